This is an optimization exercise on Yosys and OpenROAD, whose aim is small area and a short achievable clock period, not a production implementation. RTL that was checked went through simulation tests only; none was proved equivalent to the original. Runs are listed by start time; runs that overlapped did not see each other's results, and the first one shown may already differ from the original design. Some runs may be left out. An edit can pass the tests and still lose a function that they never use. The RTL of runs 2 to 7, 9, 16, 21, 22, 28, 29, 33 to 36, 40, 44 to 47 and 52 was laid out without a check of its function. Power is estimated from default activity; no workload was simulated.

$ cat flow/run.sh
#!/bin/bash
# synth_recipe.tcl (not shown) runs the flow's synth.tcl, then flattens the netlist and writes it again
# the make line also repeats each setting of config.mk as NAME=value (left out here)
make -C /OpenROAD-flow-scripts/flow DESIGN_CONFIG=/design/flow/config.mk WORK_HOME=/design/flow/orfs CLKGATE_MAP_FILE= SYNTH_SCRIPT=/design/flow/synth_recipe.tcl finish
$ cat flow/config.mk
export PLATFORM = sky130hd
export DESIGN_NAME = Vcpu32Alu
export DESIGN_NICKNAME = Vcpu32Alu
export VERILOG_FILES = /design/flow/design.v
export SDC_FILE = /design/flow/constraint.sdc
export NUM_CORES = 4
export LEC_CHECK = 0
export CAP_MARGIN = 20
export CORE_MARGIN = 2
export CORE_UTILIZATION = 40
export SLEW_MARGIN = 20
$ cat flow/constraint.sdc
create_clock -name core_clock -period 5.5 [get_ports {clk}]
set_input_delay 1.1000 -clock core_clock [delete_from_list [all_inputs] [get_ports {clk}]]
set_output_delay 1.1000 -clock core_clock [all_outputs]
set_load 0.01 [all_outputs]
$ cat flow/design.v
module AluUnit (
   input    wire[0:32-1]  a,
   input    wire[0:32-1]  b,
   input    wire[0:7]               ac,
   output   wire[0:32-1]  r,
   output   wire                    c,
   output   wire                    n,
   output   wire                    z,
   output   wire                    err
   );
   wire[0:32-1] tmpA, tmpB, tAnd, tOr, tXor, tAdd, tmpR;
   wire tCout;
   AdderUnit #( .WIDTH( 32 )) U1 ( .a( tmpA ), .b( tmpB ), .inC( ac[0] ), .s( tAdd ), .outC( tCout )); 
   Mux_8_1  U2 (  .a0( 32'd0 ),
                  .a1( tmpA ),
                  .a2( tmpB ),
                  .a3( tAdd ),
                  .a4( 32'd0 ),
                  .a5( tAnd ),
                  .a6( tOr ),
                  .a7( tXor ),
                  .sel( ac[5:7] ), 
                  .enb( 1'b1 ),
                  .y( tmpR ));
   assign tmpA =  ( ac[3:4] == 2'b00 ) ? a :
                  ( ac[3:4] == 2'b01 ) ? { a[1:31], 1'b0 } :
                  ( ac[3:4] == 2'b10 ) ? { a[2:31], 2'b00 } :
                                         { a[3:31], 3'b000 };
   assign tmpB = ( ac[1] ? ( ~ b ) : ( b ));
   assign tAnd = tmpA & tmpB;
   assign tOr  = tmpA | tmpB;
   assign tXor = tmpA ^ tmpB;
   assign r    = ( ac[2] == 1'b1 ) ? ( ~ tmpR ) : ( tmpR );
   assign n    = r[0];
   assign z    = ( r == 32'd0 );
   assign c    = ( ac[5:7] == 3 ) ? tCout : 0;
   assign err  = 1'b0;  
endmodule
module AdderUnit #( 
   parameter WIDTH = 32
   ) ( 
   input    wire[0:WIDTH-1]   a, 
   input    wire[0:WIDTH-1]   b, 
   input    wire              inC,
   output   wire[0:WIDTH-1]   s,
   output   wire              outC
   );
   assign { outC, s } = a + b + inC;
endmodule
module Mux_8_1 #( 
   parameter WIDTH = 32
   ) (
   input  wire[0:WIDTH-1]  a0,
   input  wire[0:WIDTH-1]  a1,
   input  wire[0:WIDTH-1]  a2,
   input  wire[0:WIDTH-1]  a3,
   input  wire[0:WIDTH-1]  a4,
   input  wire[0:WIDTH-1]  a5,
   input  wire[0:WIDTH-1]  a6,
   input  wire[0:WIDTH-1]  a7,
   input  wire[0:2]        sel, 
   input  wire             enb,
   output reg[0:WIDTH-1]   y 
   );
   always @(*) begin
      if ( enb == 1'b0 ) begin
         y = 1'b0;
      end else begin
         y =   ( sel == 3'b000 ) ? a0 :
               ( sel == 3'b001 ) ? a1 :
               ( sel == 3'b010 ) ? a2 :
               ( sel == 3'b011 ) ? a3 :
               ( sel == 3'b100 ) ? a4 :
               ( sel == 3'b101 ) ? a5 :
               ( sel == 3'b110 ) ? a6 :
               ( sel == 3'b111 ) ? a7 :
               1'bX;
      end
   end
endmodule 
module Vcpu32Alu (
   input    wire                    clk,
   input    wire[0:32-1]  a,
   input    wire[0:32-1]  b,
   input    wire[0:7]               ac,
   output   reg[0:32-1]   r,
   output   reg                     c,
   output   reg                     n,
   output   reg                     z,
   output   reg                     err
   );
   reg[0:32-1]   regA, regB;
   reg[0:7]                regAc;
   wire[0:32-1]  wR;
   wire                    wC, wN, wZ, wErr;
   AluUnit U0 ( .a( regA ), .b( regB ), .ac( regAc ), .r( wR ), .c( wC ), .n( wN ), .z( wZ ), .err( wErr ));
   always @( posedge clk ) begin
      regA  <= a;
      regB  <= b;
      regAc <= ac;
      r     <= wR;
      c     <= wC;
      n     <= wN;
      z     <= wZ;
      err   <= wErr;
   end
endmodule
==> summary.txt, run 1 <==
- Htree depth: 3
- Primary FF master, synth: dfxtp_1
- Die area: approximately 21000 µm²
- Max cap viols: 0
- Worst r2r src: regAc[3]$_DFF_P_
- Wirelength per Cell: around 18 µm
- Gr ovfl total: 0
- Most common cell in the netlist: dfxtp_1
- Die X: around 150 µm
- Number of port buffers: 107
- Critical Path Start: regAc[3]$_DFF_P_
- Area delta synth->final: 18.9%
- Status: finished clean
- CP required: 5.82 ns
- Ys Warns: 2
- Slew @ Worst Pin: about 0.76 ns
- Hold_buf cts: 0
- Synth Register Bits: roughly 110
- Post-route ant nets: 0
- Placed cells: between 1000 and 1500
- Worst Setup End Kind: flip-flop
- Antenna diodes: 0
- Distinct cells, synth: 93
- Cell area after synthesis: 8120 µm²
- CTS tree: done
- Final period utilization: 0.892
- Hold Crit Class: reg2reg
- Layout net count: 1165
- CP Class: reg2reg
- Root buffer cell: clkbuf_16
- Fin area: between 9000 and 10000 µm²
- Tot GR Track Use: 0.217
- Met2 Use GR: 0.313
- Clock Skews: 0.0105 ns
- Antenna violations before repair: 0
- Busiest grt layer: met1
- FFs w/ async S/R, synth: 0
- Core Region: 20100 µm²
- DP HPWL: ~18 mm
- Initial Utilization: 0.404
- Max-slew violation count: 0
- Share of post-route cells with drive strength above 1: 0.0912
- Post-synth top cells: dfxtp_1, inv_1, a21oi_1
- Final Critical Period: 4.90 ns
- Later-pin clock latency in the skew report: 0.37 ns
- Post-CTS setup buffers: 0
- Reg2Reg Setup Slack: approximately 0.60 ns
- Maximum root-to-sink buffer count: 2
- 1st-iter DRT viols: ~650
- Fin. Hold Viols: 0
- Max IR drop VDD: between 0.15 and 0.2 mV
- Largest net degree at the start of global routing: 50
- Top cells by area, synth: dfxtp_1, ha_1, xor2_1
- CP startpoint kind: flip-flop
- Worst Path Max Fanout: 27
- Clock Sinks: between 100 and 150
- Setup slack after placement: approximately 0.63 ns
- Via density: about 5.6
- First-pass GRT wire length: 36.6 mm
- Placement Cell Area: 9340 µm²
- DRC viols: 0
- Final GP Congestion: 0.929
- Setup ws final: approximately 0.60 ns
- Number of global-route vias before repair: 6619
- Leak Pwr: around 4 nW
- Detailed Route WL: approximately 23 mm
- Fill cells: approximately 1900
- RR Endpoint: z$_DFF_P_
- Pwr dens: between 200 and 300 nW/µm²
- Reg2reg path depth: 14
- Synth top area share: 0.261
- Post-CTS resize count: 0
- Setup TNS: 0 ns
- Boundary pin count: between 100 and 150
- Number of CTS-inserted buffers: 9
- Die H: about 150 µm
- Drt pass-1 iters: 5
- Max Clock Freq: 0.204 GHz
- FP Rows: 52
- Reg clk slew, reported paths: roughly 0.080 ns
- Number of synthesized flops with an enable pin: 0
- Crit path capture: z$_DFF_P_
- Relative slew slack: 0.486
- Syn_area_per_cell: 8.49 µm²
- Share of the yosys chip area belonging to registers: 0.261
- Via count: ~7300
- Finish-stage setup viols: 0
- Post-synthesis cell count: about 960
- Final std cells w/o fill: around 1300
- GR Util met1: 0.330
- Worst EP arrival: ~5.2 ns
- Yosys top cell by area: dfxtp_1
- RSZ-0062 raised after global routing: false
- M3 GR Usage: 0.0313
-- power breakdown --
part	switching, mW	leakage [nW]	total, mW	internal (mW)
registers	0.0354	0.894	0.882	0.847
logic	0.618	2.98	1.09	0.473
clock network	0.314	0.153	0.686	0.372
-- metrics by stage --
step | total power, mW | utilization | hold slack, ns
after floorplan | 1.63 | - | 0.500
after global placement | 1.97 | 0.465 | 0.849
after detailed placement | 1.98 | 0.465 | 0.855
after CTS | 2.67 | 0.480 | 0.869
after global routing | 2.82 | 0.480 | 0.899
final | 2.66 | 0.480 | 0.858
-- area by class of cell --
class / instances / area (µm²) / share of cell area
tap: 270 / 338 / 0.0350
clock buffer: 10 / 239 / 0.0247
sequential: 106 / 2130 / 0.220
inverter: 83 / 312 / 0.0323
multi-input combinational: 698 / 5340 / 0.553
timing repair buffer: 128 / 1230 / 0.127
clock inverter: 6 / 73.8 / 0.00764
-- state kept, by name (all words and copies together) (netlist names) --
signal  flops
c           1
r          32
regA       32
regAc       8
regB       32
z           1
-- logic make-up after synthesis --
group,synth area share
AOI/OAI and AO/OA,0.242
buffers and inverters,0.0815
DFF,0.261
other,0.000462
adders and majority gates,0.104
and+or+nand+nor,0.140
xor gates and xnor gates,0.0857
muxes,0.0852
-- worst min-delay path by stage --
stage,start,to,slack [ns],cells past startpoint
floorplan,regAc[2]$_DFF_P_,r[25]$_DFF_P_,0.50,1
global placement,regAc[2]$_DFF_P_,r[29]$_DFF_P_,0.85,2
detailed placement,regAc[2]$_DFF_P_,r[29]$_DFF_P_,0.85,2
CTS,regB[0]$_DFF_P_,c$_SDFF_PN0_,0.87,4
global route,regAc[2]$_DFF_P_,r[30]$_DFF_P_,0.90,2
finish,regAc[2]$_DFF_P_,r[30]$_DFF_P_,0.86,2
-- worst max-delay path: stages, from the launching register on --
cell and delay (ns):
dfxtp_1 0.63, buf_4 0.42, mux2_2 0.39, o21a_1 0.21, ha_1 0.37, nand4_1 0.15, inv_1 0.09, a221oi_4 0.47
xnor2_2 0.16, a21oi_2 0.09, or4b_1 0.53, a2111o_1 0.44, or4b_1 0.56, nor4_2 0.14, and3_1 0.17
-- metal layers --
layer / vias up / part of all wire
li1: 3597 / -
met1: 3400 / 0.50
met2: 275 / 0.41
met3: 21 / 0.072
met4: 0 / 0.019
met5: - / 0
-- cell usage in the layout (no fill, tap or decap), types with 10 or more instances in the layout --
cell type	n
nor2b_1	10
nand2_1	59
a211oi_1	10
a22oi_1	15
inv_1	81
a31oi_1	12
nor2_1	44
dfxtp_1	102
o21ai_0	46
xor2_1	45
ha_1	64
nand2b_1	11
nor3_1	11
a221oi_1	23
mux2i_1	31
xnor2_1	27
buf_4	21
clkdlybuf4s50_1	107
nand3_1	16
mux2_2	11
nand4_1	14
a21oi_1	75
==> inputs of run 2 (changes only) <==
==> flow/design.v (replaced) <==
module Vcpu32Alu #(
   parameter K = 8                         
   ) (
   input    wire          clk,
   input    wire[0:31]    a,
   input    wire[0:31]    b,
   input    wire[0:7]     ac,
   output   wire[0:31]    r,
   output   wire          c,
   output   wire          n,
   output   wire          z,
   output   wire          err
   );
   localparam NG = 32 / K;
   wire        cin   = ac[0];
   wire [31:0] tA    = a << ac[3:4];
   wire [31:0] tB    = ac[1] ? ~b : b;
   wire [2:0]  op    = ac[5:7];
   wire        isAdd = ( op == 3'd3 );
   reg  [31:0] tL;
   always @(*) begin
      case ( op )
         3'd1:    tL = tA;
         3'd2:    tL = tB;
         3'd5:    tL = tA & tB;
         3'd6:    tL = tA | tB;
         3'd7:    tL = tA ^ tB;
         default: tL = 32'd0;
      endcase
   end
   wire [31:0]   gSum;
   wire [NG-1:0] gCout;
   genvar j;
   generate
      for ( j = 0; j < NG; j = j + 1 ) begin : grp
         if ( j == 0 ) begin : g0
            assign { gCout[j], gSum[K-1:0] } = tA[K-1:0] + tB[K-1:0] + cin;
         end else begin : gn
            assign { gCout[j], gSum[K*j+K-1:K*j] } = tA[K*j+K-1:K*j] + tB[K*j+K-1:K*j];
         end
      end
   endgenerate
   reg [31:0]   s1X;
   reg [NG-1:0] s1G;
   reg          s1Inv;
   always @( posedge clk ) begin
      s1X   <= isAdd ? gSum : tL;
      s1G   <= isAdd ? gCout : { NG { 1'b0 }};
      s1Inv <= ac[2];
   end
   wire [32:0] gVec;
   generate
      for ( j = 0; j < NG; j = j + 1 ) begin : gv
         assign gVec[K*j+K] = s1G[j];
         assign gVec[K*j+K-1:K*j+1] = 0;
      end
   endgenerate
   assign gVec[0] = 1'b0;
   wire [32:0] sum = { 1'b0, s1X } + gVec;
   reg [31:0] s2R;
   reg        s2C;
   always @( posedge clk ) begin
      s2R <= sum[31:0] ^ { 32 { s1Inv }};
      s2C <= sum[32];
   end
   assign r   = s2R;
   assign c   = s2C;
   assign n   = s2R[31];
   assign z   = ( s2R == 32'd0 );
   assign err = 1'b0;
endmodule
==> summary.txt, run 2 <==
- Status: finished clean (unchanged)
- Reg2Reg Setup Slack: 3.71 ns (was 0.60 ns)
- Final std cells w/o fill: 1082 (was 1301)
- DRC viols: 0 (unchanged)
- Antenna diodes: 0 (unchanged)
- FFs w/ async S/R, synth: 0 (unchanged)
- Post-synthesis cell count: 774 (was 956)
- Slew @ Worst Pin: 0.811 ns (was 0.760 ns)
- 1st-iter DRT viols: 494 (was 654)
- Share of post-route cells with drive strength above 1: 0.0727 (was 0.0912)
- Clock Sinks: 70 (was 106)
- Ys Warns: 1 (was 2)
- Number of CTS-inserted buffers: 9 (unchanged)
- Reg clk slew, reported paths: 0.05 ns (was 0.08 ns)
- Number of port buffers: 107 (unchanged)
- Syn_area_per_cell: 8.51 µm² (was 8.49 µm²)
- Highest-count cells in the layout ignoring fill and taps: clkdlybuf4s50_1, inv_1, o21ai_0 (was clkdlybuf4s50_1, dfxtp_1, inv_1)
- Top cells by area, synth: dfxtp_1, ha_1, xor2_1 (unchanged)
- First-pass GRT wire length: 29.8 mm (was 36.6 mm)
- Primary FF master, synth: dfxtp_1 (unchanged)
- Clock Skews: 0.00646 ns (was 0.0105 ns)
- Drt pass-1 iters: 6 (was 5)
- Yosys top cell by area: dfxtp_1 (unchanged)
- Synth top area share: 0.213 (was 0.261)
- Detailed Route WL: 18.4 mm (was 23.2 mm)
- Number of synthesized flops with an enable pin: 0 (unchanged)
- Antenna violations before repair: 0 (unchanged)
- DP HPWL: 14.3 mm (was 18.2 mm)
- Post-CTS resize count: 0 (unchanged)
- Later-pin clock latency in the skew report: 0.33 ns (was 0.37 ns)
- Max Clock Freq: 0.257 GHz (was 0.204 GHz)
- CP Class: in2reg (was reg2reg)
- Largest regs: s1X (32), s2R (32), s1G (4) (was r (32), regA (32), regB (32))
- Fin. Hold Viols: 0 (unchanged)
- Via count: 5918 (was 7293)
- Maximum root-to-sink buffer count: 2 (unchanged)
- Max cap viols: 0 (unchanged)
- Max-slew violation count: 0 (unchanged)
- Placed cells: 1067 (was 1285)
- Reg area: 1400 µm² (was 2130 µm²)
- Max IR drop VDD: 0.163 mV (was 0.150 mV)
- Relative slew slack: 0.459 (was 0.486)
- Most common cell in the netlist: inv_1 (was dfxtp_1)
- Distinct cells, synth: 62 (was 93)
- Htree depth: 3 (unchanged)
- RSZ-0062 raised after global routing: false (unchanged)
- Tot GR Track Use: 0.212 (was 0.217)
- Post-synth top cells: inv_1, o21ai_0, dfxtp_1 (was dfxtp_1, inv_1, a21oi_1)
- Worst Path Max Fanout: 26 (was 27)
- Die H: 132 µm (was 146 µm)
- Cell area after synthesis: 6590 µm² (was 8120 µm²)
- Number of global-route vias before repair: 5760 (was 6619)
- Final GP Congestion: 0.861 (was 0.929)
- Die X: 132 µm (was 146 µm)
- Final Critical Period: 3.89 ns (was 4.90 ns)
- Synth Register Bits: 70 (was 106)
- Largest net degree at the start of global routing: 44 (was 50)
- Worst EP arrival: 4.09 ns (was 5.22 ns)
- Boundary pin count: 109 (unchanged)
- CP startpoint kind: input port (was flip-flop)
- Commonest non-fill, non-tap cell in the layout: clkdlybuf4s50_1 (unchanged)
- Fill cells: 1521 (was 1940)
- Share of the yosys chip area belonging to registers: 0.213 (was 0.261)
- Finish-stage setup viols: 0 (unchanged)
- Via density: 5.47 (was 5.61)
- Hold_buf cts: 0 (unchanged)
- Worst Setup End Kind: flip-flop (unchanged)
- CP required: 5.70 ns (was 5.82 ns)
- Root buffer cell: clkbuf_16 (unchanged)
- Setup TNS: 0 ns (unchanged)
- Core Region: 16000 µm² (was 20100 µm²)
- Post-CTS setup buffers: 0 (unchanged)
- Initial Utilization: 0.412 (was 0.404)
- Area occupied by multi-input gates: 4670 µm² (was 5340 µm²)
- Gr ovfl total: 0 (unchanged)
- Hold Crit Class: reg2reg (unchanged)
- Pwr dens: 260 nW/µm² (was 275 nW/µm²)
- Final core utilization: 0.504 (was 0.480)
- Final period utilization: 0.708 (was 0.892)
- Layout net count: 1008 (was 1165)
- Leak Pwr: 3.44 nW (was 4.03 nW)
- Die area: 17500 µm² (was 21500 µm²)
- FP Rows: 46 (was 52)
- Fin Hold WS: 0.416 ns (was 0.858 ns)
- Post-route ant nets: 0 (unchanged)
- CTS tree: done (unchanged)
- Area delta synth->final: 22.4% (was 18.9%)
- Wirelength per Cell: 17.0 µm (was 17.9 µm)
run 2: changes by cell type in the layout (fill, tap and decap cells not counted), moves of 12 or more:
cell      delta
xnor2_1     +18
a221oi_1    -18
dfxtp_1     -32
o21ai_0     +26
a21oi_1     -39
a31oi_1     -12
a222oi_1    +13
run 2: routing by layer:
metal	share of wire	vias up	global-route usage
met5	0	-	0
met4	0.015	0	0.0741
met3	0.075	22	0.0296
met2	0.44	243	0.328
met1	0.47	2746	0.301
li1	-	2907	-
run 2: through the flow:
stage	instance area (µm²)	power [mW]	setup WS (ns)
after floorplan	6590	1.23	2.06
after global placement	7770	1.52	1.41
after detailed placement	7770	1.55	1.29
after CTS	8060	2.10	1.63
after global routing	8060	2.22	1.33
final	8060	2.09	1.61
run 2: kinds of logic after synthesis:
family	share of synthesized area
AOI/OAI and AO/OA	0.185
other	0.000569
buffers and inverters	0.0790
DFF	0.213
xor gates and xnor gates	0.134
muxes	0.125
adders and majority gates	0.144
and+or+nand+nor	0.119
run 2: area by class of cell:
| class | count | share of cell area |
|---|---|---|
| Clock buffer | 10 | 0.0296 |
| Clock inverter | 5 | 0.00621 |
| Timing Repair Buffer | 117 | 0.141 |
| Inverter | 79 | 0.0368 |
| Tap cell | 216 | 0.0335 |
| Multi-Input combinational cell | 585 | 0.579 |
| Sequential cell | 70 | 0.174 |
run 2: path summary, 6_finish.rpt:
path | startpoint | to | cells past startpoint
max | ac[3] | s1X[28]$_DFF_P_ | 10
min | s1X[2]$_DFF_P_ | s2R[2]$_DFF_P_ | 1
max reg2reg | s1X[8]$_DFF_P_ | s2C$_DFF_P_ | 6
min reg2reg | s1X[2]$_DFF_P_ | s2R[2]$_DFF_P_ | 1
run 2: where the power goes:
group	leakage (nW)	internal, mW	switching, mW	total, mW
logic	2.70	0.426	0.447	0.874
registers	0.587	0.606	0.0631	0.669
clock network	0.148	0.357	0.194	0.550
run 2: critical path, cell delays in order:
cell	delay, ns
clkdlybuf4s50_1	0.68
buf_4	0.39
mux2_2	0.39
o21ai_0	0.40
ha_1	0.39
mux2_2	0.29
nand2_1	0.06
o21ai_0	0.08
a2bb2oi_1	0.20
o211ai_1	0.11
==> inputs of run 3 (changes only) <==
--- a/flow/design.v
+++ b/flow/design.v
@@ -1,5 +1,5 @@
 module Vcpu32Alu #(
-   parameter K = 8                         
+   parameter K = 4                         
    ) (
    input    wire          clk,
    input    wire[0:31]    a,
==> summary.txt, run 3 <==
- Hold Crit Class: reg2reg (unchanged)
- Via density: 5.43 (was 5.47)
- Max Clock Freq: 0.241 GHz (was 0.257 GHz)
- Post-route ant nets: 0 (unchanged)
- Leak Pwr: 3.58 nW (was 3.44 nW)
- FFs w/ async S/R, synth: 0 (unchanged)
- Clock Skews: 0.0105 ns (was 0.00646 ns)
- Relative slew slack: 0.249 (was 0.459)
- First-pass GRT wire length: 29.6 mm (was 29.8 mm)
- Slew @ Worst Pin: 1.12 ns (was 0.811 ns)
- Final GP Congestion: 0.868 (was 0.861)
- Clock Sinks: 74 (was 70)
- Via count: 5742 (was 5918)
- Boundary pin count: 109 (unchanged)
- Die H: 132 µm (about the same)
- Share of the yosys chip area belonging to registers: 0.225 (was 0.213)
- 1st-iter DRT viols: 391 (was 494)
- Max-slew violation count: 0 (unchanged)
- Crit path capture: s1X[13]$_DFF_P_ (was s1X[28]$_DFF_P_)
- Worst Setup End Kind: flip-flop (unchanged)
- Area occupied by multi-input gates: 4630 µm² (was 4670 µm²)
- Fill cells: 1520 (was 1521)
- Finish-stage setup viols: 0 (unchanged)
- Fin. Hold Viols: 0 (unchanged)
- Largest net degree at the start of global routing: 42 (was 44)
- Synth top area share: 0.225 (was 0.213)
- FP Rows: 46 (unchanged)
- Post-synth top cells: dfxtp_1, ha_1, inv_1 (was inv_1, o21ai_0, dfxtp_1)
- RSZ-0062 raised after global routing: false (unchanged)
- Commonest non-fill, non-tap cell in the layout: clkdlybuf4s50_1 (unchanged)
- Share of post-route cells with drive strength above 1: 0.0760 (was 0.0727)
- Reg clk slew, reported paths: 0.06 ns (was 0.05 ns)
- Setup TNS: 0 ns (unchanged)
- Top cells by area, synth: dfxtp_1, ha_1, xor2_1 (unchanged)
- Tot GR Track Use: 0.210 (was 0.212)
- Crit-path slowest cell: clkdlybuf4s50_1 (unchanged)
- Ys Warns: 1 (unchanged)
- Antenna diodes: 0 (unchanged)
- Drt pass-1 iters: 5 (was 6)
- Number of CTS-inserted buffers: 9 (unchanged)
- Post-CTS setup buffers: 0 (unchanged)
- DRC viols: 0 (unchanged)
- Highest-count cells in the layout ignoring fill and taps: clkdlybuf4s50_1, dfxtp_1, inv_1, ha_1, xor2_1 (was clkdlybuf4s50_1, inv_1, o21ai_0)
- Reg2reg path depth: 7 (was 6)
- Gr ovfl total: 0 (unchanged)
- Primary FF master, synth: dfxtp_1 (unchanged)
- CTS tree: done (unchanged)
- Post-CTS resize count: 0 (unchanged)
- Antenna violations before repair: 0 (unchanged)
- RR Endpoint: s2R[26]$_DFF_P_ (was s2C$_DFF_P_)
- Die X: 132 µm (about the same)
- Post-synthesis cell count: 752 (was 774)
- DP HPWL: 14.5 mm (was 14.3 mm)
- CP Class: in2reg (unchanged)
- Slowest stage delay, CP: 1.08 ns (was 0.68 ns)
- Htree depth: 3 (unchanged)
- Syn_area_per_cell: 8.76 µm² (was 8.51 µm²)
- Layout net count: 992 (was 1008)
- Detailed Route WL: 18.3 mm (was 18.4 mm)
- Final Critical Period: 4.14 ns (was 3.89 ns)
- Reg2Reg Setup Slack: 3.45 ns (was 3.71 ns)
- Later-pin clock latency in the skew report: 0.33 ns (about the same)
- Area delta synth->final: 22.9% (was 22.4%)
- Worst Path Max Fanout: 22 (was 26)
- Critical-path cell list: clkdlybuf4s50_1, inv_1, a21oi_1, inv_1, ha_1, mux2_2, nand2_1, o21ai_0, a222oi_1, o21ai_0 (was clkdlybuf4s50_1, buf_4, mux2_2, o21ai_0, ha_1, mux2_2, nand2_1, o21ai_0, a2bb2oi_1, o211ai_1)
- Core Region: 16000 µm² (unchanged)
- Distinct cells, synth: 54 (was 62)
- Maximum root-to-sink buffer count: 2 (unchanged)
- CP startpoint kind: input port (unchanged)
- Worst EP arrival: 4.33 ns (was 4.09 ns)
- Cell area after synthesis: 6590 µm² (about the same)
- Pwr dens: 265 nW/µm² (was 260 nW/µm²)
- Final core utilization: 0.506 (was 0.504)
- Hold_buf cts: 0 (unchanged)
- Max cap viols: 0 (unchanged)
- Die area: 17500 µm² (about the same)
- Yosys top cell by area: dfxtp_1 (unchanged)
- Status: finished clean (unchanged)
- CP required: 5.69 ns (was 5.70 ns)
- Final period utilization: 0.753 (was 0.708)
- Critical Path Start: ac[4] (was ac[3])
- Number of synthesized flops with an enable pin: 0 (unchanged)
- Initial Utilization: 0.412 (about the same)
- Number of port buffers: 107 (unchanged)
- Wirelength per Cell: 17.3 µm (was 17.0 µm)
- Placed cells: 1043 (was 1067)
- Most common cell in the netlist: dfxtp_1 (was inv_1)
- Final std cells w/o fill: 1058 (was 1082)
- Synth Register Bits: 74 (was 70)
- Root buffer cell: clkbuf_16 (unchanged)
- Worst r2r src: s1X[4]$_DFF_P_ (was s1X[8]$_DFF_P_)
- Max IR drop VDD: 0.162 mV (was 0.163 mV)
- Number of global-route vias before repair: 5822 (was 5760)
- Reg area: 1480 µm² (was 1400 µm²)
- Largest regs: s1X (32), s2R (32), s1G (8) (was s1X (32), s2R (32), s1G (4))
==> run 3: where the power goes <==
group	total (mW)	switching [mW]	internal (mW)	leakage, nW
sequential	0.718	0.0820	0.636	0.620
combinational	0.802	0.396	0.406	2.80
clock	0.623	0.215	0.408	0.152
==> run 3: per-stage QoR <==
stage               instance area, µm²  total power [mW]  worst slack, ns  hold slack, ns
floorplan                         6590              1.22             2.21           0.406
global placement                  7780              1.49             1.18           0.411
detailed placement                7780              1.53             1.05           0.411
CTS                               8100              2.15             1.40           0.419
global route                      8100              2.27            0.989           0.443
finish                            8100              2.14             1.36           0.417
==> run 3: cells by family (layout without fill, tap and decap cells) <==
logic type      count (synthesis)  after routing  synth area share
mux                            53             53             0.115
compound gates                179            179             0.179
flops                          74             74             0.225
simple gates                  144            144             0.102
xor+xnor                      107            107             0.142
other cells                     1              1          0.000569
buf+inv                       113            203            0.0720
fa+ha+maj                      81             81             0.164
==> run 3: cell type report <==
cell class	instances	share of cell area
tap	216	0.0334
timing repair buffer	115	0.138
clock buffer	11	0.0300
inverter	73	0.0338
clock inverter	4	0.00943
multi-input combinational	565	0.572
sequential	74	0.183
==> run 3: layer usage <==
| metal | GRT usage | part of all wire |
|---|---|---|
| met3 | 0.0334 | 0.059 |
| met2 | 0.347 | 0.46 |
| met5 | 0 | 0 |
| met4 | 0.0723 | 0.022 |
| met1 | 0.279 | 0.46 |
==> run 3: worst min-delay path by stage <==
stage / from / endpoint / slack [ns] / cells after the start
after detailed placement: s1X[0]$_DFF_P_ / s2R[0]$_DFF_P_ / 0.41 / 1
after CTS: s1X[0]$_DFF_P_ / s2R[0]$_DFF_P_ / 0.42 / 1
after global placement: s1X[0]$_DFF_P_ / s2R[0]$_DFF_P_ / 0.41 / 1
after global routing: s1X[1]$_DFF_P_ / s2R[1]$_DFF_P_ / 0.44 / 1
final: s1X[0]$_DFF_P_ / s2R[0]$_DFF_P_ / 0.42 / 1
after floorplan: s1X[0]$_DFF_P_ / s2R[0]$_DFF_P_ / 0.41 / 1
==> run 3: critical path: cells and delay by family <==
family          cells  cell delay (ns)
compound gates      4             0.92
fa+ha+maj           1             0.32
buf+inv             3             1.65
mux                 1             0.27
simple gates        1             0.06
==> inputs of run 4 (changes only) <==
--- a/flow/design.v
+++ b/flow/design.v
@@ -1,5 +1,5 @@
 module Vcpu32Alu #(
-   parameter K = 4                         
+   parameter K = 8                         
    ) (
    input    wire          clk,
    input    wire[0:31]    a,
--- a/flow/config.mk
+++ b/flow/config.mk
@@ -8,4 +8,5 @@
 export CAP_MARGIN = 20
 export CORE_MARGIN = 2
 export CORE_UTILIZATION = 40
+export SETUP_SLACK_MARGIN = 2.5
 export SLEW_MARGIN = 20
==> summary.txt, run 4 <==
- Fraction of the mapped netlist area in compound gates: 0.185 (was 0.179)
- Number of global-route vias before repair: 5934 (was 5822)
- CP required: 5.71 ns (was 5.69 ns)
- Via density: 5.58 (was 5.43)
- Adder-cell share of the synthesized area: 0.144 (was 0.164)
- Boundary pin count: 109 (unchanged)
- CP startpoint kind: input port (unchanged)
- Fin area: 9000 µm² (was 8100 µm²)
- 1st-iter DRT viols: 464 (was 391)
- Post-synth top cells: inv_1, o21ai_0, dfxtp_1 (was dfxtp_1, ha_1, inv_1)
- Slew @ Worst Pin: 0.538 ns (was 1.12 ns)
- Tot Pwr: 2.22 mW (was 2.14 mW)
- Primary FF master, synth: dfxtp_1 (unchanged)
- Max-slew violation count: 0 (unchanged)
- Share of post-route cells with drive strength above 1: 0.225 (was 0.0760)
- DRC viols: 0 (unchanged)
- Relative slew slack: 0.641 (was 0.249)
- Post-synthesis cell count: 774 (was 752)
- First-pass GRT wire length: 29.9 mm (was 29.6 mm)
- Setup TNS: 0 ns (unchanged)
- Final GP Congestion: 0.887 (was 0.868)
- Status: finished clean (unchanged)
- Worst Path Max Fanout: 4 (was 22)
- Placement Cell Area: 7960 µm² (was 7780 µm²)
- Core Region: 16000 µm² (unchanged)
- Simple-gate area share of the yosys netlist: 0.119 (was 0.102)
- Fin Hold WS: 0.422 ns (was 0.417 ns)
- Number of synthesized flops with an enable pin: 0 (unchanged)
- Detailed Route WL: 19.7 mm (was 18.3 mm)
- Distinct cells, synth: 62 (was 54)
- Ys Warns: 1 (unchanged)
- Max Clock Freq: 0.329 GHz (was 0.241 GHz)
- Critical-path cell list: clkdlybuf4s15_1, mux4_2, ha_4, inv_2, fa_2, nor2b_2, o2111ai_1, nand3_1, mux2i_1, a221o_1 (was clkdlybuf4s50_1, inv_1, a21oi_1, inv_1, ha_1, mux2_2, nand2_1, o21ai_0, a222oi_1, o21ai_0)
- Hold Crit Class: reg2reg (unchanged)
- DP HPWL: 14.3 mm (was 14.5 mm)
- Leak Pwr: 3.77 nW (was 3.58 nW)
- Crit-path slowest cell: mux4_2 (was clkdlybuf4s50_1)
- Worst EP arrival: 3.25 ns (was 4.33 ns)
- Via count: 6189 (was 5742)
- Largest regs: s1X (32), s2R (32), s1G (4) (was s1X (32), s2R (32), s1G (8))
- Die H: 132 µm (about the same)
- FFs w/ async S/R, synth: 0 (unchanged)
- Number of port buffers: 107 (unchanged)
- Finish-stage setup viols: 0 (unchanged)
- Synth Register Bits: 70 (was 74)
- Clock Sinks: 70 (was 74)
- Gr ovfl total: 0 (unchanged)
- Maximum root-to-sink buffer count: 2 (unchanged)
- Xor-xnor portion of the synthesized cell area: 0.134 (was 0.142)
- CTS tree: done (unchanged)
- Most common cell in the netlist: inv_1 (was dfxtp_1)
- Cell area after synthesis: 6590 µm² (about the same)
- Share of the yosys chip area belonging to registers: 0.213 (was 0.225)
- Reg clk slew, reported paths: 0.05 ns (was 0.06 ns)
- Antenna diodes: 0 (unchanged)
- Tot GR Track Use: 0.212 (was 0.210)
- Highest-count cells in the layout ignoring fill and taps: clkdlybuf4s50_1, dfxtp_1, inv_1 (was clkdlybuf4s50_1, dfxtp_1, inv_1, ha_1, xor2_1)
- Final period utilization: 0.553 (was 0.753)
- Htree depth: 3 (unchanged)
- Main combinational cell family by area after synthesis: compound AO/OA/AOI/OAI gates (unchanged)
- Largest net degree at the start of global routing: 44 (was 42)
- Commonest non-fill, non-tap cell in the layout: clkdlybuf4s50_1 (unchanged)
- Synth top area share: 0.213 (was 0.225)
- Fin. Hold Viols: 0 (unchanged)
- Area delta synth->final: 36.6% (was 22.9%)
- Later-pin clock latency in the skew report: 0.32 ns (was 0.33 ns)
- Root buffer cell: clkbuf_16 (unchanged)
- Pwr dens: 247 nW/µm² (was 265 nW/µm²)
- Worst Setup End Kind: flip-flop (unchanged)
- Drt pass-1 iters: 7 (was 5)
- Antenna violations before repair: 0 (unchanged)
- CP Class: in2reg (unchanged)
- Max IR drop VDD: 0.171 mV (was 0.162 mV)
- Number of CTS-inserted buffers: 9 (unchanged)
- Final Critical Period: 3.04 ns (was 4.14 ns)
- Multiplexer share of the synthesized area: 0.125 (was 0.115)
- Die area: 17500 µm² (about the same)
- FP Rows: 46 (unchanged)
- RSZ-0062 raised after global routing: true (was false)
- Slowest stage delay, CP: 0.54 ns (was 1.08 ns)
- Yosys top cell by area: dfxtp_1 (unchanged)
- Wirelength per Cell: 17.7 µm (was 17.3 µm)
- Initial Utilization: 0.412 (about the same)
- Hold_buf cts: 0 (unchanged)
- Max cap viols: 0 (unchanged)
- Top cells by area, synth: dfxtp_1, ha_1, xor2_1 (unchanged)
- Layout net count: 1036 (was 992)
- Clock Skews: 0.00722 ns (was 0.0105 ns)
- Post-route ant nets: 0 (unchanged)
- Syn_area_per_cell: 8.51 µm² (was 8.76 µm²)
- Die X: 132 µm (about the same)
## run 4: cell types whose count changed in the layout (fill, tap and decap cells not counted), moves of 10 or more
cell / change
ha_4: +20
mux2_2: -12
dlygate4sd2_1: +11
inv_2: +14
o21ai_1: +14
a21o_1: -12
dlymetal6s2s_1: +10
buf_4: +24
xor2_2: +10
clkdlybuf4s50_1: -34
a22oi_1: -15
ha_1: -32
xor2_1: -21
## run 4: final timing paths
check,to,slack [ns],from,depth (start not counted)
worst max-delay path,s1X[22]$_DFF_P_,2.46,a[15],10
worst min-delay path,s2R[7]$_DFF_P_,0.42,s1X[7]$_DFF_P_,1
worst max register to register,s2R[28]$_DFF_P_,3.68,s1X[8]$_DFF_P_,6
worst min register to register,s2R[7]$_DFF_P_,0.42,s1X[7]$_DFF_P_,1
## run 4: cell families after synthesis
family,Yosys count
and+or+nand+nor,164
muxes,53
adders and majority gates,73
DFF,70
buffers and inverters,119
other,1
AOI/OAI and AO/OA,193
xor gates and xnor gates,101
## run 4: timing repair
item,in CTS,in global routing
setup buffers,9,16
endpoints found under the setup margin,37,27
hold endpoints to repair,0,0
gates resized for setup,75,92
pin swaps,12,24
cloned,1,1
## run 4: cell type report
type / count / area, µm²
Inverter: 79 / 299
Sequential cell: 70 / 1400
Clock buffer: 14 / 264
Fill cell: 1439 / 7000
Tap cell: 216 / 270
Clock inverter: 1 / 5.00
Multi-Input combinational cell: 585 / 5300
Timing Repair Buffer: 145 / 1450
## run 4: per-layer routing
layer	part of all wire	vias up	GRT usage
met4	0.017	0	0.0783
met5	0	-	0
met2	0.45	299	0.333
met1	0.45	2909	0.290
met3	0.076	30	0.0404
li1	-	2951	-
## run 4: worst max-delay path, delay by kind of cell
kind            cells  cell delay [ns]
simple gates        2             0.23
compound gates      2             0.47
mux                 2             0.71
buf+inv             2             0.31
fa+ha+maj           2             0.43
## run 4: where the power goes
| part | total (mW) | internal, mW | switching, mW |
|---|---|---|---|
| Sequential | 0.674 | 0.606 | 0.0677 |
| Clock | 0.517 | 0.326 | 0.191 |
| Combinational | 1.03 | 0.517 | 0.511 |
| Total | 2.22 | 1.45 | 0.769 |
## run 4: stage by stage
step                      setup WS (ns)  instances  utilization
after global placement             1.32       1068        0.497
after CTS                          2.35       1093        0.532
final                              2.46       1110        0.562
after floorplan                    2.36        774            -
after detailed placement           1.23       1068        0.498
after global routing               2.46       1110        0.562
==> inputs of run 5 (changes only) <==
--- a/flow/config.mk
+++ b/flow/config.mk
@@ -8,5 +8,5 @@
 export CAP_MARGIN = 20
 export CORE_MARGIN = 2
 export CORE_UTILIZATION = 40
-export SETUP_SLACK_MARGIN = 2.5
+export SETUP_SLACK_MARGIN = 3.5
 export SLEW_MARGIN = 20
==> summary.txt, run 5 <==
- Cell area after synthesis: 6590 µm² (unchanged)
- Setup TNS: 0 ns (unchanged)
- Fin area: 9960 µm² (was 9000 µm²)
- Leak Pwr: 4.12 nW (was 3.77 nW)
- Final core utilization: 0.622 (was 0.562)
- Worst r2r src: s1X[16]$_DFF_P_ (was s1X[8]$_DFF_P_)
- Top cells by area, synth: dfxtp_1, ha_1, xor2_1 (unchanged)
- Most common cell in the netlist: inv_1 (unchanged)
- CTS tree: done (unchanged)
- Final Critical Period: 2.93 ns (was 3.04 ns)
- Crit-path slowest cell: mux4_2 (unchanged)
- RSZ-0062 raised after global routing: true (unchanged)
- Synth Register Bits: 70 (unchanged)
- DRC viols: 0 (unchanged)
- Via density: 5.61 (was 5.58)
- Via count: 6480 (was 6189)
- Reg2reg path depth: 6 (unchanged)
- Area delta synth->final: 51.2% (was 36.6%)
- Post-synthesis cell count: 774 (unchanged)
- Area occupied by multi-input gates: 5850 µm² (was 5300 µm²)
- Post-route ant nets: 0 (unchanged)
- Hold Crit Class: reg2reg (unchanged)
- WHS Endpoint: s2R[2]$_DFF_P_ (was s2R[7]$_DFF_P_)
- Distinct cells, synth: 62 (unchanged)
- Die X: 132 µm (unchanged)
- Primary FF master, synth: dfxtp_1 (unchanged)
- CP Class: in2reg (unchanged)
- Largest regs: s1X (32), s2R (32), s1G (4) (unchanged)
- Pwr dens: 235 nW/µm² (was 247 nW/µm²)
- Layout net count: 1082 (was 1036)
- Reg area: 1430 µm² (was 1400 µm²)
- Placement Cell Area: 8110 µm² (was 7960 µm²)
- CP required: 5.71 ns (about the same)
- Clock Skews: 0.00627 ns (was 0.00722 ns)
- Number of port buffers: 107 (unchanged)
- Worst EP arrival: 3.14 ns (was 3.25 ns)
- Ys Warns: 1 (unchanged)
- Final GP Congestion: 0.873 (was 0.887)
- Max-slew violation count: 0 (unchanged)
- Worst Setup End Kind: flip-flop (unchanged)
- Syn_area_per_cell: 8.51 µm² (unchanged)
- Critical Path Stages: 10 (unchanged)
- Share of the yosys chip area belonging to registers: 0.213 (unchanged)
- Wirelength per Cell: 18.3 µm (was 17.7 µm)
- Die H: 132 µm (unchanged)
- Initial Utilization: 0.412 (unchanged)
- Detailed Route WL: 21.1 mm (was 19.7 mm)
- Htree depth: 3 (unchanged)
- Maximum root-to-sink buffer count: 2 (unchanged)
- 1st-iter DRT viols: 465 (was 464)
- Max cap viols: 0 (unchanged)
- Hold_sp: s1X[2]$_DFF_P_ (was s1X[7]$_DFF_P_)
- Drt pass-1 iters: 5 (was 7)
- Antenna violations before repair: 0 (unchanged)
- WHS Path Cells: 1 (unchanged)
- Fin. Hold Viols: 0 (unchanged)
- Crit path max-delay family: multiplexers (unchanged)
- Fill cells: 1355 (was 1439)
- Post-synth top cells: inv_1, o21ai_0, dfxtp_1 (unchanged)
- Tot GR Track Use: 0.237 (was 0.212)
- Root buffer cell: clkbuf_16 (unchanged)
- Critical-path cell list: buf_16, mux4_2, ha_4, inv_2, fa_2, nand2b_4, a21oi_2, o21a_1, or3_1, a31o_2 (was clkdlybuf4s15_1, mux4_2, ha_4, inv_2, fa_2, nor2b_2, o2111ai_1, nand3_1, mux2i_1, a221o_1)
- Boundary pin count: 109 (unchanged)
- Synth top area share: 0.213 (unchanged)
- Commonest non-fill, non-tap cell in the layout: buf_4 (was clkdlybuf4s50_1)
- Buffers and inverters on the worst path: 2 (unchanged)
- Highest-count cells in the layout ignoring fill and taps: buf_4, dfxtp_1, nand2_1, inv_1, xnor2_1 (was clkdlybuf4s50_1, dfxtp_1, inv_1)
- Core Region: 16000 µm² (unchanged)
- Final period utilization: 0.532 (was 0.553)
- Number of synthesized flops with an enable pin: 0 (unchanged)
- Reg2Reg Setup Slack: 3.69 ns (was 3.68 ns)
- FFs w/ async S/R, synth: 0 (unchanged)
- Worst Path Max Fanout: 7 (was 4)
- Clock Sinks: 70 (unchanged)
- Status: finished clean (unchanged)
- CP startpoint kind: input port (unchanged)
- RR Endpoint: s2R[25]$_DFF_P_ (was s2R[28]$_DFF_P_)
- Die area: 17500 µm² (unchanged)
- Later-pin clock latency in the skew report: 0.32 ns (about the same)
- Antenna diodes: 0 (unchanged)
- Slowest stage delay, CP: 0.54 ns (about the same)
- Number of CTS-inserted buffers: 9 (unchanged)
- Reg clk slew, reported paths: 0.05 ns (about the same)
- Max Clock Freq: 0.342 GHz (was 0.329 GHz)
- Finish-stage setup viols: 0 (unchanged)
- Yosys top cell by area: dfxtp_1 (unchanged)
- FP Rows: 46 (unchanged)
- First-pass GRT wire length: 33.2 mm (was 29.9 mm)
- Share of post-route cells with drive strength above 1: 0.405 (was 0.225)
- Gr ovfl total: 0 (unchanged)
- Max IR drop VDD: 0.199 mV (was 0.171 mV)
- DP HPWL: 14.5 mm (was 14.3 mm)
- Number of global-route vias before repair: 6338 (was 5934)
- Largest net degree at the start of global routing: 33 (was 44)
run 5: cell counts after synthesis:
Identical to the previous run, type by type.
run 5: repair_timing:
item	in CTS	in global routing
resized for setup	384	79
gates cloned	4	0
setup buffers	48	18
hold buffers	0	0
endpoints found under the setup margin	71	50
pin swaps	70	61
run 5: area by class of cell:
class | instances | area share
clock inverter | 1 | 0.000503
inverter | 79 | 0.0310
clock buffer | 14 | 0.0265
timing repair buffer | 191 | 0.184
multi-input combinational | 585 | 0.588
tap | 216 | 0.0271
sequential | 70 | 0.143
run 5: worst max path at each step:
stage               start              end
floorplan           ac[4]  s1X[22]$_DFF_P_
global placement    ac[3]   s1X[6]$_DFF_P_
detailed placement  ac[3]   s1X[6]$_DFF_P_
CTS                 ac[4]  s1X[14]$_DFF_P_
global route        ac[4]  s1X[22]$_DFF_P_
finish              ac[4]  s1X[14]$_DFF_P_
run 5: logic make-up after synthesis:
group	Yosys count	synth area share
buffers and inverters	119	0.0790
flip-flops	70	0.213
AND/OR/NAND/NOR	164	0.119
adder cells (fa/ha/maj)	73	0.144
XOR/XNOR	101	0.134
multiplexers	53	0.125
AO/OA/AOI/OAI	193	0.185
other	1	0.000569
run 5: through the flow:
step / setup slack (ns) / power, mW / std cells / hold WS (ns)
2_1_floorplan: 2.36 / 1.30 / 774 / 0.406
3_5_place_dp: 1.34 / 1.61 / 1071 / 0.418
4_1_cts: 2.54 / 2.26 / 1138 / 0.422
6_report: 2.57 / 2.34 / 1156 / 0.417
5_1_grt: 2.53 / 2.47 / 1156 / 0.427
3_3_place_gp: 1.43 / 1.59 / 1071 / 0.416
run 5: power breakdown:
group | switching (mW) | internal [mW] | total (mW) | leakage, nW
clock | 0.179 | 0.326 | 0.505 | 0.133
combinational | 0.577 | 0.573 | 1.15 | 3.40
sequential | 0.0741 | 0.614 | 0.688 | 0.588
total | 0.831 | 1.51 | 2.34 | 4.12
run 5: per-layer routing:
layer	routed length [µm]	GRT usage
met5	0	0
met4	349	0.0687
met3	1830	0.0431
met2	9600	0.387
met1	9330	0.322
run 5: worst register-to-register path, cell delays in order, from the launching register on:
cell	delay [ns]
dfxtp_1	0.30
ha_1	0.31
and3_1	0.17
a41o_1	0.32
and2b_1	0.22
a41oi_1	0.27
xnor2_1	0.15
==> inputs of run 6 (changes only) <==
==> flow/design.v (replaced) <==
module Vcpu32Alu (
   input    wire          clk,
   input    wire[0:31]    a,
   input    wire[0:31]    b,
   input    wire[0:7]     ac,
   output   wire[0:31]    r,
   output   wire          c,
   output   wire          n,
   output   wire          z,
   output   wire          err
   );
   wire [31:0] A   = a;
   wire [31:0] B   = b;
   wire        cin = ac[0];
   wire        invB = ac[1];
   wire [1:0]  sh  = ac[3:4];
   wire [2:0]  op  = ac[5:7];
   wire isAdd = ( op == 3'd3 );
   wire selA  = ( op == 3'd1 );
   wire selB  = ( op == 3'd2 );
   wire selAnd = ( op == 3'd5 );
   wire selOr  = ( op == 3'd6 );
   wire selXor = ( op == 3'd7 );
   wire [31:0] tA = ( sh == 2'd0 ) ? A :
                    ( sh == 2'd1 ) ? { A[30:0], 1'b0 } :
                    ( sh == 2'd2 ) ? { A[29:0], 2'b00 } :
                                     { A[28:0], 3'b000 };
   wire [31:0] tB = B ^ { 32 { invB }};
   wire [31:0] g  = tA & tB;
   wire [31:0] p  = tA ^ tB;
   wire [31:0] tL = ( { 32 { selA }} & tA ) | ( { 32 { selB }} & tB ) | ( { 32 { selAnd | selOr }} & g ) |
                    ( { 32 { selOr | selXor }} & p );
   wire s1c0_g0_1 = g[1] | ( p[1] & g[0] );
   wire s1c0_p0_1 = p[1] & p[0];
   wire s1c0_g0_3 = g[3] | ( p[3] & g[2] );
   wire s1c0_p0_3 = p[3] & p[2];
   wire s1c0_g1_2 = g[2] | ( p[2] & s1c0_g0_1 );
   wire s1c0_p1_2 = p[2] & s1c0_p0_1;
   wire s1c0_g1_3 = s1c0_g0_3 | ( s1c0_p0_3 & s1c0_g0_1 );
   wire s1c0_p1_3 = s1c0_p0_3 & s1c0_p0_1;
   wire sum_0 = p[0] ^ cin;
   wire sum_1 = p[1] ^ ( g[0] | ( p[0] & cin ));
   wire sum_2 = p[2] ^ ( s1c0_g0_1 | ( s1c0_p0_1 & cin ));
   wire sum_3 = p[3] ^ ( s1c0_g1_2 | ( s1c0_p1_2 & cin ));
   wire gco_0 = ( s1c0_g1_3 | ( s1c0_p1_3 & cin ));
   wire s1c1_g0_1 = g[5] | ( p[5] & g[4] );
   wire s1c1_p0_1 = p[5] & p[4];
   wire s1c1_g0_3 = g[7] | ( p[7] & g[6] );
   wire s1c1_p0_3 = p[7] & p[6];
   wire s1c1_g1_2 = g[6] | ( p[6] & s1c1_g0_1 );
   wire s1c1_p1_2 = p[6] & s1c1_p0_1;
   wire s1c1_g1_3 = s1c1_g0_3 | ( s1c1_p0_3 & s1c1_g0_1 );
   wire s1c1_p1_3 = s1c1_p0_3 & s1c1_p0_1;
   wire sum_4 = p[4];
   wire sum_5 = p[5] ^ g[4];
   wire sum_6 = p[6] ^ s1c1_g0_1;
   wire sum_7 = p[7] ^ s1c1_g1_2;
   wire gco_1 = s1c1_g1_3;
   wire s1c2_g0_1 = g[9] | ( p[9] & g[8] );
   wire s1c2_p0_1 = p[9] & p[8];
   wire s1c2_g0_3 = g[11] | ( p[11] & g[10] );
   wire s1c2_p0_3 = p[11] & p[10];
   wire s1c2_g1_2 = g[10] | ( p[10] & s1c2_g0_1 );
   wire s1c2_p1_2 = p[10] & s1c2_p0_1;
   wire s1c2_g1_3 = s1c2_g0_3 | ( s1c2_p0_3 & s1c2_g0_1 );
   wire s1c2_p1_3 = s1c2_p0_3 & s1c2_p0_1;
   wire sum_8 = p[8];
   wire sum_9 = p[9] ^ g[8];
   wire sum_10 = p[10] ^ s1c2_g0_1;
   wire sum_11 = p[11] ^ s1c2_g1_2;
   wire gco_2 = s1c2_g1_3;
   wire s1c3_g0_1 = g[13] | ( p[13] & g[12] );
   wire s1c3_p0_1 = p[13] & p[12];
   wire s1c3_g0_3 = g[15] | ( p[15] & g[14] );
   wire s1c3_p0_3 = p[15] & p[14];
   wire s1c3_g1_2 = g[14] | ( p[14] & s1c3_g0_1 );
   wire s1c3_p1_2 = p[14] & s1c3_p0_1;
   wire s1c3_g1_3 = s1c3_g0_3 | ( s1c3_p0_3 & s1c3_g0_1 );
   wire s1c3_p1_3 = s1c3_p0_3 & s1c3_p0_1;
   wire sum_12 = p[12];
   wire sum_13 = p[13] ^ g[12];
   wire sum_14 = p[14] ^ s1c3_g0_1;
   wire sum_15 = p[15] ^ s1c3_g1_2;
   wire gco_3 = s1c3_g1_3;
   wire s1c4_g0_1 = g[17] | ( p[17] & g[16] );
   wire s1c4_p0_1 = p[17] & p[16];
   wire s1c4_g0_3 = g[19] | ( p[19] & g[18] );
   wire s1c4_p0_3 = p[19] & p[18];
   wire s1c4_g1_2 = g[18] | ( p[18] & s1c4_g0_1 );
   wire s1c4_p1_2 = p[18] & s1c4_p0_1;
   wire s1c4_g1_3 = s1c4_g0_3 | ( s1c4_p0_3 & s1c4_g0_1 );
   wire s1c4_p1_3 = s1c4_p0_3 & s1c4_p0_1;
   wire sum_16 = p[16];
   wire sum_17 = p[17] ^ g[16];
   wire sum_18 = p[18] ^ s1c4_g0_1;
   wire sum_19 = p[19] ^ s1c4_g1_2;
   wire gco_4 = s1c4_g1_3;
   wire s1c5_g0_1 = g[21] | ( p[21] & g[20] );
   wire s1c5_p0_1 = p[21] & p[20];
   wire s1c5_g0_3 = g[23] | ( p[23] & g[22] );
   wire s1c5_p0_3 = p[23] & p[22];
   wire s1c5_g1_2 = g[22] | ( p[22] & s1c5_g0_1 );
   wire s1c5_p1_2 = p[22] & s1c5_p0_1;
   wire s1c5_g1_3 = s1c5_g0_3 | ( s1c5_p0_3 & s1c5_g0_1 );
   wire s1c5_p1_3 = s1c5_p0_3 & s1c5_p0_1;
   wire sum_20 = p[20];
   wire sum_21 = p[21] ^ g[20];
   wire sum_22 = p[22] ^ s1c5_g0_1;
   wire sum_23 = p[23] ^ s1c5_g1_2;
   wire gco_5 = s1c5_g1_3;
   wire s1c6_g0_1 = g[25] | ( p[25] & g[24] );
   wire s1c6_p0_1 = p[25] & p[24];
   wire s1c6_g0_3 = g[27] | ( p[27] & g[26] );
   wire s1c6_p0_3 = p[27] & p[26];
   wire s1c6_g1_2 = g[26] | ( p[26] & s1c6_g0_1 );
   wire s1c6_p1_2 = p[26] & s1c6_p0_1;
   wire s1c6_g1_3 = s1c6_g0_3 | ( s1c6_p0_3 & s1c6_g0_1 );
   wire s1c6_p1_3 = s1c6_p0_3 & s1c6_p0_1;
   wire sum_24 = p[24];
   wire sum_25 = p[25] ^ g[24];
   wire sum_26 = p[26] ^ s1c6_g0_1;
   wire sum_27 = p[27] ^ s1c6_g1_2;
   wire gco_6 = s1c6_g1_3;
   wire s1c7_g0_1 = g[29] | ( p[29] & g[28] );
   wire s1c7_p0_1 = p[29] & p[28];
   wire s1c7_g0_3 = g[31] | ( p[31] & g[30] );
   wire s1c7_p0_3 = p[31] & p[30];
   wire s1c7_g1_2 = g[30] | ( p[30] & s1c7_g0_1 );
   wire s1c7_p1_2 = p[30] & s1c7_p0_1;
   wire s1c7_g1_3 = s1c7_g0_3 | ( s1c7_p0_3 & s1c7_g0_1 );
   wire s1c7_p1_3 = s1c7_p0_3 & s1c7_p0_1;
   wire sum_28 = p[28];
   wire sum_29 = p[29] ^ g[28];
   wire sum_30 = p[30] ^ s1c7_g0_1;
   wire sum_31 = p[31] ^ s1c7_g1_2;
   wire gco_7 = s1c7_g1_3;
   wire [31:0] gSum = { sum_31, sum_30, sum_29, sum_28, sum_27, sum_26, sum_25, sum_24, sum_23, sum_22, sum_21, sum_20, sum_19, sum_18, sum_17, sum_16, sum_15, sum_14, sum_13, sum_12, sum_11, sum_10, sum_9, sum_8, sum_7, sum_6, sum_5, sum_4, sum_3, sum_2, sum_1, sum_0 };
   wire [7:0] gCo = { gco_7, gco_6, gco_5, gco_4, gco_3, gco_2, gco_1, gco_0 };
   reg [31:0]   s1X;
   reg [7:0]   s1G;
   reg          s1Inv;
   always @( posedge clk ) begin
      s1X   <= isAdd ? gSum : tL;
      s1G   <= { 8 { isAdd }} & gCo;
      s1Inv <= ac[2];
   end
   wire gP_0 = &s1X[3:0];
   wire gP_1 = &s1X[7:4];
   wire gP_2 = &s1X[11:8];
   wire gP_3 = &s1X[15:12];
   wire gP_4 = &s1X[19:16];
   wire gP_5 = &s1X[23:20];
   wire gP_6 = &s1X[27:24];
   wire gP_7 = &s1X[31:28];
   wire s2c_g0_1 = s1G[1] | ( gP_1 & s1G[0] );
   wire s2c_p0_1 = gP_1 & gP_0;
   wire s2c_g0_3 = s1G[3] | ( gP_3 & s1G[2] );
   wire s2c_p0_3 = gP_3 & gP_2;
   wire s2c_g0_5 = s1G[5] | ( gP_5 & s1G[4] );
   wire s2c_p0_5 = gP_5 & gP_4;
   wire s2c_g0_7 = s1G[7] | ( gP_7 & s1G[6] );
   wire s2c_p0_7 = gP_7 & gP_6;
   wire s2c_g1_2 = s1G[2] | ( gP_2 & s2c_g0_1 );
   wire s2c_p1_2 = gP_2 & s2c_p0_1;
   wire s2c_g1_3 = s2c_g0_3 | ( s2c_p0_3 & s2c_g0_1 );
   wire s2c_p1_3 = s2c_p0_3 & s2c_p0_1;
   wire s2c_g1_6 = s1G[6] | ( gP_6 & s2c_g0_5 );
   wire s2c_p1_6 = gP_6 & s2c_p0_5;
   wire s2c_g1_7 = s2c_g0_7 | ( s2c_p0_7 & s2c_g0_5 );
   wire s2c_p1_7 = s2c_p0_7 & s2c_p0_5;
   wire s2c_g2_4 = s1G[4] | ( gP_4 & s2c_g1_3 );
   wire s2c_p2_4 = gP_4 & s2c_p1_3;
   wire s2c_g2_5 = s2c_g0_5 | ( s2c_p0_5 & s2c_g1_3 );
   wire s2c_p2_5 = s2c_p0_5 & s2c_p1_3;
   wire s2c_g2_6 = s2c_g1_6 | ( s2c_p1_6 & s2c_g1_3 );
   wire s2c_p2_6 = s2c_p1_6 & s2c_p1_3;
   wire s2c_g2_7 = s2c_g1_7 | ( s2c_p1_7 & s2c_g1_3 );
   wire s2c_p2_7 = s2c_p1_7 & s2c_p1_3;
   wire rs_0 = s1X[0];
   wire rs_1 = s1X[1];
   wire rs_2 = s1X[2];
   wire rs_3 = s1X[3];
   wire rs_4 = s1X[4] ^ ( s1G[0] );
   wire rs_5 = s1X[5] ^ ( s1G[0] & ( &s1X[4:4] ) );
   wire rs_6 = s1X[6] ^ ( s1G[0] & ( &s1X[5:4] ) );
   wire rs_7 = s1X[7] ^ ( s1G[0] & ( &s1X[6:4] ) );
   wire rs_8 = s1X[8] ^ ( s2c_g0_1 );
   wire rs_9 = s1X[9] ^ ( s2c_g0_1 & ( &s1X[8:8] ) );
   wire rs_10 = s1X[10] ^ ( s2c_g0_1 & ( &s1X[9:8] ) );
   wire rs_11 = s1X[11] ^ ( s2c_g0_1 & ( &s1X[10:8] ) );
   wire rs_12 = s1X[12] ^ ( s2c_g1_2 );
   wire rs_13 = s1X[13] ^ ( s2c_g1_2 & ( &s1X[12:12] ) );
   wire rs_14 = s1X[14] ^ ( s2c_g1_2 & ( &s1X[13:12] ) );
   wire rs_15 = s1X[15] ^ ( s2c_g1_2 & ( &s1X[14:12] ) );
   wire rs_16 = s1X[16] ^ ( s2c_g1_3 );
   wire rs_17 = s1X[17] ^ ( s2c_g1_3 & ( &s1X[16:16] ) );
   wire rs_18 = s1X[18] ^ ( s2c_g1_3 & ( &s1X[17:16] ) );
   wire rs_19 = s1X[19] ^ ( s2c_g1_3 & ( &s1X[18:16] ) );
   wire rs_20 = s1X[20] ^ ( s2c_g2_4 );
   wire rs_21 = s1X[21] ^ ( s2c_g2_4 & ( &s1X[20:20] ) );
   wire rs_22 = s1X[22] ^ ( s2c_g2_4 & ( &s1X[21:20] ) );
   wire rs_23 = s1X[23] ^ ( s2c_g2_4 & ( &s1X[22:20] ) );
   wire rs_24 = s1X[24] ^ ( s2c_g2_5 );
   wire rs_25 = s1X[25] ^ ( s2c_g2_5 & ( &s1X[24:24] ) );
   wire rs_26 = s1X[26] ^ ( s2c_g2_5 & ( &s1X[25:24] ) );
   wire rs_27 = s1X[27] ^ ( s2c_g2_5 & ( &s1X[26:24] ) );
   wire rs_28 = s1X[28] ^ ( s2c_g2_6 );
   wire rs_29 = s1X[29] ^ ( s2c_g2_6 & ( &s1X[28:28] ) );
   wire rs_30 = s1X[30] ^ ( s2c_g2_6 & ( &s1X[29:28] ) );
   wire rs_31 = s1X[31] ^ ( s2c_g2_6 & ( &s1X[30:28] ) );
   wire [31:0] rSum = { rs_31, rs_30, rs_29, rs_28, rs_27, rs_26, rs_25, rs_24, rs_23, rs_22, rs_21, rs_20, rs_19, rs_18, rs_17, rs_16, rs_15, rs_14, rs_13, rs_12, rs_11, rs_10, rs_9, rs_8, rs_7, rs_6, rs_5, rs_4, rs_3, rs_2, rs_1, rs_0 };
   wire rCo = s2c_g2_7;
   reg [31:0] s2R;
   reg        s2C;
   always @( posedge clk ) begin
      s2R <= rSum ^ { 32 { s1Inv }};
      s2C <= rCo;
   end
   assign r   = s2R;
   assign c   = s2C;
   assign n   = s2R[31];
   assign z   = ( s2R == 32'd0 );
   assign err = 1'b0;
endmodule
--- a/flow/config.mk
+++ b/flow/config.mk
@@ -8,5 +8,5 @@
 export CAP_MARGIN = 20
 export CORE_MARGIN = 2
 export CORE_UTILIZATION = 40
-export SETUP_SLACK_MARGIN = 3.5
+export SETUP_SLACK_MARGIN = 2.5
 export SLEW_MARGIN = 20
==> summary.txt, run 6 <==
- Worst Setup End Kind: flip-flop (unchanged)
- Most frequent CP cell: o21ai_1
- Yosys top cell by area: dfxtp_1 (unchanged)
- Die H: 124 µm (was 132 µm)
- Htree depth: 3 (unchanged)
- Root buffer cell: clkbuf_16 (unchanged)
- Status: finished clean (unchanged)
- Synth top area share: 0.258 (was 0.213)
- Placement Cell Area: 6980 µm² (was 8110 µm²)
- Antenna violations before repair: 0 (unchanged)
- Final Critical Period: 3.12 ns (was 2.93 ns)
- Setup TNS: 0 ns (unchanged)
- Boundary pin count: 109 (unchanged)
- WHS Path Cells: 1 (unchanged)
- Wirelength per Cell: 16.7 µm (was 18.3 µm)
- Die area: 15300 µm² (was 17500 µm²)
- Via density: 5.44 (was 5.61)
- Via count: 4933 (was 6480)
- Busiest grt layer: met2 (unchanged)
- Later-pin clock latency in the skew report: 0.33 ns (was 0.32 ns)
- CTS tree: done (unchanged)
- Max Clock Freq: 0.321 GHz (was 0.342 GHz)
- Max-slew violation count: 0 (unchanged)
- Share of post-route cells with drive strength above 1: 0.197 (was 0.405)
- Antenna diodes: 0 (unchanged)
- Area delta synth->final: 31.5% (was 51.2%)
- Final GP Congestion: 0.837 (was 0.873)
- M3 GR Usage: 0.0174 (was 0.0431)
- Layout net count: 849 (was 1082)
- Final period utilization: 0.567 (was 0.532)
- Drt pass-1 iters: 5 (unchanged)
- Distinct cells, synth: 61 (was 62)
- Clock Skews: 0.00761 ns (was 0.00627 ns)
- DRC viols: 0 (unchanged)
- FP Rows: 43 (was 46)
- Most common cell in the netlist: dfxtp_1 (was inv_1)
- Max IR drop VDD: 0.154 mV (was 0.199 mV)
- Fin area: 7540 µm² (was 9960 µm²)
- Number of CTS-inserted buffers: 9 (unchanged)
- Core Region: 13900 µm² (was 16000 µm²)
- DP HPWL: 11.5 mm (was 14.5 mm)
- Highest-count cells in the layout ignoring fill and taps: clkdlybuf4s50_1, dfxtp_1, xor2_1 (was buf_4, dfxtp_1, nand2_1, inv_1, xnor2_1)
- First-pass GRT wire length: 24.2 mm (was 33.2 mm)
- WHS Endpoint: s2R[0]$_DFF_P_ (was s2R[2]$_DFF_P_)
- Critical Path Start: ac[4] (unchanged)
- Finish-stage setup viols: 0 (unchanged)
- Cell area after synthesis: 5740 µm² (was 6590 µm²)
- Pwr dens: 272 nW/µm² (was 235 nW/µm²)
- Die X: 124 µm (was 132 µm)
- Largest net degree at the start of global routing: 54 (was 33)
- CP required: 5.76 ns (was 5.71 ns)
- GR Util met1: 0.307 (was 0.322)
- Slowest stage delay, CP: 0.56 ns (was 0.54 ns)
- Worst Path Max Fanout: 7 (unchanged)
- Post-route ant nets: 0 (unchanged)
- Post-synth top cells: dfxtp_1, xor2_1, xnor2_1 (was inv_1, o21ai_0, dfxtp_1)
- Gr ovfl total: 0 (unchanged)
- Number of synthesized flops with an enable pin: 0 (unchanged)
- Clock Sinks: 74 (was 70)
- Crit-path slowest cell: fa_1 (was mux4_2)
- Fill cells: 1285 (was 1355)
- Relative slew slack: 0.392
- Share of the yosys chip area belonging to registers: 0.258 (was 0.213)
- Met2 Use GR: 0.311 (was 0.387)
- Fin Hold WS: 0.422 ns (was 0.417 ns)
- Worst r2r src: s1X[14]$_DFF_P_ (was s1X[16]$_DFF_P_)
- Syn_area_per_cell: 9.28 µm² (was 8.51 µm²)
- Primary FF master, synth: dfxtp_1 (unchanged)
- Crit path capture: s1X[26]$_DFF_P_ (was s1X[14]$_DFF_P_)
- CP startpoint kind: input port (unchanged)
- Hold_buf cts: 0 (unchanged)
- Tot GR Track Use: 0.204 (was 0.237)
- Hold Crit Class: reg2reg (unchanged)
- Worst EP arrival: 3.38 ns (was 3.14 ns)
- Max cap viols: 0 (unchanged)
- Reg2reg path depth: 8 (was 6)
- Maximum root-to-sink buffer count: 2 (unchanged)
- Number of port buffers: 107 (unchanged)
- Largest regs: s1X (32), s2R (32), s1G (8) (was s1X (32), s2R (32), s1G (4))
- FFs w/ async S/R, synth: 0 (unchanged)
- Critical-path cell list: buf_16, mux4_2, ha_4, fa_2, fa_1, nand2b_4, o211ai_1, o21ai_1, nand2_1, o21ai_1 (was buf_16, mux4_2, ha_4, inv_2, fa_2, nand2b_4, a21oi_2, o21a_1, or3_1, a31o_2)
- Number of global-route vias before repair: 4700 (was 6338)
- Reg clk slew, reported paths: 0.06 ns (was 0.05 ns)
- Hold_sp: s1X[0]$_DFF_P_ (was s1X[2]$_DFF_P_)
- 1st-iter DRT viols: 304 (was 465)
- Top cells by area, synth: dfxtp_1, ha_1, xor2_1 (unchanged)
- Leak Pwr: 3.05 nW (was 4.12 nW)
- Synth Register Bits: 74 (was 70)
- Detailed Route WL: 15.2 mm (was 21.1 mm)
- Fin. Hold Viols: 0 (unchanged)
- Reg2Reg Setup Slack: 3.48 ns (was 3.69 ns)
- Post-synthesis cell count: 618 (was 774)
- RSZ-0062 raised after global routing: true (unchanged)
- CP Class: in2reg (unchanged)
- RR Endpoint: s2R[25]$_DFF_P_ (unchanged)
- Ys Warns: 1 (unchanged)
- Commonest non-fill, non-tap cell in the layout: clkdlybuf4s50_1 (was buf_4)
- Slew @ Worst Pin: a little over 0.9 ns
- Initial Utilization: 0.412 (about the same)
==> run 6: cells by family after synthesis <==
kind of cell,after synthesis,share of synthesized area
DFF,74,0.258
and+or+nand+nor,133,0.111
buffers and inverters,49,0.0421
other,1,0.000654
adders and majority gates,54,0.137
xor gates and xnor gates,97,0.151
AOI/OAI and AO/OA,156,0.173
muxes,54,0.127
==> run 6: layout make-up <==
cell class / instances / area, µm² / share of cell area
Multi-Input combinational cell: 495 / 4250 / 0.563
Sequential cell: 74 / 1480 / 0.197
Timing Repair Buffer: 132 / 1240 / 0.165
Clock buffer: 10 / 239 / 0.0317
Tap cell: 180 / 225 / 0.0299
Clock inverter: 6 / 65.1 / 0.00862
Inverter: 10 / 42.5 / 0.00564
==> run 6: critical path, delay by kind of cell <==
family                     cells  cell delay [ns]
muxes                          1             0.55
adders and majority gates      3             1.16
and+or+nand+nor                2             0.18
AOI/OAI and AO/OA              3             0.27
buffers and inverters          1             0.10
==> run 6: repair_timing <==
item                                    in CTS  in global routing
buffers inserted                            10                  6
endpoints found under the setup margin      41                 16
gates cloned                                 2                  0
pin swaps                                   13                 17
resized for setup                           98                 43
==> run 6: where the power goes <==
part / leakage [nW] / internal, mW / switching (mW)
sequential: 0.620 / 0.633 / 0.0692
clock: 0.149 / 0.364 / 0.213
combinational: 2.28 / 0.410 / 0.365
total: 3.05 / 1.41 / 0.647
==> run 6: through the flow <==
step / worst slack, ns / total power, mW / utilization / cells
after detailed placement: 1.17 / 1.45 / 0.501 / 873
after floorplan: 2.15 / 1.17 / - / 618
after global placement: 1.28 / 1.43 / 0.501 / 873
after global routing: 2.29 / 2.19 / 0.541 / 907
final: 2.38 / 2.05 / 0.541 / 907
after CTS: 2.32 / 2.05 / 0.534 / 901
==> run 6: per-layer routing <==
metal,share of wire,wire length (µm),vias up
li1,-,-,2411
met1,0.49,7500,2318
met2,0.44,6660,192
met3,0.055,841,12
met4,0.010,153,0
met5,0,0,-
## Run 7: large edit since run 6, in outline
flow/design.v: 224 -> 232 lines; modules unchanged: 0
  Vcpu32Alu: edited, 224 -> 232 lines, not shown
==> summary.txt, run 7 <==
- Status: finished clean (unchanged)
- Highest-count cells in the layout ignoring fill and taps: clkdlybuf4s50_1, dfxtp_1, buf_4 (was clkdlybuf4s50_1, dfxtp_1, xor2_1)
- FP Rows: 43 (unchanged)
- Critical Path Start: ac[3] (was ac[4])
- Via density: 5.48 (was 5.44)
- Gr ovfl total: 0 (unchanged)
- DP HPWL: 12.8 mm (was 11.5 mm)
- Fill cells: 1115 (was 1285)
- Wirelength per Cell: 17.7 µm (was 16.7 µm)
- Post-synth top cells: dfxtp_1, a21oi_1, nor2_1, xor2_1 (was dfxtp_1, xor2_1, xnor2_1)
- Syn_area_per_cell: 8.39 µm² (was 9.28 µm²)
- Final period utilization: 0.617 (was 0.567)
- Clock Sinks: 70 (was 74)
- Hold Crit Class: reg2reg (unchanged)
- Most common cell in the netlist: dfxtp_1 (unchanged)
- Finish-stage setup viols: 0 (unchanged)
- Final GP Congestion: 0.906 (was 0.837)
- RR Endpoint: s2R[31]$_DFF_P_ (was s2R[25]$_DFF_P_)
- Top cells by area, synth: dfxtp_1, xor2_1, xnor2_1 (was dfxtp_1, ha_1, xor2_1)
- Die H: 123 µm (was 124 µm)
- RSZ-0062 raised after global routing: true (unchanged)
- Crit path capture: s1X[12]$_DFF_P_ (was s1X[26]$_DFF_P_)
- Worst Setup End Kind: flip-flop (unchanged)
- CTS tree: done (unchanged)
- Die X: 123 µm (was 124 µm)
- Leak Pwr: 3.37 nW (was 3.05 nW)
- Primary FF master, synth: dfxtp_1 (unchanged)
- Pwr dens: 256 nW/µm² (was 272 nW/µm²)
- Fin area: 8410 µm² (was 7540 µm²)
- Reg2Reg Setup Slack: 3.43 ns (was 3.48 ns)
- Antenna violations before repair: 0 (unchanged)
- Worst EP arrival: 3.65 ns (was 3.38 ns)
- Max-slew violation count: 0 (unchanged)
- Post-route ant nets: 0 (unchanged)
- Ys Warns: 1 (unchanged)
- Worst Path Max Fanout: 4 (was 7)
- Htree depth: 3 (unchanged)
- First-pass GRT wire length: 27.6 mm (was 24.2 mm)
- Clock Skews: 0.00467 ns (was 0.00761 ns)
- DRC viols: 0 (unchanged)
- Number of CTS-inserted buffers: 9 (unchanged)
- Reg clk slew, reported paths: 0.05 ns (was 0.06 ns)
- Largest regs: s1X (32), s2R (32), s1G (4) (was s1X (32), s2R (32), s1G (8))
- Initial Utilization: 0.409 (was 0.412)
- Share of post-route cells with drive strength above 1: 0.240 (was 0.197)
- Root buffer cell: clkbuf_16 (unchanged)
- Number of synthesized flops with an enable pin: 0 (unchanged)
- Layout net count: 943 (was 849)
- Placement Cell Area: 7020 µm² (was 6980 µm²)
- Later-pin clock latency in the skew report: 0.33 ns (about the same)
- Slew @ Worst Pin: 0.935 ns (was 0.912 ns)
- Yosys top cell by area: dfxtp_1 (unchanged)
- Tot GR Track Use: 0.237 (was 0.204)
- Detailed Route WL: 18.0 mm (was 15.2 mm)
- Worst r2r src: s1G[0]$_DFF_P_ (was s1X[14]$_DFF_P_)
- CP Class: in2reg (unchanged)
- Number of global-route vias before repair: 5364 (was 4700)
- Fin. Hold Viols: 0 (unchanged)
- Synth Register Bits: 70 (was 74)
- Cell area after synthesis: 5660 µm² (was 5740 µm²)
- Post-synthesis cell count: 674 (was 618)
- Maximum root-to-sink buffer count: 2 (unchanged)
- Boundary pin count: 109 (unchanged)
- CP required: 5.75 ns (was 5.76 ns)
- Max Clock Freq: 0.295 GHz (was 0.321 GHz)
- Core Region: 13800 µm² (was 13900 µm²)
- Area delta synth->final: 48.6% (was 31.5%)
- Commonest non-fill, non-tap cell in the layout: clkdlybuf4s50_1 (unchanged)
- Share of the yosys chip area belonging to registers: 0.248 (was 0.258)
- Via count: 5556 (was 4933)
- FFs w/ async S/R, synth: 0 (unchanged)
- Setup TNS: 0 ns (unchanged)
- Hold_buf cts: 0 (unchanged)
- WHS Path Cells: 1 (unchanged)
- Distinct cells, synth: 56 (was 61)
- Drt pass-1 iters: 5 (unchanged)
- Largest net degree at the start of global routing: 33 (was 54)
- Max cap viols: 0 (unchanged)
- WHS Endpoint: s2R[0]$_DFF_P_ (unchanged)
- Final Critical Period: 3.39 ns (was 3.12 ns)
- Max IR drop VDD: 0.118 mV (was 0.154 mV)
- Reg2reg path depth: 6 (was 8)
- 1st-iter DRT viols: 502 (was 304)
- Hold_sp: s1X[0]$_DFF_P_ (unchanged)
- Die area: 15100 µm² (was 15300 µm²)
- Relative slew slack: 0.377 (was 0.392)
- Antenna diodes: 0 (unchanged)
- CP startpoint kind: input port (unchanged)
- Number of port buffers: 107 (unchanged)
- Synth top area share: 0.248 (was 0.258)
## run 7: cell types whose count changed after synthesis, moves of 8 or more
cell / previous run / this run
mux4_2: 13 / 3
o211ai_1: 19 / 9
nor2b_1: 4 / 14
clkbuf_1: 15 / 27
fa_1: 15 / 7
nand2_1: 42 / 52
nor3_1: 1 / 11
o21ai_0: 38 / 27
a21oi_1: 43 / 57
nor2_1: 43 / 53
## run 7: layout make-up
class	instances	area (µm²)	area share
clock buffer	15	258	0.0307
clock inverter	1	5.00	0.000595
inverter	12	53.8	0.00640
sequential	70	1400	0.167
multi-input combinational	550	4590	0.546
tap	180	225	0.0268
timing repair buffer	186	1880	0.223
## run 7: metrics by stage
step                      std cells   util  total power [mW]  setup slack (ns)  hold WS, ns
after floorplan                 674      -              1.19              1.95        0.382
final                          1014  0.608              2.15              2.11        0.422
after global routing           1014  0.608              2.28              2.06        0.433
after global placement          936  0.508              1.46              1.21        0.412
after CTS                       996  0.579              2.09              2.18        0.424
after detailed placement        936  0.508              1.48              1.10        0.415
## run 7: repair_timing
action                                  4_1_cts  5_1_grt
resized for setup                           100       57
setup buffers                                40       17
cloned                                        4        1
endpoints found under the setup margin       34       26
pin swaps                                    31       41
## run 7: cell families (layout without fill, tap and decap cells)
group | count (synthesis) | count (layout) | share of synthesized area
simple gates | 176 | 176 | 0.146
buf+inv | 54 | 214 | 0.0391
mux | 52 | 52 | 0.102
compound gates | 172 | 172 | 0.197
fa+ha+maj | 44 | 44 | 0.105
flops | 70 | 70 | 0.248
xor+xnor | 105 | 105 | 0.163
other cells | 1 | 1 | 0.000663
## run 7: power breakdown
group	internal [mW]	switching, mW	leakage [nW]
clock network	0.317	0.187	0.128
logic	0.518	0.463	2.66
registers	0.604	0.0662	0.588
total	1.44	0.716	3.37
## run 7: routing by layer
layer / share of wire / track usage / vias to the layer above
li1: - / - / 2717
met1: 0.45 / 0.318 / 2572
met2: 0.46 / 0.380 / 231
met3: 0.072 / 0.0447 / 36
met4: 0.024 / 0.0862 / 0
met5: 0 / 0 / -
## run 7: critical path: stages
cell,delay (ns)
buf_8,0.10
buf_12,0.12
buf_12,0.12
a211oi_4,0.20
a21oi_4,0.07
ha_4,0.18
fa_2,0.38
o21a_1,0.15
o21ai_4,0.18
nand2b_1,0.11
fa_2,0.57
nand2_1,0.06
a21oi_1,0.14
a21oi_1,0.05
o21ai_1,0.10
==> run 8: too many edits to list; what changed since run 7 <==
flow/design.v: 232 -> 249 lines; modules unchanged: 0
  Vcpu32Alu: edited, 232 -> 249 lines, not shown
==> summary.txt, run 8 <==
- Status: finished clean (unchanged)
- Number of CTS-inserted buffers: 9 (unchanged)
- Synth top area share: 0.294 (was 0.248)
- Die X: 122 µm (was 123 µm)
- DRC viols: 0 (unchanged)
- CP Class: in2reg (unchanged)
- Share of post-route cells with drive strength above 1: 0.103 (was 0.240)
- Highest-count cells in the layout ignoring fill and taps: clkdlybuf4s50_1, dfxtp_1, nand2_1 (was clkdlybuf4s50_1, dfxtp_1, buf_4)
- Number of port buffers: 107 (unchanged)
- Initial Utilization: 0.405 (was 0.409)
- RR Endpoint: s2R[26]$_DFF_P_ (was s2R[31]$_DFF_P_)
- Reg2reg path depth: 7 (was 6)
- CTS tree: done (unchanged)
- Worst Path Max Fanout: 4 (unchanged)
- Reg2Reg Setup Slack: 3.28 ns (was 3.43 ns)
- Root buffer cell: clkbuf_16 (unchanged)
- Gr ovfl total: 0 (unchanged)
- Simple-gate area share of the yosys netlist: 0.128 (was 0.146)
- Ys Warns: 1 (unchanged)
- Via count: 4781 (was 5556)
- WHS Path Cells: 1 (unchanged)
- Sw power: 0.612 mW (was 0.716 mW)
- Leak Pwr: 2.79 nW (was 3.37 nW)
- Largest net degree at the start of global routing: 38 (was 33)
- Crit path capture: s1X[0]$_DFF_P_ (was s1X[12]$_DFF_P_)
- Commonest non-fill, non-tap cell in the layout: clkdlybuf4s50_1 (unchanged)
- Combinational power share: 0.328 (was 0.455)
- Final std cells w/o fill: 881 (was 1014)
- CP required: 5.75 ns (about the same)
- Number of global-route vias before repair: 4332 (was 5364)
- Cell area after synthesis: 5580 µm² (was 5660 µm²)
- Adder-cell share of the synthesized area: 0.105 (about the same)
- Yosys top cell by area: dfxtp_1 (unchanged)
- Flop pwr share: 0.383 (was 0.311)
- Number of synthesized flops with an enable pin: 0 (unchanged)
- Post-synth top cells: dfxtp_1, nand2_1, xnor2_1 (was dfxtp_1, a21oi_1, nor2_1, xor2_1)
- Worst EP arrival: 3.14 ns (was 3.65 ns)
- Top cells by area, synth: dfxtp_1, mux4_2, ha_1 (was dfxtp_1, xor2_1, xnor2_1)
- FFs w/ async S/R, synth: 0 (unchanged)
- Maximum root-to-sink buffer count: 2 (unchanged)
- Via density: 5.43 (was 5.48)
- Final GP Congestion: 0.815 (was 0.906)
- Later-pin clock latency in the skew report: 0.33 ns (about the same)
- CP startpoint kind: input port (unchanged)
- Main combinational cell family by area after synthesis: compound AO/OA/AOI/OAI gates (unchanged)
- Core Region: 13800 µm² (about the same)
- Pwr dens: 288 nW/µm² (was 256 nW/µm²)
- Htree depth: 3 (unchanged)
- Setup TNS: 0 ns (unchanged)
- Finish-stage setup viols: 0 (unchanged)
- Tot GR Track Use: 0.190 (was 0.237)
- Hold_sp: s1X[1]$_DFF_P_ (was s1X[0]$_DFF_P_)
- Max cap viols: 0 (unchanged)
- FP Rows: 43 (unchanged)
- Wirelength per Cell: 15.9 µm (was 17.7 µm)
- WHS Endpoint: s2R[1]$_DFF_P_ (was s2R[0]$_DFF_P_)
- Placed cells: 862 (was 936)
- Internal power: 1.43 mW (was 1.44 mW)
- Die area: 14900 µm² (was 15100 µm²)
- Layout net count: 816 (was 943)
- Boundary pin count: 109 (unchanged)
- Share of the yosys chip area belonging to registers: 0.294 (was 0.248)
- Die H: 122 µm (was 123 µm)
- Antenna diodes: 0 (unchanged)
- Clock Sinks: 82 (was 70)
- Worst Setup End Kind: flip-flop (unchanged)
- Distinct cells, synth: 51 (was 56)
- Relative slew slack: 0.573 (was 0.377)
- Critical Path Start: a[31] (was ac[3])
- Multiplexer share of the synthesized area: 0.118 (was 0.102)
- Clock Skews: 0.00889 ns (was 0.00467 ns)
## run 8: cell count changes after synthesis, sizes merged, moves of 11 or more
| cell | before | now |
|---|---|---|
| xor2 | 53 | 33 |
| nand4 | 6 | 20 |
| dfxtp | 70 | 82 |
| mux2i | 36 | 3 |
| ha | 34 | 47 |
| nand2 | 52 | 71 |
| a21oi | 57 | 31 |
| nor2b | 14 | 3 |
| mux4 | 3 | 28 |
| nor3 | 11 | 0 |
| a31oi | 5 | 43 |
| mux2 | 13 | 0 |
| nor2 | 53 | 37 |
## run 8: through the flow
| stage | hold WS, ns | power, mW | setup WS, ns | area, µm² |
|---|---|---|---|---|
| finish | 0.426 | 2.05 | 2.61 | 7110 |
| floorplan | 0.392 | 1.17 | 2.72 | 5580 |
| CTS | 0.429 | 2.05 | 2.53 | 7060 |
| global route | 0.449 | 2.16 | 2.51 | 7110 |
| global placement | 0.406 | 1.43 | 1.84 | 6700 |
| detailed placement | 0.418 | 1.45 | 1.91 | 6710 |
## run 8: per-layer routing
metal	wire (µm)	global-route usage	vias up
met4	166	0.0553	0
met5	0	0	-
li1	-	-	2402
met2	5880	0.287	181
met3	853	0.0295	15
met1	7070	0.281	2183
## run 8: worst max-delay path: stages
cell,delay [ns]
clkdlybuf4s50_1,0.52
or3b_1,0.41
inv_1,0.10
ha_1,0.26
nand2_1,0.08
o31ai_1,0.08
a222oi_1,0.21
o21ai_1,0.14
xnor2_1,0.23
## run 8: power groups by stage
stage / clock network [mW] / logic (mW) / registers (mW)
global route: 0.628 / 0.739 / 0.797
CTS: 0.603 / 0.669 / 0.777
detailed placement: 0 / 0.664 / 0.788
finish: 0.591 / 0.672 / 0.783
floorplan: 0 / 0.371 / 0.802
global placement: 0 / 0.646 / 0.786
## run 8: repair_timing
action,in CTS,in global routing
setup endpoints to repair,34,30
pin swaps,0,1
buffers inserted,2,1
gates resized for setup,8,8
## run 8: logic make-up after synthesis
logic type	Yosys count
AO/OA/AOI/OAI	151
XOR/XNOR	83
adder cells (fa/ha/maj)	47
buffers and inverters	63
flip-flops	82
multiplexers	31
other	1
AND/OR/NAND/NOR	154
## run 8: cell type report
| type | instances | area, µm² | share of cell area |
|---|---|---|---|
| Clock buffer | 12 | 256 | 0.0361 |
| Tap cell | 180 | 225 | 0.0317 |
| Sequential cell | 82 | 1640 | 0.231 |
| Multi-Input combinational cell | 467 | 3700 | 0.520 |
| Inverter | 19 | 75.1 | 0.0106 |
| Timing Repair Buffer | 117 | 1160 | 0.164 |
| Clock inverter | 4 | 50.0 | 0.00704 |
==> inputs of run 9 (changes only) <==
==> flow/design.v (replaced) <==
module Vcpu32Alu (
   input    wire          clk,
   input    wire[0:31]    a,
   input    wire[0:31]    b,
   input    wire[0:7]     ac,
   output   wire[0:31]    r,
   output   wire          c,
   output   wire          n,
   output   wire          z,
   output   wire          err
   );
   wire [31:0] A   = a;
   wire [31:0] B   = b;
   wire        cin = ac[0];
   wire        invB = ac[1];
   wire [1:0]  sh  = ac[3:4];
   wire [2:0]  op  = ac[5:7];
   wire isAdd = ( op == 3'd3 );
   wire selA  = ( op == 3'd1 );
   wire selB  = ( op == 3'd2 );
   wire selAnd = ( op == 3'd5 );
   wire selOr  = ( op == 3'd6 );
   wire selXor = ( op == 3'd7 );
   wire [31:0] tA = ( sh == 2'd0 ) ? A :
                    ( sh == 2'd1 ) ? { A[30:0], 1'b0 } :
                    ( sh == 2'd2 ) ? { A[29:0], 2'b00 } :
                                     { A[28:0], 3'b000 };
   wire [31:0] tB = B ^ { 32 { invB }};
   wire [31:0] g  = tA & tB & { 32 { isAdd }};
   wire [31:0] p  = tA ^ tB;
   wire        cinA = cin & isAdd;
   wire [31:0] tL = ( { 32 { selA }} & tA ) | ( { 32 { selB }} & tB ) | ( { 32 { selAnd | selOr }} & tA & tB ) |
                    ( { 32 { isAdd | selOr | selXor }} & p );
   wire s1c0_g0_1 = g[1] | ( p[1] & g[0] );
   wire s1c0_p0_1 = p[1] & p[0];
   wire s1c0_g0_3 = g[3] | ( p[3] & g[2] );
   wire s1c0_p0_3 = p[3] & p[2];
   wire s1c0_g1_2 = g[2] | ( p[2] & s1c0_g0_1 );
   wire s1c0_p1_2 = p[2] & s1c0_p0_1;
   wire s1c0_g1_3 = s1c0_g0_3 | ( s1c0_p0_3 & s1c0_g0_1 );
   wire s1c0_p1_3 = s1c0_p0_3 & s1c0_p0_1;
   wire sum_0 = tL[0] ^ cinA;
   wire sum_1 = tL[1] ^ ( g[0] | ( p[0] & cinA ));
   wire sum_2 = tL[2] ^ ( s1c0_g0_1 | ( s1c0_p0_1 & cinA ));
   wire sum_3 = tL[3] ^ ( s1c0_g1_2 | ( s1c0_p1_2 & cinA ));
   wire gco_0 = ( s1c0_g1_3 | ( s1c0_p1_3 & cinA ));
   wire s1c1_g0_1 = g[5] | ( p[5] & g[4] );
   wire s1c1_p0_1 = p[5] & p[4];
   wire s1c1_g0_3 = g[7] | ( p[7] & g[6] );
   wire s1c1_p0_3 = p[7] & p[6];
   wire s1c1_g1_2 = g[6] | ( p[6] & s1c1_g0_1 );
   wire s1c1_p1_2 = p[6] & s1c1_p0_1;
   wire s1c1_g1_3 = s1c1_g0_3 | ( s1c1_p0_3 & s1c1_g0_1 );
   wire s1c1_p1_3 = s1c1_p0_3 & s1c1_p0_1;
   wire sum_4 = tL[4];
   wire sum_5 = tL[5] ^ g[4];
   wire sum_6 = tL[6] ^ s1c1_g0_1;
   wire sum_7 = tL[7] ^ s1c1_g1_2;
   wire gco_1 = s1c1_g1_3;
   wire s1c2_g0_1 = g[9] | ( p[9] & g[8] );
   wire s1c2_p0_1 = p[9] & p[8];
   wire s1c2_g0_3 = g[11] | ( p[11] & g[10] );
   wire s1c2_p0_3 = p[11] & p[10];
   wire s1c2_g1_2 = g[10] | ( p[10] & s1c2_g0_1 );
   wire s1c2_p1_2 = p[10] & s1c2_p0_1;
   wire s1c2_g1_3 = s1c2_g0_3 | ( s1c2_p0_3 & s1c2_g0_1 );
   wire s1c2_p1_3 = s1c2_p0_3 & s1c2_p0_1;
   wire sum_8 = tL[8];
   wire sum_9 = tL[9] ^ g[8];
   wire sum_10 = tL[10] ^ s1c2_g0_1;
   wire sum_11 = tL[11] ^ s1c2_g1_2;
   wire gco_2 = s1c2_g1_3;
   wire s1c3_g0_1 = g[13] | ( p[13] & g[12] );
   wire s1c3_p0_1 = p[13] & p[12];
   wire s1c3_g0_3 = g[15] | ( p[15] & g[14] );
   wire s1c3_p0_3 = p[15] & p[14];
   wire s1c3_g1_2 = g[14] | ( p[14] & s1c3_g0_1 );
   wire s1c3_p1_2 = p[14] & s1c3_p0_1;
   wire s1c3_g1_3 = s1c3_g0_3 | ( s1c3_p0_3 & s1c3_g0_1 );
   wire s1c3_p1_3 = s1c3_p0_3 & s1c3_p0_1;
   wire sum_12 = tL[12];
   wire sum_13 = tL[13] ^ g[12];
   wire sum_14 = tL[14] ^ s1c3_g0_1;
   wire sum_15 = tL[15] ^ s1c3_g1_2;
   wire gco_3 = s1c3_g1_3;
   wire s1c4_g0_1 = g[17] | ( p[17] & g[16] );
   wire s1c4_p0_1 = p[17] & p[16];
   wire s1c4_g0_3 = g[19] | ( p[19] & g[18] );
   wire s1c4_p0_3 = p[19] & p[18];
   wire s1c4_g1_2 = g[18] | ( p[18] & s1c4_g0_1 );
   wire s1c4_p1_2 = p[18] & s1c4_p0_1;
   wire s1c4_g1_3 = s1c4_g0_3 | ( s1c4_p0_3 & s1c4_g0_1 );
   wire s1c4_p1_3 = s1c4_p0_3 & s1c4_p0_1;
   wire sum_16 = tL[16];
   wire sum_17 = tL[17] ^ g[16];
   wire sum_18 = tL[18] ^ s1c4_g0_1;
   wire sum_19 = tL[19] ^ s1c4_g1_2;
   wire gco_4 = s1c4_g1_3;
   wire s1c5_g0_1 = g[21] | ( p[21] & g[20] );
   wire s1c5_p0_1 = p[21] & p[20];
   wire s1c5_g0_3 = g[23] | ( p[23] & g[22] );
   wire s1c5_p0_3 = p[23] & p[22];
   wire s1c5_g1_2 = g[22] | ( p[22] & s1c5_g0_1 );
   wire s1c5_p1_2 = p[22] & s1c5_p0_1;
   wire s1c5_g1_3 = s1c5_g0_3 | ( s1c5_p0_3 & s1c5_g0_1 );
   wire s1c5_p1_3 = s1c5_p0_3 & s1c5_p0_1;
   wire sum_20 = tL[20];
   wire sum_21 = tL[21] ^ g[20];
   wire sum_22 = tL[22] ^ s1c5_g0_1;
   wire sum_23 = tL[23] ^ s1c5_g1_2;
   wire gco_5 = s1c5_g1_3;
   wire s1c6_g0_1 = g[25] | ( p[25] & g[24] );
   wire s1c6_p0_1 = p[25] & p[24];
   wire s1c6_g0_3 = g[27] | ( p[27] & g[26] );
   wire s1c6_p0_3 = p[27] & p[26];
   wire s1c6_g1_2 = g[26] | ( p[26] & s1c6_g0_1 );
   wire s1c6_p1_2 = p[26] & s1c6_p0_1;
   wire s1c6_g1_3 = s1c6_g0_3 | ( s1c6_p0_3 & s1c6_g0_1 );
   wire s1c6_p1_3 = s1c6_p0_3 & s1c6_p0_1;
   wire sum_24 = tL[24];
   wire sum_25 = tL[25] ^ g[24];
   wire sum_26 = tL[26] ^ s1c6_g0_1;
   wire sum_27 = tL[27] ^ s1c6_g1_2;
   wire gco_6 = s1c6_g1_3;
   wire s1c7_g0_1 = g[29] | ( p[29] & g[28] );
   wire s1c7_p0_1 = p[29] & p[28];
   wire s1c7_g0_3 = g[31] | ( p[31] & g[30] );
   wire s1c7_p0_3 = p[31] & p[30];
   wire s1c7_g1_2 = g[30] | ( p[30] & s1c7_g0_1 );
   wire s1c7_p1_2 = p[30] & s1c7_p0_1;
   wire s1c7_g1_3 = s1c7_g0_3 | ( s1c7_p0_3 & s1c7_g0_1 );
   wire s1c7_p1_3 = s1c7_p0_3 & s1c7_p0_1;
   wire sum_28 = tL[28];
   wire sum_29 = tL[29] ^ g[28];
   wire sum_30 = tL[30] ^ s1c7_g0_1;
   wire sum_31 = tL[31] ^ s1c7_g1_2;
   wire gco_7 = s1c7_g1_3;
   wire [31:0] gSum = { sum_31, sum_30, sum_29, sum_28, sum_27, sum_26, sum_25, sum_24, sum_23, sum_22, sum_21, sum_20, sum_19, sum_18, sum_17, sum_16, sum_15, sum_14, sum_13, sum_12, sum_11, sum_10, sum_9, sum_8, sum_7, sum_6, sum_5, sum_4, sum_3, sum_2, sum_1, sum_0 };
   wire [7:0] gCo = { gco_7, gco_6, gco_5, gco_4, gco_3, gco_2, gco_1, gco_0 };
   reg [31:0]   s1X;
   reg [7:0]   s1G;
   reg          s1Inv;
   always @( posedge clk ) begin
      s1X   <= gSum;
      s1G   <= gCo;
      s1Inv <= ac[2];
   end
   wire gP_0 = &s1X[3:0];
   wire gP_1 = &s1X[7:4];
   wire gP_2 = &s1X[11:8];
   wire gP_3 = &s1X[15:12];
   wire gP_4 = &s1X[19:16];
   wire gP_5 = &s1X[23:20];
   wire gP_6 = &s1X[27:24];
   wire gP_7 = &s1X[31:28];
   wire s2c_g0_1 = s1G[1] | ( gP_1 & s1G[0] );
   wire s2c_p0_1 = gP_1 & gP_0;
   wire s2c_g0_3 = s1G[3] | ( gP_3 & s1G[2] );
   wire s2c_p0_3 = gP_3 & gP_2;
   wire s2c_g0_5 = s1G[5] | ( gP_5 & s1G[4] );
   wire s2c_p0_5 = gP_5 & gP_4;
   wire s2c_g0_7 = s1G[7] | ( gP_7 & s1G[6] );
   wire s2c_p0_7 = gP_7 & gP_6;
   wire s2c_g1_2 = s1G[2] | ( gP_2 & s2c_g0_1 );
   wire s2c_p1_2 = gP_2 & s2c_p0_1;
   wire s2c_g1_3 = s2c_g0_3 | ( s2c_p0_3 & s2c_g0_1 );
   wire s2c_p1_3 = s2c_p0_3 & s2c_p0_1;
   wire s2c_g1_6 = s1G[6] | ( gP_6 & s2c_g0_5 );
   wire s2c_p1_6 = gP_6 & s2c_p0_5;
   wire s2c_g1_7 = s2c_g0_7 | ( s2c_p0_7 & s2c_g0_5 );
   wire s2c_p1_7 = s2c_p0_7 & s2c_p0_5;
   wire s2c_g2_4 = s1G[4] | ( gP_4 & s2c_g1_3 );
   wire s2c_p2_4 = gP_4 & s2c_p1_3;
   wire s2c_g2_5 = s2c_g0_5 | ( s2c_p0_5 & s2c_g1_3 );
   wire s2c_p2_5 = s2c_p0_5 & s2c_p1_3;
   wire s2c_g2_6 = s2c_g1_6 | ( s2c_p1_6 & s2c_g1_3 );
   wire s2c_p2_6 = s2c_p1_6 & s2c_p1_3;
   wire s2c_g2_7 = s2c_g1_7 | ( s2c_p1_7 & s2c_g1_3 );
   wire s2c_p2_7 = s2c_p1_7 & s2c_p1_3;
   wire rs_0 = s1X[0];
   wire rs_1 = s1X[1];
   wire rs_2 = s1X[2];
   wire rs_3 = s1X[3];
   wire rs_4 = s1X[4] ^ ( s1G[0] );
   wire rs_5 = s1X[5] ^ ( s1G[0] & ( &s1X[4:4] ) );
   wire rs_6 = s1X[6] ^ ( s1G[0] & ( &s1X[5:4] ) );
   wire rs_7 = s1X[7] ^ ( s1G[0] & ( &s1X[6:4] ) );
   wire rs_8 = s1X[8] ^ ( s2c_g0_1 );
   wire rs_9 = s1X[9] ^ ( s2c_g0_1 & ( &s1X[8:8] ) );
   wire rs_10 = s1X[10] ^ ( s2c_g0_1 & ( &s1X[9:8] ) );
   wire rs_11 = s1X[11] ^ ( s2c_g0_1 & ( &s1X[10:8] ) );
   wire rs_12 = s1X[12] ^ ( s2c_g1_2 );
   wire rs_13 = s1X[13] ^ ( s2c_g1_2 & ( &s1X[12:12] ) );
   wire rs_14 = s1X[14] ^ ( s2c_g1_2 & ( &s1X[13:12] ) );
   wire rs_15 = s1X[15] ^ ( s2c_g1_2 & ( &s1X[14:12] ) );
   wire rs_16 = s1X[16] ^ ( s2c_g1_3 );
   wire rs_17 = s1X[17] ^ ( s2c_g1_3 & ( &s1X[16:16] ) );
   wire rs_18 = s1X[18] ^ ( s2c_g1_3 & ( &s1X[17:16] ) );
   wire rs_19 = s1X[19] ^ ( s2c_g1_3 & ( &s1X[18:16] ) );
   wire rs_20 = s1X[20] ^ ( s2c_g2_4 );
   wire rs_21 = s1X[21] ^ ( s2c_g2_4 & ( &s1X[20:20] ) );
   wire rs_22 = s1X[22] ^ ( s2c_g2_4 & ( &s1X[21:20] ) );
   wire rs_23 = s1X[23] ^ ( s2c_g2_4 & ( &s1X[22:20] ) );
   wire rs_24 = s1X[24] ^ ( s2c_g2_5 );
   wire rs_25 = s1X[25] ^ ( s2c_g2_5 & ( &s1X[24:24] ) );
   wire rs_26 = s1X[26] ^ ( s2c_g2_5 & ( &s1X[25:24] ) );
   wire rs_27 = s1X[27] ^ ( s2c_g2_5 & ( &s1X[26:24] ) );
   wire rs_28 = s1X[28] ^ ( s2c_g2_6 );
   wire rs_29 = s1X[29] ^ ( s2c_g2_6 & ( &s1X[28:28] ) );
   wire rs_30 = s1X[30] ^ ( s2c_g2_6 & ( &s1X[29:28] ) );
   wire rs_31 = s1X[31] ^ ( s2c_g2_6 & ( &s1X[30:28] ) );
   wire [31:0] rSum = { rs_31, rs_30, rs_29, rs_28, rs_27, rs_26, rs_25, rs_24, rs_23, rs_22, rs_21, rs_20, rs_19, rs_18, rs_17, rs_16, rs_15, rs_14, rs_13, rs_12, rs_11, rs_10, rs_9, rs_8, rs_7, rs_6, rs_5, rs_4, rs_3, rs_2, rs_1, rs_0 };
   wire rCo = s2c_g2_7;
   reg [31:0] s2R;
   reg        s2C;
   always @( posedge clk ) begin
      s2R <= rSum ^ { 32 { s1Inv }};
      s2C <= rCo;
   end
   assign r   = s2R;
   assign c   = s2C;
   assign n   = s2R[31];
   assign z   = ( s2R == 32'd0 );
   assign err = 1'b0;
endmodule
==> summary.txt, run 9 <==
- Die area: 14900 µm² (about the same)
- Highest-count cells in the layout ignoring fill and taps: clkdlybuf4s50_1, dfxtp_1, nand2_1 (unchanged)
- Max IR drop VDD: 0.136 mV (was 0.142 mV)
- Primary FF master, synth: dfxtp_1 (unchanged)
- Top cells by area, synth: dfxtp_1, xnor2_1, ha_1 (was dfxtp_1, mux4_2, ha_1)
- Number of global-route vias before repair: 4641 (was 4332)
- Final GP Congestion: 0.793 (was 0.815)
- Number of port buffers: 107 (unchanged)
- WHS Path Cells: 1 (unchanged)
- Number of CTS-inserted buffers: 9 (unchanged)
- Share of the yosys chip area belonging to registers: 0.265 (was 0.294)
- RR Endpoint: s2R[20]$_DFF_P_ (was s2R[26]$_DFF_P_)
- Largest net degree at the start of global routing: 45 (was 38)
- Detailed Route WL: 15.1 mm (was 14.0 mm)
- 1st-iter DRT viols: 308 (was 341)
- Worst Path Max Fanout: 4 (unchanged)
- Wirelength per Cell: 16.5 µm (was 15.9 µm)
- Syn_area_per_cell: 8.67 µm² (was 9.11 µm²)
- Worst EP arrival: 3.22 ns (was 3.14 ns)
- Antenna violations before repair: 0 (unchanged)
- Fin. Hold Viols: 0 (unchanged)
- Worst r2r src: s1X[9]$_DFF_P_ (was s1X[10]$_DFF_P_)
- Area delta synth->final: 26.7% (was 27.5%)
- Synth Register Bits: 74 (was 82)
- Status: finished clean (unchanged)
- Slew @ Worst Pin: 0.584 ns (was 0.641 ns)
- Layout net count: 839 (was 816)
- Hold_buf cts: 0 (unchanged)
- Reg2reg path depth: 7 (unchanged)
- CP required: 5.75 ns (about the same)
- Post-route ant nets: 0 (unchanged)
- Die H: 122 µm (about the same)
- Reg2Reg Setup Slack: 3.49 ns (was 3.28 ns)
- Ys Warns: 1 (unchanged)
- Largest regs: s1X (32), s2R (32), s1G (8) (was s1X (32), s2R (32), s1G (16))
- Via count: 4920 (was 4781)
- RSZ-0062 raised after global routing: true (was false)
- Post-synth top cells: dfxtp_1, nand2_1, xnor2_1 (unchanged)
- Final core utilization: 0.514 (was 0.516)
- CTS tree: done (unchanged)
- Initial Utilization: 0.406 (was 0.405)
- Post-synthesis cell count: 644 (was 612)
- Tot GR Track Use: 0.207 (was 0.190)
- Hold Crit Class: reg2reg (unchanged)
- Yosys top cell by area: dfxtp_1 (unchanged)
- Finish-stage setup viols: 0 (unchanged)
- Share of post-route cells with drive strength above 1: 0.0792 (was 0.103)
- Commonest non-fill, non-tap cell in the layout: clkdlybuf4s50_1 (unchanged)
- Most common cell in the netlist: dfxtp_1 (unchanged)
- Root buffer cell: clkbuf_16 (unchanged)
- Synth top area share: 0.265 (was 0.294)
- Htree depth: 3 (unchanged)
- Setup TNS: 0 ns (unchanged)
- Final Critical Period: 2.96 ns (was 2.89 ns)
- First-pass GRT wire length: 23.9 mm (was 22.2 mm)
- Final std cells w/o fill: 912 (was 881)
- Maximum root-to-sink buffer count: 2 (unchanged)
- FFs w/ async S/R, synth: 0 (unchanged)
- Distinct cells, synth: 51 (unchanged)
- Clock Skews: 0.00831 ns (was 0.00889 ns)
- Hold_sp: s1G[7]$_DFF_P_ (was s1X[1]$_DFF_P_)
- Clock Sinks: 74 (was 82)
- Max Clock Freq: 0.337 GHz (was 0.346 GHz)
- Drt pass-1 iters: 4 (was 5)
- Core Region: 13800 µm² (unchanged)
- Via density: 5.39 (was 5.43)
- Gr ovfl total: 0 (unchanged)
- Setup ws final: 2.54 ns (was 2.61 ns)
- Max-slew violation count: 0 (unchanged)
- FP Rows: 43 (unchanged)
- Number of synthesized flops with an enable pin: 0 (unchanged)
- Boundary pin count: 109 (unchanged)
- Pwr dens: 290 nW/µm² (was 288 nW/µm²)
- CP startpoint kind: input port (unchanged)
- DRC viols: 0 (unchanged)
- CP Class: in2reg (unchanged)
- Max cap viols: 0 (unchanged)
- Worst Setup End Kind: flip-flop (unchanged)
- Fin Hold WS: 0.412 ns (was 0.426 ns)
- Antenna diodes: 0 (unchanged)
- Later-pin clock latency in the skew report: 0.33 ns (about the same)
- Tot Pwr: 2.05 mW (about the same)
- Die X: 122 µm (about the same)
- Placed cells: 895 (was 862)
- Fin area: 7080 µm² (was 7110 µm²)
- Placement Cell Area: 6690 µm² (was 6710 µm²)
- Cell area after synthesis: 5590 µm² (was 5580 µm²)
- DP HPWL: 11.5 mm (was 11.0 mm)
- Relative slew slack: 0.611 (was 0.573)
- Final period utilization: 0.539 (was 0.526)
- Reg clk slew, reported paths: 0.06 ns (about the same)
- Setup slack after placement: 1.45 ns (was 1.91 ns)
- WHS Endpoint: s2C$_DFF_P_ (was s2R[1]$_DFF_P_)
- Leak Pwr: 3.01 nW (was 2.79 nW)
[run 9: cell types whose count changed after synthesis, sizes merged, moves of 9 or more]
cell,delta
nand3,+9
inv,+11
mux2,+9
mux4,-16
a22oi,+10
a31oi,-24
a21oi,+10
mux2i,+28
o211ai,-16
nand4,-15
a21o,+13
[run 9: cell families (layout without fill, tap and decap cells)]
| logic type | Yosys count | in the layout | synth area share |
|---|---|---|---|
| xor gates and xnor gates | 90 | 90 | 0.141 |
| DFF | 74 | 74 | 0.265 |
| and+or+nand+nor | 156 | 156 | 0.125 |
| buffers and inverters | 74 | 162 | 0.0636 |
| adders and majority gates | 39 | 39 | 0.0874 |
| AOI/OAI and AO/OA | 158 | 158 | 0.190 |
| muxes | 52 | 52 | 0.128 |
| other | 1 | 1 | 0.000671 |
[run 9: worst max-delay path: stages]
cell	delay, ns
clkdlybuf4s50_1	0.46
mux4_1	0.60
ha_1	0.35
a21o_1	0.21
a21o_1	0.21
nand2_1	0.08
mux2i_1	0.21
[run 9: final cells by class]
cell class | instances | area (µm²)
repair inverters | 1 | 5.00
inverters | 30 | 116
repair buffers | 115 | 1130
fillers | 1300 | 6690
flip-flops and latches | 74 | 1480
clock buffers | 12 | 267
clock inverters | 4 | 72.6
well taps | 180 | 225
multi-input cells | 496 | 3780
[run 9: routing by layer]
metal	up-vias	GRT usage	wire, µm
met5	-	0	0
met4	0	0.0575	227
met3	13	0.0440	944
met2	164	0.317	6480
met1	2284	0.293	7420
li1	2459	-	-
[run 9: timing repair]
action,4_1_cts,5_1_grt
gates cloned,1,0
setup endpoints to repair,41,22
setup buffers,0,0
resized for setup,17,9
[run 9: how the worst max path moves through the flow]
stage	start	endpoint	slack, ns	cells after the start
6_report	a[24]	s1X[11]$_DFF_P_	2.54	7
5_1_grt	a[26]	s1X[5]$_DFF_P_	2.46	11
4_1_cts	ac[3]	s1X[23]$_DFF_P_	2.47	8
3_5_place_dp	ac[3]	s1X[23]$_DFF_P_	1.45	8
3_3_place_gp	ac[3]	s1X[30]$_DFF_P_	1.50	10
2_1_floorplan	ac[4]	s1X[5]$_DFF_P_	2.52	12
[run 9: report_power, final]
part	switching, mW	internal, mW
Clock	0.212	0.433
Combinational	0.334	0.362
Sequential	0.0696	0.642
Total	0.616	1.44
==> inputs of run 10 (changes only) <==
==> flow/design.v: back to that of run 8 <==
--- a/flow/config.mk
+++ b/flow/config.mk
@@ -8,5 +8,5 @@
 export CAP_MARGIN = 20
 export CORE_MARGIN = 2
 export CORE_UTILIZATION = 40
-export SETUP_SLACK_MARGIN = 2.5
+export SETUP_SLACK_MARGIN = 3.0
 export SLEW_MARGIN = 20
==> summary.txt, run 10 <==
- CP Class: in2reg (unchanged)
- Antenna violations before repair: 0 (unchanged)
- Cell area after synthesis: 5580 µm² (was 5590 µm²)
- Crit-path slowest cell: or3b_4 (was mux4_1)
- Reg2Reg Setup Slack: 3.27 ns (was 3.49 ns)
- Final GP Congestion: 0.811 (was 0.793)
- Slew @ Worst Pin: 0.640 ns (was 0.584 ns)
- Via count: 4977 (was 4920)
- FP Rows: 43 (unchanged)
- Ys Warns: 1 (unchanged)
- Leak Pwr: 3.10 nW (was 3.01 nW)
- Fin. Hold Viols: 0 (unchanged)
- Reg2reg path depth: 7 (unchanged)
- Max cap viols: 0 (unchanged)
- Relative slew slack: 0.573 (was 0.611)
- Hold Crit Class: reg2reg (unchanged)
- Clock Skews: 0.00794 ns (was 0.00831 ns)
- Share of the yosys chip area belonging to registers: 0.294 (was 0.265)
- Status: finished clean (unchanged)
- Layout net count: 850 (was 839)
- Antenna diodes: 0 (unchanged)
- Syn_area_per_cell: 9.11 µm² (was 8.67 µm²)
- Final Critical Period: 2.48 ns (was 2.96 ns)
- Via density: 5.44 (was 5.39)
- Buffers and inverters on the worst path: 2 (was 1)
- Largest net degree at the start of global routing: 35 (was 45)
- Synth Register Bits: 82 (was 74)
- Reg area: 1640 µm² (was 1480 µm²)
- Worst EP arrival: 2.71 ns (was 3.22 ns)
- Critical Path Stages: 9 (was 7)
- Internal power: 1.57 mW (was 1.44 mW)
- Max-slew violation count: 0 (unchanged)
- Clock Sinks: 82 (was 74)
- Sw Share: 0.286 (was 0.300)
- Distinct cells, synth: 51 (unchanged)
- Commonest non-fill, non-tap cell in the layout: dfxtp_1 (was clkdlybuf4s50_1)
- Die X: 122 µm (about the same)
- CTS tree: done (unchanged)
- Root buffer cell: clkbuf_16 (unchanged)
- Core Region: 13800 µm² (unchanged)
- Clock share of power: 0.309 (was 0.314)
- Max IR drop VDD: 0.134 mV (was 0.136 mV)
- Area delta synth->final: 37.6% (was 26.7%)
- Final period utilization: 0.450 (was 0.539)
- Flop pwr share: 0.357 (was 0.347)
- Initial Utilization: 0.405 (was 0.406)
- Number of synthesized flops with an enable pin: 0 (unchanged)
- Fill cells: 1266 (was 1300)
- Tot GR Track Use: 0.201 (was 0.207)
- FFs w/ async S/R, synth: 0 (unchanged)
- Die H: 122 µm (about the same)
- Placement Cell Area: 6730 µm² (was 6690 µm²)
- Detailed Route WL: 14.9 mm (was 15.1 mm)
- First-pass GRT wire length: 23.6 mm (was 23.9 mm)
- Finish-stage setup viols: 0 (unchanged)
- Max Clock Freq: 0.404 GHz (was 0.337 GHz)
- Maximum root-to-sink buffer count: 2 (unchanged)
- Hold_buf cts: 0 (unchanged)
- Wirelength per Cell: 16.3 µm (was 16.5 µm)
- Final core utilization: 0.557 (was 0.514)
- Sw power: 0.630 mW (was 0.616 mW)
- CP required: 5.74 ns (was 5.75 ns)
- Later-pin clock latency in the skew report: 0.33 ns (about the same)
- Gr ovfl total: 0 (unchanged)
- Area occupied by multi-input gates: 3920 µm² (was 3780 µm²)
- Synth top area share: 0.294 (was 0.265)
- Reg clk slew, reported paths: 0.05 ns (was 0.06 ns)
- CP startpoint kind: input port (unchanged)
- WHS Path Cells: 1 (unchanged)
- Top cells by area, synth: dfxtp_1, mux4_2, ha_1 (was dfxtp_1, xnor2_1, ha_1)
- Crit path max-delay family: compound AO/OA/AOI/OAI gates (was multiplexers)
-- run 10: cell types whose count changed in the layout (fill, tap and decap cells not counted), moves of 10 or more --
cell             before  now
buf_4                 8   41
clkdlybuf4s50_1     102   69
mux2i_1              30    3
dlygate4sd2_1         1   25
a31oi_1              19   42
mux4_2                7   28
o211ai_1              1   17
nand4_1               5   20
a21o_1               18    4
ha_4                  0   14
inv_1                29   16
a21oi_1              41   30
a22oi_1              11    1
-- run 10: through the flow --
| stage | power [mW] | cells | hold slack [ns] |
|---|---|---|---|
| global placement | 1.43 | 862 | 0.416 |
| CTS | 2.19 | 899 | 0.423 |
| detailed placement | 1.45 | 862 | 0.415 |
| finish | 2.20 | 915 | 0.413 |
| global route | 2.33 | 915 | 0.451 |
| floorplan | 1.18 | 612 | 0.392 |
-- run 10: worst paths after layout --
kind / end / startpoint
worst max-delay path: s1X[0]$_DFF_P_ / ac[4]
worst min-delay path: s2R[1]$_DFF_P_ / s1X[1]$_DFF_P_
worst max register to register: s2R[20]$_DFF_P_ / s1X[10]$_DFF_P_
worst min register to register: s2R[1]$_DFF_P_ / s1X[1]$_DFF_P_
-- run 10: kinds of logic after synthesis --
kind of cell | share of synthesized area
compound gates | 0.171
fa+ha+maj | 0.105
xor+xnor | 0.130
mux | 0.118
simple gates | 0.128
flops | 0.294
buf+inv | 0.0516
other cells | 0.000672
-- run 10: repair_timing --
| action | 4_1_cts | 5_1_grt |
|---|---|---|
| pin swaps | 13 | 11 |
| setup buffers | 21 | 14 |
| endpoints found under the hold margin | 0 | 0 |
| gates resized for setup | 80 | 28 |
| endpoints found under the setup margin | 49 | 26 |
| cloned | 0 | 2 |
-- run 10: metal layers --
layer,track usage,vias to the layer above,share of wire,wire length [µm]
met5,0,-,0,0
met4,0.0496,0,0.010,155
met3,0.0300,10,0.046,689
met2,0.315,151,0.45,6720
met1,0.290,2345,0.49,7340
li1,-,2471,-,-
-- run 10: area by class of cell --
| type | instances | share of cell area |
|---|---|---|
| clock inverters | 4 | 0.0127 |
| inverters | 19 | 0.0101 |
| multi-input cells | 467 | 0.511 |
| repair buffers | 151 | 0.189 |
| well taps | 180 | 0.0294 |
| clock buffers | 12 | 0.0334 |
| flip-flops and latches | 82 | 0.214 |
-- run 10: power by group through the flow --
stage | combinational [mW] | sequential, mW | clock, mW
finish | 0.733 | 0.785 | 0.680
global route | 0.806 | 0.800 | 0.724
CTS | 0.705 | 0.785 | 0.697
detailed placement | 0.664 | 0.787 | 0
global placement | 0.649 | 0.783 | 0
floorplan | 0.374 | 0.802 | 0
==> inputs of run 11 (changes only) <==
==> flow/flow/run.sh (new file) <==
#!/bin/bash
# Layout flow: the standard layout (standard.sh, the standard synthesis and ORFS steps unchanged),
# except that each input and output port is buffered with a plain sky130_fd_sc_hd__buf_N cell
# (PORT_BUF below) rather than the delay buffer that buffer_ports picks by default.
# The whole make output goes to standard_flow.log in the work folder; ORFS's per-step logs are
# under orfs/logs/.
set -euo pipefail
cd "$(dirname "${BASH_SOURCE[0]}")/.."
PORT_BUF=sky130_fd_sc_hd__buf_1
export BUFFER_PORTS_ARGS="-buffer_cell ${PORT_BUF}"
bash standard.sh finish > standard_flow.log 2>&1
==> flow/standard.sh (new file) <==
#!/bin/bash
# synth_recipe.tcl (not shown) runs the flow's synth.tcl, then flattens the netlist and writes it again
# the make line also repeats each setting of config.mk as NAME=value (left out here)
make -C /OpenROAD-flow-scripts/flow DESIGN_CONFIG=/design/flow/config.mk WORK_HOME=/design/flow/orfs CLKGATE_MAP_FILE= SYNTH_SCRIPT=/design/flow/synth_recipe.tcl "${@:-finish}"
--- a/flow/config.mk
+++ b/flow/config.mk
@@ -8,5 +8,5 @@
 export CAP_MARGIN = 20
 export CORE_MARGIN = 2
 export CORE_UTILIZATION = 40
-export SETUP_SLACK_MARGIN = 3.0
+export SETUP_SLACK_MARGIN = 2.5
 export SLEW_MARGIN = 20
removed: flow/run.sh
==> summary.txt, run 11 <==
- Hold_buf cts: 0 (unchanged)
- Wirelength per Cell: 15.7 µm (was 16.3 µm)
- Final period utilization: 0.511 (was 0.450)
- Worst EP arrival: 3.03 ns (was 2.71 ns)
- Xor-xnor portion of the synthesized cell area: 0.130 (unchanged)
- Setup ws final: 2.69 ns (was 3.02 ns)
- Share of the yosys chip area belonging to registers: 0.294 (unchanged)
- Leak Pwr: 2.50 nW (was 3.10 nW)
- Combinational power share: 0.273 (was 0.333)
- Clock share of power: 0.340 (was 0.309)
- Maximum root-to-sink buffer count: 2 (unchanged)
- Post-synthesis cell count: 612 (unchanged)
- CP Class: in2reg (unchanged)
- Fill cells: 1350 (was 1266)
- FP Rows: 43 (unchanged)
- Critical-path cell list: clkbuf_4, or3b_1, inv_1, ha_1, nand2_1, o31ai_1, a222oi_1, o21ai_1, xnor2_1 (was buf_16, or3b_4, inv_4, ha_4, nand2_2, o31ai_2, a222oi_1, o21ai_1, xnor2_1)
- Fraction of the mapped netlist area in compound gates: 0.171 (unchanged)
- Root buffer cell: clkbuf_16 (unchanged)
- Number of port buffers: 107 (unchanged)
- Tot GR Track Use: 0.186 (was 0.201)
- Syn_area_per_cell: 9.11 µm² (unchanged)
- Most common cell in the netlist: dfxtp_1 (unchanged)
- Final Critical Period: 2.81 ns (was 2.48 ns)
- Max IR drop VDD: 0.158 mV (was 0.134 mV)
- Boundary pin count: 109 (unchanged)
- Layout net count: 811 (was 850)
- Pwr dens: 316 nW/µm² (was 287 nW/µm²)
- Simple-gate area share of the yosys netlist: 0.128 (unchanged)
- Finish-stage setup viols: 0 (unchanged)
- Max-slew violation count: 0 (unchanged)
- Fin area: 6410 µm² (was 7670 µm²)
- Share of post-route cells with drive strength above 1: 0.0935 (was 0.188)
- Flop pwr share: 0.387 (was 0.357)
- RSZ-0062 raised after global routing: false (was true)
- Hold Crit Class: reg2reg (unchanged)
- Via density: 5.45 (was 5.44)
- RR Endpoint: s2R[20]$_DFF_P_ (unchanged)
- Clock Skews: 0.00615 ns (was 0.00794 ns)
- Number of CTS-inserted buffers: 9 (unchanged)
- Htree depth: 3 (unchanged)
- Max cap viols: 0 (unchanged)
- Post-CTS resize count: 3 (was 80)
- Cell area after synthesis: 5580 µm² (unchanged)
- Worst r2r src: s1X[10]$_DFF_P_ (unchanged)
- Crit path max-delay family: simple AND/OR/NAND/NOR gates (was compound AO/OA/AOI/OAI gates)
- DRC viols: 0 (unchanged)
- CTS tree: done (unchanged)
- Commonest non-fill, non-tap cell in the layout: buf_1 (was dfxtp_1)
- Fin. Hold Viols: 0 (unchanged)
- Initial Utilization: 0.405 (unchanged)
- 1st-iter DRT viols: 367 (was 282)
- Final core utilization: 0.465 (was 0.557)
- Max Clock Freq: 0.356 GHz (was 0.404 GHz)
- Crit-path slowest cell: or3b_1 (was or3b_4)
- Largest regs: s1X (32), s2R (32), s1G (16) (unchanged)
- Reg area: 1640 µm² (about the same)
- Primary FF master, synth: dfxtp_1 (unchanged)
- Relative slew slack: 0.403 (was 0.573)
- Top cells by area, synth: dfxtp_1, mux4_2, ha_1 (unchanged)
- Crit path capture: s1X[0]$_DFF_P_ (unchanged)
- CP required: 5.71 ns (was 5.74 ns)
- Number of synthesized flops with an enable pin: 0 (unchanged)
- Placement Cell Area: 6040 µm² (was 6730 µm²)
- Adder-cell share of the synthesized area: 0.105 (unchanged)
- First-pass GRT wire length: 21.9 mm (was 23.6 mm)
- Clock Sinks: 82 (unchanged)
- Reg clk slew, reported paths: 0.06 ns (was 0.05 ns)
- Buffers and inverters on the worst path: 2 (unchanged)
- Yosys top cell by area: dfxtp_1 (unchanged)
- Slowest stage delay, CP: 0.51 ns (was 0.40 ns)
- Setup TNS: 0 ns (unchanged)
- Worst Setup End Kind: flip-flop (unchanged)
- Final std cells w/o fill: 875 (was 915)
- Critical Path Start: ac[4] (unchanged)
- Multiplexer share of the synthesized area: 0.118 (unchanged)
- Antenna diodes: 0 (unchanged)
- Main combinational cell family by area after synthesis: compound AO/OA/AOI/OAI gates (unchanged)
- Setup slack after placement: 1.95 ns (was 1.70 ns)
- Reg2reg path depth: 7 (unchanged)
- Number of global-route vias before repair: 4314 (was 4683)
- Drt pass-1 iters: 5 (unchanged)
- Reg2Reg Setup Slack: 3.28 ns (was 3.27 ns)
- Die X: 122 µm (unchanged)
- CP startpoint kind: input port (unchanged)
- Critical Path Stages: 9 (unchanged)
- Antenna violations before repair: 0 (unchanged)
- Area delta synth->final: 14.8% (was 37.6%)
- Internal power: 1.41 mW (was 1.57 mW)
- Placed cells: 860 (was 862)
- Via count: 4770 (was 4977)
- Post-synth top cells: dfxtp_1, nand2_1, xnor2_1 (unchanged)
- Ys Warns: 1 (unchanged)
- Distinct cells, synth: 51 (unchanged)
- DP HPWL: 10.9 mm (was 11.0 mm)
- Worst Path Max Fanout: 34 (was 12)
- Gr ovfl total: 0 (unchanged)
- Die area: 14900 µm² (unchanged)
- FFs w/ async S/R, synth: 0 (unchanged)
- Detailed Route WL: 13.7 mm (was 14.9 mm)
- Sw power: 0.610 mW (was 0.630 mW)
- Final GP Congestion: 0.854 (was 0.811)
- Status: finished clean (unchanged)
run 11: layout make-up:
| cell class | count | area share |
|---|---|---|
| Multi-Input combinational cell | 467 | 0.572 |
| Sequential cell | 82 | 0.256 |
| Timing Repair Buffer | 112 | 0.0699 |
| Clock buffer | 11 | 0.0395 |
| Tap cell | 180 | 0.0352 |
| Clock inverter | 4 | 0.0154 |
| Inverter | 19 | 0.0117 |
run 11: power by group through the flow:
stage / Combinational, mW / Clock, mW / Sequential [mW]
floorplan: 0.371 / 0 / 0.802
finish: 0.551 / 0.688 / 0.783
global placement: 0.531 / 0 / 0.792
global route: 0.617 / 0.726 / 0.797
CTS: 0.550 / 0.700 / 0.784
detailed placement: 0.547 / 0 / 0.796
run 11: cell families after synthesis:
group | after synthesis
AOI/OAI and AO/OA | 151
other | 1
buffers and inverters | 63
muxes | 31
and+or+nand+nor | 154
xor gates and xnor gates | 83
adders and majority gates | 47
DFF | 82
run 11: how the worst min path moves through the flow:
stage / startpoint / end / slack [ns] / depth (start not counted)
floorplan: s1G[15]$_DFF_P_ / s2C$_DFF_P_ / 0.39 / 1
global placement: s1X[1]$_DFF_P_ / s2R[1]$_DFF_P_ / 0.43 / 1
detailed placement: s1X[0]$_DFF_P_ / s2R[0]$_DFF_P_ / 0.41 / 1
CTS: s1X[1]$_DFF_P_ / s2R[1]$_DFF_P_ / 0.43 / 1
global route: s1X[0]$_DFF_P_ / s2R[0]$_DFF_P_ / 0.44 / 1
finish: s1X[1]$_DFF_P_ / s2R[1]$_DFF_P_ / 0.42 / 1
run 11: per-stage QoR:
stage / power, mW / hold slack [ns]
after floorplan: 1.17 / 0.392
after global placement: 1.32 / 0.428
after detailed placement: 1.34 / 0.414
after CTS: 2.03 / 0.428
after global routing: 2.14 / 0.438
final: 2.02 / 0.423
run 11: metal layers:
| metal | vias up | track usage | share of wire |
|---|---|---|---|
| met5 | - | 0 | 0 |
| met3 | 10 | 0.0290 | 0.067 |
| met1 | 2188 | 0.276 | 0.50 |
| li1 | 2390 | - | - |
| met2 | 182 | 0.276 | 0.42 |
| met4 | 0 | 0.0589 | 0.010 |
==> inputs of run 12 (changes only) <==
--- a/flow/config.mk
+++ b/flow/config.mk
@@ -5,8 +5,9 @@
 export SDC_FILE = /design/flow/constraint.sdc
 export NUM_CORES = 4
 export LEC_CHECK = 0
+export ABC_CLOCK_PERIOD_IN_PS = 2500
 export CAP_MARGIN = 20
 export CORE_MARGIN = 2
 export CORE_UTILIZATION = 40
-export SETUP_SLACK_MARGIN = 2.5
+export SETUP_SLACK_MARGIN = 3.0
 export SLEW_MARGIN = 20
==> summary.txt, run 12 <==
- Highest-count cells in the layout ignoring fill and taps: buf_1, dfxtp_1, nand2_1 (unchanged)
- CP startpoint kind: input port (unchanged)
- Largest net degree at the start of global routing: 38 (unchanged)
- CTS tree: done (unchanged)
- CP required: 5.73 ns (was 5.71 ns)
- RR Endpoint: s2R[26]$_DFF_P_ (was s2R[20]$_DFF_P_)
- Maximum root-to-sink buffer count: 2 (unchanged)
- DP HPWL: 11.0 mm (was 10.9 mm)
- Via density: 5.41 (was 5.45)
- DRC viols: 0 (unchanged)
- Max Clock Freq: 0.404 GHz (was 0.356 GHz)
- Slew @ Worst Pin: 0.883 ns (was 0.896 ns)
- Die H: 122 µm (unchanged)
- Synth top area share: 0.294 (unchanged)
- Crit-path slowest cell: ha_4 (was or3b_1)
- Tot GR Track Use: 0.185 (was 0.186)
- Final core utilization: 0.475 (was 0.465)
- Via count: 4768 (was 4770)
- Gr ovfl total: 0 (unchanged)
- Placed cells: 864 (was 860)
- RSZ-0062 raised after global routing: true (was false)
- Layout net count: 817 (was 811)
- Reg clk slew, reported paths: 0.06 ns (about the same)
- Area occupied by multi-input gates: 3740 µm² (was 3660 µm²)
- Post-route ant nets: 0 (unchanged)
- Most common cell in the netlist: dfxtp_1 (unchanged)
- Clock Skews: 0.00866 ns (was 0.00615 ns)
- FFs w/ async S/R, synth: 0 (unchanged)
- Wirelength per Cell: 16.0 µm (was 15.7 µm)
- Ys Warns: 1 (unchanged)
- Relative slew slack: 0.412 (was 0.403)
- Number of global-route vias before repair: 4315 (was 4314)
- FP Rows: 43 (unchanged)
- Post-synthesis cell count: 612 (unchanged)
- Later-pin clock latency in the skew report: 0.34 ns (was 0.33 ns)
- Drt pass-1 iters: 5 (unchanged)
- Crit path max-delay family: buffers and inverters (was simple AND/OR/NAND/NOR gates)
- Final Critical Period: 2.48 ns (was 2.81 ns)
- Worst r2r src: s1X[10]$_DFF_P_ (unchanged)
- Syn_area_per_cell: 9.11 µm² (unchanged)
- Buffers and inverters on the worst path: 3 (was 2)
- Fin. Hold Viols: 0 (unchanged)
- Commonest non-fill, non-tap cell in the layout: buf_1 (unchanged)
- CP Class: in2reg (unchanged)
- Primary FF master, synth: dfxtp_1 (unchanged)
- Final std cells w/o fill: 882 (was 875)
- Setup TNS: 0 ns (unchanged)
- Max-slew violation count: 0 (unchanged)
- Post-synth top cells: dfxtp_1, nand2_1, xnor2_1 (unchanged)
- Critical-path cell list: clkbuf_8, buf_8, xnor2_4, inv_1, ha_4, nand2_1, o31ai_1, a222oi_1, o21ai_1, xnor2_1 (was clkbuf_4, or3b_1, inv_1, ha_1, nand2_1, o31ai_1, a222oi_1, o21ai_1, xnor2_1)
- Post-CTS setup buffers: 0 (unchanged)
- Worst EP arrival: 2.70 ns (was 3.03 ns)
- Worst Setup End Kind: flip-flop (unchanged)
- Hold Crit Class: reg2reg (unchanged)
- Core Region: 13800 µm² (unchanged)
- Finish-stage setup viols: 0 (unchanged)
- Initial Utilization: 0.405 (unchanged)
- Reg2Reg Setup Slack: 3.25 ns (was 3.28 ns)
- Number of port buffers: 107 (unchanged)
- WHS Endpoint: s2R[1]$_DFF_P_ (unchanged)
- Number of CTS-inserted buffers: 9 (unchanged)
- 1st-iter DRT viols: 285 (was 367)
- Max cap viols: 0 (unchanged)
- Reg2reg path depth: 7 (unchanged)
- Boundary pin count: 109 (unchanged)
- First-pass GRT wire length: 21.9 mm (about the same)
- Top cells by area, synth: dfxtp_1, mux4_2, ha_1 (unchanged)
- Hold_sp: s1X[1]$_DFF_P_ (unchanged)
- Slowest stage delay, CP: 0.26 ns (was 0.51 ns)
- WHS Path Cells: 1 (unchanged)
- Worst Path Max Fanout: 19 (was 34)
- Antenna violations before repair: 0 (unchanged)
- Share of the yosys chip area belonging to registers: 0.294 (unchanged)
- Cell area after synthesis: 5580 µm² (unchanged)
- Share of post-route cells with drive strength above 1: 0.115 (was 0.0935)
- Fill cells: 1347 (was 1350)
- Max IR drop VDD: 0.132 mV (was 0.158 mV)
- Detailed Route WL: 14.1 mm (was 13.7 mm)
- Root buffer cell: clkbuf_16 (unchanged)
- Pwr dens: 297 nW/µm² (was 316 nW/µm²)
- Distinct cells, synth: 51 (unchanged)
- Reg area: 1640 µm² (unchanged)
- Die X: 122 µm (unchanged)
- Clock Sinks: 82 (unchanged)
- Synth Register Bits: 82 (unchanged)
- Final period utilization: 0.450 (was 0.511)
- Die area: 14900 µm² (unchanged)
- Yosys top cell by area: dfxtp_1 (unchanged)
- Largest regs: s1X (32), s2R (32), s1G (16) (unchanged)
- Htree depth: 3 (unchanged)
- Status: finished clean (unchanged)
- Final GP Congestion: 0.837 (was 0.854)
- Antenna diodes: 0 (unchanged)
- Leak Pwr: 2.55 nW (was 2.50 nW)
- Number of synthesized flops with an enable pin: 0 (unchanged)
- Area delta synth->final: 17.4% (was 14.8%)
## run 12: cells by family (layout without fill, tap and decap cells)
family,Yosys count,in the layout,synth area share
buffers and inverters,63,153,0.0516
AND/OR/NAND/NOR,154,154,0.128
flip-flops,82,82,0.294
other,1,1,0.000672
multiplexers,31,31,0.118
adder cells (fa/ha/maj),47,47,0.105
AO/OA/AOI/OAI,151,151,0.171
XOR/XNOR,83,83,0.130
## run 12: layout make-up
class	instances	area share
repair buffers	118	0.0869
clock buffers	12	0.0376
well taps	180	0.0344
multi-input cells	467	0.571
clock inverters	4	0.00783
flip-flops and latches	82	0.251
inverters	19	0.0109
## run 12: metrics by stage
step / area (µm²) / setup WS (ns) / total power, mW / hold WS, ns
global route: 6550 / 2.93 / 2.06 / 0.438
detailed placement: 6070 / 1.96 / 1.35 / 0.415
finish: 6550 / 3.02 / 1.94 / 0.429
global placement: 6070 / 1.99 / 1.33 / 0.423
floorplan: 5610 / 2.78 / 1.18 / 0.392
CTS: 6470 / 3.00 / 1.95 / 0.428
## run 12: worst max path at each step
stage,startpoint,to,slack [ns],depth (start not counted)
after detailed placement,ac[6],s1X[5]$_DFF_P_,1.96,6
after CTS,ac[3],s1X[31]$_DFF_P_,3.00,7
final,ac[1],s1X[0]$_DFF_P_,3.02,10
after global routing,ac[1],s1X[0]$_DFF_P_,2.93,10
after global placement,ac[7],s1X[1]$_DFF_P_,1.99,6
after floorplan,ac[4],s1X[0]$_DFF_P_,2.78,10
## run 12: repair_timing
action / 4_1_cts / 5_1_grt
resized for setup: 24 / 7
hold buffers: 0 / 0
endpoints found under the setup margin: 49 / 23
gates cloned: 0 / 2
hold endpoints to repair: 0 / 0
pin swaps: 2 / 3
## run 12: where the power goes
| group | leakage [nW] | total [mW] | internal [mW] | switching (mW) |
|---|---|---|---|---|
| clock network | 0.143 | 0.582 | 0.364 | 0.218 |
| logic | 1.72 | 0.568 | 0.255 | 0.313 |
| registers | 0.686 | 0.793 | 0.704 | 0.0893 |
| total | 2.55 | 1.94 | 1.32 | 0.620 |
## run 12: per-layer routing
layer  up-vias  wire length [µm]  track usage
li1       2407                 -            -
met1      2192              7100        0.272
met2       155              6140        0.281
met3        14               719       0.0290
met4         0               174       0.0524
met5         -                 0            0
==> inputs of run 13 (changes only) <==
--- a/flow/config.mk
+++ b/flow/config.mk
@@ -5,9 +5,8 @@
 export SDC_FILE = /design/flow/constraint.sdc
 export NUM_CORES = 4
 export LEC_CHECK = 0
-export ABC_CLOCK_PERIOD_IN_PS = 2500
 export CAP_MARGIN = 20
 export CORE_MARGIN = 2
 export CORE_UTILIZATION = 40
-export SETUP_SLACK_MARGIN = 3.0
+export SETUP_SLACK_MARGIN = 3.3
 export SLEW_MARGIN = 20
==> summary.txt, run 13 <==
- CP required: 4.40 ns (was 5.73 ns)
- Primary FF master, synth: dfxtp_1 (unchanged)
- Largest regs: s1X (32), s2R (32), s1G (16) (unchanged)
- Cell area after synthesis: 5580 µm² (unchanged)
- Synth Register Bits: 82 (unchanged)
- Distinct cells, synth: 51 (unchanged)
- Worst Path Max Fanout: 2 (was 19)
- Hold_buf cts: 0 (unchanged)
- Finish-stage setup viols: 0 (unchanged)
- Maximum root-to-sink buffer count: 2 (unchanged)
- Max-slew violation count: 0 (unchanged)
- Layout net count: 870 (was 817)
- Clock Skews: 0.00787 ns (was 0.00866 ns)
- Largest net degree at the start of global routing: 38 (unchanged)
- Final Critical Period: 2.43 ns (was 2.48 ns)
- Post-synth top cells: dfxtp_1, nand2_1, xnor2_1 (unchanged)
- Status: finished clean (unchanged)
- Slew @ Worst Pin: 0.883 ns (about the same)
- Antenna violations before repair: 0 (unchanged)
- Reg2Reg Setup Slack: 3.33 ns (was 3.25 ns)
- Leak Pwr: 2.97 nW (was 2.55 nW)
- Wirelength per Cell: 17.2 µm (was 16.0 µm)
- Htree depth: 3 (unchanged)
- Number of CTS-inserted buffers: 9 (unchanged)
- Die X: 122 µm (unchanged)
- Root buffer cell: clkbuf_16 (unchanged)
- DRC viols: 0 (unchanged)
- Number of global-route vias before repair: 4522 (was 4315)
- Post-route ant nets: 0 (unchanged)
- Tot GR Track Use: 0.203 (was 0.185)
- Relative slew slack: 0.411 (was 0.412)
- Max cap viols: 0 (unchanged)
- Max IR drop VDD: 0.128 mV (was 0.132 mV)
- Fin. Hold Viols: 0 (unchanged)
- Commonest non-fill, non-tap cell in the layout: buf_1 (unchanged)
- RSZ-0062 raised after global routing: true (unchanged)
- Placed cells: 861 (was 864)
- Ys Warns: 1 (unchanged)
- Setup TNS: 0 ns (unchanged)
- Via density: 5.55 (was 5.41)
- Via count: 5192 (was 4768)
- Final period utilization: 0.441 (was 0.450)
- Final std cells w/o fill: 935 (was 882)
- Antenna diodes: 0 (unchanged)
- CP Class: reg2out (was in2reg)
- Syn_area_per_cell: 9.11 µm² (unchanged)
- FFs w/ async S/R, synth: 0 (unchanged)
- Final core utilization: 0.573 (was 0.475)
- Final GP Congestion: 0.839 (was 0.837)
- Gr ovfl total: 0 (unchanged)
- Top cells by area, synth: dfxtp_1, mux4_2, ha_1 (unchanged)
- Initial Utilization: 0.405 (unchanged)
- Post-synthesis cell count: 612 (unchanged)
- Die H: 122 µm (unchanged)
- Hold Crit Class: reg2reg (unchanged)
- Setup slack after placement: 1.95 ns (was 1.96 ns)
- Boundary pin count: 109 (unchanged)
- Pwr dens: 270 nW/µm² (was 297 nW/µm²)
- FP Rows: 43 (unchanged)
- Reg clk slew, reported paths: 0.06 ns (about the same)
- Worst Setup End Kind: primary output (was flip-flop)
- DP HPWL: 10.9 mm (was 11.0 mm)
- Most common cell in the netlist: dfxtp_1 (unchanged)
- Clock Sinks: 82 (unchanged)
- 1st-iter DRT viols: 468 (was 285)
- Highest-count cells in the layout ignoring fill and taps: buf_1, dfxtp_1, nand2_1 (unchanged)
- Number of port buffers: 107 (unchanged)
- Core Region: 13800 µm² (unchanged)
- Share of the yosys chip area belonging to registers: 0.294 (unchanged)
- Number of synthesized flops with an enable pin: 0 (unchanged)
- Drt pass-1 iters: 5 (unchanged)
- First-pass GRT wire length: 23.9 mm (was 21.9 mm)
- Fin Hold WS: 0.435 ns (was 0.429 ns)
- Yosys top cell by area: dfxtp_1 (unchanged)
- Setup ws final: 3.07 ns (was 3.02 ns)
- Max Clock Freq: 0.412 GHz (was 0.404 GHz)
- Later-pin clock latency in the skew report: 0.33 ns (was 0.34 ns)
- Worst EP arrival: 1.33 ns (was 2.70 ns)
- Die area: 14900 µm² (unchanged)
- CP startpoint kind: flip-flop (was input port)
- Share of post-route cells with drive strength above 1: 0.301 (was 0.115)
- Area delta synth->final: 41.4% (was 17.4%)
- CTS tree: done (unchanged)
- Synth top area share: 0.294 (unchanged)
- Detailed Route WL: 16.0 mm (was 14.1 mm)
run 13: final cells by class:
cell class                 instances  area, µm²
fill                            1236       5880
multi-input combinational        469       4480
sequential                        82       1650
timing repair buffer             169       1150
clock buffer                      12        246
tap                              180        225
inverter                          19       77.6
clock inverter                     4       51.3
run 13: logic make-up (layout without fill, tap and decap cells):
kind of cell | Yosys count | in the layout | share of synthesized area
simple gates | 154 | 156 | 0.128
buf+inv | 63 | 204 | 0.0516
xor+xnor | 83 | 83 | 0.130
fa+ha+maj | 47 | 47 | 0.105
compound gates | 151 | 151 | 0.171
other cells | 1 | 1 | 0.000672
flops | 82 | 82 | 0.294
mux | 31 | 31 | 0.118
run 13: per-stage QoR:
stage	cell area (µm²)	power [mW]
5_1_grt	7890	2.24
4_1_cts	7310	2.04
3_5_place_dp	6220	1.37
6_report	7890	2.13
3_3_place_gp	6210	1.35
2_1_floorplan	5790	1.20
run 13: power breakdown:
| group | internal, mW | leakage (nW) | total, mW | switching (mW) |
|---|---|---|---|---|
| clock network | 0.364 | 0.143 | 0.577 | 0.213 |
| registers | 0.706 | 0.687 | 0.796 | 0.0897 |
| logic | 0.369 | 2.14 | 0.758 | 0.389 |
run 13: what timing repair did:
action / CTS / global route
gates cloned: 6 / 1
pin swaps: 18 / 63
setup endpoints to repair: 51 / 51
setup buffers: 26 / 25
resized for setup: 87 / 87
run 13: critical path: stages (launching register included):
cell and delay, ns:
dfxtp_2 0.33, nor4_4 0.27, nand4_1 0.16, nor2_1 0.11
buf_2 0.13
run 13: path summary, 6_finish.rpt:
path | startpoint | to | cells after the start
max | s2R[1]$_DFF_P_ | z | 4
min | s1X[1]$_DFF_P_ | s2R[1]$_DFF_P_ | 1
max reg2reg | s1G[4]$_DFF_P_ | s2R[20]$_DFF_P_ | 7
min reg2reg | s1X[1]$_DFF_P_ | s2R[1]$_DFF_P_ | 1
run 13: layer usage:
| layer | vias to the layer above | track usage | wire length, µm |
|---|---|---|---|
| li1 | 2501 | - | - |
| met1 | 2451 | 0.291 | 7440 |
| met2 | 225 | 0.325 | 7420 |
| met3 | 15 | 0.0225 | 1020 |
| met4 | 0 | 0.0546 | 165 |
| met5 | - | 0 | 0 |
==> inputs of run 14 (changes only) <==
--- a/flow/config.mk
+++ b/flow/config.mk
@@ -8,5 +8,5 @@
 export CAP_MARGIN = 20
 export CORE_MARGIN = 2
 export CORE_UTILIZATION = 40
-export SETUP_SLACK_MARGIN = 3.3
+export SETUP_SLACK_MARGIN = 3.6
 export SLEW_MARGIN = 20
==> summary.txt, run 14 <==
- Status: finished clean (unchanged)
- Via count: 5614 (was 5192)
- Die X: 122 µm (unchanged)
- Worst Path Max Fanout: 5 (was 2)
- Hold_buf cts: 0 (unchanged)
- Share of post-route cells with drive strength above 1: 0.526 (was 0.301)
- Root buffer cell: clkbuf_16 (unchanged)
- M1 WL: 7.63 mm (was 7.44 mm)
- Fin. Hold Viols: 0 (unchanged)
- Worst r2r src: s1G[4]$_DFF_P_ (unchanged)
- Final period utilization: 0.448 (was 0.441)
- Initial Utilization: 0.405 (unchanged)
- Final GP Congestion: 0.862 (was 0.839)
- Die H: 122 µm (unchanged)
- Clock Sinks: 82 (unchanged)
- Reg clk slew, reported paths: 0.06 ns (about the same)
- Via density: 5.75 (was 5.55)
- Crit path capture: s1X[0]$_DFF_P_ (was z)
- Cell area after synthesis: 5580 µm² (unchanged)
- Post-synthesis cell count: 612 (unchanged)
- Max-slew violation count: 0 (unchanged)
- WL met3: 1.07 mm (was 1.02 mm)
- CP required: 5.73 ns (was 4.40 ns)
- Post-synth top cells: dfxtp_1, nand2_1, xnor2_1 (unchanged)
- Area delta synth->final: 66.6% (was 41.4%)
- Critical Path Start: ac[3] (was s2R[1]$_DFF_P_)
- Synth top area share: 0.294 (unchanged)
- Yosys top cell by area: dfxtp_1 (unchanged)
- Largest net degree at the start of global routing: 39 (was 38)
- Die area: 14900 µm² (unchanged)
- FP Rows: 43 (unchanged)
- Core Region: 13800 µm² (unchanged)
- RR Endpoint: s2R[26]$_DFF_P_ (was s2R[20]$_DFF_P_)
- Later-pin clock latency in the skew report: 0.34 ns (was 0.33 ns)
- Final Critical Period: 2.46 ns (was 2.43 ns)
- Reg2reg path depth: 7 (unchanged)
- Drt pass-1 iters: 5 (unchanged)
- Detailed Route WL: 18.5 mm (was 16.0 mm)
- Commonest non-fill, non-tap cell in the layout: buf_1 (unchanged)
- Max cap viols: 0 (unchanged)
- Placed cells: 861 (unchanged)
- First-pass GRT wire length: 26.8 mm (was 23.9 mm)
- Antenna violations before repair: 0 (unchanged)
- Gr ovfl total: 0 (unchanged)
- Worst EP arrival: 2.69 ns (was 1.33 ns)
- Setup slack after placement: 1.95 ns (about the same)
- Leak Pwr: 3.51 nW (was 2.97 nW)
- Pwr dens: 272 nW/µm² (was 270 nW/µm²)
- RSZ-0062 raised after global routing: true (unchanged)
- Top routing layer used: met4 (unchanged)
- DP HPWL: 11.3 mm (was 10.9 mm)
- Met2 routed WL: 9.00 mm (was 7.42 mm)
- 1st-iter DRT viols: 467 (was 468)
- Hold Crit Class: reg2reg (unchanged)
- Fin area: 9290 µm² (was 7890 µm²)
- Max Clock Freq: 0.406 GHz (was 0.412 GHz)
- Wirelength per Cell: 19.0 µm (was 17.2 µm)
- Highest-count cells in the layout ignoring fill and taps: buf_1, buf_4, nand2_1 (was buf_1, dfxtp_1, nand2_1)
- Number of global-route vias before repair: 5373 (was 4522)
- CP startpoint kind: input port (was flip-flop)
- Tot GR Track Use: 0.229 (was 0.203)
- Antenna diodes: 0 (unchanged)
- Clock Skews: 0.00921 ns (was 0.00787 ns)
- Largest regs: s1X (32), s2R (32), s1G (16) (unchanged)
- Relative slew slack: 0.389 (was 0.411)
- FFs w/ async S/R, synth: 0 (unchanged)
- Worst Setup End Kind: flip-flop (was primary output)
- Number of port buffers: 107 (unchanged)
- Ys Warns: 1 (unchanged)
- Htree depth: 3 (unchanged)
- Number of CTS-inserted buffers: 9 (unchanged)
- CTS tree: done (unchanged)
- Tot Pwr: 2.53 mW (was 2.13 mW)
- Top cells by area, synth: dfxtp_1, mux4_2, ha_1 (unchanged)
- Synth Register Bits: 82 (unchanged)
- Setup TNS: 0 ns (unchanged)
- Max IR drop VDD: 0.147 mV (was 0.128 mV)
- Placement Cell Area: 6250 µm² (was 6220 µm²)
- Most common cell in the netlist: dfxtp_1 (unchanged)
- Boundary pin count: 109 (unchanged)
- Number of synthesized flops with an enable pin: 0 (unchanged)
- Finish-stage setup viols: 0 (unchanged)
- DRC viols: 0 (unchanged)
- Setup ws final: 3.04 ns (was 3.07 ns)
- Maximum root-to-sink buffer count: 2 (unchanged)
- Post-route ant nets: 0 (unchanged)
- Slew @ Worst Pin: 0.917 ns (was 0.883 ns)
- Primary FF master, synth: dfxtp_1 (unchanged)
- Reg2Reg Setup Slack: 3.43 ns (was 3.33 ns)
- Share of the yosys chip area belonging to registers: 0.294 (unchanged)
- Layout net count: 912 (was 870)
- Distinct cells, synth: 51 (unchanged)
- CP Class: in2reg (was reg2out)
- Syn_area_per_cell: 9.11 µm² (unchanged)
- Final std cells w/o fill: 976 (was 935)
==> run 14: per-stage QoR <==
| stage | util | hold WS, ns |
|---|---|---|
| floorplan | - | 0.392 |
| global placement | 0.454 | 0.436 |
| detailed placement | 0.454 | 0.427 |
| CTS | 0.581 | 0.455 |
| global route | 0.675 | 0.479 |
| finish | 0.675 | 0.451 |
==> run 14: logic make-up after synthesis <==
logic type	Yosys count	share of synthesized area
simple gates	154	0.128
compound gates	151	0.171
xor+xnor	83	0.130
flops	82	0.294
buf+inv	63	0.0516
fa+ha+maj	47	0.105
mux	31	0.118
other cells	1	0.000672
==> run 14: cell type report <==
class | instances | area (µm²)
fillers | 1007 | 4480
multi-input cells | 470 | 5150
repair buffers | 210 | 1770
flip-flops and latches | 82 | 1730
clock buffers | 9 | 225
well taps | 180 | 225
inverters | 19 | 77.6
clock inverters | 6 | 115
==> run 14: power breakdown <==
group	total (mW)	internal (mW)	switching [mW]
logic	1.03	0.556	0.470
registers	0.829	0.724	0.105
clock network	0.675	0.443	0.232
total	2.53	1.72	0.808
==> run 14: layer usage <==
metal / GRT usage / vias to the layer above
met2: 0.378 / 267
met3: 0.0314 / 67
met4: 0.111 / 0
li1: - / 2584
met1: 0.296 / 2696
met5: 0 / -
==> run 14: worst min-delay path by stage <==
stage | cells past startpoint | end | slack, ns | from
after floorplan | 1 | s2C$_DFF_P_ | 0.39 | s1G[15]$_DFF_P_
after global placement | 1 | s2C$_DFF_P_ | 0.44 | s1G[15]$_DFF_P_
after detailed placement | 1 | s2C$_DFF_P_ | 0.43 | s1G[15]$_DFF_P_
after CTS | 1 | s2C$_DFF_P_ | 0.45 | s1G[15]$_DFF_P_
after global routing | 1 | s2R[1]$_DFF_P_ | 0.48 | s1X[1]$_DFF_P_
final | 1 | s2R[1]$_DFF_P_ | 0.45 | s1X[1]$_DFF_P_
==> run 14: repair_timing <==
action | CTS | global route
gates resized for setup | 215 | 195
setup endpoints to repair | 89 | 95
buffers inserted | 47 | 43
pin swaps | 62 | 86
endpoints found under the hold margin | 0 | 0
gates cloned | 8 | 2
==> run 14: critical path, cell delays in order <==
cell and delay [ns]:
buf_8 0.10, buf_12 0.12, or3b_4 0.40, inv_4 0.08
ha_4 0.20, nand2_2 0.07, o31ai_1 0.06, a222oi_1 0.25
o21ai_1 0.15, xnor2_1 0.15
==> inputs of run 15 (changes only) <==
--- a/flow/config.mk
+++ b/flow/config.mk
@@ -8,5 +8,5 @@
 export CAP_MARGIN = 20
 export CORE_MARGIN = 2
 export CORE_UTILIZATION = 40
-export SETUP_SLACK_MARGIN = 3.6
+export SETUP_SLACK_MARGIN = 3.0
 export SLEW_MARGIN = 20
==> summary.txt, run 15 <==
- Die X: 122 µm (unchanged)
- Pwr dens: 297 nW/µm² (was 272 nW/µm²)
- Sw power: 0.620 mW (was 0.808 mW)
- Fin. Hold Viols: 0 (unchanged)
- Final GP Congestion: 0.837 (was 0.862)
- Max cap viols: 0 (unchanged)
- Primary FF master, synth: dfxtp_1 (unchanged)
- Share of post-route cells with drive strength above 1: 0.115 (was 0.526)
- CTS tree: done (unchanged)
- Drt pass-1 iters: 5 (unchanged)
- Combinational power share: 0.292 (was 0.406)
- Number of synthesized flops with an enable pin: 0 (unchanged)
- Detailed Route WL: 14.1 mm (was 18.5 mm)
- Sw Share: 0.319 (about the same)
- Final Critical Period: 2.48 ns (was 2.46 ns)
- Worst EP arrival: 2.70 ns (was 2.69 ns)
- Via density: 5.41 (was 5.75)
- Die H: 122 µm (unchanged)
- Antenna violations before repair: 0 (unchanged)
- Syn_area_per_cell: 9.11 µm² (unchanged)
- Clock Sinks: 82 (unchanged)
- Antenna diodes: 0 (unchanged)
- Distinct cells, synth: 51 (unchanged)
- Synth Register Bits: 82 (unchanged)
- Synth top area share: 0.294 (unchanged)
- Maximum root-to-sink buffer count: 2 (unchanged)
- Reg clk slew, reported paths: 0.06 ns (about the same)
- Top cells by area, synth: dfxtp_1, mux4_2, ha_1 (unchanged)
- Die area: 14900 µm² (unchanged)
- Tot Pwr: 1.94 mW (was 2.53 mW)
- CP Class: in2reg (unchanged)
- RSZ-0062 raised after global routing: true (unchanged)
- Number of global-route vias before repair: 4315 (was 5373)
- Tot GR Track Use: 0.185 (was 0.229)
- CP required: 5.73 ns (about the same)
- Clock Skews: 0.00866 ns (was 0.00921 ns)
- Largest regs: s1X (32), s2R (32), s1G (16) (unchanged)
- Relative slew slack: 0.412 (was 0.389)
- Most common cell in the netlist: dfxtp_1 (unchanged)
- Reg2reg path depth: 7 (unchanged)
- Post-CTS setup buffers: 0 (was 47)
- CP startpoint kind: input port (unchanged)
- DP HPWL: 11.0 mm (was 11.3 mm)
- Share of the yosys chip area belonging to registers: 0.294 (unchanged)
- Critical-path cell list: clkbuf_8, buf_8, xnor2_4, inv_1, ha_4, nand2_1, o31ai_1, a222oi_1, o21ai_1, xnor2_1 (was buf_8, buf_12, or3b_4, inv_4, ha_4, nand2_2, o31ai_1, a222oi_1, o21ai_1, xnor2_1)
- Wirelength per Cell: 16.0 µm (was 19.0 µm)
- Later-pin clock latency in the skew report: 0.34 ns (about the same)
- FP Rows: 43 (unchanged)
- Crit-path slowest cell: ha_4 (was or3b_4)
- Leak Pwr: 2.55 nW (was 3.51 nW)
- Highest-count cells in the layout ignoring fill and taps: buf_1, dfxtp_1, nand2_1 (was buf_1, buf_4, nand2_1)
- Htree depth: 3 (unchanged)
- FFs w/ async S/R, synth: 0 (unchanged)
- Post-synthesis cell count: 612 (unchanged)
- Layout net count: 817 (was 912)
- Slowest stage delay, CP: 0.26 ns (was 0.40 ns)
- Largest net degree at the start of global routing: 38 (was 39)
- 1st-iter DRT viols: 285 (was 467)
- Clock share of power: 0.299 (was 0.267)
- Slew @ Worst Pin: 0.883 ns (was 0.917 ns)
- Hold Crit Class: reg2reg (unchanged)
- Boundary pin count: 109 (unchanged)
- Cell area after synthesis: 5580 µm² (unchanged)
- Initial Utilization: 0.405 (unchanged)
- Gr ovfl total: 0 (unchanged)
- Ys Warns: 1 (unchanged)
- Number of port buffers: 107 (unchanged)
- WHS Path Cells: 1 (unchanged)
- Status: finished clean (unchanged)
- Final period utilization: 0.450 (was 0.448)
- Area delta synth->final: 17.4% (was 66.6%)
- Yosys top cell by area: dfxtp_1 (unchanged)
- Reg area: 1640 µm² (was 1730 µm²)
- Fill cells: 1347 (was 1007)
- Hold_buf cts: 0 (unchanged)
- Post-route ant nets: 0 (unchanged)
- DRC viols: 0 (unchanged)
- Flop pwr share: 0.408 (was 0.328)
- Max Clock Freq: 0.404 GHz (was 0.406 GHz)
- Via count: 4768 (was 5614)
- Worst Path Max Fanout: 19 (was 5)
- First-pass GRT wire length: 21.9 mm (was 26.8 mm)
- Number of CTS-inserted buffers: 9 (unchanged)
- Max-slew violation count: 0 (unchanged)
- Post-synth top cells: dfxtp_1, nand2_1, xnor2_1 (unchanged)
- Area occupied by multi-input gates: 3740 µm² (was 5150 µm²)
- Finish-stage setup viols: 0 (unchanged)
- Root buffer cell: clkbuf_16 (unchanged)
- Worst Setup End Kind: flip-flop (unchanged)
- Core Region: 13800 µm² (unchanged)
- Commonest non-fill, non-tap cell in the layout: buf_1 (unchanged)
- Max IR drop VDD: 0.132 mV (was 0.147 mV)
- Fin Hold WS: 0.429 ns (was 0.451 ns)
- Internal power: 1.32 mW (was 1.72 mW)
- Setup TNS: 0 ns (unchanged)
run 15: final cells by class:
type | count | share of cell area
multi-input cells | 467 | 0.571
flip-flops and latches | 82 | 0.251
repair buffers | 118 | 0.0869
clock buffers | 12 | 0.0376
well taps | 180 | 0.0344
inverters | 19 | 0.0109
clock inverters | 4 | 0.00783
run 15: worst paths after layout:
kind | startpoint | to | slack (ns)
min | s1X[1]$_DFF_P_ | s2R[1]$_DFF_P_ | 0.43
min reg2reg | s1X[1]$_DFF_P_ | s2R[1]$_DFF_P_ | 0.43
max reg2reg | s1X[10]$_DFF_P_ | s2R[26]$_DFF_P_ | 3.25
max | ac[1] | s1X[0]$_DFF_P_ | 3.02
run 15: timing repair:
action | CTS | global route
pin swaps | 2 | 3
gates resized for setup | 24 | 7
cloned | 0 | 2
setup endpoints to repair | 49 | 23
run 15: routing by layer:
metal / wire [µm] / GRT usage
met5: 0 / 0
met1: 7100 / 0.272
met4: 174 / 0.0524
met3: 719 / 0.0290
met2: 6140 / 0.281
run 15: power by group through the flow:
stage / Clock [mW] / Sequential (mW) / Combinational [mW]
finish: 0.582 / 0.793 / 0.568
global route: 0.618 / 0.808 / 0.631
CTS: 0.594 / 0.790 / 0.561
detailed placement: 0 / 0.795 / 0.550
global placement: 0 / 0.795 / 0.535
floorplan: 0 / 0.802 / 0.374
run 15: cell families (layout without fill, tap and decap cells):
group	count (synthesis)	after routing	share of synthesized area
other cells	1	1	0.000672
fa+ha+maj	47	47	0.105
mux	31	31	0.118
buf+inv	63	153	0.0516
xor+xnor	83	83	0.130
simple gates	154	154	0.128
flops	82	82	0.294
compound gates	151	151	0.171
run 15: worst max-delay path, delay by kind of cell:
family	cells	cell delay, ns
xor gates and xnor gates	2	0.29
buffers and inverters	3	0.55
and+or+nand+nor	1	0.06
AOI/OAI and AO/OA	3	0.42
adders and majority gates	1	0.26
run 15: metrics by stage:
step | util | worst slack (ns) | std cells | cell area (µm²)
detailed placement | 0.441 | 1.96 | 864 | 6070
global route | 0.475 | 2.93 | 882 | 6550
global placement | 0.441 | 1.99 | 864 | 6070
CTS | 0.470 | 3.00 | 880 | 6470
floorplan | - | 2.78 | 612 | 5610
finish | 0.475 | 3.02 | 882 | 6550
==> run 16: too many edits to list; what changed since run 15 <==
flow/design.v: 249 -> 231 lines; modules unchanged: 0
  Vcpu32Alu: edited, 249 -> 231 lines, shown in part
==> module Vcpu32Alu, changes in run 16, first 31 of 352 lines <==
@@ -25,118 +25,140 @@
                     ( sh == 2'd1 ) ? { A[30:0], 1'b0 } :
                     ( sh == 2'd2 ) ? { A[29:0], 2'b00 } :
                                      { A[28:0], 3'b000 };
-   wire [31:0] tB = B ^ { 32 { invB }};
-   wire [31:0] g  = tA & tB & { 32 { isAdd }};
-   wire [31:0] p  = tA ^ tB;
+   wire [3:0]  fT = { selA | selB | selAnd | selOr,          
+                      selA | isAdd | selOr | selXor,         
+                      selB | isAdd | selOr | selXor,         
+                      1'b0 };                                
+   wire [3:0]  uT = invB ? { fT[2], fT[3], fT[0], fT[1] } : fT;
+   wire        gP = isAdd & ~invB;                          
+   wire        gN = isAdd & invB;                           
+   wire [31:0] g  = tA & (( B & { 32 { gP }} ) | ( ~B & { 32 { gN }} ));
    wire        cinA = cin & isAdd;
-   wire [31:0] tL = ( { 32 { selA }} & tA ) | ( { 32 { selB }} & tB ) | ( { 32 { selAnd | selOr }} & tA & tB ) |
-                    ( { 32 { isAdd | selOr | selXor }} & p );
+   wire [31:0] tL = ( tA & B & { 32 { uT[3] }} ) | ( tA & ~B & { 32 { uT[2] }} ) | ( ~tA & B & { 32 { uT[1] }} ) |
+                    ( ~tA & ~B & { 32 { uT[0] }} );
+   wire [31:0] p  = tL;
    wire s1c0_g0_1 = g[1] | ( p[1] & g[0] );
    wire s1c0_p0_1 = p[1] & p[0];
+   wire s1c0_g0_3 = g[3] | ( p[3] & g[2] );
+   wire s1c0_p0_3 = p[3] & p[2];
+   wire s1c0_g1_2 = g[2] | ( p[2] & s1c0_g0_1 );
+   wire s1c0_p1_2 = p[2] & s1c0_p0_1;
+   wire s1c0_g1_3 = s1c0_g0_3 | ( s1c0_p0_3 & s1c0_g0_1 );
+   wire s1c0_p1_3 = s1c0_p0_3 & s1c0_p0_1;
    wire sum_0 = tL[0] ^ cinA;
    wire sum_1 = tL[1] ^ ( g[0] | ( p[0] & cinA ));
==> summary.txt, run 16 <==
- Core Region: 12100 µm² (was 13800 µm²)
- Slowest stage delay, CP: 0.55 ns (was 0.26 ns)
- Largest regs: s1X (32), s2R (32), s1G (8) (was s1X (32), s2R (32), s1G (16))
- Tot Pwr: 1.88 mW (was 1.94 mW)
- DP HPWL: 8.97 mm (was 11.0 mm)
- Initial Utilization: 0.413 (was 0.405)
- Area delta synth->final: 33.0% (was 17.4%)
- Crit-path slowest cell: mux4_2 (was ha_4)
- Root buffer cell: clkbuf_16 (unchanged)
- Syn_area_per_cell: 9.99 µm² (was 9.11 µm²)
- CTS tree: done (unchanged)
- Synth Register Bits: 74 (was 82)
- M3 GR Usage: 0.0288 (was 0.0290)
- Sw power: 0.578 mW (was 0.620 mW)
- Post-synthesis cell count: 500 (was 612)
- Main combinational cell family by area after synthesis: multiplexers (was compound AO/OA/AOI/OAI gates)
- GR Util met1: 0.273 (was 0.272)
- Clock share of power: 0.303 (was 0.299)
- Reg2reg path depth: 7 (unchanged)
- Xor-xnor portion of the synthesized cell area: 0.166 (was 0.130)
- Number of synthesized flops with an enable pin: 0 (unchanged)
- Final period utilization: 0.493 (was 0.450)
- Die H: 116 µm (was 122 µm)
- Fin. Hold Viols: 0 (unchanged)
- Detailed Route WL: 13.2 mm (was 14.1 mm)
- Die X: 116 µm (was 122 µm)
- Synth top area share: 0.296 (was 0.294)
- Flop pwr share: 0.385 (was 0.408)
- Distinct cells, synth: 60 (was 51)
- Antenna diodes: 0 (unchanged)
- Reg2Reg Setup Slack: 3.43 ns (was 3.25 ns)
- Max-slew violation count: 0 (unchanged)
- Final Critical Period: 2.71 ns (was 2.48 ns)
- Reg clk slew, reported paths: 0.05 ns (was 0.06 ns)
- Largest net degree at the start of global routing: 35 (was 38)
- Crit path max-delay family: multiplexers (was buffers and inverters)
- Met2 Use GR: 0.315 (was 0.281)
- Buffers and inverters on the worst path: 2 (was 3)
- Final std cells w/o fill: 798 (was 882)
- Top cells by area, synth: dfxtp_1, xnor2_1, mux2i_1 (was dfxtp_1, mux4_2, ha_1)
- Number of port buffers: 107 (unchanged)
- Worst r2r src: s1G[0]$_DFF_P_ (was s1X[10]$_DFF_P_)
- Leak Pwr: 2.66 nW (was 2.55 nW)
- Post-synth top cells: dfxtp_1, xnor2_1, mux2i_1 (was dfxtp_1, nand2_1, xnor2_1)
- Later-pin clock latency in the skew report: 0.33 ns (was 0.34 ns)
- Placed cells: 747 (was 864)
- Number of global-route vias before repair: 4088 (was 4315)
- Fin area: 6650 µm² (was 6550 µm²)
- Worst Setup End Kind: flip-flop (unchanged)
- WHS Endpoint: s2C$_DFF_P_ (was s2R[1]$_DFF_P_)
- Clock Skews: 0.00884 ns (was 0.00866 ns)
- Clock Sinks: 74 (was 82)
- Final GP Congestion: 0.809 (was 0.837)
- Setup slack after placement: 1.65 ns (was 1.96 ns)
- Relative slew slack: 0.395 (was 0.412)
- Die area: 13400 µm² (was 14900 µm²)
- Setup TNS: 0 ns (unchanged)
- Antenna violations before repair: 0 (unchanged)
- Busiest grt layer: met2 (unchanged)
- Yosys top cell by area: dfxtp_1 (unchanged)
- Via count: 4165 (was 4768)
- FFs w/ async S/R, synth: 0 (unchanged)
- Worst Path Max Fanout: 5 (was 19)
- Slew @ Worst Pin: 0.907 ns (was 0.883 ns)
- Highest-count cells in the layout ignoring fill and taps: buf_1, dfxtp_1, xnor2_1 (was buf_1, dfxtp_1, nand2_1)
- Ys Warns: 1 (unchanged)
- Internal power: 1.30 mW (was 1.32 mW)
- Multiplexer share of the synthesized area: 0.193 (was 0.118)
- Post-route ant nets: 0 (unchanged)
- RR Endpoint: s2R[28]$_DFF_P_ (was s2R[26]$_DFF_P_)
- Tot GR Track Use: 0.197 (was 0.185)
- Hold Crit Class: reg2reg (unchanged)
- Maximum root-to-sink buffer count: 2 (unchanged)
- RSZ-0062 raised after global routing: true (unchanged)
- Drt pass-1 iters: 4 (was 5)
- Sw Share: 0.307 (was 0.319)
- First-pass GRT wire length: 20.9 mm (was 21.9 mm)
- Cell area after synthesis: 5000 µm² (was 5580 µm²)
- Commonest non-fill, non-tap cell in the layout: buf_1 (unchanged)
- CP startpoint kind: input port (unchanged)
- Fraction of the mapped netlist area in compound gates: 0.129 (was 0.171)
- Finish-stage setup viols: 0 (unchanged)
- Combinational power share: 0.313 (was 0.292)
- Worst EP arrival: 2.92 ns (was 2.70 ns)
- FP Rows: 40 (was 43)
- Gr ovfl total: 0 (unchanged)
- Most common cell in the netlist: dfxtp_1 (unchanged)
- Primary FF master, synth: dfxtp_1 (unchanged)
- 1st-iter DRT viols: 229 (was 285)
- Htree depth: 3 (unchanged)
- Setup ws final: 2.79 ns (was 3.02 ns)
- Boundary pin count: 109 (unchanged)
- Max Clock Freq: 0.369 GHz (was 0.404 GHz)
- Max cap viols: 0 (unchanged)
- Wirelength per Cell: 16.6 µm (was 16.0 µm)
- Max IR drop VDD: 0.158 mV (was 0.132 mV)
- WHS Path Cells: 1 (unchanged)
- Layout net count: 721 (was 817)
- Adder-cell share of the synthesized area: 0.0576 (was 0.105)
- CP required: 5.71 ns (was 5.73 ns)
- Status: finished clean (unchanged)
- Share of post-route cells with drive strength above 1: 0.238 (was 0.115)
run 16: cell count changes in the layout (fill, tap and decap cells not counted), sizes merged, moves of 18 or more:
cell,delta
nand2,-54
mux2i,+52
a31oi,-42
xnor2,+20
nor2,-18
nand3,+19
nand4,-18
ha,-24
run 16: final cells by class:
cell class              count  area [µm²]
inverters                   4        18.8
flip-flops and latches     74        1480
multi-input cells         394        3780
repair buffers            142         861
fillers                  1124        5460
clock inverters             2        35.0
well taps                 168         210
clock buffers              14         264
run 16: worst max path at each step:
| stage | startpoint | endpoint | slack, ns | cells after the start |
|---|---|---|---|---|
| CTS | ac[4] | s1X[23]$_DFF_P_ | 2.91 | 9 |
| global route | ac[3] | s1G[2]$_DFF_P_ | 2.74 | 9 |
| global placement | ac[3] | s1X[15]$_DFF_P_ | 1.73 | 10 |
| floorplan | ac[4] | s1G[4]$_DFF_P_ | 2.49 | 9 |
| detailed placement | ac[3] | s1X[15]$_DFF_P_ | 1.65 | 10 |
| finish | ac[3] | s1G[7]$_DFF_P_ | 2.79 | 9 |
run 16: per-layer routing:
layer,up-vias,wire (µm),part of all wire
li1,2068,-,-
met1,1936,6130,0.46
met2,132,6060,0.46
met3,29,721,0.055
met4,0,312,0.024
met5,-,0,0
run 16: metrics by stage:
stage,hold slack [ns],utilization
2_1_floorplan,0.395,-
4_1_cts,0.416,0.531
3_5_place_dp,0.401,0.456
3_3_place_gp,0.404,0.456
5_1_grt,0.437,0.549
6_report,0.414,0.549
run 16: repair_timing:
action,4_1_cts,5_1_grt
setup buffers,22,4
resized for setup,61,34
gates cloned,8,1
hold buffers,0,0
pin swaps,23,19
endpoints found under the setup margin,41,24
run 16: logic make-up (layout without fill, tap and decap cells):
group                    Yosys count  after routing
AO/OA/AOI/OAI                     95             95
other                              1              1
adder cells (fa/ha/maj)           23             23
multiplexers                      73             75
flip-flops                        74             74
AND/OR/NAND/NOR                  105            105
buffers and inverters             34            162
XOR/XNOR                          95             95
run 16: power groups by stage:
stage               registers [mW]  clock network [mW]  logic, mW
CTS                          0.724               0.580      0.562
detailed placement           0.731                   0      0.489
global placement             0.729                   0      0.478
floorplan                    0.742                   0      0.336
global route                 0.740               0.607      0.640
finish                       0.724               0.570      0.588
==> run 17: too many edits to list; what changed since run 16 <==
flow/design.v: 231 -> 255 lines; modules unchanged: 0
  Vcpu32Alu: edited, 231 -> 255 lines, not shown
--- a/flow/config.mk
+++ b/flow/config.mk
@@ -8,5 +8,5 @@
 export CAP_MARGIN = 20
 export CORE_MARGIN = 2
 export CORE_UTILIZATION = 40
-export SETUP_SLACK_MARGIN = 3.0
+export SETUP_SLACK_MARGIN = 3.2
 export SLEW_MARGIN = 20
==> summary.txt, run 17 <==
- Status: finished clean (unchanged)
- Detailed Route WL: 12.0 mm (was 13.2 mm)
- M3 GR Usage: 0.0230 (was 0.0288)
- Synth top area share: 0.331 (was 0.296)
- Final GP Congestion: 0.808 (was 0.809)
- Final Critical Period: 2.42 ns (was 2.71 ns)
- Synth Register Bits: 82 (was 74)
- Antenna violations before repair: 0 (unchanged)
- Wirelength per Cell: 15.7 µm (was 16.6 µm)
- Share of post-route cells with drive strength above 1: 0.148 (was 0.238)
- Met2 Use GR: 0.249 (was 0.315)
- Largest regs: s1X (32), s2R (32), s1G (16) (was s1X (32), s2R (32), s1G (8))
- Htree depth: 3 (unchanged)
- CP required: 4.40 ns (was 5.71 ns)
- Final std cells w/o fill: 761 (was 798)
- 1st-iter DRT viols: 239 (was 229)
- Busiest grt layer: met1 (was met2)
- Reg clk slew, reported paths: 0.06 ns (was 0.05 ns)
- Post-synth top cells: dfxtp_1, xnor2_1, mux2i_1 (unchanged)
- WHS Endpoint: s2R[0]$_DFF_P_ (was s2C$_DFF_P_)
- WHS Path Cells: 1 (unchanged)
- Worst EP arrival: 1.32 ns (was 2.92 ns)
- Worst r2r src: s1X[5]$_DFF_P_ (was s1G[0]$_DFF_P_)
- Internal power: 1.30 mW (about the same)
- Initial Utilization: 0.412 (was 0.413)
- RSZ-0062 raised after global routing: true (unchanged)
- Largest net degree at the start of global routing: 37 (was 35)
- Clock share of power: 0.321 (was 0.303)
- Setup ws final: 3.08 ns (was 2.79 ns)
- Final period utilization: 0.440 (was 0.493)
- Fin. Hold Viols: 0 (unchanged)
- Placed cells: 736 (was 747)
- Pwr top: registers (unchanged)
- GR Util met1: 0.271 (was 0.273)
- Gr ovfl total: 0 (unchanged)
- Die X: 115 µm (was 116 µm)
- Commonest non-fill, non-tap cell in the layout: buf_1 (unchanged)
- Fill cells: 1171 (was 1124)
- Via count: 3960 (was 4165)
- FFs w/ async S/R, synth: 0 (unchanged)
- Highest-count cells in the layout ignoring fill and taps: buf_1, dfxtp_1, xnor2_1 (unchanged)
- Number of CTS-inserted buffers: 9 (unchanged)
- Setup TNS: 0 ns (unchanged)
- Later-pin clock latency in the skew report: 0.33 ns (about the same)
- Setup slack after placement: 2.19 ns (was 1.65 ns)
- Reg2Reg Setup Slack: 3.44 ns (was 3.43 ns)
- Combinational power share: 0.248 (was 0.313)
- Primary FF master, synth: dfxtp_1 (unchanged)
- Max-slew violation count: 0 (unchanged)
- Layout net count: 696 (was 721)
- Flop pwr share: 0.431 (was 0.385)
- Worst Setup End Kind: primary output (was flip-flop)
- First-pass GRT wire length: 18.4 mm (was 20.9 mm)
- Max cap viols: 0 (unchanged)
- Max Clock Freq: 0.413 GHz (was 0.369 GHz)
- Worst Path Max Fanout: 2 (was 5)
- Die area: 13300 µm² (was 13400 µm²)
- Syn_area_per_cell: 10.1 µm² (was 9.99 µm²)
- Root buffer cell: clkbuf_16 (unchanged)
- Most common cell in the netlist: dfxtp_1 (unchanged)
- Antenna diodes: 0 (unchanged)
- DP HPWL: 8.61 mm (was 8.97 mm)
- Share of the yosys chip area belonging to registers: 0.331 (was 0.296)
- Maximum root-to-sink buffer count: 2 (unchanged)
- Hold_buf cts: 0 (unchanged)
- Placement Cell Area: 5450 µm² (was 5520 µm²)
- Tot GR Track Use: 0.175 (was 0.197)
- DRC viols: 0 (unchanged)
- Post-route ant nets: 0 (unchanged)
- Clock Sinks: 82 (was 74)
- Leak Pwr: 2.47 nW (was 2.66 nW)
- RR Endpoint: s2R[14]$_DFF_P_ (was s2R[28]$_DFF_P_)
- Via density: 5.20 (was 5.22)
- Pwr dens: 305 nW/µm² (was 283 nW/µm²)
- Clock Skews: 0.00860 ns (was 0.00884 ns)
- Hold_sp: s1X[0]$_DFF_P_ (was s1G[7]$_DFF_P_)
- Post-synthesis cell count: 491 (was 500)
- FP Rows: 40 (unchanged)
- Max IR drop VDD: 0.118 mV (was 0.158 mV)
- Number of global-route vias before repair: 3562 (was 4088)
- Clock network power: 0.589 mW (was 0.570 mW)
- Yosys top cell by area: dfxtp_1 (unchanged)
- Core Region: 12100 µm² (about the same)
- Comb pwr: 0.454 mW (was 0.588 mW)
- Area delta synth->final: 20.9% (was 33.0%)
- Sw power: 0.532 mW (was 0.578 mW)
- Number of port buffers: 107 (unchanged)
- Distinct cells, synth: 52 (was 60)
- Slew @ Worst Pin: 0.900 ns (was 0.907 ns)
- Cell area after synthesis: 4970 µm² (was 5000 µm²)
- Hold Crit Class: reg2reg (unchanged)
- Drt pass-1 iters: 4 (unchanged)
- Boundary pin count: 109 (unchanged)
- CP Class: reg2out (was in2reg)
- Sw Share: 0.291 (was 0.307)
- Top cells by area, synth: dfxtp_1, xnor2_1, mux2i_1 (unchanged)
- Finish-stage setup viols: 0 (unchanged)
- CP startpoint kind: flip-flop (was input port)
- Flop+latch power: 0.789 mW (was 0.724 mW)
- Fin area: 6010 µm² (was 6650 µm²)
- CTS tree: done (unchanged)
- Ys Warns: 1 (unchanged)
- Relative slew slack: 0.400 (was 0.395)
- Reg2reg path depth: 7 (unchanged)
- Die H: 115 µm (was 116 µm)
- Number of synthesized flops with an enable pin: 0 (unchanged)
==> run 17: changes by cell type after synthesis, sizes merged, moves of 8 or more <==
cell    before  now
a21oi       24    6
clkbuf       3   15
buf         27   17
ha          23   32
dfxtp       74   82
nor3         6   14
nor3b       11    3
xnor2       70   62
==> run 17: routing by layer <==
metal,share of wire,vias to the layer above
li1,-,1975
met1,0.51,1825
met2,0.41,149
met3,0.059,11
met4,0.015,0
met5,0,-
==> run 17: worst max path at each step <==
stage	from	to	slack (ns)	cells after the start
after floorplan	ac[4]	s1G[2]$_DFF_P_	2.98	7
after global placement	ac[4]	s1G[2]$_DFF_P_	2.23	6
after detailed placement	ac[6]	s1X[1]$_DFF_P_	2.19	8
after CTS	s2R[21]$_DFF_P_	z	3.02	4
after global routing	s2R[21]$_DFF_P_	z	2.96	4
final	s2R[21]$_DFF_P_	z	3.08	4
==> run 17: per-stage QoR <==
step | utilization | total power, mW | hold WS (ns)
4_1_cts | 0.487 | 1.83 | 0.431
5_1_grt | 0.498 | 1.94 | 0.460
3_5_place_dp | 0.452 | 1.21 | 0.419
6_report | 0.498 | 1.83 | 0.432
2_1_floorplan | - | 1.08 | 0.390
3_3_place_gp | 0.452 | 1.21 | 0.415
==> run 17: worst max-delay path: stages (launching register included) <==
cell and delay (ns):
dfxtp_2 0.33, nor4_4 0.28, nand4_1 0.15, nor2_1 0.11, buf_2 0.13
==> run 17: layout make-up <==
class,count,area (µm²),area share
multi-input combinational,373,3230,0.538
clock buffer,9,225,0.0375
timing repair buffer,120,603,0.100
clock inverter,4,70.1,0.0117
tap,168,210,0.0350
inverter,5,18.8,0.00313
sequential,82,1650,0.274
==> run 17: what timing repair did <==
item | CTS | global route
gates cloned | 1 | 3
pin swaps | 4 | 4
setup buffers | 1 | 7
gates resized for setup | 20 | 7
setup endpoints to repair | 49 | 27
==> run 17: cell families (layout without fill, tap and decap cells) <==
group / count (synthesis) / count (layout) / share of synthesized area
AOI/OAI and AO/OA: 80 / 80 / 0.114
xor gates and xnor gates: 80 / 80 / 0.141
buffers and inverters: 37 / 138 / 0.0383
adders and majority gates: 32 / 32 / 0.0806
muxes: 76 / 77 / 0.193
other: 1 / 1 / 0.000755
and+or+nand+nor: 103 / 103 / 0.102
DFF: 82 / 82 / 0.331
==> inputs of run 18 (changes only) <==
--- a/flow/config.mk
+++ b/flow/config.mk
@@ -8,5 +8,5 @@
 export CAP_MARGIN = 20
 export CORE_MARGIN = 2
 export CORE_UTILIZATION = 40
-export SETUP_SLACK_MARGIN = 3.2
+export SETUP_SLACK_MARGIN = 3.0
 export SLEW_MARGIN = 20
==> summary.txt, run 18 <==
- Status: finished clean (unchanged)
- Detailed Route WL: 11.4 mm (was 12.0 mm)
- Fin. Hold Viols: 0 (unchanged)
- CP Class: reg2out (unchanged)
- Setup slack after placement: 2.21 ns (was 2.19 ns)
- Worst Path Max Fanout: 2 (unchanged)
- Primary FF master, synth: dfxtp_1 (unchanged)
- Critical Path Start: s2R[16]$_DFF_P_ (was s2R[21]$_DFF_P_)
- Hold_buf cts: 0 (unchanged)
- Area delta synth->final: 17.0% (was 20.9%)
- Die X: 115 µm (unchanged)
- Post-synthesis cell count: 491 (unchanged)
- CP required: 4.40 ns (about the same)
- Final GP Congestion: 0.788 (was 0.808)
- Final Critical Period: 2.44 ns (was 2.42 ns)
- Post-CTS resize count: 14 (was 20)
- Max Clock Freq: 0.410 GHz (was 0.413 GHz)
- First-pass GRT wire length: 18.2 mm (was 18.4 mm)
- Number of global-route vias before repair: 3494 (was 3562)
- Clock Skews: 0.00862 ns (was 0.00860 ns)
- CTS tree: done (unchanged)
- Worst r2r src: s1G[2]$_DFF_P_ (was s1X[5]$_DFF_P_)
- Initial Utilization: 0.412 (unchanged)
- RR Endpoint: s2R[26]$_DFF_P_ (was s2R[14]$_DFF_P_)
- Syn_area_per_cell: 10.1 µm² (unchanged)
- Htree depth: 3 (unchanged)
- Reg clk slew, reported paths: 0.05 ns (was 0.06 ns)
- Final period utilization: 0.443 (was 0.440)
- Largest net degree at the start of global routing: 37 (unchanged)
- Slew @ Worst Pin: 0.868 ns (was 0.900 ns)
- FP Rows: 40 (unchanged)
- Critical-path cell list: nor4_1, nand4_1, nor2_1, buf_2 (was nor4_4, nand4_1, nor2_1, buf_2)
- Fill cells: 1182 (was 1171)
- Share of the yosys chip area belonging to registers: 0.331 (unchanged)
- Largest regs: s1X (32), s2R (32), s1G (16) (unchanged)
- Gr ovfl total: 0 (unchanged)
- Post-synth top cells: dfxtp_1, xnor2_1, mux2i_1 (unchanged)
- Via density: 5.07 (was 5.20)
- Most common cell in the netlist: dfxtp_1 (unchanged)
- Max-slew violation count: 0 (unchanged)
- Drt pass-1 iters: 4 (unchanged)
- Post-CTS setup buffers: 0 (was 1)
- 1st-iter DRT viols: 185 (was 239)
- Maximum root-to-sink buffer count: 2 (unchanged)
- Tot GR Track Use: 0.174 (was 0.175)
- DP HPWL: 8.71 mm (was 8.61 mm)
- Crit path capture: z (unchanged)
- Layout net count: 685 (was 696)
- FFs w/ async S/R, synth: 0 (unchanged)
- Clock Sinks: 82 (unchanged)
- Reg2Reg Setup Slack: 3.39 ns (was 3.44 ns)
- Die H: 115 µm (unchanged)
- Number of synthesized flops with an enable pin: 0 (unchanged)
- Commonest non-fill, non-tap cell in the layout: buf_1 (unchanged)
- Max cap viols: 0 (unchanged)
- Antenna violations before repair: 0 (unchanged)
- Distinct cells, synth: 52 (unchanged)
- Core Region: 12100 µm² (unchanged)
- Yosys top cell by area: dfxtp_1 (unchanged)
- Reg2reg path depth: 7 (unchanged)
- Root buffer cell: clkbuf_16 (unchanged)
- RSZ-0062 raised after global routing: true (unchanged)
- DRC viols: 0 (unchanged)
- Antenna diodes: 0 (unchanged)
- Max IR drop VDD: 0.150 mV (was 0.118 mV)
- Top cells by area, synth: dfxtp_1, xnor2_1, mux2i_1 (unchanged)
- Wirelength per Cell: 15.1 µm (was 15.7 µm)
- Leak Pwr: 2.40 nW (was 2.47 nW)
- Share of post-route cells with drive strength above 1: 0.118 (was 0.148)
- Ys Warns: 1 (unchanged)
- Final core utilization: 0.482 (was 0.498)
- Highest-count cells in the layout ignoring fill and taps: buf_1, dfxtp_1, xnor2_1 (unchanged)
- Worst EP arrival: 1.34 ns (was 1.32 ns)
- Relative slew slack: 0.421 (was 0.400)
- Worst Setup End Kind: primary output (unchanged)
- Cell area after synthesis: 4970 µm² (unchanged)
- Via count: 3814 (was 3960)
- Die area: 13300 µm² (unchanged)
- Hold Crit Class: reg2reg (unchanged)
- Setup TNS: 0 ns (unchanged)
- Pwr dens: 313 nW/µm² (was 305 nW/µm²)
- Post-route ant nets: 0 (unchanged)
- Crit-path slowest cell: dfxtp_1 (was dfxtp_2)
- Synth top area share: 0.331 (unchanged)
- Boundary pin count: 109 (unchanged)
- Number of port buffers: 107 (unchanged)
- Finish-stage setup viols: 0 (unchanged)
- Number of CTS-inserted buffers: 9 (unchanged)
- Setup ws final: 3.06 ns (was 3.08 ns)
- CP startpoint kind: flip-flop (unchanged)
- Slowest stage delay, CP: 0.30 ns (was 0.33 ns)
- Synth Register Bits: 82 (unchanged)
- Later-pin clock latency in the skew report: 0.34 ns (was 0.33 ns)
-- run 18: cell counts after synthesis --
Identical to the previous run, type by type.
-- run 18: cell type report --
type                            instances  area (µm²)  area share
Multi-Input combinational cell        373        3190       0.549
Sequential cell                        82        1640       0.283
Timing Repair Buffer                  109         443      0.0762
Clock buffer                           13         270      0.0465
Tap cell                              168         210      0.0362
Clock inverter                          2        35.0     0.00603
Inverter                                5        18.8     0.00323
-- run 18: worst min-delay path by stage --
stage	startpoint	to	slack (ns)	cells after the start
floorplan	s1G[15]$_DFF_P_	s2C$_DFF_P_	0.39	1
global placement	s1G[15]$_DFF_P_	s2C$_DFF_P_	0.41	1
detailed placement	s1G[15]$_DFF_P_	s2C$_DFF_P_	0.40	1
CTS	s1G[15]$_DFF_P_	s2C$_DFF_P_	0.42	1
global route	s1G[15]$_DFF_P_	s2C$_DFF_P_	0.44	1
finish	s1G[15]$_DFF_P_	s2C$_DFF_P_	0.41	1
-- run 18: per-layer routing --
metal  global-route usage  share of wire  routed length (µm)  vias to the layer above
met4               0.0771          0.019                 220                        0
met2                0.243           0.41                4690                      108
met5                    0              0                   0                        -
li1                     -              -                   -                     1950
met3               0.0183          0.045                 513                       14
met1                0.269           0.52                5930                     1742
-- run 18: power by group --
part / switching, mW / internal (mW) / leakage [nW]
clock network: 0.216 / 0.385 / 0.152
logic: 0.237 / 0.196 / 1.56
registers: 0.0836 / 0.700 / 0.685
-- run 18: critical path, delay by kind of cell, from the launching register on --
| family | cells | cell delay, ns |
|---|---|---|
| buffers and inverters | 1 | 0.13 |
| DFF | 1 | 0.30 |
| and+or+nand+nor | 3 | 0.58 |
-- run 18: stage by stage --
| step | std cells | cell area (µm²) | hold WS, ns | power (mW) |
|---|---|---|---|---|
| 6_report | 752 | 5810 | 0.413 | 1.82 |
| 5_1_grt | 752 | 5810 | 0.443 | 1.91 |
| 4_1_cts | 751 | 5800 | 0.417 | 1.83 |
| 3_5_place_dp | 736 | 5430 | 0.397 | 1.21 |
| 3_3_place_gp | 736 | 5430 | 0.407 | 1.21 |
| 2_1_floorplan | 491 | 4990 | 0.390 | 1.08 |
-- run 18: cell families (layout without fill, tap and decap cells) --
family,Yosys count,count (layout),share of synthesized area
other cells,1,1,0.000755
buf+inv,37,129,0.0383
flops,82,82,0.331
compound gates,80,80,0.114
simple gates,103,103,0.102
mux,76,77,0.193
xor+xnor,80,80,0.141
fa+ha+maj,32,32,0.0806
==> inputs of run 19 (changes only) <==
--- a/flow/config.mk
+++ b/flow/config.mk
@@ -7,6 +7,6 @@
 export LEC_CHECK = 0
 export CAP_MARGIN = 20
 export CORE_MARGIN = 2
-export CORE_UTILIZATION = 40
+export CORE_UTILIZATION = 65
 export SETUP_SLACK_MARGIN = 3.0
 export SLEW_MARGIN = 20
==> summary.txt, run 19 <==
- Status: finished clean (unchanged)
- Worst Path Max Fanout: 2 (unchanged)
- Relative slew slack: 0.620 (was 0.421)
- Number of synthesized flops with an enable pin: 0 (unchanged)
- Final GP Congestion: 0.820 (was 0.788)
- First-pass GRT wire length: 17.3 mm (was 18.2 mm)
- Cell area after synthesis: 4970 µm² (unchanged)
- Ys Warns: 1 (unchanged)
- Worst EP arrival: 1.37 ns (was 1.34 ns)
- Top cells by area, synth: dfxtp_1, xnor2_1, mux2i_1 (unchanged)
- Placement Cell Area: 5350 µm² (was 5430 µm²)
- Clock Skews: 0.0137 ns (was 0.00862 ns)
- Worst Setup End Kind: primary output (unchanged)
- Number of CTS-inserted buffers: 9 (unchanged)
- Largest regs: s1X (32), s2R (32), s1G (16) (unchanged)
- Final Critical Period: 2.47 ns (was 2.44 ns)
- Clock share of power: 0.270 (was 0.331)
- Gr ovfl total: 0 (unchanged)
- Tot GR Track Use: 0.258 (was 0.174)
- DP HPWL: 7.82 mm (was 8.71 mm)
- Max Clock Freq: 0.405 GHz (was 0.410 GHz)
- Distinct cells, synth: 52 (unchanged)
- Detailed Route WL: 10.6 mm (was 11.4 mm)
- Max cap viols: 0 (unchanged)
- Post-synth top cells: dfxtp_1, xnor2_1, mux2i_1 (unchanged)
- Layout net count: 685 (unchanged)
- Via density: 5.77 (was 5.07)
- Via count: 3950 (was 3814)
- Final period utilization: 0.449 (was 0.443)
- CP Class: reg2out (unchanged)
- Synth Register Bits: 82 (unchanged)
- Maximum root-to-sink buffer count: 2 (unchanged)
- Syn_area_per_cell: 10.1 µm² (unchanged)
- Share of the yosys chip area belonging to registers: 0.331 (unchanged)
- Sw power: 0.537 mW (was 0.536 mW)
- Reg clk slew, reported paths: 0.08 ns (was 0.05 ns)
- Antenna diodes: 0 (unchanged)
- CP startpoint kind: flip-flop (unchanged)
- Root buffer cell: clkbuf_8 (was clkbuf_16)
- Drt pass-1 iters: 4 (unchanged)
- Finish-stage setup viols: 0 (unchanged)
- Fin area: 5630 µm² (was 5810 µm²)
- Clock Sinks: 82 (unchanged)
- Later-pin clock latency in the skew report: 0.36 ns (was 0.34 ns)
- Max IR drop VDD: 0.137 mV (was 0.150 mV)
- CTS tree: done (unchanged)
- Synth top area share: 0.331 (unchanged)
- Yosys top cell by area: dfxtp_1 (unchanged)
- Fin. Hold Viols: 0 (unchanged)
- Area occupied by multi-input gates: 3180 µm² (was 3190 µm²)
- Number of port buffers: 107 (unchanged)
- Share of post-route cells with drive strength above 1: 0.121 (was 0.118)
- Post-CTS setup buffers: 0 (unchanged)
- Flop pwr share: 0.469 (was 0.431)
- Primary FF master, synth: dfxtp_1 (unchanged)
- Fill cells: 550 (was 1182)
- CP required: 4.40 ns (about the same)
- Hold_buf cts: 0 (unchanged)
- Setup TNS: 0 ns (unchanged)
- Htree depth: 3 (unchanged)
- Combinational power share: 0.261 (was 0.238)
- 1st-iter DRT viols: 178 (was 185)
- Number of global-route vias before repair: 3587 (was 3494)
- Pwr dens: 295 nW/µm² (was 313 nW/µm²)
- Boundary pin count: 109 (unchanged)
- Hold Crit Class: reg2reg (unchanged)
- Initial Utilization: 0.677 (was 0.412)
- RSZ-0062 raised after global routing: true (unchanged)
- Commonest non-fill, non-tap cell in the layout: buf_1 (unchanged)
- Area delta synth->final: 13.3% (was 17.0%)
- Sw Share: 0.324 (was 0.295)
- Reg area: 1640 µm² (unchanged)
- Die H: 91.4 µm (was 115 µm)
- Post-route ant nets: 0 (unchanged)
- Leak Pwr: 2.35 nW (was 2.40 nW)
- Post-synthesis cell count: 491 (unchanged)
- FP Rows: 31 (was 40)
- Max-slew violation count: 0 (unchanged)
- Die area: 8350 µm² (was 13300 µm²)
- Antenna violations before repair: 0 (unchanged)
- DRC viols: 0 (unchanged)
- FFs w/ async S/R, synth: 0 (unchanged)
- Largest net degree at the start of global routing: 37 (unchanged)
- Core Region: 7330 µm² (was 12100 µm²)
- Most common cell in the netlist: dfxtp_1 (unchanged)
- Highest-count cells in the layout ignoring fill and taps: buf_1, dfxtp_1, xnor2_1 (unchanged)
- Wirelength per Cell: 15.4 µm (was 15.1 µm)
- Internal power: 1.12 mW (was 1.28 mW)
- Slew @ Worst Pin: 0.570 ns (was 0.868 ns)
- Die X: 91.4 µm (was 115 µm)
[run 19: cell counts after synthesis]
Identical to the previous run, type by type.
[run 19: critical path, cell delays in order (launching register included)]
cell	delay, ns
dfxtp_1	0.31
nor4_1	0.30
nand4_1	0.17
nor2_1	0.11
buf_2	0.13
[run 19: power by group through the flow]
stage	Clock, mW	Sequential [mW]	Combinational [mW]
2_1_floorplan	0	0.797	0.280
3_3_place_gp	0	0.777	0.414
3_5_place_dp	0	0.782	0.420
4_1_cts	0.454	0.774	0.431
5_1_grt	0.493	0.790	0.475
6_report	0.448	0.778	0.433
[run 19: cell type report]
| cell class | count | share of cell area |
|---|---|---|
| clock buffer | 10 | 0.0245 |
| clock inverter | 6 | 0.0129 |
| inverter | 5 | 0.00334 |
| multi-input combinational | 372 | 0.565 |
| sequential | 82 | 0.292 |
| tap | 99 | 0.0220 |
| timing repair buffer | 110 | 0.0801 |
[run 19: layer usage]
metal	vias up	share of wire	track usage
met4	0	0.014	0.0884
met5	-	0	0
met2	173	0.42	0.389
li1	1946	-	-
met1	1821	0.50	0.381
met3	10	0.063	0.0299
[run 19: what timing repair did]
item                       4_1_cts  5_1_grt
hold endpoints to repair         0        0
setup endpoints to repair       49        2
pin swaps                        3        1
resized for setup               13        3
[run 19: kinds of logic (layout without fill, tap and decap cells)]
family / count (synthesis) / count (layout) / synth area share
xor+xnor: 80 / 80 / 0.141
flops: 82 / 82 / 0.331
buf+inv: 37 / 131 / 0.0383
fa+ha+maj: 32 / 32 / 0.0806
mux: 76 / 76 / 0.193
other cells: 1 / 1 / 0.000755
compound gates: 80 / 80 / 0.114
simple gates: 103 / 103 / 0.102
[run 19: stage by stage]
stage	instances	setup WS, ns	total power, mW	util	hold WS [ns]
global placement	668	2.24	1.19	0.729	0.400
CTS	684	3.01	1.66	0.766	0.423
finish	684	3.03	1.66	0.767	0.419
global route	684	2.95	1.76	0.767	0.433
floorplan	491	2.98	1.08	-	0.390
detailed placement	668	2.15	1.20	0.729	0.403
[run 19: final timing paths]
kind	start	to	slack, ns	cells after the start
worst max register to register	s1X[5]$_DFF_P_	s2R[21]$_DFF_P_	3.41	9
worst min register to register	s1G[15]$_DFF_P_	s2C$_DFF_P_	0.42	1
worst max-delay path	s2R[16]$_DFF_P_	z	3.03	4
worst min-delay path	s1G[15]$_DFF_P_	s2C$_DFF_P_	0.42	1
==> inputs of run 20 (changes only) <==
--- a/flow/config.mk
+++ b/flow/config.mk
@@ -7,6 +7,7 @@
 export LEC_CHECK = 0
 export CAP_MARGIN = 20
 export CORE_MARGIN = 2
-export CORE_UTILIZATION = 65
+export CORE_UTILIZATION = 40
+export CTS_BUF_LIST = sky130_fd_sc_hd__clkbuf_4 sky130_fd_sc_hd__clkbuf_8
 export SETUP_SLACK_MARGIN = 3.0
 export SLEW_MARGIN = 20
==> summary.txt, run 20 <==
- Antenna diodes: 0 (unchanged)
- Synth Register Bits: 82 (unchanged)
- Gr ovfl total: 0 (unchanged)
- Pwr dens: 290 nW/µm² (was 295 nW/µm²)
- Sw Share: 0.311 (was 0.324)
- RSZ-0062 raised after global routing: true (unchanged)
- Placement Cell Area: 5430 µm² (was 5350 µm²)
- Number of global-route vias before repair: 3475 (was 3587)
- Post-route ant nets: 0 (unchanged)
- Clock network power: 0.442 mW (was 0.448 mW)
- Root buffer cell: clkbuf_8 (unchanged)
- Share of the yosys chip area belonging to registers: 0.331 (unchanged)
- Crit-path slowest cell: dfxtp_2 (was dfxtp_1)
- Final GP Congestion: 0.788 (was 0.820)
- Hold Crit Class: reg2reg (unchanged)
- Hold_buf cts: 0 (unchanged)
- RR Endpoint: s2R[26]$_DFF_P_ (was s2R[21]$_DFF_P_)
- Clock share of power: 0.265 (was 0.270)
- Sw power: 0.519 mW (was 0.537 mW)
- Critical-path cell list: nor4_4, nand4_1, nor2_1, buf_2 (was nor4_1, nand4_1, nor2_1, buf_2)
- FP Rows: 40 (was 31)
- Fin. Hold Viols: 0 (unchanged)
- Fin area: 5740 µm² (was 5630 µm²)
- Flop+latch power: 0.790 mW (was 0.778 mW)
- Via count: 3783 (was 3950)
- Worst EP arrival: 1.34 ns (was 1.37 ns)
- Wirelength per Cell: 14.9 µm (was 15.4 µm)
- Largest regs: s1X (32), s2R (32), s1G (16) (unchanged)
- DP HPWL: 8.71 mm (was 7.82 mm)
- Die H: 115 µm (was 91.4 µm)
- Detailed Route WL: 11.2 mm (was 10.6 mm)
- CP required: 4.40 ns (about the same)
- Internal power: 1.15 mW (was 1.12 mW)
- Largest net degree at the start of global routing: 37 (unchanged)
- Slew @ Worst Pin: 0.870 ns (was 0.570 ns)
- Htree depth: 3 (unchanged)
- Die area: 13300 µm² (was 8350 µm²)
- Hold_sp: s1G[15]$_DFF_P_ (unchanged)
- Setup TNS: 0 ns (unchanged)
- Highest-count cells in the layout ignoring fill and taps: buf_1, dfxtp_1, xnor2_1 (unchanged)
- Final std cells w/o fill: 752 (was 684)
- Area delta synth->final: 15.6% (was 13.3%)
- Synth top area share: 0.331 (unchanged)
- Cell area after synthesis: 4970 µm² (unchanged)
- Reg clk slew, reported paths: 0.07 ns (was 0.08 ns)
- Tot Pwr: 1.67 mW (was 1.66 mW)
- Combinational power share: 0.260 (was 0.261)
- Finish-stage setup viols: 0 (unchanged)
- Flop pwr share: 0.474 (was 0.469)
- Later-pin clock latency in the skew report: 0.35 ns (was 0.36 ns)
- Post-synth top cells: dfxtp_1, xnor2_1, mux2i_1 (unchanged)
- DRC viols: 0 (unchanged)
- Post-synthesis cell count: 491 (unchanged)
- Top cells by area, synth: dfxtp_1, xnor2_1, mux2i_1 (unchanged)
- Ys Warns: 1 (unchanged)
- Boundary pin count: 109 (unchanged)
- Tot GR Track Use: 0.171 (was 0.258)
- Placed cells: 736 (was 668)
- Antenna violations before repair: 0 (unchanged)
- Drt pass-1 iters: 4 (unchanged)
- Reg2Reg Setup Slack: 3.39 ns (was 3.41 ns)
- Relative slew slack: 0.420 (was 0.620)
- CP Class: reg2out (unchanged)
- Reg2reg path depth: 7 (was 9)
- Clock Sinks: 82 (unchanged)
- Slowest stage delay, CP: 0.33 ns (was 0.31 ns)
- Max IR drop VDD: 0.109 mV (was 0.137 mV)
- Leak Pwr: 2.36 nW (was 2.35 nW)
- Number of port buffers: 107 (unchanged)
- Pwr top: registers (unchanged)
- Syn_area_per_cell: 10.1 µm² (unchanged)
- Clock Skews: 0.0140 ns (was 0.0137 ns)
- WHS Path Cells: 1 (unchanged)
- Max Clock Freq: 0.409 GHz (was 0.405 GHz)
- Most common cell in the netlist: dfxtp_1 (unchanged)
- Worst Setup End Kind: primary output (unchanged)
- Number of CTS-inserted buffers: 9 (unchanged)
- Die X: 115 µm (was 91.4 µm)
- CTS tree: done (unchanged)
- Max cap viols: 0 (unchanged)
- Layout net count: 685 (unchanged)
- Status: finished clean (unchanged)
- Core Region: 12100 µm² (was 7330 µm²)
- First-pass GRT wire length: 18.0 mm (was 17.3 mm)
- Final Critical Period: 2.44 ns (was 2.47 ns)
- Crit path max-delay family: simple AND/OR/NAND/NOR gates (unchanged)
- 1st-iter DRT viols: 230 (was 178)
- WHS Endpoint: s2C$_DFF_P_ (unchanged)
- Buffers and inverters on the worst path: 1 (unchanged)
- Comb pwr: 0.434 mW (was 0.433 mW)
- Yosys top cell by area: dfxtp_1 (unchanged)
- CP startpoint kind: flip-flop (unchanged)
- Worst Path Max Fanout: 2 (unchanged)
- Distinct cells, synth: 52 (unchanged)
- Worst r2r src: s1G[2]$_DFF_P_ (was s1X[5]$_DFF_P_)
- Number of synthesized flops with an enable pin: 0 (unchanged)
- FFs w/ async S/R, synth: 0 (unchanged)
- Initial Utilization: 0.412 (was 0.677)
- Primary FF master, synth: dfxtp_1 (unchanged)
- Max-slew violation count: 0 (unchanged)
- Share of post-route cells with drive strength above 1: 0.127 (was 0.121)
- Via density: 5.03 (was 5.77)
- Maximum root-to-sink buffer count: 2 (unchanged)
- Commonest non-fill, non-tap cell in the layout: buf_1 (unchanged)
- Final period utilization: 0.444 (was 0.449)
==> run 20: cell count changes in the layout (fill, tap and decap cells not counted), moves of 2 or more <==
cell / change
nor4_4: +2
clkinv_4: -2
dfxtp_1: -3
clkbuf_8: +3
dfxtp_2: +3
inv_6: -2
==> run 20: per-layer routing <==
| layer | vias up | track usage | share of wire |
|---|---|---|---|
| li1 | 1950 | - | - |
| met2 | 109 | 0.242 | 0.42 |
| met5 | - | 0 | 0 |
| met3 | 8 | 0.0309 | 0.050 |
| met4 | 0 | 0.0434 | 0.0091 |
| met1 | 1716 | 0.266 | 0.52 |
==> run 20: worst reg2reg max path, stage by stage, from the launching register on <==
cell      delay (ns)
dfxtp_1         0.41
nor3_1          0.10
a2111o_1        0.45
o21ai_4         0.20
a41oi_1         0.20
a21oi_1         0.17
ha_1            0.26
xor2_1          0.16
==> run 20: logic make-up after synthesis <==
| family | after synthesis | synth area share |
|---|---|---|
| compound gates | 80 | 0.114 |
| fa+ha+maj | 32 | 0.0806 |
| xor+xnor | 80 | 0.141 |
| simple gates | 103 | 0.102 |
| buf+inv | 37 | 0.0383 |
| other cells | 1 | 0.000755 |
| flops | 82 | 0.331 |
| mux | 76 | 0.193 |
==> run 20: repair_timing <==
item,in CTS,in global routing
setup buffers,0,0
gates resized for setup,14,6
gates cloned,0,1
pin swaps,3,6
setup endpoints to repair,49,2
==> run 20: worst max-delay path by stage <==
stage | endpoint | start | depth (start not counted)
after floorplan | s1G[2]$_DFF_P_ | ac[4] | 7
after global routing | z | s2R[25]$_DFF_P_ | 4
after CTS | z | s2R[30]$_DFF_P_ | 4
final | z | s2R[25]$_DFF_P_ | 4
after detailed placement | s1G[5]$_DFF_P_ | ac[4] | 6
after global placement | s1G[9]$_DFF_P_ | ac[4] | 6
==> run 20: through the flow <==
step	hold WS [ns]	utilization	setup WS, ns
floorplan	0.390	-	2.98
global placement	0.407	0.450	2.24
detailed placement	0.397	0.450	2.21
CTS	0.422	0.473	2.98
global route	0.450	0.476	2.94
finish	0.415	0.476	3.06
==> run 20: layout make-up <==
class / count / area [µm²]
clock inverter: 2 / 35.0
timing repair buffer: 109 / 442
sequential: 82 / 1650
multi-input combinational: 373 / 3210
clock buffer: 13 / 173
tap: 168 / 210
inverter: 5 / 18.8
fill: 1187 / 6320
==> inputs of run 21 (changes only) <==
--- a/flow/design.v
+++ b/flow/design.v
@@ -21,10 +21,8 @@
    wire selAnd = ( op == 3'd5 );
    wire selOr  = ( op == 3'd6 );
    wire selXor = ( op == 3'd7 );
-   wire [31:0] tA = ( sh == 2'd0 ) ? A :
-                    ( sh == 2'd1 ) ? { A[30:0], 1'b0 } :
-                    ( sh == 2'd2 ) ? { A[29:0], 2'b00 } :
-                                     { A[28:0], 3'b000 };
+   wire [31:0] tA1 = sh[0] ? { A[30:0], 1'b0 } : A;
+   wire [31:0] tA  = sh[1] ? { tA1[29:0], 2'b00 } : tA1;
    wire [3:0]  fT = { selA | selB | selAnd | selOr,          
                       selA | isAdd | selOr | selXor,         
                       selB | isAdd | selOr | selXor,         
==> summary.txt, run 21 <==
- Area delta synth->final: 15.0% (was 15.6%)
- Antenna diodes: 0 (unchanged)
- Die area: 13100 µm² (was 13300 µm²)
- Ys Warns: 1 (unchanged)
- Tot GR Track Use: 0.187 (was 0.171)
- CP startpoint kind: flip-flop (unchanged)
- Reg clk slew, reported paths: 0.08 ns (was 0.07 ns)
- Worst Path Max Fanout: 2 (unchanged)
- Later-pin clock latency in the skew report: 0.36 ns (was 0.35 ns)
- Maximum root-to-sink buffer count: 2 (unchanged)
- Layout net count: 683 (was 685)
- Largest regs: s1X (32), s2R (32), s1G (16) (unchanged)
- Flop pwr share: 0.487 (was 0.474)
- Post-synth top cells: dfxtp_1, xnor2_1, mux2i_1 (unchanged)
- Post-route ant nets: 0 (unchanged)
- Highest-count cells in the layout ignoring fill and taps: buf_1, dfxtp_1, xnor2_1 (unchanged)
- Final core utilization: 0.471 (was 0.476)
- Relative slew slack: 0.363 (was 0.420)
- Area occupied by multi-input gates: 3170 µm² (was 3210 µm²)
- Clock Skews: 0.0112 ns (was 0.0140 ns)
- Drt pass-1 iters: 4 (unchanged)
- Number of port buffers: 107 (unchanged)
- Number of synthesized flops with an enable pin: 0 (unchanged)
- First-pass GRT wire length: 18.9 mm (was 18.0 mm)
- Boundary pin count: 109 (unchanged)
- Clock Sinks: 82 (unchanged)
- Die X: 115 µm (about the same)
- 1st-iter DRT viols: 199 (was 230)
- Fin. Hold Viols: 0 (unchanged)
- Distinct cells, synth: 41 (was 52)
- Core Region: 12000 µm² (was 12100 µm²)
- Status: finished clean (unchanged)
- Cell area after synthesis: 4890 µm² (was 4970 µm²)
- Post-synthesis cell count: 489 (was 491)
- Share of post-route cells with drive strength above 1: 0.123 (was 0.127)
- FFs w/ async S/R, synth: 0 (unchanged)
- Sw Share: 0.332 (was 0.311)
- Combinational power share: 0.270 (was 0.260)
- Antenna violations before repair: 0 (unchanged)
- Die H: 115 µm (about the same)
- Gr ovfl total: 0 (unchanged)
- Max Clock Freq: 0.383 GHz (was 0.409 GHz)
- Syn_area_per_cell: 10.0 µm² (was 10.1 µm²)
- Worst Setup End Kind: primary output (unchanged)
- Primary FF master, synth: dfxtp_1 (unchanged)
- Most common cell in the netlist: dfxtp_1 (unchanged)
- Leak Pwr: 2.34 nW (was 2.36 nW)
- CP required: 4.40 ns (about the same)
- Placement Cell Area: 5370 µm² (was 5430 µm²)
- Wirelength per Cell: 16.4 µm (was 14.9 µm)
- DP HPWL: 9.02 mm (was 8.71 mm)
- Fill cells: 1151 (was 1187)
- Max cap viols: 0 (unchanged)
- Finish-stage setup viols: 0 (unchanged)
- Worst EP arrival: 1.51 ns (was 1.34 ns)
- Top cells by area, synth: dfxtp_1, xnor2_1, mux2i_1 (unchanged)
- Pwr dens: 285 nW/µm² (was 290 nW/µm²)
- Final GP Congestion: 0.833 (was 0.788)
- FP Rows: 40 (unchanged)
- CP Class: reg2out (unchanged)
- Sw power: 0.532 mW (was 0.519 mW)
- Commonest non-fill, non-tap cell in the layout: buf_1 (unchanged)
- Synth Register Bits: 82 (unchanged)
- Max-slew violation count: 0 (unchanged)
- Reg area: 1650 µm² (about the same)
- DRC viols: 0 (unchanged)
- Hold_buf cts: 0 (unchanged)
- Initial Utilization: 0.409 (was 0.412)
- Slew @ Worst Pin: 0.956 ns (was 0.870 ns)
- CTS tree: done (unchanged)
- Number of CTS-inserted buffers: 9 (unchanged)
- Fin Hold WS: 0.428 ns (was 0.415 ns)
- Final period utilization: 0.475 (was 0.444)
- Yosys top cell by area: dfxtp_1 (unchanged)
- Via count: 3930 (was 3783)
- Largest net degree at the start of global routing: 37 (unchanged)
- RSZ-0062 raised after global routing: true (unchanged)
- Detailed Route WL: 12.0 mm (was 11.2 mm)
- Number of global-route vias before repair: 3783 (was 3475)
- Max IR drop VDD: 0.105 mV (was 0.109 mV)
- Share of the yosys chip area belonging to registers: 0.335 (was 0.331)
- Clock share of power: 0.242 (was 0.265)
- Setup TNS: 0 ns (unchanged)
- Synth top area share: 0.335 (was 0.331)
- Htree depth: 3 (unchanged)
- Internal power: 1.07 mW (was 1.15 mW)
- Fin area: 5630 µm² (was 5740 µm²)
- Via density: 5.38 (was 5.03)
- Final Critical Period: 2.61 ns (was 2.44 ns)
- Hold Crit Class: reg2reg (unchanged)
- Root buffer cell: clkbuf_8 (unchanged)
- Tot Pwr: 1.60 mW (was 1.67 mW)
## run 21: cell types whose count changed after synthesis, moves of 3 or more
cell,change
buf_1,+3
buf_6,-4
o21ai_0,+21
o21ai_1,-19
## run 21: cells by family after synthesis
kind of cell / Yosys count / share of synthesized area
AO/OA/AOI/OAI: 78 / 0.106
adder cells (fa/ha/maj): 32 / 0.0818
multiplexers: 76 / 0.195
XOR/XNOR: 80 / 0.143
buffers and inverters: 35 / 0.0322
other: 1 / 0.000766
flip-flops: 82 / 0.335
AND/OR/NAND/NOR: 105 / 0.106
## run 21: final cells by class
| cell class | instances | share of cell area |
|---|---|---|
| clock buffers | 11 | 0.0247 |
| clock inverters | 5 | 0.00556 |
| inverters | 3 | 0.00200 |
| multi-input cells | 372 | 0.563 |
| flip-flops and latches | 82 | 0.292 |
| well taps | 147 | 0.0327 |
| repair buffers | 110 | 0.0794 |
## run 21: worst paths after layout
kind / start / to / slack, ns / depth (start not counted)
max: s2R[25]$_DFF_P_ / z / 2.89 / 4
max reg2reg: s1G[0]$_DFF_P_ / s2R[30]$_DFF_P_ / 3.08 / 7
min reg2reg: s1X[0]$_DFF_P_ / s2R[0]$_DFF_P_ / 0.43 / 1
min: s1X[0]$_DFF_P_ / s2R[0]$_DFF_P_ / 0.43 / 1
## run 21: routing by layer
metal  global-route usage  vias to the layer above  wire length, µm
li1                     -                     1948                -
met1                0.239                     1862             5450
met2                0.307                       99             5700
met3               0.0323                       21              515
met4               0.0846                        0              330
met5                    0                        -                0
## run 21: through the flow
step	cells	setup slack, ns
4_1_cts	729	2.83
5_1_grt	730	2.79
3_5_place_dp	713	2.12
3_3_place_gp	713	2.23
2_1_floorplan	489	2.98
6_report	730	2.89
## run 21: worst max-delay path, stage by stage, from the launching register on
cell and delay, ns:
dfxtp_1 0.31, nor4_1 0.31, nand4_1 0.25, nor2_1 0.14
buf_2 0.14
## run 21: what timing repair did
action	in CTS	in global routing
pin swaps	4	2
buffers inserted	0	1
resized for setup	14	3
endpoints found under the setup margin	48	4
## run 21: power by group through the flow
stage | Combinational (mW) | Sequential, mW | Clock [mW]
5_1_grt | 0.481 | 0.796 | 0.430
2_1_floorplan | 0.283 | 0.795 | 0
3_3_place_gp | 0.421 | 0.782 | 0
6_report | 0.433 | 0.781 | 0.389
3_5_place_dp | 0.428 | 0.785 | 0
4_1_cts | 0.435 | 0.780 | 0.401
==> inputs of run 22 (changes only) <==
--- a/flow/design.v
+++ b/flow/design.v
@@ -21,8 +21,9 @@
    wire selAnd = ( op == 3'd5 );
    wire selOr  = ( op == 3'd6 );
    wire selXor = ( op == 3'd7 );
-   wire [31:0] tA1 = sh[0] ? { A[30:0], 1'b0 } : A;
-   wire [31:0] tA  = sh[1] ? { tA1[29:0], 2'b00 } : tA1;
+   wire [3:0]  shD = { sh == 2'd3, sh == 2'd2, sh == 2'd1, sh == 2'd0 };
+   wire [31:0] tA  = ( A & { 32 { shD[0] }} ) | ( { A[30:0], 1'b0 } & { 32 { shD[1] }} ) |
+                     ( { A[29:0], 2'b00 } & { 32 { shD[2] }} ) | ( { A[28:0], 3'b000 } & { 32 { shD[3] }} );
    wire [3:0]  fT = { selA | selB | selAnd | selOr,          
                       selA | isAdd | selOr | selXor,         
                       selB | isAdd | selOr | selXor,         
==> summary.txt, run 22 <==
- Commonest non-fill, non-tap cell in the layout: buf_1 (unchanged)
- RSZ-0062 raised after global routing: true (unchanged)
- Reg area: 1640 µm² (was 1650 µm²)
- Fin Hold WS: 0.424 ns (was 0.428 ns)
- Syn_area_per_cell: 10.0 µm² (about the same)
- FFs w/ async S/R, synth: 0 (unchanged)
- Pwr dens: 289 nW/µm² (was 285 nW/µm²)
- Leak Pwr: 2.35 nW (was 2.34 nW)
- Area delta synth->final: 16.0% (was 15.0%)
- Critical-path cell list: nor4_1, nand4_1, nor2_1, buf_2 (unchanged)
- Reg clk slew, reported paths: 0.07 ns (was 0.08 ns)
- Fill cells: 1184 (was 1151)
- Synth top area share: 0.334 (was 0.335)
- Crit-path slowest cell: nor4_1 (was dfxtp_1)
- Htree depth: 3 (unchanged)
- Area occupied by multi-input gates: 3220 µm² (was 3170 µm²)
- Max Clock Freq: 0.389 GHz (was 0.383 GHz)
- FP Rows: 40 (unchanged)
- Share of the yosys chip area belonging to registers: 0.334 (was 0.335)
- Die X: 115 µm (about the same)
- Cell area after synthesis: 4910 µm² (was 4890 µm²)
- Number of global-route vias before repair: 3871 (was 3783)
- Core Region: 12000 µm² (about the same)
- Final period utilization: 0.468 (was 0.475)
- CP Class: reg2out (unchanged)
- Number of synthesized flops with an enable pin: 0 (unchanged)
- First-pass GRT wire length: 19.1 mm (was 18.9 mm)
- Share of post-route cells with drive strength above 1: 0.135 (was 0.123)
- CP startpoint kind: flip-flop (unchanged)
- Clock Sinks: 82 (unchanged)
- Most common cell in the netlist: dfxtp_1 (unchanged)
- Reg2reg path depth: 7 (unchanged)
- Worst EP arrival: 1.47 ns (was 1.51 ns)
- CTS tree: done (unchanged)
- Final Critical Period: 2.57 ns (was 2.61 ns)
- Fin. Hold Viols: 0 (unchanged)
- 1st-iter DRT viols: 218 (was 199)
- Later-pin clock latency in the skew report: 0.36 ns (about the same)
- Ys Warns: 1 (unchanged)
- Initial Utilization: 0.409 (about the same)
- Slowest stage delay, CP: 0.41 ns (was 0.31 ns)
- Max cap viols: 0 (unchanged)
- Placement Cell Area: 5420 µm² (was 5370 µm²)
- Clock Skews: 0.00735 ns (was 0.0112 ns)
- Setup slack after placement: 2.15 ns (was 2.12 ns)
- Number of CTS-inserted buffers: 9 (unchanged)
- Relative slew slack: 0.351 (was 0.363)
- Fin area: 5700 µm² (was 5630 µm²)
- Largest regs: s1X (32), s2R (32), s1G (16) (unchanged)
- Layout net count: 688 (was 683)
- Boundary pin count: 109 (unchanged)
- Antenna diodes: 0 (unchanged)
- Hold Crit Class: reg2reg (unchanged)
- Post-synthesis cell count: 491 (was 489)
- Antenna violations before repair: 0 (unchanged)
- CP required: 4.40 ns (about the same)
- Highest-count cells in the layout ignoring fill and taps: buf_1, dfxtp_1, xnor2_1 (unchanged)
- Gr ovfl total: 0 (unchanged)
- Detailed Route WL: 12.3 mm (was 12.0 mm)
- Maximum root-to-sink buffer count: 2 (unchanged)
- Top cells by area, synth: dfxtp_1, xnor2_1, mux2i_1 (unchanged)
- Finish-stage setup viols: 0 (unchanged)
- Worst Path Max Fanout: 2 (unchanged)
- Max IR drop VDD: 0.113 mV (was 0.105 mV)
- Die area: 13200 µm² (was 13100 µm²)
- Via density: 5.44 (was 5.38)
- Hold_buf cts: 0 (unchanged)
- Die H: 115 µm (about the same)
- Setup ws final: 2.93 ns (was 2.89 ns)
- Number of port buffers: 107 (unchanged)
- Post-route ant nets: 0 (unchanged)
- Synth Register Bits: 82 (unchanged)
- Root buffer cell: clkbuf_8 (unchanged)
- Worst Setup End Kind: primary output (unchanged)
- Drt pass-1 iters: 4 (unchanged)
- Slew @ Worst Pin: 0.974 ns (was 0.956 ns)
- Wirelength per Cell: 16.8 µm (was 16.4 µm)
- Status: finished clean (unchanged)
- Post-synth top cells: dfxtp_1, xnor2_1, mux2i_1 (unchanged)
- WHS Path Cells: 1 (unchanged)
- Yosys top cell by area: dfxtp_1 (unchanged)
- Max-slew violation count: 0 (unchanged)
- DP HPWL: 8.92 mm (was 9.02 mm)
- Tot GR Track Use: 0.186 (was 0.187)
- Via count: 3990 (was 3930)
- Primary FF master, synth: dfxtp_1 (unchanged)
- Final GP Congestion: 0.862 (was 0.833)
- Setup TNS: 0 ns (unchanged)
- Distinct cells, synth: 43 (was 41)
- DRC viols: 0 (unchanged)
- Largest net degree at the start of global routing: 37 (unchanged)
[run 22: changes by cell type after synthesis, sizes merged, moves of 2 or more]
cell and change:
a31o -2, a311o -2, nand4 -3, or4 +2
inv -3, nand3 +5, buf -2, a211oi -2
nor2 -2
[run 22: per-layer routing]
layer / share of wire / wire (µm) / track usage / vias up
li1: - / - / - / 1970
met1: 0.45 / 5580 / 0.246 / 1864
met2: 0.46 / 5670 / 0.303 / 141
met3: 0.069 / 846 / 0.0401 / 15
met4: 0.017 / 209 / 0.0675 / 0
met5: 0 / 0 / 0 / -
[run 22: per-stage QoR]
step                       util  cells  power, mW
after floorplan               -    491       1.08
after global placement    0.451    717       1.20
after detailed placement  0.451    717       1.21
after CTS                 0.472    732       1.66
after global routing      0.474    734       1.75
final                     0.474    734       1.65
[run 22: cell type report]
cell class | instances | share of cell area
sequential | 82 | 0.288
tap | 147 | 0.0323
clock buffer | 12 | 0.0268
clock inverter | 3 | 0.00703
timing repair buffer | 111 | 0.0801
multi-input combinational | 379 | 0.565
[run 22: kinds of logic after synthesis]
logic type | Yosys count | synth area share
AOI/OAI and AO/OA | 78 | 0.107
xor gates and xnor gates | 80 | 0.143
adders and majority gates | 32 | 0.0815
buffers and inverters | 31 | 0.0278
DFF | 82 | 0.334
muxes | 75 | 0.192
other | 1 | 0.000763
and+or+nand+nor | 112 | 0.114
[run 22: critical path, delay by kind of cell (launching register included)]
| kind | cells | cell delay [ns] |
|---|---|---|
| buffers and inverters | 1 | 0.14 |
| DFF | 1 | 0.32 |
| and+or+nand+nor | 3 | 0.66 |
[run 22: worst paths after layout]
| check | start | end | slack, ns |
|---|---|---|---|
| max reg2reg | s1X[2]$_DFF_P_ | s2R[30]$_DFF_P_ | 3.08 |
| min reg2reg | s1X[0]$_DFF_P_ | s2R[0]$_DFF_P_ | 0.42 |
| min | s1X[0]$_DFF_P_ | s2R[0]$_DFF_P_ | 0.42 |
| max | s2R[1]$_DFF_P_ | z | 2.93 |
[run 22: report_power, final]
part           internal, mW  total, mW  switching, mW
Sequential            0.698      0.776         0.0772
Clock                 0.228      0.436          0.207
Combinational         0.201      0.437          0.236
[run 22: what timing repair did]
action	CTS	global route
setup endpoints to repair	51	9
pin swaps	5	4
cloned	0	1
setup buffers	0	1
resized for setup	14	1
==> inputs of run 23 (changes only) <==
--- a/flow/design.v
+++ b/flow/design.v
@@ -21,9 +21,10 @@
    wire selAnd = ( op == 3'd5 );
    wire selOr  = ( op == 3'd6 );
    wire selXor = ( op == 3'd7 );
-   wire [3:0]  shD = { sh == 2'd3, sh == 2'd2, sh == 2'd1, sh == 2'd0 };
-   wire [31:0] tA  = ( A & { 32 { shD[0] }} ) | ( { A[30:0], 1'b0 } & { 32 { shD[1] }} ) |
-                     ( { A[29:0], 2'b00 } & { 32 { shD[2] }} ) | ( { A[28:0], 3'b000 } & { 32 { shD[3] }} );
+   wire [31:0] tA = ( sh == 2'd0 ) ? A :
+                    ( sh == 2'd1 ) ? { A[30:0], 1'b0 } :
+                    ( sh == 2'd2 ) ? { A[29:0], 2'b00 } :
+                                     { A[28:0], 3'b000 };
    wire [3:0]  fT = { selA | selB | selAnd | selOr,          
                       selA | isAdd | selOr | selXor,         
                       selB | isAdd | selOr | selXor,         
--- a/flow/config.mk
+++ b/flow/config.mk
@@ -8,6 +8,6 @@
 export CAP_MARGIN = 20
 export CORE_MARGIN = 2
 export CORE_UTILIZATION = 40
-export CTS_BUF_LIST = sky130_fd_sc_hd__clkbuf_4 sky130_fd_sc_hd__clkbuf_8
+export CTS_BUF_LIST = sky130_fd_sc_hd__clkbuf_4
 export SETUP_SLACK_MARGIN = 3.0
 export SLEW_MARGIN = 20
==> summary.txt, run 23 <==
- Syn_area_per_cell: 10.1 µm² (was 10.0 µm²)
- Share of post-route cells with drive strength above 1: 0.120 (was 0.135)
- Area delta synth->final: 13.6% (was 16.0%)
- Finish-stage setup viols: 0 (unchanged)
- Number of CTS-inserted buffers: 9 (unchanged)
- Leak Pwr: 2.31 nW (was 2.35 nW)
- FFs w/ async S/R, synth: 0 (unchanged)
- Highest-count cells in the layout ignoring fill and taps: buf_1, dfxtp_1, xnor2_1 (unchanged)
- Wirelength per Cell: 14.8 µm (was 16.8 µm)
- Post-route ant nets: 0 (unchanged)
- Commonest non-fill, non-tap cell in the layout: buf_1 (unchanged)
- Setup ws final: 2.98 ns (was 2.93 ns)
- Htree depth: 3 (unchanged)
- Drt pass-1 iters: 4 (unchanged)
- Clock Sinks: 82 (unchanged)
- Hold_buf cts: 0 (unchanged)
- CP required: 4.40 ns (about the same)
- 1st-iter DRT viols: 270 (was 218)
- Relative slew slack: 0.417 (was 0.351)
- Distinct cells, synth: 52 (was 43)
- Root buffer cell: clkbuf_4 (was clkbuf_8)
- Setup TNS: 0 ns (unchanged)
- Slowest stage delay, CP: 0.35 ns (was 0.41 ns)
- Max-slew violation count: 0 (unchanged)
- Setup slack after placement: 2.21 ns (was 2.15 ns)
- RSZ-0062 raised after global routing: true (unchanged)
- Die area: 13300 µm² (was 13200 µm²)
- Reg clk slew, reported paths: 0.10 ns (was 0.07 ns)
- Simple-gate area share of the yosys netlist: 0.102 (was 0.114)
- Gr ovfl total: 0 (unchanged)
- Most common cell in the netlist: dfxtp_1 (unchanged)
- Xor-xnor portion of the synthesized cell area: 0.141 (was 0.143)
- Boundary pin count: 109 (unchanged)
- Layout net count: 684 (was 688)
- Die H: 115 µm (about the same)
- Main combinational cell family by area after synthesis: multiplexers (unchanged)
- Core Region: 12100 µm² (was 12000 µm²)
- FP Rows: 40 (unchanged)
- Fraction of the mapped netlist area in compound gates: 0.114 (was 0.107)
- Post-synthesis cell count: 491 (unchanged)
- Multiplexer share of the synthesized area: 0.193 (was 0.192)
- Crit-path slowest cell: dfxtp_2 (was nor4_1)
- Post-CTS setup buffers: 0 (unchanged)
- Fin area: 5640 µm² (was 5700 µm²)
- Fin Hold WS: 0.421 ns (was 0.424 ns)
- Max Clock Freq: 0.397 GHz (was 0.389 GHz)
- Number of port buffers: 107 (unchanged)
- Yosys top cell by area: dfxtp_1 (unchanged)
- Fin. Hold Viols: 0 (unchanged)
- CP Class: reg2out (unchanged)
- Number of global-route vias before repair: 3498 (was 3871)
- Die X: 115 µm (about the same)
- CTS tree: done (unchanged)
- Hold Crit Class: reg2reg (unchanged)
- Slew @ Worst Pin: 0.875 ns (was 0.974 ns)
- DP HPWL: 8.71 mm (was 8.92 mm)
- Post-synth top cells: dfxtp_1, xnor2_1, mux2i_1 (unchanged)
- Synth top area share: 0.331 (was 0.334)
- Tot GR Track Use: 0.172 (was 0.186)
- Final period utilization: 0.458 (was 0.468)
- Final Critical Period: 2.52 ns (was 2.57 ns)
- Reg area: 1650 µm² (was 1640 µm²)
- Largest regs: s1X (32), s2R (32), s1G (16) (unchanged)
- Primary FF master, synth: dfxtp_1 (unchanged)
- Cell area after synthesis: 4970 µm² (was 4910 µm²)
- Via count: 3777 (was 3990)
- Fill cells: 1201 (was 1184)
- CP startpoint kind: flip-flop (unchanged)
- Worst Path Max Fanout: 2 (unchanged)
- Adder-cell share of the synthesized area: 0.0806 (was 0.0815)
- Via density: 5.02 (was 5.44)
- Ys Warns: 1 (unchanged)
- Number of synthesized flops with an enable pin: 0 (unchanged)
- Clock Skews: 0.0211 ns (was 0.00735 ns)
- Final GP Congestion: 0.788 (was 0.862)
- Placement Cell Area: 5430 µm² (was 5420 µm²)
- Critical-path cell list: nor4_4, nand4_1, nor2_1, buf_2 (was nor4_1, nand4_1, nor2_1, buf_2)
- Status: finished clean (unchanged)
- Pwr dens: 273 nW/µm² (was 289 nW/µm²)
- Max IR drop VDD: 0.0801 mV (was 0.113 mV)
- Area occupied by multi-input gates: 3210 µm² (was 3220 µm²)
- Later-pin clock latency in the skew report: 0.42 ns (was 0.36 ns)
- Synth Register Bits: 82 (unchanged)
- Worst Setup End Kind: primary output (unchanged)
- DRC viols: 0 (unchanged)
- Max cap viols: 0 (unchanged)
- First-pass GRT wire length: 18.1 mm (was 19.1 mm)
- Antenna violations before repair: 1 (was 0)
- Share of the yosys chip area belonging to registers: 0.331 (was 0.334)
- Tot Pwr: 1.54 mW (was 1.65 mW)
- Initial Utilization: 0.412 (was 0.409)
- Maximum root-to-sink buffer count: 2 (unchanged)
- Largest net degree at the start of global routing: 37 (unchanged)
- Worst EP arrival: 1.42 ns (was 1.47 ns)
- Top cells by area, synth: dfxtp_1, xnor2_1, mux2i_1 (unchanged)
- Detailed Route WL: 11.1 mm (was 12.3 mm)
run 23: cells by family (layout without fill, tap and decap cells):
group                      count (synthesis)  after routing
and+or+nand+nor                          103            103
buffers and inverters                     37            129
adders and majority gates                 32             32
other                                      1              2
muxes                                     76             76
AOI/OAI and AO/OA                         80             80
xor gates and xnor gates                  80             80
DFF                                       82             82
run 23: path summary, 6_finish.rpt:
| check | start | end | cells past startpoint | slack [ns] |
|---|---|---|---|---|
| setup / recovery | s2R[25]$_DFF_P_ | z | 4 | 2.98 |
| setup reg to reg | s1G[2]$_DFF_P_ | s2R[26]$_DFF_P_ | 7 | 3.38 |
| hold reg to reg | s1G[15]$_DFF_P_ | s2C$_DFF_P_ | 1 | 0.42 |
| hold / removal | s1G[15]$_DFF_P_ | s2C$_DFF_P_ | 1 | 0.42 |
run 23: worst max-delay path: cells and delay by family, from the launching register on:
family	cells	cell delay (ns)
flip-flops	1	0.35
buffers and inverters	1	0.13
AND/OR/NAND/NOR	3	0.55
run 23: routing by layer:
metal,up-vias,part of all wire,GRT usage
met1,1702,0.52,0.268
met4,0,0.011,0.0482
met3,11,0.054,0.0324
met2,107,0.42,0.242
li1,1957,-,-
met5,-,0,0
run 23: power by group:
part           total [mW]  internal (mW)  switching (mW)
Sequential          0.790          0.700          0.0904
Combinational       0.431          0.197           0.234
Clock               0.320          0.137           0.183
run 23: repair_timing:
action	CTS	global route
endpoints found under the setup margin	37	31
pin swaps	3	4
resized for setup	11	10
run 23: metrics by stage:
stage	cells	utilization
5_1_grt	752	0.468
3_5_place_dp	736	0.450
3_3_place_gp	736	0.450
6_report	752	0.468
2_1_floorplan	491	-
4_1_cts	751	0.464
run 23: layout make-up:
cell class | instances | share of cell area
diodes | 1 | 0.000444
clock buffers | 10 | 0.0133
clock inverters | 5 | 0.00821
inverters | 5 | 0.00333
multi-input cells | 372 | 0.569
flip-flops and latches | 82 | 0.292
well taps | 168 | 0.0373
repair buffers | 109 | 0.0768
==> inputs of run 24 (changes only) <==
--- a/flow/config.mk
+++ b/flow/config.mk
@@ -8,6 +8,8 @@
 export CAP_MARGIN = 20
 export CORE_MARGIN = 2
 export CORE_UTILIZATION = 40
-export CTS_BUF_LIST = sky130_fd_sc_hd__clkbuf_4
+export CTS_BUF_LIST = sky130_fd_sc_hd__clkbuf_2 sky130_fd_sc_hd__clkbuf_4
+export CTS_CLUSTER_DIAMETER = 100
+export CTS_CLUSTER_SIZE = 40
 export SETUP_SLACK_MARGIN = 3.0
 export SLEW_MARGIN = 20
==> summary.txt, run 24 <==
- Fin area: 5640 µm² (unchanged)
- Boundary pin count: 109 (unchanged)
- Fin. Hold Viols: 0 (unchanged)
- Setup slack after placement: 2.21 ns (unchanged)
- Number of port buffers: 107 (unchanged)
- RSZ-0062 raised after global routing: true (unchanged)
- Number of global-route vias before repair: 3498 (unchanged)
- Final GP Congestion: 0.788 (unchanged)
- Yosys top cell by area: dfxtp_1 (unchanged)
- Relative slew slack: 0.417 (unchanged)
- Maximum root-to-sink buffer count: 2 (unchanged)
- Later-pin clock latency in the skew report: 0.42 ns (about the same)
- Via count: 3777 (unchanged)
- Layout net count: 684 (unchanged)
- Syn_area_per_cell: 10.1 µm² (unchanged)
- Drt pass-1 iters: 4 (unchanged)
- Core Region: 12100 µm² (unchanged)
- Synth top area share: 0.331 (unchanged)
- Area delta synth->final: 13.6% (unchanged)
- Max-slew violation count: 0 (unchanged)
- Die X: 115 µm (unchanged)
- Largest regs: s1X (32), s2R (32), s1G (16) (unchanged)
- 1st-iter DRT viols: 270 (unchanged)
- Finish-stage setup viols: 0 (unchanged)
- Antenna violations before repair: 1 (unchanged)
- Detailed Route WL: 11.1 mm (unchanged)
- Wirelength per Cell: 14.8 µm (unchanged)
- First-pass GRT wire length: 18.1 mm (unchanged)
- DRC viols: 0 (unchanged)
- Post-synth top cells: dfxtp_1, xnor2_1, mux2i_1 (unchanged)
- Root buffer cell: clkbuf_4 (unchanged)
- Ys Warns: 1 (unchanged)
- DP HPWL: 8.71 mm (unchanged)
- Hold Crit Class: reg2reg (unchanged)
- Placement Cell Area: 5430 µm² (unchanged)
- Highest-count cells in the layout ignoring fill and taps: buf_1, dfxtp_1, xnor2_1 (unchanged)
- Die area: 13300 µm² (unchanged)
- Post-synthesis cell count: 491 (unchanged)
- Setup TNS: 0 ns (unchanged)
- Post-route ant nets: 0 (unchanged)
- Number of synthesized flops with an enable pin: 0 (unchanged)
- Die H: 115 µm (unchanged)
- Final std cells w/o fill: 752 (unchanged)
- Pwr dens: 273 nW/µm² (unchanged)
- Post-CTS setup buffers: 0 (unchanged)
- Worst Setup End Kind: primary output (unchanged)
- Top cells by area, synth: dfxtp_1, xnor2_1, mux2i_1 (unchanged)
- Clock Sinks: 82 (unchanged)
- CTS tree: done (unchanged)
- Final period utilization: 0.458 (unchanged)
- CP startpoint kind: flip-flop (unchanged)
- Critical-path cell list: nor4_4, nand4_1, nor2_1, buf_2 (unchanged)
- Gr ovfl total: 0 (unchanged)
- Most common cell in the netlist: dfxtp_1 (unchanged)
- Slowest stage delay, CP: 0.35 ns (about the same)
- Max Clock Freq: 0.397 GHz (unchanged)
- Reg clk slew, reported paths: 0.10 ns (about the same)
- Share of post-route cells with drive strength above 1: 0.120 (unchanged)
- Number of CTS-inserted buffers: 9 (unchanged)
- Max IR drop VDD: 0.0801 mV (unchanged)
- Via density: 5.02 (unchanged)
- CP Class: reg2out (unchanged)
- Commonest non-fill, non-tap cell in the layout: buf_1 (unchanged)
- Htree depth: 3 (unchanged)
- Tot GR Track Use: 0.172 (unchanged)
- Slew @ Worst Pin: 0.875 ns (unchanged)
- Max cap viols: 0 (unchanged)
- Synth Register Bits: 82 (unchanged)
- FFs w/ async S/R, synth: 0 (unchanged)
- Worst EP arrival: 1.42 ns (about the same)
- Distinct cells, synth: 52 (unchanged)
- Worst Path Max Fanout: 2 (unchanged)
- Placed cells: 736 (unchanged)
- Primary FF master, synth: dfxtp_1 (unchanged)
- Cell area after synthesis: 4970 µm² (unchanged)
- Leak Pwr: 2.31 nW (unchanged)
- Share of the yosys chip area belonging to registers: 0.331 (unchanged)
- Reg2Reg Setup Slack: 3.38 ns (about the same)
- Tot Pwr: 1.54 mW (unchanged)
- Setup ws final: 2.98 ns (unchanged)
- Initial Utilization: 0.412 (unchanged)
- Largest net degree at the start of global routing: 37 (unchanged)
- Final Critical Period: 2.52 ns (unchanged)
- Clock Skews: 0.0211 ns (unchanged)
- Status: finished clean (unchanged)
- CP required: 4.40 ns (about the same)
- FP Rows: 40 (unchanged)
- Crit-path slowest cell: dfxtp_2 (unchanged)
[run 24: cell families after synthesis]
family | synth area share
other cells | 0.000755
flops | 0.331
mux | 0.193
fa+ha+maj | 0.0806
compound gates | 0.114
xor+xnor | 0.141
simple gates | 0.102
buf+inv | 0.0383
[run 24: per-stage QoR]
stage,hold slack [ns],utilization
2_1_floorplan,0.390,-
3_3_place_gp,0.407,0.450
3_5_place_dp,0.397,0.450
4_1_cts,0.424,0.464
5_1_grt,0.453,0.468
6_report,0.421,0.468
[run 24: worst paths after layout]
check        cells past startpoint             from         endpoint
max                              4  s2R[25]$_DFF_P_                z
min                              1  s1G[15]$_DFF_P_      s2C$_DFF_P_
max reg2reg                      7   s1G[2]$_DFF_P_  s2R[26]$_DFF_P_
min reg2reg                      1  s1G[15]$_DFF_P_      s2C$_DFF_P_
[run 24: metal layers]
layer / global-route usage / routed length, µm / vias to the layer above
met5: 0 / 0 / -
met4: 0.0482 / 119 / 0
met3: 0.0324 / 595 / 11
met2: 0.242 / 4640 / 107
met1: 0.268 / 5760 / 1702
li1: - / - / 1957
[run 24: layout make-up]
type | instances | area (µm²)
antenna | 1 | 2.50
clock buffer | 10 | 75.1
clock inverter | 5 | 46.3
fill | 1201 | 6420
inverter | 5 | 18.8
multi-input combinational | 372 | 3210
sequential | 82 | 1650
tap | 168 | 210
timing repair buffer | 109 | 433
[run 24: worst max-delay path: cells and delay by family, from the launching register on]
kind	cells	cell delay [ns]
and+or+nand+nor	3	0.55
DFF	1	0.35
buffers and inverters	1	0.13
[run 24: where the power goes]
group / internal, mW / switching, mW / total, mW
Combinational: 0.197 / 0.234 / 0.431
Sequential: 0.700 / 0.0904 / 0.790
Clock: 0.137 / 0.183 / 0.320
[run 24: what timing repair did]
item                       CTS  global route
pin swaps                    3             4
gates resized for setup     11            10
setup endpoints to repair   37            31
hold buffers                 0             0
==> inputs of run 25 (changes only) <==
==> flow/config.mk (replaced) <==
export PLATFORM = sky130hd
export DESIGN_NAME = Vcpu32Alu
export DESIGN_NICKNAME = Vcpu32Alu
export VERILOG_FILES = /design/flow/design.v
export SDC_FILE = /design/flow/constraint.sdc
export NUM_CORES = 4
export LEC_CHECK = 0
export CAP_MARGIN = 20
export CORE_MARGIN = 2
export CORE_UTILIZATION = 65
export CTS_BUF_LIST = sky130_fd_sc_hd__clkbuf_4 sky130_fd_sc_hd__clkbuf_8
export SETUP_SLACK_MARGIN = 3.0
export SLEW_MARGIN = 20
==> summary.txt, run 25 <==
- Status: finished clean (unchanged)
- Post-synth top cells: dfxtp_1, xnor2_1, mux2i_1 (unchanged)
- Area delta synth->final: 13.3% (was 13.6%)
- Final Critical Period: 2.47 ns (was 2.52 ns)
- Final period utilization: 0.449 (was 0.458)
- Via density: 5.77 (was 5.02)
- Setup TNS: 0 ns (unchanged)
- Die X: 91.4 µm (was 115 µm)
- Max-slew violation count: 0 (unchanged)
- Core Region: 7330 µm² (was 12100 µm²)
- Number of synthesized flops with an enable pin: 0 (unchanged)
- Slew @ Worst Pin: 0.570 ns (was 0.875 ns)
- DRC viols: 0 (unchanged)
- Largest net degree at the start of global routing: 37 (unchanged)
- Critical-path cell list: nor4_1, nand4_1, nor2_1, buf_2 (was nor4_4, nand4_1, nor2_1, buf_2)
- Commonest non-fill, non-tap cell in the layout: buf_1 (unchanged)
- Most common cell in the netlist: dfxtp_1 (unchanged)
- Top cells by area, synth: dfxtp_1, xnor2_1, mux2i_1 (unchanged)
- Gr ovfl total: 0 (unchanged)
- Ys Warns: 1 (unchanged)
- Number of global-route vias before repair: 3587 (was 3498)
- Later-pin clock latency in the skew report: 0.36 ns (was 0.42 ns)
- Worst Path Max Fanout: 2 (unchanged)
- Hold Crit Class: reg2reg (unchanged)
- Tot GR Track Use: 0.258 (was 0.172)
- Met2 Use GR: 0.389 (was 0.242)
- Final core utilization: 0.767 (was 0.468)
- Cell area after synthesis: 4970 µm² (unchanged)
- Fin Hold WS: 0.419 ns (was 0.421 ns)
- First-pass GRT wire length: 17.3 mm (was 18.1 mm)
- Relative slew slack: 0.620 (was 0.417)
- Highest-count cells in the layout ignoring fill and taps: buf_1, dfxtp_1, xnor2_1 (unchanged)
- FFs w/ async S/R, synth: 0 (unchanged)
- Htree depth: 3 (unchanged)
- Drt pass-1 iters: 4 (unchanged)
- Wirelength per Cell: 15.4 µm (was 14.8 µm)
- Yosys top cell by area: dfxtp_1 (unchanged)
- Max Clock Freq: 0.405 GHz (was 0.397 GHz)
- Root buffer cell: clkbuf_8 (was clkbuf_4)
- Synth top area share: 0.331 (unchanged)
- CP required: 4.40 ns (about the same)
- Setup ws final: 3.03 ns (was 2.98 ns)
- Setup slack after placement: 2.15 ns (was 2.21 ns)
- Share of the yosys chip area belonging to registers: 0.331 (unchanged)
- Fin. Hold Viols: 0 (unchanged)
- Finish-stage setup viols: 0 (unchanged)
- GR Util met1: 0.381 (was 0.268)
- Post-synthesis cell count: 491 (unchanged)
- Reg clk slew, reported paths: 0.08 ns (was 0.10 ns)
- Crit-path slowest cell: dfxtp_1 (was dfxtp_2)
- Busiest grt layer: met2 (was met1)
- CP Class: reg2out (unchanged)
- Worst EP arrival: 1.37 ns (was 1.42 ns)
- Pwr dens: 295 nW/µm² (was 273 nW/µm²)
- Max IR drop VDD: 0.137 mV (was 0.0801 mV)
- Clock Sinks: 82 (unchanged)
- DP HPWL: 7.82 mm (was 8.71 mm)
- Final GP Congestion: 0.820 (was 0.788)
- Share of post-route cells with drive strength above 1: 0.121 (was 0.120)
- Max cap viols: 0 (unchanged)
- Number of CTS-inserted buffers: 9 (unchanged)
- Maximum root-to-sink buffer count: 2 (unchanged)
- Post-route ant nets: 0 (unchanged)
- Slowest stage delay, CP: 0.31 ns (was 0.35 ns)
- Detailed Route WL: 10.6 mm (was 11.1 mm)
- CTS tree: done (unchanged)
- Clock Skews: 0.0137 ns (was 0.0211 ns)
- Syn_area_per_cell: 10.1 µm² (unchanged)
- Boundary pin count: 109 (unchanged)
- Via count: 3950 (was 3777)
- Leak Pwr: 2.35 nW (was 2.31 nW)
- Layout net count: 685 (was 684)
- Distinct cells, synth: 52 (unchanged)
- Antenna diodes: 0 (was 1)
- Largest regs: s1X (32), s2R (32), s1G (16) (unchanged)
- FP Rows: 31 (was 40)
- Worst Setup End Kind: primary output (unchanged)
- Synth Register Bits: 82 (unchanged)
- Antenna violations before repair: 0 (was 1)
- CP startpoint kind: flip-flop (unchanged)
- Die H: 91.4 µm (was 115 µm)
- Number of port buffers: 107 (unchanged)
- Die area: 8350 µm² (was 13300 µm²)
- Hold_buf cts: 0 (unchanged)
- 1st-iter DRT viols: 178 (was 270)
- M3 GR Usage: 0.0299 (was 0.0324)
- RSZ-0062 raised after global routing: true (unchanged)
- Primary FF master, synth: dfxtp_1 (unchanged)
- Initial Utilization: 0.677 (was 0.412)
==> run 25: cell count changes in the layout (fill, tap and decap cells not counted), sizes merged <==
cell,delta
clkinv,-2
inv,+2
clkbuf,+1
clkinvlp,+1
diode,-1
==> run 25: path summary, 6_finish.rpt <==
kind / startpoint / cells past startpoint / slack, ns / endpoint
min: s1G[15]$_DFF_P_ / 1 / 0.42 / s2C$_DFF_P_
max: s2R[16]$_DFF_P_ / 4 / 3.03 / z
max reg2reg: s1X[5]$_DFF_P_ / 9 / 3.41 / s2R[21]$_DFF_P_
min reg2reg: s1G[15]$_DFF_P_ / 1 / 0.42 / s2C$_DFF_P_
==> run 25: final cells by class <==
cell class / count / area [µm²]
repair buffers: 110 / 450
clock inverters: 6 / 72.6
well taps: 99 / 124
clock buffers: 10 / 138
fillers: 550 / 1710
flip-flops and latches: 82 / 1640
multi-input cells: 372 / 3180
inverters: 5 / 18.8
==> run 25: per-layer routing <==
metal  vias up  routed length (µm)  part of all wire
li1       1946                   -                 -
met1      1821                5310              0.50
met2       173                4450              0.42
met3        10                 664             0.063
met4         0                 146             0.014
met5         -                   0                 0
==> run 25: what timing repair did <==
item,CTS,global route
setup endpoints to repair,49,2
gates resized for setup,13,3
setup buffers,0,0
pin swaps,3,1
==> run 25: worst max-delay path, delay by kind of cell, from the launching register on <==
kind                   cells  cell delay [ns]
and+or+nand+nor            3             0.58
DFF                        1             0.31
buffers and inverters      1             0.13
==> run 25: cell families (layout without fill, tap and decap cells) <==
family | after synthesis | after routing | synth area share
XOR/XNOR | 80 | 80 | 0.141
AO/OA/AOI/OAI | 80 | 80 | 0.114
flip-flops | 82 | 82 | 0.331
adder cells (fa/ha/maj) | 32 | 32 | 0.0806
AND/OR/NAND/NOR | 103 | 103 | 0.102
other | 1 | 1 | 0.000755
multiplexers | 76 | 76 | 0.193
buffers and inverters | 37 | 131 | 0.0383
==> run 25: through the flow <==
stage / power (mW) / instance area (µm²) / instances
finish: 1.66 / 5630 / 684
global placement: 1.19 / 5350 / 668
detailed placement: 1.20 / 5350 / 668
global route: 1.76 / 5630 / 684
CTS: 1.66 / 5620 / 684
floorplan: 1.08 / 4990 / 491
==> run 25: report_power, final <==
| group | switching, mW | total (mW) | leakage (nW) | internal, mW |
|---|---|---|---|---|
| sequential | 0.0788 | 0.778 | 0.685 | 0.699 |
| clock | 0.221 | 0.448 | 0.103 | 0.227 |
| combinational | 0.237 | 0.433 | 1.56 | 0.196 |
==> inputs of run 26 (changes only) <==
--- a/flow/config.mk
+++ b/flow/config.mk
@@ -7,7 +7,7 @@
 export LEC_CHECK = 0
 export CAP_MARGIN = 20
 export CORE_MARGIN = 2
-export CORE_UTILIZATION = 65
+export CORE_UTILIZATION = 40
 export CTS_BUF_LIST = sky130_fd_sc_hd__clkbuf_4 sky130_fd_sc_hd__clkbuf_8
-export SETUP_SLACK_MARGIN = 3.0
+export SETUP_SLACK_MARGIN = 3.1
 export SLEW_MARGIN = 20
==> summary.txt, run 26 <==
- FFs w/ async S/R, synth: 0 (unchanged)
- Max cap viols: 0 (unchanged)
- 1st-iter DRT viols: 217 (was 178)
- RSZ-0062 raised after global routing: true (unchanged)
- Die H: 115 µm (was 91.4 µm)
- DRC viols: 0 (unchanged)
- Htree depth: 3 (unchanged)
- Wirelength per Cell: 14.9 µm (was 15.4 µm)
- DP HPWL: 8.81 mm (was 7.82 mm)
- Primary FF master, synth: dfxtp_1 (unchanged)
- Maximum root-to-sink buffer count: 2 (unchanged)
- Synth top area share: 0.331 (unchanged)
- Clock share of power: 0.272 (was 0.270)
- Post-route ant nets: 0 (unchanged)
- Number of global-route vias before repair: 3540 (was 3587)
- Reg clk slew, reported paths: 0.08 ns (about the same)
- Die area: 13300 µm² (was 8350 µm²)
- Worst EP arrival: 1.32 ns (was 1.37 ns)
- CP Class: reg2out (unchanged)
- Detailed Route WL: 11.2 mm (was 10.6 mm)
- Fin Hold WS: 0.419 ns (about the same)
- FP Rows: 40 (was 31)
- First-pass GRT wire length: 18.2 mm (was 17.3 mm)
- Combinational power share: 0.260 (was 0.261)
- Clock Sinks: 82 (unchanged)
- Slowest stage delay, CP: 0.33 ns (was 0.31 ns)
- Cell area after synthesis: 4970 µm² (unchanged)
- Largest regs: s1X (32), s2R (32), s1G (16) (unchanged)
- Relative slew slack: 0.420 (was 0.620)
- Hold Crit Class: reg2reg (unchanged)
- Status: finished clean (unchanged)
- Critical-path cell list: nor4_4, nand4_1, nor2_1, buf_2 (was nor4_1, nand4_1, nor2_1, buf_2)
- Number of synthesized flops with an enable pin: 0 (unchanged)
- Final period utilization: 0.441 (was 0.449)
- Max-slew violation count: 0 (unchanged)
- Antenna violations before repair: 0 (unchanged)
- Buffers and inverters on the worst path: 1 (unchanged)
- Sw Share: 0.311 (was 0.324)
- Hold_buf cts: 0 (unchanged)
- Ys Warns: 1 (unchanged)
- CP required: 4.40 ns (about the same)
- Tot Pwr: 1.68 mW (was 1.66 mW)
- Post-CTS setup buffers: 0 (unchanged)
- Worst Setup End Kind: primary output (unchanged)
- Commonest non-fill, non-tap cell in the layout: buf_1 (unchanged)
- Antenna diodes: 0 (unchanged)
- Drt pass-1 iters: 4 (unchanged)
- Most common cell in the netlist: dfxtp_1 (unchanged)
- Setup slack after placement: 2.17 ns (was 2.15 ns)
- Tot GR Track Use: 0.174 (was 0.258)
- Synth Register Bits: 82 (unchanged)
- Root buffer cell: clkbuf_8 (unchanged)
- Largest net degree at the start of global routing: 37 (unchanged)
- Core Region: 12100 µm² (was 7330 µm²)
- Internal power: 1.16 mW (was 1.12 mW)
- Crit-path slowest cell: dfxtp_2 (was dfxtp_1)
- Setup ws final: 3.08 ns (was 3.03 ns)
- Final core utilization: 0.478 (was 0.767)
- Post-synthesis cell count: 491 (unchanged)
- Max IR drop VDD: 0.110 mV (was 0.137 mV)
- Crit path max-delay family: simple AND/OR/NAND/NOR gates (unchanged)
- Layout net count: 684 (was 685)
- Gr ovfl total: 0 (unchanged)
- Highest-count cells in the layout ignoring fill and taps: buf_1, dfxtp_1, xnor2_1 (unchanged)
- Share of the yosys chip area belonging to registers: 0.331 (unchanged)
- Top cells by area, synth: dfxtp_1, xnor2_1, mux2i_1 (unchanged)
- CP startpoint kind: flip-flop (unchanged)
- Final Critical Period: 2.42 ns (was 2.47 ns)
- Clock Skews: 0.0131 ns (was 0.0137 ns)
- Syn_area_per_cell: 10.1 µm² (unchanged)
- Later-pin clock latency in the skew report: 0.34 ns (was 0.36 ns)
- Boundary pin count: 109 (unchanged)
- Yosys top cell by area: dfxtp_1 (unchanged)
- Area delta synth->final: 16.0% (was 13.3%)
- Sw power: 0.522 mW (was 0.537 mW)
- Via count: 3808 (was 3950)
- Via density: 5.06 (was 5.77)
- CTS tree: done (unchanged)
- Final GP Congestion: 0.799 (was 0.820)
- Distinct cells, synth: 52 (unchanged)
- Post-synth top cells: dfxtp_1, xnor2_1, mux2i_1 (unchanged)
- Number of port buffers: 107 (unchanged)
- Share of post-route cells with drive strength above 1: 0.125 (was 0.121)
- Leak Pwr: 2.36 nW (was 2.35 nW)
- Finish-stage setup viols: 0 (unchanged)
- Worst Path Max Fanout: 2 (unchanged)
- Initial Utilization: 0.412 (was 0.677)
- Fin. Hold Viols: 0 (unchanged)
- Die X: 115 µm (was 91.4 µm)
- Number of CTS-inserted buffers: 9 (unchanged)
- Flop pwr share: 0.469 (about the same)
- Slew @ Worst Pin: 0.870 ns (was 0.570 ns)
- Pwr dens: 292 nW/µm² (was 295 nW/µm²)
- Max Clock Freq: 0.413 GHz (was 0.405 GHz)
- Setup TNS: 0 ns (unchanged)
[run 26: cell counts after synthesis]
No cell type changed its count.
[run 26: metal layers]
metal	wire length (µm)	vias to the layer above	global-route usage
li1	-	1939	-
met1	5960	1760	0.276
met2	4690	104	0.243
met3	502	5	0.0241
met4	89	0	0.0474
met5	0	-	0
[run 26: logic make-up after synthesis]
kind of cell	after synthesis	share of synthesized area
AOI/OAI and AO/OA	80	0.114
xor gates and xnor gates	80	0.141
adders and majority gates	32	0.0806
buffers and inverters	37	0.0383
DFF	82	0.331
muxes	76	0.193
other	1	0.000755
and+or+nand+nor	103	0.102
[run 26: power by group through the flow]
stage	clock network (mW)	registers (mW)	logic, mW
global route	0.495	0.802	0.483
global placement	0	0.787	0.421
detailed placement	0	0.788	0.427
floorplan	0	0.797	0.282
finish	0.456	0.787	0.436
CTS	0.470	0.783	0.437
[run 26: worst paths after layout]
| check | startpoint | endpoint | cells after the start | slack [ns] |
|---|---|---|---|---|
| worst min register to register | s1G[15]$_DFF_P_ | s2C$_DFF_P_ | 1 | 0.42 |
| worst min-delay path | s1G[15]$_DFF_P_ | s2C$_DFF_P_ | 1 | 0.42 |
| worst max register to register | s1G[2]$_DFF_P_ | s2R[26]$_DFF_P_ | 7 | 3.40 |
| worst max-delay path | s2R[30]$_DFF_P_ | z | 4 | 3.08 |
[run 26: repair_timing]
| action | CTS | global route |
|---|---|---|
| pin swaps | 3 | 0 |
| cloned | 0 | 0 |
| endpoints found under the setup margin | 49 | 30 |
| gates resized for setup | 15 | 8 |
[run 26: cell type report]
class                   count  area [µm²]
clock inverters             3        45.0
flip-flops and latches     82        1640
clock buffers              13         179
inverters                   5        18.8
multi-input cells         372        3210
fillers                  1191        6300
well taps                 168         210
repair buffers            109         453
[run 26: per-stage QoR]
stage / std cells / instance area [µm²]
after CTS: 752 / 5730
after floorplan: 491 / 5010
after detailed placement: 736 / 5430
after global routing: 752 / 5760
after global placement: 736 / 5430
final: 752 / 5760
==> inputs of run 27 (changes only) <==
--- a/flow/flow/run.sh
+++ b/flow/flow/run.sh
@@ -8,4 +8,5 @@
 cd "$(dirname "${BASH_SOURCE[0]}")/.."
 PORT_BUF=sky130_fd_sc_hd__buf_1
 export BUFFER_PORTS_ARGS="-buffer_cell ${PORT_BUF}"
+export RECOVER_POWER=${RECOVER_POWER:-100}
 bash standard.sh finish > standard_flow.log 2>&1
--- a/flow/config.mk
+++ b/flow/config.mk
@@ -9,5 +9,5 @@
 export CORE_MARGIN = 2
 export CORE_UTILIZATION = 40
 export CTS_BUF_LIST = sky130_fd_sc_hd__clkbuf_4 sky130_fd_sc_hd__clkbuf_8
-export SETUP_SLACK_MARGIN = 3.1
+export SETUP_SLACK_MARGIN = 3.0
 export SLEW_MARGIN = 20
==> summary.txt, run 27 <==
- Status: failed layout checks (was finished clean)
- Distinct cells, synth: 52 (unchanged)
- Tot GR Track Use: 0.171 (was 0.174)
- Finish-stage setup viols: 0 (unchanged)
- Clock Sinks: 82 (unchanged)
- Cell area after synthesis: 4970 µm² (unchanged)
- CP startpoint kind: input port (was flip-flop)
- Post-CTS setup buffers: 0 (unchanged)
- Antenna diodes: 0 (unchanged)
- Flop pwr share: 0.476 (was 0.469)
- Max IR drop VDD: 0.109 mV (was 0.110 mV)
- FP Rows: 40 (unchanged)
- Number of global-route vias before repair: 3475 (was 3540)
- Root buffer cell: clkbuf_8 (unchanged)
- Via count: 3781 (was 3808)
- Max-slew violation count: 69 (was 0)
- Post-synthesis cell count: 491 (unchanged)
- DRC viols: 0 (unchanged)
- Layout net count: 685 (was 684)
- Core Region: 12100 µm² (unchanged)
- Highest-count cells in the layout ignoring fill and taps: buf_1, dfxtp_1, xnor2_1 (unchanged)
- Share of post-route cells with drive strength above 1: 0.108 (was 0.125)
- Final core utilization: 0.473 (was 0.478)
- Slowest stage delay, CP: 1.08 ns (was 0.33 ns)
- Clock Skews: 0.0156 ns (was 0.0131 ns)
- Syn_area_per_cell: 10.1 µm² (unchanged)
- Leak Pwr: 2.34 nW (was 2.36 nW)
- Pwr dens: 290 nW/µm² (was 292 nW/µm²)
- Share of the yosys chip area belonging to registers: 0.331 (unchanged)
- Wirelength per Cell: 14.9 µm (about the same)
- Yosys top cell by area: dfxtp_1 (unchanged)
- Ys Warns: 1 (unchanged)
- Worst EP arrival: 3.87 ns (was 1.32 ns)
- Hold Crit Class: reg2reg (unchanged)
- Sw power: 0.514 mW (was 0.522 mW)
- Detailed Route WL: 11.2 mm (about the same)
- First-pass GRT wire length: 18.0 mm (was 18.2 mm)
- Number of CTS-inserted buffers: 9 (unchanged)
- Combinational power share: 0.258 (was 0.260)
- Relative slew slack: -0.0810 (was 0.420)
- Largest regs: s1X (32), s2R (32), s1G (16) (unchanged)
- Internal power: 1.14 mW (was 1.16 mW)
- CP required: 5.72 ns (was 4.40 ns)
- Later-pin clock latency in the skew report: 0.35 ns (was 0.34 ns)
- Die X: 115 µm (unchanged)
- Most common cell in the netlist: dfxtp_1 (unchanged)
- CP Class: in2reg (was reg2out)
- Reg clk slew, reported paths: 0.07 ns (was 0.08 ns)
- Top cells by area, synth: dfxtp_1, xnor2_1, mux2i_1 (unchanged)
- Boundary pin count: 109 (unchanged)
- Number of port buffers: 107 (unchanged)
- FFs w/ async S/R, synth: 0 (unchanged)
- Crit path max-delay family: buffers and inverters (was simple AND/OR/NAND/NOR gates)
- Setup TNS: 0 ns (unchanged)
- Sw Share: 0.310 (was 0.311)
- Gr ovfl total: 0 (unchanged)
- Post-route ant nets: 0 (unchanged)
- Most frequent CP cell: ha_1
- Crit-path slowest cell: clkbuf_1 (was dfxtp_2)
- Drt pass-1 iters: 4 (unchanged)
- Final Critical Period: 3.65 ns (was 2.42 ns)
- Synth Register Bits: 82 (unchanged)
- Primary FF master, synth: dfxtp_1 (unchanged)
- Critical-path cell list: buf_1, clkbuf_1, ha_1, mux2i_1, o21ai_1, ha_1, a21oi_1, xnor2_1 (was nor4_4, nand4_1, nor2_1, buf_2)
- Maximum root-to-sink buffer count: 2 (unchanged)
- Final GP Congestion: 0.788 (was 0.799)
- Max Clock Freq: 0.274 GHz (was 0.413 GHz)
- Worst Setup End Kind: flip-flop (was primary output)
- Area delta synth->final: 14.9% (was 16.0%)
- Fin. Hold Viols: 0 (unchanged)
- Antenna violations before repair: 0 (unchanged)
- Final period utilization: 0.664 (was 0.441)
- Largest net degree at the start of global routing: 37 (unchanged)
- RSZ-0062 raised after global routing: true (unchanged)
- Initial Utilization: 0.412 (unchanged)
- 1st-iter DRT viols: 255 (was 217)
- Max cap viols: 2 (was 0)
- Worst Path Max Fanout: 36 (was 2)
- CTS tree: done (unchanged)
- Die H: 115 µm (unchanged)
- Number of synthesized flops with an enable pin: 0 (unchanged)
- Synth top area share: 0.331 (unchanged)
- Slew @ Worst Pin: 1.62 ns (was 0.870 ns)
- Commonest non-fill, non-tap cell in the layout: buf_1 (unchanged)
- Buffers and inverters on the worst path: 2 (was 1)
- Clock share of power: 0.266 (was 0.272)
- Die area: 13300 µm² (unchanged)
- Htree depth: 3 (unchanged)
- Via density: 5.03 (was 5.06)
- DP HPWL: 8.71 mm (was 8.81 mm)
- SO Viols: capacitance limit, slew limit
- Post-synth top cells: dfxtp_1, xnor2_1, mux2i_1 (unchanged)
run 27: power groups by stage:
| stage | Combinational [mW] | Clock (mW) | Sequential, mW |
|---|---|---|---|
| 6_report | 0.427 | 0.441 | 0.788 |
| 3_5_place_dp | 0.424 | 0 | 0.790 |
| 5_1_grt | 0.474 | 0.479 | 0.803 |
| 2_1_floorplan | 0.280 | 0 | 0.797 |
| 4_1_cts | 0.433 | 0.456 | 0.783 |
| 3_3_place_gp | 0.419 | 0 | 0.788 |
run 27: final cells by class:
type                       instances  area, µm²
clock buffer                      13        173
clock inverter                     2       35.0
fill                            1190       6360
inverter                           5       18.8
multi-input combinational        373       3190
sequential                        82       1640
tap                              168        210
timing repair buffer             109        437
run 27: what timing repair did:
action / CTS / global route
endpoints found under the setup margin: 49 / 2
gates cloned: 0 / 1
hold buffers: 0 / 0
pin swaps: 3 / 6
gates resized for setup: 14 / 6
run 27: cells by family after synthesis:
kind of cell | synth area share
fa+ha+maj | 0.0806
buf+inv | 0.0383
mux | 0.193
compound gates | 0.114
flops | 0.331
other cells | 0.000755
simple gates | 0.102
xor+xnor | 0.141
run 27: per-layer routing:
metal  track usage  vias to the layer above  routed length [µm]
met3        0.0309                        8                 638
met1         0.266                     1707                5730
met2         0.242                      118                4730
met5             0                        -                   0
li1              -                     1948                   -
met4        0.0434                        0                 102
run 27: per-stage QoR:
step                      area, µm²  worst slack [ns]  hold WS [ns]  instances  total power, mW
after floorplan                4990              2.98         0.390        491             1.08
after global placement         5430              2.24         0.407        736             1.21
after detailed placement       5430              2.21         0.397        736             1.21
after CTS                      5700              2.98         0.422        751             1.67
after global routing           5700              1.47         0.450        752             1.76
final                          5700              1.85         0.416        752             1.66
run 27: worst paths after layout:
check                  start               to  slack, ns  depth (start not counted)
max reg2reg   s1G[2]$_DFF_P_  s2R[26]$_DFF_P_       2.98                          7
min          s1G[15]$_DFF_P_      s2C$_DFF_P_       0.42                          1
min reg2reg  s1G[15]$_DFF_P_      s2C$_DFF_P_       0.42                          1
max                    ac[6]   s1X[1]$_DFF_P_       1.85                          8
==> inputs of run 28 (changes only) <==
--- a/flow/design.v
+++ b/flow/design.v
@@ -1,13 +1,9 @@
-module Vcpu32Alu (
-   input    wire          clk,
+module AluStage1 (
    input    wire[0:31]    a,
    input    wire[0:31]    b,
    input    wire[0:7]     ac,
-   output   wire[0:31]    r,
-   output   wire          c,
-   output   wire          n,
-   output   wire          z,
-   output   wire          err
+   output   wire[31:0]    gSum,
+   output   wire[15:0]    gCo
    );
    wire [31:0] A   = a;
    wire [31:0] B   = b;
@@ -117,16 +113,16 @@
    wire sum_30 = tL[30];
    wire sum_31 = tL[31] ^ g[30];
    wire gco_15 = s1c15_g0_1;
-   wire [31:0] gSum = { sum_31, sum_30, sum_29, sum_28, sum_27, sum_26, sum_25, sum_24, sum_23, sum_22, sum_21, sum_20, sum_19, sum_18, sum_17, sum_16, sum_15, sum_14, sum_13, sum_12, sum_11, sum_10, sum_9, sum_8, sum_7, sum_6, sum_5, sum_4, sum_3, sum_2, sum_1, sum_0 };
-   wire [15:0] gCo = { gco_15, gco_14, gco_13, gco_12, gco_11, gco_10, gco_9, gco_8, gco_7, gco_6, gco_5, gco_4, gco_3, gco_2, gco_1, gco_0 };
-   reg [31:0]   s1X;
-   reg [15:0]   s1G;
-   reg          s1Inv;
-   always @( posedge clk ) begin
-      s1X   <= gSum;
-      s1G   <= gCo;
-      s1Inv <= ac[2];
-   end
+   assign gSum = { sum_31, sum_30, sum_29, sum_28, sum_27, sum_26, sum_25, sum_24, sum_23, sum_22, sum_21, sum_20, sum_19, sum_18, sum_17, sum_16, sum_15, sum_14, sum_13, sum_12, sum_11, sum_10, sum_9, sum_8, sum_7, sum_6, sum_5, sum_4, sum_3, sum_2, sum_1, sum_0 };
+   assign gCo = { gco_15, gco_14, gco_13, gco_12, gco_11, gco_10, gco_9, gco_8, gco_7, gco_6, gco_5, gco_4, gco_3, gco_2, gco_1, gco_0 };
+endmodule
+module AluStage2 (
+   input    wire[31:0]    s1X,
+   input    wire[15:0]    s1G,
+   input    wire          s1Inv,
+   output   wire[31:0]    rOut,
+   output   wire          rCo
+   );
    wire gP_0 = &s1X[1:0];
    wire gP_1 = &s1X[3:2];
    wire gP_2 = &s1X[5:4];
@@ -240,11 +236,38 @@
    wire rs_30 = s1X[30] ^ ( s2c_g3_14 );
    wire rs_31 = s1X[31] ^ ( s2c_g3_14 & ( &s1X[30:30] ) );
    wire [31:0] rSum = { rs_31, rs_30, rs_29, rs_28, rs_27, rs_26, rs_25, rs_24, rs_23, rs_22, rs_21, rs_20, rs_19, rs_18, rs_17, rs_16, rs_15, rs_14, rs_13, rs_12, rs_11, rs_10, rs_9, rs_8, rs_7, rs_6, rs_5, rs_4, rs_3, rs_2, rs_1, rs_0 };
-   wire rCo = s2c_g3_15;
+   assign rCo = s2c_g3_15;
+   assign rOut = rSum ^ { 32 { s1Inv }};
+endmodule
+module Vcpu32Alu (
+   input    wire          clk,
+   input    wire[0:31]    a,
+   input    wire[0:31]    b,
+   input    wire[0:7]     ac,
+   output   wire[0:31]    r,
+   output   wire          c,
+   output   wire          n,
+   output   wire          z,
+   output   wire          err
+   );
+   wire [31:0]   gSum;
+   wire [15:0]   gCo;
+   wire [31:0]   rOut;
+   wire          rCo;
+   AluStage1 U1 ( .a( a ), .b( b ), .ac( ac ), .gSum( gSum ), .gCo( gCo ));
+   reg [31:0]   s1X;
+   reg [15:0]   s1G;
+   reg          s1Inv;
+   always @( posedge clk ) begin
+      s1X   <= gSum;
+      s1G   <= gCo;
+      s1Inv <= ac[2];
+   end
+   AluStage2 U2 ( .s1X( s1X ), .s1G( s1G ), .s1Inv( s1Inv ), .rOut( rOut ), .rCo( rCo ));
    reg [31:0] s2R;
    reg        s2C;
    always @( posedge clk ) begin
-      s2R <= rSum ^ { 32 { s1Inv }};
+      s2R <= rOut;
       s2C <= rCo;
    end
    assign r   = s2R;
--- a/flow/flow/run.sh
+++ b/flow/flow/run.sh
@@ -8,5 +8,4 @@
 cd "$(dirname "${BASH_SOURCE[0]}")/.."
 PORT_BUF=sky130_fd_sc_hd__buf_1
 export BUFFER_PORTS_ARGS="-buffer_cell ${PORT_BUF}"
-export RECOVER_POWER=${RECOVER_POWER:-100}
 bash standard.sh finish > standard_flow.log 2>&1
--- a/flow/config.mk
+++ b/flow/config.mk
@@ -9,5 +9,6 @@
 export CORE_MARGIN = 2
 export CORE_UTILIZATION = 40
 export CTS_BUF_LIST = sky130_fd_sc_hd__clkbuf_4 sky130_fd_sc_hd__clkbuf_8
-export SETUP_SLACK_MARGIN = 3.0
+export SETUP_SLACK_MARGIN = 2.5
 export SLEW_MARGIN = 20
+export SYNTH_HIERARCHICAL = 1
==> summary.txt, run 28 <==
- Status: finished clean (was failed layout checks)
- Crit-path slowest cell: buf_2 (was clkbuf_1)
- Fin Hold WS: 0.431 ns (was 0.416 ns)
- Maximum root-to-sink buffer count: 2 (unchanged)
- Die H: 120 µm (was 115 µm)
- Post-synthesis cell count: 540 (was 491)
- Final Critical Period: 2.86 ns (was 3.65 ns)
- Sw Share: 0.314 (was 0.310)
- Slew @ Worst Pin: 1.05 ns (was 1.62 ns)
- Post-CTS setup buffers: 0 (unchanged)
- Post-synth top cells: dfxtp_1, xnor2_1, nor2_1 (was dfxtp_1, xnor2_1, mux2i_1)
- Distinct cells, synth: 57 (was 52)
- DRC viols: 0 (unchanged)
- Via density: 5.10 (was 5.03)
- Worst Setup End Kind: flip-flop (unchanged)
- Detailed Route WL: 11.8 mm (was 11.2 mm)
- Combinational power share: 0.269 (was 0.258)
- Clock Skews: 0.0184 ns (was 0.0156 ns)
- Top cells by area, synth: dfxtp_1, xnor2_1, ha_1 (was dfxtp_1, xnor2_1, mux2i_1)
- Final GP Congestion: 0.791 (was 0.788)
- Main combinational cell family by area after synthesis: multiplexers (unchanged)
- Area delta synth->final: 7.80% (was 14.9%)
- Clock Sinks: 82 (unchanged)
- Share of the yosys chip area belonging to registers: 0.307 (was 0.331)
- Adder-cell share of the synthesized area: 0.0750 (was 0.0806)
- Die X: 120 µm (was 115 µm)
- CP Class: in2reg (unchanged)
- Tot GR Track Use: 0.167 (was 0.171)
- Flop+latch power: 0.774 mW (was 0.788 mW)
- Number of port buffers: 107 (unchanged)
- Hold Crit Class: reg2reg (unchanged)
- Gr ovfl total: 0 (unchanged)
- FFs w/ async S/R, synth: 0 (unchanged)
- Critical-path cell list: buf_2, mux4_2, nor2_1, a21oi_1, o21ai_0, ha_1 (was buf_1, clkbuf_1, ha_1, mux2i_1, o21ai_1, ha_1, a21oi_1, xnor2_1)
- Drt pass-1 iters: 4 (unchanged)
- Ys Warns: 7 (was 1)
- Placed cells: 761 (was 736)
- Via count: 3959 (was 3781)
- Die area: 14300 µm² (was 13300 µm²)
- Internal power: 1.12 mW (was 1.14 mW)
- Hold_buf cts: 0 (unchanged)
- Max IR drop VDD: 0.0950 mV (was 0.109 mV)
- Highest-count cells in the layout ignoring fill and taps: buf_1, dfxtp_1, xnor2_1 (unchanged)
- Syn_area_per_cell: 9.89 µm² (was 10.1 µm²)
- Primary FF master, synth: dfxtp_1 (unchanged)
- Most common cell in the netlist: dfxtp_1 (unchanged)
- Setup ws final: 2.64 ns (was 1.85 ns)
- Crit path max-delay family: buffers and inverters (unchanged)
- RSZ-0062 raised after global routing: false (was true)
- Tot Pwr: 1.64 mW (was 1.66 mW)
- Max cap viols: 0 (was 2)
- Antenna diodes: 0 (unchanged)
- Number of CTS-inserted buffers: 9 (unchanged)
- Htree depth: 3 (unchanged)
- CP startpoint kind: input port (unchanged)
- Post-route ant nets: 0 (unchanged)
- Slowest stage delay, CP: 0.70 ns (was 1.08 ns)
- Largest net degree at the start of global routing: 37 (unchanged)
- Sw power: 0.516 mW (was 0.514 mW)
- Clock network power: 0.425 mW (was 0.441 mW)
- Simple-gate area share of the yosys netlist: 0.128 (was 0.102)
- Pwr dens: 285 nW/µm² (was 290 nW/µm²)
- Setup TNS: 0 ns (unchanged)
- Pwr top: registers (unchanged)
- FP Rows: 42 (was 40)
- Leak Pwr: 2.30 nW (was 2.34 nW)
- Fill cells: 1303 (was 1190)
- Max-slew violation count: 0 (was 69)
- Fin area: 5760 µm² (was 5700 µm²)
- Worst Path Max Fanout: 36 (unchanged)
- 1st-iter DRT viols: 224 (was 255)
## run 28: changes by cell type after synthesis, sizes merged, moves of 5 or more
cell   before  now
buf        17   51
mux2i      48   19
nor2       24   45
a21oi       6   25
mux4       14   22
nand2      20   12
nand3      20   27
nor3b       3   10
o22ai      13    6
mux2       14    9
o21ai      24   29
## run 28: repair_timing
item | 4_1_cts | 5_1_grt
pin swaps | 0 | 0
endpoints found under the hold margin | 0 | 0
resized for setup | 1 | 3
setup endpoints to repair | 1 | 9
## run 28: per-module statistics from Yosys (local to each module, per instance)
module | flops+latches | times used | cells
AluStage2 | 0 | 1 | 115
Vcpu32Alu | 82 | 1 | 96
AluStage1 | 0 | 1 | 329
## run 28: per-layer routing
layer / part of all wire / up-vias / wire length [µm] / global-route usage
met1: 0.50 / 1804 / 5850 / 0.248
met4: 0.012 / 0 / 143 / 0.0485
met5: 0 / - / 0 / 0
met3: 0.061 / 10 / 724 / 0.0309
li1: - / 2022 / - / -
met2: 0.43 / 123 / 5100 / 0.249
## run 28: worst reg2reg max path, cell delays in order, from the launching register on
cell	delay, ns
dfxtp_1	0.36
a31oi_1	0.28
o21ba_2	0.20
nor2_1	0.05
a2111oi_2	0.43
inv_2	0.11
a31o_1	0.24
ha_1	0.29
xor2_1	0.16
## run 28: cell type report
class | instances | area, µm² | area share
multi-input cells | 391 | 3270 | 0.568
flip-flops and latches | 82 | 1640 | 0.285
repair buffers | 108 | 415 | 0.0721
well taps | 176 | 220 | 0.0382
clock buffers | 12 | 153 | 0.0265
clock inverters | 3 | 40.0 | 0.00695
inverters | 4 | 15.0 | 0.00261
## run 28: kinds of logic (layout without fill, tap and decap cells)
| kind of cell | Yosys count | after routing |
|---|---|---|
| and+or+nand+nor | 131 | 131 |
| xor gates and xnor gates | 81 | 81 |
| buffers and inverters | 67 | 127 |
| AOI/OAI and AO/OA | 96 | 96 |
| other | 1 | 1 |
| muxes | 50 | 50 |
| DFF | 82 | 82 |
| adders and majority gates | 32 | 32 |
## run 28: worst paths after layout
| path | slack, ns | cells after the start | startpoint | end |
|---|---|---|---|---|
| setup / recovery | 2.64 | 6 | ac[3] | s1X[23]$_DFF_P_ |
| hold / removal | 0.43 | 1 | s1G[15]$_DFF_P_ | s2C$_DFF_P_ |
| setup reg to reg | 3.22 | 8 | s1X[19]$_DFF_P_ | s2R[26]$_DFF_P_ |
| hold reg to reg | 0.43 | 1 | s1G[15]$_DFF_P_ | s2C$_DFF_P_ |
==> inputs of run 29 (changes only) <==
--- a/flow/config.mk
+++ b/flow/config.mk
@@ -9,6 +9,6 @@
 export CORE_MARGIN = 2
 export CORE_UTILIZATION = 40
 export CTS_BUF_LIST = sky130_fd_sc_hd__clkbuf_4 sky130_fd_sc_hd__clkbuf_8
-export SETUP_SLACK_MARGIN = 2.5
+export SETUP_SLACK_MARGIN = 3.0
 export SLEW_MARGIN = 20
 export SYNTH_HIERARCHICAL = 1
==> summary.txt, run 29 <==
- Status: finished clean (unchanged)
- Reg2Reg Setup Slack: 3.25 ns (was 3.22 ns)
- Detailed Route WL: 11.9 mm (was 11.8 mm)
- Later-pin clock latency in the skew report: 0.35 ns (about the same)
- Final Critical Period: 2.46 ns (was 2.86 ns)
- Reg area: 1640 µm² (about the same)
- Leak Pwr: 2.35 nW (was 2.30 nW)
- Largest net degree at the start of global routing: 37 (unchanged)
- Yosys top cell by area: dfxtp_1 (unchanged)
- Pwr dens: 288 nW/µm² (was 285 nW/µm²)
- Layout net count: 704 (was 701)
- Finish-stage setup viols: 0 (unchanged)
- Placed cells: 762 (was 761)
- Max IR drop VDD: 0.115 mV (was 0.0950 mV)
- Antenna violations before repair: 0 (unchanged)
- FFs w/ async S/R, synth: 0 (unchanged)
- Maximum root-to-sink buffer count: 2 (unchanged)
- Final GP Congestion: 0.829 (was 0.791)
- Via density: 5.16 (was 5.10)
- Antenna diodes: 0 (unchanged)
- Post-synth top cells: dfxtp_1, xnor2_1, nor2_1 (unchanged)
- Most common cell in the netlist: dfxtp_1 (unchanged)
- Setup slack after placement: 2.08 ns (was 2.12 ns)
- CTS tree: done (unchanged)
- Worst r2r src: s1X[19]$_DFF_P_ (unchanged)
- Largest regs: s1X (32), s2R (32), s1G (16) (unchanged)
- Gr ovfl total: 0 (unchanged)
- Clock Skews: 0.0107 ns (was 0.0184 ns)
- CP startpoint kind: flip-flop (was input port)
- Highest-count cells in the layout ignoring fill and taps: buf_1, dfxtp_1, xnor2_1 (unchanged)
- Tot Pwr: 1.72 mW (was 1.64 mW)
- Slowest stage delay, CP: 0.34 ns (was 0.70 ns)
- Fin area: 5980 µm² (was 5760 µm²)
- Boundary pin count: 109 (unchanged)
- CP Class: reg2out (was in2reg)
- Reg2reg path depth: 8 (unchanged)
- Post-CTS setup buffers: 0 (unchanged)
- Fin Hold WS: 0.442 ns (was 0.431 ns)
- Max Clock Freq: 0.407 GHz (was 0.350 GHz)
- RR Endpoint: s2R[26]$_DFF_P_ (unchanged)
- Number of CTS-inserted buffers: 9 (unchanged)
- First-pass GRT wire length: 19.5 mm (was 19.2 mm)
- Synth Register Bits: 82 (unchanged)
- Htree depth: 3 (unchanged)
- Final period utilization: 0.447 (was 0.520)
- Root buffer cell: clkbuf_8 (unchanged)
- Die area: 14300 µm² (unchanged)
- FP Rows: 42 (unchanged)
- Core Region: 13100 µm² (unchanged)
- Wirelength per Cell: 15.3 µm (was 15.2 µm)
- Share of the yosys chip area belonging to registers: 0.307 (unchanged)
- Max-slew violation count: 0 (unchanged)
- Drt pass-1 iters: 4 (unchanged)
- Cell area after synthesis: 5340 µm² (unchanged)
- RSZ-0062 raised after global routing: true (was false)
- Hold Crit Class: reg2reg (unchanged)
- 1st-iter DRT viols: 267 (was 224)
- Number of synthesized flops with an enable pin: 0 (unchanged)
- Worst Setup End Kind: primary output (was flip-flop)
- Setup ws final: 3.04 ns (was 2.64 ns)
- Hold_sp: s1G[15]$_DFF_P_ (unchanged)
- Final core utilization: 0.455 (was 0.438)
- Top cells by area, synth: dfxtp_1, xnor2_1, ha_1 (unchanged)
- CP required: 4.40 ns (was 5.73 ns)
- Via count: 4025 (was 3959)
- Synth top area share: 0.307 (unchanged)
- Setup TNS: 0 ns (unchanged)
- Share of post-route cells with drive strength above 1: 0.147 (was 0.108)
- Die X: 120 µm (unchanged)
- DP HPWL: 9.27 mm (was 9.44 mm)
- Initial Utilization: 0.407 (unchanged)
- Number of port buffers: 107 (unchanged)
- Max cap viols: 0 (unchanged)
- Tot GR Track Use: 0.171 (was 0.167)
- WHS Path Cells: 1 (unchanged)
- Placement Cell Area: 5620 µm² (was 5560 µm²)
- Crit path max-delay family: simple AND/OR/NAND/NOR gates (was buffers and inverters)
- Critical Path Stages: 4 (was 6)
- Buffers and inverters on the worst path: 1 (unchanged)
- Area occupied by multi-input gates: 3370 µm² (was 3270 µm²)
- Worst Path Max Fanout: 2 (was 36)
- Slew @ Worst Pin: 0.856 ns (was 1.05 ns)
- Worst EP arrival: 1.36 ns (was 3.09 ns)
- Syn_area_per_cell: 9.89 µm² (unchanged)
- Area delta synth->final: 12.0% (was 7.80%)
- WHS Endpoint: s2C$_DFF_P_ (unchanged)
- Post-synthesis cell count: 540 (unchanged)
- Crit-path slowest cell: dfxtp_2 (was buf_2)
- Die H: 120 µm (unchanged)
- DRC viols: 0 (unchanged)
- Distinct cells, synth: 57 (unchanged)
- Fin. Hold Viols: 0 (unchanged)
- Commonest non-fill, non-tap cell in the layout: buf_1 (unchanged)
- Clock Sinks: 82 (unchanged)
- Post-route ant nets: 0 (unchanged)
- Relative slew slack: 0.429 (was 0.302)
- Fill cells: 1312 (was 1303)
- Critical-path cell list: nor4_4, nand4_1, nor2_1, buf_2 (was buf_2, mux4_2, nor2_1, a21oi_1, o21ai_0, ha_1)
- Hold_buf cts: 0 (unchanged)
- Final std cells w/o fill: 780 (was 776)
- Ys Warns: 7 (unchanged)
- Primary FF master, synth: dfxtp_1 (unchanged)
- Number of global-route vias before repair: 3786 (was 3720)
- Reg clk slew, reported paths: 0.08 ns (about the same)
run 29: where the power goes:
part	internal (mW)	switching (mW)
Sequential	0.699	0.0839
Clock	0.278	0.198
Combinational	0.211	0.250
Total	1.19	0.532
run 29: routing by layer:
layer,part of all wire,GRT usage,wire length [µm],vias up
met5,0,0,0,-
met3,0.055,0.0304,657,11
met4,0.012,0.0471,139,0
met2,0.43,0.256,5170,111
met1,0.50,0.254,5980,1876
li1,-,-,-,2027
run 29: per-module statistics from Yosys (local to each module, per instance):
module	flip-flops and latches	cells	times used	area, µm²
AluStage1	0	329	1	2680
Vcpu32Alu	82	96	1	1730
AluStage2	0	115	1	925
run 29: cell families after synthesis:
family                   after synthesis  share of synthesized area
AND/OR/NAND/NOR                      131                      0.128
flip-flops                            82                      0.307
multiplexers                          50                      0.163
AO/OA/AOI/OAI                         96                      0.112
adder cells (fa/ha/maj)               32                     0.0750
XOR/XNOR                              81                      0.133
buffers and inverters                 67                     0.0815
other                                  1                   0.000702
run 29: area by class of cell:
class / instances / share of cell area
Clock inverter: 4 / 0.0126
Multi-Input combinational cell: 391 / 0.564
Timing Repair Buffer: 110 / 0.0822
Sequential cell: 82 / 0.275
Timing Repair inverter: 1 / 0.00126
Inverter: 4 / 0.00314
Clock buffer: 12 / 0.0255
Tap cell: 176 / 0.0368
run 29: worst max path at each step:
stage,startpoint,endpoint,slack [ns]
final,s2R[1]$_DFF_P_,z,3.04
after global routing,s2R[2]$_DFF_P_,z,2.88
after CTS,s2R[1]$_DFF_P_,z,2.99
after detailed placement,ac[4],s1X[25]$_DFF_P_,2.08
after global placement,ac[4],s1X[19]$_DFF_P_,2.13
after floorplan,ac[4],s1G[13]$_DFF_P_,2.87
run 29: repair_timing:
| item | 4_1_cts | 5_1_grt |
|---|---|---|
| setup endpoints to repair | 49 | 20 |
| pin swaps | 3 | 4 |
| resized for setup | 19 | 5 |
| gates cloned | 2 | 0 |
==> inputs of run 30 (changes only) <==
==> flow/design.v: back to that of run 17 <==
==> flow/flow/run.sh (replaced) <==
#!/bin/bash
# Layout flow: the standard layout (standard.sh: the standard synthesis script and ORFS steps), with
# two changes:
#  - each input and output port is buffered with a plain sky130_fd_sc_hd__buf_1 (PORT_BUF) rather than
#    the delay buffer that buffer_ports picks by default;
#  - the 4-input multiplexer cells (slow select inputs) are added to the platform's don't-use list
#    (EXTRA_DONT_USE), so synthesis builds the A pre-shift from 2-input multiplexers.
# The whole make output goes to standard_flow.log in the work folder; ORFS's per-step logs are
# under orfs/logs/.
set -euo pipefail
cd "$(dirname "${BASH_SOURCE[0]}")/.."
PORT_BUF=sky130_fd_sc_hd__buf_1
EXTRA_DONT_USE="sky130_fd_sc_hd__mux4_1 sky130_fd_sc_hd__mux4_2 sky130_fd_sc_hd__mux4_4"
export BUFFER_PORTS_ARGS="-buffer_cell ${PORT_BUF}"
# the platform's own don't-use list, as ORFS's make computes it
PLATFORM_DONT_USE=$(make -s -C "$FLOW_HOME" DESIGN_CONFIG="$PWD/config.mk" WORK_HOME="$PWD/orfs" \
  print-DONT_USE_CELLS 2> dont_use_probe.log | sed -n 's/^DONT_USE_CELLS: *//p')
echo "platform don't-use: $PLATFORM_DONT_USE" > dont_use.log
[[ -n "$PLATFORM_DONT_USE" ]]
bash standard.sh "DONT_USE_CELLS=${PLATFORM_DONT_USE} ${EXTRA_DONT_USE}" finish > standard_flow.log 2>&1
--- a/flow/config.mk
+++ b/flow/config.mk
@@ -11,4 +11,3 @@
 export CTS_BUF_LIST = sky130_fd_sc_hd__clkbuf_4 sky130_fd_sc_hd__clkbuf_8
 export SETUP_SLACK_MARGIN = 3.0
 export SLEW_MARGIN = 20
-export SYNTH_HIERARCHICAL = 1
==> summary.txt, run 30 <==
- Clock Skews: 0.0139 ns (was 0.0107 ns)
- DP HPWL: 8.74 mm (was 9.27 mm)
- Leak Pwr: 2.43 nW (was 2.35 nW)
- CP required: 4.40 ns (about the same)
- Worst EP arrival: 1.36 ns (about the same)
- Later-pin clock latency in the skew report: 0.35 ns (about the same)
- Slew @ Worst Pin: 0.873 ns (was 0.856 ns)
- M3 GR Usage: 0.0237 (was 0.0304)
- DRC viols: 0 (unchanged)
- Final core utilization: 0.473 (was 0.455)
- Die X: 115 µm (was 120 µm)
- Commonest non-fill, non-tap cell in the layout: buf_1 (unchanged)
- Drt pass-1 iters: 4 (unchanged)
- Antenna violations before repair: 0 (unchanged)
- Status: finished clean (unchanged)
- Area delta synth->final: 15.1% (was 12.0%)
- RSZ-0062 raised after global routing: true (unchanged)
- Boundary pin count: 109 (unchanged)
- Top cells by area, synth: dfxtp_1, mux2i_1, xnor2_1 (was dfxtp_1, xnor2_1, ha_1)
- WL met3: 596 µm (was 657 µm)
- Post-route ant nets: 0 (unchanged)
- Met2 Use GR: 0.250 (was 0.256)
- CP Class: reg2out (unchanged)
- Max Clock Freq: 0.407 GHz (about the same)
- Detailed Route WL: 11.2 mm (was 11.9 mm)
- Number of CTS-inserted buffers: 9 (unchanged)
- Reg clk slew, reported paths: 0.08 ns (about the same)
- Max-slew violation count: 0 (unchanged)
- Clock Sinks: 82 (unchanged)
- GR Util met1: 0.260 (was 0.254)
- Synth top area share: 0.333 (was 0.307)
- Fin Hold WS: 0.493 ns (was 0.442 ns)
- Top routing layer used: met4 (unchanged)
- Met2 routed WL: 4.80 mm (was 5.17 mm)
- Primary FF master, synth: dfxtp_1 (unchanged)
- Antenna diodes: 0 (unchanged)
- 1st-iter DRT viols: 226 (was 267)
- Post-synthesis cell count: 506 (was 540)
- Root buffer cell: clkbuf_8 (unchanged)
- Layout net count: 700 (was 704)
- Maximum root-to-sink buffer count: 2 (unchanged)
- CTS tree: done (unchanged)
- Relative slew slack: 0.418 (was 0.429)
- Number of global-route vias before repair: 3587 (was 3786)
- Setup TNS: 0 ns (unchanged)
- Core Region: 12000 µm² (was 13100 µm²)
- Via count: 3828 (was 4025)
- Post-synth top cells: mux2i_1, dfxtp_1, xnor2_1 (was dfxtp_1, xnor2_1, nor2_1)
- Tot Pwr: 1.65 mW (was 1.72 mW)
- Syn_area_per_cell: 9.75 µm² (was 9.89 µm²)
- Share of the yosys chip area belonging to registers: 0.333 (was 0.307)
- Hold Crit Class: reg2reg (unchanged)
- Max IR drop VDD: 0.103 mV (was 0.115 mV)
- Crit-path slowest cell: dfxtp_2 (unchanged)
- Highest-count cells in the layout ignoring fill and taps: buf_1, mux2i_1, dfxtp_1 (was buf_1, dfxtp_1, xnor2_1)
- Largest regs: s1X (32), s2R (32), s1G (16) (unchanged)
- Synth Register Bits: 82 (unchanged)
- Fin. Hold Viols: 0 (unchanged)
- Busiest grt layer: met1 (was met2)
- Via density: 5.12 (was 5.16)
- Max cap viols: 0 (unchanged)
- Ys Warns: 1 (was 7)
- Die H: 115 µm (was 120 µm)
- Pwr dens: 291 nW/µm² (was 288 nW/µm²)
- Final GP Congestion: 0.779 (was 0.829)
- Yosys top cell by area: dfxtp_1 (unchanged)
- Final Critical Period: 2.46 ns (about the same)
- Number of synthesized flops with an enable pin: 0 (unchanged)
- Slowest stage delay, CP: 0.34 ns (about the same)
- Finish-stage setup viols: 0 (unchanged)
- CP startpoint kind: flip-flop (unchanged)
- Cell area after synthesis: 4930 µm² (was 5340 µm²)
- Die area: 13200 µm² (was 14300 µm²)
- Wirelength per Cell: 15.0 µm (was 15.3 µm)
- Number of port buffers: 107 (unchanged)
- Final period utilization: 0.447 (about the same)
- Worst Path Max Fanout: 2 (unchanged)
- Initial Utilization: 0.411 (was 0.407)
- Distinct cells, synth: 45 (was 57)
- FP Rows: 40 (was 42)
- M1 WL: 5.71 mm (was 5.98 mm)
- Hold_buf cts: 0 (unchanged)
- Tot GR Track Use: 0.172 (was 0.171)
- Htree depth: 3 (unchanged)
- Critical-path cell list: nor4_4, nand4_1, nor2_1, buf_2 (unchanged)
- Largest net degree at the start of global routing: 38 (was 37)
- Gr ovfl total: 0 (unchanged)
- Most common cell in the netlist: mux2i_1 (was dfxtp_1)
- Worst Setup End Kind: primary output (unchanged)
- Share of post-route cells with drive strength above 1: 0.0767 (was 0.147)
- First-pass GRT wire length: 18.1 mm (was 19.5 mm)
- FFs w/ async S/R, synth: 0 (unchanged)
-- run 30: cell types whose count changed in the layout (fill, tap and decap cells not counted), moves of 6 or more --
| cell | delta |
|---|---|
| nor2_1 | -18 |
| mux4_2 | -16 |
| o21ai_1 | +14 |
| o22ai_1 | -6 |
| mux4_1 | -6 |
| nor3b_1 | +10 |
| mux2i_1 | +74 |
| nor3_1 | -10 |
| nand3_1 | +6 |
| o21ai_0 | -7 |
| a21oi_1 | -17 |
-- run 30: path summary, 6_finish.rpt --
check / start / endpoint / slack (ns) / cells after the start
max reg2reg: s1X[3]$_DFF_P_ / s2R[30]$_DFF_P_ / 3.37 / 7
min: s1X[9]$_DFF_P_ / s2R[9]$_DFF_P_ / 0.49 / 1
min reg2reg: s1X[9]$_DFF_P_ / s2R[9]$_DFF_P_ / 0.49 / 1
max: s2R[25]$_DFF_P_ / z / 3.04 / 4
-- run 30: area by class of cell --
type / instances / area (µm²)
clock inverters: 5 / 62.6
clock buffers: 11 / 145
multi-input cells: 387 / 3180
well taps: 147 / 184
inverters: 5 / 18.8
fillers: 1190 / 6340
flip-flops and latches: 82 / 1650
repair buffers: 110 / 443
-- run 30: power breakdown --
part	internal [mW]	switching (mW)	total [mW]
sequential	0.700	0.0891	0.789
clock	0.229	0.212	0.441
combinational	0.188	0.235	0.423
-- run 30: kinds of logic (layout without fill, tap and decap cells) --
| family | count (synthesis) | count (layout) | synth area share |
|---|---|---|---|
| AOI/OAI and AO/OA | 80 | 80 | 0.109 |
| DFF | 82 | 82 | 0.333 |
| and+or+nand+nor | 104 | 104 | 0.113 |
| adders and majority gates | 32 | 32 | 0.0812 |
| xor gates and xnor gates | 80 | 80 | 0.142 |
| other | 1 | 1 | 0.000760 |
| muxes | 90 | 90 | 0.183 |
| buffers and inverters | 37 | 131 | 0.0376 |
-- run 30: per-stage QoR --
step           std cells  setup WS, ns  area, µm²
2_1_floorplan        506          2.98       4930
3_3_place_gp         730          2.26       5370
3_5_place_dp         730          2.17       5370
4_1_cts              746          2.98       5640
5_1_grt              747          2.92       5680
6_report             747          3.04       5680
-- run 30: what timing repair did --
action                                  CTS  global route
setup buffers                             0             1
pin swaps                                 3             4
endpoints found under the setup margin   42             6
cloned                                    0             0
resized for setup                        14             6
-- run 30: worst max-delay path, delay by kind of cell (launching register included) --
kind / cells / cell delay (ns)
AND/OR/NAND/NOR: 3 / 0.55
flip-flops: 1 / 0.34
buffers and inverters: 1 / 0.13
==> inputs of run 31 (changes only) <==
--- a/flow/config.mk
+++ b/flow/config.mk
@@ -9,5 +9,5 @@
 export CORE_MARGIN = 2
 export CORE_UTILIZATION = 40
 export CTS_BUF_LIST = sky130_fd_sc_hd__clkbuf_4 sky130_fd_sc_hd__clkbuf_8
-export SETUP_SLACK_MARGIN = 3.0
+export SETUP_SLACK_MARGIN = 3.5
 export SLEW_MARGIN = 20
==> summary.txt, run 31 <==
- Top cells by area, synth: dfxtp_1, mux2i_1, xnor2_1 (unchanged)
- Final GP Congestion: 0.813 (was 0.779)
- Fin. Hold Viols: 0 (unchanged)
- Post-synthesis cell count: 506 (unchanged)
- Worst Setup End Kind: primary output (unchanged)
- CP required: 4.40 ns (about the same)
- Synth top area share: 0.333 (unchanged)
- Layout net count: 769 (was 700)
- Max-slew violation count: 0 (unchanged)
- Synth Register Bits: 82 (unchanged)
- Max cap viols: 0 (unchanged)
- Relative slew slack: 0.410 (was 0.418)
- Clock Sinks: 82 (unchanged)
- Wirelength per Cell: 17.7 µm (was 15.0 µm)
- Ys Warns: 1 (unchanged)
- DRC viols: 0 (unchanged)
- Reg clk slew, reported paths: 0.08 ns (about the same)
- Die H: 115 µm (unchanged)
- Hold Crit Class: reg2reg (unchanged)
- CP startpoint kind: flip-flop (unchanged)
- Share of the yosys chip area belonging to registers: 0.333 (unchanged)
- Worst Path Max Fanout: 2 (unchanged)
- Final core utilization: 0.622 (was 0.473)
- FFs w/ async S/R, synth: 0 (unchanged)
- Antenna violations before repair: 0 (unchanged)
- Root buffer cell: clkbuf_8 (unchanged)
- Clock share of power: 0.253 (was 0.267)
- CP Class: reg2out (unchanged)
- Via density: 5.37 (was 5.12)
- Post-synth top cells: mux2i_1, dfxtp_1, xnor2_1 (unchanged)
- Final period utilization: 0.446 (was 0.447)
- RSZ-0062 raised after global routing: true (unchanged)
- Later-pin clock latency in the skew report: 0.35 ns (about the same)
- Leak Pwr: 2.99 nW (was 2.43 nW)
- Primary FF master, synth: dfxtp_1 (unchanged)
- Core Region: 12000 µm² (unchanged)
- Pwr dens: 256 nW/µm² (was 291 nW/µm²)
- Fin Hold WS: 0.453 ns (was 0.493 ns)
- DP HPWL: 8.66 mm (was 8.74 mm)
- Htree depth: 3 (unchanged)
- First-pass GRT wire length: 21.4 mm (was 18.1 mm)
- Flop pwr share: 0.413 (was 0.477)
- Final std cells w/o fill: 816 (was 747)
- Tot GR Track Use: 0.209 (was 0.172)
- Finish-stage setup viols: 0 (unchanged)
- Largest net degree at the start of global routing: 33 (was 38)
- Sw power: 0.600 mW (was 0.536 mW)
- Maximum root-to-sink buffer count: 2 (unchanged)
- Combinational power share: 0.334 (was 0.256)
- Number of CTS-inserted buffers: 9 (unchanged)
- FP Rows: 40 (unchanged)
- Worst EP arrival: 1.35 ns (was 1.36 ns)
- Initial Utilization: 0.411 (unchanged)
- Detailed Route WL: 14.5 mm (was 11.2 mm)
- Number of synthesized flops with an enable pin: 0 (unchanged)
- Commonest non-fill, non-tap cell in the layout: buf_1 (unchanged)
- Boundary pin count: 109 (unchanged)
- Slew @ Worst Pin: 0.886 ns (was 0.873 ns)
- Die X: 115 µm (unchanged)
- Number of port buffers: 107 (unchanged)
- Highest-count cells in the layout ignoring fill and taps: buf_1, dfxtp_1, xnor2_1 (was buf_1, mux2i_1, dfxtp_1)
- Yosys top cell by area: dfxtp_1 (unchanged)
- Largest regs: s1X (32), s2R (32), s1G (16) (unchanged)
- Cell area after synthesis: 4930 µm² (unchanged)
- Clock Skews: 0.0117 ns (was 0.0139 ns)
- Fill cells: 974 (was 1190)
- Setup TNS: 0 ns (unchanged)
- Final Critical Period: 2.45 ns (was 2.46 ns)
- Placed cells: 731 (was 730)
- Max Clock Freq: 0.408 GHz (was 0.407 GHz)
- Gr ovfl total: 0 (unchanged)
- Sw Share: 0.314 (was 0.324)
- Distinct cells, synth: 45 (unchanged)
- Drt pass-1 iters: 4 (unchanged)
- Via count: 4381 (was 3828)
- Area delta synth->final: 51.4% (was 15.1%)
- Status: finished clean (unchanged)
- Die area: 13200 µm² (unchanged)
- Syn_area_per_cell: 9.75 µm² (unchanged)
- Max IR drop VDD: 0.101 mV (was 0.103 mV)
- Post-route ant nets: 0 (unchanged)
- Number of global-route vias before repair: 4181 (was 3587)
- Share of post-route cells with drive strength above 1: 0.369 (was 0.0767)
- Tot Pwr: 1.91 mW (was 1.65 mW)
- Antenna diodes: 0 (unchanged)
- Internal power: 1.31 mW (was 1.12 mW)
- Most common cell in the netlist: mux2i_1 (unchanged)
- CTS tree: done (unchanged)
- 1st-iter DRT viols: 255 (was 226)
==> run 31: cell counts after synthesis <==
No cell type changed its count.
==> run 31: layer usage <==
metal | wire, µm | up-vias | track usage
li1 | - | 2129 | -
met1 | 6500 | 2074 | 0.275
met2 | 6960 | 151 | 0.351
met3 | 709 | 27 | 0.0300
met4 | 312 | 0 | 0.0723
met5 | 0 | - | 0
==> run 31: logic make-up after synthesis <==
group           after synthesis  share of synthesized area
compound gates               80                      0.109
xor+xnor                     80                      0.142
fa+ha+maj                    32                     0.0812
buf+inv                      37                     0.0376
flops                        82                      0.333
mux                          90                      0.183
other cells                   1                   0.000760
simple gates                104                      0.113
==> run 31: worst max-delay path: stages, from the launching register on <==
cell	delay, ns
dfxtp_1	0.32
nor4_1	0.30
nand4_1	0.17
nor2_1	0.10
buf_2	0.13
==> run 31: area by class of cell <==
type	count	area, µm²	area share
Inverter	5	18.8	0.00251
Clock buffer	12	159	0.0213
Tap cell	147	184	0.0246
Clock inverter	4	73.8	0.00989
Sequential cell	82	1680	0.225
Timing Repair Buffer	178	1350	0.181
Multi-Input combinational cell	388	4000	0.536
==> run 31: path summary, 6_finish.rpt <==
check             cells after the start               to             from  slack, ns
setup / recovery                      4                z  s2R[16]$_DFF_P_       3.05
hold / removal                        1      s2C$_DFF_P_  s1G[15]$_DFF_P_       0.45
setup reg to reg                      7  s2R[26]$_DFF_P_   s1G[3]$_DFF_P_       3.49
hold reg to reg                       1      s2C$_DFF_P_  s1G[15]$_DFF_P_       0.45
==> run 31: what timing repair did <==
action / CTS / global route
gates resized for setup: 149 / 64
setup endpoints to repair: 54 / 61
cloned: 11 / 0
hold buffers: 0 / 0
pin swaps: 18 / 20
buffers inserted: 32 / 26
==> run 31: power by group through the flow <==
stage	logic (mW)	clock network, mW	registers [mW]
3_5_place_dp	0.431	0	0.789
6_report	0.638	0.484	0.789
5_1_grt	0.679	0.522	0.803
3_3_place_gp	0.426	0	0.786
4_1_cts	0.564	0.495	0.786
2_1_floorplan	0.287	0	0.797
==> run 31: stage by stage <==
step	setup WS (ns)	cell area, µm²
4_1_cts	2.98	7000
2_1_floorplan	3.07	5080
6_report	3.05	7470
3_3_place_gp	2.27	5490
3_5_place_dp	2.22	5490
5_1_grt	2.92	7470
==> inputs of run 32 (changes only) <==
--- a/flow/config.mk
+++ b/flow/config.mk
@@ -9,5 +9,5 @@
 export CORE_MARGIN = 2
 export CORE_UTILIZATION = 40
 export CTS_BUF_LIST = sky130_fd_sc_hd__clkbuf_4 sky130_fd_sc_hd__clkbuf_8
-export SETUP_SLACK_MARGIN = 3.5
+export SETUP_SLACK_MARGIN = 3.3
 export SLEW_MARGIN = 20
==> summary.txt, run 32 <==
- CP startpoint kind: flip-flop (unchanged)
- CP Class: reg2out (unchanged)
- Main combinational cell family by area after synthesis: multiplexers (unchanged)
- Via density: 5.33 (was 5.37)
- Reg area: 1640 µm² (was 1680 µm²)
- Status: finished clean (unchanged)
- 1st-iter DRT viols: 259 (was 255)
- Simple-gate area share of the yosys netlist: 0.113 (unchanged)
- Antenna diodes: 0 (unchanged)
- Share of post-route cells with drive strength above 1: 0.186 (was 0.369)
- Post-synthesis cell count: 506 (unchanged)
- Xor-xnor portion of the synthesized cell area: 0.142 (unchanged)
- Cell area after synthesis: 4930 µm² (unchanged)
- Max IR drop VDD: 0.113 mV (was 0.101 mV)
- Top cells by area, synth: dfxtp_1, mux2i_1, xnor2_1 (unchanged)
- Final GP Congestion: 0.774 (was 0.813)
- Primary FF master, synth: dfxtp_1 (unchanged)
- Leak Pwr: 2.63 nW (was 2.99 nW)
- Boundary pin count: 109 (unchanged)
- Distinct cells, synth: 45 (unchanged)
- Crit-path slowest cell: dfxtp_1 (unchanged)
- Die area: 13200 µm² (unchanged)
- Synth top area share: 0.333 (unchanged)
- Most common cell in the netlist: mux2i_1 (unchanged)
- Htree depth: 3 (unchanged)
- Antenna violations before repair: 1 (was 0)
- Area occupied by multi-input gates: 3400 µm² (was 4000 µm²)
- Die H: 115 µm (unchanged)
- Fraction of the mapped netlist area in compound gates: 0.109 (unchanged)
- Root buffer cell: clkbuf_8 (unchanged)
- Adder-cell share of the synthesized area: 0.0812 (unchanged)
- Commonest non-fill, non-tap cell in the layout: buf_1 (unchanged)
- Wirelength per Cell: 16.8 µm (was 17.7 µm)
- Slowest stage delay, CP: 0.31 ns (was 0.32 ns)
- CTS tree: done (unchanged)
- Synth Register Bits: 82 (unchanged)
- Drt pass-1 iters: 7 (was 4)
- Pwr dens: 276 nW/µm² (was 256 nW/µm²)
- Layout net count: 730 (was 769)
- DP HPWL: 8.84 mm (was 8.66 mm)
- Number of global-route vias before repair: 3970 (was 4181)
- Worst EP arrival: 1.34 ns (was 1.35 ns)
- Clock Sinks: 82 (unchanged)
- Reg clk slew, reported paths: 0.08 ns (about the same)
- Final period utilization: 0.444 (was 0.446)
- FFs w/ async S/R, synth: 0 (unchanged)
- Share of the yosys chip area belonging to registers: 0.333 (unchanged)
- Gr ovfl total: 0 (unchanged)
- Fin. Hold Viols: 0 (unchanged)
- Worst Path Max Fanout: 2 (unchanged)
- Via count: 4133 (was 4381)
- Max cap viols: 0 (unchanged)
- Final Critical Period: 2.44 ns (was 2.45 ns)
- Maximum root-to-sink buffer count: 2 (unchanged)
- Max-slew violation count: 0 (unchanged)
- Setup slack after placement: 2.23 ns (was 2.22 ns)
- Highest-count cells in the layout ignoring fill and taps: buf_1, dfxtp_1, xnor2_1 (unchanged)
- Max Clock Freq: 0.409 GHz (was 0.408 GHz)
- Initial Utilization: 0.411 (unchanged)
- Yosys top cell by area: dfxtp_1 (unchanged)
- Die X: 115 µm (unchanged)
- Tot GR Track Use: 0.189 (was 0.209)
- Buffers and inverters on the worst path: 1 (unchanged)
- Core Region: 12000 µm² (unchanged)
- Detailed Route WL: 13.0 mm (was 14.5 mm)
- CP required: 4.40 ns (about the same)
- Number of port buffers: 107 (unchanged)
- Syn_area_per_cell: 9.75 µm² (unchanged)
- Hold Crit Class: reg2reg (unchanged)
- Number of synthesized flops with an enable pin: 0 (unchanged)
- Tot Pwr: 1.75 mW (was 1.91 mW)
- Post-route ant nets: 0 (unchanged)
- Multiplexer share of the synthesized area: 0.183 (unchanged)
- Crit path max-delay family: simple AND/OR/NAND/NOR gates (unchanged)
- Setup TNS: 0 ns (unchanged)
- Post-synth top cells: mux2i_1, dfxtp_1, xnor2_1 (unchanged)
- Setup ws final: 3.06 ns (was 3.05 ns)
- Fin Hold WS: 0.438 ns (was 0.453 ns)
- Largest regs: s1X (32), s2R (32), s1G (16) (unchanged)
- DRC viols: 0 (unchanged)
- Fill cells: 1110 (was 974)
- FP Rows: 40 (unchanged)
- Critical-path cell list: nor4_1, nand4_1, nor2_1, buf_2 (unchanged)
- Finish-stage setup viols: 0 (unchanged)
- First-pass GRT wire length: 19.9 mm (was 21.4 mm)
- RSZ-0062 raised after global routing: true (unchanged)
- Later-pin clock latency in the skew report: 0.35 ns (about the same)
- Largest net degree at the start of global routing: 34 (was 33)
- Area delta synth->final: 28.4% (was 51.4%)
- Worst Setup End Kind: primary output (unchanged)
- Ys Warns: 1 (unchanged)
- Clock Skews: 0.0139 ns (was 0.0117 ns)
- Number of CTS-inserted buffers: 9 (unchanged)
==> run 32: logic make-up (layout without fill, tap and decap cells) <==
group                      count (synthesis)  after routing
DFF                                       82             82
xor gates and xnor gates                  80             80
other                                      1              1
AOI/OAI and AO/OA                         80             80
buffers and inverters                     37            158
muxes                                     90             91
and+or+nand+nor                          104            104
adders and majority gates                 32             32
==> run 32: final timing paths <==
kind,startpoint,depth (start not counted),endpoint,slack (ns)
max,s2R[16]$_DFF_P_,4,z,3.06
min reg2reg,s1G[15]$_DFF_P_,1,s2C$_DFF_P_,0.44
min,s1G[15]$_DFF_P_,1,s2C$_DFF_P_,0.44
max reg2reg,s1G[2]$_DFF_P_,8,s2R[20]$_DFF_P_,3.42
==> run 32: per-layer routing <==
metal  wire length (µm)  part of all wire  up-vias  GRT usage
met4                159             0.012        2     0.0739
li1                   -                 -     2039          -
met5                 13            0.0010        -          0
met3                741             0.057       18     0.0279
met2               5900              0.45      151      0.295
met1               6210              0.48     1923      0.264
==> run 32: per-stage QoR <==
stage | area, µm² | utilization | std cells
floorplan | 5040 | - | 506
global placement | 5460 | 0.455 | 732
detailed placement | 5460 | 0.455 | 732
CTS | 5940 | 0.494 | 753
global route | 6330 | 0.527 | 775
finish | 6330 | 0.527 | 775
==> run 32: cell type report <==
type | instances | area share
Clock buffer | 11 | 0.0229
Clock inverter | 3 | 0.0103
Inverter | 5 | 0.00296
Multi-Input combinational cell | 388 | 0.536
Sequential cell | 82 | 0.259
Tap cell | 147 | 0.0290
Timing Repair Buffer | 139 | 0.139
==> run 32: timing repair <==
item,CTS,global route
endpoints found under the hold margin,0,0
pin swaps,5,7
endpoints found under the setup margin,49,32
hold buffers,0,0
gates resized for setup,28,40
buffers inserted,4,19
cloned,3,3
==> run 32: worst reg2reg max path, delay by kind of cell (launching register included) <==
kind            cells  cell delay (ns)
compound gates      4             0.78
xor+xnor            1             0.17
fa+ha+maj           1             0.28
buf+inv             1             0.06
flops               1             0.35
simple gates        1             0.30
==> run 32: report_power, final <==
group          switching (mW)  leakage, nW  total [mW]  internal (mW)
Combinational           0.273         1.84       0.512          0.239
Clock                   0.192        0.109       0.460          0.267
Sequential             0.0771        0.685       0.776          0.699
Total                   0.542         2.63        1.75           1.21
==> inputs of run 33 (changes only) <==
==> flow/design.v (replaced) <==
module AluShiftBit (
   input    wire[3:0]   d,
   input    wire[1:0]   sh,
   output   wire        t
   );
   assign t = d[3 - sh];
endmodule
module AluPair (
   input    wire[1:0]   tA,
   input    wire[1:0]   b,
   input    wire[3:0]   u,
   input    wire        gP,
   input    wire        gN,
   input    wire        ci,
   output   wire[1:0]   x,
   output   wire        co
   );
   wire [1:0] l = { u[{ tA[1], b[1] }], u[{ tA[0], b[0] }] };
   wire [1:0] g = tA & (( b & { 2 { gP }} ) | ( ~b & { 2 { gN }} ));
   wire       c1 = g[0] | ( l[0] & ci );
   assign x  = l ^ { c1, ci };
   assign co = g[1] | ( l[1] & c1 );
endmodule
module AluStage2 (
   input    wire[31:0]  x,
   input    wire[15:0]  g,
   input    wire        inv,
   output   wire[31:0]  r,
   output   wire        co
   );
   wire [15:0] p;
   genvar j;
   generate
      for ( j = 0; j < 16; j = j + 1 ) begin : gp
         assign p[j] = x[2*j+1] & x[2*j];
      end
   endgenerate
   wire [15:0] g1, p1, g2, p2, g3, p3, g4;
   generate
      for ( j = 0; j < 16; j = j + 1 ) begin : sk
         if ( j % 2 == 1 ) begin : l1a
            assign g1[j] = g[j] | ( p[j] & g[j-1] );
            assign p1[j] = p[j] & p[j-1];
         end else begin : l1b
            assign g1[j] = g[j];
            assign p1[j] = p[j];
         end
         if ( j % 4 >= 2 ) begin : l2a
            assign g2[j] = g1[j] | ( p1[j] & g1[j - j % 4 + 1] );
            assign p2[j] = p1[j] & p1[j - j % 4 + 1];
         end else begin : l2b
            assign g2[j] = g1[j];
            assign p2[j] = p1[j];
         end
         if ( j % 8 >= 4 ) begin : l3a
            assign g3[j] = g2[j] | ( p2[j] & g2[j - j % 8 + 3] );
            assign p3[j] = p2[j] & p2[j - j % 8 + 3];
         end else begin : l3b
            assign g3[j] = g2[j];
            assign p3[j] = p2[j];
         end
         if ( j >= 8 ) begin : l4a
            assign g4[j] = g3[j] | ( p3[j] & g3[7] );
         end else begin : l4b
            assign g4[j] = g3[j];
         end
      end
   endgenerate
   wire [15:0] cin = { g4[14:0], 1'b0 };
   generate
      for ( j = 0; j < 16; j = j + 1 ) begin : inc
         assign r[2*j]   = x[2*j] ^ cin[j] ^ inv;
         assign r[2*j+1] = x[2*j+1] ^ ( cin[j] & x[2*j] ) ^ inv;
      end
   endgenerate
   assign co = g4[15];
endmodule
module Vcpu32Alu (
   input    wire          clk,
   input    wire[0:31]    a,
   input    wire[0:31]    b,
   input    wire[0:7]     ac,
   output   wire[0:31]    r,
   output   wire          c,
   output   wire          n,
   output   wire          z,
   output   wire          err
   );
   wire [31:0] A    = a;
   wire [31:0] B    = b;
   wire        cin  = ac[0];
   wire        invB = ac[1];
   wire [1:0]  sh   = ac[3:4];
   wire [2:0]  op   = ac[5:7];
   wire isAdd  = ( op == 3'd3 );
   wire selA   = ( op == 3'd1 );
   wire selB   = ( op == 3'd2 );
   wire selAnd = ( op == 3'd5 );
   wire selOr  = ( op == 3'd6 );
   wire selXor = ( op == 3'd7 );
   wire [3:0]  fT = { selA | selB | selAnd | selOr,          
                      selA | isAdd | selOr | selXor,         
                      selB | isAdd | selOr | selXor,         
                      1'b0 };                                
   wire [3:0]  uT = invB ? { fT[2], fT[3], fT[0], fT[1] } : fT;
   wire        gP = isAdd & ~invB;                          
   wire        gN = isAdd & invB;                           
   wire        cinA = cin & isAdd;
   wire [34:0] Ax = { A, 3'b000 };
   wire [31:0] tA;
   wire [31:0] gSum;
   wire [15:0] gCo;
   genvar i;
   generate
      for ( i = 0; i < 32; i = i + 1 ) begin : sb
         AluShiftBit S ( .d( Ax[i+3:i] ), .sh( sh ), .t( tA[i] ));
      end
      for ( i = 0; i < 16; i = i + 1 ) begin : pr
         AluPair P ( .tA( tA[2*i+1:2*i] ), .b( B[2*i+1:2*i] ), .u( uT ), .gP( gP ), .gN( gN ),
                     .ci( i == 0 ? cinA : 1'b0 ), .x( gSum[2*i+1:2*i] ), .co( gCo[i] ));
      end
   endgenerate
   reg [31:0]   s1X;
   reg [15:0]   s1G;
   reg          s1Inv;
   always @( posedge clk ) begin
      s1X   <= gSum;
      s1G   <= gCo;
      s1Inv <= ac[2];
   end
   wire [31:0] rOut;
   wire        rCo;
   AluStage2 U2 ( .x( s1X ), .g( s1G ), .inv( s1Inv ), .r( rOut ), .co( rCo ));
   reg [31:0] s2R;
   reg        s2C;
   always @( posedge clk ) begin
      s2R <= rOut;
      s2C <= rCo;
   end
   assign r   = s2R;
   assign c   = s2C;
   assign n   = s2R[31];
   assign z   = ( s2R == 32'd0 );
   assign err = 1'b0;
endmodule
==> flow/flow/run.sh (replaced) <==
#!/bin/bash
# Layout flow: the standard layout (standard.sh, the standard synthesis and ORFS steps unchanged),
# except that each input and output port is buffered with a plain sky130_fd_sc_hd__buf_N cell
# (PORT_BUF below) rather than the delay buffer that buffer_ports picks by default.
# The whole make output goes to standard_flow.log in the work folder; ORFS's per-step logs are
# under orfs/logs/.
set -euo pipefail
cd "$(dirname "${BASH_SOURCE[0]}")/.."
PORT_BUF=sky130_fd_sc_hd__buf_1
export BUFFER_PORTS_ARGS="-buffer_cell ${PORT_BUF}"
bash standard.sh finish > standard_flow.log 2>&1
--- a/flow/config.mk
+++ b/flow/config.mk
@@ -9,5 +9,6 @@
 export CORE_MARGIN = 2
 export CORE_UTILIZATION = 40
 export CTS_BUF_LIST = sky130_fd_sc_hd__clkbuf_4 sky130_fd_sc_hd__clkbuf_8
-export SETUP_SLACK_MARGIN = 3.3
+export SETUP_SLACK_MARGIN = 3.0
 export SLEW_MARGIN = 20
+export SYNTH_HIERARCHICAL = 1
==> summary.txt, run 33 <==
- Yosys top cell by area: dfxtp_1 (unchanged)
- Primary FF master, synth: dfxtp_1 (unchanged)
- Most common cell in the netlist: dfxtp_1 (was mux2i_1)
- Max cap viols: 0 (unchanged)
- Gr ovfl total: 0 (unchanged)
- Boundary pin count: 109 (unchanged)
- FP Rows: 41 (was 40)
- First-pass GRT wire length: 20.0 mm (was 19.9 mm)
- Placement Cell Area: 5970 µm² (was 5460 µm²)
- Largest regs: s1X (32), s2R (32), s1G (16) (unchanged)
- Pwr dens: 309 nW/µm² (was 276 nW/µm²)
- Crit path max-delay family: multiplexers (was simple AND/OR/NAND/NOR gates)
- Leak Pwr: 2.75 nW (was 2.63 nW)
- Critical Path Start: ac[5] (was s2R[16]$_DFF_P_)
- Post-synthesis cell count: 380 (was 506)
- Number of synthesized flops with an enable pin: 0 (unchanged)
- Reg2reg path depth: 8 (unchanged)
- Die H: 118 µm (was 115 µm)
- Relative slew slack: 0.418
- Antenna violations before repair: 0 (was 1)
- Finish-stage setup viols: 0 (unchanged)
- Htree depth: 3 (unchanged)
- Tot GR Track Use: 0.182 (was 0.189)
- CTS tree: done (unchanged)
- Worst r2r src: s1X[5]$_DFF_P_ (was s1G[2]$_DFF_P_)
- Commonest non-fill, non-tap cell in the layout: buf_1 (unchanged)
- Ys Warns: 7 (was 1)
- Final period utilization: 0.488 (was 0.444)
- Number of global-route vias before repair: 3688 (was 3970)
- Status: finished clean (unchanged)
- Highest-count cells in the layout ignoring fill and taps: buf_1, dfxtp_1, mux4_2 (was buf_1, dfxtp_1, xnor2_1)
- Setup ws final: 2.82 ns (was 3.06 ns)
- Hold_buf cts: 0 (unchanged)
- Largest net degree at the start of global routing: 33 (was 34)
- Fin. Hold Viols: 0 (unchanged)
- Crit-path slowest cell: mux4_2 (was dfxtp_1)
- Reg2Reg Setup Slack: 3.32 ns (was 3.42 ns)
- Crit path capture: s1G[0]$_DFF_P_ (was z)
- Critical-path cell list: buf_8, mux2_4, mux2_4, mux4_2, ha_4, a21o_1, ha_2, a21o_1 (was nor4_1, nand4_1, nor2_1, buf_2)
- Reg area: 1640 µm² (about the same)
- Initial Utilization: 0.411 (about the same)
- Area delta synth->final: 25.7% (was 28.4%)
- DRC viols: 0 (unchanged)
- Slowest stage delay, CP: 0.50 ns (was 0.31 ns)
- CP Class: in2reg (was reg2out)
- Die X: 118 µm (was 115 µm)
- Later-pin clock latency in the skew report: 0.36 ns (was 0.35 ns)
- Wirelength per Cell: 17.9 µm (was 16.8 µm)
- Fill cells: 1134 (was 1110)
- Max Clock Freq: 0.373 GHz (was 0.409 GHz)
- Antenna diodes: 0 (unchanged)
- Area occupied by multi-input gates: 3910 µm² (was 3400 µm²)
- Worst Setup End Kind: flip-flop (was primary output)
- Fin Hold WS: 0.464 ns (was 0.438 ns)
- Share of the yosys chip area belonging to registers: 0.315 (was 0.333)
- Hold_sp: s1X[0]$_DFF_P_ (was s1G[15]$_DFF_P_)
- CP required: 5.76 ns (was 4.40 ns)
- Worst Path Max Fanout: 3 (was 2)
- FFs w/ async S/R, synth: 0 (unchanged)
- Number of CTS-inserted buffers: 9 (unchanged)
- Fin area: 6550 µm² (was 6330 µm²)
- Die area: 13900 µm² (was 13200 µm²)
- Buffers and inverters on the worst path: 1 (unchanged)
- Clock Skews: 0.0143 ns (was 0.0139 ns)
- Core Region: 12700 µm² (was 12000 µm²)
- Max IR drop VDD: 0.119 mV (was 0.113 mV)
- Syn_area_per_cell: 13.7 µm² (was 9.75 µm²)
- Layout net count: 647 (was 730)
- Clock Sinks: 82 (unchanged)
- Distinct cells, synth: 41 (was 45)
- Detailed Route WL: 12.6 mm (was 13.0 mm)
- Top cells by area, synth: dfxtp_1, mux4_2, ha_1 (was dfxtp_1, mux2i_1, xnor2_1)
- Final Critical Period: 2.68 ns (was 2.44 ns)
- CP startpoint kind: input port (was flip-flop)
- Post-synth top cells: dfxtp_1, mux4_2, ha_1 (was mux2i_1, dfxtp_1, xnor2_1)
- DP HPWL: 8.93 mm (was 8.84 mm)
- Setup slack after placement: 2.11 ns (was 2.23 ns)
- RSZ-0062 raised after global routing: true (unchanged)
- Via density: 5.49 (was 5.33)
- Reg clk slew, reported paths: 0.08 ns (about the same)
- Maximum root-to-sink buffer count: 2 (unchanged)
- Hold Crit Class: reg2reg (unchanged)
- Final GP Congestion: 0.832 (was 0.774)
- Synth top area share: 0.315 (was 0.333)
- Slew @ Worst Pin: 0.873 ns
- Root buffer cell: clkbuf_8 (unchanged)
- Drt pass-1 iters: 4 (was 7)
- Via count: 3861 (was 4133)
- Critical Path Stages: 8 (was 4)
- Setup TNS: 0 ns (unchanged)
- Post-route ant nets: 0 (unchanged)
- Share of post-route cells with drive strength above 1: 0.279 (was 0.186)
- Synth Register Bits: 82 (unchanged)
- Number of port buffers: 107 (unchanged)
- Worst EP arrival: 2.94 ns (was 1.34 ns)
- Cell area after synthesis: 5200 µm² (was 4930 µm²)
- Max-slew violation count: 0 (unchanged)
- RR Endpoint: s2R[25]$_DFF_P_ (was s2R[20]$_DFF_P_)
- 1st-iter DRT viols: 323 (was 259)
run 33: per-stage QoR:
| step | total power [mW] | std cells | util |
|---|---|---|---|
| floorplan | 1.26 | 401 | - |
| global placement | 1.48 | 676 | 0.470 |
| detailed placement | 1.49 | 677 | 0.471 |
| CTS | 2.00 | 700 | 0.503 |
| global route | 2.16 | 703 | 0.517 |
| finish | 2.02 | 703 | 0.517 |
run 33: Yosys stat by module (local to each module, per instance):
module | copies in the design | cells inside
AluPair | 16 | 8
AluShiftBit | 32 | 1
AluStage2 | 1 | 115
Vcpu32Alu | 1 | 105
run 33: what timing repair did:
action,CTS,global route
gates cloned,3,2
endpoints found under the setup margin,49,44
pin swaps,3,1
resized for setup,27,16
setup buffers,4,1
run 33: how the worst min path moves through the flow:
stage / end / slack [ns] / cells past startpoint
final: s2R[0]$_DFF_P_ / 0.46 / 1
after global routing: s2R[0]$_DFF_P_ / 0.49 / 1
after CTS: s2R[0]$_DFF_P_ / 0.47 / 1
after detailed placement: s2R[0]$_DFF_P_ / 0.44 / 1
after global placement: s2R[0]$_DFF_P_ / 0.42 / 1
after floorplan: s2R[0]$_DFF_P_ / 0.41 / 1
run 33: metal layers:
layer	global-route usage	share of wire	routed length, µm	up-vias
met5	0	0	0	-
met1	0.261	0.45	5650	1887
met3	0.0388	0.074	925	11
met4	0.0693	0.015	187	0
li1	-	-	-	1817
met2	0.268	0.46	5820	146
run 33: report_power, final:
group	switching, mW	total, mW	internal [mW]
Clock	0.204	0.476	0.271
Combinational	0.320	0.657	0.336
Sequential	0.129	0.891	0.763
Total	0.653	2.02	1.37
run 33: kinds of logic (layout without fill, tap and decap cells):
| kind of cell | count (synthesis) | in the layout | share of synthesized area |
|---|---|---|---|
| other | 1 | 22 | 0.000720 |
| multiplexers | 99 | 103 | 0.353 |
| XOR/XNOR | 47 | 47 | 0.0791 |
| flip-flops | 82 | 82 | 0.315 |
| buffers and inverters | 8 | 134 | 0.00793 |
| AND/OR/NAND/NOR | 36 | 36 | 0.0430 |
| AO/OA/AOI/OAI | 59 | 59 | 0.0851 |
| adder cells (fa/ha/maj) | 48 | 48 | 0.115 |
run 33: layout make-up:
class	count	area share
clock buffer	11	0.0222
clock inverter	5	0.0119
inverter	2	0.00115
multi-input combinational	315	0.598
sequential	82	0.251
tap	172	0.0329
timing repair buffer	116	0.0832
==> inputs of run 34 (changes only) <==
==> flow/flow/run.sh (replaced) <==
#!/bin/bash
# Layout flow: the standard layout (standard.sh: the standard synthesis script and ORFS steps), with
# two changes:
#  - each input and output port is buffered with a plain sky130_fd_sc_hd__buf_1 (PORT_BUF) rather than
#    the delay buffer that buffer_ports picks by default;
#  - the 4-input multiplexer cells (slow select inputs) are added to the platform's don't-use list
#    (EXTRA_DONT_USE), so synthesis builds the A pre-shift from 2-input multiplexers.
# The whole make output goes to standard_flow.log in the work folder; ORFS's per-step logs are
# under orfs/logs/.
set -euo pipefail
cd "$(dirname "${BASH_SOURCE[0]}")/.."
PORT_BUF=sky130_fd_sc_hd__buf_1
EXTRA_DONT_USE="sky130_fd_sc_hd__mux4_1 sky130_fd_sc_hd__mux4_2 sky130_fd_sc_hd__mux4_4"
export BUFFER_PORTS_ARGS="-buffer_cell ${PORT_BUF}"
# the platform's own don't-use list, as ORFS's make computes it
PLATFORM_DONT_USE=$(make -s -C "$FLOW_HOME" DESIGN_CONFIG="$PWD/config.mk" WORK_HOME="$PWD/orfs" \
  print-DONT_USE_CELLS 2> dont_use_probe.log | sed -n 's/^DONT_USE_CELLS: *//p')
echo "platform don't-use: $PLATFORM_DONT_USE" > dont_use.log
[[ -n "$PLATFORM_DONT_USE" ]]
bash standard.sh "DONT_USE_CELLS=${PLATFORM_DONT_USE} ${EXTRA_DONT_USE}" finish > standard_flow.log 2>&1
==> summary.txt, run 34 <==
- Status: finished clean (unchanged)
- Max cap viols: 0 (unchanged)
- Die area: 15200 µm² (was 13900 µm²)
- Simple-gate area share of the yosys netlist: 0.0394 (was 0.0430)
- Antenna violations before repair: 0 (unchanged)
- Worst Setup End Kind: primary output (was flip-flop)
- Primary FF master, synth: dfxtp_1 (unchanged)
- Yosys top cell by area: mux2i_1 (was dfxtp_1)
- Layout net count: 775 (was 647)
- Detailed Route WL: 15.9 mm (was 12.6 mm)
- Post-synthesis cell count: 508 (was 380)
- Reg area: 1650 µm² (was 1640 µm²)
- Flop pwr share: 0.424 (was 0.440)
- Sw power: 0.722 mW (was 0.653 mW)
- Leak Pwr: 3.48 nW (was 2.75 nW)
- Htree depth: 3 (unchanged)
- Number of CTS-inserted buffers: 9 (unchanged)
- Fin. Hold Viols: 0 (unchanged)
- CP startpoint kind: flip-flop (was input port)
- Max Clock Freq: 0.365 GHz (was 0.373 GHz)
- Syn_area_per_cell: 11.2 µm² (was 13.7 µm²)
- Final Critical Period: 2.74 ns (was 2.68 ns)
- 1st-iter DRT viols: 251 (was 323)
- Fin area: 6920 µm² (was 6550 µm²)
- Max IR drop VDD: 0.143 mV (was 0.119 mV)
- Slowest stage delay, CP: 0.38 ns (was 0.50 ns)
- Later-pin clock latency in the skew report: 0.37 ns (was 0.36 ns)
- DRC viols: 0 (unchanged)
- RSZ-0062 raised after global routing: true (unchanged)
- Worst EP arrival: 1.64 ns (was 2.94 ns)
- Commonest non-fill, non-tap cell in the layout: mux2i_1 (was buf_1)
- Gr ovfl total: 0 (unchanged)
- Crit-path slowest cell: nor4_4 (was mux4_2)
- Finish-stage setup viols: 0 (unchanged)
- Root buffer cell: clkbuf_8 (unchanged)
- Setup TNS: 0 ns (unchanged)
- CP Class: reg2out (was in2reg)
- Multiplexer share of the synthesized area: 0.408 (was 0.353)
- Main combinational cell family by area after synthesis: multiplexers (unchanged)
- First-pass GRT wire length: 24.8 mm (was 20.0 mm)
- Final std cells w/o fill: 838 (was 703)
- Number of global-route vias before repair: 4659 (was 3688)
- Reg2Reg Setup Slack: 3.14 ns (was 3.32 ns)
- Tot GR Track Use: 0.216 (was 0.182)
- Fill cells: 1300 (was 1134)
- FFs w/ async S/R, synth: 0 (unchanged)
- Post-synth top cells: mux2i_1, dfxtp_1, ha_1 (was dfxtp_1, mux4_2, ha_1)
- Initial Utilization: 0.410 (was 0.411)
- Area occupied by multi-input gates: 4240 µm² (was 3910 µm²)
- CP required: 4.40 ns (was 5.76 ns)
- Top cells by area, synth: mux2i_1, dfxtp_1, ha_1 (was dfxtp_1, mux4_2, ha_1)
- Clock share of power: 0.242 (was 0.235)
- Highest-count cells in the layout ignoring fill and taps: mux2i_1, buf_1, dfxtp_1 (was buf_1, dfxtp_1, mux4_2)
- Distinct cells, synth: 41 (unchanged)
- WHS Endpoint: s2R[1]$_DFF_P_ (was s2R[0]$_DFF_P_)
- Share of post-route cells with drive strength above 1: 0.120 (was 0.279)
- Pwr dens: 301 nW/µm² (was 309 nW/µm²)
- Via count: 4495 (was 3861)
- Largest regs: s1X (32), s2R (32), s1G (16) (unchanged)
- Die H: 123 µm (was 118 µm)
- FP Rows: 43 (was 41)
- Xor-xnor portion of the synthesized cell area: 0.0724 (was 0.0791)
- Final GP Congestion: 0.793 (was 0.832)
- Antenna diodes: 0 (unchanged)
- Maximum root-to-sink buffer count: 2 (unchanged)
- Wirelength per Cell: 18.9 µm (was 17.9 µm)
- Adder-cell share of the synthesized area: 0.106 (was 0.115)
- Tot Pwr: 2.08 mW (was 2.02 mW)
- Placed cells: 816 (was 677)
- Critical-path cell list: nor4_4, nand4_1, nor2_1, buf_2 (was buf_8, mux2_4, mux2_4, mux4_2, ha_4, a21o_1, ha_2, a21o_1)
- Max-slew violation count: 0 (unchanged)
==> run 34: power groups by stage <==
stage	Clock, mW	Combinational, mW	Sequential [mW]
after floorplan	0	0.384	0.908
after global placement	0	0.646	0.882
after detailed placement	0	0.659	0.889
after CTS	0.514	0.691	0.883
after global routing	0.541	0.770	0.906
final	0.504	0.696	0.885
==> run 34: logic make-up (layout without fill, tap and decap cells) <==
kind of cell	count (synthesis)	after routing
fa+ha+maj	48	48
xor+xnor	47	47
buf+inv	8	135
mux	227	229
other cells	1	22
flops	82	82
compound gates	59	59
simple gates	36	36
==> run 34: Yosys stat by module, one instance, submodules excluded <==
| module | copies in the design | cells inside | cell area, µm² | flip-flops and latches |
|---|---|---|---|---|
| AluShiftBit | 32 | 3 | 30.0 | 0 |
| AluStage2 | 1 | 115 | 946 | 0 |
| AluPair | 16 | 12 | 123 | 0 |
| Vcpu32Alu | 1 | 105 | 1820 | 82 |
==> run 34: worst max path at each step <==
stage                               from         endpoint  slack (ns)  depth (start not counted)
after floorplan                    ac[5]   s1G[0]$_DFF_P_        2.79                          8
after global placement             ac[3]  s1X[30]$_DFF_P_        2.23                          7
after detailed placement           ac[3]  s1X[24]$_DFF_P_        2.13                          7
after CTS                 s2R[2]$_DFF_P_                z        2.69                          4
after global routing      s2R[2]$_DFF_P_                z        2.70                          4
final                     s2R[2]$_DFF_P_                z        2.76                          4
==> run 34: routing by layer <==
layer  up-vias  global-route usage  share of wire
li1       2204                   -              -
met1      2180               0.270           0.44
met2        92               0.379           0.51
met3        19              0.0304          0.038
met4         0              0.0753          0.017
met5         -                   0              0
==> run 34: what timing repair did <==
item                                    CTS  global route
endpoints found under the hold margin     0             0
endpoints found under the setup margin   46            39
buffers inserted                          2             2
hold buffers                              0             0
pin swaps                                 3             2
cloned                                    2             1
gates resized for setup                  17            17
==> run 34: metrics by stage <==
stage / worst slack (ns) / hold WS, ns / util
after floorplan: 2.79 / 0.406 / -
after global placement: 2.23 / 0.413 / 0.464
after detailed placement: 2.13 / 0.410 / 0.464
after CTS: 2.69 / 0.422 / 0.492
after global routing: 2.70 / 0.439 / 0.499
final: 2.76 / 0.420 / 0.499
==> run 34: cell type report <==
type,count,area share
timing repair buffer,118,0.0837
sequential,82,0.238
clock buffer,11,0.0219
inverter,2,0.00108
clock inverter,4,0.0108
tap,180,0.0325
multi-input combinational,441,0.612
==> run 35: too many edits to list; what changed since run 34 <==
flow/design.v: 145 -> 264 lines; modules unchanged: 0
  Vcpu32Alu: edited, 68 -> 264 lines, shown in part
  removed: AluShiftBit, AluPair, AluStage2
==> module Vcpu32Alu, changes in run 35, first 38 of 283 lines <==
@@ -9,18 +9,22 @@
    output   wire          z,
    output   wire          err
    );
-   wire [31:0] A    = a;
-   wire [31:0] B    = b;
-   wire        cin  = ac[0];
+   wire [31:0] A   = a;
+   wire [31:0] B   = b;
+   wire        cin = ac[0];
    wire        invB = ac[1];
-   wire [1:0]  sh   = ac[3:4];
-   wire [2:0]  op   = ac[5:7];
-   wire isAdd  = ( op == 3'd3 );
-   wire selA   = ( op == 3'd1 );
-   wire selB   = ( op == 3'd2 );
+   wire [1:0]  sh  = ac[3:4];
+   wire [2:0]  op  = ac[5:7];
+   wire isAdd = ( op == 3'd3 );
+   wire selA  = ( op == 3'd1 );
+   wire selB  = ( op == 3'd2 );
    wire selAnd = ( op == 3'd5 );
    wire selOr  = ( op == 3'd6 );
    wire selXor = ( op == 3'd7 );
+   wire [31:0] tA = ( sh == 2'd0 ) ? A :
+                    ( sh == 2'd1 ) ? { A[30:0], 1'b0 } :
+                    ( sh == 2'd2 ) ? { A[29:0], 2'b00 } :
+                                     { A[28:0], 3'b000 };
    wire [3:0]  fT = { selA | selB | selAnd | selOr,          
                       selA | isAdd | selOr | selXor,         
                       selB | isAdd | selOr | selXor,         
@@ -28,21 +32,93 @@
    wire [3:0]  uT = invB ? { fT[2], fT[3], fT[0], fT[1] } : fT;
    wire        gP = isAdd & ~invB;                          
    wire        gN = isAdd & invB;                           
+   wire [31:0] g  = tA & (( B & { 32 { gP }} ) | ( ~B & { 32 { gN }} ));
    wire        cinA = cin & isAdd;
-   wire [34:0] Ax = { A, 3'b000 };
--- a/flow/config.mk
+++ b/flow/config.mk
@@ -11,4 +11,3 @@
 export CTS_BUF_LIST = sky130_fd_sc_hd__clkbuf_4 sky130_fd_sc_hd__clkbuf_8
 export SETUP_SLACK_MARGIN = 3.0
 export SLEW_MARGIN = 20
-export SYNTH_HIERARCHICAL = 1
==> summary.txt, run 35 <==
- Finish-stage setup viols: 0 (unchanged)
- Synth Register Bits: 90 (was 82)
- Clock Sinks: 90 (was 82)
- Fin. Hold Viols: 0 (unchanged)
- Worst r2r src: s1X[10]$_DFF_P_ (was s1X[11]$_DFF_P_)
- Slew @ Worst Pin: 0.848 ns (was 1.01 ns)
- DRC viols: 0 (unchanged)
- Distinct cells, synth: 40 (was 41)
- Area occupied by multi-input gates: 3200 µm² (was 4240 µm²)
- Cell area after synthesis: 5070 µm² (was 5690 µm²)
- Post-route ant nets: 0 (unchanged)
- Internal power: 1.19 mW (was 1.36 mW)
- Initial Utilization: 0.405 (was 0.410)
- Fill cells: 1251 (was 1300)
- Largest net degree at the start of global routing: 38 (was 45)
- Via count: 3879 (was 4495)
- Leak Pwr: 2.53 nW (was 3.48 nW)
- CP startpoint kind: flip-flop (unchanged)
- CP required: 5.75 ns (was 4.40 ns)
- CTS tree: done (unchanged)
- Reg clk slew, reported paths: 0.09 ns (was 0.08 ns)
- Drt pass-1 iters: 4 (unchanged)
- Max cap viols: 0 (unchanged)
- Fin Hold WS: 0.446 ns (was 0.420 ns)
- Yosys top cell by area: dfxtp_1 (was mux2i_1)
- Later-pin clock latency in the skew report: 0.35 ns (was 0.37 ns)
- Critical Path Start: s1X[10]$_DFF_P_ (was s2R[2]$_DFF_P_)
- Gr ovfl total: 0 (unchanged)
- Hold Crit Class: reg2reg (unchanged)
- CP Class: reg2reg (was reg2out)
- RSZ-0062 raised after global routing: true (unchanged)
- Primary FF master, synth: dfxtp_1 (unchanged)
- Boundary pin count: 109 (unchanged)
- Worst EP arrival: 2.69 ns (was 1.64 ns)
- Largest regs: s1X (32), s2R (32), s1G (16) (unchanged)
- Antenna diodes: 0 (unchanged)
- Reg2Reg Setup Slack: 3.06 ns (was 3.14 ns)
- Sw power: 0.525 mW (was 0.722 mW)
- Layout net count: 715 (was 775)
- FP Rows: 41 (was 43)
- RR Endpoint: s2Zc[7]$_DFF_P_ (was s2R[31]$_DFF_P_)
- Post-synthesis cell count: 515 (was 508)
- Detailed Route WL: 11.2 mm (was 15.9 mm)
- Number of CTS-inserted buffers: 9 (unchanged)
- Core Region: 12500 µm² (was 13900 µm²)
- Clock share of power: 0.254 (was 0.242)
- Share of post-route cells with drive strength above 1: 0.0798 (was 0.120)
- Htree depth: 3 (unchanged)
- FFs w/ async S/R, synth: 0 (unchanged)
- Final Critical Period: 2.44 ns (was 2.74 ns)
- Die H: 117 µm (was 123 µm)
- Relative slew slack: 0.435 (was 0.325)
- Ys Warns: 1 (was 7)
- Number of port buffers: 107 (unchanged)
- Clock Skews: 0.0134 ns (was 0.00687 ns)
- Antenna violations before repair: 0 (unchanged)
- Tot GR Track Use: 0.166 (was 0.216)
- Setup TNS: 0 ns (unchanged)
- Pwr dens: 290 nW/µm² (was 301 nW/µm²)
- Reg area: 1810 µm² (was 1650 µm²)
- Post-synth top cells: dfxtp_1, mux2i_1, xnor2_1 (was mux2i_1, dfxtp_1, ha_1)
- Combinational power share: 0.264 (was 0.334)
- Most common cell in the netlist: dfxtp_1 (was mux2i_1)
- Max Clock Freq: 0.410 GHz (was 0.365 GHz)
- Worst Setup End Kind: flip-flop (was primary output)
- Hold_buf cts: 0 (unchanged)
- Max-slew violation count: 0 (unchanged)
- Flop pwr share: 0.483 (was 0.424)
- Final GP Congestion: 0.794 (was 0.793)
- Number of synthesized flops with an enable pin: 0 (unchanged)
- Highest-count cells in the layout ignoring fill and taps: buf_1, dfxtp_1, mux2i_1 (was mux2i_1, buf_1, dfxtp_1)
- Crit path capture: s2Zc[7]$_DFF_P_ (was z)
- Maximum root-to-sink buffer count: 2 (unchanged)
- Sw Share: 0.306 (was 0.346)
- First-pass GRT wire length: 17.6 mm (was 24.8 mm)
- Top cells by area, synth: dfxtp_1, mux2i_1, xnor2_1 (was mux2i_1, dfxtp_1, ha_1)
- Wirelength per Cell: 14.2 µm (was 18.9 µm)
- DP HPWL: 8.76 mm (was 10.7 mm)
- 1st-iter DRT viols: 170 (was 251)
- Syn_area_per_cell: 9.84 µm² (was 11.2 µm²)
- Via density: 4.94 (was 5.36)
- Commonest non-fill, non-tap cell in the layout: buf_1 (was mux2i_1)
- Share of the yosys chip area belonging to registers: 0.356 (was 0.289)
- Final period utilization: 0.444 (was 0.499)
- Number of global-route vias before repair: 3526 (was 4659)
- Die area: 13600 µm² (was 15200 µm²)
- Status: finished clean (unchanged)
- Reg2reg path depth: 8 (unchanged)
- Worst Path Max Fanout: 3 (was 2)
- Root buffer cell: clkbuf_8 (unchanged)
- Die X: 117 µm (was 123 µm)
- Area delta synth->final: 16.5% (was 21.7%)
- Max IR drop VDD: 0.115 mV (was 0.143 mV)
- Synth top area share: 0.356 (was 0.338)
-- run 35: worst min path at each step --
| stage | end | startpoint | cells after the start |
|---|---|---|---|
| floorplan | s2C$_DFF_P_ | s1G[15]$_DFF_P_ | 1 |
| CTS | s2C$_DFF_P_ | s1G[15]$_DFF_P_ | 1 |
| finish | s2C$_DFF_P_ | s1G[15]$_DFF_P_ | 1 |
| detailed placement | s2C$_DFF_P_ | s1G[15]$_DFF_P_ | 1 |
| global placement | s2C$_DFF_P_ | s1G[15]$_DFF_P_ | 1 |
| global route | s2C$_DFF_P_ | s1G[15]$_DFF_P_ | 1 |
-- run 35: routing by layer --
layer  up-vias  global-route usage  routed length, µm
li1       2029                   -                  -
met1      1743               0.251               5910
met2        89               0.231               4490
met3        18              0.0296                518
met4         0              0.0620                267
met5         -                   0                  0
-- run 35: repair_timing --
action,in CTS,in global routing
buffers inserted,2,4
resized for setup,6,16
pin swaps,2,8
endpoints found under the setup margin,45,34
-- run 35: critical path, stage by stage, from the launching register on --
cell and delay, ns:
dfxtp_2 0.34, a311o_1 0.36, a41o_1 0.27, buf_4 0.14, a22oi_1 0.27, a31oi_2 0.16
ha_1 0.31, xor2_1 0.18, nor4_2 0.31
-- run 35: area by class of cell --
type                    count  area share
clock buffers              12      0.0259
clock inverters             3     0.00678
inverters                   1    0.000636
multi-input cells         393       0.543
flip-flops and latches     90       0.306
well taps                 172      0.0364
repair buffers            115      0.0818
-- run 35: metrics by stage --
stage          instance area [µm²]  power (mW)   util  std cells  setup WS [ns]
2_1_floorplan                 5070        1.14      -        515           2.97
3_3_place_gp                  5560        1.27  0.444        765           2.28
3_5_place_dp                  5560        1.27  0.444        765           2.20
4_1_cts                       5790        1.71  0.463        782           2.95
5_1_grt                       5900        1.82  0.472        786           2.96
6_report                      5900        1.71  0.472        786           3.06
-- run 35: power groups by stage --
stage | sequential (mW) | combinational (mW) | clock, mW
after floorplan | 0.852 | 0.283 | 0
after global placement | 0.840 | 0.425 | 0
after detailed placement | 0.841 | 0.432 | 0
after CTS | 0.826 | 0.439 | 0.448
after global routing | 0.840 | 0.503 | 0.476
final | 0.827 | 0.451 | 0.434
-- run 35: cell families (layout without fill, tap and decap cells) --
logic type      after synthesis  count (layout)  share of synthesized area
fa+ha+maj                    32              32                     0.0790
flops                        90              90                      0.356
buf+inv                      32             131                     0.0301
simple gates                111             111                      0.117
other cells                   1               1                   0.000740
mux                          89              89                      0.177
xor+xnor                     80              80                      0.138
compound gates               80              80                      0.102
==> inputs of run 36 (changes only) <==
--- a/flow/config.mk
+++ b/flow/config.mk
@@ -9,5 +9,5 @@
 export CORE_MARGIN = 2
 export CORE_UTILIZATION = 40
 export CTS_BUF_LIST = sky130_fd_sc_hd__clkbuf_4 sky130_fd_sc_hd__clkbuf_8
-export SETUP_SLACK_MARGIN = 3.0
+export SETUP_SLACK_MARGIN = 3.2
 export SLEW_MARGIN = 20
==> summary.txt, run 36 <==
- Max Clock Freq: 0.423 GHz (was 0.410 GHz)
- Number of CTS-inserted buffers: 9 (unchanged)
- Hold Crit Class: reg2reg (unchanged)
- CP required: 5.76 ns (was 5.75 ns)
- WL met3: 566 µm (was 518 µm)
- RSZ-0062 raised after global routing: true (unchanged)
- Die H: 117 µm (unchanged)
- Root buffer cell: clkbuf_8 (unchanged)
- Antenna diodes: 0 (unchanged)
- Tot Pwr: 1.72 mW (was 1.71 mW)
- Cell area after synthesis: 5070 µm² (unchanged)
- M3 GR Usage: 0.0197 (was 0.0296)
- Clock Sinks: 90 (unchanged)
- Wirelength per Cell: 15.5 µm (was 14.2 µm)
- Post-synthesis cell count: 515 (unchanged)
- Initial Utilization: 0.405 (unchanged)
- Met2 routed WL: 5.46 mm (was 4.49 mm)
- Worst r2r src: s1G[4]$_DFF_P_ (was s1X[10]$_DFF_P_)
- Worst Path Max Fanout: 2 (was 3)
- M1 WL: 6.19 mm (was 5.91 mm)
- Clock share of power: 0.227 (was 0.254)
- Reg clk slew, reported paths: 0.08 ns (was 0.09 ns)
- Relative slew slack: 0.396 (was 0.435)
- Largest net degree at the start of global routing: 38 (unchanged)
- FP Rows: 41 (unchanged)
- Layout net count: 726 (was 715)
- Boundary pin count: 109 (unchanged)
- Pwr dens: 275 nW/µm² (was 290 nW/µm²)
- Later-pin clock latency in the skew report: 0.35 ns (about the same)
- Final GP Congestion: 0.784 (was 0.794)
- Area occupied by multi-input gates: 3440 µm² (was 3200 µm²)
- Synth Register Bits: 90 (unchanged)
- Post-route ant nets: 0 (unchanged)
- Post-synth top cells: dfxtp_1, mux2i_1, xnor2_1 (unchanged)
- CP Class: reg2reg (unchanged)
- Drt pass-1 iters: 4 (unchanged)
- Met2 Use GR: 0.255 (was 0.231)
- Via count: 4056 (was 3879)
- DRC viols: 0 (unchanged)
- Slowest stage delay, CP: 0.33 ns (was 0.36 ns)
- Most common cell in the netlist: dfxtp_1 (unchanged)
- Highest-count cells in the layout ignoring fill and taps: buf_1, dfxtp_1, mux2i_1 (unchanged)
- Share of the yosys chip area belonging to registers: 0.356 (unchanged)
- CP startpoint kind: flip-flop (unchanged)
- Share of post-route cells with drive strength above 1: 0.188 (was 0.0798)
- GR Util met1: 0.255 (was 0.251)
- Hold_sp: s1G[15]$_DFF_P_ (unchanged)
- Distinct cells, synth: 40 (unchanged)
- Number of global-route vias before repair: 3662 (was 3526)
- Primary FF master, synth: dfxtp_1 (unchanged)
- Synth top area share: 0.356 (unchanged)
- Number of port buffers: 107 (unchanged)
- Syn_area_per_cell: 9.84 µm² (unchanged)
- Area delta synth->final: 23.7% (was 16.5%)
- Die area: 13600 µm² (unchanged)
- Largest regs: s1X (32), s2R (32), s1G (16) (unchanged)
- Flop pwr share: 0.482 (was 0.483)
- Yosys top cell by area: dfxtp_1 (unchanged)
- Sw power: 0.545 mW (was 0.525 mW)
- Ys Warns: 1 (unchanged)
- Final core utilization: 0.501 (was 0.472)
- Gr ovfl total: 0 (unchanged)
- Final period utilization: 0.429 (was 0.444)
- Most frequent CP cell: xnor2_2
- Reg area: 1820 µm² (was 1810 µm²)
- Leak Pwr: 2.60 nW (was 2.53 nW)
- 1st-iter DRT viols: 164 (was 170)
- Hold_buf cts: 0 (unchanged)
- Clock Skews: 0.00804 ns (was 0.0134 ns)
- Top cells by area, synth: dfxtp_1, mux2i_1, xnor2_1 (unchanged)
- Setup TNS: 0 ns (unchanged)
- Status: finished clean (unchanged)
- Via density: 5.08 (was 4.94)
- Final Critical Period: 2.36 ns (was 2.44 ns)
- Antenna violations before repair: 0 (unchanged)
- Commonest non-fill, non-tap cell in the layout: buf_1 (unchanged)
- Busiest grt layer: met1 (unchanged)
- Detailed Route WL: 12.4 mm (was 11.2 mm)
- Htree depth: 3 (unchanged)
- Worst Setup End Kind: flip-flop (unchanged)
- CTS tree: done (unchanged)
- First-pass GRT wire length: 18.2 mm (was 17.6 mm)
- Max IR drop VDD: 0.0954 mV (was 0.115 mV)
- Die X: 117 µm (unchanged)
- Maximum root-to-sink buffer count: 2 (unchanged)
- FFs w/ async S/R, synth: 0 (unchanged)
- Tot GR Track Use: 0.171 (was 0.166)
- Number of synthesized flops with an enable pin: 0 (unchanged)
- Worst EP arrival: 2.62 ns (was 2.69 ns)
- Finish-stage setup viols: 0 (unchanged)
- DP HPWL: 9.05 mm (was 8.76 mm)
- Core Region: 12500 µm² (unchanged)
- Combinational power share: 0.292 (was 0.264)
- Fill cells: 1235 (was 1251)
- Fin. Hold Viols: 0 (unchanged)
- Internal power: 1.18 mW (was 1.19 mW)
- Critical-path cell list: a311o_1, a41o_1, a21oi_2, buf_4, o21ai_2, a31o_1, ha_2, xnor2_2, xnor2_2, nor4_1 (was a311o_1, a41o_1, buf_4, a22oi_1, a31oi_2, ha_1, xor2_1, nor4_2)
- Top routing layer used: met4 (unchanged)
- Slew @ Worst Pin: 0.906 ns (was 0.848 ns)
- Crit-path slowest cell: a311o_1 (unchanged)
- Max cap viols: 0 (unchanged)
- Sw Share: 0.316 (was 0.306)
==> run 36: changes by cell type in the layout (fill, tap and decap cells not counted), sizes merged <==
cell / delta
bufinv: -1
buf: +8
clkbuf: +3
mux2: +1
clkinv: +1
==> run 36: critical path, delay by kind of cell, from the launching register on <==
| family | cells | cell delay [ns] |
|---|---|---|
| AOI/OAI and AO/OA | 5 | 1.06 |
| DFF | 1 | 0.32 |
| xor gates and xnor gates | 2 | 0.29 |
| and+or+nand+nor | 1 | 0.28 |
| adders and majority gates | 1 | 0.18 |
| buffers and inverters | 1 | 0.15 |
==> run 36: cells by family (layout without fill, tap and decap cells) <==
| family | count (synthesis) | after routing | synth area share |
|---|---|---|---|
| adders and majority gates | 32 | 32 | 0.0790 |
| xor gates and xnor gates | 80 | 80 | 0.138 |
| buffers and inverters | 32 | 142 | 0.0301 |
| other | 1 | 1 | 0.000740 |
| and+or+nand+nor | 111 | 111 | 0.117 |
| muxes | 89 | 90 | 0.177 |
| AOI/OAI and AO/OA | 80 | 80 | 0.102 |
| DFF | 90 | 90 | 0.356 |
==> run 36: what timing repair did <==
action	in CTS	in global routing
cloned	0	3
setup endpoints to repair	54	25
resized for setup	19	45
pin swaps	12	18
buffers inserted	7	7
==> run 36: power by group through the flow <==
stage | clock network [mW] | logic (mW) | registers [mW]
after global routing | 0.428 | 0.551 | 0.841
after global placement | 0 | 0.442 | 0.838
final | 0.391 | 0.502 | 0.830
after floorplan | 0 | 0.302 | 0.852
after CTS | 0.401 | 0.470 | 0.826
after detailed placement | 0 | 0.452 | 0.841
==> run 36: layout make-up <==
type	count	share of cell area
Sequential cell	90	0.290
Inverter	1	0.000599
Clock inverter	3	0.00240
Multi-Input combinational cell	394	0.549
Tap cell	172	0.0343
Clock buffer	13	0.0255
Timing Repair Buffer	125	0.0982
==> run 36: per-stage QoR <==
stage	hold slack (ns)	cell area (µm²)	setup WS (ns)	std cells
after CTS	0.454	5970	3.13	788
after detailed placement	0.436	5650	2.22	765
after global placement	0.440	5650	2.24	765
final	0.440	6270	3.14	798
after global routing	0.470	6270	3.03	798
after floorplan	0.392	5220	3.07	515
==> run 36: path summary, 6_finish.rpt <==
check,endpoint,cells after the start
worst max-delay path,s2Zc[5]$_DFF_P_,10
worst min-delay path,s2C$_DFF_P_,1
worst max register to register,s2Zc[5]$_DFF_P_,10
worst min register to register,s2C$_DFF_P_,1
==> inputs of run 37 (changes only) <==
--- a/flow/design.v
+++ b/flow/design.v
@@ -243,22 +243,13 @@
    wire rCo = s2c_g3_15;
    reg [31:0] s2R;
    reg        s2C;
-   reg [7:0]  s2Zc;
    always @( posedge clk ) begin
       s2R <= rSum ^ { 32 { s1Inv }};
       s2C <= rCo;
-      s2Zc[0] <= ~|( rSum[3:0] ^ { 4 { s1Inv }} );
-      s2Zc[1] <= ~|( rSum[7:4] ^ { 4 { s1Inv }} );
-      s2Zc[2] <= ~|( rSum[11:8] ^ { 4 { s1Inv }} );
-      s2Zc[3] <= ~|( rSum[15:12] ^ { 4 { s1Inv }} );
-      s2Zc[4] <= ~|( rSum[19:16] ^ { 4 { s1Inv }} );
-      s2Zc[5] <= ~|( rSum[23:20] ^ { 4 { s1Inv }} );
-      s2Zc[6] <= ~|( rSum[27:24] ^ { 4 { s1Inv }} );
-      s2Zc[7] <= ~|( rSum[31:28] ^ { 4 { s1Inv }} );
    end
    assign r   = s2R;
    assign c   = s2C;
    assign n   = s2R[31];
-   assign z   = &s2Zc;
+   assign z   = ( s2R == 32'd0 );
    assign err = 1'b0;
 endmodule
--- a/flow/config.mk
+++ b/flow/config.mk
@@ -7,7 +7,7 @@
 export LEC_CHECK = 0
 export CAP_MARGIN = 20
 export CORE_MARGIN = 2
-export CORE_UTILIZATION = 40
+export CORE_UTILIZATION = 75
 export CTS_BUF_LIST = sky130_fd_sc_hd__clkbuf_4 sky130_fd_sc_hd__clkbuf_8
-export SETUP_SLACK_MARGIN = 3.2
+export SETUP_SLACK_MARGIN = 3.0
 export SLEW_MARGIN = 20
==> summary.txt, run 37 <==
- Status: finished clean (unchanged)
- Main combinational cell family by area after synthesis: multiplexers (unchanged)
- Final period utilization: 0.477 (was 0.429)
- Fin. Hold Viols: 0 (unchanged)
- GR Util met1: 0.461 (was 0.255)
- Area delta synth->final: 13.8% (was 23.7%)
- RSZ-0062 raised after global routing: true (unchanged)
- Max IR drop VDD: 0.327 mV (was 0.0954 mV)
- Number of CTS-inserted buffers: 9 (unchanged)
- Boundary pin count: 109 (unchanged)
- Yosys top cell by area: dfxtp_1 (unchanged)
- Htree depth: 3 (unchanged)
- Final Critical Period: 2.62 ns (was 2.36 ns)
- Ys Warns: 1 (unchanged)
- Worst EP arrival: 1.52 ns (was 2.62 ns)
- Fill cells: 330 (was 1235)
- Post-route ant nets: 0 (unchanged)
- Hold_buf cts: 0 (unchanged)
- Clock Skews: 0.0150 ns (was 0.00804 ns)
- 1st-iter DRT viols: 166 (was 164)
- Clock Sinks: 82 (was 90)
- Primary FF master, synth: dfxtp_1 (unchanged)
- Most common cell in the netlist: mux2i_1 (was dfxtp_1)
- Wirelength per Cell: 17.5 µm (was 15.5 µm)
- Final std cells w/o fill: 677 (was 798)
- Via density: 6.14 (was 5.08)
- Setup TNS: 0 ns (unchanged)
- Multiplexer share of the synthesized area: 0.183 (was 0.177)
- CP Class: reg2out (was reg2reg)
- Max cap viols: 0 (unchanged)
- Highest-count cells in the layout ignoring fill and taps: buf_1, mux2i_1, dfxtp_1 (was buf_1, dfxtp_1, mux2i_1)
- Placed cells: 661 (was 765)
- DP HPWL: 8.05 mm (was 9.05 mm)
- Antenna violations before repair: 0 (unchanged)
- Distinct cells, synth: 45 (was 40)
- Simple-gate area share of the yosys netlist: 0.113 (was 0.117)
- Number of global-route vias before repair: 3966 (was 3662)
- Slowest stage delay, CP: 0.33 ns (about the same)
- Leak Pwr: 2.45 nW (was 2.60 nW)
- Busiest grt layer: met2 (was met1)
- Setup slack after placement: 2.25 ns (was 2.22 ns)
- Finish-stage setup viols: 0 (unchanged)
- First-pass GRT wire length: 19.3 mm (was 18.2 mm)
- Share of the yosys chip area belonging to registers: 0.333 (was 0.356)
- Cell area after synthesis: 4930 µm² (was 5070 µm²)
- Post-synthesis cell count: 506 (was 515)
- Xor-xnor portion of the synthesized cell area: 0.142 (was 0.138)
- DRC viols: 0 (unchanged)
- Worst Path Max Fanout: 2 (unchanged)
- FFs w/ async S/R, synth: 0 (unchanged)
- Tot GR Track Use: 0.332 (was 0.171)
- CTS tree: done (unchanged)
- Drt pass-1 iters: 6 (was 4)
- Die area: 7240 µm² (was 13600 µm²)
- Antenna diodes: 0 (unchanged)
- Pwr dens: 311 nW/µm² (was 275 nW/µm²)
- Gr ovfl total: 0 (unchanged)
- Die X: 85.1 µm (was 117 µm)
- Core Region: 6350 µm² (was 12500 µm²)
- Maximum root-to-sink buffer count: 2 (unchanged)
- Tot Pwr: 1.75 mW (was 1.72 mW)
- Largest regs: s1X (32), s2R (32), s1G (16) (unchanged)
- Number of synthesized flops with an enable pin: 0 (unchanged)
- Die H: 85.1 µm (was 117 µm)
- M3 GR Usage: 0.0516 (was 0.0197)
- Commonest non-fill, non-tap cell in the layout: buf_1 (unchanged)
- Crit-path slowest cell: dfxtp_1 (was a311o_1)
- Hold Crit Class: reg2reg (unchanged)
- Met2 Use GR: 0.553 (was 0.255)
- Detailed Route WL: 11.8 mm (was 12.4 mm)
- Slew @ Worst Pin: 0.591 ns (was 0.906 ns)
- Largest net degree at the start of global routing: 38 (unchanged)
- Adder-cell share of the synthesized area: 0.0812 (was 0.0790)
- Setup ws final: 2.88 ns (was 3.14 ns)
- Fin Hold WS: 0.465 ns (was 0.440 ns)
- Max Clock Freq: 0.381 GHz (was 0.423 GHz)
- Fraction of the mapped netlist area in compound gates: 0.109 (was 0.102)
- Syn_area_per_cell: 9.75 µm² (was 9.84 µm²)
- Layout net count: 700 (was 726)
- Root buffer cell: clkbuf_8 (unchanged)
- CP required: 4.40 ns (was 5.76 ns)
- CP startpoint kind: flip-flop (unchanged)
- Final GP Congestion: 0.859 (was 0.784)
- Relative slew slack: 0.606 (was 0.396)
- Synth top area share: 0.333 (was 0.356)
- Reg clk slew, reported paths: 0.08 ns (about the same)
- Post-synth top cells: mux2i_1, dfxtp_1, xnor2_1 (was dfxtp_1, mux2i_1, xnor2_1)
- Via count: 4159 (was 4056)
- Top cells by area, synth: dfxtp_1, mux2i_1, xnor2_1 (unchanged)
- Later-pin clock latency in the skew report: 0.36 ns (was 0.35 ns)
- Synth Register Bits: 82 (was 90)
- Number of port buffers: 107 (unchanged)
- Initial Utilization: 0.777 (was 0.405)
- Share of post-route cells with drive strength above 1: 0.0733 (was 0.188)
- Max-slew violation count: 0 (unchanged)
- FP Rows: 29 (was 41)
- Worst Setup End Kind: primary output (was flip-flop)
- Critical-path cell list: nor4_2, nand4_1, nor2_1, buf_2 (was a311o_1, a41o_1, a21oi_2, buf_4, o21ai_2, a31o_1, ha_2, xnor2_2, xnor2_2, nor4_1)
[run 37: what timing repair did]
action                     CTS  global route
setup endpoints to repair   38            24
setup buffers                0             0
resized for setup           13             6
pin swaps                    3             0
[run 37: per-layer routing]
layer | vias up | wire length (µm)
met5 | - | 0
met2 | 229 | 5540
li1 | 1984 | -
met1 | 1931 | 5210
met4 | 0 | 135
met3 | 15 | 945
[run 37: final cells by class]
cell class,instances,area [µm²],area share
clock inverters,7,116,0.0207
inverters,5,18.8,0.00334
clock buffers,9,124,0.0221
repair buffers,110,447,0.0796
multi-input cells,387,3170,0.564
flip-flops and latches,82,1640,0.293
well taps,77,96.3,0.0172
[run 37: metrics by stage]
stage / instance area [µm²] / util
floorplan: 4930 / -
global placement: 5290 / 0.833
detailed placement: 5290 / 0.833
CTS: 5590 / 0.880
global route: 5610 / 0.884
finish: 5610 / 0.884
[run 37: kinds of logic after synthesis]
family | Yosys count
AO/OA/AOI/OAI | 80
XOR/XNOR | 80
adder cells (fa/ha/maj) | 32
buffers and inverters | 37
flip-flops | 82
multiplexers | 90
other | 1
AND/OR/NAND/NOR | 104
[run 37: path summary, 6_finish.rpt]
check	startpoint	to	slack, ns	cells after the start
max	s2R[24]$_DFF_P_	z	2.88	4
min	s1X[0]$_DFF_P_	s2R[0]$_DFF_P_	0.47	1
max reg2reg	s1G[2]$_DFF_P_	s2R[21]$_DFF_P_	3.30	9
min reg2reg	s1X[0]$_DFF_P_	s2R[0]$_DFF_P_	0.47	1
[run 37: power by group]
| group | internal (mW) | leakage (nW) | switching [mW] |
|---|---|---|---|
| registers | 0.699 | 0.685 | 0.0895 |
| logic | 0.187 | 1.65 | 0.249 |
| clock network | 0.301 | 0.120 | 0.220 |
[run 37: critical path: cells and delay by family (launching register included)]
| kind | cells | cell delay, ns |
|---|---|---|
| simple gates | 3 | 0.69 |
| flops | 1 | 0.33 |
| buf+inv | 1 | 0.16 |
==> inputs of run 38 (changes only) <==
--- a/flow/config.mk
+++ b/flow/config.mk
@@ -7,7 +7,7 @@
 export LEC_CHECK = 0
 export CAP_MARGIN = 20
 export CORE_MARGIN = 2
-export CORE_UTILIZATION = 75
+export CORE_UTILIZATION = 60
 export CTS_BUF_LIST = sky130_fd_sc_hd__clkbuf_4 sky130_fd_sc_hd__clkbuf_8
 export SETUP_SLACK_MARGIN = 3.0
 export SLEW_MARGIN = 20
==> summary.txt, run 38 <==
- CP Class: reg2out (unchanged)
- Final core utilization: 0.693 (was 0.884)
- RSZ-0062 raised after global routing: true (unchanged)
- Reg clk slew, reported paths: 0.07 ns (was 0.08 ns)
- Share of the yosys chip area belonging to registers: 0.333 (unchanged)
- Final Critical Period: 2.44 ns (was 2.62 ns)
- Number of CTS-inserted buffers: 9 (unchanged)
- Post-CTS setup buffers: 0 (unchanged)
- Setup TNS: 0 ns (unchanged)
- FP Rows: 33 (was 29)
- Finish-stage setup viols: 0 (unchanged)
- Antenna violations before repair: 0 (unchanged)
- Post-route ant nets: 0 (unchanged)
- Largest net degree at the start of global routing: 38 (unchanged)
- Share of post-route cells with drive strength above 1: 0.0686 (was 0.0733)
- Top cells by area, synth: dfxtp_1, mux2i_1, xnor2_1 (unchanged)
- Slew @ Worst Pin: 0.870 ns (was 0.591 ns)
- Final GP Congestion: 0.797 (was 0.859)
- CP required: 4.40 ns (about the same)
- Max IR drop VDD: 0.142 mV (was 0.327 mV)
- Boundary pin count: 109 (unchanged)
- Root buffer cell: clkbuf_8 (unchanged)
- 1st-iter DRT viols: 187 (was 166)
- Worst Setup End Kind: primary output (unchanged)
- CTS tree: done (unchanged)
- Antenna diodes: 0 (unchanged)
- Via density: 5.57 (was 6.14)
- Later-pin clock latency in the skew report: 0.35 ns (was 0.36 ns)
- Hold Crit Class: reg2reg (unchanged)
- Pwr dens: 299 nW/µm² (was 311 nW/µm²)
- Worst Path Max Fanout: 2 (unchanged)
- Drt pass-1 iters: 4 (was 6)
- Highest-count cells in the layout ignoring fill and taps: buf_1, mux2i_1, dfxtp_1 (unchanged)
- Maximum root-to-sink buffer count: 2 (unchanged)
- Area delta synth->final: 13.8% (about the same)
- Die X: 94.7 µm (was 85.1 µm)
- Syn_area_per_cell: 9.75 µm² (unchanged)
- Layout net count: 699 (was 700)
- Htree depth: 3 (unchanged)
- Relative slew slack: 0.420 (was 0.606)
- Post-synth top cells: mux2i_1, dfxtp_1, xnor2_1 (unchanged)
- Synth top area share: 0.333 (unchanged)
- Gr ovfl total: 0 (unchanged)
- Ys Warns: 1 (unchanged)
- Initial Utilization: 0.609 (was 0.777)
- Final period utilization: 0.444 (was 0.477)
- WL met3: 545 µm (was 945 µm)
- Max-slew violation count: 0 (unchanged)
- DRC viols: 0 (unchanged)
- CP startpoint kind: flip-flop (unchanged)
- M1 WL: 5.54 mm (was 5.21 mm)
- Status: finished clean (unchanged)
- Commonest non-fill, non-tap cell in the layout: buf_1 (unchanged)
- Leak Pwr: 2.44 nW (was 2.45 nW)
- Fill cells: 660 (was 330)
- Yosys top cell by area: dfxtp_1 (unchanged)
- Number of global-route vias before repair: 3478 (was 3966)
- Primary FF master, synth: dfxtp_1 (unchanged)
- Clock Skews: 0.00987 ns (was 0.0150 ns)
- Hold_buf cts: 0 (unchanged)
- Top routing layer used: met4 (unchanged)
- Met2 routed WL: 4.20 mm (was 5.54 mm)
- Most common cell in the netlist: mux2i_1 (unchanged)
- Detailed Route WL: 10.3 mm (was 11.8 mm)
- Wirelength per Cell: 14.7 µm (was 17.5 µm)
- Fin. Hold Viols: 0 (unchanged)
- Synth Register Bits: 82 (unchanged)
- Die H: 94.7 µm (was 85.1 µm)
- Via count: 3916 (was 4159)
- DP HPWL: 7.83 mm (was 8.05 mm)
- First-pass GRT wire length: 16.6 mm (was 19.3 mm)
- Cell area after synthesis: 4930 µm² (unchanged)
- Die area: 8960 µm² (was 7240 µm²)
- Worst EP arrival: 1.34 ns (was 1.52 ns)
- Clock Sinks: 82 (unchanged)
- Core Region: 8090 µm² (was 6350 µm²)
- Tot GR Track Use: 0.238 (was 0.332)
- Max cap viols: 0 (unchanged)
- Number of port buffers: 107 (unchanged)
- Post-synthesis cell count: 506 (unchanged)
- Max Clock Freq: 0.409 GHz (was 0.381 GHz)
- Largest regs: s1X (32), s2R (32), s1G (16) (unchanged)
- Number of synthesized flops with an enable pin: 0 (unchanged)
- FFs w/ async S/R, synth: 0 (unchanged)
- Distinct cells, synth: 45 (unchanged)
-- run 38: worst paths after layout --
path / startpoint / endpoint / slack [ns] / cells after the start
setup reg to reg: s1X[3]$_DFF_P_ / s2R[26]$_DFF_P_ / 3.38 / 7
setup / recovery: s2R[16]$_DFF_P_ / z / 3.06 / 4
hold reg to reg: s1X[0]$_DFF_P_ / s2R[0]$_DFF_P_ / 0.47 / 1
hold / removal: s1X[0]$_DFF_P_ / s2R[0]$_DFF_P_ / 0.47 / 1
-- run 38: per-stage QoR --
| step | setup WS, ns | instances | hold WS, ns | total power [mW] | cell area, µm² |
|---|---|---|---|---|---|
| 6_report | 3.06 | 703 | 0.469 | 1.68 | 5610 |
| 5_1_grt | 2.94 | 703 | 0.494 | 1.77 | 5610 |
| 4_1_cts | 3.01 | 703 | 0.468 | 1.68 | 5590 |
| 3_5_place_dp | 2.23 | 688 | 0.462 | 1.19 | 5320 |
| 3_3_place_gp | 2.29 | 688 | 0.460 | 1.18 | 5320 |
| 2_1_floorplan | 2.98 | 506 | 0.390 | 1.07 | 4930 |
-- run 38: area by class of cell --
type	instances	area [µm²]	share of cell area
inverters	5	18.8	0.00334
multi-input cells	387	3160	0.563
repair buffers	109	435	0.0776
clock inverters	4	76.3	0.0136
clock buffers	11	145	0.0259
well taps	105	131	0.0234
flip-flops and latches	82	1640	0.293
-- run 38: worst max-delay path, stage by stage (launching register included) --
cell and delay, ns:
dfxtp_1 0.31, nor4_1 0.28, nand4_1 0.16, nor2_1 0.11, buf_2 0.13
-- run 38: power by group --
| group | switching [mW] | internal, mW |
|---|---|---|
| Combinational | 0.230 | 0.185 |
| Clock | 0.207 | 0.271 |
| Sequential | 0.0842 | 0.699 |
| Total | 0.521 | 1.16 |
-- run 38: what timing repair did --
action                                  CTS  global route
pin swaps                                 3             0
resized for setup                        11             5
endpoints found under the setup margin   43            12
-- run 38: logic make-up (layout without fill, tap and decap cells) --
logic type	Yosys count	in the layout	synth area share
adders and majority gates	32	32	0.0812
DFF	82	82	0.333
xor gates and xnor gates	80	80	0.142
buffers and inverters	37	129	0.0376
and+or+nand+nor	104	104	0.113
muxes	90	90	0.183
AOI/OAI and AO/OA	80	80	0.109
other	1	1	0.000760
-- run 38: routing by layer --
layer  vias to the layer above  global-route usage
met3                         5              0.0335
met4                         0              0.0652
met1                      1785               0.363
met5                         -                   0
met2                       134               0.349
li1                       1992                   -
==> inputs of run 39 (changes only) <==
--- a/flow/config.mk
+++ b/flow/config.mk
@@ -9,5 +9,5 @@
 export CORE_MARGIN = 2
 export CORE_UTILIZATION = 60
 export CTS_BUF_LIST = sky130_fd_sc_hd__clkbuf_4 sky130_fd_sc_hd__clkbuf_8
-export SETUP_SLACK_MARGIN = 3.0
+export SETUP_SLACK_MARGIN = 3.1
 export SLEW_MARGIN = 20
==> summary.txt, run 39 <==
- Status: finished clean (unchanged)
- Later-pin clock latency in the skew report: 0.34 ns (was 0.35 ns)
- Number of port buffers: 107 (unchanged)
- Core Region: 8090 µm² (unchanged)
- Antenna diodes: 0 (unchanged)
- Die H: 94.7 µm (unchanged)
- Via count: 3892 (was 3916)
- Worst Setup End Kind: primary output (unchanged)
- Boundary pin count: 109 (unchanged)
- Worst Path Max Fanout: 2 (unchanged)
- Yosys top cell by area: dfxtp_1 (unchanged)
- Max IR drop VDD: 0.121 mV (was 0.142 mV)
- Primary FF master, synth: dfxtp_1 (unchanged)
- Highest-count cells in the layout ignoring fill and taps: buf_1, dfxtp_1, mux2i_1 (was buf_1, mux2i_1, dfxtp_1)
- Htree depth: 3 (unchanged)
- CP Class: reg2out (unchanged)
- FP Rows: 33 (unchanged)
- Hold Crit Class: reg2reg (unchanged)
- RSZ-0062 raised after global routing: true (unchanged)
- Initial Utilization: 0.609 (unchanged)
- Setup TNS: 0 ns (unchanged)
- CTS tree: done (unchanged)
- Post-route ant nets: 0 (unchanged)
- Most common cell in the netlist: mux2i_1 (unchanged)
- Synth Register Bits: 82 (unchanged)
- Number of CTS-inserted buffers: 9 (unchanged)
- Final GP Congestion: 0.818 (was 0.797)
- Post-synth top cells: mux2i_1, dfxtp_1, xnor2_1 (unchanged)
- Wirelength per Cell: 15.3 µm (was 14.7 µm)
- Largest regs: s1X (32), s2R (32), s1G (16) (unchanged)
- Clock Skews: 0.0105 ns (was 0.00987 ns)
- Leak Pwr: 2.40 nW (was 2.44 nW)
- Number of global-route vias before repair: 3503 (was 3478)
- Detailed Route WL: 10.8 mm (was 10.3 mm)
- Final Critical Period: 2.42 ns (was 2.44 ns)
- Worst r2r src: s1X[11]$_DFF_P_ (was s1X[3]$_DFF_P_)
- Distinct cells, synth: 45 (unchanged)
- Pwr dens: 288 nW/µm² (was 299 nW/µm²)
- CP startpoint kind: flip-flop (unchanged)
- Slew @ Worst Pin: 0.845 ns (was 0.870 ns)
- Syn_area_per_cell: 9.75 µm² (unchanged)
- Via density: 5.52 (was 5.57)
- Ys Warns: 1 (unchanged)
- FFs w/ async S/R, synth: 0 (unchanged)
- Max-slew violation count: 0 (unchanged)
- Area delta synth->final: 15.5% (was 13.8%)
- Number of synthesized flops with an enable pin: 0 (unchanged)
- Fin. Hold Viols: 0 (unchanged)
- Share of post-route cells with drive strength above 1: 0.107 (was 0.0686)
- DRC viols: 0 (unchanged)
- Antenna violations before repair: 0 (unchanged)
- Commonest non-fill, non-tap cell in the layout: buf_1 (unchanged)
- Die X: 94.7 µm (unchanged)
- Finish-stage setup viols: 0 (unchanged)
- Maximum root-to-sink buffer count: 2 (unchanged)
- Root buffer cell: clkbuf_8 (unchanged)
- Hold_sp: s1X[15]$_DFF_P_ (was s1X[0]$_DFF_P_)
- Max Clock Freq: 0.413 GHz (was 0.409 GHz)
- Critical Path Start: s2R[30]$_DFF_P_ (was s2R[16]$_DFF_P_)
- Reg clk slew, reported paths: 0.09 ns (was 0.07 ns)
- Share of the yosys chip area belonging to registers: 0.333 (unchanged)
- First-pass GRT wire length: 16.6 mm (about the same)
- Tot GR Track Use: 0.238 (about the same)
- Cell area after synthesis: 4930 µm² (unchanged)
- Top cells by area, synth: dfxtp_1, mux2i_1, xnor2_1 (unchanged)
- Synth top area share: 0.333 (unchanged)
- Hold_buf cts: 0 (unchanged)
- DP HPWL: 7.96 mm (was 7.83 mm)
- Layout net count: 701 (was 699)
- 1st-iter DRT viols: 169 (was 187)
- Worst EP arrival: 1.32 ns (was 1.34 ns)
- CP required: 4.40 ns (about the same)
- Die area: 8960 µm² (unchanged)
- Placement Cell Area: 5380 µm² (was 5320 µm²)
- Final period utilization: 0.440 (was 0.444)
- Post-synthesis cell count: 506 (unchanged)
- Drt pass-1 iters: 5 (was 4)
- Gr ovfl total: 0 (unchanged)
- Max cap viols: 0 (unchanged)
- Relative slew slack: 0.436 (was 0.420)
- Largest net degree at the start of global routing: 38 (unchanged)
- Clock Sinks: 82 (unchanged)
- Fin area: 5700 µm² (was 5610 µm²)
==> run 39: cell counts after synthesis <==
No cell type changed its count.
==> run 39: path summary, 6_finish.rpt <==
kind,end,slack (ns),cells past startpoint
worst min-delay path,s2R[15]$_DFF_P_,0.47,1
worst max-delay path,z,3.08,4
worst max register to register,s2R[20]$_DFF_P_,3.42,8
worst min register to register,s2R[15]$_DFF_P_,0.47,1
==> run 39: final cells by class <==
class,instances,area (µm²)
clock buffers,9,124
clock inverters,6,67.6
fillers,652,2400
inverters,5,18.8
multi-input cells,388,3240
flip-flops and latches,82,1650
well taps,105,131
repair buffers,110,467
==> run 39: cells by family (layout without fill, tap and decap cells) <==
logic type | count (synthesis) | in the layout | share of synthesized area
and+or+nand+nor | 104 | 104 | 0.113
buffers and inverters | 37 | 130 | 0.0376
DFF | 82 | 82 | 0.333
AOI/OAI and AO/OA | 80 | 80 | 0.109
adders and majority gates | 32 | 32 | 0.0812
muxes | 90 | 91 | 0.183
xor gates and xnor gates | 80 | 80 | 0.142
other | 1 | 1 | 0.000760
==> run 39: routing by layer <==
layer / up-vias / track usage / wire length (µm) / part of all wire
met4: 0 / 0.0616 / 114 / 0.011
li1: 1986 / - / - / -
met1: 1768 / 0.359 / 5620 / 0.52
met5: - / 0 / 0 / 0
met2: 130 / 0.352 / 4470 / 0.41
met3: 8 / 0.0359 / 588 / 0.054
==> run 39: metrics by stage <==
stage / util / setup WS, ns / instances / power (mW) / hold WS [ns]
6_report: 0.704 / 3.08 / 705 / 1.64 / 0.473
5_1_grt: 0.704 / 2.97 / 705 / 1.73 / 0.491
4_1_cts: 0.697 / 3.03 / 703 / 1.64 / 0.473
3_5_place_dp: 0.665 / 2.22 / 688 / 1.20 / 0.452
3_3_place_gp: 0.665 / 2.29 / 688 / 1.19 / 0.454
2_1_floorplan: - / 3.07 / 506 / 1.08 / 0.390
==> run 39: what timing repair did <==
item / CTS / global route
buffers inserted: 0 / 1
resized for setup: 15 / 8
gates cloned: 0 / 1
pin swaps: 4 / 1
setup endpoints to repair: 49 / 14
==> run 39: worst max-delay path, stage by stage, from the launching register on <==
cell     delay [ns]
dfxtp_2        0.34
nor4_4         0.27
nand4_1        0.14
nor2_1         0.10
buf_2          0.13
==> run 39: where the power goes <==
| part | internal [mW] | switching, mW |
|---|---|---|
| Combinational | 0.194 | 0.239 |
| Clock | 0.209 | 0.212 |
| Sequential | 0.699 | 0.0848 |
| Total | 1.10 | 0.536 |
==> inputs of run 40 (changes only) <==
==> flow/design.v: back to that of run 28 <==
--- a/flow/config.mk
+++ b/flow/config.mk
@@ -9,5 +9,6 @@
 export CORE_MARGIN = 2
 export CORE_UTILIZATION = 60
 export CTS_BUF_LIST = sky130_fd_sc_hd__clkbuf_4 sky130_fd_sc_hd__clkbuf_8
-export SETUP_SLACK_MARGIN = 3.1
+export SETUP_SLACK_MARGIN = 3.0
 export SLEW_MARGIN = 20
+export SYNTH_HIERARCHICAL = 1
==> summary.txt, run 40 <==
- Final period utilization: 0.442 (was 0.440)
- Worst EP arrival: 1.33 ns (was 1.32 ns)
- Clock Sinks: 82 (unchanged)
- Antenna violations before repair: 0 (unchanged)
- FFs w/ async S/R, synth: 0 (unchanged)
- Largest regs: s1X (32), s2R (32), s1G (16) (unchanged)
- Antenna diodes: 0 (unchanged)
- Post-synthesis cell count: 538 (was 506)
- First-pass GRT wire length: 17.3 mm (was 16.6 mm)
- Setup TNS: 0 ns (unchanged)
- Boundary pin count: 109 (unchanged)
- Initial Utilization: 0.611 (was 0.609)
- Distinct cells, synth: 53 (was 45)
- Post-synth top cells: mux2i_1, dfxtp_1, xnor2_1 (unchanged)
- Max-slew violation count: 0 (unchanged)
- Root buffer cell: clkbuf_8 (unchanged)
- Fin. Hold Viols: 0 (unchanged)
- Core Region: 8590 µm² (was 8090 µm²)
- Wirelength per Cell: 15.6 µm (was 15.3 µm)
- Status: finished clean (unchanged)
- Share of post-route cells with drive strength above 1: 0.100 (was 0.107)
- Largest net degree at the start of global routing: 37 (was 38)
- Buffers and inverters on the worst path: 1 (unchanged)
- Synth Register Bits: 82 (unchanged)
- Tot GR Track Use: 0.225 (was 0.238)
- Setup ws final: 3.07 ns (was 3.08 ns)
- 1st-iter DRT viols: 231 (was 169)
- Via density: 5.63 (was 5.52)
- Max cap viols: 0 (unchanged)
- Max Clock Freq: 0.411 GHz (was 0.413 GHz)
- Slew @ Worst Pin: 0.874 ns (was 0.845 ns)
- Final std cells w/o fill: 708 (was 705)
- Worst Path Max Fanout: 2 (unchanged)
- Layout net count: 700 (was 701)
- Relative slew slack: 0.418 (was 0.436)
- Gr ovfl total: 0 (unchanged)
- Yosys top cell by area: dfxtp_1 (unchanged)
- Ys Warns: 7 (was 1)
- Commonest non-fill, non-tap cell in the layout: buf_1 (unchanged)
- Placed cells: 690 (was 688)
- Fin Hold WS: 0.434 ns (was 0.473 ns)
- CP required: 4.40 ns (about the same)
- Top cells by area, synth: dfxtp_1, mux2i_1, xnor2_1 (unchanged)
- Max IR drop VDD: 0.124 mV (was 0.121 mV)
- Pwr dens: 298 nW/µm² (was 288 nW/µm²)
- Final core utilization: 0.667 (was 0.704)
- Share of the yosys chip area belonging to registers: 0.313 (was 0.333)
- Htree depth: 3 (unchanged)
- Primary FF master, synth: dfxtp_1 (unchanged)
- Die area: 9510 µm² (was 8960 µm²)
- Later-pin clock latency in the skew report: 0.35 ns (was 0.34 ns)
- Detailed Route WL: 11.1 mm (was 10.8 mm)
- Via count: 3986 (was 3892)
- Syn_area_per_cell: 9.75 µm² (about the same)
- Die H: 97.5 µm (was 94.7 µm)
- FP Rows: 34 (was 33)
- Worst Setup End Kind: primary output (unchanged)
- Number of synthesized flops with an enable pin: 0 (unchanged)
- Crit-path slowest cell: dfxtp_2 (unchanged)
- Highest-count cells in the layout ignoring fill and taps: buf_1, mux2i_1, dfxtp_1 (was buf_1, dfxtp_1, mux2i_1)
- Slowest stage delay, CP: 0.34 ns (about the same)
- Drt pass-1 iters: 4 (was 5)
- Number of CTS-inserted buffers: 9 (unchanged)
- Most common cell in the netlist: mux2i_1 (unchanged)
- CP startpoint kind: flip-flop (unchanged)
- Crit path max-delay family: simple AND/OR/NAND/NOR gates (unchanged)
- DP HPWL: 8.14 mm (was 7.96 mm)
- Number of global-route vias before repair: 3565 (was 3503)
- Area delta synth->final: 9.30% (was 15.5%)
- CP Class: reg2out (unchanged)
- CTS tree: done (unchanged)
- Reg clk slew, reported paths: 0.08 ns (was 0.09 ns)
- Leak Pwr: 2.47 nW (was 2.40 nW)
- Synth top area share: 0.313 (was 0.333)
- Final Critical Period: 2.43 ns (was 2.42 ns)
- Finish-stage setup viols: 0 (unchanged)
- Hold Crit Class: reg2reg (unchanged)
- Die X: 97.5 µm (was 94.7 µm)
- Cell area after synthesis: 5250 µm² (was 4930 µm²)
- RSZ-0062 raised after global routing: true (unchanged)
- Number of port buffers: 107 (unchanged)
- Maximum root-to-sink buffer count: 2 (unchanged)
- Setup slack after placement: 2.09 ns (was 2.22 ns)
- Clock Skews: 0.0144 ns (was 0.0105 ns)
- Critical-path cell list: nor4_4, nand4_1, nor2_1, buf_2 (unchanged)
- Final GP Congestion: 0.772 (was 0.818)
- Post-route ant nets: 0 (unchanged)
- DRC viols: 0 (unchanged)
[run 40: repair_timing]
item	in CTS	in global routing
endpoints found under the setup margin	49	21
setup buffers	0	1
pin swaps	2	8
resized for setup	12	14
hold buffers	0	0
gates cloned	0	1
[run 40: kinds of logic (layout without fill, tap and decap cells)]
logic type      after synthesis  count (layout)  share of synthesized area
buf+inv                      68             129                     0.0904
mux                          91              92                      0.175
compound gates               74              74                     0.0911
flops                        82              82                      0.313
other cells                   1               1                   0.000715
xor+xnor                     81              81                      0.135
fa+ha+maj                    32              32                     0.0763
simple gates                109             109                      0.119
[run 40: routing by layer]
metal / share of wire / up-vias / global-route usage
met5: 0 / - / 0
met3: 0.057 / 11 / 0.0338
met4: 0.014 / 0 / 0.0652
met2: 0.41 / 143 / 0.324
met1: 0.52 / 1839 / 0.345
li1: - / 1993 / -
[run 40: metrics by stage]
stage	total power [mW]	area [µm²]
finish	1.71	5730
global route	1.80	5730
CTS	1.69	5640
detailed placement	1.21	5360
global placement	1.20	5360
floorplan	1.12	5280
[run 40: final cells by class]
type / instances / area, µm²
clock inverters: 5 / 77.6
flip-flops and latches: 82 / 1650
multi-input cells: 389 / 3270
well taps: 108 / 135
fillers: 700 / 2860
clock buffers: 11 / 145
inverters: 4 / 15.0
repair buffers: 109 / 447
[run 40: power breakdown]
part	internal, mW	switching, mW	total (mW)
sequential	0.701	0.0914	0.792
clock	0.271	0.203	0.475
combinational	0.201	0.243	0.444
total	1.17	0.537	1.71
[run 40: modules after synthesis (local to each module, per instance)]
module	flip-flops and latches	copies in the design	cells	area (µm²)
AluStage2	0	1	115	925
AluStage1	0	1	327	2590
Vcpu32Alu	82	1	96	1730
[run 40: path summary, 6_finish.rpt]
path                    from              end  slack, ns  cells after the start
max          s2R[28]$_DFF_P_                z       3.07                      4
max reg2reg   s1X[4]$_DFF_P_  s2R[26]$_DFF_P_       3.15                      8
min reg2reg  s1G[15]$_DFF_P_      s2C$_DFF_P_       0.43                      1
min          s1G[15]$_DFF_P_      s2C$_DFF_P_       0.43                      1
==> inputs of run 41 (changes only) <==
==> flow/design.v: back to that of run 17 <==
--- a/flow/config.mk
+++ b/flow/config.mk
@@ -9,6 +9,7 @@
 export CORE_MARGIN = 2
 export CORE_UTILIZATION = 60
 export CTS_BUF_LIST = sky130_fd_sc_hd__clkbuf_4 sky130_fd_sc_hd__clkbuf_8
+export CTS_CLUSTER_DIAMETER = 80
+export CTS_CLUSTER_SIZE = 30
 export SETUP_SLACK_MARGIN = 3.0
 export SLEW_MARGIN = 20
-export SYNTH_HIERARCHICAL = 1
==> summary.txt, run 41 <==
- Pwr dens: 299 nW/µm² (was 298 nW/µm²)
- Setup TNS: 0 ns (unchanged)
- Synth top area share: 0.333 (was 0.313)
- Antenna diodes: 0 (unchanged)
- Boundary pin count: 109 (unchanged)
- Xor-xnor portion of the synthesized cell area: 0.142 (was 0.135)
- Later-pin clock latency in the skew report: 0.35 ns (about the same)
- Worst Setup End Kind: primary output (unchanged)
- Slew @ Worst Pin: 0.870 ns (was 0.874 ns)
- Distinct cells, synth: 45 (was 53)
- Via count: 3916 (was 3986)
- Gr ovfl total: 0 (unchanged)
- CP startpoint kind: flip-flop (unchanged)
- Primary FF master, synth: dfxtp_1 (unchanged)
- Max Clock Freq: 0.409 GHz (was 0.411 GHz)
- Most common cell in the netlist: mux2i_1 (unchanged)
- Leak Pwr: 2.44 nW (was 2.47 nW)
- Clock Sinks: 82 (unchanged)
- Highest-count cells in the layout ignoring fill and taps: buf_1, mux2i_1, dfxtp_1 (unchanged)
- CP required: 4.40 ns (about the same)
- 1st-iter DRT viols: 187 (was 231)
- Cell area after synthesis: 4930 µm² (was 5250 µm²)
- DP HPWL: 7.83 mm (was 8.14 mm)
- Worst r2r src: s1X[3]$_DFF_P_ (was s1X[4]$_DFF_P_)
- Detailed Route WL: 10.3 mm (was 11.1 mm)
- Synth Register Bits: 82 (unchanged)
- Top cells by area, synth: dfxtp_1, mux2i_1, xnor2_1 (unchanged)
- Initial Utilization: 0.609 (was 0.611)
- Share of post-route cells with drive strength above 1: 0.0686 (was 0.100)
- Fill cells: 660 (was 700)
- Number of global-route vias before repair: 3478 (was 3565)
- Post-CTS setup buffers: 0 (unchanged)
- Ys Warns: 1 (was 7)
- Worst EP arrival: 1.34 ns (was 1.33 ns)
- Post-synthesis cell count: 506 (was 538)
- Max-slew violation count: 0 (unchanged)
- Root buffer cell: clkbuf_8 (unchanged)
- Reg2reg path depth: 7 (was 8)
- Main combinational cell family by area after synthesis: multiplexers (unchanged)
- Clock Skews: 0.00987 ns (was 0.0144 ns)
- Via density: 5.57 (was 5.63)
- Max IR drop VDD: 0.142 mV (was 0.124 mV)
- WHS Endpoint: s2R[0]$_DFF_P_ (was s2C$_DFF_P_)
- Post-route ant nets: 0 (unchanged)
- Htree depth: 3 (unchanged)
- CP Class: reg2out (unchanged)
- Buffers and inverters on the worst path: 1 (unchanged)
- Post-synth top cells: mux2i_1, dfxtp_1, xnor2_1 (unchanged)
- Multiplexer share of the synthesized area: 0.183 (was 0.175)
- FFs w/ async S/R, synth: 0 (unchanged)
- Syn_area_per_cell: 9.75 µm² (about the same)
- Fin. Hold Viols: 0 (unchanged)
- CTS tree: done (unchanged)
- Largest net degree at the start of global routing: 38 (was 37)
- Fin Hold WS: 0.469 ns (was 0.434 ns)
- Die X: 94.7 µm (was 97.5 µm)
- Number of synthesized flops with an enable pin: 0 (unchanged)
- Reg2Reg Setup Slack: 3.38 ns (was 3.15 ns)
- Fraction of the mapped netlist area in compound gates: 0.109 (was 0.0911)
- Number of CTS-inserted buffers: 9 (unchanged)
- Worst Path Max Fanout: 2 (unchanged)
- Critical-path cell list: nor4_1, nand4_1, nor2_1, buf_2 (was nor4_4, nand4_1, nor2_1, buf_2)
- Share of the yosys chip area belonging to registers: 0.333 (was 0.313)
- RR Endpoint: s2R[26]$_DFF_P_ (unchanged)
- Wirelength per Cell: 14.7 µm (was 15.6 µm)
- Final GP Congestion: 0.797 (was 0.772)
- Status: finished clean (unchanged)
- Crit path max-delay family: simple AND/OR/NAND/NOR gates (unchanged)
- Max cap viols: 0 (unchanged)
- Die area: 8960 µm² (was 9510 µm²)
- Drt pass-1 iters: 4 (unchanged)
- Relative slew slack: 0.420 (was 0.418)
- First-pass GRT wire length: 16.6 mm (was 17.3 mm)
- Largest regs: s1X (32), s2R (32), s1G (16) (unchanged)
- Final period utilization: 0.444 (was 0.442)
- Slowest stage delay, CP: 0.31 ns (was 0.34 ns)
- Area delta synth->final: 13.8% (was 9.30%)
- Die H: 94.7 µm (was 97.5 µm)
- Antenna violations before repair: 0 (unchanged)
- Simple-gate area share of the yosys netlist: 0.113 (was 0.119)
- Number of port buffers: 107 (unchanged)
- Final Critical Period: 2.44 ns (was 2.43 ns)
- WHS Path Cells: 1 (unchanged)
- Tot Pwr: 1.68 mW (was 1.71 mW)
- Yosys top cell by area: dfxtp_1 (unchanged)
- Adder-cell share of the synthesized area: 0.0812 (was 0.0763)
- RSZ-0062 raised after global routing: true (unchanged)
- Hold Crit Class: reg2reg (unchanged)
- Reg clk slew, reported paths: 0.07 ns (was 0.08 ns)
- Finish-stage setup viols: 0 (unchanged)
- Crit-path slowest cell: dfxtp_1 (was dfxtp_2)
- Layout net count: 699 (was 700)
- Hold_buf cts: 0 (unchanged)
- Maximum root-to-sink buffer count: 2 (unchanged)
- Core Region: 8090 µm² (was 8590 µm²)
- Commonest non-fill, non-tap cell in the layout: buf_1 (unchanged)
- FP Rows: 33 (was 34)
- Hold_sp: s1X[0]$_DFF_P_ (was s1G[15]$_DFF_P_)
- Tot GR Track Use: 0.238 (was 0.225)
- DRC viols: 0 (unchanged)
run 41: changes by cell type after synthesis, moves of 3 or more:
cell	change
buf_2	-4
nor3_1	-4
buf_4	-31
a21oi_1	+4
a31oi_1	-3
nor2_1	+3
clkbuf_1	+8
run 41: worst max-delay path by stage:
stage	to	cells past startpoint	slack (ns)	from
after floorplan	s1G[13]$_DFF_P_	7	2.98	ac[3]
after global placement	s1G[14]$_DFF_P_	8	2.29	ac[4]
after detailed placement	s1X[1]$_DFF_P_	8	2.23	ac[6]
after CTS	z	4	3.01	s2R[24]$_DFF_P_
after global routing	z	4	2.94	s2R[24]$_DFF_P_
final	z	4	3.06	s2R[16]$_DFF_P_
run 41: area by class of cell:
| type | instances | area [µm²] | share of cell area |
|---|---|---|---|
| Clock inverter | 4 | 76.3 | 0.0136 |
| Sequential cell | 82 | 1640 | 0.293 |
| Tap cell | 105 | 131 | 0.0234 |
| Clock buffer | 11 | 145 | 0.0259 |
| Timing Repair Buffer | 109 | 435 | 0.0776 |
| Inverter | 5 | 18.8 | 0.00334 |
| Multi-Input combinational cell | 387 | 3160 | 0.563 |
run 41: what timing repair did:
item / in CTS / in global routing
endpoints found under the setup margin: 43 / 12
gates resized for setup: 11 / 5
pin swaps: 3 / 0
run 41: logic make-up after synthesis:
kind of cell / count (synthesis)
and+or+nand+nor: 104
xor gates and xnor gates: 80
AOI/OAI and AO/OA: 80
adders and majority gates: 32
buffers and inverters: 37
other: 1
muxes: 90
DFF: 82
run 41: per-layer routing:
layer	part of all wire	up-vias	track usage	routed length (µm)
met5	0	-	0	0
met4	0.0062	0	0.0652	64
met3	0.053	5	0.0335	545
met2	0.41	134	0.349	4200
met1	0.54	1785	0.363	5540
li1	-	1992	-	-
run 41: metrics by stage:
stage	area [µm²]	cells	setup slack [ns]	util
2_1_floorplan	4930	506	2.98	-
3_3_place_gp	5320	688	2.29	0.657
3_5_place_dp	5320	688	2.23	0.657
4_1_cts	5590	703	3.01	0.690
5_1_grt	5610	703	2.94	0.693
6_report	5610	703	3.06	0.693
run 41: power breakdown:
group          switching (mW)  leakage, nW  total, mW  internal (mW)
combinational           0.230         1.64      0.416          0.185
sequential             0.0842        0.685      0.783          0.699
clock                   0.207        0.109      0.478          0.271
total                   0.521         2.44       1.68           1.16
==> inputs of run 42 (changes only) <==
--- a/flow/config.mk
+++ b/flow/config.mk
@@ -9,7 +9,6 @@
 export CORE_MARGIN = 2
 export CORE_UTILIZATION = 60
 export CTS_BUF_LIST = sky130_fd_sc_hd__clkbuf_4 sky130_fd_sc_hd__clkbuf_8
-export CTS_CLUSTER_DIAMETER = 80
-export CTS_CLUSTER_SIZE = 30
+export PLACE_DENSITY = 0.75
 export SETUP_SLACK_MARGIN = 3.0
 export SLEW_MARGIN = 20
==> summary.txt, run 42 <==
- Die area: 8960 µm² (unchanged)
- Setup TNS: 0 ns (unchanged)
- Highest-count cells in the layout ignoring fill and taps: buf_1, mux2i_1, dfxtp_1 (unchanged)
- CP required: 4.40 ns (about the same)
- Worst EP arrival: 1.35 ns (was 1.34 ns)
- Share of the yosys chip area belonging to registers: 0.333 (unchanged)
- Status: finished clean (unchanged)
- Htree depth: 3 (unchanged)
- FFs w/ async S/R, synth: 0 (unchanged)
- Ys Warns: 1 (unchanged)
- Reg clk slew, reported paths: 0.08 ns (was 0.07 ns)
- Distinct cells, synth: 45 (unchanged)
- CP Class: reg2out (unchanged)
- Wirelength per Cell: 15.0 µm (was 14.7 µm)
- Post-synth top cells: mux2i_1, dfxtp_1, xnor2_1 (unchanged)
- Clock Skews: 0.0125 ns (was 0.00987 ns)
- Final core utilization: 0.694 (was 0.693)
- Post-synthesis cell count: 506 (unchanged)
- Adder-cell share of the synthesized area: 0.0812 (unchanged)
- FP Rows: 33 (unchanged)
- Hold_buf cts: 0 (unchanged)
- Main combinational cell family by area after synthesis: multiplexers (unchanged)
- Final Critical Period: 2.45 ns (was 2.44 ns)
- Antenna violations before repair: 0 (unchanged)
- Post-CTS setup buffers: 0 (unchanged)
- Core Region: 8090 µm² (unchanged)
- Boundary pin count: 109 (unchanged)
- 1st-iter DRT viols: 173 (was 187)
- Pwr dens: 298 nW/µm² (was 299 nW/µm²)
- Final period utilization: 0.446 (was 0.444)
- Largest regs: s1X (32), s2R (32), s1G (16) (unchanged)
- Relative slew slack: 0.614 (was 0.420)
- Commonest non-fill, non-tap cell in the layout: buf_1 (unchanged)
- Number of CTS-inserted buffers: 9 (unchanged)
- Fin. Hold Viols: 0 (unchanged)
- Number of global-route vias before repair: 3624 (was 3478)
- Max cap viols: 0 (unchanged)
- Hold Crit Class: reg2reg (unchanged)
- Most common cell in the netlist: mux2i_1 (unchanged)
- CTS tree: done (unchanged)
- Layout net count: 700 (was 699)
- Slew @ Worst Pin: 0.579 ns (was 0.870 ns)
- CP startpoint kind: flip-flop (unchanged)
- Via count: 3914 (was 3916)
- Worst Setup End Kind: primary output (unchanged)
- Die X: 94.7 µm (unchanged)
- Cell area after synthesis: 4930 µm² (unchanged)
- Fill cells: 653 (was 660)
- Largest net degree at the start of global routing: 38 (unchanged)
- Multiplexer share of the synthesized area: 0.183 (unchanged)
- Root buffer cell: clkbuf_8 (unchanged)
- Post-route ant nets: 0 (unchanged)
- Clock Sinks: 82 (unchanged)
- Area delta synth->final: 13.9% (was 13.8%)
- Max Clock Freq: 0.408 GHz (was 0.409 GHz)
- Maximum root-to-sink buffer count: 2 (unchanged)
- Number of synthesized flops with an enable pin: 0 (unchanged)
- Gr ovfl total: 0 (unchanged)
- Syn_area_per_cell: 9.75 µm² (unchanged)
- Setup slack after placement: 2.20 ns (was 2.23 ns)
- Share of post-route cells with drive strength above 1: 0.0683 (was 0.0686)
- Yosys top cell by area: dfxtp_1 (unchanged)
- Simple-gate area share of the yosys netlist: 0.113 (unchanged)
- Synth top area share: 0.333 (unchanged)
- Later-pin clock latency in the skew report: 0.35 ns (about the same)
- Die H: 94.7 µm (unchanged)
- Max-slew violation count: 0 (unchanged)
- Finish-stage setup viols: 0 (unchanged)
- Leak Pwr: 2.45 nW (was 2.44 nW)
- Final GP Congestion: 0.777 (was 0.797)
- Worst Path Max Fanout: 2 (unchanged)
- DP HPWL: 8.02 mm (was 7.83 mm)
- Primary FF master, synth: dfxtp_1 (unchanged)
- Number of port buffers: 107 (unchanged)
- Max IR drop VDD: 0.165 mV (was 0.142 mV)
- Antenna diodes: 0 (unchanged)
- Tot GR Track Use: 0.242 (was 0.238)
- Synth Register Bits: 82 (unchanged)
- Via density: 5.55 (was 5.57)
- Xor-xnor portion of the synthesized cell area: 0.142 (unchanged)
- Detailed Route WL: 10.6 mm (was 10.3 mm)
- Top cells by area, synth: dfxtp_1, mux2i_1, xnor2_1 (unchanged)
- Fin Hold WS: 0.487 ns (was 0.469 ns)
- Drt pass-1 iters: 4 (unchanged)
- Setup ws final: 3.05 ns (was 3.06 ns)
- RSZ-0062 raised after global routing: true (unchanged)
- Initial Utilization: 0.609 (unchanged)
- First-pass GRT wire length: 17.1 mm (was 16.6 mm)
- Fraction of the mapped netlist area in compound gates: 0.109 (unchanged)
- DRC viols: 0 (unchanged)
## run 42: cell counts after synthesis
Identical to the previous run, type by type.
## run 42: power by group
group	switching [mW]	internal (mW)	leakage, nW
combinational	0.239	0.186	1.65
clock	0.205	0.265	0.114
sequential	0.0802	0.699	0.685
## run 42: layer usage
metal  vias to the layer above  global-route usage  share of wire
met2                       150               0.379           0.43
met3                        12              0.0263          0.055
li1                       1989                   -              -
met4                         0              0.0749          0.012
met5                         -                   0              0
met1                      1763               0.349           0.50
## run 42: final timing paths
| check | slack (ns) | start | cells after the start | to |
|---|---|---|---|---|
| min | 0.49 | s1X[23]$_DFF_P_ | 1 | s2R[23]$_DFF_P_ |
| min reg2reg | 0.49 | s1X[23]$_DFF_P_ | 1 | s2R[23]$_DFF_P_ |
| max | 3.05 | s2R[16]$_DFF_P_ | 4 | z |
| max reg2reg | 3.42 | s1X[3]$_DFF_P_ | 8 | s2R[20]$_DFF_P_ |
## run 42: through the flow
stage	cell area [µm²]	power, mW	std cells
6_report	5620	1.67	705
4_1_cts	5600	1.68	705
3_5_place_dp	5320	1.20	689
5_1_grt	5620	1.76	705
3_3_place_gp	5320	1.18	689
2_1_floorplan	4930	1.07	506
## run 42: logic make-up after synthesis
family,count (synthesis)
adder cells (fa/ha/maj),32
other,1
buffers and inverters,37
AND/OR/NAND/NOR,104
AO/OA/AOI/OAI,80
flip-flops,82
multiplexers,90
XOR/XNOR,80
## run 42: cell type report
class,count,area [µm²],share of cell area
multi-input cells,387,3160,0.563
well taps,105,131,0.0234
inverters,5,18.8,0.00334
clock buffers,11,139,0.0247
flip-flops and latches,82,1640,0.292
repair buffers,110,443,0.0789
clock inverters,5,78.8,0.0140
## run 42: what timing repair did
action	CTS	global route
endpoints found under the hold margin	0	0
gates resized for setup	13	3
pin swaps	3	0
setup endpoints to repair	47	8
## run 42: worst max-delay path, stage by stage (launching register included)
cell and delay, ns:
dfxtp_1 0.32, nor4_1 0.30, nand4_1 0.16, nor2_1 0.10, buf_2 0.13
==> inputs of run 43 (changes only) <==
==> flow/flow/run.sh (replaced) <==
#!/bin/bash
# Layout flow: the standard layout (standard.sh: the standard flow's synthesis script and the ORFS steps), with
# three changes:
#  - synthesis runs synth_recipe.tcl through flow/synth_abc.tcl, which only swaps the script of the abc
#    technology-mapping step for flow/abc_map.script (area-oriented mapping);
#  - the 4-input multiplexer cells (slow select inputs) are added to the platform's don't-use list
#    (EXTRA_DONT_USE), so synthesis builds the A pre-shift from 2-input multiplexers;
#  - each input and output port is buffered with a plain sky130_fd_sc_hd__buf_1 (PORT_BUF) rather than
#    the delay buffer that buffer_ports picks by default.
# The whole make output goes to standard_flow.log in the work folder; ORFS's per-step logs are
# under orfs/logs/.
set -euo pipefail
cd "$(dirname "${BASH_SOURCE[0]}")/.."
PORT_BUF=sky130_fd_sc_hd__buf_1
EXTRA_DONT_USE="sky130_fd_sc_hd__mux4_1 sky130_fd_sc_hd__mux4_2 sky130_fd_sc_hd__mux4_4"
export BUFFER_PORTS_ARGS="-buffer_cell ${PORT_BUF}"
export FLOW_SYNTH_TCL="$PWD/synth_recipe.tcl"
export FLOW_ABC_SCRIPT="$PWD/flow/abc_map.script"
# the platform's own don't-use list, as ORFS's make computes it
PLATFORM_DONT_USE=$(make -s -C "$FLOW_HOME" DESIGN_CONFIG="$PWD/config.mk" WORK_HOME="$PWD/orfs" \
  print-DONT_USE_CELLS 2> dont_use_probe.log | sed -n 's/^DONT_USE_CELLS: *//p')
echo "platform don't-use: $PLATFORM_DONT_USE" > dont_use.log
[[ -n "$PLATFORM_DONT_USE" ]]
bash standard.sh "DONT_USE_CELLS=${PLATFORM_DONT_USE} ${EXTRA_DONT_USE}" \
  "SYNTH_SCRIPT=$PWD/flow/synth_abc.tcl" finish > standard_flow.log 2>&1
==> flow/flow/abc_map.script (new file) <==
&get -n
&st
&syn3
&dch -f
&nf -R 1000
&put
==> flow/flow/synth_abc.tcl (new file) <==
# The standard flow's synthesis script (synth_recipe.tcl in the work folder, unchanged), with the script of its abc
# mapping step replaced by flow/abc_map.script: a lighter, area-oriented mapping than ORFS's
# abc_speed.script. Nothing else changes: the same passes, registers and names.
proc abc {args} {
  set i [lsearch -exact $args -script]
  if { $i >= 0 } {
    lset args [expr { $i + 1 }] $::env(FLOW_ABC_SCRIPT)
  }
  puts "abc (flow/synth_abc.tcl): script $::env(FLOW_ABC_SCRIPT)"
  yosys abc {*}$args
}
source $::env(FLOW_SYNTH_TCL)
--- a/flow/config.mk
+++ b/flow/config.mk
@@ -9,6 +9,5 @@
 export CORE_MARGIN = 2
 export CORE_UTILIZATION = 60
 export CTS_BUF_LIST = sky130_fd_sc_hd__clkbuf_4 sky130_fd_sc_hd__clkbuf_8
-export PLACE_DENSITY = 0.75
 export SETUP_SLACK_MARGIN = 3.0
 export SLEW_MARGIN = 20
==> summary.txt, run 43 <==
- Status: finished clean (unchanged)
- 1st-iter DRT viols: 234 (was 173)
- Worst Setup End Kind: flip-flop (was primary output)
- Number of CTS-inserted buffers: 9 (unchanged)
- Sw power: 0.513 mW (was 0.524 mW)
- FFs w/ async S/R, synth: 0 (unchanged)
- CP startpoint kind: flip-flop (unchanged)
- Core Region: 7330 µm² (was 8090 µm²)
- Fin. Hold Viols: 0 (unchanged)
- Flop pwr share: 0.472 (was 0.465)
- Number of global-route vias before repair: 3958 (was 3624)
- Primary FF master, synth: dfxtp_1 (unchanged)
- Hold Crit Class: reg2reg (unchanged)
- Clock share of power: 0.272 (was 0.281)
- Cell area after synthesis: 4600 µm² (was 4930 µm²)
- Hold_sp: s1X[1]$_DFF_P_ (was s1X[23]$_DFF_P_)
- RSZ-0062 raised after global routing: true (unchanged)
- Layout net count: 711 (was 700)
- Crit-path slowest cell: dfxtp_2 (was dfxtp_1)
- Ys Warns: 1 (unchanged)
- Share of the yosys chip area belonging to registers: 0.357 (was 0.333)
- Pwr dens: 288 nW/µm² (was 298 nW/µm²)
- Die X: 91.5 µm (was 94.7 µm)
- Worst r2r src: s1X[3]$_DFF_P_ (unchanged)
- Most common cell in the netlist: dfxtp_1 (was mux2i_1)
- Gr ovfl total: 0 (unchanged)
- Synth top area share: 0.357 (was 0.333)
- Final core utilization: 0.784 (was 0.694)
- Most frequent CP cell: a31o_1
- Share of post-route cells with drive strength above 1: 0.113 (was 0.0683)
- Synth Register Bits: 82 (unchanged)
- Detailed Route WL: 11.6 mm (was 10.6 mm)
- Clock Skews: 0.00975 ns (was 0.0125 ns)
- Largest regs: s1X (32), s2R (32), s1G (16) (unchanged)
- Number of synthesized flops with an enable pin: 0 (unchanged)
- Yosys top cell by area: dfxtp_1 (unchanged)
- Post-synthesis cell count: 471 (was 506)
- Die H: 91.5 µm (was 94.7 µm)
- Drt pass-1 iters: 5 (was 4)
- DP HPWL: 7.71 mm (was 8.02 mm)
- Initial Utilization: 0.627 (was 0.609)
- Worst Path Max Fanout: 3 (was 2)
- Fill cells: 527 (was 653)
- Number of port buffers: 107 (unchanged)
- WHS Path Cells: 1 (unchanged)
- Finish-stage setup viols: 0 (unchanged)
- First-pass GRT wire length: 18.5 mm (was 17.1 mm)
- Reg2Reg Setup Slack: 2.25 ns (was 3.42 ns)
- Final period utilization: 0.591 (was 0.446)
- Tot GR Track Use: 0.277 (was 0.242)
- Htree depth: 3 (unchanged)
- Antenna diodes: 0 (unchanged)
- FP Rows: 31 (was 33)
- Area delta synth->final: 25.0% (was 13.9%)
- Final GP Congestion: 0.858 (was 0.777)
- CTS tree: done (unchanged)
- Later-pin clock latency in the skew report: 0.34 ns (was 0.35 ns)
- RR Endpoint: s2R[30]$_DFF_P_ (was s2R[20]$_DFF_P_)
- DRC viols: 0 (unchanged)
- Internal power: 1.14 mW (was 1.15 mW)
- Top cells by area, synth: dfxtp_1, mux2i_1, xnor2_1 (unchanged)
- CP required: 5.68 ns (was 4.40 ns)
- Root buffer cell: clkbuf_8 (unchanged)
- Via density: 5.70 (was 5.55)
- Setup TNS: 0 ns (unchanged)
- Max cap viols: 0 (unchanged)
- Clock Sinks: 82 (unchanged)
- Distinct cells, synth: 28 (was 45)
- Post-route ant nets: 0 (unchanged)
- WHS Endpoint: s2R[1]$_DFF_P_ (was s2R[23]$_DFF_P_)
- Tot Pwr: 1.65 mW (was 1.67 mW)
- Sw Share: 0.311 (was 0.313)
- Wirelength per Cell: 16.4 µm (was 15.0 µm)
- Highest-count cells in the layout ignoring fill and taps: buf_1, dfxtp_1, xnor2_1 (was buf_1, mux2i_1, dfxtp_1)
- Combinational power share: 0.256 (was 0.254)
- Leak Pwr: 2.40 nW (was 2.45 nW)
- Largest net degree at the start of global routing: 51 (was 38)
- Commonest non-fill, non-tap cell in the layout: buf_1 (unchanged)
- Crit path max-delay family: compound AO/OA/AOI/OAI gates (was simple AND/OR/NAND/NOR gates)
- Reg2reg path depth: 17 (was 8)
- Slowest stage delay, CP: 0.32 ns (about the same)
- Slew @ Worst Pin: 1.01 ns (was 0.579 ns)
- Max-slew violation count: 0 (unchanged)
- Final Critical Period: 3.25 ns (was 2.45 ns)
- Relative slew slack: 0.324 (was 0.614)
- Worst EP arrival: 3.43 ns (was 1.35 ns)
- Die area: 8380 µm² (was 8960 µm²)
- Maximum root-to-sink buffer count: 2 (unchanged)
- Reg clk slew, reported paths: 0.07 ns (was 0.08 ns)
- Max IR drop VDD: 0.166 mV (was 0.165 mV)
- Antenna violations before repair: 0 (unchanged)
- Buffers and inverters on the worst path: 0 (was 1)
- CP Class: reg2reg (was reg2out)
- Critical-path cell list: a31o_1, a31o_1, a31o_1, a31o_1, a31o_1, a31o_1, a31o_1, and3_4, nand3_4, nand3_2, a21boi_4, nand3_2, nor2_1, nand3_1, nand2_1, ha_2, xor2_1 (was nor4_1, nand4_1, nor2_1, buf_2)
- Post-synth top cells: dfxtp_1, xnor2_1, mux2i_1 (was mux2i_1, dfxtp_1, xnor2_1)
- Via count: 4044 (was 3914)
- Boundary pin count: 109 (unchanged)
- Syn_area_per_cell: 9.76 µm² (was 9.75 µm²)
- Max Clock Freq: 0.308 GHz (was 0.408 GHz)
## run 43: stage by stage
step | worst slack [ns] | hold slack [ns] | cell area, µm² | cells
CTS | 2.33 | 0.433 | 5590 | 703
finish | 2.25 | 0.429 | 5750 | 709
global placement | 2.28 | 0.411 | 5150 | 678
detailed placement | 2.19 | 0.422 | 5150 | 678
floorplan | 2.57 | 0.406 | 4620 | 471
global route | 2.14 | 0.439 | 5750 | 709
## run 43: per-layer routing
layer	global-route usage	wire, µm	up-vias	share of wire
met3	0.0639	796	14	0.068
met5	0	0	-	0
li1	-	-	1977	-
met4	0.0707	159	0	0.014
met1	0.355	5110	1899	0.44
met2	0.467	5570	154	0.48
## run 43: repair_timing
action	in CTS	in global routing
setup endpoints to repair	64	41
pin swaps	11	11
resized for setup	30	22
hold buffers	0	0
cloned	1	0
buffers inserted	9	6
## run 43: cell type report
cell class / count / area [µm²] / share of cell area
multi-input cells: 385 / 3150 / 0.549
flip-flops and latches: 82 / 1650 / 0.287
repair buffers: 125 / 601 / 0.105
clock buffers: 13 / 173 / 0.0301
well taps: 99 / 124 / 0.0216
clock inverters: 2 / 35.0 / 0.00610
inverters: 3 / 11.3 / 0.00196
## run 43: logic make-up (layout without fill, tap and decap cells)
group,Yosys count,in the layout,synth area share
mux,77,78,0.174
flops,82,82,0.357
simple gates,113,113,0.112
other cells,1,1,0.000816
fa+ha+maj,32,32,0.0871
compound gates,81,81,0.111
buf+inv,5,143,0.00571
xor+xnor,80,80,0.152
## run 43: worst max path at each step
stage / start / endpoint / slack, ns / cells past startpoint
after global routing: s1X[3]$_DFF_P_ / s2R[30]$_DFF_P_ / 2.14 / 17
after detailed placement: ac[1] / s1G[13]$_DFF_P_ / 2.19 / 8
after floorplan: s1X[3]$_DFF_P_ / s2R[30]$_DFF_P_ / 2.57 / 17
final: s1X[3]$_DFF_P_ / s2R[30]$_DFF_P_ / 2.25 / 17
after CTS: s1X[3]$_DFF_P_ / s2R[30]$_DFF_P_ / 2.33 / 17
after global placement: ac[1] / s1G[13]$_DFF_P_ / 2.28 / 8
## run 43: power by group through the flow
stage	registers (mW)	logic, mW	clock network [mW]
floorplan	0.795	0.228	0
global placement	0.772	0.381	0
detailed placement	0.776	0.389	0
CTS	0.773	0.407	0.456
global route	0.793	0.465	0.484
finish	0.779	0.423	0.450
==> inputs of run 44 (changes only) <==
--- a/flow/design.v
+++ b/flow/design.v
@@ -21,10 +21,9 @@
    wire selAnd = ( op == 3'd5 );
    wire selOr  = ( op == 3'd6 );
    wire selXor = ( op == 3'd7 );
-   wire [31:0] tA = ( sh == 2'd0 ) ? A :
-                    ( sh == 2'd1 ) ? { A[30:0], 1'b0 } :
-                    ( sh == 2'd2 ) ? { A[29:0], 2'b00 } :
-                                     { A[28:0], 3'b000 };
+   wire [3:0]  shD = { sh == 2'd3, sh == 2'd2, sh == 2'd1, sh == 2'd0 };
+   wire [31:0] tA  = ( A & { 32 { shD[0] }} ) | ( { A[30:0], 1'b0 } & { 32 { shD[1] }} ) |
+                     ( { A[29:0], 2'b00 } & { 32 { shD[2] }} ) | ( { A[28:0], 3'b000 } & { 32 { shD[3] }} );
    wire [3:0]  fT = { selA | selB | selAnd | selOr,          
                       selA | isAdd | selOr | selXor,         
                       selB | isAdd | selOr | selXor,         
==> flow/flow/run.sh (replaced) <==
#!/bin/bash
# Layout flow: the standard layout (standard.sh: the standard synthesis script and ORFS steps), with
# two changes:
#  - each input and output port is buffered with a plain sky130_fd_sc_hd__buf_1 (PORT_BUF) rather than
#    the delay buffer that buffer_ports picks by default;
#  - the 4-input multiplexer cells (slow select inputs) are added to the platform's don't-use list
#    (EXTRA_DONT_USE), so synthesis builds the A pre-shift from 2-input multiplexers.
# The whole make output goes to standard_flow.log in the work folder; ORFS's per-step logs are
# under orfs/logs/.
set -euo pipefail
cd "$(dirname "${BASH_SOURCE[0]}")/.."
PORT_BUF=sky130_fd_sc_hd__buf_1
EXTRA_DONT_USE="sky130_fd_sc_hd__mux4_1 sky130_fd_sc_hd__mux4_2 sky130_fd_sc_hd__mux4_4"
export BUFFER_PORTS_ARGS="-buffer_cell ${PORT_BUF}"
# the platform's own don't-use list, as ORFS's make computes it
PLATFORM_DONT_USE=$(make -s -C "$FLOW_HOME" DESIGN_CONFIG="$PWD/config.mk" WORK_HOME="$PWD/orfs" \
  print-DONT_USE_CELLS 2> dont_use_probe.log | sed -n 's/^DONT_USE_CELLS: *//p')
echo "platform don't-use: $PLATFORM_DONT_USE" > dont_use.log
[[ -n "$PLATFORM_DONT_USE" ]]
bash standard.sh "DONT_USE_CELLS=${PLATFORM_DONT_USE} ${EXTRA_DONT_USE}" finish > standard_flow.log 2>&1
removed: flow/flow/abc_map.script
removed: flow/flow/synth_abc.tcl
==> summary.txt, run 44 <==
- Status: finished clean (unchanged)
- Die X: 94.3 µm (was 91.5 µm)
- Pwr dens: 301 nW/µm² (was 288 nW/µm²)
- Reg clk slew, reported paths: 0.09 ns (was 0.07 ns)
- Setup TNS: 0 ns (unchanged)
- Worst EP arrival: 1.48 ns (was 3.43 ns)
- Largest net degree at the start of global routing: 38 (was 51)
- Area delta synth->final: 15.3% (was 25.0%)
- Hold Crit Class: reg2reg (unchanged)
- Largest regs: s1X (32), s2R (32), s1G (16) (unchanged)
- Later-pin clock latency in the skew report: 0.36 ns (was 0.34 ns)
- 1st-iter DRT viols: 146 (was 234)
- Via count: 3933 (was 4044)
- Final Critical Period: 2.58 ns (was 3.25 ns)
- Core Region: 7810 µm² (was 7330 µm²)
- Max Clock Freq: 0.387 GHz (was 0.308 GHz)
- Worst Setup End Kind: primary output (was flip-flop)
- Final period utilization: 0.469 (was 0.591)
- Gr ovfl total: 0 (unchanged)
- DP HPWL: 8.16 mm (was 7.71 mm)
- Fin Hold WS: 0.445 ns (was 0.429 ns)
- Most common cell in the netlist: mux2i_1 (was dfxtp_1)
- Final GP Congestion: 0.851 (was 0.858)
- Tot GR Track Use: 0.254 (was 0.277)
- Setup slack after placement: 2.22 ns (was 2.19 ns)
- Die H: 94.3 µm (was 91.5 µm)
- Antenna violations before repair: 0 (unchanged)
- Ys Warns: 1 (unchanged)
- Yosys top cell by area: dfxtp_1 (unchanged)
- Post-synthesis cell count: 506 (was 471)
- Leak Pwr: 2.46 nW (was 2.40 nW)
- Number of synthesized flops with an enable pin: 0 (unchanged)
- Share of the yosys chip area belonging to registers: 0.335 (was 0.357)
- Via density: 5.60 (was 5.70)
- Htree depth: 3 (unchanged)
- CP startpoint kind: flip-flop (unchanged)
- Max IR drop VDD: 0.140 mV (was 0.166 mV)
- Detailed Route WL: 10.9 mm (was 11.6 mm)
- Clock Skews: 0.00988 ns (was 0.00975 ns)
- Fin. Hold Viols: 0 (unchanged)
- CP required: 4.40 ns (was 5.68 ns)
- Wirelength per Cell: 15.6 µm (was 16.4 µm)
- Max cap viols: 0 (unchanged)
- Final core utilization: 0.723 (was 0.784)
- Tot Pwr: 1.70 mW (was 1.65 mW)
- Number of CTS-inserted buffers: 9 (unchanged)
- Relative slew slack: 0.367 (was 0.324)
- Placement Cell Area: 5320 µm² (was 5150 µm²)
- Syn_area_per_cell: 9.68 µm² (was 9.76 µm²)
- Commonest non-fill, non-tap cell in the layout: buf_1 (unchanged)
- Die area: 8900 µm² (was 8380 µm²)
- Drt pass-1 iters: 4 (was 5)
- Share of post-route cells with drive strength above 1: 0.0883 (was 0.113)
- FFs w/ async S/R, synth: 0 (unchanged)
- Post-route ant nets: 0 (unchanged)
- FP Rows: 32 (was 31)
- Highest-count cells in the layout ignoring fill and taps: buf_1, mux2i_1, dfxtp_1 (was buf_1, dfxtp_1, xnor2_1)
- Cell area after synthesis: 4900 µm² (was 4600 µm²)
- Final std cells w/o fill: 702 (was 709)
- Synth Register Bits: 82 (unchanged)
- Worst Path Max Fanout: 2 (was 3)
- Max-slew violation count: 0 (unchanged)
- Primary FF master, synth: dfxtp_1 (unchanged)
- Clock Sinks: 82 (unchanged)
- Placed cells: 686 (was 678)
- Antenna diodes: 0 (unchanged)
- Finish-stage setup viols: 0 (unchanged)
- Top cells by area, synth: dfxtp_1, mux2i_1, xnor2_1 (unchanged)
- Post-CTS setup buffers: 0 (was 9)
- Number of global-route vias before repair: 3789 (was 3958)
- Boundary pin count: 109 (unchanged)
- Fin area: 5640 µm² (was 5750 µm²)
- Distinct cells, synth: 41 (was 28)
- Root buffer cell: clkbuf_8 (unchanged)
- Maximum root-to-sink buffer count: 2 (unchanged)
- Synth top area share: 0.335 (was 0.357)
- CTS tree: done (unchanged)
- Layout net count: 700 (was 711)
- Hold_buf cts: 0 (unchanged)
- Setup ws final: 2.92 ns (was 2.25 ns)
- First-pass GRT wire length: 17.6 mm (was 18.5 mm)
- Post-synth top cells: mux2i_1, dfxtp_1, xnor2_1 (was dfxtp_1, xnor2_1, mux2i_1)
- Number of port buffers: 107 (unchanged)
- CP Class: reg2out (was reg2reg)
- RSZ-0062 raised after global routing: true (unchanged)
- Initial Utilization: 0.627 (about the same)
- DRC viols: 0 (unchanged)
- Slew @ Worst Pin: 0.950 ns (was 1.01 ns)
==> run 44: changes by cell type after synthesis, moves of 9 or more <==
cell,delta
a21o_1,+9
a31o_1,-14
buf_2,+11
clkbuf_1,+16
mux2_1,-24
mux2i_1,+33
nand2_1,-30
nand3_1,+21
nor3_1,-14
nor3b_1,+16
o21ai_0,+9
o22ai_1,-12
==> run 44: critical path: stages (launching register included) <==
cell and delay [ns]:
dfxtp_2 0.35, nor4_4 0.31, nand4_1 0.20, nor2_1 0.13
buf_2 0.13
==> run 44: final cells by class <==
cell class	count	area (µm²)
Tap cell	102	128
Sequential cell	82	1650
Clock buffer	11	145
Fill cell	620	2160
Clock inverter	5	85.1
Multi-Input combinational cell	393	3200
Timing Repair Buffer	109	435
==> run 44: final timing paths <==
check | cells past startpoint | startpoint | slack [ns] | endpoint
worst max-delay path | 4 | s2R[24]$_DFF_P_ | 2.92 | z
worst max register to register | 7 | s1G[2]$_DFF_P_ | 3.06 | s2R[28]$_DFF_P_
worst min-delay path | 1 | s1X[1]$_DFF_P_ | 0.44 | s2R[1]$_DFF_P_
worst min register to register | 1 | s1X[1]$_DFF_P_ | 0.44 | s2R[1]$_DFF_P_
==> run 44: where the power goes <==
group	internal [mW]	total [mW]	switching [mW]
Sequential	0.700	0.782	0.0823
Clock	0.276	0.500	0.223
Combinational	0.188	0.417	0.229
==> run 44: timing repair <==
action	4_1_cts	5_1_grt
setup endpoints to repair	42	14
pin swaps	5	6
resized for setup	15	11
==> run 44: metal layers <==
metal | global-route usage | vias up | wire length [µm]
met5 | 0 | - | 0
met4 | 0.100 | 0 | 180
met3 | 0.0375 | 18 | 573
met2 | 0.433 | 129 | 5150
met1 | 0.324 | 1793 | 5020
li1 | - | 1993 | -
==> run 44: kinds of logic after synthesis <==
| logic type | synth area share |
|---|---|
| multiplexers | 0.183 |
| flip-flops | 0.335 |
| AO/OA/AOI/OAI | 0.103 |
| AND/OR/NAND/NOR | 0.125 |
| other | 0.000766 |
| buffers and inverters | 0.0281 |
| adder cells (fa/ha/maj) | 0.0818 |
| XOR/XNOR | 0.143 |
==> inputs of run 45 (changes only) <==
--- a/flow/design.v
+++ b/flow/design.v
@@ -21,9 +21,8 @@
    wire selAnd = ( op == 3'd5 );
    wire selOr  = ( op == 3'd6 );
    wire selXor = ( op == 3'd7 );
-   wire [3:0]  shD = { sh == 2'd3, sh == 2'd2, sh == 2'd1, sh == 2'd0 };
-   wire [31:0] tA  = ( A & { 32 { shD[0] }} ) | ( { A[30:0], 1'b0 } & { 32 { shD[1] }} ) |
-                     ( { A[29:0], 2'b00 } & { 32 { shD[2] }} ) | ( { A[28:0], 3'b000 } & { 32 { shD[3] }} );
+   wire [31:0] tA2 = sh[1] ? { A[29:0], 2'b00 } : A;
+   wire [31:0] tA  = sh[0] ? { tA2[30:0], 1'b0 } : tA2;
    wire [3:0]  fT = { selA | selB | selAnd | selOr,          
                       selA | isAdd | selOr | selXor,         
                       selB | isAdd | selOr | selXor,         
==> summary.txt, run 45 <==
- Status: finished clean (unchanged)
- Post-route ant nets: 0 (unchanged)
- Detailed Route WL: 11.2 mm (was 10.9 mm)
- Number of global-route vias before repair: 3780 (was 3789)
- Die H: 94.2 µm (was 94.3 µm)
- Synth Register Bits: 82 (unchanged)
- Final GP Congestion: 0.847 (was 0.851)
- Antenna diodes: 0 (unchanged)
- Fin. Hold Viols: 0 (unchanged)
- Highest-count cells in the layout ignoring fill and taps: buf_1, dfxtp_1, mux2i_1 (was buf_1, mux2i_1, dfxtp_1)
- Slew @ Worst Pin: 0.986 ns (was 0.950 ns)
- Ys Warns: 1 (unchanged)
- Post-synth top cells: mux2i_1, dfxtp_1, xnor2_1 (unchanged)
- Reg clk slew, reported paths: 0.08 ns (was 0.09 ns)
- CTS tree: done (unchanged)
- Largest regs: s1X (32), s2R (32), s1G (16) (unchanged)
- Placed cells: 683 (was 686)
- GR Util met1: 0.357 (was 0.324)
- Number of port buffers: 107 (unchanged)
- Largest net degree at the start of global routing: 38 (unchanged)
- DP HPWL: 8.34 mm (was 8.16 mm)
- Max IR drop VDD: 0.157 mV (was 0.140 mV)
- Area delta synth->final: 15.9% (was 15.3%)
- Setup ws final: 2.95 ns (was 2.92 ns)
- 1st-iter DRT viols: 198 (was 146)
- RSZ-0062 raised after global routing: true (unchanged)
- First-pass GRT wire length: 18.3 mm (was 17.6 mm)
- Root buffer cell: clkbuf_8 (unchanged)
- Boundary pin count: 109 (unchanged)
- Max Clock Freq: 0.392 GHz (was 0.387 GHz)
- Commonest non-fill, non-tap cell in the layout: buf_1 (unchanged)
- Met2 Use GR: 0.449 (was 0.433)
- Setup TNS: 0 ns (unchanged)
- Htree depth: 3 (unchanged)
- Die area: 8870 µm² (was 8900 µm²)
- CP required: 4.40 ns (about the same)
- Max-slew violation count: 0 (unchanged)
- Max cap viols: 0 (unchanged)
- Gr ovfl total: 0 (unchanged)
- Maximum root-to-sink buffer count: 2 (unchanged)
- Layout net count: 697 (was 700)
- M3 GR Usage: 0.0353 (was 0.0375)
- Later-pin clock latency in the skew report: 0.35 ns (was 0.36 ns)
- Primary FF master, synth: dfxtp_1 (unchanged)
- Number of CTS-inserted buffers: 9 (unchanged)
- Core Region: 7810 µm² (unchanged)
- Number of synthesized flops with an enable pin: 0 (unchanged)
- DRC viols: 0 (unchanged)
- Top cells by area, synth: dfxtp_1, mux2i_1, xnor2_1 (unchanged)
- Post-CTS setup buffers: 0 (unchanged)
- Wirelength per Cell: 16.0 µm (was 15.6 µm)
- Final Critical Period: 2.55 ns (was 2.58 ns)
- Worst Setup End Kind: primary output (unchanged)
- Die X: 94.2 µm (was 94.3 µm)
- Via density: 5.69 (was 5.60)
- Initial Utilization: 0.625 (was 0.627)
- Setup slack after placement: 2.13 ns (was 2.22 ns)
- Post-synthesis cell count: 504 (was 506)
- Yosys top cell by area: dfxtp_1 (unchanged)
- Pwr dens: 304 nW/µm² (was 301 nW/µm²)
- Antenna violations before repair: 0 (unchanged)
- Hold Crit Class: reg2reg (unchanged)
- WHS Path Cells: 1 (unchanged)
- Leak Pwr: 2.45 nW (was 2.46 nW)
- Share of post-route cells with drive strength above 1: 0.0872 (was 0.0883)
- Cell area after synthesis: 4880 µm² (was 4900 µm²)
- Busiest grt layer: met2 (unchanged)
- Hold_buf cts: 0 (unchanged)
- Syn_area_per_cell: 9.68 µm² (about the same)
- Finish-stage setup viols: 0 (unchanged)
- CP Class: reg2out (unchanged)
- Reg2reg path depth: 7 (unchanged)
- Via count: 3971 (was 3933)
- Share of the yosys chip area belonging to registers: 0.336 (was 0.335)
- Worst EP arrival: 1.45 ns (was 1.48 ns)
- FP Rows: 32 (unchanged)
- Drt pass-1 iters: 5 (was 4)
- Clock Sinks: 82 (unchanged)
- FFs w/ async S/R, synth: 0 (unchanged)
- Distinct cells, synth: 36 (was 41)
- CP startpoint kind: flip-flop (unchanged)
- Most common cell in the netlist: mux2i_1 (unchanged)
- Final std cells w/o fill: 698 (was 702)
- Tot GR Track Use: 0.267 (was 0.254)
- Synth top area share: 0.336 (was 0.335)
- Final period utilization: 0.464 (was 0.469)
- Worst Path Max Fanout: 2 (unchanged)
- Relative slew slack: 0.343 (was 0.367)
- Clock Skews: 0.0115 ns (was 0.00988 ns)
[run 45: changes by cell type in the layout (fill, tap and decap cells not counted), moves of 3 or more]
cell / previous run / this run
a31o_1: 0 / 4
dfxtp_1: 73 / 80
dfxtp_2: 9 / 2
inv_1: 0 / 3
mux2i_1: 84 / 74
mux2i_2: 2 / 13
nand3_1: 36 / 32
nand4_1: 4 / 7
[run 45: worst paths after layout]
| kind | slack, ns | from | to |
|---|---|---|---|
| setup / recovery | 2.95 | s2R[29]$_DFF_P_ | z |
| hold / removal | 0.45 | s1G[15]$_DFF_P_ | s2C$_DFF_P_ |
| setup reg to reg | 3.08 | s1G[0]$_DFF_P_ | s2R[30]$_DFF_P_ |
| hold reg to reg | 0.45 | s1G[15]$_DFF_P_ | s2C$_DFF_P_ |
[run 45: metrics by stage]
step                 util  hold WS (ns)  power, mW  instance area (µm²)
finish              0.724         0.453       1.72                 5650
detailed placement  0.683         0.442       1.19                 5330
floorplan               -         0.406       1.06                 4950
global route        0.724         0.470       1.82                 5650
global placement    0.683         0.446       1.18                 5330
CTS                 0.721         0.462       1.73                 5630
[run 45: final cells by class]
type	instances	area (µm²)
fillers	653	2150
well taps	102	128
multi-input cells	387	3190
inverters	3	11.3
clock buffers	9	124
repair buffers	109	443
flip-flops and latches	82	1640
clock inverters	6	115
[run 45: logic make-up after synthesis]
group / after synthesis / share of synthesized area
simple gates: 106 / 0.116
mux: 90 / 0.185
flops: 82 / 0.336
xor+xnor: 80 / 0.144
compound gates: 78 / 0.103
buf+inv: 35 / 0.0328
fa+ha+maj: 32 / 0.0821
other cells: 1 / 0.000768
[run 45: layer usage]
layer  share of wire  vias to the layer above  wire, µm
met5               0                        -         0
met4           0.011                        0       125
met3           0.052                       13       580
met2            0.48                      133      5330
met1            0.46                     1846      5150
li1                -                     1979         -
[run 45: report_power, final]
| group | total [mW] | switching [mW] | internal, mW |
|---|---|---|---|
| Sequential | 0.778 | 0.0800 | 0.698 |
| Combinational | 0.415 | 0.230 | 0.186 |
| Clock | 0.528 | 0.226 | 0.302 |
| Total | 1.72 | 0.536 | 1.19 |
[run 45: critical path, cell delays in order (launching register included)]
cell,delay (ns)
dfxtp_1,0.33
nor4_2,0.32
nand4_1,0.19
nor2_1,0.12
buf_2,0.14
[run 45: what timing repair did]
action | CTS | global route
endpoints found under the setup margin | 47 | 25
resized for setup | 14 | 6
pin swaps | 5 | 2
==> inputs of run 46 (changes only) <==
==> flow/design.v (replaced) <==
module Vcpu32Alu (
   input    wire          clk,
   input    wire[0:31]    a,
   input    wire[0:31]    b,
   input    wire[0:7]     ac,
   output   wire[0:31]    r,
   output   wire          c,
   output   wire          n,
   output   wire          z,
   output   wire          err
   );
   wire [31:0] A   = a;
   wire [31:0] B   = b;
   wire        cin = ac[0];
   wire        invB = ac[1];
   wire [1:0]  sh  = ac[3:4];
   wire [2:0]  op  = ac[5:7];
   wire isAdd = ( op == 3'd3 );
   wire selA  = ( op == 3'd1 );
   wire selB  = ( op == 3'd2 );
   wire selAnd = ( op == 3'd5 );
   wire selOr  = ( op == 3'd6 );
   wire selXor = ( op == 3'd7 );
   wire [31:0] tA = ( sh == 2'd0 ) ? A :
                    ( sh == 2'd1 ) ? { A[30:0], 1'b0 } :
                    ( sh == 2'd2 ) ? { A[29:0], 2'b00 } :
                                     { A[28:0], 3'b000 };
   wire [3:0]  fT = { selA | selB | selAnd | selOr,          
                      selA | isAdd | selOr | selXor,         
                      selB | isAdd | selOr | selXor,         
                      1'b0 };                                
   wire [3:0]  uT = invB ? { fT[2], fT[3], fT[0], fT[1] } : fT;
   wire        gP = isAdd & ~invB;                          
   wire        gN = isAdd & invB;                           
   wire [31:0] g  = tA & (( B & { 32 { gP }} ) | ( ~B & { 32 { gN }} ));
   wire        cinA = cin & isAdd;
   wire [31:0] tL = ( tA & B & { 32 { uT[3] }} ) | ( tA & ~B & { 32 { uT[2] }} ) | ( ~tA & B & { 32 { uT[1] }} ) |
                    ( ~tA & ~B & { 32 { uT[0] }} );
   wire [31:0] p  = tL;
   wire s1c0_g0_1 = g[1] | ( p[1] & g[0] );
   wire s1c0_p0_1 = p[1] & p[0];
   wire sum_0 = tL[0] ^ cinA;
   wire sum_1 = tL[1] ^ ( g[0] | ( p[0] & cinA ));
   wire gco_0 = ( s1c0_g0_1 | ( s1c0_p0_1 & cinA ));
   wire s1c1_g0_1 = g[3] | ( p[3] & g[2] );
   wire s1c1_p0_1 = p[3] & p[2];
   wire s1c1_g1_2 = g[4] | ( p[4] & s1c1_g0_1 );
   wire s1c1_p1_2 = p[4] & s1c1_p0_1;
   wire sum_2 = tL[2];
   wire sum_3 = tL[3] ^ g[2];
   wire sum_4 = tL[4] ^ s1c1_g0_1;
   wire gco_1 = s1c1_g1_2;
   wire s1c2_g0_1 = g[6] | ( p[6] & g[5] );
   wire s1c2_p0_1 = p[6] & p[5];
   wire s1c2_g1_2 = g[7] | ( p[7] & s1c2_g0_1 );
   wire s1c2_p1_2 = p[7] & s1c2_p0_1;
   wire sum_5 = tL[5];
   wire sum_6 = tL[6] ^ g[5];
   wire sum_7 = tL[7] ^ s1c2_g0_1;
   wire gco_2 = s1c2_g1_2;
   wire s1c3_g0_1 = g[9] | ( p[9] & g[8] );
   wire s1c3_p0_1 = p[9] & p[8];
   wire s1c3_g1_2 = g[10] | ( p[10] & s1c3_g0_1 );
   wire s1c3_p1_2 = p[10] & s1c3_p0_1;
   wire sum_8 = tL[8];
   wire sum_9 = tL[9] ^ g[8];
   wire sum_10 = tL[10] ^ s1c3_g0_1;
   wire gco_3 = s1c3_g1_2;
   wire s1c4_g0_1 = g[12] | ( p[12] & g[11] );
   wire s1c4_p0_1 = p[12] & p[11];
   wire s1c4_g1_2 = g[13] | ( p[13] & s1c4_g0_1 );
   wire s1c4_p1_2 = p[13] & s1c4_p0_1;
   wire sum_11 = tL[11];
   wire sum_12 = tL[12] ^ g[11];
   wire sum_13 = tL[13] ^ s1c4_g0_1;
   wire gco_4 = s1c4_g1_2;
   wire s1c5_g0_1 = g[15] | ( p[15] & g[14] );
   wire s1c5_p0_1 = p[15] & p[14];
   wire s1c5_g1_2 = g[16] | ( p[16] & s1c5_g0_1 );
   wire s1c5_p1_2 = p[16] & s1c5_p0_1;
   wire sum_14 = tL[14];
   wire sum_15 = tL[15] ^ g[14];
   wire sum_16 = tL[16] ^ s1c5_g0_1;
   wire gco_5 = s1c5_g1_2;
   wire s1c6_g0_1 = g[18] | ( p[18] & g[17] );
   wire s1c6_p0_1 = p[18] & p[17];
   wire s1c6_g1_2 = g[19] | ( p[19] & s1c6_g0_1 );
   wire s1c6_p1_2 = p[19] & s1c6_p0_1;
   wire sum_17 = tL[17];
   wire sum_18 = tL[18] ^ g[17];
   wire sum_19 = tL[19] ^ s1c6_g0_1;
   wire gco_6 = s1c6_g1_2;
   wire s1c7_g0_1 = g[21] | ( p[21] & g[20] );
   wire s1c7_p0_1 = p[21] & p[20];
   wire s1c7_g1_2 = g[22] | ( p[22] & s1c7_g0_1 );
   wire s1c7_p1_2 = p[22] & s1c7_p0_1;
   wire sum_20 = tL[20];
   wire sum_21 = tL[21] ^ g[20];
   wire sum_22 = tL[22] ^ s1c7_g0_1;
   wire gco_7 = s1c7_g1_2;
   wire s1c8_g0_1 = g[24] | ( p[24] & g[23] );
   wire s1c8_p0_1 = p[24] & p[23];
   wire s1c8_g1_2 = g[25] | ( p[25] & s1c8_g0_1 );
   wire s1c8_p1_2 = p[25] & s1c8_p0_1;
   wire sum_23 = tL[23];
   wire sum_24 = tL[24] ^ g[23];
   wire sum_25 = tL[25] ^ s1c8_g0_1;
   wire gco_8 = s1c8_g1_2;
   wire s1c9_g0_1 = g[27] | ( p[27] & g[26] );
   wire s1c9_p0_1 = p[27] & p[26];
   wire s1c9_g1_2 = g[28] | ( p[28] & s1c9_g0_1 );
   wire s1c9_p1_2 = p[28] & s1c9_p0_1;
   wire sum_26 = tL[26];
   wire sum_27 = tL[27] ^ g[26];
   wire sum_28 = tL[28] ^ s1c9_g0_1;
   wire gco_9 = s1c9_g1_2;
   wire s1c10_g0_1 = g[30] | ( p[30] & g[29] );
   wire s1c10_p0_1 = p[30] & p[29];
   wire s1c10_g1_2 = g[31] | ( p[31] & s1c10_g0_1 );
   wire s1c10_p1_2 = p[31] & s1c10_p0_1;
   wire sum_29 = tL[29];
   wire sum_30 = tL[30] ^ g[29];
   wire sum_31 = tL[31] ^ s1c10_g0_1;
   wire gco_10 = s1c10_g1_2;
   wire [31:0] gSum = { sum_31, sum_30, sum_29, sum_28, sum_27, sum_26, sum_25, sum_24, sum_23, sum_22, sum_21, sum_20, sum_19, sum_18, sum_17, sum_16, sum_15, sum_14, sum_13, sum_12, sum_11, sum_10, sum_9, sum_8, sum_7, sum_6, sum_5, sum_4, sum_3, sum_2, sum_1, sum_0 };
   wire [10:0] gCo = { gco_10, gco_9, gco_8, gco_7, gco_6, gco_5, gco_4, gco_3, gco_2, gco_1, gco_0 };
   reg [31:0]   s1X;
   reg [10:0]   s1G;
   reg          s1Inv;
   always @( posedge clk ) begin
      s1X   <= gSum;
      s1G   <= gCo;
      s1Inv <= ac[2];
   end
   wire gP_0 = &s1X[1:0];
   wire gP_1 = &s1X[4:2];
   wire gP_2 = &s1X[7:5];
   wire gP_3 = &s1X[10:8];
   wire gP_4 = &s1X[13:11];
   wire gP_5 = &s1X[16:14];
   wire gP_6 = &s1X[19:17];
   wire gP_7 = &s1X[22:20];
   wire gP_8 = &s1X[25:23];
   wire gP_9 = &s1X[28:26];
   wire gP_10 = &s1X[31:29];
   wire s2c_g0_1 = s1G[1] | ( gP_1 & s1G[0] );
   wire s2c_p0_1 = gP_1 & gP_0;
   wire s2c_g0_3 = s1G[3] | ( gP_3 & s1G[2] );
   wire s2c_p0_3 = gP_3 & gP_2;
   wire s2c_g0_5 = s1G[5] | ( gP_5 & s1G[4] );
   wire s2c_p0_5 = gP_5 & gP_4;
   wire s2c_g0_7 = s1G[7] | ( gP_7 & s1G[6] );
   wire s2c_p0_7 = gP_7 & gP_6;
   wire s2c_g0_9 = s1G[9] | ( gP_9 & s1G[8] );
   wire s2c_p0_9 = gP_9 & gP_8;
   wire s2c_g1_2 = s1G[2] | ( gP_2 & s2c_g0_1 );
   wire s2c_p1_2 = gP_2 & s2c_p0_1;
   wire s2c_g1_3 = s2c_g0_3 | ( s2c_p0_3 & s2c_g0_1 );
   wire s2c_p1_3 = s2c_p0_3 & s2c_p0_1;
   wire s2c_g1_6 = s1G[6] | ( gP_6 & s2c_g0_5 );
   wire s2c_p1_6 = gP_6 & s2c_p0_5;
   wire s2c_g1_7 = s2c_g0_7 | ( s2c_p0_7 & s2c_g0_5 );
   wire s2c_p1_7 = s2c_p0_7 & s2c_p0_5;
   wire s2c_g1_10 = s1G[10] | ( gP_10 & s2c_g0_9 );
   wire s2c_p1_10 = gP_10 & s2c_p0_9;
   wire s2c_g2_4 = s1G[4] | ( gP_4 & s2c_g1_3 );
   wire s2c_p2_4 = gP_4 & s2c_p1_3;
   wire s2c_g2_5 = s2c_g0_5 | ( s2c_p0_5 & s2c_g1_3 );
   wire s2c_p2_5 = s2c_p0_5 & s2c_p1_3;
   wire s2c_g2_6 = s2c_g1_6 | ( s2c_p1_6 & s2c_g1_3 );
   wire s2c_p2_6 = s2c_p1_6 & s2c_p1_3;
   wire s2c_g2_7 = s2c_g1_7 | ( s2c_p1_7 & s2c_g1_3 );
   wire s2c_p2_7 = s2c_p1_7 & s2c_p1_3;
   wire s2c_g3_8 = s1G[8] | ( gP_8 & s2c_g2_7 );
   wire s2c_p3_8 = gP_8 & s2c_p2_7;
   wire s2c_g3_9 = s2c_g0_9 | ( s2c_p0_9 & s2c_g2_7 );
   wire s2c_p3_9 = s2c_p0_9 & s2c_p2_7;
   wire s2c_g3_10 = s2c_g1_10 | ( s2c_p1_10 & s2c_g2_7 );
   wire s2c_p3_10 = s2c_p1_10 & s2c_p2_7;
   wire rs_0 = s1X[0];
   wire rs_1 = s1X[1];
   wire rs_2 = s1X[2] ^ ( s1G[0] );
   wire rs_3 = s1X[3] ^ ( s1G[0] & ( &s1X[2:2] ) );
   wire rs_4 = s1X[4] ^ ( s1G[0] & ( &s1X[3:2] ) );
   wire rs_5 = s1X[5] ^ ( s2c_g0_1 );
   wire rs_6 = s1X[6] ^ ( s2c_g0_1 & ( &s1X[5:5] ) );
   wire rs_7 = s1X[7] ^ ( s2c_g0_1 & ( &s1X[6:5] ) );
   wire rs_8 = s1X[8] ^ ( s2c_g1_2 );
   wire rs_9 = s1X[9] ^ ( s2c_g1_2 & ( &s1X[8:8] ) );
   wire rs_10 = s1X[10] ^ ( s2c_g1_2 & ( &s1X[9:8] ) );
   wire rs_11 = s1X[11] ^ ( s2c_g1_3 );
   wire rs_12 = s1X[12] ^ ( s2c_g1_3 & ( &s1X[11:11] ) );
   wire rs_13 = s1X[13] ^ ( s2c_g1_3 & ( &s1X[12:11] ) );
   wire rs_14 = s1X[14] ^ ( s2c_g2_4 );
   wire rs_15 = s1X[15] ^ ( s2c_g2_4 & ( &s1X[14:14] ) );
   wire rs_16 = s1X[16] ^ ( s2c_g2_4 & ( &s1X[15:14] ) );
   wire rs_17 = s1X[17] ^ ( s2c_g2_5 );
   wire rs_18 = s1X[18] ^ ( s2c_g2_5 & ( &s1X[17:17] ) );
   wire rs_19 = s1X[19] ^ ( s2c_g2_5 & ( &s1X[18:17] ) );
   wire rs_20 = s1X[20] ^ ( s2c_g2_6 );
   wire rs_21 = s1X[21] ^ ( s2c_g2_6 & ( &s1X[20:20] ) );
   wire rs_22 = s1X[22] ^ ( s2c_g2_6 & ( &s1X[21:20] ) );
   wire rs_23 = s1X[23] ^ ( s2c_g2_7 );
   wire rs_24 = s1X[24] ^ ( s2c_g2_7 & ( &s1X[23:23] ) );
   wire rs_25 = s1X[25] ^ ( s2c_g2_7 & ( &s1X[24:23] ) );
   wire rs_26 = s1X[26] ^ ( s2c_g3_8 );
   wire rs_27 = s1X[27] ^ ( s2c_g3_8 & ( &s1X[26:26] ) );
   wire rs_28 = s1X[28] ^ ( s2c_g3_8 & ( &s1X[27:26] ) );
   wire rs_29 = s1X[29] ^ ( s2c_g3_9 );
   wire rs_30 = s1X[30] ^ ( s2c_g3_9 & ( &s1X[29:29] ) );
   wire rs_31 = s1X[31] ^ ( s2c_g3_9 & ( &s1X[30:29] ) );
   wire [31:0] rSum = { rs_31, rs_30, rs_29, rs_28, rs_27, rs_26, rs_25, rs_24, rs_23, rs_22, rs_21, rs_20, rs_19, rs_18, rs_17, rs_16, rs_15, rs_14, rs_13, rs_12, rs_11, rs_10, rs_9, rs_8, rs_7, rs_6, rs_5, rs_4, rs_3, rs_2, rs_1, rs_0 };
   wire rCo = s2c_g3_10;
   reg [31:0] s2R;
   reg        s2C;
   always @( posedge clk ) begin
      s2R <= rSum ^ { 32 { s1Inv }};
      s2C <= rCo;
   end
   assign r   = s2R;
   assign c   = s2C;
   assign n   = s2R[31];
   assign z   = ( s2R == 32'd0 );
   assign err = 1'b0;
endmodule
==> summary.txt, run 46 <==
- Leak Pwr: 2.44 nW (was 2.45 nW)
- Hold Crit Class: reg2reg (unchanged)
- Largest net degree at the start of global routing: 33 (was 38)
- Number of synthesized flops with an enable pin: 0 (unchanged)
- Final std cells w/o fill: 743 (was 698)
- Wirelength per Cell: 16.9 µm (was 16.0 µm)
- Setup ws final: 2.95 ns (about the same)
- Relative slew slack: 0.393 (was 0.343)
- Detailed Route WL: 12.5 mm (was 11.2 mm)
- FFs w/ async S/R, synth: 0 (unchanged)
- Largest regs: s1X (32), s2R (32), s1G (11) (was s1X (32), s2R (32), s1G (16))
- Boundary pin count: 109 (unchanged)
- Area occupied by multi-input gates: 3570 µm² (was 3190 µm²)
- Initial Utilization: 0.613 (was 0.625)
- Post-route ant nets: 0 (unchanged)
- Final period utilization: 0.464 (about the same)
- Final Critical Period: 2.55 ns (about the same)
- Distinct cells, synth: 46 (was 36)
- Primary FF master, synth: dfxtp_1 (unchanged)
- Core Region: 8090 µm² (was 7810 µm²)
- Worst Setup End Kind: flip-flop (was primary output)
- Final core utilization: 0.749 (was 0.724)
- First-pass GRT wire length: 19.7 mm (was 18.3 mm)
- Share of the yosys chip area belonging to registers: 0.311 (was 0.336)
- Synth top area share: 0.311 (was 0.336)
- CP Class: in2reg (was reg2out)
- Placed cells: 719 (was 683)
- 1st-iter DRT viols: 191 (was 198)
- Antenna violations before repair: 0 (unchanged)
- Clock Skews: 0.0114 ns (was 0.0115 ns)
- Critical-path cell list: buf_1, ha_4, nor2b_2, buf_4, and2_1, ha_1, a21oi_1, xnor2_1 (was nor4_2, nand4_1, nor2_1, buf_2)
- Post-synth top cells: dfxtp_1, mux2i_1, xnor2_1 (was mux2i_1, dfxtp_1, xnor2_1)
- Yosys top cell by area: dfxtp_1 (unchanged)
- Area delta synth->final: 22.3% (was 15.9%)
- Synth Register Bits: 77 (was 82)
- Fin Hold WS: 0.434 ns (was 0.453 ns)
- Max cap viols: 0 (unchanged)
- Slew @ Worst Pin: 0.911 ns (was 0.986 ns)
- Top cells by area, synth: dfxtp_1, mux2i_1, xnor2_1 (unchanged)
- CP startpoint kind: input port (was flip-flop)
- Layout net count: 738 (was 697)
- Crit path max-delay family: buffers and inverters (was simple AND/OR/NAND/NOR gates)
- Crit-path slowest cell: xnor2_1 (was dfxtp_1)
- Fin area: 6060 µm² (was 5650 µm²)
- Worst Path Max Fanout: 8 (was 2)
- Finish-stage setup viols: 0 (unchanged)
- Buffers and inverters on the worst path: 2 (was 1)
- Worst EP arrival: 2.78 ns (was 1.45 ns)
- Commonest non-fill, non-tap cell in the layout: buf_1 (unchanged)
- Setup TNS: 0 ns (unchanged)
- DRC viols: 0 (unchanged)
- Syn_area_per_cell: 9.25 µm² (was 9.68 µm²)
- Max-slew violation count: 0 (unchanged)
- Final GP Congestion: 0.892 (was 0.847)
- Status: finished clean (unchanged)
- Most common cell in the netlist: dfxtp_1 (was mux2i_1)
- DP HPWL: 8.68 mm (was 8.34 mm)
- Tot GR Track Use: 0.282 (was 0.267)
- Tot Pwr: 1.67 mW (was 1.72 mW)
- Die area: 9010 µm² (was 8870 µm²)
- Max Clock Freq: 0.391 GHz (was 0.392 GHz)
- Cell area after synthesis: 4960 µm² (was 4880 µm²)
- Highest-count cells in the layout ignoring fill and taps: buf_1, dfxtp_1, xnor2_1 (was buf_1, dfxtp_1, mux2i_1)
- Max IR drop VDD: 0.162 mV (was 0.157 mV)
- Via count: 4296 (was 3971)
- Share of post-route cells with drive strength above 1: 0.179 (was 0.0872)
- RSZ-0062 raised after global routing: true (unchanged)
- Fill cells: 612 (was 653)
- CP required: 5.73 ns (was 4.40 ns)
- Number of global-route vias before repair: 3997 (was 3780)
- Gr ovfl total: 0 (unchanged)
- Later-pin clock latency in the skew report: 0.34 ns (was 0.35 ns)
- FP Rows: 33 (was 32)
- Reg area: 1550 µm² (was 1640 µm²)
- Via density: 5.78 (was 5.69)
- CTS tree: done (unchanged)
- Clock Sinks: 77 (was 82)
- Fin. Hold Viols: 0 (unchanged)
- Maximum root-to-sink buffer count: 2 (unchanged)
- Placement Cell Area: 5440 µm² (was 5330 µm²)
- Ys Warns: 1 (unchanged)
- Setup slack after placement: 1.93 ns (was 2.13 ns)
- Slowest stage delay, CP: 0.31 ns (was 0.33 ns)
- Reg clk slew, reported paths: 0.08 ns (about the same)
- Pwr dens: 275 nW/µm² (was 304 nW/µm²)
- Antenna diodes: 0 (unchanged)
- Drt pass-1 iters: 4 (was 5)
- Root buffer cell: clkbuf_8 (unchanged)
- Htree depth: 3 (unchanged)
- Hold_buf cts: 0 (unchanged)
- Number of CTS-inserted buffers: 9 (unchanged)
- Number of port buffers: 107 (unchanged)
- Post-synthesis cell count: 536 (was 504)
- Die X: 94.9 µm (was 94.2 µm)
- Die H: 94.9 µm (was 94.2 µm)
## run 46: cell count changes in the layout (fill, tap and decap cells not counted), moves of 6 or more
cell,delta
a21oi_1,+31
a31o_2,+7
dfxtp_1,-8
ha_1,-15
ha_2,+9
ha_4,+6
mux2_2,+6
mux2i_1,-30
mux2i_4,+6
nor2_1,+10
o21ai_0,-30
o21ai_1,+23
xnor2_1,-6
xor2_1,+8
## run 46: area by class of cell
class                      instances  share of cell area
inverter                           5             0.00392
tap                              105              0.0217
multi-input combinational        423               0.588
clock buffer                       9              0.0204
timing repair buffer             117               0.102
clock inverter                     7             0.00846
sequential                        77               0.255
## run 46: path summary, 6_finish.rpt
| check | start | endpoint | slack [ns] | cells past startpoint |
|---|---|---|---|---|
| worst max-delay path | ac[7] | s1X[1]$_DFF_P_ | 2.95 | 8 |
| worst min-delay path | s1X[0]$_DFF_P_ | s2R[0]$_DFF_P_ | 0.43 | 1 |
| worst max register to register | s1X[20]$_DFF_P_ | s2R[29]$_DFF_P_ | 3.37 | 7 |
| worst min register to register | s1X[0]$_DFF_P_ | s2R[0]$_DFF_P_ | 0.43 | 1 |
## run 46: timing repair
item,in CTS,in global routing
hold endpoints to repair,0,0
pin swaps,3,11
setup buffers,1,2
gates cloned,4,1
resized for setup,33,45
endpoints found under the setup margin,44,16
## run 46: logic make-up after synthesis
family / after synthesis / share of synthesized area
buf+inv: 37 / 0.0363
xor+xnor: 82 / 0.145
other cells: 1 / 0.000756
mux: 75 / 0.155
fa+ha+maj: 32 / 0.0807
simple gates: 124 / 0.128
compound gates: 108 / 0.144
flops: 77 / 0.311
## run 46: per-layer routing
layer / GRT usage / share of wire / vias to the layer above
met5: 0 / 0 / -
met4: 0.0713 / 0.011 / 0
met3: 0.0447 / 0.053 / 13
met2: 0.456 / 0.46 / 167
met1: 0.392 / 0.47 / 1991
li1: - / - / 2125
## run 46: worst register-to-register path, delay by kind of cell, from the launching register on
| kind | cells | cell delay (ns) |
|---|---|---|
| AO/OA/AOI/OAI | 4 | 1.04 |
| flip-flops | 1 | 0.36 |
| adder cells (fa/ha/maj) | 1 | 0.28 |
| XOR/XNOR | 1 | 0.16 |
| AND/OR/NAND/NOR | 1 | 0.14 |
## run 46: report_power, final
part | total [mW] | switching [mW] | internal (mW) | leakage [nW]
registers | 0.761 | 0.0919 | 0.669 | 0.645
logic | 0.538 | 0.294 | 0.245 | 1.71
clock network | 0.368 | 0.203 | 0.165 | 0.0856
==> inputs of run 47 (changes only) <==
==> flow/design.v: back to that of run 16 <==
==> summary.txt, run 47 <==
- Htree depth: 3 (unchanged)
- Core Region: 7810 µm² (was 8090 µm²)
- Clock Skews: 0.00573 ns (was 0.0114 ns)
- Leak Pwr: 2.47 nW (was 2.44 nW)
- Final GP Congestion: 0.804 (was 0.892)
- Later-pin clock latency in the skew report: 0.33 ns (was 0.34 ns)
- Setup TNS: 0 ns (unchanged)
- Hold Crit Class: reg2reg (unchanged)
- First-pass GRT wire length: 18.9 mm (was 19.7 mm)
- Crit-path slowest cell: mux2i_2 (was xnor2_1)
- Via density: 5.83 (was 5.78)
- Number of port buffers: 107 (unchanged)
- CP Class: in2reg (unchanged)
- Combinational power share: 0.342 (was 0.323)
- Largest regs: s1X (32), s2R (32), s1G (8) (was s1X (32), s2R (32), s1G (11))
- DRC viols: 0 (unchanged)
- Area delta synth->final: 25.4% (was 22.3%)
- Number of CTS-inserted buffers: 9 (unchanged)
- Worst Setup End Kind: flip-flop (unchanged)
- Post-route ant nets: 0 (unchanged)
- Worst Path Max Fanout: 8 (unchanged)
- Ys Warns: 1 (unchanged)
- Sw Share: 0.330 (was 0.353)
- Die H: 94.4 µm (was 94.9 µm)
- Cell area after synthesis: 4900 µm² (was 4960 µm²)
- Sw power: 0.540 mW (was 0.588 mW)
- CP required: 5.72 ns (was 5.73 ns)
- Reg clk slew, reported paths: 0.06 ns (was 0.08 ns)
- Finish-stage setup viols: 0 (unchanged)
- Relative slew slack: 0.657 (was 0.393)
- Syn_area_per_cell: 9.68 µm² (was 9.25 µm²)
- Antenna diodes: 0 (unchanged)
- Top cells by area, synth: dfxtp_1, mux2i_1, xnor2_1 (unchanged)
- RSZ-0062 raised after global routing: true (unchanged)
- Flop pwr share: 0.443 (was 0.457)
- Number of synthesized flops with an enable pin: 0 (unchanged)
- Slowest stage delay, CP: 0.31 ns (about the same)
- Max-slew violation count: 0 (unchanged)
- Tot GR Track Use: 0.271 (was 0.282)
- Share of the yosys chip area belonging to registers: 0.302 (was 0.311)
- Crit path max-delay family: compound AO/OA/AOI/OAI gates (was buffers and inverters)
- Wirelength per Cell: 17.1 µm (was 16.9 µm)
- Final Critical Period: 2.60 ns (was 2.55 ns)
- Detailed Route WL: 12.5 mm (about the same)
- Largest net degree at the start of global routing: 33 (unchanged)
- Max Clock Freq: 0.384 GHz (was 0.391 GHz)
- FFs w/ async S/R, synth: 0 (unchanged)
- Yosys top cell by area: dfxtp_1 (unchanged)
- Layout net count: 718 (was 738)
- 1st-iter DRT viols: 281 (was 191)
- Die area: 8900 µm² (was 9010 µm²)
- CP startpoint kind: input port (unchanged)
- CTS tree: done (unchanged)
- Pwr dens: 266 nW/µm² (was 275 nW/µm²)
- Highest-count cells in the layout ignoring fill and taps: buf_1, dfxtp_1, xnor2_1 (unchanged)
- Initial Utilization: 0.627 (was 0.613)
- Share of post-route cells with drive strength above 1: 0.211 (was 0.179)
- Status: finished clean (unchanged)
- Most frequent CP cell: a22o_1
- Clock Sinks: 74 (was 77)
- Die X: 94.4 µm (was 94.9 µm)
- Hold_buf cts: 0 (unchanged)
- Number of global-route vias before repair: 3837 (was 3997)
- Critical-path cell list: clkbuf_16, mux2i_2, mux2i_4, mux2i_1, a21oi_1, ha_2, a31o_1, a22o_1, a22o_1 (was buf_1, ha_4, nor2b_2, buf_4, and2_1, ha_1, a21oi_1, xnor2_1)
- Antenna violations before repair: 0 (unchanged)
- Worst EP arrival: 2.82 ns (was 2.78 ns)
- Fin. Hold Viols: 0 (unchanged)
- Max cap viols: 0 (unchanged)
- Boundary pin count: 109 (unchanged)
- Via count: 4248 (was 4296)
- Synth top area share: 0.302 (was 0.311)
- Gr ovfl total: 0 (unchanged)
- DP HPWL: 7.93 mm (was 8.68 mm)
- Buffers and inverters on the worst path: 1 (was 2)
- Most common cell in the netlist: mux2i_1 (was dfxtp_1)
- Synth Register Bits: 74 (was 77)
- Max IR drop VDD: 0.128 mV (was 0.162 mV)
- Commonest non-fill, non-tap cell in the layout: buf_1 (unchanged)
- Distinct cells, synth: 49 (was 46)
- Setup ws final: 2.90 ns (was 2.95 ns)
- Post-synth top cells: mux2i_1, dfxtp_1, xnor2_1 (was dfxtp_1, mux2i_1, xnor2_1)
- Maximum root-to-sink buffer count: 2 (unchanged)
- FP Rows: 32 (was 33)
- Clock share of power: 0.215 (was 0.221)
- Setup slack after placement: 1.83 ns (was 1.93 ns)
- Primary FF master, synth: dfxtp_1 (unchanged)
- Post-synthesis cell count: 506 (was 536)
- Slew @ Worst Pin: 0.500 ns (was 0.911 ns)
- Internal power: 1.10 mW (was 1.08 mW)
- Final period utilization: 0.473 (was 0.464)
- Drt pass-1 iters: 5 (was 4)
- Root buffer cell: clkbuf_8 (unchanged)
==> run 47: cell type report <==
cell class / instances / area (µm²)
clock buffer: 13 / 160
timing repair buffer: 133 / 774
clock inverter: 3 / 15.0
multi-input combinational: 401 / 3570
fill: 538 / 1660
tap: 102 / 128
sequential: 74 / 1480
inverter: 3 / 11.3
==> run 47: what timing repair did <==
action | CTS | global route
pin swaps | 2 | 19
setup endpoints to repair | 40 | 25
setup buffers | 12 | 4
gates resized for setup | 44 | 37
cloned | 7 | 1
==> run 47: kinds of logic (layout without fill, tap and decap cells) <==
kind of cell | Yosys count | count (layout) | synth area share
compound gates | 95 | 95 | 0.128
xor+xnor | 95 | 95 | 0.170
simple gates | 95 | 95 | 0.105
mux | 90 | 92 | 0.192
flops | 74 | 74 | 0.302
buf+inv | 33 | 152 | 0.0429
fa+ha+maj | 23 | 23 | 0.0587
other cells | 1 | 1 | 0.000766
==> run 47: worst paths after layout <==
kind                      to  slack, ns            from  cells after the start
max           s1G[4]$_DFF_P_       2.90           ac[4]                      9
min           s2R[2]$_DFF_P_       0.41  s1X[2]$_DFF_P_                      1
max reg2reg  s2R[28]$_DFF_P_       3.47  s1G[0]$_DFF_P_                      7
min reg2reg   s2R[2]$_DFF_P_       0.41  s1X[2]$_DFF_P_                      1
==> run 47: power groups by stage <==
stage / logic [mW] / registers (mW) / clock network, mW
6_report: 0.559 / 0.724 / 0.352
5_1_grt: 0.605 / 0.736 / 0.389
4_1_cts: 0.527 / 0.714 / 0.363
3_5_place_dp: 0.475 / 0.723 / 0
3_3_place_gp: 0.464 / 0.716 / 0
2_1_floorplan: 0.326 / 0.741 / 0
==> run 47: stage by stage <==
stage	power (mW)	hold WS [ns]	cell area [µm²]	cells	utilization
global route	1.73	0.439	6140	729	0.787
detailed placement	1.20	0.403	5330	689	0.683
finish	1.64	0.412	6140	729	0.787
floorplan	1.07	0.392	5010	506	-
global placement	1.18	0.406	5330	689	0.683
CTS	1.60	0.419	5930	724	0.760
==> run 47: per-layer routing <==
layer  part of all wire  wire length [µm]  track usage
met1               0.44              5480        0.377
met2               0.46              5790        0.446
met3              0.082              1020       0.0367
met4              0.015               193       0.0737
met5                  0                 0            0
==> inputs of run 48 (changes only) <==
==> flow/design.v: back to that of run 17 <==
--- a/flow/config.mk
+++ b/flow/config.mk
@@ -9,5 +9,6 @@
 export CORE_MARGIN = 2
 export CORE_UTILIZATION = 60
 export CTS_BUF_LIST = sky130_fd_sc_hd__clkbuf_4 sky130_fd_sc_hd__clkbuf_8
+export GPL_TIMING_DRIVEN = 0
 export SETUP_SLACK_MARGIN = 3.0
 export SLEW_MARGIN = 20
==> summary.txt, run 48 <==
- Antenna violations before repair: 0 (unchanged)
- Leak Pwr: 2.51 nW (was 2.47 nW)
- RSZ-0062 raised after global routing: true (unchanged)
- Clock Skews: 0.0114 ns (was 0.00573 ns)
- Post-synthesis cell count: 506 (unchanged)
- Setup TNS: 0 ns (unchanged)
- Reg area: 1640 µm² (was 1480 µm²)
- Core Region: 8090 µm² (was 7810 µm²)
- CP startpoint kind: flip-flop (was input port)
- CP Class: reg2out (was in2reg)
- Most common cell in the netlist: mux2i_1 (unchanged)
- Top routing layer used: met4 (unchanged)
- Final Critical Period: 2.43 ns (was 2.60 ns)
- Maximum root-to-sink buffer count: 2 (unchanged)
- Finish-stage setup viols: 0 (unchanged)
- Syn_area_per_cell: 9.75 µm² (was 9.68 µm²)
- Largest net degree at the start of global routing: 15 (was 33)
- Htree depth: 3 (unchanged)
- Share of post-route cells with drive strength above 1: 0.0974 (was 0.211)
- Primary FF master, synth: dfxtp_1 (unchanged)
- Met2 routed WL: 4.95 mm (was 5.79 mm)
- Post-CTS setup buffers: 0 (was 12)
- Max IR drop VDD: 0.136 mV (was 0.128 mV)
- Root buffer cell: clkbuf_8 (unchanged)
- Placement Cell Area: 5450 µm² (was 5330 µm²)
- Largest regs: s1X (32), s2R (32), s1G (16) (was s1X (32), s2R (32), s1G (8))
- Slew @ Worst Pin: 0.609 ns (was 0.500 ns)
- Later-pin clock latency in the skew report: 0.36 ns (was 0.33 ns)
- Reg2Reg Setup Slack: 3.42 ns (was 3.47 ns)
- Drt pass-1 iters: 4 (was 5)
- Ys Warns: 1 (unchanged)
- Max-slew violation count: 0 (unchanged)
- Pwr dens: 301 nW/µm² (was 266 nW/µm²)
- First-pass GRT wire length: 17.9 mm (was 18.9 mm)
- Number of CTS-inserted buffers: 9 (unchanged)
- Relative slew slack: 0.594 (was 0.657)
- Die H: 94.7 µm (was 94.4 µm)
- Area delta synth->final: 16.7% (was 25.4%)
- Via density: 5.49 (was 5.83)
- DP HPWL: 9.23 mm (was 7.93 mm)
- Status: finished clean (unchanged)
- Number of synthesized flops with an enable pin: 0 (unchanged)
- GR Util met1: 0.360 (was 0.377)
- Top cells by area, synth: dfxtp_1, mux2i_1, xnor2_1 (unchanged)
- Busiest grt layer: met2 (unchanged)
- Detailed Route WL: 11.3 mm (was 12.5 mm)
- Distinct cells, synth: 45 (was 49)
- Hold Crit Class: reg2reg (unchanged)
- Highest-count cells in the layout ignoring fill and taps: buf_1, mux2i_1, dfxtp_1 (was buf_1, dfxtp_1, xnor2_1)
- Cell area after synthesis: 4930 µm² (was 4900 µm²)
- Fill cells: 679 (was 538)
- Tot GR Track Use: 0.262 (was 0.271)
- Number of port buffers: 104 (was 107)
- Share of the yosys chip area belonging to registers: 0.333 (was 0.302)
- Synth top area share: 0.333 (was 0.302)
- Area occupied by multi-input gates: 3150 µm² (was 3570 µm²)
- Fin area: 5760 µm² (was 6140 µm²)
- Met2 Use GR: 0.414 (was 0.446)
- Worst Setup End Kind: primary output (was flip-flop)
- Layout net count: 726 (was 718)
- Number of global-route vias before repair: 3707 (was 3837)
- 1st-iter DRT viols: 179 (was 281)
- Initial Utilization: 0.609 (was 0.627)
- Antenna diodes: 0 (unchanged)
- Final period utilization: 0.442 (was 0.473)
- CP required: 4.40 ns (was 5.72 ns)
- FP Rows: 33 (was 32)
- Wirelength per Cell: 15.5 µm (was 17.1 µm)
- Synth Register Bits: 82 (was 74)
- WL met3: 651 µm (was 1.02 mm)
- Commonest non-fill, non-tap cell in the layout: buf_1 (unchanged)
- Post-route ant nets: 0 (unchanged)
- M1 WL: 5.55 mm (was 5.48 mm)
- Boundary pin count: 109 (unchanged)
- Yosys top cell by area: dfxtp_1 (unchanged)
- DRC viols: 0 (unchanged)
- Via count: 4014 (was 4248)
- Fin. Hold Viols: 0 (unchanged)
- Reg clk slew, reported paths: 0.08 ns (was 0.06 ns)
- Post-synth top cells: mux2i_1, dfxtp_1, xnor2_1 (unchanged)
- Worst Path Max Fanout: 2 (was 8)
- Max cap viols: 0 (unchanged)
- Die area: 8960 µm² (was 8900 µm²)
- Hold_buf cts: 0 (unchanged)
- M3 GR Usage: 0.0407 (was 0.0367)
- Die X: 94.7 µm (was 94.4 µm)
- FFs w/ async S/R, synth: 0 (unchanged)
- Final GP Congestion: 0.867 (was 0.804)
- Worst EP arrival: 1.33 ns (was 2.82 ns)
- Clock Sinks: 82 (was 74)
- CTS tree: done (unchanged)
- Max Clock Freq: 0.411 GHz (was 0.384 GHz)
- Gr ovfl total: 0 (unchanged)
==> run 48: area by class of cell <==
class,instances,share of cell area
Timing Repair Buffer,104,0.0680
Clock buffer,10,0.0228
Buffer,32,0.0300
Clock inverter,6,0.0198
Sequential cell,82,0.285
Multi-Input combinational cell,387,0.548
Tap cell,105,0.0228
Inverter,5,0.00326
==> run 48: power breakdown <==
| group | leakage (nW) | switching, mW | internal (mW) |
|---|---|---|---|
| logic | 1.71 | 0.248 | 0.194 |
| registers | 0.685 | 0.0764 | 0.699 |
| clock network | 0.117 | 0.206 | 0.308 |
| total | 2.51 | 0.530 | 1.20 |
==> run 48: path summary, 6_finish.rpt <==
kind              startpoint               to  cells past startpoint
min          s1G[15]$_DFF_P_      s2C$_DFF_P_                      1
max          s2R[16]$_DFF_P_                z                      4
max reg2reg  s1X[10]$_DFF_P_  s2R[21]$_DFF_P_                      9
min reg2reg  s1G[15]$_DFF_P_      s2C$_DFF_P_                      1
==> run 48: critical path: stages, from the launching register on <==
cell and delay [ns]:
dfxtp_1 0.31, nor4_1 0.29, nand4_1 0.16, nor2_1 0.10
buf_2 0.13
==> run 48: metrics by stage <==
| stage | hold slack, ns | utilization | total power, mW | setup WS [ns] | instances |
|---|---|---|---|---|---|
| after floorplan | 0.390 | - | 1.07 | 2.98 | 506 |
| after global placement | 0.398 | 0.674 | 1.20 | 2.59 | 715 |
| after detailed placement | 0.406 | 0.674 | 1.21 | 2.55 | 715 |
| after CTS | 0.425 | 0.705 | 1.72 | 2.93 | 731 |
| after global routing | 0.434 | 0.711 | 1.82 | 2.95 | 731 |
| final | 0.419 | 0.711 | 1.73 | 3.07 | 731 |
==> run 48: repair_timing <==
action / in CTS / in global routing
pin swaps: 0 / 3
setup endpoints to repair: 2 / 19
cloned: 0 / 0
resized for setup: 2 / 19
endpoints found under the hold margin: 0 / 0
==> run 48: cells by family (layout without fill, tap and decap cells) <==
group                    Yosys count  after routing  share of synthesized area
XOR/XNOR                          80             80                      0.142
multiplexers                      90             90                      0.183
flip-flops                        82             82                      0.333
AND/OR/NAND/NOR                  104            104                      0.113
buffers and inverters             37            157                     0.0376
AO/OA/AOI/OAI                     80             80                      0.109
adder cells (fa/ha/maj)           32             32                     0.0812
other                              1              1                   0.000760
==> inputs of run 49 (changes only) <==
--- a/flow/config.mk
+++ b/flow/config.mk
@@ -6,9 +6,9 @@
 export NUM_CORES = 4
 export LEC_CHECK = 0
 export CAP_MARGIN = 20
+export CORE_ASPECT_RATIO = 0.6
 export CORE_MARGIN = 2
 export CORE_UTILIZATION = 60
 export CTS_BUF_LIST = sky130_fd_sc_hd__clkbuf_4 sky130_fd_sc_hd__clkbuf_8
-export GPL_TIMING_DRIVEN = 0
 export SETUP_SLACK_MARGIN = 3.0
 export SLEW_MARGIN = 20
==> summary.txt, run 49 <==
- Status: finished clean (unchanged)
- Clock Skews: 0.00672 ns (was 0.0114 ns)
- Placement Cell Area: 5340 µm² (was 5450 µm²)
- Area delta synth->final: 15.3% (was 16.7%)
- CP Class: reg2out (unchanged)
- First-pass GRT wire length: 17.9 mm (about the same)
- CTS tree: done (unchanged)
- Share of post-route cells with drive strength above 1: 0.0765 (was 0.0974)
- Main combinational cell family by area after synthesis: multiplexers (unchanged)
- Setup TNS: 0 ns (unchanged)
- RSZ-0062 raised after global routing: true (unchanged)
- Gr ovfl total: 0 (unchanged)
- Number of CTS-inserted buffers: 9 (unchanged)
- Maximum root-to-sink buffer count: 2 (unchanged)
- Final Critical Period: 2.48 ns (was 2.43 ns)
- Max IR drop VDD: 0.218 mV (was 0.136 mV)
- Synth Register Bits: 82 (unchanged)
- Fraction of the mapped netlist area in compound gates: 0.109 (unchanged)
- Relative slew slack: 0.404 (was 0.594)
- Htree depth: 3 (unchanged)
- Slew @ Worst Pin: 0.894 ns (was 0.609 ns)
- Share of the yosys chip area belonging to registers: 0.333 (unchanged)
- Commonest non-fill, non-tap cell in the layout: buf_1 (unchanged)
- Die H: 74.2 µm (was 94.7 µm)
- Xor-xnor portion of the synthesized cell area: 0.142 (unchanged)
- Die X: 121 µm (was 94.7 µm)
- Worst EP arrival: 1.38 ns (was 1.33 ns)
- Yosys top cell by area: dfxtp_1 (unchanged)
- Final period utilization: 0.452 (was 0.442)
- DP HPWL: 8.36 mm (was 9.23 mm)
- Post-CTS setup buffers: 0 (unchanged)
- Max-slew violation count: 0 (unchanged)
- 1st-iter DRT viols: 182 (was 179)
- Number of global-route vias before repair: 3909 (was 3707)
- Most common cell in the netlist: mux2i_1 (unchanged)
- Primary FF master, synth: dfxtp_1 (unchanged)
- Hold Crit Class: reg2reg (unchanged)
- Critical Path Start: s2R[22]$_DFF_P_ (was s2R[16]$_DFF_P_)
- Antenna diodes: 0 (unchanged)
- Final GP Congestion: 0.811 (was 0.867)
- Fin area: 5690 µm² (was 5760 µm²)
- Wirelength per Cell: 15.5 µm (about the same)
- Number of synthesized flops with an enable pin: 0 (unchanged)
- Multiplexer share of the synthesized area: 0.183 (unchanged)
- Critical-path cell list: nor4_4, nand4_1, nor2_1, buf_2 (was nor4_1, nand4_1, nor2_1, buf_2)
- Reg2reg path depth: 8 (was 9)
- Die area: 8980 µm² (was 8960 µm²)
- Drt pass-1 iters: 4 (unchanged)
- Max cap viols: 0 (unchanged)
- Highest-count cells in the layout ignoring fill and taps: buf_1, mux2i_1, dfxtp_1 (unchanged)
- Crit-path slowest cell: dfxtp_2 (was dfxtp_1)
- CP startpoint kind: flip-flop (unchanged)
- Adder-cell share of the synthesized area: 0.0812 (unchanged)
- Via density: 5.49 (about the same)
- FFs w/ async S/R, synth: 0 (unchanged)
- Worst r2r src: s1G[2]$_DFF_P_ (was s1X[10]$_DFF_P_)
- Finish-stage setup viols: 0 (unchanged)
- Root buffer cell: clkbuf_8 (unchanged)
- Number of port buffers: 107 (was 104)
- Tot GR Track Use: 0.255 (was 0.262)
- Leak Pwr: 2.47 nW (was 2.51 nW)
- Largest net degree at the start of global routing: 38 (was 15)
- Distinct cells, synth: 45 (unchanged)
- Post-synth top cells: mux2i_1, dfxtp_1, xnor2_1 (unchanged)
- Synth top area share: 0.333 (unchanged)
- CP required: 4.40 ns (about the same)
- Crit path capture: z (unchanged)
- Core Region: 7910 µm² (was 8090 µm²)
- Layout net count: 701 (was 726)
- Reg2Reg Setup Slack: 3.42 ns (about the same)
- Pwr dens: 304 nW/µm² (was 301 nW/µm²)
- Cell area after synthesis: 4930 µm² (unchanged)
- Post-route ant nets: 0 (unchanged)
- DRC viols: 0 (unchanged)
- Hold_buf cts: 0 (unchanged)
- Fin. Hold Viols: 0 (unchanged)
- Largest regs: s1X (32), s2R (32), s1G (16) (unchanged)
- Post-synthesis cell count: 506 (unchanged)
- Syn_area_per_cell: 9.75 µm² (unchanged)
- Via count: 3894 (was 4014)
- Simple-gate area share of the yosys netlist: 0.113 (unchanged)
- Ys Warns: 1 (unchanged)
- FP Rows: 25 (was 33)
- Boundary pin count: 109 (unchanged)
- Antenna violations before repair: 0 (unchanged)
- Top cells by area, synth: dfxtp_1, mux2i_1, xnor2_1 (unchanged)
- Initial Utilization: 0.623 (was 0.609)
- Max Clock Freq: 0.402 GHz (was 0.411 GHz)
- RR Endpoint: s2R[20]$_DFF_P_ (was s2R[21]$_DFF_P_)
- Reg clk slew, reported paths: 0.08 ns (about the same)
- Clock Sinks: 82 (unchanged)
- Worst Setup End Kind: primary output (unchanged)
- Worst Path Max Fanout: 2 (unchanged)
- Slowest stage delay, CP: 0.34 ns (was 0.31 ns)
- Detailed Route WL: 11.0 mm (was 11.3 mm)
- Later-pin clock latency in the skew report: 0.34 ns (was 0.36 ns)
-- run 49: critical path, delay by kind of cell (launching register included) --
kind / cells / cell delay [ns]
DFF: 1 / 0.34
and+or+nand+nor: 3 / 0.57
buffers and inverters: 1 / 0.13
-- run 49: metrics by stage --
stage | worst slack, ns | cells | total power [mW] | hold WS (ns) | util
finish | 3.02 | 709 | 1.73 | 0.432 | 0.719
global route | 2.89 | 709 | 1.83 | 0.454 | 0.719
CTS | 2.98 | 709 | 1.74 | 0.436 | 0.716
detailed placement | 2.23 | 693 | 1.20 | 0.418 | 0.674
global placement | 2.31 | 693 | 1.19 | 0.422 | 0.674
floorplan | 2.98 | 506 | 1.07 | 0.390 | -
-- run 49: layer usage --
metal,track usage,wire [µm],vias up
met5,0,0,-
met2,0.496,5650,74
met3,0.0583,479,10
met4,0.0465,70,0
met1,0.294,4770,1827
li1,-,-,1983
-- run 49: worst min-delay path by stage --
stage | end | startpoint | slack [ns] | cells past startpoint
2_1_floorplan | s2C$_DFF_P_ | s1G[15]$_DFF_P_ | 0.39 | 1
3_3_place_gp | s2C$_DFF_P_ | s1G[15]$_DFF_P_ | 0.42 | 1
3_5_place_dp | s2C$_DFF_P_ | s1G[15]$_DFF_P_ | 0.42 | 1
4_1_cts | s2C$_DFF_P_ | s1G[15]$_DFF_P_ | 0.44 | 1
5_1_grt | s2C$_DFF_P_ | s1G[15]$_DFF_P_ | 0.45 | 1
6_report | s2C$_DFF_P_ | s1G[15]$_DFF_P_ | 0.43 | 1
-- run 49: kinds of logic after synthesis --
kind of cell | count (synthesis)
AOI/OAI and AO/OA | 80
xor gates and xnor gates | 80
adders and majority gates | 32
buffers and inverters | 37
DFF | 82
muxes | 90
other | 1
and+or+nand+nor | 104
-- run 49: layout make-up --
cell class | count | area, µm²
fill | 616 | 2230
clock buffer | 11 | 151
inverter | 5 | 18.8
sequential | 82 | 1650
clock inverter | 5 | 100
timing repair buffer | 111 | 460
tap | 108 | 135
multi-input combinational | 387 | 3180
-- run 49: timing repair --
action | 4_1_cts | 5_1_grt
resized for setup | 16 | 5
pin swaps | 4 | 1
setup endpoints to repair | 41 | 17
-- run 49: report_power, final --
group | switching (mW) | total [mW] | internal (mW) | leakage, nW
clock | 0.197 | 0.522 | 0.325 | 0.129
sequential | 0.0881 | 0.788 | 0.700 | 0.685
combinational | 0.232 | 0.419 | 0.188 | 1.66
total | 0.517 | 1.73 | 1.21 | 2.47
==> inputs of run 50 (changes only) <==
==> flow/flow/run.sh (replaced) <==
#!/bin/bash
# Layout flow: the standard layout (standard.sh: the standard flow's synthesis script and the ORFS steps), with
# three changes:
#  - synthesis runs synth_recipe.tcl through flow/synth_abc.tcl, which only swaps the script of the abc
#    technology-mapping step for flow/abc_map.script (area-oriented mapping);
#  - the 4-input multiplexer cells (slow select inputs) are added to the platform's don't-use list
#    (EXTRA_DONT_USE), so synthesis builds the A pre-shift from 2-input multiplexers;
#  - each input and output port is buffered with a plain sky130_fd_sc_hd__buf_1 (PORT_BUF) rather than
#    the delay buffer that buffer_ports picks by default.
# The whole make output goes to standard_flow.log in the work folder; ORFS's per-step logs are
# under orfs/logs/.
set -euo pipefail
cd "$(dirname "${BASH_SOURCE[0]}")/.."
PORT_BUF=sky130_fd_sc_hd__buf_1
EXTRA_DONT_USE="sky130_fd_sc_hd__mux4_1 sky130_fd_sc_hd__mux4_2 sky130_fd_sc_hd__mux4_4"
export BUFFER_PORTS_ARGS="-buffer_cell ${PORT_BUF}"
export FLOW_SYNTH_TCL="$PWD/synth_recipe.tcl"
export FLOW_ABC_SCRIPT="$PWD/flow/abc_map.script"
# the platform's own don't-use list, as ORFS's make computes it
PLATFORM_DONT_USE=$(make -s -C "$FLOW_HOME" DESIGN_CONFIG="$PWD/config.mk" WORK_HOME="$PWD/orfs" \
  print-DONT_USE_CELLS 2> dont_use_probe.log | sed -n 's/^DONT_USE_CELLS: *//p')
echo "platform don't-use: $PLATFORM_DONT_USE" > dont_use.log
[[ -n "$PLATFORM_DONT_USE" ]]
bash standard.sh "DONT_USE_CELLS=${PLATFORM_DONT_USE} ${EXTRA_DONT_USE}" \
  "SYNTH_SCRIPT=$PWD/flow/synth_abc.tcl" finish > standard_flow.log 2>&1
==> flow/flow/abc_map.script (new file) <==
&get -n
&st
&dch
&nf
&st
&syn2
&if -g -K 6
&synch2
&nf
&st
&syn2
&if -g -K 6
&synch2
&nf
&st
&syn2
&if -g -K 6
&synch2
&nf
&st
&syn2
&if -g -K 6
&synch2
&nf
&st
&syn2
&if -g -K 6
&synch2
&nf -R 1000
&put
buffer -c
topo
stime -c
upsize -c
dnsize -c
==> flow/flow/synth_abc.tcl (new file) <==
# The standard flow's synthesis script (synth_recipe.tcl in the work folder, unchanged), with the script of its abc
# mapping step replaced by flow/abc_map.script: a lighter, area-oriented mapping than ORFS's
# abc_speed.script. Nothing else changes: the same passes, registers and names.
proc abc {args} {
  set i [lsearch -exact $args -script]
  if { $i >= 0 } {
    lset args [expr { $i + 1 }] $::env(FLOW_ABC_SCRIPT)
  }
  puts "abc (flow/synth_abc.tcl): script $::env(FLOW_ABC_SCRIPT)"
  yosys abc {*}$args
}
source $::env(FLOW_SYNTH_TCL)
--- a/flow/config.mk
+++ b/flow/config.mk
@@ -6,7 +6,6 @@
 export NUM_CORES = 4
 export LEC_CHECK = 0
 export CAP_MARGIN = 20
-export CORE_ASPECT_RATIO = 0.6
 export CORE_MARGIN = 2
 export CORE_UTILIZATION = 60
 export CTS_BUF_LIST = sky130_fd_sc_hd__clkbuf_4 sky130_fd_sc_hd__clkbuf_8
==> summary.txt, run 50 <==
- Die X: 93.9 µm (was 121 µm)
- Final period utilization: 0.478 (was 0.452)
- Yosys top cell by area: dfxtp_1 (unchanged)
- Pwr dens: 292 nW/µm² (was 304 nW/µm²)
- Worst Path Max Fanout: 2 (unchanged)
- Tot Pwr: 1.66 mW (was 1.73 mW)
- Drt pass-1 iters: 4 (unchanged)
- Core Region: 7770 µm² (was 7910 µm²)
- Final Critical Period: 2.63 ns (was 2.48 ns)
- Antenna violations before repair: 0 (unchanged)
- Number of global-route vias before repair: 3762 (was 3909)
- Synth Register Bits: 82 (unchanged)
- Layout net count: 702 (was 701)
- Commonest non-fill, non-tap cell in the layout: buf_1 (unchanged)
- Max Clock Freq: 0.380 GHz (was 0.402 GHz)
- Maximum root-to-sink buffer count: 2 (unchanged)
- Boundary pin count: 109 (unchanged)
- Worst Setup End Kind: primary output (unchanged)
- Number of port buffers: 107 (unchanged)
- Worst r2r src: s1X[4]$_DFF_P_ (was s1G[2]$_DFF_P_)
- Leak Pwr: 2.50 nW (was 2.47 nW)
- CTS tree: done (unchanged)
- Distinct cells, synth: 38 (was 45)
- Max IR drop VDD: 0.145 mV (was 0.218 mV)
- Setup TNS: 0 ns (unchanged)
- CP required: 4.40 ns (about the same)
- WHS Endpoint: s2R[0]$_DFF_P_ (was s2C$_DFF_P_)
- DRC viols: 0 (unchanged)
- Gr ovfl total: 0 (unchanged)
- Clock Skews: 0.0115 ns (was 0.00672 ns)
- Reg2Reg Setup Slack: 2.98 ns (was 3.42 ns)
- Crit path capture: z (unchanged)
- Post-synth top cells: mux2i_1, dfxtp_1, xnor2_1 (unchanged)
- Die area: 8820 µm² (was 8980 µm²)
- Cell area after synthesis: 4850 µm² (was 4930 µm²)
- First-pass GRT wire length: 18.1 mm (was 17.9 mm)
- Critical Path Start: s2R[17]$_DFF_P_ (was s2R[22]$_DFF_P_)
- Initial Utilization: 0.624 (was 0.623)
- Status: finished clean (unchanged)
- Detailed Route WL: 11.2 mm (was 11.0 mm)
- Hold_sp: s1X[0]$_DFF_P_ (was s1G[15]$_DFF_P_)
- Number of synthesized flops with an enable pin: 0 (unchanged)
- CP startpoint kind: flip-flop (unchanged)
- CP Class: reg2out (unchanged)
- Slew @ Worst Pin: 0.958 ns (was 0.894 ns)
- Final GP Congestion: 0.823 (was 0.811)
- DP HPWL: 8.09 mm (was 8.36 mm)
- Synth top area share: 0.339 (was 0.333)
- Root buffer cell: clkbuf_8 (unchanged)
- Largest regs: s1X (32), s2R (32), s1G (16) (unchanged)
- Ys Warns: 1 (unchanged)
- Antenna diodes: 0 (unchanged)
- Post-route ant nets: 0 (unchanged)
- Via count: 3910 (was 3894)
- Number of CTS-inserted buffers: 9 (unchanged)
- Reg clk slew, reported paths: 0.09 ns (was 0.08 ns)
- Critical-path cell list: nor4_4, nand4_1, nor2_1, buf_2 (unchanged)
- Share of post-route cells with drive strength above 1: 0.111 (was 0.0765)
- 1st-iter DRT viols: 115 (was 182)
- Finish-stage setup viols: 0 (unchanged)
- Placed cells: 681 (was 693)
- FFs w/ async S/R, synth: 0 (unchanged)
- Relative slew slack: 0.361 (was 0.404)
- Area delta synth->final: 17.6% (was 15.3%)
- Largest net degree at the start of global routing: 39 (was 38)
- Hold_buf cts: 0 (unchanged)
- Reg2reg path depth: 11 (was 8)
- Top cells by area, synth: dfxtp_1, mux2i_1, xnor2_1 (unchanged)
- RSZ-0062 raised after global routing: true (unchanged)
- Share of the yosys chip area belonging to registers: 0.339 (was 0.333)
- Via density: 5.55 (was 5.49)
- Wirelength per Cell: 15.9 µm (was 15.5 µm)
- Highest-count cells in the layout ignoring fill and taps: buf_1, mux2i_1, dfxtp_1 (unchanged)
- Post-synthesis cell count: 502 (was 506)
- Htree depth: 3 (unchanged)
- Hold Crit Class: reg2reg (unchanged)
- Later-pin clock latency in the skew report: 0.37 ns (was 0.34 ns)
- Primary FF master, synth: dfxtp_1 (unchanged)
- Max cap viols: 0 (unchanged)
- Max-slew violation count: 0 (unchanged)
- FP Rows: 32 (was 25)
- WHS Path Cells: 1 (unchanged)
- Crit-path slowest cell: dfxtp_2 (unchanged)
- Worst EP arrival: 1.53 ns (was 1.38 ns)
- Syn_area_per_cell: 9.66 µm² (was 9.75 µm²)
- RR Endpoint: s2R[30]$_DFF_P_ (was s2R[20]$_DFF_P_)
- Die H: 93.9 µm (was 74.2 µm)
- Fill cells: 608 (was 616)
- Slowest stage delay, CP: 0.35 ns (was 0.34 ns)
- Final std cells w/o fill: 704 (was 709)
- Fin. Hold Viols: 0 (unchanged)
- Tot GR Track Use: 0.265 (was 0.255)
- Most common cell in the netlist: mux2i_1 (unchanged)
- Clock Sinks: 82 (unchanged)
## run 50: cell types whose count changed after synthesis, moves of 3 or more
cell | previous run | this run
clkbuf_1 | 15 | 21
o21ai_0 | 6 | 36
buf_4 | 5 | 2
nand2_1 | 7 | 11
buf_1 | 0 | 7
buf_2 | 10 | 2
o21ai_1 | 30 | 1
nand4_1 | 5 | 2
## run 50: stage by stage
| step | setup slack (ns) | utilization | area (µm²) | hold WS [ns] |
|---|---|---|---|---|
| 2_1_floorplan | 3.00 | - | 4930 | 0.392 |
| 3_3_place_gp | 2.26 | 0.683 | 5310 | 0.401 |
| 3_5_place_dp | 2.16 | 0.683 | 5310 | 0.415 |
| 4_1_cts | 2.89 | 0.729 | 5670 | 0.423 |
| 5_1_grt | 2.85 | 0.734 | 5700 | 0.430 |
| 6_report | 2.87 | 0.734 | 5700 | 0.419 |
## run 50: worst max-delay path, delay by kind of cell, from the launching register on
family	cells	cell delay [ns]
DFF	1	0.35
and+or+nand+nor	3	0.68
buffers and inverters	1	0.14
## run 50: final cells by class
type / instances / area [µm²] / share of cell area
multi-input cells: 386 / 3220 / 0.564
flip-flops and latches: 82 / 1650 / 0.290
repair buffers: 116 / 493 / 0.0865
clock buffers: 10 / 138 / 0.0241
well taps: 102 / 128 / 0.0224
clock inverters: 6 / 65.1 / 0.0114
inverters: 2 / 7.51 / 0.00132
## run 50: power breakdown
part	internal (mW)	switching (mW)	leakage, nW
Combinational	0.189	0.234	1.71
Sequential	0.701	0.0861	0.686
Clock	0.223	0.231	0.103
Total	1.11	0.551	2.50
## run 50: cell families (layout without fill, tap and decap cells)
group	Yosys count	count (layout)	share of synthesized area
flip-flops	82	82	0.339
other	1	1	0.000773
buffers and inverters	34	134	0.0284
XOR/XNOR	80	80	0.145
adder cells (fa/ha/maj)	32	32	0.0826
AND/OR/NAND/NOR	108	108	0.116
multiplexers	89	89	0.185
AO/OA/AOI/OAI	76	76	0.104
## run 50: repair_timing
action                                  CTS  global route
resized for setup                        23             9
endpoints found under the setup margin   44            22
pin swaps                                13             8
setup buffers                             6             1
## run 50: metal layers
layer  routed length [µm]  track usage  vias to the layer above
li1                     -            -                     1961
met3                  449       0.0514                       14
met4                  239       0.0978                        0
met1                 5140        0.338                     1845
met5                    0            0                        -
met2                 5380        0.443                       90
==> inputs of run 51 (changes only) <==
--- a/flow/flow/abc_map.script
+++ b/flow/flow/abc_map.script
@@ -28,8 +28,3 @@
 &synch2
 &nf -R 1000
 &put
-buffer -c
-topo
-stime -c
-upsize -c
-dnsize -c
==> summary.txt, run 51 <==
- Status: finished clean (unchanged)
- Share of the yosys chip area belonging to registers: 0.350 (was 0.339)
- Relative slew slack: 0.348 (was 0.361)
- 1st-iter DRT viols: 137 (was 115)
- Post-route ant nets: 0 (unchanged)
- Reg area: 1650 µm² (unchanged)
- Fin area: 5710 µm² (was 5700 µm²)
- Clock Sinks: 82 (unchanged)
- Core Region: 7650 µm² (was 7770 µm²)
- CTS tree: done (unchanged)
- Primary FF master, synth: dfxtp_1 (unchanged)
- Sw power: 0.550 mW (was 0.551 mW)
- Boundary pin count: 109 (unchanged)
- Worst EP arrival: 1.49 ns (was 1.53 ns)
- Post-synthesis cell count: 472 (was 502)
- Flop pwr share: 0.458 (was 0.473)
- Yosys top cell by area: dfxtp_1 (unchanged)
- Gr ovfl total: 0 (unchanged)
- First-pass GRT wire length: 18.3 mm (was 18.1 mm)
- Clock share of power: 0.300 (was 0.273)
- Clock Skews: 0.0121 ns (was 0.0115 ns)
- Number of CTS-inserted buffers: 9 (unchanged)
- Syn_area_per_cell: 9.92 µm² (was 9.66 µm²)
- Antenna violations before repair: 0 (unchanged)
- Placed cells: 681 (unchanged)
- Maximum root-to-sink buffer count: 2 (unchanged)
- Max Clock Freq: 0.386 GHz (was 0.380 GHz)
- Number of port buffers: 107 (unchanged)
- Tot Pwr: 1.72 mW (was 1.66 mW)
- Die area: 8530 µm² (was 8820 µm²)
- Post-synth top cells: mux2i_1, dfxtp_1, xnor2_1 (unchanged)
- Highest-count cells in the layout ignoring fill and taps: buf_1, mux2i_1, dfxtp_1 (unchanged)
- Final std cells w/o fill: 705 (was 704)
- Synth top area share: 0.350 (was 0.339)
- Final core utilization: 0.747 (was 0.734)
- CP startpoint kind: flip-flop (unchanged)
- Synth Register Bits: 82 (unchanged)
- Die X: 92.4 µm (was 93.9 µm)
- Setup ws final: 2.91 ns (was 2.87 ns)
- Wirelength per Cell: 15.9 µm (about the same)
- Sw Share: 0.320 (was 0.331)
- Pwr dens: 301 nW/µm² (was 292 nW/µm²)
- Ys Warns: 1 (unchanged)
- Root buffer cell: clkbuf_8 (unchanged)
- Setup TNS: 0 ns (unchanged)
- Commonest non-fill, non-tap cell in the layout: buf_1 (unchanged)
- Antenna diodes: 0 (unchanged)
- Area delta synth->final: 22.0% (was 17.6%)
- Hold Crit Class: reg2reg (unchanged)
- Slew @ Worst Pin: 0.978 ns (was 0.958 ns)
- Tot GR Track Use: 0.271 (was 0.265)
- Max cap viols: 0 (unchanged)
- Worst Setup End Kind: primary output (unchanged)
- Area occupied by multi-input gates: 3190 µm² (was 3220 µm²)
- Initial Utilization: 0.613 (was 0.624)
- Internal power: 1.17 mW (was 1.11 mW)
- Share of post-route cells with drive strength above 1: 0.0978 (was 0.111)
- Fin. Hold Viols: 0 (unchanged)
- Placement Cell Area: 5220 µm² (was 5310 µm²)
- Top cells by area, synth: dfxtp_1, mux2i_1, xnor2_1 (unchanged)
- FFs w/ async S/R, synth: 0 (unchanged)
- Hold_buf cts: 0 (unchanged)
- Combinational power share: 0.242 (was 0.254)
- Via density: 5.63 (was 5.55)
- Via count: 3972 (was 3910)
- Leak Pwr: 2.52 nW (was 2.50 nW)
- Fill cells: 595 (was 608)
- CP required: 4.40 ns (about the same)
- Later-pin clock latency in the skew report: 0.36 ns (was 0.37 ns)
- Drt pass-1 iters: 5 (was 4)
- Number of synthesized flops with an enable pin: 0 (unchanged)
- Htree depth: 3 (unchanged)
- Largest net degree at the start of global routing: 39 (unchanged)
- Max-slew violation count: 0 (unchanged)
- FP Rows: 32 (unchanged)
- DP HPWL: 7.95 mm (was 8.09 mm)
- Die H: 92.4 µm (was 93.9 µm)
- Final Critical Period: 2.59 ns (was 2.63 ns)
- Fin Hold WS: 0.428 ns (was 0.419 ns)
- Reg clk slew, reported paths: 0.09 ns (about the same)
- Detailed Route WL: 11.2 mm (about the same)
- DRC viols: 0 (unchanged)
- Final GP Congestion: 0.849 (was 0.823)
- RSZ-0062 raised after global routing: true (unchanged)
- Largest regs: s1X (32), s2R (32), s1G (16) (unchanged)
- Worst Path Max Fanout: 2 (unchanged)
- Most common cell in the netlist: mux2i_1 (unchanged)
- Layout net count: 703 (was 702)
- Distinct cells, synth: 30 (was 38)
- CP Class: reg2out (unchanged)
- Final period utilization: 0.471 (was 0.478)
- Max IR drop VDD: 0.216 mV (was 0.145 mV)
- Number of global-route vias before repair: 4003 (was 3762)
- Finish-stage setup viols: 0 (unchanged)
- Setup slack after placement: 2.23 ns (was 2.16 ns)
- Cell area after synthesis: 4680 µm² (was 4850 µm²)
run 51: cell count changes after synthesis, sizes merged:
cell and change:
clkbuf -21, clkinv +2, buf -9, inv -2
run 51: critical path, cell delays in order, from the launching register on:
cell and delay [ns]:
dfxtp_2 0.34, nor4_4 0.29, nand4_1 0.19, nor2_2 0.17, buf_2 0.15
run 51: routing by layer:
layer	track usage	part of all wire	wire (µm)	vias to the layer above
met5	0	0	0	-
met4	0.0883	0.015	174	0
met2	0.464	0.48	5400	132
met3	0.0561	0.058	650	14
li1	-	-	-	1973
met1	0.341	0.45	5020	1853
run 51: final timing paths:
path / from / to / slack [ns] / cells past startpoint
worst min register to register: s1X[0]$_DFF_P_ / s2R[0]$_DFF_P_ / 0.43 / 1
worst max register to register: s1X[4]$_DFF_P_ / s2R[30]$_DFF_P_ / 3.00 / 11
worst min-delay path: s1X[0]$_DFF_P_ / s2R[0]$_DFF_P_ / 0.43 / 1
worst max-delay path: s2R[2]$_DFF_P_ / z / 2.91 / 4
run 51: power groups by stage:
stage          sequential [mW]  combinational, mW  clock (mW)
2_1_floorplan            0.797              0.231           0
3_3_place_gp             0.776              0.386           0
3_5_place_dp             0.780              0.396           0
4_1_cts                  0.787              0.417       0.527
5_1_grt                  0.802              0.460       0.548
6_report                 0.789              0.416       0.517
run 51: what timing repair did:
item,CTS,global route
setup endpoints to repair,54,26
cloned,0,0
setup buffers,5,3
endpoints found under the hold margin,0,0
pin swaps,12,6
gates resized for setup,37,7
run 51: cell type report:
cell class,count,share of cell area
multi-input cells,386,0.558
well taps,102,0.0223
clock buffers,11,0.0265
repair buffers,117,0.0876
clock inverters,5,0.0149
flip-flops and latches,82,0.289
inverters,2,0.00131
run 51: cell families after synthesis:
group                    after synthesis  share of synthesized area
adder cells (fa/ha/maj)               32                     0.0855
buffers and inverters                  4                    0.00481
flip-flops                            82                      0.350
AO/OA/AOI/OAI                         76                     0.0991
XOR/XNOR                              80                      0.150
other                                  1                   0.000801
multiplexers                          89                      0.191
AND/OR/NAND/NOR                      108                      0.119
==> inputs of run 52 (changes only) <==
--- a/flow/design.v
+++ b/flow/design.v
@@ -32,10 +32,16 @@
    wire [3:0]  uT = invB ? { fT[2], fT[3], fT[0], fT[1] } : fT;
    wire        gP = isAdd & ~invB;                          
    wire        gN = isAdd & invB;                           
-   wire [31:0] g  = tA & (( B & { 32 { gP }} ) | ( ~B & { 32 { gN }} ));
+   wire [31:0] g;
    wire        cinA = cin & isAdd;
-   wire [31:0] tL = ( tA & B & { 32 { uT[3] }} ) | ( tA & ~B & { 32 { uT[2] }} ) | ( ~tA & B & { 32 { uT[1] }} ) |
-                    ( ~tA & ~B & { 32 { uT[0] }} );
+   wire [31:0] tL;
+   genvar k;
+   generate
+      for ( k = 0; k < 32; k = k + 1 ) begin : lut
+         assign tL[k] = tA[k] ? ( B[k] ? uT[3] : uT[2] ) : ( B[k] ? uT[1] : uT[0] );
+         assign g[k]  = tA[k] & ( B[k] ? gP : gN );
+      end
+   endgenerate
    wire [31:0] p  = tL;
    wire s1c0_g0_1 = g[1] | ( p[1] & g[0] );
    wire s1c0_p0_1 = p[1] & p[0];
==> flow/flow/run.sh (replaced) <==
#!/bin/bash
# Layout flow: the standard layout (standard.sh: the standard synthesis script and ORFS steps), with
# two changes:
#  - each input and output port is buffered with a plain sky130_fd_sc_hd__buf_1 (PORT_BUF) rather than
#    the delay buffer that buffer_ports picks by default;
#  - the 4-input multiplexer cells (slow select inputs) are added to the platform's don't-use list
#    (EXTRA_DONT_USE), so synthesis builds the A pre-shift from 2-input multiplexers.
# The whole make output goes to standard_flow.log in the work folder; ORFS's per-step logs are
# under orfs/logs/.
set -euo pipefail
cd "$(dirname "${BASH_SOURCE[0]}")/.."
PORT_BUF=sky130_fd_sc_hd__buf_1
EXTRA_DONT_USE="sky130_fd_sc_hd__mux4_1 sky130_fd_sc_hd__mux4_2 sky130_fd_sc_hd__mux4_4"
export BUFFER_PORTS_ARGS="-buffer_cell ${PORT_BUF}"
# the platform's own don't-use list, as ORFS's make computes it
PLATFORM_DONT_USE=$(make -s -C "$FLOW_HOME" DESIGN_CONFIG="$PWD/config.mk" WORK_HOME="$PWD/orfs" \
  print-DONT_USE_CELLS 2> dont_use_probe.log | sed -n 's/^DONT_USE_CELLS: *//p')
echo "platform don't-use: $PLATFORM_DONT_USE" > dont_use.log
[[ -n "$PLATFORM_DONT_USE" ]]
bash standard.sh "DONT_USE_CELLS=${PLATFORM_DONT_USE} ${EXTRA_DONT_USE}" finish > standard_flow.log 2>&1
removed: flow/flow/abc_map.script
removed: flow/flow/synth_abc.tcl
==> summary.txt, run 52 <==
- Status: finished clean (unchanged)
- Worst r2r src: s1X[15]$_DFF_P_ (was s1X[4]$_DFF_P_)
- Pwr dens: 278 nW/µm² (was 301 nW/µm²)
- Post-synth top cells: mux2i_1, dfxtp_1, xnor2_1 (unchanged)
- Drt pass-1 iters: 4 (was 5)
- Slowest stage delay, CP: 0.34 ns (about the same)
- Reg area: 1640 µm² (was 1650 µm²)
- Crit path max-delay family: simple AND/OR/NAND/NOR gates (unchanged)
- Die area: 8950 µm² (was 8530 µm²)
- FFs w/ async S/R, synth: 0 (unchanged)
- Post-synthesis cell count: 519 (was 472)
- Leak Pwr: 2.44 nW (was 2.52 nW)
- Worst Path Max Fanout: 2 (unchanged)
- Gr ovfl total: 0 (unchanged)
- Max Clock Freq: 0.412 GHz (was 0.386 GHz)
- Final Critical Period: 2.43 ns (was 2.59 ns)
- Htree depth: 3 (unchanged)
- Boundary pin count: 109 (unchanged)
- Clock Skews: 0.0124 ns (was 0.0121 ns)
- First-pass GRT wire length: 16.1 mm (was 18.3 mm)
- WHS Path Cells: 1 (unchanged)
- Finish-stage setup viols: 0 (unchanged)
- Die X: 94.6 µm (was 92.4 µm)
- Crit path capture: z (unchanged)
- Critical-path cell list: nor4_4, nand4_1, nor2_1, buf_2 (was nor4_4, nand4_1, nor2_2, buf_2)
- Fin. Hold Viols: 0 (unchanged)
- Top cells by area, synth: dfxtp_1, mux2i_1, xnor2_1 (unchanged)
- Maximum root-to-sink buffer count: 2 (unchanged)
- Initial Utilization: 0.609 (was 0.613)
- Share of the yosys chip area belonging to registers: 0.333 (was 0.350)
- Largest regs: s1X (32), s2R (32), s1G (16) (unchanged)
- Tot Pwr: 1.56 mW (was 1.72 mW)
- Slew @ Worst Pin: 0.587 ns (was 0.978 ns)
- Fin Hold WS: 0.466 ns (was 0.428 ns)
- Reg2reg path depth: 7 (was 11)
- Yosys top cell by area: dfxtp_1 (unchanged)
- Internal power: 1.05 mW (was 1.17 mW)
- Most common cell in the netlist: mux2i_1 (unchanged)
- Sw Share: 0.323 (was 0.320)
- Antenna violations before repair: 0 (unchanged)
- Buffers and inverters on the worst path: 1 (unchanged)
- Share of post-route cells with drive strength above 1: 0.0668 (was 0.0978)
- Final core utilization: 0.692 (was 0.747)
- Synth top area share: 0.333 (was 0.350)
- RR Endpoint: s2R[30]$_DFF_P_ (unchanged)
- CP startpoint kind: flip-flop (unchanged)
- Number of port buffers: 107 (unchanged)
- Flop pwr share: 0.499 (was 0.458)
- Area delta synth->final: 13.6% (was 22.0%)
- CP required: 4.40 ns (about the same)
- Antenna diodes: 0 (unchanged)
- Clock share of power: 0.229 (was 0.300)
- Tot GR Track Use: 0.231 (was 0.271)
- Combinational power share: 0.271 (was 0.242)
- Area occupied by multi-input gates: 3190 µm² (about the same)
- Highest-count cells in the layout ignoring fill and taps: buf_1, mux2i_1, dfxtp_1 (unchanged)
- Setup TNS: 0 ns (unchanged)
- Post-route ant nets: 0 (unchanged)
- 1st-iter DRT viols: 155 (was 137)
- Final period utilization: 0.442 (was 0.471)
- Hold_buf cts: 0 (unchanged)
- Synth Register Bits: 82 (unchanged)
- CP Class: reg2out (unchanged)
- Crit-path slowest cell: dfxtp_2 (unchanged)
- Distinct cells, synth: 37 (was 30)
- CTS tree: done (unchanged)
- Critical Path Start: s2R[30]$_DFF_P_ (was s2R[2]$_DFF_P_)
- Number of CTS-inserted buffers: 9 (unchanged)
- Root buffer cell: clkbuf_8 (unchanged)
- Commonest non-fill, non-tap cell in the layout: buf_1 (unchanged)
- Later-pin clock latency in the skew report: 0.34 ns (was 0.36 ns)
- Reg clk slew, reported paths: 0.08 ns (was 0.09 ns)
- Die H: 94.6 µm (was 92.4 µm)
- Setup slack after placement: 2.20 ns (was 2.23 ns)
- Core Region: 8090 µm² (was 7650 µm²)
- Max cap viols: 0 (unchanged)
- Detailed Route WL: 10.5 mm (was 11.2 mm)
- Syn_area_per_cell: 9.49 µm² (was 9.92 µm²)
- DP HPWL: 7.84 mm (was 7.95 mm)
- Layout net count: 715 (was 703)
- Number of global-route vias before repair: 3368 (was 4003)
- Number of synthesized flops with an enable pin: 0 (unchanged)
- DRC viols: 0 (unchanged)
- Setup ws final: 3.07 ns (was 2.91 ns)
- RSZ-0062 raised after global routing: true (unchanged)
- Primary FF master, synth: dfxtp_1 (unchanged)
- Worst Setup End Kind: primary output (unchanged)
- FP Rows: 33 (was 32)
- Final GP Congestion: 0.791 (was 0.849)
- Critical Path Stages: 4 (unchanged)
- Hold Crit Class: reg2reg (unchanged)
- Fill cells: 671 (was 595)
- Wirelength per Cell: 14.7 µm (was 15.9 µm)
- Via density: 5.47 (was 5.63)
- Via count: 3933 (was 3972)
- Max-slew violation count: 0 (unchanged)
- Ys Warns: 1 (unchanged)
- Clock Sinks: 82 (unchanged)
- Worst EP arrival: 1.33 ns (was 1.49 ns)
- Max IR drop VDD: 0.122 mV (was 0.216 mV)
- Cell area after synthesis: 4930 µm² (was 4680 µm²)
- Largest net degree at the start of global routing: 37 (was 39)
- Relative slew slack: 0.609 (was 0.348)
- Reg2Reg Setup Slack: 3.30 ns (was 3.00 ns)
- Sw power: 0.503 mW (was 0.550 mW)
==> run 52: cell count changes in the layout (fill, tap and decap cells not counted), moves of 4 or more <==
cell	delta
dfxtp_1	+7
nand2_1	+4
or3_1	+4
buf_4	-7
a31o_1	-6
clkinv_2	+4
nor2_1	+4
inv_1	+5
dfxtp_2	-7
nor4_1	+4
o31ai_1	+4
==> run 52: power groups by stage <==
stage	sequential (mW)	clock (mW)	combinational [mW]
2_1_floorplan	0.793	0	0.264
3_3_place_gp	0.774	0	0.398
3_5_place_dp	0.778	0	0.406
4_1_cts	0.768	0.367	0.414
5_1_grt	0.789	0.385	0.471
6_report	0.778	0.357	0.423
==> run 52: cells by family after synthesis <==
family / after synthesis / share of synthesized area
AND/OR/NAND/NOR: 118 / 0.126
multiplexers: 91 / 0.186
flip-flops: 82 / 0.333
XOR/XNOR: 80 / 0.142
AO/OA/AOI/OAI: 78 / 0.0960
buffers and inverters: 37 / 0.0353
adder cells (fa/ha/maj): 32 / 0.0813
other: 1 / 0.000761
==> run 52: worst min path at each step <==
stage | startpoint | endpoint
6_report | s1X[3]$_DFF_P_ | s2R[3]$_DFF_P_
5_1_grt | s1X[9]$_DFF_P_ | s2R[9]$_DFF_P_
4_1_cts | s1X[3]$_DFF_P_ | s2R[3]$_DFF_P_
3_5_place_dp | s1G[15]$_DFF_P_ | s2C$_DFF_P_
3_3_place_gp | s1G[15]$_DFF_P_ | s2C$_DFF_P_
2_1_floorplan | s1G[15]$_DFF_P_ | s2C$_DFF_P_
==> run 52: what timing repair did <==
action	CTS	global route
setup endpoints to repair	47	20
setup buffers	0	1
pin swaps	3	5
resized for setup	11	9
gates cloned	0	1
==> run 52: metal layers <==
layer  global-route usage  vias to the layer above  wire length (µm)  share of wire
li1                     -                     2020                 -              -
met1                0.347                     1769              5410           0.51
met2                0.337                      135              4440           0.42
met3               0.0343                        9               581          0.055
met4               0.0761                        0               120          0.011
met5                    0                        -                 0              0
==> run 52: metrics by stage <==
step	area (µm²)	instances
after floorplan	4930	519
after global placement	5330	702
after detailed placement	5330	702
after CTS	5540	717
after global routing	5600	719
final	5600	719
==> run 52: final cells by class <==
class,count,area share
Tap cell,105,0.0235
Clock buffer,11,0.0248
Inverter,5,0.00335
Clock inverter,4,0.00358
Timing Repair Buffer,111,0.0820
Multi-Input combinational cell,401,0.569
Sequential cell,82,0.294

## afterwards: timing with drivers on the ports
How much do the figures lean on ideal ports? The routed layouts below were timed once more, with nothing changed but the port constraints. Step 1 sets driving cells, clkbuf_16 on the clock port and buf_2 on the other inputs (assumed; they add their load-dependent delay and slew). Step 2, shift: input delay + t, output delay - t, t = (earliest + latest rising clock arrival at the registers) / 2. This alone moves slack from input paths to output paths. a / b / c = ideal ports / drivers / drivers and shift; a / b = the first two.
run | t (ns) | slack for setup (ns) | hold slack, ns | worst slew at a driven data input, ns
run 1 | 0.408 | 0.596 / 0.596 / 0.596 | 0.858 / 0.858 / 0.858 | 0.04
run 2 | 0.362 | 1.608 / 1.623 / 1.261 | 0.416 / 0.416 / 0.416 | 0.04
run 3 | 0.363 | 1.359 / 1.374 / 1.011 | 0.417 / 0.417 / 0.417 | 0.05
run 4 | 0.360 | 2.461 / 2.420 / 2.060 | 0.422 / 0.422 / 0.422 | 0.16
run 5 | 0.355 | 2.572 / 2.489 / 2.133 | 0.417 / 0.417 / 0.417 | 0.12
run 6 | 0.361 | 2.381 / 2.182 / 1.821 | 0.422 / 0.422 / 0.422 | 0.24
run 7 | 0.358 | 2.105 / 2.045 / 1.687 | 0.422 / 0.422 / 0.422 | 0.14
run 8 | 0.362 | 2.607 / 2.602 / 2.249 | 0.426 / 0.426 / 0.426 | 0.05
run 9 | 0.359 | 2.535 / 2.543 / 2.184 | 0.412 / 0.412 / 0.412 | 0.05
run 10 | 0.357 | 3.025 / 2.937 / 2.580 | 0.413 / 0.413 / 0.413 | 0.14
run 11 | 0.359 | 2.688 / 2.698 / 2.339 | 0.423 / 0.423 / 0.423 | 0.03
run 12 | 0.361 | 3.025 / 3.020 / 2.659 | 0.429 / 0.429 / 0.429 | 0.10
run 13 | 0.356 | 3.072 / 3.028 / 2.671 | 0.435 / 0.435 / 0.435 | 0.23
run 14 | 0.368 | 3.035 / 3.005 / 2.637 | 0.451 / 0.451 / 0.451 | 0.17
run 15 | 0.361 | 3.025 / 3.020 / 2.659 | 0.429 / 0.429 / 0.429 | 0.10
run 16 | 0.354 | 2.788 / 2.715 / 2.361 | 0.414 / 0.414 / 0.414 | 0.14
run 17 | 0.351 | 3.079 / 3.047 / 2.845 | 0.432 / 0.432 / 0.432 | 0.10
run 18 | 0.364 | 3.062 / 3.028 / 2.742 | 0.413 / 0.413 / 0.413 | 0.05
run 19 | 0.376 | 3.029 / 3.004 / 2.718 | 0.419 / 0.419 / 0.419 | 0.05
run 20 | 0.365 | 3.057 / 3.031 / 2.722 | 0.415 / 0.415 / 0.415 | 0.04
run 21 | 0.390 | 2.886 / 2.854 / 2.674 | 0.428 / 0.428 / 0.428 | 0.04
run 22 | 0.389 | 2.926 / 2.894 / 2.672 | 0.424 / 0.424 / 0.424 | 0.06
run 23 | 0.434 | 2.979 / 2.951 / 2.662 | 0.421 / 0.421 / 0.421 | 0.04
run 24 | 0.434 | 2.979 / 2.951 / 2.662 | 0.421 / 0.421 / 0.421 | 0.04
run 25 | 0.376 | 3.029 / 3.004 / 2.718 | 0.419 / 0.419 / 0.419 | 0.05
run 26 | 0.365 | 3.076 / 3.048 / 2.786 | 0.419 / 0.419 / 0.419 | 0.06
run 27 | 0.366 | 1.846 / 1.846 / 1.480 | 0.416 / 0.416 / 0.416 | 0.04
run 28 | 0.371 | 2.640 / 2.646 / 2.275 | 0.431 / 0.431 / 0.431 | 0.04
run 29 | 0.377 | 3.044 / 3.015 / 2.714 | 0.442 / 0.442 / 0.442 | 0.06
run 30 | 0.374 | 3.041 / 3.012 / 2.703 | 0.493 / 0.493 / 0.493 | 0.04
run 31 | 0.371 | 3.046 / 3.020 / 2.805 | 0.453 / 0.453 / 0.453 | 0.23
run 32 | 0.371 | 3.057 / 3.027 / 2.870 | 0.438 / 0.438 / 0.438 | 0.12
run 33 | 0.390 | 2.817 / 2.813 / 2.424 | 0.464 / 0.464 / 0.464 | 0.05
run 34 | 0.403 | 2.758 / 2.724 / 2.594 | 0.420 / 0.420 / 0.420 | 0.15
run 35 | 0.371 | 3.060 / 3.060 / 2.750 | 0.446 / 0.446 / 0.446 | 0.04
run 36 | 0.372 | 3.139 / 3.139 / 2.895 | 0.440 / 0.440 / 0.440 | 0.09
run 37 | 0.378 | 2.877 / 2.848 / 2.734 | 0.465 / 0.465 / 0.465 | 0.04
run 38 | 0.368 | 3.058 / 3.034 / 2.731 | 0.469 / 0.469 / 0.469 | 0.04
run 39 | 0.369 | 3.079 / 3.046 / 2.850 | 0.473 / 0.473 / 0.473 | 0.06
run 40 | 0.372 | 3.067 / 3.040 / 2.733 | 0.434 / 0.434 / 0.434 | 0.04
run 41 | 0.368 | 3.058 / 3.034 / 2.731 | 0.469 / 0.469 / 0.469 | 0.04
run 42 | 0.369 | 3.049 / 3.020 / 2.720 | 0.487 / 0.487 / 0.487 | 0.04
run 43 | 0.371 | 2.249 / 2.249 / 2.249 | 0.429 / 0.429 / 0.429 | 0.06
run 44 | 0.387 | 2.918 / 2.885 / 2.718 | 0.445 / 0.445 / 0.445 | 0.05
run 45 | 0.381 | 2.949 / 2.915 / 2.676 | 0.453 / 0.453 / 0.453 | 0.04
run 46 | 0.364 | 2.945 / 2.895 / 2.531 | 0.434 / 0.434 / 0.434 | 0.16
run 47 | 0.351 | 2.898 / 2.735 / 2.384 | 0.412 / 0.412 / 0.412 | 0.18
run 48 | 0.382 | 3.070 / 3.039 / 2.717 | 0.419 / 0.419 / 0.419 | 0.04
run 49 | 0.366 | 3.015 / 2.986 / 2.709 | 0.432 / 0.432 / 0.432 | 0.05
run 50 | 0.395 | 2.872 / 2.839 / 2.729 | 0.419 / 0.419 / 0.419 | 0.05
run 51 | 0.387 | 2.912 / 2.880 / 2.712 | 0.428 / 0.428 / 0.428 | 0.04
run 52 | 0.363 | 3.070 / 3.041 / 2.723 | 0.466 / 0.466 / 0.466 | 0.05
The setup slack of run 6, which loses most, moves by -0.199 ns with the drivers and by -0.560 ns with both steps.
